This design comes from an exercise in tuning for small area on the open sky130 flow, not from production work.
Function was checked by simulation only, so behaviour that the tests miss may differ from the original.
The runs stand in the order in which they began. Some may have run side by side, so a run need not build on the results above it, and the first need not be the original design.
Not every run is shown, and edits may drop behaviour that the tests do not exercise.

`flow/design.v`:
```
`timescale 1ns / 1ps
module pll(
    input wire sys_clk , 
    input wire sys_rst_n , 
    output wire vga_en 
);
reg clk_25;
always @(posedge sys_clk or negedge sys_rst_n) begin
    if (!sys_rst_n) begin
        clk_25 <= 0;
    end else begin
        clk_25 <= ~clk_25;
    end
end
assign vga_en = ~clk_25;
endmodule
`timescale 1ns / 1ps
module vga_ctrl(
    input  wire        vga_clk,     
    input  wire        vga_en,
    input  wire        sys_rst_n,   
    input  wire [15:0] pix_data,    
    output wire [9:0]  pix_x,       
    output wire [9:0]  pix_y,       
    output wire        hsync,       
    output wire        vsync,       
    output wire [15:0] rgb          
);
localparam H_SYNC_PULSE  = 10'd96;   
localparam H_BACK_PORCH  = 10'd40;  
localparam H_LEFT_BORDER = 10'd8;   
localparam H_ACTIVE      = 10'd640;  
localparam H_RIGHT_BORDER= 10'd8;    
localparam H_FRONT_PORCH = 10'd8;   
localparam H_TOTAL_CYCLES= 10'd800;  
localparam V_SYNC_PULSE  = 10'd2;   
localparam V_BACK_PORCH  = 10'd25;   
localparam V_TOP_BORDER  = 10'd8;    
localparam V_ACTIVE      = 10'd480;  
localparam V_BOTTOM_BORDER=10'd8;   
localparam V_FRONT_PORCH = 10'd2;   
localparam V_TOTAL_LINES = 10'd525;  
localparam H_SYNC_END   = H_SYNC_PULSE;
localparam H_BP_END     = H_SYNC_END + H_BACK_PORCH;
localparam H_BORDER_END = H_BP_END + H_LEFT_BORDER;
localparam H_ACTIVE_END = H_BORDER_END + H_ACTIVE;
localparam H_FP_START   = H_ACTIVE_END + H_RIGHT_BORDER;
localparam V_SYNC_END   = V_SYNC_PULSE;
localparam V_BP_END     = V_SYNC_END + V_BACK_PORCH;
localparam V_BORDER_END = V_BP_END + V_TOP_BORDER;
localparam V_ACTIVE_END = V_BORDER_END + V_ACTIVE;
localparam V_FP_START   = V_ACTIVE_END + V_BOTTOM_BORDER;
reg [9:0] h_counter;    
reg [9:0] v_counter;   
wire in_h_active_region;  
wire in_v_active_region;  
wire in_active_display;  
wire data_request_region; 
always @(posedge vga_clk or negedge sys_rst_n) begin
    if (!sys_rst_n) begin
        h_counter <= 10'd0;
    end else if (vga_en) begin
        if (h_counter == H_TOTAL_CYCLES - 1'd1) begin
            h_counter <= 10'd0;  
        end else begin
            h_counter <= h_counter + 1'd1;  
        end
    end
end
always @(posedge vga_clk or negedge sys_rst_n) begin
    if (!sys_rst_n) begin
        v_counter <= 10'd0;
    end else if (vga_en) begin
        if (h_counter == H_TOTAL_CYCLES - 1'd1) begin
            if (v_counter == V_TOTAL_LINES - 1'd1) begin
                v_counter <= 10'd0;  
            end else begin
                v_counter <= v_counter + 1'd1;  
            end
        end
    end
end
assign hsync = (h_counter < H_SYNC_PULSE) ? 1'b1 : 1'b0;
assign vsync = (v_counter < V_SYNC_PULSE) ? 1'b1 : 1'b0;
assign in_h_active_region = (h_counter >= H_BORDER_END) && 
                           (h_counter < H_ACTIVE_END);
assign in_v_active_region = (v_counter >= V_BORDER_END) && 
                           (v_counter < V_ACTIVE_END);
assign in_active_display = in_h_active_region && in_v_active_region;
assign data_request_region = ((h_counter >= H_BORDER_END - 1'd1) && 
                             (h_counter < H_ACTIVE_END - 1'd1)) &&
                             in_v_active_region;
assign pix_x = data_request_region ? 
              (h_counter - (H_BORDER_END - 1'd1)) : 10'h3FF;
assign pix_y = data_request_region ? 
              (v_counter - V_BORDER_END) : 10'h3FF;
assign rgb = in_active_display ? pix_data : 16'h0000;
endmodule
`timescale 1ns/1ps
module vga_bar_pic(
    input  wire        vga_clk,
    input  wire        vga_en,
    input  wire        sys_rst_n,
    input  wire [9:0]  pix_x,
    input  wire [9:0]  pix_y,
    output reg  [15:0] pix_data
);
    localparam COLOR_0  = 16'hF800;  
    localparam COLOR_1  = 16'hFC00;  
    localparam COLOR_2  = 16'hFFE0;  
    localparam COLOR_3  = 16'h87E0;  
    localparam COLOR_4  = 16'h07FF;  
    localparam COLOR_5  = 16'h001F;  
    localparam COLOR_6  = 16'h481F;  
    localparam COLOR_7  = 16'hF81F;  
    localparam COLOR_8  = 16'hFFFF;  
    localparam COLOR_9  = 16'h8410;  
    localparam SCREEN_WIDTH  = 10'd640;
    localparam SCREEN_HEIGHT = 10'd480;
    localparam NUM_BARS = 10;                     
    localparam BAR_WIDTH = SCREEN_WIDTH / NUM_BARS;  
    wire [3:0] bar_index;
    assign bar_index = pix_x / BAR_WIDTH;
    always @(posedge vga_clk or negedge sys_rst_n) begin
        if (!sys_rst_n)
            pix_data <= 16'h0000;  
        else if (vga_en) begin
            case (bar_index)
                4'd0: pix_data <= COLOR_0;
                4'd1: pix_data <= COLOR_1;
                4'd2: pix_data <= COLOR_2;
                4'd3: pix_data <= COLOR_3;
                4'd4: pix_data <= COLOR_4;
                4'd5: pix_data <= COLOR_5;
                4'd6: pix_data <= COLOR_6;
                4'd7: pix_data <= COLOR_7;
                4'd8: pix_data <= COLOR_8;
                4'd9: pix_data <= COLOR_9;
                default: pix_data <= 16'h0000;  
            endcase
        end
    end
endmodule
`timescale 1ns / 1ps
module vga_must_pic(
    input  wire        vga_clk,
    input  wire        vga_en,
    input  wire        sys_rst_n,
    input  wire [9:0]  pix_x,
    input  wire [9:0]  pix_y,
    output reg  [15:0] pix_data
);
    localparam BLACK  = 16'h0000;
    localparam WHITE  = 16'hFFFF;
    localparam X_START  = 10'd120;  
    localparam Y_START  = 10'd190;
    localparam LETTER_H = 10'd90;   
    localparam LETTER_W = 10'd90;   
    localparam GAP      = 10'd25;   
    localparam STROKE   = 10'd15;      
    localparam MID_STROKE = 10'd22;
    wire in_m_box = (pix_x >= X_START) &&
                    (pix_x <  X_START + LETTER_W) &&
                    (pix_y >= Y_START) &&
                    (pix_y <  Y_START + LETTER_H);
    wire [9:0] m_x_off = pix_x - X_START;
    wire [9:0] m_y_off = pix_y - Y_START;
    wire m_left_bar   = (m_x_off < STROKE + 2); 
    wire m_right_bar  = (m_x_off >= LETTER_W - STROKE - 2); 
    wire m_slope1     = (m_x_off >= STROKE - 2) && (m_x_off < LETTER_W/2) && 
                        (m_y_off >= (LETTER_H * (m_x_off - (STROKE - 2))) / (LETTER_W/2 - (STROKE - 2)) - STROKE/2) &&
                        (m_y_off <= (LETTER_H * (m_x_off - (STROKE - 2))) / (LETTER_W/2 - (STROKE - 2)) + STROKE/2) &&
                        (m_y_off >= 0);
    wire m_slope2     = (m_x_off >= LETTER_W/2) && (m_x_off < LETTER_W - STROKE + 2) && 
                        (m_y_off >= LETTER_H - (LETTER_H * (m_x_off - LETTER_W/2)) / (LETTER_W/2 - (STROKE - 2)) - STROKE/2) &&
                        (m_y_off <= LETTER_H - (LETTER_H * (m_x_off - LETTER_W/2)) / (LETTER_W/2 - (STROKE - 2)) + STROKE/2) &&
                        (m_y_off >= 0);
    wire draw_m = in_m_box && (m_left_bar || m_right_bar || m_slope1 || m_slope2);
    localparam U_X_START = X_START + LETTER_W + GAP;
    wire in_u_box = (pix_x >= U_X_START) &&
                    (pix_x < U_X_START + LETTER_W) &&
                    (pix_y >= Y_START) &&
                    (pix_y < Y_START + LETTER_H);
    wire [9:0] u_x_off = pix_x - U_X_START;
    wire [9:0] u_y_off = pix_y - Y_START;
    wire u_left_bar   = (u_x_off < STROKE);                            
    wire u_right_bar  = (u_x_off >= LETTER_W - STROKE);               
    wire u_bottom_bar = (u_y_off >= LETTER_H - STROKE) &&              
                        (u_x_off >= 0) && (u_x_off < LETTER_W);
    wire draw_u = in_u_box && (u_left_bar || u_right_bar || u_bottom_bar);
    localparam S_X_START = U_X_START + LETTER_W + GAP;
    wire in_s_box = (pix_x >= S_X_START) &&
                    (pix_x < S_X_START + LETTER_W) &&
                    (pix_y >= Y_START) &&
                    (pix_y < Y_START + LETTER_H);
    wire [9:0] s_x_off = pix_x - S_X_START;
    wire [9:0] s_y_off = pix_y - Y_START;
    wire s_top_bar = (s_y_off < STROKE) && 
                     (s_x_off >= STROKE);
    wire s_mid_bar = (s_y_off >= LETTER_H/2 - STROKE/2) &&
                     (s_y_off <= LETTER_H/2 + STROKE/2) &&
                     (s_x_off >= (s_y_off < LETTER_H/2 ? 0 : STROKE)) &&
                     (s_x_off <= (s_y_off < LETTER_H/2 ? LETTER_W - STROKE : LETTER_W));
    wire s_bottom_bar = (s_y_off > LETTER_H - STROKE) &&
                        (s_x_off <= LETTER_W - STROKE);
    wire s_left_top = (s_x_off < STROKE) &&
                      (s_y_off >= STROKE) &&
                      (s_y_off < LETTER_H/2);
    wire s_right_bottom = (s_x_off > LETTER_W - STROKE) &&
                          (s_y_off > LETTER_H/2) &&
                          (s_y_off <= LETTER_H - STROKE);
    wire draw_s = in_s_box && (s_top_bar || s_mid_bar || s_bottom_bar || s_left_top || s_right_bottom);
    localparam T_X_START = S_X_START + LETTER_W + GAP;
    wire in_t_box = (pix_x >= T_X_START) &&
                    (pix_x < T_X_START + LETTER_W) &&
                    (pix_y >= Y_START) &&
                    (pix_y < Y_START + LETTER_H);
    wire [9:0] t_x_off = pix_x - T_X_START;
    wire [9:0] t_y_off = pix_y - Y_START;
    wire t_horizontal = (t_y_off < STROKE) &&                        
                        (t_x_off >= 0) && (t_x_off < LETTER_W);
    wire t_vertical   = (t_x_off >= LETTER_W/2 - STROKE/2) &&       
                        (t_x_off <= LETTER_W/2 + STROKE/2) &&
                        (t_y_off >= STROKE);
    wire draw_t = in_t_box && (t_horizontal || t_vertical);
    always @(posedge vga_clk or negedge sys_rst_n) begin
        if (!sys_rst_n)
            pix_data <= BLACK;
        else if (vga_en)
            pix_data <= (draw_m || draw_u || draw_s || draw_t) ? WHITE : BLACK;
    end
endmodule
`timescale 1ns/1ps
module vga_end_pic(
    input  wire        vga_clk,
    input  wire        vga_en,
    input  wire        sys_rst_n,
    input  wire [9:0]  pix_x,
    input  wire [9:0]  pix_y,
    output reg  [15:0] pix_data
);
    localparam BLACK  = 16'h0000;
    localparam WHITE  = 16'hFFFF;
    localparam LETTER_H = 10'd80;     
    localparam LETTER_W = 10'd48;     
    localparam GAP      = 10'd12;     
    localparam STROKE   = 10'd10;     
    localparam TOTAL_WIDTH  = 3*LETTER_W + 2*GAP;   
    localparam X_START      = 10'd320 - (TOTAL_WIDTH/2);   
    localparam Y_START      = 10'd240 - (LETTER_H/2);      
    wire in_e_box = (pix_x >= X_START) && (pix_x < X_START + LETTER_W) &&
                    (pix_y >= Y_START) && (pix_y < Y_START + LETTER_H);
    wire in_n_box = (pix_x >= X_START + LETTER_W + GAP) && 
                    (pix_x < X_START + 2*LETTER_W + GAP) &&
                    (pix_y >= Y_START) && (pix_y < Y_START + LETTER_H);
    wire in_d_box = (pix_x >= X_START + 2*(LETTER_W + GAP)) && 
                    (pix_x < X_START + 3*LETTER_W + 2*GAP) &&
                    (pix_y >= Y_START) && (pix_y < Y_START + LETTER_H);
    wire draw_e = in_e_box && (
        (pix_x < X_START + STROKE) ||
        (pix_y < Y_START + STROKE) ||
        (pix_y > Y_START + LETTER_H - STROKE) ||
        (pix_y > Y_START + LETTER_H/2 - STROKE/2 && pix_y < Y_START + LETTER_H/2 + STROKE/2)
    );
    wire [9:0] n_x_base = X_START + LETTER_W + GAP;
    wire [9:0] n_x_off = pix_x - n_x_base;
    wire [9:0] n_y_off = pix_y - Y_START;
    wire n_diag = (n_y_off >= (LETTER_H * n_x_off) / LETTER_W - (STROKE/2)) &&
                  (n_y_off <= (LETTER_H * n_x_off) / LETTER_W + (STROKE/2));
    wire draw_n = in_n_box && (
        (pix_x < n_x_base + STROKE) ||
        (pix_x > n_x_base + LETTER_W - STROKE) ||
        n_diag
    );
    wire [9:0] d_x_base = X_START + 2*(LETTER_W + GAP);
    wire d_left  = (pix_x >= d_x_base) && (pix_x < d_x_base + STROKE);
    wire d_top   = (pix_y >= Y_START) && (pix_y < Y_START + STROKE) && 
                   (pix_x >= d_x_base) && (pix_x < d_x_base + STROKE);
    wire d_bottom= (pix_y >= Y_START + LETTER_H - STROKE) && (pix_y < Y_START + LETTER_H) && 
                   (pix_x >= d_x_base) && (pix_x < d_x_base + STROKE);
    wire [9:0] d_arc_cx = d_x_base + STROKE;
    wire [9:0] d_arc_cy = Y_START + LETTER_H/2;
    wire [9:0] d_arc_r = LETTER_H/2;   
    wire [19:0] dx_sq = (pix_x - d_arc_cx) * (pix_x - d_arc_cx);
    wire [19:0] dy_sq = (pix_y - d_arc_cy) * (pix_y - d_arc_cy);
    wire d_right_arc = (dx_sq + dy_sq <= d_arc_r * d_arc_r) && 
                       (dx_sq + dy_sq >= (d_arc_r - STROKE) * (d_arc_r - STROKE));
    wire draw_d = in_d_box && (d_left || d_top || d_bottom || d_right_arc);
    always @(posedge vga_clk or negedge sys_rst_n) begin
        if (!sys_rst_n)
            pix_data <= BLACK;
        else if (vga_en)
            pix_data <= (draw_e || draw_n || draw_d) ? WHITE : BLACK;
    end
endmodule
`timescale 1ns/1ps
module vga_ttop(
    input  wire        sys_clk, 
    input  wire        sys_rst_n, 
    input  wire        btn_next, 
    output wire        hsync, 
    output wire        vsync, 
    output wire [15:0] rgb       
);
    wire        vga_en;        
    wire [9:0]  pix_x;       
    wire [9:0]  pix_y;     
    wire [15:0] pix_data;      
    wire [15:0] bar_data;
    wire [15:0] must_data;
    wire [15:0] end_data;
    parameter S_BAR = 2'b00;
    parameter S_MUST      = 2'b01;
    parameter S_END       = 2'b10;
    reg [1:0] current_state;
    reg [1:0] next_state;
    reg [19:0] debounce_cnt;
    reg        key_reg0, key_reg1, key_reg2;
    wire       key_posedge;
    always @(posedge sys_clk or negedge sys_rst_n) begin
        if (!sys_rst_n) begin
            key_reg0 <= 1'b1;
            key_reg1 <= 1'b1;
            key_reg2 <= 1'b1;
        end else begin
            key_reg0 <= btn_next;
            key_reg1 <= key_reg0;
            key_reg2 <= key_reg1;
        end
    end
assign key_posedge = (key_reg1 == 1'b0) && (key_reg2 == 1'b1); 
    always @(posedge sys_clk or negedge sys_rst_n) begin
        if (!sys_rst_n)
            current_state <= S_BAR;
        else
            current_state <= next_state;
    end
    always @(*) begin
        case (current_state)
            S_BAR: next_state = key_posedge ? S_MUST : S_BAR;
            S_MUST:      next_state = key_posedge ? S_END  : S_MUST;
            S_END:       next_state = key_posedge ? S_BAR : S_END;
            default:     next_state = S_BAR;
        endcase
    end
    pll pll_inst (
        .sys_clk  (sys_clk),
        .sys_rst_n(sys_rst_n),
        .vga_en   (vga_en)
    );
    vga_bar_pic vga_bar_pic_inst (
        .vga_clk  (sys_clk),
        .vga_en   (vga_en),
        .sys_rst_n(sys_rst_n),
        .pix_x    (pix_x),
	     .pix_y    (pix_y),
        .pix_data (bar_data)
    );
    vga_must_pic vga_must_pic_inst (
        .vga_clk  (sys_clk),
        .vga_en   (vga_en),
        .sys_rst_n(sys_rst_n),
        .pix_x    (pix_x),
        .pix_y    (pix_y),
        .pix_data (must_data)
    );
    vga_end_pic vga_end_pic_inst (
        .vga_clk  (sys_clk),
        .vga_en   (vga_en),
        .sys_rst_n(sys_rst_n),
        .pix_x    (pix_x),
        .pix_y    (pix_y),
        .pix_data (end_data)
    );
    vga_ctrl vga_ctrl_inst (
        .vga_clk  (sys_clk),
        .vga_en   (vga_en),
        .sys_rst_n(sys_rst_n),
        .pix_data (pix_data),
        .pix_x    (pix_x),
        .pix_y    (pix_y),
        .hsync    (hsync),
        .vsync    (vsync),
        .rgb      (rgb)
    );
    assign pix_data = (current_state == S_BAR) ? bar_data :
                      (current_state == S_MUST)      ? must_data  :
                      (current_state == S_END)       ? end_data   :
                                                       16'h0000;
endmodule
```
`flow/run.sh`:
```
#!/bin/bash
# synth_recipe.tcl (not shown) runs the flow's synth.tcl, then flattens the netlist and writes it again
# the make line also repeats each setting of config.mk as NAME=value (left out here)
make -C /OpenROAD-flow-scripts/flow DESIGN_CONFIG=/design/flow/config.mk WORK_HOME=/design/flow/orfs CLKGATE_MAP_FILE= SYNTH_SCRIPT=/design/flow/synth_recipe.tcl finish
```
`flow/config.mk`:
```
export PLATFORM = sky130hd
export DESIGN_NAME = vga_ttop
export DESIGN_NICKNAME = vga_ttop
export VERILOG_FILES = /design/flow/design.v
export SDC_FILE = /design/flow/constraint.sdc
export NUM_CORES = 4
export LEC_CHECK = 0
export CAP_MARGIN = 20
export CORE_MARGIN = 2
export CORE_UTILIZATION = 40
export SLEW_MARGIN = 20
```
`flow/constraint.sdc`:
```
create_clock -name core_clock -period 20.0 [get_ports {sys_clk}]
set_input_delay 4.0000 -clock core_clock [delete_from_list [all_inputs] [get_ports {sys_clk}]]
set_output_delay 4.0000 -clock core_clock [all_outputs]
set_load 0.01 [all_outputs]
```
==> impl_metrics.toml, run 1 <==
[run_status]
status = "finished clean"

[route]
detailroute.via_count = 17500
routed_wire_length_per_instance_um = 17.8
ant_nets = 0
drc_errors = 0
overall_routed_net_length_mm = 56.8
detail_route.first_pass.iterations = 5
routed_via_density = 5.49
drt_iter0_drcs = 1048

[critical_path]
worst_path_largest_cell_delay_ns = 0.62
r2r.worst_path.cells = 48
reg2reg_to = "vga_end_pic_inst.pix_data[14]$_DFFE_PN0N_"
worst-r2r-setup-slack_ns = 6.95
critPathSlowestCell = "sky130_fd_sc_hd__or4b_4"
cp_class = "flip-flop to flip-flop"
crit_path_max_fanout = 32
critPathBufInv = 5
timing.critical_path.max_delay_family = "compound AO/OA/AOI/OAI gates"
worstSetupStartpointType = "flip-flop"
worst_r2r_startpoint = "vga_ctrl_inst.v_counter[0]$_DFFE_PN0P_"
critical_path.endpoint_type = "flip-flop"
crit_path_frequent_cell = "sky130_fd_sc_hd__ha_1"
worst-endpoint-arrival_ns = 13.22
wp_data_required_ns = 20.17

[clocking]
clock_insertion_delay_worst_skew_ns = 0.29
cts.path.max_buffers = 2
cts_hold_buf = 0
cts.htree.levels = 2
clkSlewWorstSetupHoldPaths_ns = 0.06
tritoncts = "built"
cts_repair_resize_count = 0
clock-sinks = 35
cts_root_buf = "sky130_fd_sc_hd__clkbuf_16"
tritoncts.num_buffers = 5
post-cts-setup-buffers = 0

[cells_and_area]
seqCellArea_um2 = 880
layout-drive-gt1-share_pct = 3.06
final_net_count = 3099
antenna_cells_inserted = 0
syn_to_final_growth_pct = 5.19
multi_input_combinational_cell_area_um2 = 18100
fillerInstances = 5220
layout.core_utilization_pct = 42.7

[place]
portBuffers = 20
place_hpwl_mm = 48.4
gp_routability_congestion = 0.946

[timing]
final_hold_viol_count = 0
timing.final.crit_share_pct = 65.3
clock.fmax_mhz = 76.6
worst_slew_margin_rel_pct = 27.3
timing.final.setup_violations = 0
finalClockSkew_ns = 0.00241
grt_setup_unrepaired = "false"
fin_tns_setup_ns = 0
min_period_ns = 13.05
timing_max_transition_violations_final = 0
worst_slew_pin_slew_ns = 1.09

[worst_hold_path]
hold_start = "key_reg0$_DFF_PN1_"
worst_hold_path_type = "flip-flop to flip-flop"
holdPathEnd = "key_reg1$_DFF_PN1_"
min_delay_path_depth = 0

[synthesis]
synthAdderAreaFrac_pct = 45.3
syn-instance-count = 2534
synth_area_leader_cell = "sky130_fd_sc_hd__fa_1"
post-synth-top-count-cell = "sky130_fd_sc_hd__inv_1"
ys_top_cells_by_count = "427 x sky130_fd_sc_hd__inv_1, 294 x sky130_fd_sc_hd__ha_1, 289 x sky130_fd_sc_hd__fa_1"
yosys-mux-area-fraction_pct = 0.239
synth-compound-area-share_pct = 15.7
postSynthNetCount = 3120
synth_top_area_share_pct = 27.6
ys_warn_count = 6
share_of_synthesized_registers_carrying_an_async_set_or_reset_pct = 100
syn_area_um2 = 20900
postSynth.topFlopCell = "sky130_fd_sc_hd__dfrtp_1"
synth.top_cells.by_area = "sky130_fd_sc_hd__fa_1 28%, sky130_fd_sc_hd__ha_1 18%, sky130_fd_sc_hd__inv_1 7.7%, sky130_fd_sc_hd__xnor2_1 6.7%, sky130_fd_sc_hd__nand2_1 4.0%"
synth.ff_latch_count = 35
synth-simple-area-share_pct = 15.9
synth_xor_area_share_pct = 9.36
synth_top_family_by_area = "adder cells"
post_synth.cell_area_avg_um2 = 8.26
synth.distinct_cells = 100
synth-edff-count = 0
synth.yosys.seq_area_share_pct = 4.20

[global_routing]
grtUsageTotal_pct = 21.5
global_route_wire_length_before_repair_mm = 93.4
via_count_of_the_first_global_routing_pass = 18100
antenna_violations_before_repair = 0
overflow_left_after_global_routing = 0
pin_count_of_the_biggest_net_entering_global_routing = 36

[run]
max_cap_viol_count = 0

[floorplanning]
chipWidth_um = 233
floorplan.die.height_um = 233
floorplan.io_pins = 21
rows = 83
floorplan.initialDensity_pct = 40.6
floorplan.core_area_um2 = 51500
die-area_um2 = 54200
-- stage by stage --
stage                     cell area (um2)  hold slack, ns  cells  setup slack (ns)
after global routing                22000           0.361   3194              5.88
after floorplan                     20900           0.345   2534              9.05
final                               22000           0.356   3194              6.95
after CTS                           22000           0.358   3194              7.04
after detailed placement            21800           0.349   3186              7.08
after global placement              21800           0.346   3186              7.32
-- logic make-up (layout without fill, tap and decap cells) --
| logic type | count (synthesis) | after routing |
|---|---|---|
| xor gates and xnor gates | 221 | 221 |
| and+or+nand+nor | 697 | 697 |
| buffers and inverters | 507 | 487 |
| AOI/OAI and AO/OA | 485 | 485 |
| DFF | 35 | 35 |
| muxes | 5 | 5 |
| adders and majority gates | 584 | 584 |
-- layer usage --
metal  share of wire (%)  track usage, %
met1                  45            29.1
met2                  49            37.1
met3                 4.0            1.45
met4                 2.4            5.21
met5                   0               0
-- flip-flops by register name, indices dropped and copies added (netlist names) --
register                    flops
key_reg1                        1
key_reg0                        1
vga_bar_pic_inst.pix_data       7
vga_ctrl_inst.h_counter        10
pll_inst.clk_25                 1
vga_must_pic_inst.pix_data      1
vga_ctrl_inst.v_counter        10
key_reg2                        1
vga_end_pic_inst.pix_data       1
current_state                   2
-- final cells by class --
cell class | count | area share (%)
repair buffers | 43 | 1.67
multi-input cells | 1992 | 82.3
well taps | 680 | 3.86
clock inverters | 1 | 0.0341
inverters | 436 | 7.43
clock buffers | 7 | 0.693
flip-flops and latches | 35 | 4.00
-- worst reg2reg max path, delay by kind of cell, from the launching register on --
family / cells / cell delay (ns)
AO/OA/AOI/OAI: 24 / 7.05
buffers and inverters: 5 / 0.97
flip-flops: 1 / 0.48
adder cells (fa/ha/maj): 7 / 2.27
AND/OR/NAND/NOR: 12 / 2.18
-- how the worst max path moves through the flow --
| stage | startpoint | end | slack (ns) | cells after the start |
|---|---|---|---|---|
| floorplan | vga_ctrl_inst.v_counter[1]$_DFFE_PN0P_ | vga_end_pic_inst.pix_data[14]$_DFFE_PN0N_ | 9.05 | 42 |
| CTS | vga_ctrl_inst.v_counter[0]$_DFFE_PN0P_ | vga_end_pic_inst.pix_data[14]$_DFFE_PN0N_ | 7.04 | 46 |
| global placement | vga_ctrl_inst.v_counter[0]$_DFFE_PN0P_ | vga_end_pic_inst.pix_data[14]$_DFFE_PN0N_ | 7.32 | 42 |
| global route | vga_ctrl_inst.v_counter[0]$_DFFE_PN0P_ | vga_end_pic_inst.pix_data[14]$_DFFE_PN0N_ | 5.88 | 48 |
| finish | vga_ctrl_inst.v_counter[0]$_DFFE_PN0P_ | vga_end_pic_inst.pix_data[14]$_DFFE_PN0N_ | 6.95 | 48 |
| detailed placement | vga_ctrl_inst.v_counter[0]$_DFFE_PN0P_ | vga_end_pic_inst.pix_data[14]$_DFFE_PN0N_ | 7.08 | 48 |
-- layout by cell type (no fill, tap or decap), drive strengths merged, types with 50 or more instances in the layout --
cell   count
a21oi    125
fa       289
ha       294
inv      428
nand2    225
nand3     50
nor2     174
nor3      53
o21ai    105
xnor2    164
xor2      57
Power of run 1 is not shown: the default activity estimate is doubtful for this run.
==> inputs of run 2 (changes only) <==
==> flow/design.v (replaced) <==
module must_pix(pix_x, pix_y, draw);
  input [9:0] pix_x;
  wire [9:0] pix_x;
  input [9:0] pix_y;
  wire [9:0] pix_y;
  output draw;
  wire draw;
  wire _000_;
  wire _001_;
  wire _002_;
  wire _003_;
  wire _004_;
  wire _005_;
  wire _006_;
  wire _007_;
  wire _008_;
  wire _009_;
  wire _010_;
  wire _011_;
  wire _012_;
  wire _013_;
  wire _014_;
  wire _015_;
  wire _016_;
  wire _017_;
  wire _018_;
  wire _019_;
  wire _020_;
  wire _021_;
  wire _022_;
  wire _023_;
  wire _024_;
  wire _025_;
  wire _026_;
  wire _027_;
  wire _028_;
  wire _029_;
  wire _030_;
  wire _031_;
  wire _032_;
  wire _033_;
  wire _034_;
  wire _035_;
  wire _036_;
  wire _037_;
  wire _038_;
  wire _039_;
  wire _040_;
  wire _041_;
  wire _042_;
  wire _043_;
  wire _044_;
  wire _045_;
  wire _046_;
  wire _047_;
  wire _048_;
  wire _049_;
  wire _050_;
  wire _051_;
  wire _052_;
  wire _053_;
  wire _054_;
  wire _055_;
  wire _056_;
  wire _057_;
  wire _058_;
  wire _059_;
  wire _060_;
  wire _061_;
  wire _062_;
  wire _063_;
  wire _064_;
  wire _065_;
  wire _066_;
  wire _067_;
  wire _068_;
  wire _069_;
  wire _070_;
  wire _071_;
  wire _072_;
  wire _073_;
  wire _074_;
  wire _075_;
  wire _076_;
  wire _077_;
  wire _078_;
  wire _079_;
  wire _080_;
  wire _081_;
  wire _082_;
  wire _083_;
  wire _084_;
  wire _085_;
  wire _086_;
  wire _087_;
  wire _088_;
  wire _089_;
  wire _090_;
  wire _091_;
  wire _092_;
  wire _093_;
  wire _094_;
  wire _095_;
  wire _096_;
  wire _097_;
  wire _098_;
  wire _099_;
  wire _100_;
  wire _101_;
  wire _102_;
  wire _103_;
  wire _104_;
  wire _105_;
  wire _106_;
  wire _107_;
  wire _108_;
  wire _109_;
  wire _110_;
  wire _111_;
  wire _112_;
  wire _113_;
  wire _114_;
  wire _115_;
  wire _116_;
  wire _117_;
  wire _118_;
  wire _119_;
  wire _120_;
  wire _121_;
  wire _122_;
  wire _123_;
  wire _124_;
  wire _125_;
  wire _126_;
  wire _127_;
  wire _128_;
  wire _129_;
  wire _130_;
  wire _131_;
  wire _132_;
  wire _133_;
  wire _134_;
  wire _135_;
  wire _136_;
  wire _137_;
  wire _138_;
  wire _139_;
  wire _140_;
  wire _141_;
  wire _142_;
  wire _143_;
  wire _144_;
  wire _145_;
  wire _146_;
  wire _147_;
  wire _148_;
  wire _149_;
  wire _150_;
  wire _151_;
  wire _152_;
  wire _153_;
  wire _154_;
  wire _155_;
  wire _156_;
  wire _157_;
  wire _158_;
  wire _159_;
  wire _160_;
  wire _161_;
  wire _162_;
  wire _163_;
  wire _164_;
  wire _165_;
  wire _166_;
  wire _167_;
  wire _168_;
  wire _169_;
  wire _170_;
  wire _171_;
  wire _172_;
  wire _173_;
  wire _174_;
  wire _175_;
  wire _176_;
  wire _177_;
  wire _178_;
  wire _179_;
  wire _180_;
  wire _181_;
  wire _182_;
  wire _183_;
  wire _184_;
  wire _185_;
  wire _186_;
  wire _187_;
  wire _188_;
  wire _189_;
  wire _190_;
  wire _191_;
  wire _192_;
  wire _193_;
  wire _194_;
  wire _195_;
  wire _196_;
  wire _197_;
  wire _198_;
  wire _199_;
  wire _200_;
  wire _201_;
  wire _202_;
  wire _203_;
  wire _204_;
  wire _205_;
  wire _206_;
  wire _207_;
  wire _208_;
  wire _209_;
  wire _210_;
  wire _211_;
  wire _212_;
  wire _213_;
  wire _214_;
  wire _215_;
  wire _216_;
  wire _217_;
  wire _218_;
  wire _219_;
  wire _220_;
  wire _221_;
  wire _222_;
  wire _223_;
  wire _224_;
  wire _225_;
  wire _226_;
  wire _227_;
  wire _228_;
  wire _229_;
  wire _230_;
  wire _231_;
  wire _232_;
  wire _233_;
  wire _234_;
  wire _235_;
  wire _236_;
  wire _237_;
  wire _238_;
  wire _239_;
  wire _240_;
  wire _241_;
  wire _242_;
  wire _243_;
  wire _244_;
  wire _245_;
  wire _246_;
  wire _247_;
  wire _248_;
  wire _249_;
  wire _250_;
  wire _251_;
  wire _252_;
  wire _253_;
  wire _254_;
  wire _255_;
  wire _256_;
  wire _257_;
  wire _258_;
  wire _259_;
  wire _260_;
  wire _261_;
  wire _262_;
  wire _263_;
  wire _264_;
  wire _265_;
  wire _266_;
  wire _267_;
  wire _268_;
  wire _269_;
  wire _270_;
  wire _271_;
  wire _272_;
  wire _273_;
  wire _274_;
  wire _275_;
  wire _276_;
  wire _277_;
  wire _278_;
  wire _279_;
  wire _280_;
  wire _281_;
  wire _282_;
  wire _283_;
  wire _284_;
  wire _285_;
  wire _286_;
  wire _287_;
  wire _288_;
  wire _289_;
  wire _290_;
  wire [8:0] hi;
  wire [8:0] lo;
  wire [9:0] x;
  wire [8:0] y;
  assign _110_ = 4'h8 >> pix_x[5:4];
  assign _121_ = 4'h2 >> { _110_, pix_x[2] };
  assign _132_ = 4'h2 >> { _121_, pix_x[3] };
  assign _143_ = 4'h2 >> { _132_, pix_x[4] };
  assign _154_ = 4'h8 >> { pix_x[0], pix_x[1] };
  assign _165_ = 4'h8 >> { _154_, pix_x[3] };
  assign _176_ = 4'h1 >> { pix_x[5], pix_x[3] };
  assign _187_ = 4'h4 >> { _176_, pix_x[1] };
  assign _198_ = 4'h1 >> { _187_, _165_ };
  assign _209_ = 4'h8 >> { _154_, _121_ };
  assign _220_ = 4'h2 >> { _209_, _198_ };
  assign _223_ = 4'h8 >> pix_x[2:1];
  assign _224_ = 4'h8 >> { pix_x[0], pix_x[4] };
  assign _225_ = 4'h8 >> { _224_, _223_ };
  assign _226_ = 4'h8 >> { _225_, _220_ };
  assign _227_ = 4'h2 >> { pix_x[1], pix_x[3] };
  assign _228_ = 4'h1 >> { pix_x[2], pix_x[5] };
  assign _229_ = 4'h8 >> { _228_, pix_x[4] };
  assign _230_ = 4'h4 >> { _229_, _227_ };
  assign _231_ = 4'h8 >> { pix_x[2], pix_x[3] };
  assign _232_ = 4'h4 >> { _231_, _110_ };
  assign _233_ = 4'h8 >> { _232_, pix_x[5] };
  assign _234_ = 4'h1 >> { _233_, _230_ };
  assign _235_ = 4'h4 >> { _234_, _226_ };
  assign _236_ = 4'h1 >> { _235_, _143_ };
  assign _237_ = 4'h8 >> { pix_x[5], pix_x[3] };
  assign _238_ = 4'h2 >> { _237_, pix_x[4] };
  assign _239_ = 4'h8 >> { _238_, _235_ };
  assign _240_ = 4'h1 >> { _239_, _236_ };
  assign _241_ = 4'h8 >> { _240_, _110_ };
  assign _242_ = 4'h8 >> { pix_y[2], pix_y[3] };
  assign _243_ = 4'h1 >> { _242_, pix_y[4] };
  assign _244_ = 4'h1 >> { pix_y[0], pix_y[1] };
  assign _245_ = 4'h4 >> { _244_, pix_y[4] };
  assign _246_ = 4'h1 >> { _245_, pix_y[5] };
  assign _247_ = 4'h4 >> { _246_, _243_ };
  assign _248_ = 4'h1 >> pix_y[6:5];
  assign _249_ = 4'h8 >> pix_y[6:5];
  assign _250_ = 4'h1 >> { _249_, _248_ };
  assign _251_ = 4'h4 >> { _250_, _247_ };
  assign _252_ = 4'h1 >> { pix_x[0], pix_x[1] };
  assign _253_ = 4'h2 >> { _252_, pix_x[4] };
  assign _254_ = 4'h1 >> { _253_, pix_x[5] };
  assign _255_ = 4'h8 >> { _254_, _240_ };
  assign _256_ = 4'h2 >> { _255_, _251_ };
  assign _257_ = 4'h1 >> { _256_, _241_ };
  assign _258_ = 4'h1 >> { _223_, pix_x[3] };
  assign _259_ = 4'h2 >> { _258_, _110_ };
  assign _260_ = 4'h2 >> { _244_, pix_y[3] };
  assign _261_ = 4'h2 >> { _260_, _243_ };
  assign _262_ = 4'h2 >> { _261_, pix_y[8] };
  assign _263_ = 4'h1 >> { _262_, _259_ };
  assign _264_ = 4'h1 >> { _263_, pix_x[6] };
  assign _265_ = 4'h1 >> { pix_x[1], pix_x[4] };
  assign _266_ = 4'h1 >> { _265_, _253_ };
  assign _267_ = 4'h2 >> { _266_, pix_x[3] };
  assign _268_ = 4'h2 >> { _267_, pix_x[2] };
  assign _269_ = 4'h8 >> { _265_, pix_x[0] };
  assign _270_ = 4'h1 >> { _269_, pix_x[3] };
  assign _271_ = 4'h2 >> { _270_, _268_ };
  assign _272_ = 4'h1 >> pix_x[2:1];
  assign _273_ = 4'h4 >> pix_x[4:3];
  assign _274_ = 4'h8 >> { _273_, _272_ };
  assign _275_ = 4'h1 >> { _274_, _271_ };
  assign _276_ = 4'h1 >> pix_x[5:4];
  assign _277_ = 4'h8 >> { _276_, _258_ };
  assign _278_ = 4'h8 >> { _277_, pix_x[6] };
  assign _279_ = 4'h8 >> { _278_, _275_ };
  assign _280_ = 4'h1 >> { _279_, _264_ };
  assign _281_ = 4'h8 >> { _280_, pix_x[7] };
  assign _282_ = 4'h4 >> { _281_, _257_ };
  assign _283_ = 4'h1 >> { _280_, pix_x[7] };
  assign _284_ = 4'h2 >> { _272_, _237_ };
  assign _285_ = 4'h1 >> { _284_, _110_ };
  assign _286_ = 4'h1 >> { _285_, pix_x[6] };
  assign _287_ = 4'h1 >> { pix_y[2], pix_y[3] };
  assign _288_ = 4'h2 >> { _287_, pix_y[5] };
  assign _289_ = 4'h1 >> { _288_, pix_y[8] };
  assign _290_ = 4'h1 >> { _289_, _286_ };
  assign _000_ = 4'h2 >> { _252_, pix_x[3] };
  assign _001_ = 4'h8 >> { pix_x[2], pix_x[5] };
  assign _002_ = 4'h1 >> { _001_, _228_ };
  assign _003_ = 4'h2 >> { _002_, _000_ };
  assign _004_ = 4'h2 >> { _110_, pix_x[6] };
  assign _005_ = 4'h4 >> { _004_, _003_ };
  assign _006_ = 4'h1 >> { _005_, _290_ };
  assign _007_ = 4'h8 >> { pix_y[0], pix_y[1] };
  assign _008_ = 4'h8 >> { _007_, pix_y[3] };
  assign _009_ = 4'h8 >> { _243_, pix_y[5] };
  assign _010_ = 4'h4 >> { _009_, _008_ };
  assign _011_ = 4'h1 >> pix_y[2:1];
  assign _012_ = 4'h8 >> { pix_y[8], pix_y[3] };
  assign _013_ = 4'h4 >> { _012_, _011_ };
  assign _014_ = 4'h8 >> { _237_, pix_x[4] };
  assign _015_ = 4'h4 >> { _014_, pix_x[6] };
  assign _016_ = 4'h1 >> { _015_, _013_ };
  assign _017_ = 4'h4 >> { _016_, _247_ };
  assign _018_ = 4'h4 >> { _017_, _010_ };
  assign _019_ = 4'h1 >> { _018_, _006_ };
  assign _020_ = 4'h2 >> { _007_, _287_ };
  assign _021_ = 4'h2 >> { _020_, pix_y[4] };
  assign _022_ = 4'h4 >> { _021_, pix_y[6] };
  assign _023_ = 4'h2 >> { _021_, pix_y[6] };
  assign _024_ = 4'h1 >> { _023_, _286_ };
  assign _025_ = 4'h4 >> { _024_, _022_ };
  assign _026_ = 4'h4 >> { _018_, _005_ };
  assign _027_ = 4'h4 >> { _026_, _025_ };
  assign _028_ = 4'h1 >> { _027_, _019_ };
  assign _029_ = 4'h1 >> pix_x[7:6];
  assign _030_ = 4'h8 >> pix_x[4:3];
  assign _031_ = 4'h8 >> { _030_, _223_ };
  assign _032_ = 4'h1 >> { _031_, pix_x[5] };
  assign _033_ = 4'h1 >> { _032_, pix_x[7] };
  assign _034_ = 4'h2 >> { _033_, pix_x[6] };
  assign _035_ = 4'h1 >> { _034_, _029_ };
  assign _036_ = 4'h4 >> { _035_, _028_ };
  assign _037_ = 4'h2 >> { _036_, pix_x[8] };
  assign _038_ = 4'h4 >> { _037_, _283_ };
  assign _039_ = 4'h4 >> { _038_, _282_ };
  assign _040_ = 4'h1 >> { _231_, pix_x[4] };
  assign _041_ = 4'h8 >> { _040_, _198_ };
  assign _042_ = 4'h2 >> { _041_, pix_x[5] };
  assign _043_ = 4'h4 >> { _030_, _272_ };
  assign _044_ = 4'h4 >> { _043_, _262_ };
  assign _045_ = 4'h2 >> { _044_, _042_ };
  assign _046_ = 4'h1 >> { pix_x[2], pix_x[3] };
  assign _047_ = 4'h8 >> { _252_, pix_x[6] };
  assign _048_ = 4'h8 >> { _047_, _046_ };
  assign _049_ = 4'h2 >> { _048_, _276_ };
  assign _050_ = 4'h2 >> pix_x[8:7];
  assign _051_ = 4'h4 >> { _050_, _274_ };
  assign _052_ = 4'h4 >> { _051_, _049_ };
  assign _053_ = 4'h4 >> { _052_, _045_ };
  assign _054_ = 4'h4 >> { _040_, _000_ };
  assign _055_ = 4'h1 >> { _054_, pix_x[6] };
  assign _056_ = 4'h1 >> { _014_, pix_x[7] };
  assign _057_ = 4'h1 >> { _056_, _055_ };
  assign _058_ = 4'h1 >> { pix_x[8], pix_x[9] };
  assign _059_ = 4'h4 >> { _058_, _057_ };
  assign _060_ = 4'h1 >> { _059_, _053_ };
  assign _061_ = 4'h4 >> { _060_, _039_ };
  assign _062_ = 4'h1 >> { pix_x[0], pix_x[4] };
  assign _063_ = 4'h2 >> { _062_, _002_ };
  assign _064_ = 4'h1 >> { _252_, pix_x[3] };
  assign _065_ = 4'h1 >> { _064_, _265_ };
  assign _066_ = 4'h8 >> { _065_, _063_ };
  assign _067_ = 4'h2 >> { _066_, _235_ };
  assign _068_ = 4'h1 >> { _067_, pix_y[4] };
  assign _069_ = 4'h8 >> { _067_, pix_y[4] };
  assign _070_ = 4'h1 >> { _069_, _068_ };
  assign _071_ = 4'h8 >> { _067_, pix_x[0] };
  assign _072_ = 4'h1 >> { _071_, _132_ };
  assign _073_ = 4'h8 >> { _071_, _132_ };
  assign _074_ = 4'h1 >> { _073_, pix_x[1] };
  assign _075_ = 4'h4 >> { _074_, _072_ };
  assign _076_ = 4'h1 >> { _276_, _220_ };
  assign _077_ = 4'h2 >> { pix_x[0], pix_x[1] };
  assign _078_ = 4'h8 >> { _046_, pix_x[5] };
  assign _079_ = 4'h1 >> { _276_, _232_ };
  assign _080_ = 4'h4 >> { _079_, _078_ };
  assign _081_ = 4'h2 >> { _080_, _077_ };
  assign _082_ = 4'h1 >> { _081_, _076_ };
  assign _083_ = 4'h4 >> { _082_, _075_ };
  assign _084_ = 4'h4 >> { _083_, pix_y[1] };
  assign _085_ = 4'h1 >> { _062_, _224_ };
  assign _086_ = 4'h1 >> { _258_, _231_ };
  assign _087_ = 4'h4 >> { _086_, _165_ };
  assign _088_ = 4'h2 >> { _087_, _085_ };
  assign _089_ = 4'h4 >> { _087_, _085_ };
  assign _090_ = 4'h1 >> { _089_, _088_ };
  assign _091_ = 4'h8 >> { _090_, pix_y[0] };
  assign _092_ = 4'h4 >> { _077_, _040_ };
  assign _093_ = 4'h1 >> { _002_, _269_ };
  assign _094_ = 4'h4 >> { _093_, _092_ };
  assign _095_ = 4'h1 >> { _252_, _154_ };
  assign _096_ = 4'h1 >> { _095_, pix_x[3] };
  assign _097_ = 4'h4 >> { _063_, _209_ };
  assign _098_ = 4'h4 >> { _097_, _096_ };
  assign _099_ = 4'h1 >> { _098_, _094_ };
  assign _100_ = 4'h1 >> { _143_, pix_x[1] };
  assign _101_ = 4'h8 >> { _231_, _224_ };
  assign _102_ = 4'h4 >> { _101_, _100_ };
  assign _103_ = 4'h1 >> { _176_, _110_ };
  assign _104_ = 4'h8 >> { _272_, pix_x[0] };
  assign _105_ = 4'h4 >> { _104_, _103_ };
  assign _106_ = 4'h4 >> { pix_x[2], pix_x[0] };
  assign _107_ = 4'h8 >> { _106_, _014_ };
  assign _108_ = 4'h1 >> { pix_x[2], pix_x[4] };
  assign _109_ = 4'h8 >> { _154_, pix_x[5] };
  assign _111_ = 4'h8 >> { _109_, _108_ };
  assign _112_ = 4'h1 >> { _111_, _107_ };
  assign _113_ = 4'h4 >> { _112_, _105_ };
  assign _114_ = 4'h4 >> { _113_, _102_ };
  assign _115_ = 4'h4 >> { _114_, _099_ };
  assign _116_ = 4'h2 >> { _115_, pix_y[2] };
  assign _117_ = 4'h1 >> { _116_, _091_ };
  assign _118_ = 4'h8 >> { _117_, _084_ };
  assign _119_ = 4'h1 >> { _115_, _083_ };
  assign _120_ = 4'h4 >> { _115_, pix_y[2] };
  assign _122_ = 4'h1 >> { _120_, _119_ };
  assign _123_ = 4'h4 >> { _122_, _118_ };
  assign _124_ = 4'h2 >> { _083_, pix_y[1] };
  assign _125_ = 4'h1 >> { _115_, pix_y[2] };
  assign _126_ = 4'h2 >> { _125_, _091_ };
  assign _127_ = 4'h8 >> { _126_, _124_ };
  assign _128_ = 4'h1 >> { _127_, _123_ };
  assign _129_ = 4'h4 >> { _128_, pix_y[3] };
  assign _130_ = 4'h1 >> { _253_, pix_x[3] };
  assign _131_ = 4'h8 >> { _130_, _121_ };
  assign _133_ = 4'h8 >> { _046_, _253_ };
  assign _134_ = 4'h8 >> { _133_, _198_ };
  assign _135_ = 4'h8 >> { _106_, _276_ };
  assign _136_ = 4'h1 >> { _135_, _111_ };
  assign _137_ = 4'h4 >> { _136_, _134_ };
  assign _138_ = 4'h4 >> { _137_, _131_ };
  assign _139_ = 4'h4 >> { _138_, _226_ };
  assign _140_ = 4'h1 >> { _107_, _143_ };
  assign _141_ = 4'h2 >> { _140_, _000_ };
  assign _142_ = 4'h1 >> { _108_, _105_ };
  assign _144_ = 4'h8 >> { _142_, _100_ };
  assign _145_ = 4'h1 >> { _144_, _141_ };
  assign _146_ = 4'h8 >> { _145_, _139_ };
  assign _147_ = 4'h4 >> { _146_, _129_ };
  assign _148_ = 4'h2 >> { _128_, pix_y[3] };
  assign _149_ = 4'h1 >> { _148_, _147_ };
  assign _150_ = 4'h8 >> { _149_, _070_ };
  assign _151_ = 4'h1 >> { _149_, _070_ };
  assign _152_ = 4'h8 >> { _108_, pix_x[0] };
  assign _153_ = 4'h2 >> { _152_, _227_ };
  assign _155_ = 4'h4 >> { _153_, _268_ };
  assign _156_ = 4'h1 >> { _228_, pix_x[1] };
  assign _157_ = 4'h2 >> { _106_, _064_ };
  assign _158_ = 4'h4 >> { _157_, _156_ };
  assign _159_ = 4'h8 >> { _062_, _001_ };
  assign _160_ = 4'h1 >> { _159_, _031_ };
  assign _161_ = 4'h4 >> { _160_, _158_ };
  assign _162_ = 4'h4 >> { _161_, _155_ };
  assign _163_ = 4'h8 >> { _162_, pix_y[3] };
  assign _164_ = 4'h1 >> { _090_, pix_y[0] };
  assign _166_ = 4'h1 >> { _164_, _084_ };
  assign _167_ = 4'h1 >> { _124_, _116_ };
  assign _168_ = 4'h4 >> { _167_, _166_ };
  assign _169_ = 4'h1 >> { _168_, _120_ };
  assign _170_ = 4'h1 >> { _169_, _163_ };
  assign _171_ = 4'h1 >> { _275_, pix_y[4] };
  assign _172_ = 4'h1 >> { _162_, pix_y[3] };
  assign _173_ = 4'h8 >> { pix_y[3], pix_y[4] };
  assign _174_ = 4'h4 >> { _173_, pix_y[6] };
  assign _175_ = 4'h1 >> { _174_, _172_ };
  assign _177_ = 4'h4 >> { _175_, _171_ };
  assign _178_ = 4'h4 >> { _177_, _170_ };
  assign _179_ = 4'h8 >> { _069_, _275_ };
  assign _180_ = 4'h1 >> { _240_, pix_y[5] };
  assign _181_ = 4'h8 >> { _240_, pix_y[5] };
  assign _182_ = 4'h1 >> { _181_, _180_ };
  assign _183_ = 4'h4 >> { _182_, _179_ };
  assign _184_ = 4'h4 >> { _183_, _178_ };
  assign _185_ = 4'h1 >> { _180_, pix_y[8] };
  assign _186_ = 4'h2 >> { _108_, pix_y[5] };
  assign _188_ = 4'h4 >> { _186_, _225_ };
  assign _189_ = 4'h1 >> { _030_, pix_x[5] };
  assign _190_ = 4'h1 >> { _189_, _259_ };
  assign _191_ = 4'h4 >> { _190_, _188_ };
  assign _192_ = 4'h1 >> { _191_, _185_ };
  assign _193_ = 4'h1 >> { _182_, _068_ };
  assign _194_ = 4'h4 >> { _191_, pix_y[8] };
  assign _195_ = 4'h2 >> { _276_, pix_x[6] };
  assign _196_ = 4'h2 >> { _195_, _050_ };
  assign _197_ = 4'h4 >> { _196_, _194_ };
  assign _199_ = 4'h4 >> { _197_, _193_ };
  assign _200_ = 4'h4 >> { _199_, _192_ };
  assign _201_ = 4'h4 >> { _200_, _184_ };
  assign _202_ = 4'h4 >> { _201_, _151_ };
  assign _203_ = 4'h4 >> { _202_, _150_ };
  assign _204_ = 4'h1 >> { _203_, _061_ };
  assign _205_ = 4'h8 >> pix_y[2:1];
  assign _206_ = 4'h8 >> { _205_, _173_ };
  assign _207_ = 4'h1 >> { _206_, pix_y[6] };
  assign _208_ = 4'h4 >> { pix_y[7], pix_y[8] };
  assign _210_ = 4'h4 >> { _208_, _248_ };
  assign _211_ = 4'h4 >> { _210_, _207_ };
  assign _212_ = 4'h2 >> { pix_y[7], pix_y[8] };
  assign _213_ = 4'h8 >> { _212_, _248_ };
  assign _214_ = 4'h4 >> { _213_, _173_ };
  assign _215_ = 4'h1 >> { _214_, _211_ };
  assign _216_ = 4'h1 >> { _277_, _251_ };
  assign _217_ = 4'h4 >> { _029_, pix_x[8] };
  assign _218_ = 4'h4 >> { _217_, _042_ };
  assign _219_ = 4'h4 >> { _218_, _216_ };
  assign _221_ = 4'h2 >> { _219_, pix_x[9] };
  assign _222_ = 4'h1 >> { _221_, _215_ };
  assign draw = 4'h4 >> { _222_, _204_ };
  assign hi[7] = hi[6];
  assign lo[0] = hi[0];
  assign y = pix_y[8:0];
  assign x = pix_x;
endmodule
module end_pix(pix_x, pix_y, draw);
  input [9:0] pix_x;
  wire [9:0] pix_x;
  input [9:0] pix_y;
  wire [9:0] pix_y;
  output draw;
  wire draw;
  wire _000_;
  wire _001_;
  wire _002_;
  wire _003_;
  wire _004_;
  wire _005_;
  wire _006_;
  wire _007_;
  wire _008_;
  wire _009_;
  wire _010_;
  wire _011_;
  wire _012_;
  wire _013_;
  wire _014_;
  wire _015_;
  wire _016_;
  wire _017_;
  wire _018_;
  wire _019_;
  wire _020_;
  wire _021_;
  wire _022_;
  wire _023_;
  wire _024_;
  wire _025_;
  wire _026_;
  wire _027_;
  wire _028_;
  wire _029_;
  wire _030_;
  wire _031_;
  wire _032_;
  wire _033_;
  wire _034_;
  wire _035_;
  wire _036_;
  wire _037_;
  wire _038_;
  wire _039_;
  wire _040_;
  wire _041_;
  wire _042_;
  wire _043_;
  wire _044_;
  wire _045_;
  wire _046_;
  wire _047_;
  wire _048_;
  wire _049_;
  wire _050_;
  wire _051_;
  wire _052_;
  wire _053_;
  wire _054_;
  wire _055_;
  wire _056_;
  wire _057_;
  wire _058_;
  wire _059_;
  wire _060_;
  wire _061_;
  wire _062_;
  wire _063_;
  wire _064_;
  wire _065_;
  wire _066_;
  wire _067_;
  wire _068_;
  wire _069_;
  wire _070_;
  wire _071_;
  wire _072_;
  wire _073_;
  wire _074_;
  wire _075_;
  wire _076_;
  wire _077_;
  wire _078_;
  wire _079_;
  wire _080_;
  wire _081_;
  wire _082_;
  wire _083_;
  wire _084_;
  wire _085_;
  wire _086_;
  wire _087_;
  wire _088_;
  wire _089_;
  wire _090_;
  wire _091_;
  wire _092_;
  wire _093_;
  wire _094_;
  wire _095_;
  wire _096_;
  wire _097_;
  wire _098_;
  wire _099_;
  wire _100_;
  wire _101_;
  wire _102_;
  wire _103_;
  wire _104_;
  wire _105_;
  wire _106_;
  wire _107_;
  wire _108_;
  wire _109_;
  wire _110_;
  wire _111_;
  wire _112_;
  wire _113_;
  wire _114_;
  wire _115_;
  wire _116_;
  wire _117_;
  wire _118_;
  wire _119_;
  wire _120_;
  wire _121_;
  wire _122_;
  wire _123_;
  wire _124_;
  wire _125_;
  wire _126_;
  wire _127_;
  wire _128_;
  wire _129_;
  wire _130_;
  wire _131_;
  wire _132_;
  wire _133_;
  wire _134_;
  wire _135_;
  wire _136_;
  wire _137_;
  wire _138_;
  wire _139_;
  wire _140_;
  wire _141_;
  wire _142_;
  wire _143_;
  wire _144_;
  wire _145_;
  wire _146_;
  wire _147_;
  wire _148_;
  wire _149_;
  wire _150_;
  wire _151_;
  wire _152_;
  wire _153_;
  wire _154_;
  wire _155_;
  wire _156_;
  wire _157_;
  wire _158_;
  wire _159_;
  wire _160_;
  wire _161_;
  wire _162_;
  wire _163_;
  wire _164_;
  wire _165_;
  wire _166_;
  wire _167_;
  wire _168_;
  wire _169_;
  wire _170_;
  wire _171_;
  wire _172_;
  wire _173_;
  wire _174_;
  wire _175_;
  wire _176_;
  wire _177_;
  wire _178_;
  wire _179_;
  wire _180_;
  wire _181_;
  wire _182_;
  wire _183_;
  wire _184_;
  wire _185_;
  wire _186_;
  wire _187_;
  wire _188_;
  wire _189_;
  wire _190_;
  wire _191_;
  wire _192_;
  wire _193_;
  wire _194_;
  wire _195_;
  wire _196_;
  wire _197_;
  wire _198_;
  wire _199_;
  wire _200_;
  wire _201_;
  wire _202_;
  wire _203_;
  wire _204_;
  wire _205_;
  wire _206_;
  wire _207_;
  wire _208_;
  wire _209_;
  wire _210_;
  wire _211_;
  wire _212_;
  wire _213_;
  wire _214_;
  wire _215_;
  wire _216_;
  wire _217_;
  wire _218_;
  wire _219_;
  wire _220_;
  wire _221_;
  wire _222_;
  wire _223_;
  wire _224_;
  wire _225_;
  wire _226_;
  wire _227_;
  wire _228_;
  wire _229_;
  wire _230_;
  wire _231_;
  wire _232_;
  wire _233_;
  wire _234_;
  wire _235_;
  wire _236_;
  wire _237_;
  wire _238_;
  wire _239_;
  wire _240_;
  wire _241_;
  wire _242_;
  wire _243_;
  wire _244_;
  wire _245_;
  wire _246_;
  wire _247_;
  wire _248_;
  wire _249_;
  wire _250_;
  wire _251_;
  wire _252_;
  wire _253_;
  wire _254_;
  wire _255_;
  wire _256_;
  wire _257_;
  wire _258_;
  wire _259_;
  wire _260_;
  wire _261_;
  wire _262_;
  wire _263_;
  wire _264_;
  wire _265_;
  wire _266_;
  wire _267_;
  wire _268_;
  wire _269_;
  wire _270_;
  wire _271_;
  wire _272_;
  wire _273_;
  wire _274_;
  wire _275_;
  wire _276_;
  wire _277_;
  wire _278_;
  wire _279_;
  wire _280_;
  wire _281_;
  wire _282_;
  wire _283_;
  wire _284_;
  wire _285_;
  wire _286_;
  wire _287_;
  wire _288_;
  wire _289_;
  wire _290_;
  wire _291_;
  wire _292_;
  wire _293_;
  wire _294_;
  wire _295_;
  wire _296_;
  wire _297_;
  wire _298_;
  wire _299_;
  wire _300_;
  wire _301_;
  wire _302_;
  wire _303_;
  wire _304_;
  wire _305_;
  wire _306_;
  wire _307_;
  wire _308_;
  wire _309_;
  wire _310_;
  wire _311_;
  wire _312_;
  wire _313_;
  wire _314_;
  wire _315_;
  wire _316_;
  wire _317_;
  wire _318_;
  wire _319_;
  wire _320_;
  wire _321_;
  wire _322_;
  wire _323_;
  wire _324_;
  wire _325_;
  wire _326_;
  wire _327_;
  wire _328_;
  wire _329_;
  wire _330_;
  wire _331_;
  wire _332_;
  wire _333_;
  wire _334_;
  wire _335_;
  wire _336_;
  wire _337_;
  wire _338_;
  wire _339_;
  wire _340_;
  wire _341_;
  wire _342_;
  wire _343_;
  wire _344_;
  wire _345_;
  wire _346_;
  wire _347_;
  wire _348_;
  wire _349_;
  wire _350_;
  wire _351_;
  wire _352_;
  wire _353_;
  wire _354_;
  wire _355_;
  wire _356_;
  wire _357_;
  wire _358_;
  wire [5:0] dx;
  wire [6:0] dyo;
  wire [8:0] nhi;
  wire [8:0] nlo;
  wire [5:0] nx;
  wire [9:0] x;
  wire [8:0] y;
  assign _110_ = 4'h8 >> pix_x[3:2];
  assign _121_ = 4'h8 >> { _110_, pix_x[4] };
  assign _132_ = 4'h4 >> { pix_x[2], pix_x[4] };
  assign _143_ = 4'h4 >> { _132_, pix_x[0] };
  assign _154_ = 4'h2 >> { pix_x[2], pix_x[4] };
  assign _165_ = 4'h1 >> { _154_, _143_ };
  assign _176_ = 4'h2 >> { pix_x[1], pix_x[3] };
  assign _187_ = 4'h4 >> { pix_x[1], pix_x[3] };
  assign _198_ = 4'h1 >> { _187_, _176_ };
  assign _209_ = 4'h2 >> { _198_, _165_ };
  assign _220_ = 4'h2 >> { _165_, pix_x[3] };
  assign _231_ = 4'h2 >> { _220_, pix_x[1] };
  assign _242_ = 4'h2 >> { _132_, pix_x[0] };
  assign _253_ = 4'h1 >> { _242_, _143_ };
  assign _264_ = 4'h1 >> { _165_, pix_x[1] };
  assign _275_ = 4'h1 >> { _264_, _253_ };
  assign _286_ = 4'h4 >> { _275_, _231_ };
  assign _297_ = 4'h1 >> { _286_, _209_ };
  assign _298_ = 4'h1 >> { _297_, _121_ };
  assign _299_ = 4'h1 >> { _110_, pix_x[4] };
  assign _300_ = 4'h1 >> { _299_, pix_x[1] };
  assign _301_ = 4'h4 >> { _300_, _298_ };
  assign _302_ = 4'h4 >> { pix_x[1], pix_x[4] };
  assign _303_ = 4'h1 >> { _302_, pix_x[0] };
  assign _304_ = 4'h8 >> { pix_x[1], pix_x[2] };
  assign _305_ = 4'h1 >> { pix_x[1], pix_x[2] };
  assign _306_ = 4'h1 >> { _305_, _304_ };
  assign _307_ = 4'h2 >> { _154_, pix_x[0] };
  assign _308_ = 4'h8 >> { _307_, _306_ };
  assign _309_ = 4'h1 >> { _308_, _303_ };
  assign _310_ = 4'h4 >> { _309_, pix_x[3] };
  assign _311_ = 4'h2 >> { _309_, _121_ };
  assign _312_ = 4'h8 >> { pix_x[0], pix_x[1] };
  assign _313_ = 4'h1 >> { _187_, pix_x[4] };
  assign _314_ = 4'h8 >> { _313_, _312_ };
  assign _315_ = 4'h1 >> { _314_, _311_ };
  assign _316_ = 4'h4 >> { _315_, _310_ };
  assign _317_ = 4'h4 >> { _316_, _301_ };
  assign _318_ = 4'h8 >> { _317_, pix_y[2] };
  assign _319_ = 4'h1 >> { _220_, _176_ };
  assign _320_ = 4'h8 >> { _319_, _253_ };
  assign _321_ = 4'h1 >> { _319_, _253_ };
  assign _322_ = 4'h1 >> { _321_, _320_ };
  assign _323_ = 4'h4 >> { _322_, _318_ };
  assign _324_ = 4'h2 >> { _317_, pix_y[2] };
  assign _325_ = 4'h2 >> { _297_, pix_y[0] };
  assign _326_ = 4'h1 >> { _322_, pix_y[1] };
  assign _327_ = 4'h4 >> { _326_, _325_ };
  assign _328_ = 4'h4 >> { _327_, _324_ };
  assign _329_ = 4'h1 >> { _328_, _323_ };
  assign _330_ = 4'h1 >> { _317_, pix_y[2] };
  assign _331_ = 4'h8 >> { _322_, pix_y[1] };
  assign _332_ = 4'h4 >> { _297_, pix_y[0] };
  assign _333_ = 4'h1 >> { _332_, _326_ };
  assign _334_ = 4'h1 >> { _333_, _331_ };
  assign _335_ = 4'h4 >> { _334_, _318_ };
  assign _336_ = 4'h1 >> { _335_, _330_ };
  assign _337_ = 4'h8 >> { pix_y[0], pix_y[1] };
  assign _338_ = 4'h4 >> { _337_, _297_ };
  assign _339_ = 4'h8 >> { _338_, _336_ };
  assign _340_ = 4'h1 >> { _339_, _329_ };
  assign _341_ = 4'h1 >> { _322_, pix_y[2] };
  assign _342_ = 4'h8 >> { _341_, _317_ };
  assign _343_ = 4'h8 >> { pix_y[4], pix_x[3] };
  assign _344_ = 4'h1 >> { pix_y[4], pix_x[3] };
  assign _345_ = 4'h1 >> { _344_, _343_ };
  assign _346_ = 4'h4 >> { pix_y[3], pix_x[2] };
  assign _347_ = 4'h2 >> { _346_, _345_ };
  assign _348_ = 4'h4 >> { _176_, pix_x[0] };
  assign _349_ = 4'h1 >> { _348_, _313_ };
  assign _350_ = 4'h2 >> { pix_y[3], pix_x[2] };
  assign _351_ = 4'h1 >> { _350_, _349_ };
  assign _352_ = 4'h2 >> { _351_, _347_ };
  assign _353_ = 4'h4 >> { _346_, _345_ };
  assign _354_ = 4'h1 >> { _349_, _347_ };
  assign _355_ = 4'h1 >> { _354_, _353_ };
  assign _356_ = 4'h4 >> { _355_, _352_ };
  assign _357_ = 4'h4 >> { _356_, _342_ };
  assign _358_ = 4'h4 >> { _357_, _340_ };
  assign _000_ = 4'h2 >> { pix_x[3], pix_x[4] };
  assign _001_ = 4'h8 >> { _000_, pix_y[4] };
  assign _002_ = 4'h4 >> { _001_, _297_ };
  assign _003_ = 4'h1 >> { _304_, pix_x[4] };
  assign _004_ = 4'h1 >> { _003_, _305_ };
  assign _005_ = 4'h8 >> { pix_x[0], pix_x[2] };
  assign _006_ = 4'h2 >> { _005_, _343_ };
  assign _007_ = 4'h4 >> { _006_, _004_ };
  assign _008_ = 4'h8 >> { _312_, _110_ };
  assign _009_ = 4'h1 >> { _312_, pix_x[3] };
  assign _010_ = 4'h4 >> { _009_, pix_x[4] };
  assign _011_ = 4'h1 >> { _010_, _008_ };
  assign _012_ = 4'h1 >> { _011_, pix_y[4] };
  assign _013_ = 4'h1 >> { _012_, _007_ };
  assign _014_ = 4'h4 >> { _013_, _002_ };
  assign _015_ = 4'h1 >> { _004_, pix_y[4] };
  assign _016_ = 4'h1 >> { pix_x[2], pix_x[4] };
  assign _017_ = 4'h1 >> { _016_, pix_y[3] };
  assign _018_ = 4'h8 >> { _017_, _345_ };
  assign _019_ = 4'h4 >> { _018_, _015_ };
  assign _020_ = 4'h2 >> { _019_, _014_ };
  assign _021_ = 4'h1 >> { _020_, _336_ };
  assign _022_ = 4'h1 >> { _350_, _345_ };
  assign _023_ = 4'h1 >> { _022_, _354_ };
  assign _024_ = 4'h2 >> { _023_, _014_ };
  assign _025_ = 4'h1 >> { _014_, pix_y[3] };
  assign _026_ = 4'h4 >> pix_y[5:4];
  assign _027_ = 4'h2 >> pix_y[5:4];
  assign _028_ = 4'h1 >> { _027_, _026_ };
  assign _029_ = 4'h8 >> { _110_, pix_y[4] };
  assign _030_ = 4'h2 >> { _029_, _028_ };
  assign _031_ = 4'h1 >> { _030_, pix_x[6] };
  assign _032_ = 4'h2 >> { _031_, pix_x[4] };
  assign _033_ = 4'h1 >> pix_x[3:2];
  assign _034_ = 4'h2 >> { _033_, _026_ };
  assign _035_ = 4'h1 >> { pix_y[5], pix_y[8] };
  assign _036_ = 4'h2 >> { _035_, pix_x[6] };
  assign _037_ = 4'h4 >> { _036_, _034_ };
  assign _038_ = 4'h1 >> { _037_, pix_x[4] };
  assign _039_ = 4'h1 >> { _009_, pix_y[4] };
  assign _040_ = 4'h2 >> { _039_, pix_y[8] };
  assign _041_ = 4'h8 >> { _027_, _110_ };
  assign _042_ = 4'h1 >> { _041_, _040_ };
  assign _043_ = 4'h4 >> { _042_, _038_ };
  assign _044_ = 4'h4 >> { _043_, _032_ };
  assign _045_ = 4'h4 >> { _044_, _025_ };
  assign _046_ = 4'h4 >> { _045_, _024_ };
  assign _047_ = 4'h4 >> { _046_, _021_ };
  assign _048_ = 4'h4 >> { _047_, _358_ };
  assign _049_ = 4'h2 >> { _305_, pix_x[5] };
  assign _050_ = 4'h2 >> { _049_, _000_ };
  assign _051_ = 4'h4 >> { pix_x[3], pix_x[6] };
  assign _052_ = 4'h8 >> { pix_x[5], pix_x[6] };
  assign _053_ = 4'h1 >> { _052_, _051_ };
  assign _054_ = 4'h4 >> { _053_, _008_ };
  assign _055_ = 4'h1 >> { _054_, pix_x[4] };
  assign _056_ = 4'h1 >> { _055_, _050_ };
  assign _057_ = 4'h4 >> { _056_, _048_ };
  assign _058_ = 4'h8 >> { _110_, pix_x[1] };
  assign _059_ = 4'h1 >> { _058_, _033_ };
  assign _060_ = 4'h2 >> { _059_, _052_ };
  assign _061_ = 4'h4 >> pix_x[8:7];
  assign _062_ = 4'h1 >> { pix_x[5], pix_x[6] };
  assign _063_ = 4'h2 >> { _062_, _061_ };
  assign _064_ = 4'h4 >> { _063_, _060_ };
  assign _065_ = 4'h4 >> { _064_, _057_ };
  assign _066_ = 4'h8 >> { pix_y[6], pix_y[4] };
  assign _067_ = 4'h4 >> pix_y[6:5];
  assign _068_ = 4'h1 >> { _067_, pix_y[4] };
  assign _069_ = 4'h1 >> { _068_, _066_ };
  assign _070_ = 4'h8 >> pix_y[4:3];
  assign _071_ = 4'h1 >> { _337_, pix_y[6] };
  assign _072_ = 4'h8 >> pix_y[3:2];
  assign _073_ = 4'h4 >> { _072_, _071_ };
  assign _074_ = 4'h1 >> { pix_y[0], pix_y[1] };
  assign _075_ = 4'h2 >> { _074_, pix_y[2] };
  assign _076_ = 4'h1 >> pix_y[2:1];
  assign _077_ = 4'h1 >> { _076_, pix_y[5] };
  assign _078_ = 4'h2 >> { _077_, pix_y[4] };
  assign _079_ = 4'h4 >> { _078_, _075_ };
  assign _080_ = 4'h1 >> { _079_, _073_ };
  assign _081_ = 4'h1 >> { _080_, _070_ };
  assign _082_ = 4'h1 >> { _081_, _069_ };
  assign _083_ = 4'h1 >> { _304_, pix_x[3] };
  assign _084_ = 4'h2 >> { _083_, pix_x[4] };
  assign _085_ = 4'h1 >> { _084_, pix_x[8] };
  assign _086_ = 4'h2 >> { _085_, _082_ };
  assign _087_ = 4'h2 >> pix_x[8:7];
  assign _088_ = 4'h8 >> { _087_, _052_ };
  assign _089_ = 4'h4 >> { _088_, _299_ };
  assign _090_ = 4'h8 >> { _062_, _061_ };
  assign _091_ = 4'h4 >> { _090_, _121_ };
  assign _092_ = 4'h1 >> { _091_, _089_ };
  assign _093_ = 4'h1 >> { _092_, _086_ };
  assign _094_ = 4'h1 >> { _083_, _058_ };
  assign _095_ = 4'h1 >> { _337_, pix_y[2] };
  assign _096_ = 4'h8 >> { _337_, pix_y[2] };
  assign _097_ = 4'h4 >> { pix_y[6], pix_y[3] };
  assign _098_ = 4'h4 >> { _097_, _096_ };
  assign _099_ = 4'h4 >> { _098_, _095_ };
  assign _100_ = 4'h1 >> pix_y[4:3];
  assign _101_ = 4'h2 >> { pix_y[4], pix_y[1] };
  assign _102_ = 4'h4 >> { _101_, pix_y[6] };
  assign _103_ = 4'h1 >> { _102_, _100_ };
  assign _104_ = 4'h1 >> { _103_, pix_y[2] };
  assign _105_ = 4'h1 >> { pix_y[6], pix_y[1] };
  assign _106_ = 4'h8 >> { _105_, _072_ };
  assign _107_ = 4'h8 >> pix_y[2:1];
  assign _108_ = 4'h8 >> { _107_, _070_ };
  assign _109_ = 4'h1 >> { _108_, pix_y[5] };
  assign _111_ = 4'h4 >> { _109_, _106_ };
  assign _112_ = 4'h4 >> { _111_, _104_ };
  assign _113_ = 4'h4 >> { _112_, _099_ };
  assign _114_ = 4'h8 >> { _113_, _094_ };
  assign _115_ = 4'h1 >> { _096_, _076_ };
  assign _116_ = 4'h2 >> { _115_, _082_ };
  assign _117_ = 4'h2 >> pix_y[4:3];
  assign _118_ = 4'h4 >> { _117_, pix_y[5] };
  assign _119_ = 4'h4 >> { _027_, pix_y[3] };
  assign _120_ = 4'h1 >> { _119_, _118_ };
  assign _122_ = 4'h1 >> { _120_, _116_ };
  assign _123_ = 4'h2 >> { _122_, _299_ };
  assign _124_ = 4'h4 >> { _122_, _299_ };
  assign _125_ = 4'h1 >> { _124_, _123_ };
  assign _126_ = 4'h1 >> { _113_, _094_ };
  assign _127_ = 4'h4 >> { _074_, pix_y[2] };
  assign _128_ = 4'h4 >> { _127_, pix_y[5] };
  assign _129_ = 4'h1 >> { _118_, _108_ };
  assign _130_ = 4'h4 >> { _129_, _128_ };
  assign _131_ = 4'h1 >> { _337_, pix_y[4] };
  assign _133_ = 4'h2 >> { _131_, pix_y[5] };
  assign _134_ = 4'h2 >> { _133_, _104_ };
  assign _135_ = 4'h1 >> { _134_, _130_ };
  assign _136_ = 4'h1 >> { _074_, _337_ };
  assign _137_ = 4'h8 >> { _136_, pix_y[6] };
  assign _138_ = 4'h2 >> { _137_, pix_y[4] };
  assign _139_ = 4'h2 >> { _138_, pix_y[2] };
  assign _140_ = 4'h1 >> { _133_, pix_y[3] };
  assign _141_ = 4'h4 >> { _140_, _139_ };
  assign _142_ = 4'h1 >> { _141_, _135_ };
  assign _144_ = 4'h4 >> { _142_, _306_ };
  assign _145_ = 4'h1 >> { _144_, _126_ };
  assign _146_ = 4'h1 >> { _145_, _121_ };
  assign _147_ = 4'h4 >> { _146_, _125_ };
  assign _148_ = 4'h1 >> { _123_, pix_x[4] };
  assign _149_ = 4'h4 >> pix_y[3:2];
  assign _150_ = 4'h1 >> { _149_, _117_ };
  assign _151_ = 4'h1 >> { _150_, pix_y[0] };
  assign _152_ = 4'h8 >> { _108_, pix_y[0] };
  assign _153_ = 4'h1 >> { _072_, pix_y[1] };
  assign _155_ = 4'h2 >> { _153_, _067_ };
  assign _156_ = 4'h4 >> { _155_, _152_ };
  assign _157_ = 4'h4 >> { _156_, _151_ };
  assign _158_ = 4'h2 >> { pix_y[5], pix_y[2] };
  assign _159_ = 4'h1 >> { _149_, pix_y[1] };
  assign _160_ = 4'h4 >> { _159_, _158_ };
  assign _161_ = 4'h1 >> { _160_, pix_y[0] };
  assign _162_ = 4'h1 >> { _107_, _028_ };
  assign _163_ = 4'h8 >> { _076_, pix_y[0] };
  assign _164_ = 4'h2 >> { _163_, _028_ };
  assign _166_ = 4'h1 >> { _164_, _162_ };
  assign _167_ = 4'h1 >> { _166_, _161_ };
  assign _168_ = 4'h4 >> { _167_, _157_ };
  assign _169_ = 4'h2 >> { _167_, pix_x[0] };
  assign _170_ = 4'h1 >> { _169_, _168_ };
  assign _171_ = 4'h8 >> { _170_, pix_x[1] };
  assign _172_ = 4'h2 >> { _337_, pix_y[4] };
  assign _173_ = 4'h8 >> { _172_, _158_ };
  assign _174_ = 4'h1 >> { _173_, pix_y[6] };
  assign _175_ = 4'h1 >> { _174_, _130_ };
  assign _177_ = 4'h2 >> { _173_, _130_ };
  assign _178_ = 4'h1 >> { _177_, _175_ };
  assign _179_ = 4'h2 >> pix_y[3:2];
  assign _180_ = 4'h1 >> { _179_, _149_ };
  assign _181_ = 4'h2 >> { _180_, _105_ };
  assign _182_ = 4'h4 >> { _181_, _178_ };
  assign _183_ = 4'h2 >> { _181_, _178_ };
  assign _184_ = 4'h8 >> { _127_, pix_y[3] };
  assign _185_ = 4'h4 >> { _100_, _095_ };
  assign _186_ = 4'h2 >> { _107_, _070_ };
  assign _188_ = 4'h2 >> { _186_, pix_y[5] };
  assign _189_ = 4'h4 >> { _188_, _185_ };
  assign _190_ = 4'h4 >> { _189_, _184_ };
  assign _191_ = 4'h1 >> { _190_, _183_ };
  assign _192_ = 4'h4 >> { _191_, _182_ };
  assign _193_ = 4'h4 >> { _192_, _171_ };
  assign _194_ = 4'h2 >> { _075_, pix_y[3] };
  assign _195_ = 4'h4 >> { _194_, _127_ };
  assign _196_ = 4'h8 >> { _100_, _076_ };
  assign _197_ = 4'h1 >> { _196_, pix_y[6] };
  assign _199_ = 4'h8 >> { _136_, pix_y[4] };
  assign _200_ = 4'h2 >> { _199_, _197_ };
  assign _201_ = 4'h4 >> { _200_, _195_ };
  assign _202_ = 4'h2 >> { _101_, _067_ };
  assign _203_ = 4'h4 >> { _202_, _179_ };
  assign _204_ = 4'h4 >> { _203_, _096_ };
  assign _205_ = 4'h1 >> { _204_, _201_ };
  assign _206_ = 4'h4 >> { _205_, _306_ };
  assign _207_ = 4'h8 >> { _206_, _082_ };
  assign _208_ = 4'h1 >> { _207_, _142_ };
  assign _210_ = 4'h1 >> { _170_, pix_x[1] };
  assign _211_ = 4'h2 >> { _210_, _145_ };
  assign _212_ = 4'h4 >> { _211_, _208_ };
  assign _213_ = 4'h4 >> { _212_, _193_ };
  assign _214_ = 4'h4 >> { _213_, _148_ };
  assign _215_ = 4'h1 >> { _214_, _147_ };
  assign _216_ = 4'h1 >> { _215_, _114_ };
  assign _217_ = 4'h2 >> { _127_, _069_ };
  assign _218_ = 4'h8 >> { _217_, _094_ };
  assign _219_ = 4'h2 >> { _218_, pix_x[7] };
  assign _221_ = 4'h8 >> { _121_, pix_x[1] };
  assign _222_ = 4'h1 >> { _221_, _124_ };
  assign _223_ = 4'h2 >> { _222_, _052_ };
  assign _224_ = 4'h1 >> { _223_, _219_ };
  assign _225_ = 4'h8 >> { _118_, pix_y[2] };
  assign _226_ = 4'h1 >> { _074_, pix_y[6] };
  assign _227_ = 4'h2 >> { _226_, _119_ };
  assign _228_ = 4'h1 >> { _100_, pix_y[2] };
  assign _229_ = 4'h8 >> { _228_, _226_ };
  assign _230_ = 4'h1 >> { _229_, _227_ };
  assign _232_ = 4'h4 >> { _230_, _225_ };
  assign _233_ = 4'h1 >> { _058_, pix_x[4] };
  assign _234_ = 4'h4 >> { _233_, _232_ };
  assign _235_ = 4'h4 >> { _232_, _122_ };
  assign _236_ = 4'h1 >> { _235_, _234_ };
  assign _237_ = 4'h2 >> { _236_, _062_ };
  assign _238_ = 4'h2 >> { _237_, pix_x[7] };
  assign _239_ = 4'h4 >> { _067_, pix_y[2] };
  assign _240_ = 4'h4 >> { _239_, _070_ };
  assign _241_ = 4'h1 >> { _240_, _196_ };
  assign _243_ = 4'h4 >> { _241_, _178_ };
  assign _244_ = 4'h1 >> { _243_, pix_y[0] };
  assign _245_ = 4'h8 >> { _066_, pix_y[0] };
  assign _246_ = 4'h1 >> { _245_, _105_ };
  assign _247_ = 4'h8 >> { _246_, _115_ };
  assign _248_ = 4'h1 >> { _097_, pix_y[5] };
  assign _249_ = 4'h4 >> { _248_, _247_ };
  assign _250_ = 4'h4 >> { _249_, _178_ };
  assign _251_ = 4'h1 >> { _250_, _244_ };
  assign _252_ = 4'h1 >> { _107_, pix_y[3] };
  assign _254_ = 4'h8 >> { _136_, pix_y[3] };
  assign _255_ = 4'h1 >> { _254_, _252_ };
  assign _256_ = 4'h2 >> { pix_y[0], pix_y[4] };
  assign _257_ = 4'h2 >> { _256_, _197_ };
  assign _258_ = 4'h4 >> { _257_, _255_ };
  assign _259_ = 4'h1 >> { _258_, _157_ };
  assign _260_ = 4'h2 >> { _259_, pix_x[1] };
  assign _261_ = 4'h2 >> { _260_, pix_x[0] };
  assign _262_ = 4'h4 >> { _261_, _251_ };
  assign _263_ = 4'h2 >> { _205_, _306_ };
  assign _265_ = 4'h4 >> { _259_, pix_x[1] };
  assign _266_ = 4'h1 >> { _265_, _263_ };
  assign _267_ = 4'h4 >> { _266_, _262_ };
  assign _268_ = 4'h2 >> { _217_, _083_ };
  assign _269_ = 4'h2 >> { _268_, _234_ };
  assign _270_ = 4'h4 >> { _217_, _094_ };
  assign _271_ = 4'h2 >> { _233_, _232_ };
  assign _272_ = 4'h4 >> { _271_, _270_ };
  assign _273_ = 4'h1 >> { _272_, _269_ };
  assign _274_ = 4'h1 >> { _273_, _206_ };
  assign _276_ = 4'h4 >> { _274_, _267_ };
  assign _277_ = 4'h8 >> { _232_, _084_ };
  assign _278_ = 4'h4 >> { _277_, _218_ };
  assign _279_ = 4'h2 >> { _278_, pix_x[8] };
  assign _280_ = 4'h4 >> { _279_, _276_ };
  assign _281_ = 4'h4 >> { _280_, _238_ };
  assign _282_ = 4'h4 >> { _281_, _224_ };
  assign _283_ = 4'h4 >> { _282_, _216_ };
  assign _284_ = 4'h1 >> { _283_, _093_ };
  assign _285_ = 4'h4 >> { _284_, _065_ };
  assign _287_ = 4'h1 >> { pix_y[5], pix_y[7] };
  assign _288_ = 4'h4 >> { _287_, pix_y[6] };
  assign _289_ = 4'h4 >> { _288_, _070_ };
  assign _290_ = 4'h2 >> { _289_, pix_y[8] };
  assign _291_ = 4'h8 >> { _100_, _035_ };
  assign _292_ = 4'h8 >> { pix_y[6], pix_y[7] };
  assign _293_ = 4'h1 >> { _292_, pix_y[8] };
  assign _294_ = 4'h1 >> { _293_, pix_x[9] };
  assign _295_ = 4'h4 >> { _294_, _291_ };
  assign _296_ = 4'h4 >> { _295_, _290_ };
  assign draw = 4'h4 >> { _296_, _285_ };
  assign dx[0] = pix_x[0];
  assign dyo[2:0] = pix_y[2:0];
  assign nhi[7] = nhi[6];
  assign { nlo[7], nlo[0] } = { nlo[6], nhi[0] };
  assign nx[2:0] = pix_x[2:0];
  assign y = pix_y[8:0];
  assign x = pix_x;
endmodule
`timescale 1ns/1ps
module vga_ttop(
    input  wire        sys_clk,
    input  wire        sys_rst_n,
    input  wire        btn_next,
    output wire        hsync,
    output wire        vsync,
    output wire [15:0] rgb
);
    reg key_reg0, key_reg1, key_reg2;
    always @(posedge sys_clk or negedge sys_rst_n) begin
        if (!sys_rst_n) begin
            key_reg0 <= 1'b1;
            key_reg1 <= 1'b1;
            key_reg2 <= 1'b1;
        end else begin
            key_reg0 <= btn_next;
            key_reg1 <= key_reg0;
            key_reg2 <= key_reg1;
        end
    end
    wire key_edge = ~key_reg1 & key_reg2;
    reg sel_must, sel_end;
    always @(posedge sys_clk or negedge sys_rst_n) begin
        if (!sys_rst_n) begin
            sel_must <= 1'b0;
            sel_end  <= 1'b0;
        end else if (key_edge) begin
            sel_must <= ~sel_must & ~sel_end;
            sel_end  <= sel_must;
        end
    end
    wire sel_bar = ~sel_must & ~sel_end;
    reg [10:0] hc;
    wire [10:0] hc_inc = hc + 11'd1;
    wire hwrap = hc[10] & ~hc[9] & hc[8] & (&hc[4:0]);    
    always @(posedge sys_clk or negedge sys_rst_n) begin
        if (!sys_rst_n)
            hc <= 11'd1761;
        else
            hc <= {hc_inc[10], hc_inc[9] | hwrap, hc_inc[8] & ~hwrap,
                   hc_inc[7] | hwrap, hc_inc[6] | hwrap, hc_inc[5:0]};
    end
    reg [9:0] vc;
    wire [9:0] vc_inc = vc + 10'd1;
    wire vwrap = vc[9] & vc[3] & vc[2];                   
    always @(posedge sys_clk or negedge sys_rst_n) begin
        if (!sys_rst_n)
            vc <= 10'd490;
        else if (hwrap)
            vc <= vwrap ? 10'd0 : vc_inc;
    end
    wire [9:0] x = hc[10:1];
    wire [9:0] y = vc;
    assign hsync = x[9] & x[8] & ~(x[7] & x[6] & (x[5] | x[4]));    
    assign vsync = (y[9:1] == 9'd245);                               
    wire active = (~x[9] | (~x[8] & ~x[7])) & ~y[9] & ~(y[8] & y[7] & y[6] & y[5]);
    reg [15:0] bar;
    always @(*) begin
        case (x[9:6])
            4'd0: bar = 16'hF800;
            4'd1: bar = 16'hFC00;
            4'd2: bar = 16'hFFE0;
            4'd3: bar = 16'h87E0;
            4'd4: bar = 16'h07FF;
            4'd5: bar = 16'h001F;
            4'd6: bar = 16'h481F;
            4'd7: bar = 16'hF81F;
            4'd8: bar = 16'hFFFF;
            default: bar = 16'h8410;
        endcase
    end
    wire mpix, epix;
    must_pix u_must (.pix_x(x), .pix_y(y), .draw(mpix));
    end_pix  u_end  (.pix_x(x), .pix_y(y), .draw(epix));
    wire white = (sel_must & mpix) | (sel_end & epix);
    assign rgb = active ? ((sel_bar ? bar : 16'h0000) | {16{white}}) : 16'h0000;
endmodule
==> impl_metrics.toml, run 2 <==
[timing]
grt_setup_unrepaired = "false"
worst_slew_margin_rel_pct = 34.5
worst_slew_pin_slew_ns = 0.983
final_hold_viol_count = 0
hold_slack_ns = 0.363
finalClockSkew_ns = 0.00501
clock.fmax_mhz = 106
timing.final.crit_share_pct = 47.2
timing_max_transition_violations_final = 0
min_period_ns = 9.45
fin_tns_setup_ns = 0
timing.final.setup_violations = 0

[clocking]
cts.htree.levels = 1
clkSlewWorstSetupHoldPaths_ns = 0.10
tritoncts.num_buffers = 3
post-cts-setup-buffers = 0
tritoncts = "built"
clock_insertion_delay_worst_skew_ns = 0.29
cts_root_buf = "sky130_fd_sc_hd__clkbuf_8"
cts_hold_buf = 0
cts_repair_resize_count = 0
clock-sinks = 26
cts.path.max_buffers = 2

[route]
wl_met3_mm = 1.23
detailroute.via_count = 4746
overall_routed_net_length_mm = 15.0
routed_wire_length_per_instance_um = 20.5
met1Wirelength_mm = 6.59
ant_nets = 0
drt_iter0_drcs = 551
routed_via_density = 6.50
routed-wl-met2_mm = 6.82
detail_route.first_pass.iterations = 6
dr.max_layer_used = "met4"
drc_errors = 0

[cells_and_area]
layout.cells.most_common_list = "71 x sky130_fd_sc_hd__nand2_1, 62 x sky130_fd_sc_hd__o21ai_0, 45 x sky130_fd_sc_hd__nor2_1, 39 x sky130_fd_sc_hd__a21oi_1, 34 x sky130_fd_sc_hd__ha_1"
antenna_cells_inserted = 0
mostFrequentLayoutCell = "sky130_fd_sc_hd__nand2_1"
final_net_count = 628
syn_to_final_growth_pct = 3.60
layout-drive-gt1-share_pct = 7.63
largest_register_ffs = 11
post-route-cell-area_um2 = 4570
largest_register = "hc"
stdcell_count = 730
largest_registers_in_the_final_layout = "hc: 11 flops, vc: 10 flops"

[synthesis]
postSynth.topFlopCell = "sky130_fd_sc_hd__dfstp_2"
synth_top_area_share_pct = 9.64
ys_warn_count = 1
synth_area_leader_cell = "sky130_fd_sc_hd__ha_1"
syn_area_um2 = 4410
postSynthNetCount = 657
synth.distinct_cells = 83
post-synth-top-count-cell = "sky130_fd_sc_hd__nand2_1"
synth-edff-count = 0
synth.ff_latch_count = 26
synth.top_cells.by_area = "sky130_fd_sc_hd__ha_1 9.6%, sky130_fd_sc_hd__dfstp_2 8.9%, sky130_fd_sc_hd__o21ai_0 7.0%, sky130_fd_sc_hd__dfrtp_1 6.2%, sky130_fd_sc_hd__nand2_1 6.0%"
syn-instance-count = 620
synth.yosys.seq_area_share_pct = 15.2
share_of_synthesized_registers_carrying_an_async_set_or_reset_pct = 100
post_synth.cell_area_avg_um2 = 7.12
ys_top_cells_by_count = "71 x sky130_fd_sc_hd__nand2_1, 62 x sky130_fd_sc_hd__o21ai_0, 45 x sky130_fd_sc_hd__nor2_1"

[global_routing]
pin_count_of_the_biggest_net_entering_global_routing = 40
overflow_left_after_global_routing = 0
global_route_wire_length_before_repair_mm = 23.8
grtUsageTotal_pct = 25.5
via_count_of_the_first_global_routing_pass = 4312
antenna_violations_before_repair = 0

[critical_path]
reg2reg_to = "vc[4]$_DFFE_PN0P_"
cp_class = "flip-flop to output port"
worstSetupStartpointType = "flip-flop"
worst-r2r-setup-slack_ns = 17.00
wp_data_required_ns = 16.00
r2r.worst_path.cells = 7
crit_path_max_fanout = 18
critical_path.endpoint_type = "output port"
worst-endpoint-arrival_ns = 5.45
worst_r2r_startpoint = "hc[2]$_DFF_PN0_"

[place]
placed_area_um2 = 4500
placedCellCount = 726
portBuffers = 20
place_hpwl_mm = 10.7
gp_routability_congestion = 0.949

[floorplanning]
floorplan.die.height_um = 109
die-area_um2 = 11900
floorplan.initialDensity_pct = 40.9
chipWidth_um = 109
rows = 38
floorplan.core_area_um2 = 10800
floorplan.io_pins = 21

[run_status]
status = "finished clean"

[worst_hold_path]
min_delay_path_depth = 0
holdPathEnd = "key_reg1$_DFF_PN1_"
hold_start = "key_reg0$_DFF_PN1_"
worst_hold_path_type = "flip-flop to flip-flop"

[run]
max_cap_viol_count = 0
[run 2: cell types whose count changed after synthesis, moves of 24 or more]
cell                       delta
sky130_fd_sc_hd__a21oi_1     -85
sky130_fd_sc_hd__clkbuf_1    -30
sky130_fd_sc_hd__fa_1       -289
sky130_fd_sc_hd__ha_1       -260
sky130_fd_sc_hd__inv_1      -406
sky130_fd_sc_hd__nand2_1    -152
sky130_fd_sc_hd__nand3_1     -29
sky130_fd_sc_hd__nor2_1     -129
sky130_fd_sc_hd__nor3_1      -44
sky130_fd_sc_hd__o21ai_0     -36
sky130_fd_sc_hd__o21bai_1    -24
sky130_fd_sc_hd__xnor2_1    -155
sky130_fd_sc_hd__xor2_1      -53
[run 2: critical path: stages (launching register included)]
cell                              delay, ns
sky130_fd_sc_hd__dfrtp_1               0.74
sky130_fd_sc_hd__clkinv_1              0.42
sky130_fd_sc_hd__ha_1                  0.38
sky130_fd_sc_hd__nand2b_1              0.18
sky130_fd_sc_hd__a21boi_0              0.17
sky130_fd_sc_hd__o41ai_1               0.59
sky130_fd_sc_hd__a21oi_1               0.26
sky130_fd_sc_hd__ha_1                  0.35
sky130_fd_sc_hd__a2111oi_0             0.42
sky130_fd_sc_hd__a32oi_1               0.09
sky130_fd_sc_hd__and4_1                0.22
sky130_fd_sc_hd__o211ai_1              0.18
sky130_fd_sc_hd__a31oi_2               0.17
sky130_fd_sc_hd__a41oi_4               0.29
sky130_fd_sc_hd__nand2_1               0.17
sky130_fd_sc_hd__clkdlybuf4s50_1       0.52
[run 2: worst max-delay path by stage]
stage	slack, ns	to	cells past startpoint	from
after floorplan	12.45	rgb[6]	14	hc[1]$_DFF_PN0_
after global placement	10.85	rgb[5]	15	vc[0]$_DFFE_PN0P_
after detailed placement	10.89	rgb[8]	15	vc[0]$_DFFE_PN0P_
after CTS	10.53	rgb[8]	15	vc[0]$_DFFE_PN0P_
after global routing	10.07	rgb[7]	15	vc[0]$_DFFE_PN0P_
final	10.55	rgb[8]	15	vc[0]$_DFFE_PN0P_
[run 2: routing by layer]
layer  up-vias  global-route usage [%]
li1       2246                       -
met1      2254                    36.2
met2       228                    40.1
met3        18                    2.81
met4         0                    8.15
met5         -                       0
[run 2: cell families (layout without fill, tap and decap cells)]
logic type      after synthesis  in the layout  synth area share (%)
buf+inv                      84             54                  9.41
simple gates                228            228                  26.2
flops                        26             26                  15.2
compound gates              227            227                  35.0
mux                           8              8                  1.87
xor+xnor                     10             10                  1.98
fa+ha+maj                    37             37                  10.3
[run 2: per-stage QoR]
step	setup slack (ns)	utilization, %
floorplan	12.45	-
global placement	10.85	41.7
detailed placement	10.89	41.7
CTS	10.53	42.4
global route	10.07	42.4
finish	10.55	42.4
[run 2: cell type report]
type / count / area [um2]
clock buffer: 3 / 41.3
clock inverter: 1 / 30.0
fill: 1084 / 6220
inverter: 26 / 97.6
multi-input combinational: 510 / 3330
sequential: 26 / 669
tap: 140 / 175
timing repair buffer: 24 / 230
Power of run 2 is not shown: the default activity estimate is doubtful for this run.
==> inputs of run 3 (changes only) <==
==> flow/flow/run.sh (new file) <==
#!/bin/bash
# Own layout flow: the standard synthesis, its combinational logic re-mapped for
# area (flip-flops untouched), then the standard ORFS layout with port buffers
# of the smallest buffer and a clock tree without dummy loads.
set -euo pipefail
W=$PWD
R=$W/orfs/results/$FLOW_PLATFORM/vga_ttop/base
LIB=$FLOW_HOME/platforms/$FLOW_PLATFORM/lib/sky130_fd_sc_hd__tt_025C_1v80.lib

bash standard.sh "$R/1_2_yosys.v" > synth.log 2>&1
cp "$R/1_2_yosys.v" std_netlist.v
ln -sf "$LIB" lib.lib
python3 flow/mkmodels.py "$LIB" models.v > models.log 2>&1
yosys -s flow/reopt.ys > reopt.log 2>&1
cp reopt_netlist.v "$R/1_2_yosys.v"

export BUFFER_PORTS_ARGS="-buffer_cell sky130_fd_sc_hd__buf_1"
export CTS_ARGS="-sink_clustering_enable -repair_clock_nets -dont_use_dummy_load"
bash standard.sh finish > layout.log 2>&1
==> flow/flow/area.abc (new file) <==
strash
&get -n
&deepsyn -T 60
&put
dch -f
map -a
topo
==> flow/flow/mkmodels.py (new file) <==
#!/usr/bin/env python3
"""Write Verilog models of the liberty's combinational cells (for re-mapping) and blackbox
stubs of its sequential cells. usage: mkmodels.py LIB OUT.v"""
import re, sys
lib = open(sys.argv[1]).read()
out = []
def conv(f):
    f = f.strip().strip('"')
    f = f.replace('!', '~').replace('+', '|').replace('*', '&')
    # implicit AND (space between operands)
    f = re.sub(r'(?<=[\w\)])\s+(?=[\w\(~])', ' & ', f)
    return f
for m in re.finditer(r'\n\s*cell\s*\(\s*"?(\w+)"?\s*\)\s*\{', lib):
    name = m.group(1)
    start = m.end(); depth = 1; i = start
    while depth:
        c = lib[i]
        if c == '{': depth += 1
        elif c == '}': depth -= 1
        i += 1
    body = lib[start:i]
    seq = re.search(r'\b(ff|latch|statetable)\s*\(', body) is not None
    pins = []
    for pm in re.finditer(r'\bpin\s*\(\s*"?(\w+)"?\s*\)\s*\{', body):
        ps = pm.end(); d = 1; j = ps
        while d:
            c = body[j]
            if c == '{': d += 1
            elif c == '}': d -= 1
            j += 1
        pb = body[ps:j]
        dm = re.search(r'direction\s*:\s*"?(\w+)"?', pb)
        fm = re.search(r'\bfunction\s*:\s*("[^"]*")', pb)
        pins.append((pm.group(1), dm.group(1) if dm else 'input', fm.group(1) if fm else None))
    seen=set(); pins=[p for p in pins if not (p[0] in seen or seen.add(p[0]))]
    if not pins: continue
    decl = ", ".join(p[0] for p in pins)
    lines = [f"module {name}({decl});"]
    for p, d, f in pins:
        lines.append(f"  {'output' if d == 'output' else 'input'} {p};")
    outs = [p for p in pins if p[1] == 'output']
    if seq or any(f is None for _, _, f in outs) or not outs:
        lines.insert(0, "(* blackbox *)")
    else:
        for p, d, f in outs:
            lines.append(f"  assign {p} = {conv(f)};")
    lines.append("endmodule")
    out.append("\n".join(lines))
open(sys.argv[2], 'w').write("\n\n".join(out) + "\n")
==> flow/flow/reopt.ys (new file) <==
# Re-map the combinational logic of the standard synthesis for area. Every
# flip-flop is a blackbox here, so its instance, name and cell stay as they are.
read_verilog -lib models.v
read_verilog std_netlist.v
hierarchy -top vga_ttop
read_verilog -overwrite models.v
hierarchy -top vga_ttop
tee -o reopt_before.txt stat -liberty lib.lib
flatten
opt -purge
techmap
opt -fast -purge
abc -script flow/area.abc -liberty lib.lib -dont_use sky130_fd_sc_hd__probe_p_8 -dont_use sky130_fd_sc_hd__probec_p_8 -dont_use sky130_fd_sc_hd__lpflow_*
opt_clean -purge
hilomap -singleton -hicell sky130_fd_sc_hd__conb_1 HI -locell sky130_fd_sc_hd__conb_1 LO
splitnets
opt_clean -purge
tee -o reopt_after.txt stat -liberty lib.lib
write_verilog -noattr -nohex -nodec reopt_netlist.v
==> flow/standard.sh (new file) <==
#!/bin/bash
# synth_recipe.tcl (not shown) runs the flow's synth.tcl, then flattens the netlist and writes it again
# the make line also repeats each setting of config.mk as NAME=value (left out here)
make -C /OpenROAD-flow-scripts/flow DESIGN_CONFIG=/design/flow/config.mk WORK_HOME=/design/flow/orfs CLKGATE_MAP_FILE= SYNTH_SCRIPT=/design/flow/synth_recipe.tcl "${@:-finish}"
removed: flow/run.sh
==> impl_metrics.toml, run 3 <==
[cells_and_area]
largest_registers_in_the_final_layout = "hc: 11 flops, vc: 10 flops"
final_net_count = 581
layout.cells.most_common_list = "139 x sky130_fd_sc_hd__nor2_1, 83 x sky130_fd_sc_hd__nand2_1, 77 x sky130_fd_sc_hd__clkinv_1, 46 x sky130_fd_sc_hd__a21oi_1, 45 x sky130_fd_sc_hd__o21ai_0"
stdcell_count = 678
largest_register_ffs = 11
layout-drive-gt1-share_pct = 4.17
syn_to_final_growth_pct = 8.17
mostFrequentLayoutCell = "sky130_fd_sc_hd__nor2_1"
antenna_cells_inserted = 0
largest_register = "hc"

[critical_path]
worst-r2r-setup-slack_ns = 15.84
wp_data_required_ns = 16.00
reg2reg_to = "vc[7]$_DFFE_PN1P_"
worstSetupStartpointType = "flip-flop"
cp_class = "flip-flop to output port"
worst_r2r_startpoint = "hc[3]$_DFF_PN0_"
crit_path_max_fanout = 14
r2r.worst_path.cells = 14
worst-endpoint-arrival_ns = 5.38
critical_path.endpoint_type = "output port"

[clocking]
clkSlewWorstSetupHoldPaths_ns = 0.08
post-cts-setup-buffers = 0
clock-sinks = 26
cts_hold_buf = 0
cts_root_buf = "sky130_fd_sc_hd__clkbuf_8"
cts.htree.levels = 1
cts_repair_resize_count = 0
tritoncts = "built"
clock_insertion_delay_worst_skew_ns = 0.27
tritoncts.num_buffers = 3
cts.path.max_buffers = 2

[worst_hold_path]
hold_start = "key_reg0$_DFF_PN1_"
min_delay_path_depth = 0
worst_hold_path_type = "flip-flop to flip-flop"
holdPathEnd = "key_reg1$_DFF_PN1_"

[synthesis]
postSynthNetCount = 554
syn-instance-count = 551
ys_warn_count = 1
post_synth.cell_area_avg_um2 = 5.75
syn_area_um2 = 3170

[place]
placedCellCount = 675
gp_routability_congestion = 1.01
place_hpwl_mm = 10.6
portBuffers = 20

[global_routing]
pin_count_of_the_biggest_net_entering_global_routing = 27
grtUsageTotal_pct = 31.1
global_route_wire_length_before_repair_mm = 21.1
overflow_left_after_global_routing = 0
via_count_of_the_first_global_routing_pass = 3943
antenna_violations_before_repair = 0

[route]
drc_errors = 0
drt_iter0_drcs = 522
detailroute.via_count = 4371
ant_nets = 0
routed_via_density = 6.45
routed_wire_length_per_instance_um = 19.9
overall_routed_net_length_mm = 13.5
detail_route.first_pass.iterations = 6

[run_status]
status = "finished clean"

[timing]
timing_max_transition_violations_final = 0
final_hold_viol_count = 0
timing.final.setup_violations = 0
min_period_ns = 9.38
timing.final.crit_share_pct = 46.9
finalClockSkew_ns = 0.00888
worst_slew_pin_slew_ns = 1.05
fin_tns_setup_ns = 0
clock.fmax_mhz = 107
worst_slew_margin_rel_pct = 28.9
grt_setup_unrepaired = "false"

[floorplanning]
floorplan.initialDensity_pct = 41.2
floorplan.io_pins = 21
floorplan.core_area_um2 = 7690
die-area_um2 = 8650
rows = 32
chipWidth_um = 93.0
floorplan.die.height_um = 93.0

[run]
max_cap_viol_count = 0
run 3: area by class of cell:
class | instances | area [um2]
flip-flops and latches | 26 | 669
repair buffers | 22 | 90.1
multi-input cells | 448 | 2210
clock buffers | 3 | 41.3
inverters | 77 | 289
fillers | 861 | 4260
well taps | 102 | 128
run 3: critical path: stages, from the launching register on:
cell,delay [ns]
sky130_fd_sc_hd__dfstp_2,0.71
sky130_fd_sc_hd__clkinv_1,0.44
sky130_fd_sc_hd__nor2_1,0.58
sky130_fd_sc_hd__clkinv_1,0.48
sky130_fd_sc_hd__o211ai_1,0.30
sky130_fd_sc_hd__o21ai_0,0.26
sky130_fd_sc_hd__nor3_1,0.24
sky130_fd_sc_hd__a221oi_1,0.07
sky130_fd_sc_hd__a21oi_1,0.36
sky130_fd_sc_hd__a2111oi_0,0.17
sky130_fd_sc_hd__o221ai_1,0.09
sky130_fd_sc_hd__o21ai_0,0.12
sky130_fd_sc_hd__nand2_1,0.08
sky130_fd_sc_hd__nor2_1,0.04
sky130_fd_sc_hd__o21ai_0,0.43
sky130_fd_sc_hd__o21ai_0,0.35
sky130_fd_sc_hd__o21bai_1,0.25
sky130_fd_sc_hd__buf_1,0.13
run 3: how the worst max path moves through the flow:
stage	from	endpoint	cells past startpoint	slack (ns)
4_1_cts	hc[5]$_DFF_PN1_	rgb[10]	17	10.80
6_report	hc[5]$_DFF_PN1_	rgb[10]	17	10.62
5_1_grt	hc[4]$_DFF_PN0_	rgb[10]	17	10.29
2_1_floorplan	hc[5]$_DFF_PN1_	rgb[10]	15	11.94
3_3_place_gp	hc[5]$_DFF_PN1_	rgb[10]	18	11.26
3_5_place_dp	hc[5]$_DFF_PN1_	rgb[10]	17	11.13
run 3: per-layer routing:
| metal | GRT usage (%) | up-vias | wire [um] |
|---|---|---|---|
| li1 | - | 2007 | - |
| met1 | 45.2 | 2010 | 5760 |
| met2 | 47.3 | 319 | 5910 |
| met3 | 3.63 | 35 | 1470 |
| met4 | 11.4 | 0 | 382 |
| met5 | 0 | - | 0 |
run 3: per-stage QoR:
step	hold WS, ns	setup WS (ns)	util (%)	area, um2
final	0.363	10.62	44.6	3430
after global placement	0.353	11.26	44.1	3390
after CTS	0.366	10.80	44.6	3430
after global routing	0.367	10.29	44.6	3430
after detailed placement	0.351	11.13	44.1	3390
after floorplan	0.345	11.94	-	3170
Power of run 3 is not shown: the default activity estimate is doubtful for this run.
==> inputs of run 4 (changes only) <==
==> flow/design.v (replaced) <==
module must_pix(pix_x, pix_y, draw);
  input [9:0] pix_x;
  wire [9:0] pix_x;
  input [9:0] pix_y;
  wire [9:0] pix_y;
  output draw;
  wire draw;
  wire _000_;
  wire _001_;
  wire _002_;
  wire _003_;
  wire _004_;
  wire _005_;
  wire _006_;
  wire _007_;
  wire _008_;
  wire _009_;
  wire _010_;
  wire _011_;
  wire _012_;
  wire _013_;
  wire _014_;
  wire _015_;
  wire _016_;
  wire _017_;
  wire _018_;
  wire _019_;
  wire _020_;
  wire _021_;
  wire _022_;
  wire _023_;
  wire _024_;
  wire _025_;
  wire _026_;
  wire _027_;
  wire _028_;
  wire _029_;
  wire _030_;
  wire _031_;
  wire _032_;
  wire _033_;
  wire _034_;
  wire _035_;
  wire _036_;
  wire _037_;
  wire _038_;
  wire _039_;
  wire _040_;
  wire _041_;
  wire _042_;
  wire _043_;
  wire _044_;
  wire _045_;
  wire _046_;
  wire _047_;
  wire _048_;
  wire _049_;
  wire _050_;
  wire _051_;
  wire _052_;
  wire _053_;
  wire _054_;
  wire _055_;
  wire _056_;
  wire _057_;
  wire _058_;
  wire _059_;
  wire _060_;
  wire _061_;
  wire _062_;
  wire _063_;
  wire _064_;
  wire _065_;
  wire _066_;
  wire _067_;
  wire _068_;
  wire _069_;
  wire _070_;
  wire _071_;
  wire _072_;
  wire _073_;
  wire _074_;
  wire _075_;
  wire _076_;
  wire _077_;
  wire _078_;
  wire _079_;
  wire _080_;
  wire _081_;
  wire _082_;
  wire _083_;
  wire _084_;
  wire _085_;
  wire _086_;
  wire _087_;
  wire _088_;
  wire _089_;
  wire _090_;
  wire _091_;
  wire _092_;
  wire _093_;
  wire _094_;
  wire _095_;
  wire _096_;
  wire _097_;
  wire _098_;
  wire _099_;
  wire _100_;
  wire _101_;
  wire _102_;
  wire _103_;
  wire _104_;
  wire _105_;
  wire _106_;
  wire _107_;
  wire _108_;
  wire _109_;
  wire _110_;
  wire _111_;
  wire _112_;
  wire _113_;
  wire _114_;
  wire _115_;
  wire _116_;
  wire _117_;
  wire _118_;
  wire _119_;
  wire _120_;
  wire _121_;
  wire _122_;
  wire _123_;
  wire _124_;
  wire _125_;
  wire _126_;
  wire _127_;
  wire _128_;
  wire _129_;
  wire _130_;
  wire _131_;
  wire _132_;
  wire _133_;
  wire _134_;
  wire _135_;
  wire _136_;
  wire _137_;
  wire _138_;
  wire _139_;
  wire _140_;
  wire _141_;
  wire _142_;
  wire _143_;
  wire _144_;
  wire _145_;
  wire _146_;
  wire _147_;
  wire _148_;
  wire _149_;
  wire _150_;
  wire _151_;
  wire _152_;
  wire _153_;
  wire _154_;
  wire _155_;
  wire _156_;
  wire _157_;
  wire _158_;
  wire _159_;
  wire _160_;
  wire _161_;
  wire _162_;
  wire _163_;
  wire _164_;
  wire _165_;
  wire _166_;
  wire _167_;
  wire _168_;
  wire _169_;
  wire _170_;
  wire _171_;
  wire _172_;
  wire _173_;
  wire _174_;
  wire _175_;
  wire _176_;
  wire _177_;
  wire _178_;
  wire _179_;
  wire _180_;
  wire _181_;
  wire _182_;
  wire _183_;
  wire _184_;
  wire _185_;
  wire _186_;
  wire _187_;
  wire _188_;
  wire _189_;
  wire _190_;
  wire _191_;
  wire _192_;
  wire _193_;
  wire _194_;
  wire _195_;
  wire _196_;
  wire _197_;
  wire _198_;
  wire _199_;
  wire _200_;
  wire _201_;
  wire _202_;
  wire _203_;
  wire _204_;
  wire _205_;
  wire _206_;
  wire _207_;
  wire _208_;
  wire _209_;
  wire _210_;
  wire _211_;
  wire _212_;
  wire _213_;
  wire _214_;
  wire _215_;
  wire _216_;
  wire _217_;
  wire _218_;
  wire _219_;
  wire _220_;
  wire _221_;
  wire _222_;
  wire _223_;
  wire _224_;
  wire _225_;
  wire _226_;
  wire _227_;
  wire _228_;
  wire _229_;
  wire _230_;
  wire _231_;
  wire _232_;
  wire _233_;
  wire _234_;
  wire _235_;
  wire _236_;
  wire _237_;
  wire _238_;
  wire _239_;
  wire _240_;
  wire _241_;
  wire _242_;
  wire _243_;
  wire _244_;
  wire _245_;
  wire _246_;
  wire _247_;
  wire _248_;
  wire _249_;
  wire _250_;
  wire _251_;
  wire _252_;
  wire _253_;
  wire _254_;
  wire _255_;
  wire _256_;
  wire _257_;
  wire _258_;
  wire _259_;
  wire _260_;
  wire _261_;
  wire _262_;
  wire _263_;
  wire [9:0] x;
  wire [8:0] y;
  assign _110_ = 4'h1 >> pix_y[6:5];
  assign _121_ = 4'h8 >> pix_y[4:3];
  assign _132_ = 4'h4 >> pix_y[8:7];
  assign _143_ = 4'h4 >> { _132_, _121_ };
  assign _154_ = 4'h8 >> { _143_, _110_ };
  assign _165_ = 4'h8 >> { pix_y[2], pix_y[3] };
  assign _176_ = 4'h8 >> { pix_y[4], pix_y[5] };
  assign _187_ = 4'h8 >> { _176_, pix_y[1] };
  assign _193_ = 4'h8 >> { _187_, _165_ };
  assign _194_ = 4'h1 >> { _193_, pix_y[6] };
  assign _195_ = 4'h2 >> pix_y[8:7];
  assign _196_ = 4'h4 >> { _195_, _194_ };
  assign _197_ = 4'h1 >> { _196_, _154_ };
  assign _198_ = 4'h8 >> { pix_x[0], pix_x[1] };
  assign _199_ = 4'h8 >> { _198_, pix_x[2] };
  assign _200_ = 4'h4 >> { pix_x[5], pix_x[3] };
  assign _201_ = 4'h2 >> { pix_x[5], pix_x[3] };
  assign _202_ = 4'h1 >> { _201_, _200_ };
  assign _203_ = 4'h2 >> { _202_, pix_x[4] };
  assign _204_ = 4'h4 >> { _203_, _199_ };
  assign _205_ = 4'h1 >> pix_x[5:4];
  assign _206_ = 4'h2 >> { _205_, pix_x[2] };
  assign _207_ = 4'h8 >> { pix_x[3], pix_x[4] };
  assign _208_ = 4'h1 >> { _207_, _200_ };
  assign _209_ = 4'h8 >> { _208_, _206_ };
  assign _210_ = 4'h1 >> { _209_, _204_ };
  assign _211_ = 4'h8 >> { _210_, pix_x[4] };
  assign _212_ = 4'h1 >> { pix_y[0], pix_y[1] };
  assign _213_ = 4'h2 >> { _212_, _165_ };
  assign _214_ = 4'h1 >> { pix_y[4], pix_y[5] };
  assign _215_ = 4'h4 >> { _214_, _213_ };
  assign _216_ = 4'h2 >> { _215_, pix_y[6] };
  assign _217_ = 4'h1 >> { _216_, _110_ };
  assign _218_ = 4'h4 >> { _217_, _205_ };
  assign _219_ = 4'h2 >> { _218_, pix_x[6] };
  assign _220_ = 4'h4 >> { _219_, _211_ };
  assign _221_ = 4'h1 >> pix_x[2:1];
  assign _222_ = 4'h2 >> { _221_, pix_x[3] };
  assign _223_ = 4'h1 >> { _222_, pix_x[4] };
  assign _224_ = 4'h2 >> { _223_, pix_x[5] };
  assign _225_ = 4'h1 >> { pix_x[0], pix_x[1] };
  assign _226_ = 4'h1 >> { pix_x[2], pix_x[5] };
  assign _227_ = 4'h4 >> { _226_, pix_x[3] };
  assign _228_ = 4'h8 >> { _227_, _225_ };
  assign _229_ = 4'h2 >> { _228_, _217_ };
  assign _230_ = 4'h1 >> { _229_, _224_ };
  assign _231_ = 4'h1 >> { _165_, pix_y[4] };
  assign _232_ = 4'h8 >> { pix_y[1], pix_y[3] };
  assign _233_ = 4'h2 >> { _232_, pix_y[8] };
  assign _234_ = 4'h8 >> { _233_, _231_ };
  assign _235_ = 4'h4 >> { _234_, _207_ };
  assign _236_ = 4'h1 >> { _235_, pix_x[6] };
  assign _237_ = 4'h2 >> { _236_, pix_x[7] };
  assign _238_ = 4'h4 >> { _237_, _230_ };
  assign _239_ = 4'h4 >> { _238_, _220_ };
  assign _240_ = 4'h2 >> { _224_, pix_x[7] };
  assign _241_ = 4'h1 >> { _240_, pix_x[6] };
  assign _242_ = 4'h8 >> { _232_, pix_y[0] };
  assign _243_ = 4'h2 >> { _242_, _231_ };
  assign _244_ = 4'h2 >> { _243_, pix_y[5] };
  assign _245_ = 4'h1 >> { _244_, _215_ };
  assign _246_ = 4'h8 >> { pix_x[5], pix_x[6] };
  assign _247_ = 4'h8 >> { pix_x[1], pix_x[3] };
  assign _248_ = 4'h8 >> { _247_, pix_x[2] };
  assign _249_ = 4'h1 >> { _248_, pix_x[4] };
  assign _250_ = 4'h8 >> { pix_x[2], pix_x[0] };
  assign _251_ = 4'h8 >> { _250_, pix_x[3] };
  assign _252_ = 4'h2 >> { _251_, _249_ };
  assign _253_ = 4'h2 >> { _252_, _246_ };
  assign _254_ = 4'h1 >> { _253_, pix_x[7] };
  assign _255_ = 4'h1 >> { pix_y[2], pix_y[3] };
  assign _256_ = 4'h2 >> { _255_, _231_ };
  assign _257_ = 4'h1 >> { _256_, _254_ };
  assign _258_ = 4'h2 >> { _257_, _245_ };
  assign _259_ = 4'h1 >> { _258_, pix_y[8] };
  assign _260_ = 4'h1 >> { _259_, _241_ };
  assign _261_ = 4'h8 >> { pix_y[0], pix_y[1] };
  assign _262_ = 4'h2 >> { _261_, _255_ };
  assign _263_ = 4'h8 >> { pix_y[6], pix_y[4] };
  assign _000_ = 4'h4 >> { _263_, _262_ };
  assign _001_ = 4'h1 >> { _000_, _241_ };
  assign _002_ = 4'h1 >> { _207_, pix_y[8] };
  assign _003_ = 4'h8 >> { _002_, _241_ };
  assign _004_ = 4'h1 >> { _003_, _001_ };
  assign _005_ = 4'h1 >> { _254_, _245_ };
  assign _006_ = 4'h4 >> { _005_, _004_ };
  assign _007_ = 4'h1 >> { _006_, _260_ };
  assign _008_ = 4'h8 >> { _248_, pix_x[4] };
  assign _009_ = 4'h1 >> { _008_, pix_x[5] };
  assign _010_ = 4'h1 >> { _009_, pix_x[7] };
  assign _011_ = 4'h2 >> { _010_, pix_x[6] };
  assign _012_ = 4'h1 >> { _011_, _234_ };
  assign _013_ = 4'h4 >> { _012_, _007_ };
  assign _014_ = 4'h1 >> { _013_, _239_ };
  assign _015_ = 4'h2 >> { _014_, pix_x[8] };
  assign _016_ = 4'h1 >> { pix_x[1], pix_x[3] };
  assign _017_ = 4'h1 >> { _016_, _227_ };
  assign _018_ = 4'h2 >> { _017_, _205_ };
  assign _019_ = 4'h4 >> { _018_, _250_ };
  assign _020_ = 4'h2 >> { _019_, pix_x[6] };
  assign _021_ = 4'h1 >> { pix_x[2], pix_x[3] };
  assign _022_ = 4'h2 >> { _021_, pix_x[4] };
  assign _023_ = 4'h8 >> { _022_, pix_x[5] };
  assign _024_ = 4'h4 >> { _023_, _016_ };
  assign _025_ = 4'h4 >> { _024_, pix_x[6] };
  assign _026_ = 4'h2 >> { _212_, pix_y[3] };
  assign _027_ = 4'h2 >> { _026_, _231_ };
  assign _028_ = 4'h2 >> { _027_, pix_y[8] };
  assign _029_ = 4'h2 >> { _024_, pix_x[6] };
  assign _030_ = 4'h1 >> { _029_, _028_ };
  assign _031_ = 4'h4 >> { _030_, _025_ };
  assign _032_ = 4'h1 >> { _031_, _020_ };
  assign _033_ = 4'h2 >> { _032_, pix_x[8] };
  assign _034_ = 4'h1 >> { _033_, pix_x[7] };
  assign _035_ = 4'h1 >> { _034_, _015_ };
  assign _036_ = 4'h1 >> { pix_x[8], pix_x[9] };
  assign _037_ = 4'h8 >> { _246_, _207_ };
  assign _038_ = 4'h2 >> { _037_, _036_ };
  assign _039_ = 4'h4 >> { pix_x[2], pix_x[4] };
  assign _040_ = 4'h1 >> { _039_, pix_x[0] };
  assign _041_ = 4'h4 >> { _040_, pix_x[4] };
  assign _042_ = 4'h2 >> { _041_, _224_ };
  assign _043_ = 4'h2 >> { _042_, _217_ };
  assign _044_ = 4'h1 >> { _043_, _018_ };
  assign _045_ = 4'h1 >> { pix_x[8], pix_x[6] };
  assign _046_ = 4'h4 >> { _045_, _044_ };
  assign _047_ = 4'h2 >> { _046_, pix_x[9] };
  assign _048_ = 4'h1 >> { _047_, _038_ };
  assign _049_ = 4'h4 >> { _048_, _035_ };
  assign _050_ = 4'h4 >> { _042_, _031_ };
  assign _051_ = 4'h1 >> { _221_, _200_ };
  assign _052_ = 4'h2 >> { _201_, pix_x[4] };
  assign _053_ = 4'h4 >> { _052_, _051_ };
  assign _054_ = 4'h1 >> { _053_, _205_ };
  assign _055_ = 4'h4 >> { _054_, _050_ };
  assign _056_ = 4'h2 >> { _039_, _225_ };
  assign _057_ = 4'h2 >> { _056_, pix_x[3] };
  assign _058_ = 4'h1 >> { _057_, pix_x[4] };
  assign _059_ = 4'h1 >> { _058_, pix_x[6] };
  assign _060_ = 4'h2 >> { _247_, pix_x[2] };
  assign _061_ = 4'h1 >> { _060_, _016_ };
  assign _062_ = 4'h8 >> { _041_, pix_x[6] };
  assign _063_ = 4'h4 >> { _062_, _061_ };
  assign _064_ = 4'h1 >> { _063_, _059_ };
  assign _065_ = 4'h4 >> { _064_, _055_ };
  assign _066_ = 4'h1 >> { _210_, pix_y[5] };
  assign _067_ = 4'h8 >> { _210_, pix_y[5] };
  assign _068_ = 4'h1 >> { _067_, _066_ };
  assign _069_ = 4'h2 >> { _225_, pix_x[2] };
  assign _070_ = 4'h2 >> { _069_, _207_ };
  assign _071_ = 4'h4 >> { pix_x[0], pix_x[1] };
  assign _072_ = 4'h1 >> { _071_, pix_x[3] };
  assign _073_ = 4'h1 >> { _072_, pix_x[4] };
  assign _074_ = 4'h4 >> { pix_x[1], pix_x[3] };
  assign _075_ = 4'h8 >> { pix_x[0], pix_x[4] };
  assign _076_ = 4'h8 >> { _075_, _074_ };
  assign _077_ = 4'h1 >> { _076_, _073_ };
  assign _078_ = 4'h2 >> { _077_, pix_x[2] };
  assign _079_ = 4'h1 >> { _078_, _070_ };
  assign _080_ = 4'h2 >> { _079_, pix_x[5] };
  assign _081_ = 4'h1 >> { _051_, _016_ };
  assign _082_ = 4'h1 >> { _081_, pix_x[2] };
  assign _083_ = 4'h1 >> { _198_, pix_x[5] };
  assign _084_ = 4'h8 >> { _083_, _222_ };
  assign _085_ = 4'h2 >> { _084_, pix_x[4] };
  assign _086_ = 4'h4 >> { _085_, _082_ };
  assign _087_ = 4'h1 >> { _086_, _249_ };
  assign _088_ = 4'h1 >> { _087_, _080_ };
  assign _089_ = 4'h8 >> { _088_, pix_y[4] };
  assign _090_ = 4'h2 >> { _089_, _068_ };
  assign _091_ = 4'h2 >> { _052_, _247_ };
  assign _092_ = 4'h4 >> { _016_, _226_ };
  assign _093_ = 4'h4 >> { pix_x[3], pix_x[4] };
  assign _094_ = 4'h4 >> { _093_, pix_x[2] };
  assign _095_ = 4'h1 >> { _094_, _092_ };
  assign _096_ = 4'h4 >> { _095_, _091_ };
  assign _097_ = 4'h2 >> { _096_, pix_x[0] };
  assign _098_ = 4'h4 >> { _247_, _206_ };
  assign _099_ = 4'h2 >> { _061_, _040_ };
  assign _100_ = 4'h1 >> { _099_, _098_ };
  assign _101_ = 4'h4 >> { _100_, _097_ };
  assign _102_ = 4'h2 >> { _101_, pix_y[3] };
  assign _103_ = 4'h4 >> { _101_, pix_y[3] };
  assign _104_ = 4'h1 >> { _103_, _102_ };
  assign _105_ = 4'h2 >> { _074_, pix_x[2] };
  assign _106_ = 4'h1 >> { _105_, _021_ };
  assign _107_ = 4'h2 >> { _106_, pix_x[0] };
  assign _108_ = 4'h2 >> { _247_, pix_x[0] };
  assign _109_ = 4'h2 >> { _108_, _106_ };
  assign _111_ = 4'h1 >> { _109_, _107_ };
  assign _112_ = 4'h2 >> { _111_, pix_x[4] };
  assign _113_ = 4'h4 >> { _111_, pix_x[4] };
  assign _114_ = 4'h1 >> { _113_, _112_ };
  assign _115_ = 4'h4 >> { _114_, pix_x[5] };
  assign _116_ = 4'h2 >> { _040_, pix_x[1] };
  assign _117_ = 4'h4 >> { _075_, pix_x[2] };
  assign _118_ = 4'h2 >> { _117_, _057_ };
  assign _119_ = 4'h4 >> { _118_, _116_ };
  assign _120_ = 4'h1 >> { _108_, _016_ };
  assign _122_ = 4'h4 >> { _120_, pix_x[2] };
  assign _123_ = 4'h4 >> { _250_, pix_x[4] };
  assign _124_ = 4'h2 >> { _123_, _072_ };
  assign _125_ = 4'h4 >> { _124_, _122_ };
  assign _126_ = 4'h1 >> { _125_, _119_ };
  assign _127_ = 4'h4 >> { _126_, _115_ };
  assign _128_ = 4'h1 >> { _127_, pix_x[5] };
  assign _129_ = 4'h2 >> { _120_, pix_x[2] };
  assign _130_ = 4'h1 >> { _129_, _122_ };
  assign _131_ = 4'h2 >> { _130_, pix_x[4] };
  assign _133_ = 4'h4 >> { _060_, pix_x[0] };
  assign _134_ = 4'h4 >> { _071_, pix_x[2] };
  assign _135_ = 4'h1 >> { _134_, _199_ };
  assign _136_ = 4'h4 >> { _135_, _133_ };
  assign _137_ = 4'h1 >> { _136_, pix_x[4] };
  assign _138_ = 4'h1 >> { _137_, _131_ };
  assign _139_ = 4'h2 >> { _138_, _128_ };
  assign _140_ = 4'h4 >> { _138_, _128_ };
  assign _141_ = 4'h1 >> { _140_, _139_ };
  assign _142_ = 4'h4 >> { _141_, pix_y[2] };
  assign _144_ = 4'h2 >> { _142_, _104_ };
  assign _145_ = 4'h2 >> { _141_, pix_y[2] };
  assign _146_ = 4'h2 >> { _126_, pix_y[1] };
  assign _147_ = 4'h4 >> { _126_, pix_y[1] };
  assign _148_ = 4'h1 >> { _147_, _146_ };
  assign _149_ = 4'h2 >> { _148_, pix_x[5] };
  assign _150_ = 4'h4 >> { _148_, pix_x[5] };
  assign _151_ = 4'h1 >> { _150_, _149_ };
  assign _152_ = 4'h2 >> { _151_, _114_ };
  assign _153_ = 4'h4 >> { _152_, pix_y[0] };
  assign _155_ = 4'h1 >> { _127_, pix_y[1] };
  assign _156_ = 4'h4 >> { _155_, _152_ };
  assign _157_ = 4'h1 >> { _156_, _153_ };
  assign _158_ = 4'h1 >> { _157_, _145_ };
  assign _159_ = 4'h2 >> { _158_, _144_ };
  assign _160_ = 4'h1 >> { _159_, _102_ };
  assign _161_ = 4'h1 >> { _088_, pix_y[4] };
  assign _162_ = 4'h1 >> { _161_, _160_ };
  assign _163_ = 4'h2 >> { _162_, _090_ };
  assign _164_ = 4'h1 >> { _145_, _104_ };
  assign _166_ = 4'h2 >> { _164_, _157_ };
  assign _167_ = 4'h1 >> { _166_, _144_ };
  assign _168_ = 4'h2 >> { _114_, pix_y[0] };
  assign _169_ = 4'h8 >> { _168_, _148_ };
  assign _170_ = 4'h1 >> { _169_, _153_ };
  assign _171_ = 4'h1 >> { _170_, _159_ };
  assign _172_ = 4'h4 >> { _171_, _167_ };
  assign _173_ = 4'h1 >> { _160_, _090_ };
  assign _174_ = 4'h1 >> { _161_, _068_ };
  assign _175_ = 4'h2 >> { _018_, pix_x[6] };
  assign _177_ = 4'h1 >> { _022_, pix_x[5] };
  assign _178_ = 4'h1 >> { _023_, pix_y[5] };
  assign _179_ = 4'h4 >> { _178_, _177_ };
  assign _180_ = 4'h2 >> { _179_, pix_y[6] };
  assign _181_ = 4'h4 >> { _179_, pix_y[6] };
  assign _182_ = 4'h1 >> { _181_, _180_ };
  assign _183_ = 4'h1 >> { _182_, _175_ };
  assign _184_ = 4'h4 >> { _183_, _174_ };
  assign _185_ = 4'h4 >> { _184_, _173_ };
  assign _186_ = 4'h4 >> { _185_, _172_ };
  assign _188_ = 4'h4 >> { _186_, _163_ };
  assign _189_ = 4'h1 >> { _188_, _065_ };
  assign _190_ = 4'h8 >> { _036_, pix_x[7] };
  assign _191_ = 4'h4 >> { _190_, _189_ };
  assign _192_ = 4'h1 >> { _191_, _049_ };
  assign draw = 4'h1 >> { _192_, _197_ };
  assign y = pix_y[8:0];
  assign x = pix_x;
endmodule
module end_pix(pix_x, pix_y, draw);
  input [9:0] pix_x;
  wire [9:0] pix_x;
  input [9:0] pix_y;
  wire [9:0] pix_y;
  output draw;
  wire draw;
  wire _000_;
  wire _001_;
  wire _002_;
  wire _003_;
  wire _004_;
  wire _005_;
  wire _006_;
  wire _007_;
  wire _008_;
  wire _009_;
  wire _010_;
  wire _011_;
  wire _012_;
  wire _013_;
  wire _014_;
  wire _015_;
  wire _016_;
  wire _017_;
  wire _018_;
  wire _019_;
  wire _020_;
  wire _021_;
  wire _022_;
  wire _023_;
  wire _024_;
  wire _025_;
  wire _026_;
  wire _027_;
  wire _028_;
  wire _029_;
  wire _030_;
  wire _031_;
  wire _032_;
  wire _033_;
  wire _034_;
  wire _035_;
  wire _036_;
  wire _037_;
  wire _038_;
  wire _039_;
  wire _040_;
  wire _041_;
  wire _042_;
  wire _043_;
  wire _044_;
  wire _045_;
  wire _046_;
  wire _047_;
  wire _048_;
  wire _049_;
  wire _050_;
  wire _051_;
  wire _052_;
  wire _053_;
  wire _054_;
  wire _055_;
  wire _056_;
  wire _057_;
  wire _058_;
  wire _059_;
  wire _060_;
  wire _061_;
  wire _062_;
  wire _063_;
  wire _064_;
  wire _065_;
  wire _066_;
  wire _067_;
  wire _068_;
  wire _069_;
  wire _070_;
  wire _071_;
  wire _072_;
  wire _073_;
  wire _074_;
  wire _075_;
  wire _076_;
  wire _077_;
  wire _078_;
  wire _079_;
  wire _080_;
  wire _081_;
  wire _082_;
  wire _083_;
  wire _084_;
  wire _085_;
  wire _086_;
  wire _087_;
  wire _088_;
  wire _089_;
  wire _090_;
  wire _091_;
  wire _092_;
  wire _093_;
  wire _094_;
  wire _095_;
  wire _096_;
  wire _097_;
  wire _098_;
  wire _099_;
  wire _100_;
  wire _101_;
  wire _102_;
  wire _103_;
  wire _104_;
  wire _105_;
  wire _106_;
  wire _107_;
  wire _108_;
  wire _109_;
  wire _110_;
  wire _111_;
  wire _112_;
  wire _113_;
  wire _114_;
  wire _115_;
  wire _116_;
  wire _117_;
  wire _118_;
  wire _119_;
  wire _120_;
  wire _121_;
  wire _122_;
  wire _123_;
  wire _124_;
  wire _125_;
  wire _126_;
  wire _127_;
  wire _128_;
  wire _129_;
  wire _130_;
  wire _131_;
  wire _132_;
  wire _133_;
  wire _134_;
  wire _135_;
  wire _136_;
  wire _137_;
  wire _138_;
  wire _139_;
  wire _140_;
  wire _141_;
  wire _142_;
  wire _143_;
  wire _144_;
  wire _145_;
  wire _146_;
  wire _147_;
  wire _148_;
  wire _149_;
  wire _150_;
  wire _151_;
  wire _152_;
  wire _153_;
  wire _154_;
  wire _155_;
  wire _156_;
  wire _157_;
  wire _158_;
  wire _159_;
  wire _160_;
  wire _161_;
  wire _162_;
  wire _163_;
  wire _164_;
  wire _165_;
  wire _166_;
  wire _167_;
  wire _168_;
  wire _169_;
  wire _170_;
  wire _171_;
  wire _172_;
  wire _173_;
  wire _174_;
  wire _175_;
  wire _176_;
  wire _177_;
  wire _178_;
  wire _179_;
  wire _180_;
  wire _181_;
  wire _182_;
  wire _183_;
  wire _184_;
  wire _185_;
  wire _186_;
  wire _187_;
  wire _188_;
  wire _189_;
  wire _190_;
  wire _191_;
  wire _192_;
  wire _193_;
  wire _194_;
  wire _195_;
  wire _196_;
  wire _197_;
  wire _198_;
  wire _199_;
  wire _200_;
  wire _201_;
  wire _202_;
  wire _203_;
  wire _204_;
  wire _205_;
  wire _206_;
  wire _207_;
  wire _208_;
  wire _209_;
  wire _210_;
  wire _211_;
  wire _212_;
  wire _213_;
  wire _214_;
  wire _215_;
  wire _216_;
  wire _217_;
  wire _218_;
  wire _219_;
  wire _220_;
  wire _221_;
  wire _222_;
  wire _223_;
  wire _224_;
  wire _225_;
  wire _226_;
  wire _227_;
  wire _228_;
  wire _229_;
  wire _230_;
  wire _231_;
  wire _232_;
  wire _233_;
  wire _234_;
  wire _235_;
  wire _236_;
  wire _237_;
  wire _238_;
  wire _239_;
  wire _240_;
  wire _241_;
  wire _242_;
  wire _243_;
  wire _244_;
  wire _245_;
  wire _246_;
  wire _247_;
  wire _248_;
  wire _249_;
  wire _250_;
  wire _251_;
  wire _252_;
  wire _253_;
  wire _254_;
  wire _255_;
  wire _256_;
  wire _257_;
  wire _258_;
  wire _259_;
  wire _260_;
  wire _261_;
  wire _262_;
  wire _263_;
  wire _264_;
  wire _265_;
  wire _266_;
  wire _267_;
  wire _268_;
  wire _269_;
  wire _270_;
  wire _271_;
  wire _272_;
  wire _273_;
  wire _274_;
  wire _275_;
  wire _276_;
  wire _277_;
  wire _278_;
  wire _279_;
  wire _280_;
  wire _281_;
  wire _282_;
  wire _283_;
  wire _284_;
  wire _285_;
  wire _286_;
  wire _287_;
  wire _288_;
  wire _289_;
  wire _290_;
  wire _291_;
  wire _292_;
  wire _293_;
  wire _294_;
  wire _295_;
  wire _296_;
  wire _297_;
  wire _298_;
  wire _299_;
  wire _300_;
  wire _301_;
  wire _302_;
  wire _303_;
  wire _304_;
  wire _305_;
  wire _306_;
  wire _307_;
  wire _308_;
  wire _309_;
  wire _310_;
  wire _311_;
  wire _312_;
  wire _313_;
  wire _314_;
  wire _315_;
  wire _316_;
  wire _317_;
  wire _318_;
  wire _319_;
  wire _320_;
  wire _321_;
  wire [5:0] a_lo;
  wire [5:0] ady;
  wire [5:0] dx;
  wire [6:0] dy;
  wire [9:0] x;
  wire [8:0] y;
  assign _110_ = 4'h8 >> { pix_y[6], pix_y[4] };
  assign _121_ = 4'h1 >> { pix_y[6], pix_y[4] };
  assign _132_ = 4'h1 >> { _121_, _110_ };
  assign _143_ = 4'h4 >> pix_y[4:3];
  assign _154_ = 4'h2 >> pix_y[4:3];
  assign _165_ = 4'h1 >> { _154_, _143_ };
  assign _176_ = 4'h2 >> { pix_y[0], pix_y[1] };
  assign _187_ = 4'h1 >> { pix_y[1], pix_y[2] };
  assign _198_ = 4'h8 >> { pix_y[1], pix_y[2] };
  assign _209_ = 4'h1 >> { _198_, _187_ };
  assign _220_ = 4'h4 >> { _209_, _176_ };
  assign _231_ = 4'h2 >> { _220_, _165_ };
  assign _242_ = 4'h1 >> { pix_y[2], pix_y[3] };
  assign _253_ = 4'h8 >> { pix_y[2], pix_y[3] };
  assign _257_ = 4'h1 >> { _253_, _242_ };
  assign _258_ = 4'h2 >> { _257_, _231_ };
  assign _259_ = 4'h8 >> { pix_y[0], pix_y[1] };
  assign _260_ = 4'h4 >> { _259_, pix_y[3] };
  assign _261_ = 4'h2 >> { pix_y[4], pix_y[1] };
  assign _262_ = 4'h4 >> { _261_, pix_y[2] };
  assign _263_ = 4'h2 >> { _261_, pix_y[2] };
  assign _264_ = 4'h1 >> { _263_, _262_ };
  assign _265_ = 4'h1 >> { _264_, _260_ };
  assign _266_ = 4'h1 >> { _265_, _242_ };
  assign _267_ = 4'h4 >> { _266_, pix_y[0] };
  assign _268_ = 4'h8 >> { pix_y[0], pix_y[4] };
  assign _269_ = 4'h4 >> { _268_, _198_ };
  assign _270_ = 4'h1 >> { _268_, _187_ };
  assign _271_ = 4'h1 >> { _270_, _269_ };
  assign _272_ = 4'h1 >> { _271_, _257_ };
  assign _273_ = 4'h2 >> { _253_, pix_y[0] };
  assign _274_ = 4'h4 >> { _273_, _272_ };
  assign _275_ = 4'h4 >> { pix_y[2], pix_y[3] };
  assign _276_ = 4'h2 >> { _198_, pix_y[4] };
  assign _277_ = 4'h4 >> { _276_, pix_y[0] };
  assign _278_ = 4'h1 >> { _277_, _275_ };
  assign _279_ = 4'h8 >> { _275_, pix_y[4] };
  assign _280_ = 4'h1 >> { _279_, _278_ };
  assign _281_ = 4'h1 >> { _280_, _274_ };
  assign _282_ = 4'h4 >> { _281_, _267_ };
  assign _283_ = 4'h4 >> { _282_, pix_y[2] };
  assign _284_ = 4'h2 >> { _282_, pix_y[2] };
  assign _285_ = 4'h1 >> { _284_, pix_y[1] };
  assign _286_ = 4'h4 >> { _285_, _283_ };
  assign _287_ = 4'h1 >> { _286_, _260_ };
  assign _288_ = 4'h1 >> { _287_, pix_y[5] };
  assign _289_ = 4'h1 >> { _288_, _258_ };
  assign _290_ = 4'h8 >> { _289_, _132_ };
  assign _291_ = 4'h1 >> { pix_y[0], pix_y[1] };
  assign _292_ = 4'h2 >> { _291_, pix_y[2] };
  assign _293_ = 4'h1 >> { _292_, pix_y[6] };
  assign _294_ = 4'h4 >> { _291_, pix_y[2] };
  assign _295_ = 4'h2 >> { _294_, _293_ };
  assign _296_ = 4'h8 >> { _295_, pix_y[3] };
  assign _297_ = 4'h8 >> { pix_y[6], pix_y[2] };
  assign _298_ = 4'h4 >> { _297_, pix_y[3] };
  assign _299_ = 4'h1 >> { _298_, pix_y[5] };
  assign _300_ = 4'h4 >> { _299_, _296_ };
  assign _301_ = 4'h4 >> { _300_, _290_ };
  assign _302_ = 4'h1 >> { _301_, pix_x[2] };
  assign _303_ = 4'h8 >> { pix_x[1], pix_x[2] };
  assign _304_ = 4'h8 >> pix_y[4:3];
  assign _305_ = 4'h4 >> { _304_, pix_y[2] };
  assign _306_ = 4'h1 >> { _305_, _132_ };
  assign _307_ = 4'h1 >> { _306_, pix_y[0] };
  assign _308_ = 4'h1 >> { _253_, pix_y[1] };
  assign _309_ = 4'h2 >> { _308_, pix_y[6] };
  assign _310_ = 4'h1 >> { _291_, _259_ };
  assign _311_ = 4'h2 >> { _310_, pix_y[3] };
  assign _312_ = 4'h1 >> { _198_, pix_y[6] };
  assign _313_ = 4'h1 >> { _312_, _253_ };
  assign _314_ = 4'h1 >> { _313_, _311_ };
  assign _315_ = 4'h1 >> { _314_, _309_ };
  assign _316_ = 4'h1 >> { _315_, _307_ };
  assign _317_ = 4'h1 >> { _316_, _303_ };
  assign _318_ = 4'h4 >> { _317_, _302_ };
  assign _319_ = 4'h1 >> { pix_x[1], pix_x[3] };
  assign _320_ = 4'h1 >> pix_x[3:2];
  assign _321_ = 4'h1 >> { _320_, _319_ };
  assign _000_ = 4'h8 >> { _303_, pix_x[3] };
  assign _001_ = 4'h2 >> { _000_, _321_ };
  assign _002_ = 4'h2 >> { _295_, _143_ };
  assign _003_ = 4'h2 >> { _297_, _154_ };
  assign _004_ = 4'h4 >> { _003_, _294_ };
  assign _005_ = 4'h1 >> { _004_, _002_ };
  assign _006_ = 4'h8 >> { _005_, _001_ };
  assign _007_ = 4'h8 >> { _176_, _165_ };
  assign _008_ = 4'h1 >> { _007_, _316_ };
  assign _009_ = 4'h1 >> { _008_, pix_x[2] };
  assign _010_ = 4'h8 >> { _282_, pix_x[0] };
  assign _011_ = 4'h4 >> { _010_, _009_ };
  assign _012_ = 4'h1 >> { _011_, _301_ };
  assign _013_ = 4'h1 >> { pix_x[1], pix_x[2] };
  assign _014_ = 4'h1 >> { _013_, _303_ };
  assign _015_ = 4'h4 >> { _271_, pix_x[0] };
  assign _016_ = 4'h2 >> { _015_, _014_ };
  assign _017_ = 4'h1 >> { _271_, pix_x[1] };
  assign _018_ = 4'h1 >> { _017_, _008_ };
  assign _019_ = 4'h2 >> { _282_, pix_x[0] };
  assign _020_ = 4'h4 >> { _019_, _018_ };
  assign _021_ = 4'h1 >> { _020_, _016_ };
  assign _022_ = 4'h1 >> { _021_, _012_ };
  assign _023_ = 4'h1 >> { _022_, _006_ };
  assign _024_ = 4'h4 >> { _023_, _318_ };
  assign _025_ = 4'h1 >> { _005_, _001_ };
  assign _026_ = 4'h8 >> { _187_, _143_ };
  assign _027_ = 4'h1 >> { _026_, _132_ };
  assign _028_ = 4'h1 >> { _027_, pix_y[5] };
  assign _029_ = 4'h1 >> { _259_, pix_y[6] };
  assign _030_ = 4'h8 >> { _154_, pix_y[2] };
  assign _031_ = 4'h4 >> { _030_, _029_ };
  assign _032_ = 4'h1 >> { _031_, _028_ };
  assign _033_ = 4'h8 >> { _032_, _005_ };
  assign _034_ = 4'h1 >> { _033_, pix_y[5] };
  assign _035_ = 4'h1 >> { _000_, pix_x[4] };
  assign _036_ = 4'h8 >> { pix_x[2], pix_x[4] };
  assign _037_ = 4'h8 >> { pix_x[1], pix_x[3] };
  assign _038_ = 4'h8 >> { _037_, _036_ };
  assign _039_ = 4'h1 >> { _038_, _035_ };
  assign _040_ = 4'h2 >> { _039_, _034_ };
  assign _041_ = 4'h2 >> { _297_, _132_ };
  assign _042_ = 4'h1 >> { _041_, _187_ };
  assign _043_ = 4'h1 >> { _042_, _276_ };
  assign _044_ = 4'h1 >> { _043_, _165_ };
  assign _045_ = 4'h1 >> { _044_, _035_ };
  assign _046_ = 4'h1 >> { _045_, _040_ };
  assign _047_ = 4'h1 >> { _046_, _025_ };
  assign _048_ = 4'h4 >> { _047_, _024_ };
  assign _049_ = 4'h2 >> { _014_, _289_ };
  assign _050_ = 4'h2 >> { _049_, _001_ };
  assign _051_ = 4'h1 >> { _280_, _266_ };
  assign _052_ = 4'h1 >> { _051_, pix_y[5] };
  assign _053_ = 4'h1 >> { _052_, _050_ };
  assign _054_ = 4'h4 >> { _014_, _289_ };
  assign _055_ = 4'h2 >> { _051_, _001_ };
  assign _056_ = 4'h1 >> { _271_, _231_ };
  assign _057_ = 4'h2 >> { _056_, pix_x[0] };
  assign _058_ = 4'h1 >> { _057_, _272_ };
  assign _059_ = 4'h1 >> { _058_, _291_ };
  assign _060_ = 4'h1 >> { _059_, _055_ };
  assign _061_ = 4'h8 >> { _154_, pix_y[0] };
  assign _062_ = 4'h2 >> { _143_, pix_x[0] };
  assign _063_ = 4'h8 >> { _062_, _257_ };
  assign _064_ = 4'h4 >> { _063_, _061_ };
  assign _065_ = 4'h8 >> { _220_, _165_ };
  assign _066_ = 4'h2 >> { _065_, pix_y[5] };
  assign _067_ = 4'h4 >> { _066_, _064_ };
  assign _068_ = 4'h1 >> { _067_, _060_ };
  assign _069_ = 4'h1 >> { pix_x[0], pix_y[0] };
  assign _070_ = 4'h4 >> { _069_, _264_ };
  assign _071_ = 4'h1 >> { _070_, pix_x[1] };
  assign _072_ = 4'h1 >> { _071_, _068_ };
  assign _073_ = 4'h4 >> { _072_, _054_ };
  assign _074_ = 4'h8 >> { _039_, _271_ };
  assign _075_ = 4'h1 >> { pix_x[2], pix_x[4] };
  assign _076_ = 4'h8 >> { _075_, _319_ };
  assign _077_ = 4'h4 >> { _076_, _271_ };
  assign _078_ = 4'h1 >> { _077_, _074_ };
  assign _079_ = 4'h4 >> { _078_, _073_ };
  assign _080_ = 4'h4 >> { _079_, _053_ };
  assign _081_ = 4'h4 >> { _040_, _271_ };
  assign _082_ = 4'h8 >> pix_x[3:2];
  assign _083_ = 4'h1 >> { _082_, pix_x[4] };
  assign _084_ = 4'h8 >> { pix_x[3], pix_x[4] };
  assign _085_ = 4'h1 >> { _084_, pix_x[5] };
  assign _086_ = 4'h4 >> { _085_, _083_ };
  assign _087_ = 4'h1 >> { _086_, _028_ };
  assign _088_ = 4'h4 >> { _087_, _081_ };
  assign _089_ = 4'h4 >> { _088_, _080_ };
  assign _090_ = 4'h2 >> { _035_, _034_ };
  assign _091_ = 4'h1 >> { pix_x[5], pix_x[6] };
  assign _092_ = 4'h8 >> { _091_, pix_x[7] };
  assign _093_ = 4'h4 >> { _092_, _036_ };
  assign _094_ = 4'h4 >> { _093_, _090_ };
  assign _095_ = 4'h2 >> pix_x[7:6];
  assign _096_ = 4'h8 >> { _095_, pix_x[5] };
  assign _097_ = 4'h8 >> { _096_, _090_ };
  assign _098_ = 4'h1 >> { _097_, _094_ };
  assign _099_ = 4'h4 >> { _041_, _293_ };
  assign _100_ = 4'h8 >> { _099_, _040_ };
  assign _101_ = 4'h1 >> { _100_, _098_ };
  assign _102_ = 4'h4 >> { _101_, _089_ };
  assign _103_ = 4'h4 >> { _102_, _048_ };
  assign _104_ = 4'h8 >> { pix_x[0], pix_x[3] };
  assign _105_ = 4'h4 >> { pix_x[1], pix_x[4] };
  assign _106_ = 4'h8 >> { pix_x[0], pix_x[1] };
  assign _107_ = 4'h1 >> { _106_, _082_ };
  assign _108_ = 4'h1 >> { _107_, _105_ };
  assign _109_ = 4'h2 >> { _014_, pix_x[0] };
  assign _111_ = 4'h1 >> { _109_, _108_ };
  assign _112_ = 4'h1 >> { _111_, _104_ };
  assign _113_ = 4'h4 >> { _112_, _303_ };
  assign _114_ = 4'h1 >> { _113_, pix_x[4] };
  assign _115_ = 4'h2 >> { _303_, pix_x[4] };
  assign _116_ = 4'h4 >> { _037_, pix_x[0] };
  assign _117_ = 4'h1 >> { _116_, _115_ };
  assign _118_ = 4'h4 >> { _117_, _114_ };
  assign _119_ = 4'h4 >> { pix_x[0], pix_x[3] };
  assign _120_ = 4'h2 >> { _119_, _075_ };
  assign _122_ = 4'h8 >> { _119_, _036_ };
  assign _123_ = 4'h1 >> { _122_, _013_ };
  assign _124_ = 4'h4 >> { _123_, _120_ };
  assign _125_ = 4'h4 >> { _124_, _118_ };
  assign _126_ = 4'h8 >> { _125_, pix_y[3] };
  assign _127_ = 4'h1 >> { _125_, pix_y[3] };
  assign _128_ = 4'h1 >> { _127_, _126_ };
  assign _129_ = 4'h2 >> { pix_x[1], pix_x[4] };
  assign _130_ = 4'h1 >> { _129_, _105_ };
  assign _131_ = 4'h1 >> { _119_, _116_ };
  assign _133_ = 4'h4 >> { _131_, _130_ };
  assign _134_ = 4'h1 >> { _133_, _112_ };
  assign _135_ = 4'h1 >> { _134_, pix_y[2] };
  assign _136_ = 4'h2 >> { _135_, _128_ };
  assign _137_ = 4'h4 >> { pix_x[2], pix_x[4] };
  assign _138_ = 4'h1 >> { _137_, pix_x[3] };
  assign _139_ = 4'h1 >> { _082_, _037_ };
  assign _140_ = 4'h1 >> { _139_, _115_ };
  assign _141_ = 4'h1 >> { _140_, _138_ };
  assign _142_ = 4'h8 >> { _141_, pix_x[0] };
  assign _144_ = 4'h1 >> { _141_, pix_x[0] };
  assign _145_ = 4'h1 >> { _144_, _142_ };
  assign _146_ = 4'h1 >> { _145_, pix_y[1] };
  assign _147_ = 4'h4 >> { _137_, pix_x[0] };
  assign _148_ = 4'h2 >> { _147_, _037_ };
  assign _149_ = 4'h4 >> { _148_, _142_ };
  assign _150_ = 4'h2 >> { _141_, pix_x[0] };
  assign _151_ = 4'h2 >> { _150_, _319_ };
  assign _152_ = 4'h2 >> { pix_x[2], pix_x[4] };
  assign _153_ = 4'h1 >> { _152_, _147_ };
  assign _155_ = 4'h1 >> { _153_, _037_ };
  assign _156_ = 4'h1 >> { _155_, _151_ };
  assign _157_ = 4'h4 >> { _156_, _149_ };
  assign _158_ = 4'h1 >> { _157_, pix_y[0] };
  assign _159_ = 4'h1 >> { _158_, _146_ };
  assign _160_ = 4'h8 >> { _134_, pix_y[2] };
  assign _161_ = 4'h8 >> { _145_, pix_y[1] };
  assign _162_ = 4'h1 >> { _161_, _160_ };
  assign _163_ = 4'h4 >> { _162_, _159_ };
  assign _164_ = 4'h2 >> { _163_, _136_ };
  assign _166_ = 4'h1 >> { _162_, _135_ };
  assign _167_ = 4'h1 >> { _166_, _128_ };
  assign _168_ = 4'h8 >> { _157_, pix_y[0] };
  assign _169_ = 4'h4 >> { _168_, _167_ };
  assign _170_ = 4'h1 >> { _160_, _128_ };
  assign _171_ = 4'h1 >> { _170_, _146_ };
  assign _172_ = 4'h1 >> { pix_x[0], pix_x[1] };
  assign _173_ = 4'h2 >> { _172_, pix_x[2] };
  assign _174_ = 4'h1 >> { _173_, pix_x[5] };
  assign _175_ = 4'h1 >> { _174_, _139_ };
  assign _177_ = 4'h4 >> { _320_, pix_x[5] };
  assign _178_ = 4'h4 >> { _177_, _106_ };
  assign _179_ = 4'h1 >> { _178_, _175_ };
  assign _180_ = 4'h8 >> pix_y[5:4];
  assign _181_ = 4'h4 >> { _180_, _179_ };
  assign _182_ = 4'h4 >> { pix_y[6], pix_x[5] };
  assign _183_ = 4'h2 >> { pix_y[5], pix_x[5] };
  assign _184_ = 4'h1 >> { _183_, pix_y[4] };
  assign _185_ = 4'h4 >> { _184_, _182_ };
  assign _186_ = 4'h8 >> { _185_, _179_ };
  assign _188_ = 4'h1 >> { _186_, _181_ };
  assign _189_ = 4'h4 >> { _188_, _126_ };
  assign _190_ = 4'h1 >> { _189_, _171_ };
  assign _191_ = 4'h4 >> { _190_, _169_ };
  assign _192_ = 4'h1 >> { _191_, _164_ };
  assign _193_ = 4'h1 >> { _136_, _126_ };
  assign _194_ = 4'h4 >> { pix_y[5], pix_x[5] };
  assign _195_ = 4'h1 >> { _194_, _183_ };
  assign _196_ = 4'h2 >> { _195_, _110_ };
  assign _197_ = 4'h8 >> { _196_, _179_ };
  assign _199_ = 4'h2 >> { _185_, pix_x[2] };
  assign _200_ = 4'h4 >> pix_y[5:4];
  assign _201_ = 4'h1 >> { _200_, pix_x[2] };
  assign _202_ = 4'h1 >> { _201_, _199_ };
  assign _203_ = 4'h4 >> { _202_, _179_ };
  assign _204_ = 4'h1 >> { _203_, _197_ };
  assign _205_ = 4'h4 >> { _204_, _193_ };
  assign _206_ = 4'h8 >> { pix_x[5], pix_x[6] };
  assign _207_ = 4'h1 >> { _206_, pix_x[7] };
  assign _208_ = 4'h4 >> { pix_x[4], pix_x[5] };
  assign _210_ = 4'h1 >> { pix_x[4], pix_x[6] };
  assign _211_ = 4'h1 >> { _210_, _208_ };
  assign _212_ = 4'h8 >> { _211_, _207_ };
  assign _213_ = 4'h4 >> { _212_, _205_ };
  assign _214_ = 4'h4 >> { _213_, _192_ };
  assign _215_ = 4'h8 >> { _321_, pix_x[4] };
  assign _216_ = 4'h2 >> { _215_, pix_x[5] };
  assign _217_ = 4'h8 >> { _143_, pix_y[5] };
  assign _218_ = 4'h4 >> { _217_, _292_ };
  assign _219_ = 4'h1 >> { _218_, _216_ };
  assign _221_ = 4'h8 >> { _219_, _032_ };
  assign _222_ = 4'h1 >> { _221_, _095_ };
  assign _223_ = 4'h1 >> { _082_, pix_x[5] };
  assign _224_ = 4'h1 >> { _129_, pix_x[3] };
  assign _225_ = 4'h2 >> { _320_, pix_x[4] };
  assign _226_ = 4'h1 >> { _225_, _224_ };
  assign _227_ = 4'h1 >> { _226_, _223_ };
  assign _228_ = 4'h1 >> { _227_, pix_x[7] };
  assign _229_ = 4'h2 >> { _228_, pix_x[8] };
  assign _230_ = 4'h2 >> { _229_, _222_ };
  assign _232_ = 4'h2 >> { _106_, pix_x[3] };
  assign _233_ = 4'h2 >> { _232_, _086_ };
  assign _234_ = 4'h2 >> { _320_, pix_x[5] };
  assign _235_ = 4'h8 >> { _234_, _035_ };
  assign _236_ = 4'h1 >> { _235_, _233_ };
  assign _237_ = 4'h2 >> { _236_, _095_ };
  assign _238_ = 4'h1 >> { _237_, _230_ };
  assign _239_ = 4'h4 >> { _238_, _214_ };
  assign _240_ = 4'h4 >> { _239_, _103_ };
  assign _241_ = 4'h4 >> { _206_, _083_ };
  assign _243_ = 4'h8 >> { _241_, _222_ };
  assign _244_ = 4'h1 >> { _243_, pix_x[8] };
  assign _245_ = 4'h1 >> { _304_, pix_y[5] };
  assign _246_ = 4'h8 >> { _245_, _165_ };
  assign _247_ = 4'h4 >> { pix_y[7], pix_y[8] };
  assign _248_ = 4'h8 >> { _247_, pix_y[6] };
  assign _249_ = 4'h4 >> { _248_, _246_ };
  assign _250_ = 4'h2 >> { pix_y[7], pix_y[8] };
  assign _251_ = 4'h4 >> { _250_, pix_y[6] };
  assign _252_ = 4'h8 >> { _251_, _245_ };
  assign _254_ = 4'h1 >> { _252_, _249_ };
  assign _255_ = 4'h1 >> { _254_, pix_x[9] };
  assign _256_ = 4'h4 >> { _255_, _244_ };
  assign draw = 4'h4 >> { _256_, _240_ };
  assign a_lo[5] = 1'h0;
  assign ady[0] = pix_y[0];
  assign dy[3:0] = pix_y[3:0];
  assign dx[0] = pix_x[0];
  assign y = pix_y[8:0];
  assign x = pix_x;
endmodule
`timescale 1ns/1ps
module vga_ttop(
    input  wire        sys_clk,
    input  wire        sys_rst_n,
    input  wire        btn_next,
    output wire        hsync,
    output wire        vsync,
    output wire [15:0] rgb
);
    reg key_reg0, key_reg1, key_reg2;
    always @(posedge sys_clk or negedge sys_rst_n) begin
        if (!sys_rst_n) begin
            key_reg0 <= 1'b1;
            key_reg1 <= 1'b1;
            key_reg2 <= 1'b1;
        end else begin
            key_reg0 <= btn_next;
            key_reg1 <= key_reg0;
            key_reg2 <= key_reg1;
        end
    end
    wire key_edge = ~key_reg1 & key_reg2;
    reg sel_must, sel_end;
    always @(posedge sys_clk or negedge sys_rst_n) begin
        if (!sys_rst_n) begin
            sel_must <= 1'b0;
            sel_end  <= 1'b0;
        end else if (key_edge) begin
            sel_must <= ~sel_must & ~sel_end;
            sel_end  <= sel_must;
        end
    end
    wire sel_bar = ~sel_must & ~sel_end;
    reg [10:0] hc;
    wire [10:0] hc_inc = hc + 11'd1;
    wire hwrap = hc[10] & ~hc[9] & hc[8] & (&hc[4:0]);    
    always @(posedge sys_clk or negedge sys_rst_n) begin
        if (!sys_rst_n)
            hc <= 11'd1761;
        else
            hc <= {hc_inc[10], hc_inc[9] | hwrap, hc_inc[8] & ~hwrap,
                   hc_inc[7] | hwrap, hc_inc[6] | hwrap, hc_inc[5:0]};
    end
    reg [9:0] vc;
    wire [9:0] vc_inc = vc + {9'd0, hwrap};
    wire vclr = hwrap & vc[9] & vc[3] & vc[2];            
    always @(posedge sys_clk or negedge sys_rst_n) begin
        if (!sys_rst_n)
            vc <= 10'd490;
        else
            vc <= vc_inc & ~({10{vclr}} & 10'b10_0000_1101);
    end
    wire [9:0] x = hc[10:1];
    wire [9:0] y = vc;
    assign hsync = x[9] & x[8] & ~(x[7] & x[6] & (x[5] | x[4]));    
    assign vsync = (y[9:1] == 9'd245);                               
    wire active = (~x[9] | (~x[8] & ~x[7])) & ~y[9] & ~(y[8] & y[7] & y[6] & y[5]);
    wire [3:0] b = x[9:6];
    wire g0  = b[2] | (b[3] & ~b[0]);                                         
    wire g4  = b[2] | b[3];                                                   
    wire g5  = (~b[2] & b[1]) | (~b[1] & ~b[0] & (b[2] | b[3]));              
    wire g10 = b[3] | (~b[2] & (b[1] | b[0])) | (b[2] & ~b[1] & ~b[0]);       
    wire lo3 = ~b[3] & ~b[2] & ~(b[1] & b[0]);                                
    wire g11 = lo3 | (b[2] & b[1]) | (b[3] & ~b[0]);                          
    wire g12 = lo3 | (b[2] & b[1] & b[0]) | (b[3] & ~b[0]);                   
    wire g15 = ~b[2] | (b[1] & b[0]);                                         
    wire [15:0] bar = {g15, g11, g12, g12, g11, g10, g5, g5, g5, g5, g5, g4, g0, g0, g0, g0};
    wire mpix, epix;
    must_pix u_must (.pix_x(x), .pix_y(y), .draw(mpix));
    end_pix  u_end  (.pix_x(x), .pix_y(y), .draw(epix));
    wire white = (sel_must & mpix) | (sel_end & epix);
    assign rgb = active ? ((sel_bar ? bar : 16'h0000) | {16{white}}) : 16'h0000;
endmodule
==> flow/flow/area.abc (replaced) <==
strash
&get -n
&deepsyn -T 60
&put
dch -f
amap
topo
==> impl_metrics.toml, run 4 <==
[worst_hold_path]
worst_hold_path_type = "flip-flop to flip-flop"

[timing]
clock.fmax_mhz = 102
worst_slew_pin_slew_ns = 0.747
grt_setup_unrepaired = "false"
final_hold_viol_count = 0
timing.final.crit_share_pct = 49.0
finalClockSkew_ns = 0.0193
hold_slack_ns = 0.368
fin_tns_setup_ns = 0
timing.final.setup_violations = 0
timing_max_transition_violations_final = 0
min_period_ns = 9.80
worst_slew_margin_rel_pct = 50.0

[place]
placedCellCount = 610
portBuffers = 20
gp_routability_congestion = 1.03
placed_area_um2 = 3140
place_hpwl_mm = 8.91

[run_status]
status = "finished clean"

[critical_path]
worst-endpoint-arrival_ns = 5.80
crit_path_max_fanout = 11
crit_path_frequent_cell = "sky130_fd_sc_hd__o21ai_0"
cp_class = "flip-flop to output port"
worst_path_largest_cell_delay_ns = 0.64
worst-r2r-setup-slack_ns = 15.67
cell_chain_of_the_critical_path = "clkinv_1 > nor2_1 > nor2_1 > clkinv_1 > nor3_1 > a2111oi_0 > o21ai_0 > a31oi_1 > a21boi_0 > a21o_1 > o211ai_1 > o21ai_0 > o31ai_1 > a31oi_1 > or4_1 > nor2b_1 > o21ai_0 > nor2b_1 > buf_1"
timing.critical_path.max_delay_family = "compound AO/OA/AOI/OAI gates"
worstSetupStartpointType = "flip-flop"
wp_data_required_ns = 16.00
critPathSlowestCell = "sky130_fd_sc_hd__dfrtp_1"
critical_path.endpoint_type = "output port"
critPathBufInv = 3

[route]
drt_iter0_drcs = 545
detail_route.first_pass.iterations = 7
routed_via_density = 6.30
routed_wire_length_per_instance_um = 18.7
detailroute.via_count = 3859
overall_routed_net_length_mm = 11.4
ant_nets = 0
drc_errors = 0

[global_routing]
antenna_violations_before_repair = 0
global_route_wire_length_before_repair_mm = 18.3
overflow_left_after_global_routing = 0
grtUsageTotal_pct = 27.8
via_count_of_the_first_global_routing_pass = 3399
pin_count_of_the_biggest_net_entering_global_routing = 27

[synthesis]
syn_area_um2 = 2940
postSynthNetCount = 493
post_synth.cell_area_avg_um2 = 6.00
ys_warn_count = 1
syn-instance-count = 490

[cells_and_area]
largest_registers_in_the_final_layout = "hc: 11 flops, vc: 10 flops"
largest_register_ffs = 11
seqCellArea_um2 = 669
mostFrequentLayoutCell = "sky130_fd_sc_hd__nor2_1"
largest_register = "hc"
layout.cells.most_common_list = "153 x sky130_fd_sc_hd__nor2_1, 69 x sky130_fd_sc_hd__clkinv_1, 40 x sky130_fd_sc_hd__o21ai_0, 36 x sky130_fd_sc_hd__nor3_1, 33 x sky130_fd_sc_hd__nand2_1"
fillerInstances = 777
post-route-cell-area_um2 = 3190
stdcell_count = 613
multi_input_combinational_cell_area_um2 = 2010
layout-drive-gt1-share_pct = 3.70
syn_to_final_growth_pct = 8.43
final_net_count = 519
antenna_cells_inserted = 0

[floorplanning]
floorplan.die.height_um = 89.7
floorplan.core_area_um2 = 7180
chipWidth_um = 89.7
floorplan.io_pins = 21
rows = 31
floorplan.initialDensity_pct = 40.9
die-area_um2 = 8050

[clocking]
cts_repair_resize_count = 0
clkSlewWorstSetupHoldPaths_ns = 0.10
tritoncts = "built"
post-cts-setup-buffers = 0
tritoncts.num_buffers = 3
clock_insertion_delay_worst_skew_ns = 0.29
cts.htree.levels = 1
cts.path.max_buffers = 2
cts_root_buf = "sky130_fd_sc_hd__clkbuf_8"
cts_hold_buf = 0
clock-sinks = 26

[run]
max_cap_viol_count = 0
## run 4: changes by cell type in the layout (fill, tap and decap cells not counted), moves of 7 or more
cell | previous run | this run
sky130_fd_sc_hd__nand3_1 | 18 | 2
sky130_fd_sc_hd__nor3_1 | 24 | 36
sky130_fd_sc_hd__a21oi_1 | 46 | 28
sky130_fd_sc_hd__clkinv_1 | 77 | 69
sky130_fd_sc_hd__nand4_1 | 8 | 0
sky130_fd_sc_hd__o211ai_1 | 10 | 3
sky130_fd_sc_hd__nand2_1 | 83 | 33
sky130_fd_sc_hd__nor2_1 | 139 | 153
## run 4: worst paths after layout
check / startpoint / end / cells past startpoint
min in group asynchronous: sys_rst_n / vc[9]$_DFF_PN0_ / 2
worst max register to register: hc[3]$_DFF_PN0_ / vc[8]$_DFF_PN1_ / 14
worst max-delay path: hc[3]$_DFF_PN0_ / rgb[3] / 19
max in group asynchronous: sys_rst_n / hc[0]$_DFF_PN1_ / 2
worst min-delay path: key_reg0$_DFF_PN1_ / key_reg1$_DFF_PN1_ / 0
worst min register to register: key_reg0$_DFF_PN1_ / key_reg1$_DFF_PN1_ / 0
## run 4: routing by layer
metal / GRT usage, % / wire length (um) / vias to the layer above
met5: 0 / 0 / -
met1: 40.6 / 4980 / 1753
met4: 8.33 / 350 / 0
met3: 3.60 / 1150 / 43
met2: 43.0 / 4960 / 262
li1: - / - / 1801
## run 4: worst reg2reg max path, cell delays in order (launching register included)
cell and delay [ns]:
sky130_fd_sc_hd__dfrtp_1 0.64, sky130_fd_sc_hd__clkinv_1 0.35, sky130_fd_sc_hd__nor2_1 0.63, sky130_fd_sc_hd__nand2_1 0.16
sky130_fd_sc_hd__nor2_1 0.19, sky130_fd_sc_hd__clkinv_1 0.16, sky130_fd_sc_hd__nor3_1 0.41, sky130_fd_sc_hd__clkinv_1 0.36
sky130_fd_sc_hd__nor2_1 0.28, sky130_fd_sc_hd__clkinv_1 0.13, sky130_fd_sc_hd__nor3_1 0.43, sky130_fd_sc_hd__nand2_1 0.14
sky130_fd_sc_hd__nor2_1 0.20, sky130_fd_sc_hd__nor2_1 0.06, sky130_fd_sc_hd__a21oi_1 0.14
## run 4: area by class of cell
type / instances / share of cell area, %
flip-flops and latches: 26 / 21.0
multi-input cells: 395 / 63.1
clock buffers: 3 / 1.30
well taps: 99 / 3.89
repair buffers: 21 / 2.59
inverters: 69 / 8.13
## run 4: through the flow
step | util (%) | worst slack (ns)
2_1_floorplan | - | 11.61
5_1_grt | 44.4 | 9.66
6_report | 44.4 | 10.20
3_3_place_gp | 43.8 | 10.67
3_5_place_dp | 43.8 | 10.72
4_1_cts | 44.4 | 10.39
Power of run 4 is not shown: the default activity estimate is doubtful for this run.
==> inputs of run 5 (changes only) <==
--- a/flow/flow/run.sh
+++ b/flow/flow/run.sh
@@ -16,4 +16,4 @@
 
 export BUFFER_PORTS_ARGS="-buffer_cell sky130_fd_sc_hd__buf_1"
-export CTS_ARGS="-sink_clustering_enable -repair_clock_nets -dont_use_dummy_load"
+export CTS_ARGS="-sink_clustering_enable -repair_clock_nets -dont_use_dummy_load -sink_clustering_size 30 -sink_clustering_max_diameter 200 -buf_list sky130_fd_sc_hd__clkbuf_8 -root_buf sky130_fd_sc_hd__clkbuf_8"
 bash standard.sh finish > layout.log 2>&1
==> impl_metrics.toml, run 5 <==
[run_status]
status = "finished clean"

[floorplanning]
floorplan.core_area_um2 = 7180
floorplan.die.height_um = 89.7
chipWidth_um = 89.7
rows = 31
floorplan.io_pins = 21
floorplan.initialDensity_pct = 40.9
die-area_um2 = 8050

[timing]
min_period_ns = 9.80
hold_slack_ns = 0.368
timing_max_transition_violations_final = 0
fin_tns_setup_ns = 0
grt_setup_unrepaired = "false"
worst_slew_margin_rel_pct = 50.0
timing.final.crit_share_pct = 49.0
worst_slew_pin_slew_ns = 0.747
timing.final.setup_violations = 0
clock.fmax_mhz = 102
final_hold_viol_count = 0
finalClockSkew_ns = 0.0193

[global_routing]
antenna_violations_before_repair = 0
overflow_left_after_global_routing = 0
grtUsageTotal_pct = 27.8
global_route_wire_length_before_repair_mm = 18.3
pin_count_of_the_biggest_net_entering_global_routing = 27
via_count_of_the_first_global_routing_pass = 3399

[cells_and_area]
stdcell_count = 613
seqCellArea_um2 = 669
largest_register_ffs = 11
antenna_cells_inserted = 0
syn_to_final_growth_pct = 8.43
mostFrequentLayoutCell = "sky130_fd_sc_hd__nor2_1"
layout-drive-gt1-share_pct = 3.70
largest_register = "hc"
final_net_count = 519
multi_input_combinational_cell_area_um2 = 2010
fillerInstances = 777
largest_registers_in_the_final_layout = "hc: 11 flops, vc: 10 flops"
layout.cells.most_common_list = "153 x sky130_fd_sc_hd__nor2_1, 69 x sky130_fd_sc_hd__clkinv_1, 40 x sky130_fd_sc_hd__o21ai_0, 36 x sky130_fd_sc_hd__nor3_1, 33 x sky130_fd_sc_hd__nand2_1"
layout.core_utilization_pct = 44.4

[worst_hold_path]
hold_start = "key_reg0$_DFF_PN1_"
worst_hold_path_type = "flip-flop to flip-flop"

[critical_path]
cp_class = "flip-flop to output port"
worstSetupStartpointType = "flip-flop"
worst-endpoint-arrival_ns = 5.80
crit_path_max_fanout = 11
critical_path.endpoint_type = "output port"
wp_data_required_ns = 16.00
worst_r2r_startpoint = "hc[3]$_DFF_PN0_"
critPathLaunch = "hc[3]$_DFF_PN0_"

[route]
routed_wire_length_per_instance_um = 18.7
ant_nets = 0
drt_iter0_drcs = 545
overall_routed_net_length_mm = 11.4
drc_errors = 0
routed_via_density = 6.30
detailroute.via_count = 3859
detail_route.first_pass.iterations = 7

[place]
placedCellCount = 610
portBuffers = 20
gp_routability_congestion = 1.03
place_hpwl_mm = 8.91

[clocking]
tritoncts = "built"
cts_root_buf = "sky130_fd_sc_hd__clkbuf_8"
clock_insertion_delay_worst_skew_ns = 0.29
cts.htree.levels = 1
cts_hold_buf = 0
cts_repair_resize_count = 0
tritoncts.num_buffers = 3
cts.path.max_buffers = 2
post-cts-setup-buffers = 0
clock-sinks = 26
clkSlewWorstSetupHoldPaths_ns = 0.10

[synthesis]
syn-instance-count = 490
ys_warn_count = 1
syn_area_um2 = 2940
post_synth.cell_area_avg_um2 = 6.00
postSynthNetCount = 493

[run]
max_cap_viol_count = 0
## run 5: cell counts in the layout (fill, tap and decap cells not counted)
Identical to the previous run, type by type.
## run 5: final timing paths
check                                      to  slack [ns]  cells past startpoint
max                                    rgb[3]       10.20                     19
min                        key_reg1$_DFF_PN1_        0.37                      0
max reg2reg                   vc[8]$_DFF_PN1_       15.67                     14
min reg2reg                key_reg1$_DFF_PN1_        0.37                      0
max in group asynchronous     hc[0]$_DFF_PN1_       15.99                      2
min in group asynchronous     vc[9]$_DFF_PN0_        3.68                      2
## run 5: worst max-delay path, cell delays in order (launching register included)
cell	delay, ns
sky130_fd_sc_hd__dfrtp_1	0.64
sky130_fd_sc_hd__clkinv_1	0.35
sky130_fd_sc_hd__nor2_1	0.63
sky130_fd_sc_hd__nor2_1	0.27
sky130_fd_sc_hd__clkinv_1	0.18
sky130_fd_sc_hd__nor3_1	0.06
sky130_fd_sc_hd__a2111oi_0	0.50
sky130_fd_sc_hd__o21ai_0	0.32
sky130_fd_sc_hd__a31oi_1	0.26
sky130_fd_sc_hd__a21boi_0	0.14
sky130_fd_sc_hd__a21o_1	0.20
sky130_fd_sc_hd__o211ai_1	0.21
sky130_fd_sc_hd__o21ai_0	0.14
sky130_fd_sc_hd__o31ai_1	0.28
sky130_fd_sc_hd__a31oi_1	0.17
sky130_fd_sc_hd__or4_1	0.42
sky130_fd_sc_hd__nor2b_1	0.17
sky130_fd_sc_hd__o21ai_0	0.13
sky130_fd_sc_hd__nor2b_1	0.26
sky130_fd_sc_hd__buf_1	0.18
## run 5: area by class of cell
cell class / count / share of cell area (%)
Multi-Input combinational cell: 395 / 63.1
Sequential cell: 26 / 21.0
Clock buffer: 3 / 1.30
Timing Repair Buffer: 21 / 2.59
Inverter: 69 / 8.13
Tap cell: 99 / 3.89
## run 5: per-layer routing
metal	part of all wire, %	wire [um]	vias up	global-route usage (%)
met3	10	1150	43	3.60
met2	43	4960	262	43.0
met1	44	4980	1753	40.6
met4	3.1	350	0	8.33
met5	0	0	-	0
li1	-	-	1801	-
## run 5: per-stage QoR
step                instance area [um2]  setup slack [ns]
floorplan                          2940             11.61
global placement                   3140             10.67
detailed placement                 3140             10.72
CTS                                3190             10.39
global route                       3190              9.66
finish                             3190             10.20
Power of run 5 is not shown: the default activity estimate is doubtful for this run.
==> inputs of run 6 (changes only) <==
==> flow/design.v (replaced) <==
module pic_pix(sel_end, pix_x, pix_y, draw);
  input sel_end;
  wire sel_end;
  input [9:0] pix_x;
  wire [9:0] pix_x;
  input [9:0] pix_y;
  wire [9:0] pix_y;
  output draw;
  wire draw;
  wire _0000_;
  wire _0001_;
  wire _0002_;
  wire _0003_;
  wire _0004_;
  wire _0005_;
  wire _0006_;
  wire _0007_;
  wire _0008_;
  wire _0009_;
  wire _0010_;
  wire _0011_;
  wire _0012_;
  wire _0013_;
  wire _0014_;
  wire _0015_;
  wire _0016_;
  wire _0017_;
  wire _0018_;
  wire _0019_;
  wire _0020_;
  wire _0021_;
  wire _0022_;
  wire _0023_;
  wire _0024_;
  wire _0025_;
  wire _0026_;
  wire _0027_;
  wire _0028_;
  wire _0029_;
  wire _0030_;
  wire _0031_;
  wire _0032_;
  wire _0033_;
  wire _0034_;
  wire _0035_;
  wire _0036_;
  wire _0037_;
  wire _0038_;
  wire _0039_;
  wire _0040_;
  wire _0041_;
  wire _0042_;
  wire _0043_;
  wire _0044_;
  wire _0045_;
  wire _0046_;
  wire _0047_;
  wire _0048_;
  wire _0049_;
  wire _0050_;
  wire _0051_;
  wire _0052_;
  wire _0053_;
  wire _0054_;
  wire _0055_;
  wire _0056_;
  wire _0057_;
  wire _0058_;
  wire _0059_;
  wire _0060_;
  wire _0061_;
  wire _0062_;
  wire _0063_;
  wire _0064_;
  wire _0065_;
  wire _0066_;
  wire _0067_;
  wire _0068_;
  wire _0069_;
  wire _0070_;
  wire _0071_;
  wire _0072_;
  wire _0073_;
  wire _0074_;
  wire _0075_;
  wire _0076_;
  wire _0077_;
  wire _0078_;
  wire _0079_;
  wire _0080_;
  wire _0081_;
  wire _0082_;
  wire _0083_;
  wire _0084_;
  wire _0085_;
  wire _0086_;
  wire _0087_;
  wire _0088_;
  wire _0089_;
  wire _0090_;
  wire _0091_;
  wire _0092_;
  wire _0093_;
  wire _0094_;
  wire _0095_;
  wire _0096_;
  wire _0097_;
  wire _0098_;
  wire _0099_;
  wire _0100_;
  wire _0101_;
  wire _0102_;
  wire _0103_;
  wire _0104_;
  wire _0105_;
  wire _0106_;
  wire _0107_;
  wire _0108_;
  wire _0109_;
  wire _0110_;
  wire _0111_;
  wire _0112_;
  wire _0113_;
  wire _0114_;
  wire _0115_;
  wire _0116_;
  wire _0117_;
  wire _0118_;
  wire _0119_;
  wire _0120_;
  wire _0121_;
  wire _0122_;
  wire _0123_;
  wire _0124_;
  wire _0125_;
  wire _0126_;
  wire _0127_;
  wire _0128_;
  wire _0129_;
  wire _0130_;
  wire _0131_;
  wire _0132_;
  wire _0133_;
  wire _0134_;
  wire _0135_;
  wire _0136_;
  wire _0137_;
  wire _0138_;
  wire _0139_;
  wire _0140_;
  wire _0141_;
  wire _0142_;
  wire _0143_;
  wire _0144_;
  wire _0145_;
  wire _0146_;
  wire _0147_;
  wire _0148_;
  wire _0149_;
  wire _0150_;
  wire _0151_;
  wire _0152_;
  wire _0153_;
  wire _0154_;
  wire _0155_;
  wire _0156_;
  wire _0157_;
  wire _0158_;
  wire _0159_;
  wire _0160_;
  wire _0161_;
  wire _0162_;
  wire _0163_;
  wire _0164_;
  wire _0165_;
  wire _0166_;
  wire _0167_;
  wire _0168_;
  wire _0169_;
  wire _0170_;
  wire _0171_;
  wire _0172_;
  wire _0173_;
  wire _0174_;
  wire _0175_;
  wire _0176_;
  wire _0177_;
  wire _0178_;
  wire _0179_;
  wire _0180_;
  wire _0181_;
  wire _0182_;
  wire _0183_;
  wire _0184_;
  wire _0185_;
  wire _0186_;
  wire _0187_;
  wire _0188_;
  wire _0189_;
  wire _0190_;
  wire _0191_;
  wire _0192_;
  wire _0193_;
  wire _0194_;
  wire _0195_;
  wire _0196_;
  wire _0197_;
  wire _0198_;
  wire _0199_;
  wire _0200_;
  wire _0201_;
  wire _0202_;
  wire _0203_;
  wire _0204_;
  wire _0205_;
  wire _0206_;
  wire _0207_;
  wire _0208_;
  wire _0209_;
  wire _0210_;
  wire _0211_;
  wire _0212_;
  wire _0213_;
  wire _0214_;
  wire _0215_;
  wire _0216_;
  wire _0217_;
  wire _0218_;
  wire _0219_;
  wire _0220_;
  wire _0221_;
  wire _0222_;
  wire _0223_;
  wire _0224_;
  wire _0225_;
  wire _0226_;
  wire _0227_;
  wire _0228_;
  wire _0229_;
  wire _0230_;
  wire _0231_;
  wire _0232_;
  wire _0233_;
  wire _0234_;
  wire _0235_;
  wire _0236_;
  wire _0237_;
  wire _0238_;
  wire _0239_;
  wire _0240_;
  wire _0241_;
  wire _0242_;
  wire _0243_;
  wire _0244_;
  wire _0245_;
  wire _0246_;
  wire _0247_;
  wire _0248_;
  wire _0249_;
  wire _0250_;
  wire _0251_;
  wire _0252_;
  wire _0253_;
  wire _0254_;
  wire _0255_;
  wire _0256_;
  wire _0257_;
  wire _0258_;
  wire _0259_;
  wire _0260_;
  wire _0261_;
  wire _0262_;
  wire _0263_;
  wire _0264_;
  wire _0265_;
  wire _0266_;
  wire _0267_;
  wire _0268_;
  wire _0269_;
  wire _0270_;
  wire _0271_;
  wire _0272_;
  wire _0273_;
  wire _0274_;
  wire _0275_;
  wire _0276_;
  wire _0277_;
  wire _0278_;
  wire _0279_;
  wire _0280_;
  wire _0281_;
  wire _0282_;
  wire _0283_;
  wire _0284_;
  wire _0285_;
  wire _0286_;
  wire _0287_;
  wire _0288_;
  wire _0289_;
  wire _0290_;
  wire _0291_;
  wire _0292_;
  wire _0293_;
  wire _0294_;
  wire _0295_;
  wire _0296_;
  wire _0297_;
  wire _0298_;
  wire _0299_;
  wire _0300_;
  wire _0301_;
  wire _0302_;
  wire _0303_;
  wire _0304_;
  wire _0305_;
  wire _0306_;
  wire _0307_;
  wire _0308_;
  wire _0309_;
  wire _0310_;
  wire _0311_;
  wire _0312_;
  wire _0313_;
  wire _0314_;
  wire _0315_;
  wire _0316_;
  wire _0317_;
  wire _0318_;
  wire _0319_;
  wire _0320_;
  wire _0321_;
  wire _0322_;
  wire _0323_;
  wire _0324_;
  wire _0325_;
  wire _0326_;
  wire _0327_;
  wire _0328_;
  wire _0329_;
  wire _0330_;
  wire _0331_;
  wire _0332_;
  wire _0333_;
  wire _0334_;
  wire _0335_;
  wire _0336_;
  wire _0337_;
  wire _0338_;
  wire _0339_;
  wire _0340_;
  wire _0341_;
  wire _0342_;
  wire _0343_;
  wire _0344_;
  wire _0345_;
  wire _0346_;
  wire _0347_;
  wire _0348_;
  wire _0349_;
  wire _0350_;
  wire _0351_;
  wire _0352_;
  wire _0353_;
  wire _0354_;
  wire _0355_;
  wire _0356_;
  wire _0357_;
  wire _0358_;
  wire _0359_;
  wire _0360_;
  wire _0361_;
  wire _0362_;
  wire _0363_;
  wire _0364_;
  wire _0365_;
  wire _0366_;
  wire _0367_;
  wire _0368_;
  wire _0369_;
  wire _0370_;
  wire _0371_;
  wire _0372_;
  wire _0373_;
  wire _0374_;
  wire _0375_;
  wire _0376_;
  wire _0377_;
  wire _0378_;
  wire _0379_;
  wire _0380_;
  wire _0381_;
  wire _0382_;
  wire _0383_;
  wire _0384_;
  wire _0385_;
  wire _0386_;
  wire _0387_;
  wire _0388_;
  wire _0389_;
  wire _0390_;
  wire _0391_;
  wire _0392_;
  wire _0393_;
  wire _0394_;
  wire _0395_;
  wire _0396_;
  wire _0397_;
  wire _0398_;
  wire _0399_;
  wire _0400_;
  wire _0401_;
  wire _0402_;
  wire _0403_;
  wire _0404_;
  wire _0405_;
  wire _0406_;
  wire _0407_;
  wire _0408_;
  wire _0409_;
  wire _0410_;
  wire _0411_;
  wire _0412_;
  wire _0413_;
  wire _0414_;
  wire _0415_;
  wire _0416_;
  wire _0417_;
  wire _0418_;
  wire _0419_;
  wire _0420_;
  wire _0421_;
  wire _0422_;
  wire _0423_;
  wire _0424_;
  wire _0425_;
  wire _0426_;
  wire _0427_;
  wire _0428_;
  wire _0429_;
  wire _0430_;
  wire _0431_;
  wire _0432_;
  wire _0433_;
  wire _0434_;
  wire _0435_;
  wire _0436_;
  wire _0437_;
  wire _0438_;
  wire _0439_;
  wire _0440_;
  wire _0441_;
  wire _0442_;
  wire _0443_;
  wire _0444_;
  wire _0445_;
  wire _0446_;
  wire _0447_;
  wire _0448_;
  wire _0449_;
  wire _0450_;
  wire _0451_;
  wire _0452_;
  wire _0453_;
  wire _0454_;
  wire _0455_;
  wire _0456_;
  wire _0457_;
  wire _0458_;
  wire _0459_;
  wire _0460_;
  wire _0461_;
  wire _0462_;
  wire _0463_;
  wire _0464_;
  wire _0465_;
  wire _0466_;
  wire _0467_;
  wire _0468_;
  wire _0469_;
  wire _0470_;
  wire _0471_;
  wire _0472_;
  wire _0473_;
  wire _0474_;
  wire _0475_;
  wire _0476_;
  wire _0477_;
  wire _0478_;
  wire _0479_;
  wire _0480_;
  wire _0481_;
  wire _0482_;
  wire _0483_;
  wire _0484_;
  wire _0485_;
  wire _0486_;
  wire _0487_;
  wire _0488_;
  wire _0489_;
  wire _0490_;
  wire _0491_;
  wire _0492_;
  wire _0493_;
  wire _0494_;
  wire _0495_;
  wire _0496_;
  wire _0497_;
  wire _0498_;
  wire _0499_;
  wire _0500_;
  wire _0501_;
  wire _0502_;
  wire _0503_;
  wire _0504_;
  wire _0505_;
  wire _0506_;
  wire _0507_;
  wire _0508_;
  wire _0509_;
  wire _0510_;
  wire _0511_;
  wire _0512_;
  wire _0513_;
  wire _0514_;
  wire _0515_;
  wire _0516_;
  wire _0517_;
  wire _0518_;
  wire _0519_;
  wire _0520_;
  wire _0521_;
  wire _0522_;
  wire _0523_;
  wire _0524_;
  wire _0525_;
  wire _0526_;
  wire _0527_;
  wire _0528_;
  wire _0529_;
  wire _0530_;
  wire _0531_;
  wire _0532_;
  wire _0533_;
  wire _0534_;
  wire _0535_;
  wire _0536_;
  wire _0537_;
  wire _0538_;
  wire [5:0] a_lo;
  wire [5:0] ady;
  wire [5:0] dx;
  wire [6:0] dy;
  wire [9:0] x;
  wire [8:0] y;
  assign _0120_ = 4'h8 >> { pix_x[4], pix_x[5] };
  assign _0131_ = 4'h2 >> pix_x[9:8];
  assign _0142_ = 4'h1 >> { pix_x[6], pix_x[7] };
  assign _0153_ = 4'h8 >> { _0142_, _0131_ };
  assign _0164_ = 4'h8 >> { _0153_, _0120_ };
  assign _0175_ = 4'h1 >> { pix_x[7], pix_x[5] };
  assign _0186_ = 4'h8 >> { _0175_, pix_x[6] };
  assign _0197_ = 4'h8 >> pix_x[4:3];
  assign _0208_ = 4'h2 >> { _0197_, _0131_ };
  assign _0219_ = 4'h8 >> { _0208_, _0186_ };
  assign _0230_ = 4'h1 >> { _0219_, _0164_ };
  assign _0241_ = 4'h1 >> { pix_x[1], pix_x[2] };
  assign _0252_ = 4'h1 >> { pix_x[0], pix_x[1] };
  assign _0263_ = 4'h2 >> { _0252_, pix_x[2] };
  assign _0274_ = 4'h1 >> { _0263_, _0241_ };
  assign _0285_ = 4'h4 >> { _0274_, pix_x[3] };
  assign _0296_ = 4'h8 >> { pix_x[0], pix_x[1] };
  assign _0307_ = 4'h1 >> { _0296_, _0252_ };
  assign _0318_ = 4'h1 >> { _0307_, pix_x[3] };
  assign _0329_ = 4'h8 >> { _0318_, pix_x[2] };
  assign _0340_ = 4'h8 >> { pix_x[1], pix_x[2] };
  assign _0351_ = 4'h1 >> { _0340_, pix_x[3] };
  assign _0362_ = 4'h4 >> { _0351_, pix_x[0] };
  assign _0373_ = 4'h1 >> { _0362_, _0329_ };
  assign _0384_ = 4'h8 >> { _0373_, _0263_ };
  assign _0395_ = 4'h1 >> { _0384_, _0285_ };
  assign _0406_ = 4'h2 >> { _0395_, _0120_ };
  assign _0417_ = 4'h2 >> { _0241_, pix_x[3] };
  assign _0428_ = 4'h1 >> { pix_x[2], pix_x[3] };
  assign _0439_ = 4'h1 >> { _0428_, _0417_ };
  assign _0450_ = 4'h8 >> { _0340_, pix_x[0] };
  assign _0461_ = 4'h1 >> { _0450_, _0439_ };
  assign _0472_ = 4'h2 >> { _0461_, pix_x[4] };
  assign _0483_ = 4'h1 >> { _0340_, pix_x[4] };
  assign _0494_ = 4'h1 >> { _0483_, _0472_ };
  assign _0496_ = 4'h1 >> { _0494_, pix_x[5] };
  assign _0497_ = 4'h8 >> { pix_x[2], pix_x[3] };
  assign _0498_ = 4'h1 >> { _0497_, pix_x[4] };
  assign _0499_ = 4'h8 >> { _0498_, pix_x[5] };
  assign _0500_ = 4'h8 >> { pix_x[0], pix_x[2] };
  assign _0501_ = 4'h4 >> { _0500_, pix_x[1] };
  assign _0502_ = 4'h2 >> { _0501_, _0499_ };
  assign _0503_ = 4'h1 >> { _0502_, _0496_ };
  assign _0504_ = 4'h4 >> { _0503_, _0406_ };
  assign _0505_ = 4'h1 >> { _0504_, sel_end };
  assign _0506_ = 4'h2 >> { _0417_, pix_x[5] };
  assign _0507_ = 4'h2 >> { _0506_, sel_end };
  assign _0508_ = 4'h8 >> { _0500_, pix_x[3] };
  assign _0509_ = 4'h8 >> { _0340_, pix_x[3] };
  assign _0510_ = 4'h1 >> { _0509_, pix_x[4] };
  assign _0511_ = 4'h4 >> { _0510_, _0508_ };
  assign _0512_ = 4'h4 >> { _0428_, _0296_ };
  assign _0513_ = 4'h2 >> { _0512_, _0511_ };
  assign _0514_ = 4'h2 >> { _0513_, _0507_ };
  assign _0515_ = 4'h1 >> { _0514_, _0505_ };
  assign _0516_ = 4'h2 >> { _0515_, pix_y[4] };
  assign _0517_ = 4'h1 >> { _0511_, pix_x[5] };
  assign _0518_ = 4'h2 >> { _0517_, _0507_ };
  assign _0519_ = 4'h8 >> { _0417_, _0307_ };
  assign _0520_ = 4'h1 >> { _0519_, pix_x[5] };
  assign _0521_ = 4'h8 >> { _0340_, _0197_ };
  assign _0522_ = 4'h8 >> { _0521_, _0520_ };
  assign _0523_ = 4'h1 >> { _0499_, sel_end };
  assign _0524_ = 4'h4 >> { _0523_, _0522_ };
  assign _0525_ = 4'h2 >> { _0428_, pix_x[4] };
  assign _0526_ = 4'h1 >> { _0525_, pix_x[5] };
  assign _0527_ = 4'h2 >> { _0351_, _0120_ };
  assign _0528_ = 4'h8 >> { _0241_, pix_x[0] };
  assign _0529_ = 4'h2 >> { pix_x[0], pix_x[2] };
  assign _0530_ = 4'h2 >> { _0529_, pix_x[1] };
  assign _0531_ = 4'h1 >> { _0530_, pix_x[3] };
  assign _0532_ = 4'h4 >> { _0531_, _0528_ };
  assign _0533_ = 4'h2 >> { _0532_, _0527_ };
  assign _0534_ = 4'h1 >> { _0533_, _0526_ };
  assign _0535_ = 4'h8 >> { _0534_, _0524_ };
  assign _0536_ = 4'h1 >> { _0535_, _0518_ };
  assign _0537_ = 4'h1 >> { _0536_, pix_y[5] };
  assign _0538_ = 4'h8 >> { _0536_, pix_y[5] };
  assign _0000_ = 4'h1 >> { _0538_, _0537_ };
  assign _0001_ = 4'h4 >> { _0000_, _0516_ };
  assign _0002_ = 4'h1 >> { _0529_, _0528_ };
  assign _0003_ = 4'h1 >> { _0002_, pix_x[4] };
  assign _0004_ = 4'h8 >> { _0252_, pix_x[2] };
  assign _0005_ = 4'h8 >> { _0530_, pix_x[3] };
  assign _0006_ = 4'h1 >> { _0005_, _0004_ };
  assign _0007_ = 4'h4 >> { _0006_, _0532_ };
  assign _0008_ = 4'h4 >> { _0007_, _0003_ };
  assign _0009_ = 4'h1 >> { _0529_, pix_x[4] };
  assign _0010_ = 4'h1 >> { _0009_, _0517_ };
  assign _0011_ = 4'h1 >> { _0010_, _0008_ };
  assign _0012_ = 4'h2 >> { _0329_, pix_x[4] };
  assign _0013_ = 4'h8 >> { _0012_, _0285_ };
  assign _0014_ = 4'h4 >> pix_x[4:3];
  assign _0015_ = 4'h4 >> { _0014_, _0329_ };
  assign _0016_ = 4'h1 >> { _0015_, _0274_ };
  assign _0017_ = 4'h2 >> { _0016_, _0120_ };
  assign _0018_ = 4'h4 >> { _0017_, _0013_ };
  assign _0019_ = 4'h1 >> { _0018_, _0011_ };
  assign _0020_ = 4'h1 >> { _0019_, sel_end };
  assign _0021_ = 4'h2 >> { _0472_, pix_x[5] };
  assign _0022_ = 4'h4 >> { _0318_, _0241_ };
  assign _0023_ = 4'h1 >> { _0022_, _0263_ };
  assign _0024_ = 4'h4 >> { _0023_, _0021_ };
  assign _0025_ = 4'h1 >> { _0022_, _0472_ };
  assign _0026_ = 4'h8 >> { _0263_, pix_x[5] };
  assign _0027_ = 4'h4 >> { _0026_, _0025_ };
  assign _0028_ = 4'h2 >> { _0027_, sel_end };
  assign _0029_ = 4'h4 >> { _0028_, _0024_ };
  assign _0030_ = 4'h1 >> { _0029_, _0020_ };
  assign _0031_ = 4'h4 >> { _0030_, pix_y[3] };
  assign _0032_ = 4'h2 >> { _0030_, pix_y[3] };
  assign _0033_ = 4'h1 >> { _0032_, _0031_ };
  assign _0034_ = 4'h2 >> { _0530_, pix_x[3] };
  assign _0035_ = 4'h1 >> { _0034_, _0022_ };
  assign _0036_ = 4'h2 >> { _0035_, pix_x[5] };
  assign _0037_ = 4'h4 >> { _0307_, pix_x[2] };
  assign _0038_ = 4'h2 >> { _0037_, _0351_ };
  assign _0039_ = 4'h8 >> { _0241_, pix_x[3] };
  assign _0040_ = 4'h2 >> { _0039_, _0520_ };
  assign _0041_ = 4'h4 >> { _0040_, _0038_ };
  assign _0042_ = 4'h1 >> { _0041_, _0036_ };
  assign _0043_ = 4'h2 >> { _0042_, sel_end };
  assign _0044_ = 4'h4 >> { _0002_, _0340_ };
  assign _0045_ = 4'h1 >> { _0012_, _0519_ };
  assign _0046_ = 4'h1 >> { _0045_, _0044_ };
  assign _0047_ = 4'h4 >> { _0044_, pix_x[4] };
  assign _0048_ = 4'h4 >> { _0318_, pix_x[2] };
  assign _0049_ = 4'h1 >> { _0048_, _0047_ };
  assign _0050_ = 4'h4 >> { _0049_, _0046_ };
  assign _0051_ = 4'h2 >> { _0050_, pix_x[5] };
  assign _0052_ = 4'h2 >> { _0039_, _0037_ };
  assign _0053_ = 4'h1 >> { _0052_, _0508_ };
  assign _0054_ = 4'h8 >> { _0053_, _0012_ };
  assign _0055_ = 4'h1 >> { _0047_, pix_x[5] };
  assign _0056_ = 4'h4 >> { _0055_, _0054_ };
  assign _0057_ = 4'h1 >> { _0056_, sel_end };
  assign _0058_ = 4'h4 >> { _0057_, _0051_ };
  assign _0059_ = 4'h1 >> { _0058_, _0043_ };
  assign _0060_ = 4'h8 >> { _0059_, pix_y[2] };
  assign _0061_ = 4'h1 >> { pix_y[0], pix_y[1] };
  assign _0062_ = 4'h1 >> { _0007_, pix_x[5] };
  assign _0063_ = 4'h1 >> { _0340_, _0241_ };
  assign _0064_ = 4'h4 >> { _0063_, _0037_ };
  assign _0065_ = 4'h2 >> { _0064_, pix_x[3] };
  assign _0066_ = 4'h1 >> { _0065_, _0285_ };
  assign _0067_ = 4'h2 >> { _0066_, pix_x[5] };
  assign _0068_ = 4'h1 >> { _0067_, _0062_ };
  assign _0069_ = 4'h2 >> { _0068_, sel_end };
  assign _0070_ = 4'h2 >> { _0002_, pix_x[3] };
  assign _0071_ = 4'h2 >> { _0070_, _0373_ };
  assign _0072_ = 4'h2 >> { _0071_, pix_x[4] };
  assign _0073_ = 4'h4 >> { _0071_, pix_x[4] };
  assign _0074_ = 4'h1 >> { _0073_, _0072_ };
  assign _0075_ = 4'h1 >> { _0074_, sel_end };
  assign _0076_ = 4'h1 >> { _0075_, _0069_ };
  assign _0077_ = 4'h2 >> { _0076_, _0061_ };
  assign _0078_ = 4'h2 >> { pix_y[0], pix_y[1] };
  assign _0079_ = 4'h4 >> { _0078_, _0076_ };
  assign _0080_ = 4'h2 >> { _0079_, pix_y[1] };
  assign _0081_ = 4'h1 >> { _0074_, pix_x[5] };
  assign _0082_ = 4'h4 >> { _0252_, pix_x[2] };
  assign _0083_ = 4'h1 >> { _0340_, _0296_ };
  assign _0084_ = 4'h4 >> { _0083_, _0082_ };
  assign _0085_ = 4'h1 >> { _0084_, pix_x[3] };
  assign _0086_ = 4'h1 >> { _0085_, _0519_ };
  assign _0087_ = 4'h8 >> { _0086_, _0012_ };
  assign _0088_ = 4'h2 >> pix_x[4:3];
  assign _0089_ = 4'h4 >> { _0088_, _0084_ };
  assign _0090_ = 4'h4 >> { _0009_, pix_x[3] };
  assign _0091_ = 4'h4 >> { _0090_, _0048_ };
  assign _0092_ = 4'h1 >> { _0091_, _0089_ };
  assign _0093_ = 4'h4 >> { _0092_, _0087_ };
  assign _0094_ = 4'h1 >> { _0093_, _0081_ };
  assign _0095_ = 4'h8 >> { _0093_, _0081_ };
  assign _0096_ = 4'h1 >> { _0095_, sel_end };
  assign _0097_ = 4'h4 >> { _0096_, _0094_ };
  assign _0098_ = 4'h2 >> { _0439_, pix_x[0] };
  assign _0099_ = 4'h4 >> { _0439_, pix_x[0] };
  assign _0100_ = 4'h1 >> { _0099_, _0098_ };
  assign _0101_ = 4'h1 >> { _0100_, pix_x[5] };
  assign _0102_ = 4'h2 >> { _0340_, _0197_ };
  assign _0103_ = 4'h1 >> { _0102_, pix_x[0] };
  assign _0104_ = 4'h8 >> { _0102_, pix_x[0] };
  assign _0105_ = 4'h1 >> { _0104_, _0103_ };
  assign _0106_ = 4'h8 >> { _0105_, pix_x[5] };
  assign _0107_ = 4'h2 >> { _0106_, sel_end };
  assign _0108_ = 4'h4 >> { _0107_, _0101_ };
  assign _0109_ = 4'h1 >> { _0108_, _0097_ };
  assign _0110_ = 4'h1 >> { _0109_, _0080_ };
  assign _0111_ = 4'h1 >> { _0110_, _0077_ };
  assign _0112_ = 4'h1 >> { _0059_, pix_y[2] };
  assign _0113_ = 4'h1 >> { _0112_, _0060_ };
  assign _0114_ = 4'h8 >> { _0113_, _0111_ };
  assign _0115_ = 4'h1 >> { _0114_, _0060_ };
  assign _0116_ = 4'h8 >> { _0115_, _0033_ };
  assign _0117_ = 4'h1 >> { _0116_, _0031_ };
  assign _0118_ = 4'h4 >> { _0515_, pix_y[4] };
  assign _0119_ = 4'h2 >> { _0118_, _0117_ };
  assign _0121_ = 4'h2 >> { _0119_, _0001_ };
  assign _0122_ = 4'h1 >> { _0113_, _0111_ };
  assign _0123_ = 4'h1 >> { _0122_, _0114_ };
  assign _0124_ = 4'h8 >> { _0123_, sel_end };
  assign _0125_ = 4'h8 >> { pix_y[0], pix_y[1] };
  assign _0126_ = 4'h8 >> { _0125_, _0076_ };
  assign _0127_ = 4'h1 >> { _0126_, _0077_ };
  assign _0128_ = 4'h2 >> { _0127_, _0109_ };
  assign _0129_ = 4'h8 >> { _0076_, pix_y[0] };
  assign _0130_ = 4'h1 >> { _0129_, _0079_ };
  assign _0132_ = 4'h2 >> { _0130_, _0110_ };
  assign _0133_ = 4'h1 >> { _0132_, _0128_ };
  assign _0134_ = 4'h4 >> { _0133_, _0124_ };
  assign _0135_ = 4'h1 >> { _0115_, _0033_ };
  assign _0136_ = 4'h1 >> { _0135_, _0116_ };
  assign _0137_ = 4'h1 >> { _0123_, sel_end };
  assign _0138_ = 4'h1 >> { _0137_, _0136_ };
  assign _0139_ = 4'h4 >> { _0138_, _0134_ };
  assign _0140_ = 4'h4 >> { _0117_, _0001_ };
  assign _0141_ = 4'h8 >> { _0510_, pix_x[5] };
  assign _0143_ = 4'h4 >> { _0141_, _0508_ };
  assign _0144_ = 4'h1 >> { _0143_, _0517_ };
  assign _0145_ = 4'h1 >> { _0144_, _0524_ };
  assign _0146_ = 4'h1 >> { _0537_, pix_y[6] };
  assign _0147_ = 4'h8 >> { _0537_, pix_y[6] };
  assign _0148_ = 4'h1 >> { _0147_, _0146_ };
  assign _0149_ = 4'h4 >> { _0148_, _0145_ };
  assign _0150_ = 4'h2 >> { _0148_, _0145_ };
  assign _0151_ = 4'h1 >> { _0150_, _0149_ };
  assign _0152_ = 4'h1 >> { _0118_, _0000_ };
  assign _0154_ = 4'h1 >> { _0152_, _0151_ };
  assign _0155_ = 4'h4 >> { _0154_, _0140_ };
  assign _0156_ = 4'h4 >> { _0155_, _0139_ };
  assign _0157_ = 4'h4 >> { _0156_, _0121_ };
  assign _0158_ = 4'h4 >> { _0157_, _0230_ };
  assign _0159_ = 4'h1 >> { _0521_, _0510_ };
  assign _0160_ = 4'h8 >> { pix_y[4], pix_y[5] };
  assign _0161_ = 4'h2 >> { _0160_, pix_y[6] };
  assign _0162_ = 4'h4 >> { _0160_, pix_y[6] };
  assign _0163_ = 4'h1 >> { _0162_, _0161_ };
  assign _0165_ = 4'h1 >> { _0125_, _0061_ };
  assign _0166_ = 4'h8 >> { _0165_, _0163_ };
  assign _0167_ = 4'h2 >> { _0163_, pix_y[1] };
  assign _0168_ = 4'h1 >> { _0167_, _0166_ };
  assign _0169_ = 4'h2 >> { _0168_, pix_y[0] };
  assign _0170_ = 4'h1 >> { _0169_, _0061_ };
  assign _0171_ = 4'h4 >> { _0061_, pix_y[2] };
  assign _0172_ = 4'h2 >> { _0061_, pix_y[2] };
  assign _0173_ = 4'h1 >> { _0172_, _0171_ };
  assign _0174_ = 4'h4 >> { _0173_, _0163_ };
  assign _0176_ = 4'h8 >> { _0163_, pix_y[2] };
  assign _0177_ = 4'h1 >> { _0176_, _0174_ };
  assign _0178_ = 4'h4 >> { _0177_, _0170_ };
  assign _0179_ = 4'h2 >> { _0171_, pix_y[3] };
  assign _0180_ = 4'h4 >> { _0171_, pix_y[3] };
  assign _0181_ = 4'h1 >> { _0180_, _0163_ };
  assign _0182_ = 4'h4 >> { _0181_, _0179_ };
  assign _0183_ = 4'h8 >> { _0163_, pix_y[3] };
  assign _0184_ = 4'h1 >> { _0183_, _0182_ };
  assign _0185_ = 4'h2 >> { _0181_, pix_y[4] };
  assign _0187_ = 4'h4 >> { pix_y[6], pix_y[4] };
  assign _0188_ = 4'h4 >> { _0187_, _0180_ };
  assign _0189_ = 4'h1 >> { _0188_, _0185_ };
  assign _0190_ = 4'h4 >> { _0189_, _0184_ };
  assign _0191_ = 4'h4 >> { _0190_, _0178_ };
  assign _0192_ = 4'h8 >> { _0180_, pix_y[4] };
  assign _0193_ = 4'h1 >> { _0192_, _0187_ };
  assign _0194_ = 4'h1 >> { _0193_, pix_y[5] };
  assign _0195_ = 4'h1 >> { pix_y[4], pix_y[5] };
  assign _0196_ = 4'h1 >> { _0195_, pix_y[6] };
  assign _0198_ = 4'h4 >> { _0196_, _0192_ };
  assign _0199_ = 4'h1 >> { _0198_, _0194_ };
  assign _0200_ = 4'h4 >> { _0199_, _0191_ };
  assign _0201_ = 4'h8 >> { _0200_, _0159_ };
  assign _0202_ = 4'h1 >> { _0509_, _0351_ };
  assign _0203_ = 4'h4 >> { _0184_, _0177_ };
  assign _0204_ = 4'h2 >> { _0177_, _0170_ };
  assign _0205_ = 4'h1 >> { _0204_, _0178_ };
  assign _0206_ = 4'h1 >> { _0205_, _0184_ };
  assign _0207_ = 4'h1 >> { _0206_, _0203_ };
  assign _0209_ = 4'h2 >> { _0207_, _0189_ };
  assign _0210_ = 4'h1 >> { _0209_, _0202_ };
  assign _0211_ = 4'h8 >> { _0177_, _0170_ };
  assign _0212_ = 4'h4 >> { _0211_, _0184_ };
  assign _0213_ = 4'h1 >> { _0204_, _0189_ };
  assign _0214_ = 4'h1 >> { _0213_, _0203_ };
  assign _0215_ = 4'h4 >> { _0214_, _0212_ };
  assign _0216_ = 4'h8 >> { _0215_, _0063_ };
  assign _0217_ = 4'h1 >> { _0177_, _0061_ };
  assign _0218_ = 4'h8 >> { _0177_, _0168_ };
  assign _0220_ = 4'h1 >> { _0218_, _0217_ };
  assign _0221_ = 4'h8 >> { _0184_, _0078_ };
  assign _0222_ = 4'h1 >> { _0221_, _0220_ };
  assign _0223_ = 4'h8 >> { _0211_, _0184_ };
  assign _0224_ = 4'h2 >> { _0223_, _0189_ };
  assign _0225_ = 4'h4 >> { _0224_, _0222_ };
  assign _0226_ = 4'h1 >> { _0178_, _0078_ };
  assign _0227_ = 4'h1 >> { _0189_, _0184_ };
  assign _0228_ = 4'h4 >> { _0227_, _0226_ };
  assign _0229_ = 4'h1 >> { _0228_, _0225_ };
  assign _0231_ = 4'h1 >> { _0229_, pix_x[0] };
  assign _0232_ = 4'h8 >> { _0203_, _0169_ };
  assign _0233_ = 4'h1 >> { _0232_, _0061_ };
  assign _0234_ = 4'h4 >> { _0233_, _0212_ };
  assign _0235_ = 4'h2 >> { _0234_, _0189_ };
  assign _0236_ = 4'h2 >> { _0189_, _0184_ };
  assign _0237_ = 4'h4 >> { _0204_, _0189_ };
  assign _0238_ = 4'h1 >> { _0237_, _0236_ };
  assign _0239_ = 4'h4 >> { _0238_, _0235_ };
  assign _0240_ = 4'h4 >> { _0239_, _0231_ };
  assign _0242_ = 4'h2 >> { _0240_, pix_x[1] };
  assign _0243_ = 4'h1 >> { _0215_, _0063_ };
  assign _0244_ = 4'h2 >> { _0239_, _0231_ };
  assign _0245_ = 4'h1 >> { _0244_, _0243_ };
  assign _0246_ = 4'h4 >> { _0245_, _0242_ };
  assign _0247_ = 4'h1 >> { _0246_, _0216_ };
  assign _0248_ = 4'h1 >> { _0247_, _0210_ };
  assign _0249_ = 4'h8 >> { _0209_, _0202_ };
  assign _0250_ = 4'h2 >> { _0249_, _0199_ };
  assign _0251_ = 4'h4 >> { _0250_, _0248_ };
  assign _0253_ = 4'h1 >> { _0251_, _0201_ };
  assign _0254_ = 4'h1 >> { _0200_, _0159_ };
  assign _0255_ = 4'h1 >> { _0510_, pix_x[5] };
  assign _0256_ = 4'h1 >> { _0255_, _0141_ };
  assign _0257_ = 4'h4 >> { _0256_, _0254_ };
  assign _0258_ = 4'h4 >> { _0257_, _0253_ };
  assign _0259_ = 4'h4 >> { _0220_, _0199_ };
  assign _0260_ = 4'h2 >> { _0205_, _0184_ };
  assign _0261_ = 4'h2 >> { _0184_, _0168_ };
  assign _0262_ = 4'h1 >> { _0261_, _0260_ };
  assign _0264_ = 4'h2 >> { _0262_, _0259_ };
  assign _0265_ = 4'h4 >> { _0262_, _0259_ };
  assign _0266_ = 4'h1 >> { _0265_, _0264_ };
  assign _0267_ = 4'h2 >> { _0266_, pix_x[1] };
  assign _0268_ = 4'h1 >> { _0205_, _0199_ };
  assign _0269_ = 4'h2 >> { _0184_, pix_y[0] };
  assign _0270_ = 4'h1 >> { _0269_, _0221_ };
  assign _0271_ = 4'h8 >> { _0270_, _0224_ };
  assign _0272_ = 4'h1 >> { _0271_, _0268_ };
  assign _0273_ = 4'h2 >> { _0272_, pix_x[0] };
  assign _0275_ = 4'h4 >> { _0273_, _0267_ };
  assign _0276_ = 4'h4 >> { _0266_, pix_x[1] };
  assign _0277_ = 4'h2 >> { _0199_, _0168_ };
  assign _0278_ = 4'h1 >> { _0220_, _0211_ };
  assign _0279_ = 4'h1 >> { _0278_, _0184_ };
  assign _0280_ = 4'h8 >> { _0184_, _0178_ };
  assign _0281_ = 4'h2 >> { _0280_, _0189_ };
  assign _0282_ = 4'h4 >> { _0281_, _0279_ };
  assign _0283_ = 4'h1 >> { _0282_, _0277_ };
  assign _0284_ = 4'h2 >> { _0283_, _0063_ };
  assign _0286_ = 4'h1 >> { _0284_, _0276_ };
  assign _0287_ = 4'h4 >> { _0286_, _0275_ };
  assign _0288_ = 4'h4 >> { _0190_, _0171_ };
  assign _0289_ = 4'h2 >> { _0288_, _0199_ };
  assign _0290_ = 4'h8 >> { _0278_, _0236_ };
  assign _0291_ = 4'h1 >> { _0290_, _0199_ };
  assign _0292_ = 4'h1 >> { _0291_, _0289_ };
  assign _0293_ = 4'h4 >> { _0292_, _0202_ };
  assign _0294_ = 4'h4 >> { _0283_, _0063_ };
  assign _0295_ = 4'h1 >> { _0294_, _0293_ };
  assign _0297_ = 4'h4 >> { _0295_, _0287_ };
  assign _0298_ = 4'h2 >> { _0292_, _0202_ };
  assign _0299_ = 4'h8 >> { _0236_, _0217_ };
  assign _0300_ = 4'h2 >> { _0192_, _0171_ };
  assign _0301_ = 4'h1 >> { _0300_, _0299_ };
  assign _0302_ = 4'h1 >> { _0301_, _0159_ };
  assign _0303_ = 4'h1 >> { _0302_, _0298_ };
  assign _0304_ = 4'h4 >> { _0303_, _0297_ };
  assign _0305_ = 4'h4 >> { _0289_, _0159_ };
  assign _0306_ = 4'h2 >> { _0289_, _0159_ };
  assign _0308_ = 4'h8 >> { _0306_, _0301_ };
  assign _0309_ = 4'h1 >> { _0308_, _0305_ };
  assign _0310_ = 4'h4 >> { _0309_, _0304_ };
  assign _0311_ = 4'h1 >> { _0289_, _0256_ };
  assign _0312_ = 4'h4 >> { _0526_, pix_x[6] };
  assign _0313_ = 4'h2 >> { _0312_, pix_x[7] };
  assign _0314_ = 4'h8 >> pix_x[6:5];
  assign _0315_ = 4'h4 >> { _0314_, _0510_ };
  assign _0316_ = 4'h1 >> { _0315_, pix_x[7] };
  assign _0317_ = 4'h2 >> { _0316_, _0131_ };
  assign _0319_ = 4'h4 >> { _0317_, _0313_ };
  assign _0320_ = 4'h4 >> { _0319_, _0311_ };
  assign _0321_ = 4'h4 >> { _0320_, _0310_ };
  assign _0322_ = 4'h4 >> { _0321_, _0258_ };
  assign _0323_ = 4'h1 >> { _0527_, pix_x[8] };
  assign _0324_ = 4'h8 >> { pix_y[2], pix_y[3] };
  assign _0325_ = 4'h2 >> { _0324_, pix_y[5] };
  assign _0326_ = 4'h2 >> { _0325_, pix_y[6] };
  assign _0327_ = 4'h8 >> { _0324_, _0125_ };
  assign _0328_ = 4'h1 >> { _0327_, pix_y[4] };
  assign _0330_ = 4'h4 >> { _0328_, _0326_ };
  assign _0331_ = 4'h1 >> { pix_y[1], pix_y[2] };
  assign _0332_ = 4'h1 >> { _0331_, pix_y[5] };
  assign _0333_ = 4'h1 >> { _0172_, pix_y[3] };
  assign _0334_ = 4'h4 >> { _0333_, _0332_ };
  assign _0335_ = 4'h8 >> { pix_y[6], pix_y[4] };
  assign _0336_ = 4'h4 >> { _0335_, _0334_ };
  assign _0337_ = 4'h1 >> { _0336_, _0330_ };
  assign _0338_ = 4'h1 >> { _0337_, _0323_ };
  assign _0339_ = 4'h2 >> pix_x[8:7];
  assign _0341_ = 4'h4 >> { _0339_, pix_x[9] };
  assign _0342_ = 4'h4 >> { _0314_, _0498_ };
  assign _0343_ = 4'h8 >> { _0342_, _0341_ };
  assign _0344_ = 4'h8 >> { _0497_, pix_x[4] };
  assign _0345_ = 4'h4 >> { _0153_, pix_x[5] };
  assign _0346_ = 4'h4 >> { _0345_, _0344_ };
  assign _0347_ = 4'h1 >> { _0346_, _0343_ };
  assign _0348_ = 4'h1 >> { _0347_, _0338_ };
  assign _0349_ = 4'h2 >> { _0428_, _0131_ };
  assign _0350_ = 4'h8 >> { _0349_, _0314_ };
  assign _0352_ = 4'h8 >> { _0350_, _0316_ };
  assign _0353_ = 4'h8 >> { _0014_, _0241_ };
  assign _0354_ = 4'h1 >> { _0353_, _0088_ };
  assign _0355_ = 4'h8 >> { _0153_, pix_x[5] };
  assign _0356_ = 4'h4 >> { _0355_, _0354_ };
  assign _0357_ = 4'h2 >> { _0498_, _0219_ };
  assign _0358_ = 4'h4 >> { _0357_, _0034_ };
  assign _0359_ = 4'h1 >> { _0358_, _0356_ };
  assign _0360_ = 4'h4 >> { _0359_, _0352_ };
  assign _0361_ = 4'h4 >> { _0360_, _0348_ };
  assign _0363_ = 4'h4 >> { _0361_, _0322_ };
  assign _0364_ = 4'h4 >> { _0363_, _0158_ };
  assign _0365_ = 4'h4 >> { pix_y[7], pix_y[8] };
  assign _0366_ = 4'h8 >> { _0365_, pix_y[6] };
  assign _0367_ = 4'h8 >> { pix_y[3], pix_y[4] };
  assign _0368_ = 4'h2 >> { pix_y[7], pix_y[8] };
  assign _0369_ = 4'h1 >> pix_y[6:5];
  assign _0370_ = 4'h8 >> { _0369_, _0368_ };
  assign _0371_ = 4'h4 >> { _0370_, _0367_ };
  assign _0372_ = 4'h1 >> { _0371_, _0366_ };
  assign _0374_ = 4'h1 >> { pix_y[3], pix_y[5] };
  assign _0375_ = 4'h8 >> { _0374_, _0187_ };
  assign _0376_ = 4'h2 >> { _0375_, sel_end };
  assign _0377_ = 4'h4 >> { _0376_, _0372_ };
  assign _0378_ = 4'h4 >> { _0377_, _0364_ };
  assign _0379_ = 4'h1 >> { pix_x[4], pix_x[5] };
  assign _0380_ = 4'h8 >> { _0379_, _0351_ };
  assign _0381_ = 4'h2 >> { _0380_, pix_x[6] };
  assign _0382_ = 4'h4 >> { _0380_, pix_x[6] };
  assign _0383_ = 4'h2 >> { _0382_, _0341_ };
  assign _0385_ = 4'h4 >> { _0383_, _0381_ };
  assign _0386_ = 4'h8 >> { _0385_, _0157_ };
  assign _0387_ = 4'h8 >> { _0120_, pix_x[3] };
  assign _0388_ = 4'h1 >> { _0387_, pix_x[6] };
  assign _0389_ = 4'h2 >> { _0388_, pix_x[7] };
  assign _0390_ = 4'h1 >> { _0417_, pix_x[4] };
  assign _0391_ = 4'h2 >> { _0390_, pix_x[5] };
  assign _0392_ = 4'h1 >> { _0391_, pix_x[6] };
  assign _0393_ = 4'h2 >> { _0392_, pix_x[7] };
  assign _0394_ = 4'h1 >> { _0125_, pix_y[2] };
  assign _0396_ = 4'h4 >> { _0394_, pix_y[3] };
  assign _0397_ = 4'h2 >> { _0396_, _0160_ };
  assign _0398_ = 4'h8 >> { _0397_, _0393_ };
  assign _0399_ = 4'h4 >> { _0324_, _0061_ };
  assign _0400_ = 4'h2 >> { _0399_, _0195_ };
  assign _0401_ = 4'h2 >> { _0400_, pix_y[6] };
  assign _0402_ = 4'h2 >> { _0394_, pix_y[3] };
  assign _0403_ = 4'h1 >> { _0402_, pix_y[4] };
  assign _0404_ = 4'h2 >> { _0403_, pix_y[5] };
  assign _0405_ = 4'h4 >> { _0404_, _0397_ };
  assign _0407_ = 4'h2 >> { _0405_, _0401_ };
  assign _0408_ = 4'h4 >> { _0314_, _0511_ };
  assign _0409_ = 4'h1 >> { _0408_, pix_x[7] };
  assign _0410_ = 4'h1 >> { _0409_, _0407_ };
  assign _0411_ = 4'h1 >> { _0410_, _0398_ };
  assign _0412_ = 4'h1 >> { _0411_, _0389_ };
  assign _0413_ = 4'h8 >> { _0409_, _0401_ };
  assign _0414_ = 4'h1 >> { pix_y[3], pix_y[4] };
  assign _0415_ = 4'h4 >> { _0414_, pix_y[2] };
  assign _0416_ = 4'h2 >> { _0415_, pix_y[5] };
  assign _0418_ = 4'h1 >> { _0416_, _0413_ };
  assign _0419_ = 4'h2 >> { _0521_, _0175_ };
  assign _0420_ = 4'h1 >> { _0419_, _0142_ };
  assign _0421_ = 4'h4 >> { _0420_, _0393_ };
  assign _0422_ = 4'h4 >> { _0421_, _0404_ };
  assign _0423_ = 4'h4 >> { _0422_, _0418_ };
  assign _0424_ = 4'h1 >> { _0423_, _0412_ };
  assign _0425_ = 4'h2 >> { _0331_, pix_y[3] };
  assign _0426_ = 4'h1 >> { _0425_, pix_y[4] };
  assign _0427_ = 4'h8 >> { _0426_, _0393_ };
  assign _0429_ = 4'h2 >> { _0427_, pix_y[8] };
  assign _0430_ = 4'h2 >> { _0429_, pix_x[8] };
  assign _0431_ = 4'h4 >> { _0430_, _0424_ };
  assign _0432_ = 4'h8 >> { _0314_, _0197_ };
  assign _0433_ = 4'h4 >> { _0432_, _0241_ };
  assign _0434_ = 4'h1 >> { _0527_, pix_x[6] };
  assign _0435_ = 4'h1 >> { _0434_, _0433_ };
  assign _0436_ = 4'h1 >> { _0179_, pix_y[4] };
  assign _0437_ = 4'h2 >> { _0436_, pix_y[8] };
  assign _0438_ = 4'h1 >> { _0437_, _0435_ };
  assign _0440_ = 4'h2 >> { _0105_, _0009_ };
  assign _0441_ = 4'h2 >> { _0440_, _0391_ };
  assign _0442_ = 4'h8 >> { _0339_, pix_x[6] };
  assign _0443_ = 4'h8 >> { _0442_, _0441_ };
  assign _0444_ = 4'h4 >> { _0380_, _0500_ };
  assign _0445_ = 4'h2 >> { _0444_, pix_x[6] };
  assign _0446_ = 4'h4 >> pix_x[8:7];
  assign _0447_ = 4'h4 >> { _0446_, _0445_ };
  assign _0448_ = 4'h1 >> { _0447_, _0443_ };
  assign _0449_ = 4'h1 >> { _0448_, _0438_ };
  assign _0451_ = 4'h8 >> { pix_y[8], pix_x[8] };
  assign _0452_ = 4'h4 >> { _0451_, _0426_ };
  assign _0453_ = 4'h8 >> { _0452_, _0421_ };
  assign _0454_ = 4'h1 >> { _0453_, _0449_ };
  assign _0455_ = 4'h4 >> { _0454_, _0431_ };
  assign _0456_ = 4'h1 >> { _0455_, pix_x[9] };
  assign _0457_ = 4'h4 >> pix_x[9:8];
  assign _0458_ = 4'h8 >> { _0457_, _0142_ };
  assign _0459_ = 4'h4 >> { _0458_, _0441_ };
  assign _0460_ = 4'h2 >> { _0252_, pix_x[4] };
  assign _0462_ = 4'h2 >> { _0460_, _0526_ };
  assign _0463_ = 4'h8 >> { pix_x[6], pix_x[7] };
  assign _0464_ = 4'h8 >> { _0463_, _0131_ };
  assign _0465_ = 4'h4 >> { _0464_, _0462_ };
  assign _0466_ = 4'h1 >> { _0465_, _0459_ };
  assign _0467_ = 4'h1 >> { _0401_, pix_y[8] };
  assign _0468_ = 4'h1 >> { _0380_, _0533_ };
  assign _0469_ = 4'h4 >> { _0468_, _0467_ };
  assign _0470_ = 4'h1 >> { _0469_, _0466_ };
  assign _0471_ = 4'h2 >> { _0082_, pix_x[3] };
  assign _0473_ = 4'h8 >> { _0379_, pix_x[7] };
  assign _0474_ = 4'h4 >> { _0473_, _0471_ };
  assign _0475_ = 4'h1 >> { _0474_, _0432_ };
  assign _0476_ = 4'h1 >> { _0475_, _0463_ };
  assign _0477_ = 4'h8 >> { _0090_, _0252_ };
  assign _0478_ = 4'h8 >> { pix_x[1], pix_x[4] };
  assign _0479_ = 4'h2 >> { _0478_, _0463_ };
  assign _0480_ = 4'h8 >> { _0479_, _0526_ };
  assign _0481_ = 4'h4 >> { _0480_, _0477_ };
  assign _0482_ = 4'h1 >> { _0481_, _0476_ };
  assign _0484_ = 4'h1 >> pix_x[9:8];
  assign _0485_ = 4'h4 >> { _0484_, _0482_ };
  assign _0486_ = 4'h1 >> { _0485_, _0470_ };
  assign _0487_ = 4'h4 >> { _0486_, _0456_ };
  assign _0488_ = 4'h4 >> { _0487_, _0386_ };
  assign _0489_ = 4'h8 >> { _0160_, pix_y[1] };
  assign _0490_ = 4'h8 >> { _0365_, _0324_ };
  assign _0491_ = 4'h8 >> { _0490_, _0489_ };
  assign _0492_ = 4'h2 >> { _0491_, _0372_ };
  assign _0493_ = 4'h1 >> { _0492_, sel_end };
  assign _0495_ = 4'h4 >> { _0493_, _0488_ };
  assign draw = 4'he >> { _0495_, _0378_ };
  assign a_lo[5] = 1'h0;
  assign ady[0] = pix_y[0];
  assign dy[3:0] = pix_y[3:0];
  assign dx[0] = pix_x[0];
  assign y = pix_y[8:0];
  assign x = pix_x;
endmodule
`timescale 1ns/1ps
module vga_ttop(
    input  wire        sys_clk,
    input  wire        sys_rst_n,
    input  wire        btn_next,
    output wire        hsync,
    output wire        vsync,
    output wire [15:0] rgb
);
    reg key_reg0, key_reg1, key_reg2;
    always @(posedge sys_clk or negedge sys_rst_n) begin
        if (!sys_rst_n) begin
            key_reg0 <= 1'b1;
            key_reg1 <= 1'b1;
            key_reg2 <= 1'b1;
        end else begin
            key_reg0 <= btn_next;
            key_reg1 <= key_reg0;
            key_reg2 <= key_reg1;
        end
    end
    wire key_edge = ~key_reg1 & key_reg2;
    reg sel_must, sel_end;
    always @(posedge sys_clk or negedge sys_rst_n) begin
        if (!sys_rst_n) begin
            sel_must <= 1'b0;
            sel_end  <= 1'b0;
        end else if (key_edge) begin
            sel_must <= ~sel_must & ~sel_end;
            sel_end  <= sel_must;
        end
    end
    wire sel_bar = ~sel_must & ~sel_end;
    reg [10:0] hc;
    wire [10:0] hc_inc = hc + 11'd1;
    wire hwrap = hc[10] & ~hc[9] & hc[8] & (&hc[4:0]);    
    always @(posedge sys_clk or negedge sys_rst_n) begin
        if (!sys_rst_n)
            hc <= 11'd1761;
        else
            hc <= {hc_inc[10], hc_inc[9] | hwrap, hc_inc[8] & ~hwrap,
                   hc_inc[7] | hwrap, hc_inc[6] | hwrap, hc_inc[5:0]};
    end
    reg [9:0] vc;
    wire [9:0] vc_inc = vc + {9'd0, hwrap};
    wire vclr = hwrap & vc[9] & vc[3] & vc[2];            
    always @(posedge sys_clk or negedge sys_rst_n) begin
        if (!sys_rst_n)
            vc <= 10'd490;
        else
            vc <= vc_inc & ~({10{vclr}} & 10'b10_0000_1101);
    end
    wire [9:0] x = hc[10:1];
    wire [9:0] y = vc;
    assign hsync = x[9] & x[8] & ~(x[7] & x[6] & (x[5] | x[4]));    
    assign vsync = (y[9:1] == 9'd245);                               
    wire active = (~x[9] | (~x[8] & ~x[7])) & ~y[9] & ~(y[8] & y[7] & y[6] & y[5]);
    wire [3:0] b = x[9:6];
    wire g0  = b[2] | (b[3] & ~b[0]);                                         
    wire g4  = b[2] | b[3];                                                   
    wire g5  = (~b[2] & b[1]) | (~b[1] & ~b[0] & (b[2] | b[3]));              
    wire g10 = b[3] | (~b[2] & (b[1] | b[0])) | (b[2] & ~b[1] & ~b[0]);       
    wire lo3 = ~b[3] & ~b[2] & ~(b[1] & b[0]);                                
    wire g11 = lo3 | (b[2] & b[1]) | (b[3] & ~b[0]);                          
    wire g12 = lo3 | (b[2] & b[1] & b[0]) | (b[3] & ~b[0]);                   
    wire g15 = ~b[2] | (b[1] & b[0]);                                         
    wire [15:0] bar = {g15, g11, g12, g12, g11, g10, g5, g5, g5, g5, g5, g4, g0, g0, g0, g0};
    wire pix;
    pic_pix u_pix (.sel_end(sel_end), .pix_x(x), .pix_y(y), .draw(pix));
    wire white = ~sel_bar & pix;
    assign rgb = active ? ((sel_bar ? bar : 16'h0000) | {16{white}}) : 16'h0000;
endmodule
--- a/flow/flow/run.sh
+++ b/flow/flow/run.sh
@@ -16,4 +16,4 @@
 
 export BUFFER_PORTS_ARGS="-buffer_cell sky130_fd_sc_hd__buf_1"
-export CTS_ARGS="-sink_clustering_enable -repair_clock_nets -dont_use_dummy_load -sink_clustering_size 30 -sink_clustering_max_diameter 200 -buf_list sky130_fd_sc_hd__clkbuf_8 -root_buf sky130_fd_sc_hd__clkbuf_8"
+export CTS_ARGS="-sink_clustering_enable -repair_clock_nets -dont_use_dummy_load"
 bash standard.sh finish > layout.log 2>&1
==> impl_metrics.toml, run 6 <==
[clocking]
clock-sinks = 26
clock_insertion_delay_worst_skew_ns = 0.27
tritoncts.num_buffers = 3
cts_repair_resize_count = 0
tritoncts = "built"
cts.path.max_buffers = 2
clkSlewWorstSetupHoldPaths_ns = 0.09
cts_root_buf = "sky130_fd_sc_hd__clkbuf_8"
post-cts-setup-buffers = 0
cts.htree.levels = 1
cts_hold_buf = 0

[critical_path]
worst_r2r_startpoint = "hc[1]$_DFF_PN0_"
worst-endpoint-arrival_ns = 6.34
timing.critical_path.max_delay_family = "simple AND/OR/NAND/NOR gates"
reg2reg_to = "vc[6]$_DFF_PN1_"
worst_path_largest_cell_delay_ns = 0.59
critPathBufInv = 5
critical_path.endpoint_type = "output port"
r2r.worst_path.cells = 14
wp_data_required_ns = 16.00
worst-r2r-setup-slack_ns = 16.68
worstSetupStartpointType = "flip-flop"
crit_path_frequent_cell = "sky130_fd_sc_hd__nor2_1"
crit_path_max_fanout = 8
critPathSlowestCell = "sky130_fd_sc_hd__or4b_1"
cp_class = "flip-flop to output port"

[worst_hold_path]
min_delay_path_depth = 0
worst_hold_path_type = "flip-flop to flip-flop"
hold_start = "key_reg0$_DFF_PN1_"
holdPathEnd = "key_reg1$_DFF_PN1_"

[route]
detail_route.first_pass.iterations = 5
overall_routed_net_length_mm = 9.81
drc_errors = 0
routed_via_density = 6.02
drt_iter0_drcs = 321
routed_wire_length_per_instance_um = 16.3
detailroute.via_count = 3621
ant_nets = 0

[synthesis]
ys_warn_count = 1
syn-instance-count = 478
post_synth.cell_area_avg_um2 = 6.07
postSynthNetCount = 481
syn_area_um2 = 2900

[cells_and_area]
layout-drive-gt1-share_pct = 3.78
layout.cells.most_common_list = "138 x sky130_fd_sc_hd__nor2_1, 67 x sky130_fd_sc_hd__clkinv_1, 41 x sky130_fd_sc_hd__nand2_1, 41 x sky130_fd_sc_hd__a21oi_1, 35 x sky130_fd_sc_hd__o21ai_0"
largest_register = "hc"
largest_register_ffs = 11
mostFrequentLayoutCell = "sky130_fd_sc_hd__nor2_1"
fillerInstances = 807
final_net_count = 507
layout.core_utilization_pct = 44.1
syn_to_final_growth_pct = 8.54
antenna_cells_inserted = 0
largest_registers_in_the_final_layout = "hc: 11 flops, vc: 10 flops"

[timing]
worst_slew_margin_rel_pct = 45.3
min_period_ns = 10.34
finalClockSkew_ns = 0.00506
timing.final.crit_share_pct = 51.7
clock.fmax_mhz = 96.7
timing_max_transition_violations_final = 0
final_hold_viol_count = 0
worst_slew_pin_slew_ns = 0.817
timing.final.setup_violations = 0
fin_tns_setup_ns = 0
grt_setup_unrepaired = "false"

[place]
place_hpwl_mm = 7.71
gp_routability_congestion = 1.02
portBuffers = 20

[global_routing]
pin_count_of_the_biggest_net_entering_global_routing = 27
global_route_wire_length_before_repair_mm = 16.1
overflow_left_after_global_routing = 0
grtUsageTotal_pct = 25.4
antenna_violations_before_repair = 0
via_count_of_the_first_global_routing_pass = 3207

[run_status]
status = "finished clean"

[floorplanning]
chipWidth_um = 89.2
floorplan.initialDensity_pct = 40.7
floorplan.io_pins = 21
die-area_um2 = 7950
floorplan.die.height_um = 89.2
floorplan.core_area_um2 = 7140
rows = 31

[run]
max_cap_viol_count = 0
run 6: through the flow:
stage	cell area (um2)	setup WS (ns)	hold WS, ns	cells
2_1_floorplan	2900	10.67	0.345	478
3_3_place_gp	3110	10.10	0.349	598
3_5_place_dp	3110	10.06	0.350	598
4_1_cts	3150	9.74	0.364	601
5_1_grt	3150	9.08	0.365	601
6_report	3150	9.66	0.362	601
run 6: worst reg2reg max path, cell delays in order (launching register included):
cell                       delay, ns
sky130_fd_sc_hd__dfrtp_1        0.54
sky130_fd_sc_hd__clkinv_1       0.40
sky130_fd_sc_hd__nor2_1         0.25
sky130_fd_sc_hd__clkinv_1       0.12
sky130_fd_sc_hd__nor2_1         0.15
sky130_fd_sc_hd__clkinv_1       0.15
sky130_fd_sc_hd__nor2_1         0.22
sky130_fd_sc_hd__nand2_1        0.23
sky130_fd_sc_hd__nor2_1         0.23
sky130_fd_sc_hd__nand2_1        0.17
sky130_fd_sc_hd__nor3_1         0.31
sky130_fd_sc_hd__nand2_1        0.15
sky130_fd_sc_hd__nor2_1         0.16
sky130_fd_sc_hd__nor2_1         0.06
sky130_fd_sc_hd__a21oi_1        0.12
run 6: metal layers:
metal,up-vias,global-route usage (%),part of all wire (%)
li1,1765,-,-
met1,1676,35.8,47
met2,158,40.7,45
met3,22,2.22,6.1
met4,0,8.55,2.6
met5,-,0,0
run 6: cell type report:
type	count	area (um2)	area share [%]
timing repair buffer	21	82.6	2.62
clock buffer	3	41.3	1.31
tap	99	124	3.93
sequential	26	669	21.3
inverter	67	251	7.99
multi-input combinational	385	1980	62.9
run 6: how the worst max path moves through the flow:
stage	depth (start not counted)	slack, ns	end	from
finish	29	9.66	rgb[7]	hc[3]$_DFF_PN0_
global route	29	9.08	rgb[6]	hc[3]$_DFF_PN0_
CTS	29	9.74	rgb[7]	hc[3]$_DFF_PN0_
detailed placement	29	10.06	rgb[7]	hc[3]$_DFF_PN0_
global placement	29	10.10	rgb[9]	hc[3]$_DFF_PN0_
floorplan	27	10.67	rgb[5]	hc[2]$_DFF_PN0_
Power of run 6 is not shown: the default activity estimate is doubtful for this run.
==> inputs of run 7 (changes only) <==
--- a/flow/design.v
+++ b/flow/design.v
@@ -1109,17 +1109,17 @@
     output wire [15:0] rgb
 );
-    reg key_reg0, key_reg1, key_reg2;
+    reg key_n0, key_n1, key_n2;
     always @(posedge sys_clk or negedge sys_rst_n) begin
         if (!sys_rst_n) begin
-            key_reg0 <= 1'b1;
-            key_reg1 <= 1'b1;
-            key_reg2 <= 1'b1;
+            key_n0 <= 1'b0;
+            key_n1 <= 1'b0;
+            key_n2 <= 1'b0;
         end else begin
-            key_reg0 <= btn_next;
-            key_reg1 <= key_reg0;
-            key_reg2 <= key_reg1;
+            key_n0 <= ~btn_next;
+            key_n1 <= key_n0;
+            key_n2 <= key_n1;
         end
     end
-    wire key_edge = ~key_reg1 & key_reg2;
+    wire key_edge = key_n1 & ~key_n2;    
     reg sel_must, sel_end;
     always @(posedge sys_clk or negedge sys_rst_n) begin
@@ -1133,22 +1133,28 @@
     end
     wire sel_bar = ~sel_must & ~sel_end;
-    reg [10:0] hc;
+    localparam [10:0] HC_RST = 11'd1761;
+    reg  [10:0] hc_q;
+    wire [10:0] hc = hc_q ^ HC_RST;
     wire [10:0] hc_inc = hc + 11'd1;
     wire hwrap = hc[10] & ~hc[9] & hc[8] & (&hc[4:0]);    
+    wire [10:0] hc_next = {hc_inc[10], hc_inc[9] | hwrap, hc_inc[8] & ~hwrap,
+                           hc_inc[7] | hwrap, hc_inc[6] | hwrap, hc_inc[5:0]};
     always @(posedge sys_clk or negedge sys_rst_n) begin
         if (!sys_rst_n)
-            hc <= 11'd1761;
+            hc_q <= 11'd0;
         else
-            hc <= {hc_inc[10], hc_inc[9] | hwrap, hc_inc[8] & ~hwrap,
-                   hc_inc[7] | hwrap, hc_inc[6] | hwrap, hc_inc[5:0]};
+            hc_q <= hc_next ^ HC_RST;
     end
-    reg [9:0] vc;
+    localparam [9:0] VC_RST = 10'd490;
+    reg  [9:0] vc_q;
+    wire [9:0] vc = vc_q ^ VC_RST;
     wire [9:0] vc_inc = vc + {9'd0, hwrap};
     wire vclr = hwrap & vc[9] & vc[3] & vc[2];            
+    wire [9:0] vc_next = vc_inc & ~({10{vclr}} & 10'b10_0000_1101);
     always @(posedge sys_clk or negedge sys_rst_n) begin
         if (!sys_rst_n)
-            vc <= 10'd490;
+            vc_q <= 10'd0;
         else
-            vc <= vc_inc & ~({10{vclr}} & 10'b10_0000_1101);
+            vc_q <= vc_next ^ VC_RST;
     end
     wire [9:0] x = hc[10:1];
==> flow/flow/run.sh (replaced) <==
#!/bin/bash
# Own layout flow: the standard synthesis; its combinational logic re-mapped for
# area with a few ABC scripts in parallel (flip-flops untouched), keeping the
# smallest netlist; then the standard ORFS layout, with port buffers of the
# smallest buffer and a clock tree without dummy loads.
set -euo pipefail
W=$PWD
R=$W/orfs/results/$FLOW_PLATFORM/vga_ttop/base
LIB=$FLOW_HOME/platforms/$FLOW_PLATFORM/lib/sky130_fd_sc_hd__tt_025C_1v80.lib

bash standard.sh "$R/1_2_yosys.v" > synth.log 2>&1
cp "$R/1_2_yosys.v" std_netlist.v
ln -sf "$LIB" lib.lib
python3 flow/mkmodels.py "$LIB" models.v > models.log 2>&1

for i in 1 2 3 4; do
  mkdir -p reopt$i
  cp flow/area$i.abc reopt$i/area.abc
  (cd reopt$i && yosys -s ../flow/reopt.ys > reopt.log 2>&1) &
done
wait

best=""; best_area=""
for i in 1 2 3 4; do
  a=$(grep 'Chip area' reopt$i/reopt_after.txt 2>/dev/null | head -1 | awk '{print $NF}' || true)
  echo "reopt$i: ${a:-failed}" >> reopt_summary.log
  [ -n "$a" ] && [ -s reopt$i/reopt_netlist.v ] || continue
  if [ -z "$best" ] || awk -v a="$a" -v b="$best_area" 'BEGIN{exit !(a < b)}'; then
    best=$i; best_area=$a
  fi
done
echo "chosen: reopt$best ($best_area)" >> reopt_summary.log
cp reopt$best/reopt_netlist.v "$R/1_2_yosys.v"

export BUFFER_PORTS_ARGS="-buffer_cell sky130_fd_sc_hd__buf_1"
export CTS_ARGS="-sink_clustering_enable -repair_clock_nets -dont_use_dummy_load"
bash standard.sh finish > layout.log 2>&1
==> flow/flow/area1.abc (new file) <==
strash
&get -n
&deepsyn -T 20 -I 5
&put
dch -f
amap
topo
==> flow/flow/area2.abc (new file) <==
strash
&get -n
&deepsyn -T 30 -I 8
&put
dch -f
amap
topo
==> flow/flow/area3.abc (new file) <==
strash
&get -n
&deepsyn -T 60
&put
dch -f
amap
topo
==> flow/flow/area4.abc (new file) <==
strash
dch -f
amap
topo
==> flow/flow/reopt.ys (replaced) <==
# Re-map the combinational logic of the standard synthesis for area. Every
# flip-flop is a blackbox here, so its instance, name and cell stay as they are.
read_verilog -lib ../models.v
read_verilog ../std_netlist.v
hierarchy -top vga_ttop
read_verilog -overwrite ../models.v
hierarchy -top vga_ttop
tee -o reopt_before.txt stat -liberty ../lib.lib
flatten
opt -purge
techmap
opt -fast -purge
abc -script area.abc -liberty ../lib.lib -dont_use sky130_fd_sc_hd__probe_p_8 -dont_use sky130_fd_sc_hd__probec_p_8 -dont_use sky130_fd_sc_hd__lpflow_*
opt_clean -purge
hilomap -singleton -hicell sky130_fd_sc_hd__conb_1 HI -locell sky130_fd_sc_hd__conb_1 LO
splitnets
opt_clean -purge
tee -o reopt_after.txt stat -liberty ../lib.lib
write_verilog -noattr -nohex -nodec reopt_netlist.v
removed: flow/flow/area.abc
==> impl_metrics.toml, run 7 <==
[run_status]
status = "finished clean"

[route]
routed-wl-met2_mm = 4.49
detail_route.first_pass.iterations = 6
met1Wirelength_mm = 4.56
wl_met3_um = 780
routed_wire_length_per_instance_um = 17.1
drt_iter0_drcs = 443
overall_routed_net_length_mm = 9.95
detailroute.via_count = 3604
dr.max_layer_used = "met4"
routed_via_density = 6.18
drc_errors = 0
ant_nets = 0

[global_routing]
overflow_left_after_global_routing = 0
via_count_of_the_first_global_routing_pass = 3233
grtUsageTotal_pct = 26.2
antenna_violations_before_repair = 0
global_route_wire_length_before_repair_mm = 16.0
pin_count_of_the_biggest_net_entering_global_routing = 27

[cells_and_area]
layout.cells.most_common_list = "127 x sky130_fd_sc_hd__nor2_1, 72 x sky130_fd_sc_hd__clkinv_1, 34 x sky130_fd_sc_hd__a21oi_1, 31 x sky130_fd_sc_hd__nand2_1, 29 x sky130_fd_sc_hd__o21ai_0"
mostFrequentLayoutCell = "sky130_fd_sc_hd__nor2_1"
syn_to_final_growth_pct = 8.64
final_net_count = 492
layout-drive-gt1-share_pct = 0.821
largest_register = "hc_q"
fillerInstances = 753
antenna_cells_inserted = 0
largest_registers_in_the_final_layout = "hc_q: 11 flops, vc_q: 10 flops"
largest_register_ffs = 11

[place]
gp_routability_congestion = 0.966
portBuffers = 20
place_hpwl_mm = 7.59

[timing]
timing.final.setup_violations = 0
final_hold_viol_count = 0
worst_slew_pin_slew_ns = 0.591
hold_slack_ns = 0.364
timing.final.crit_share_pct = 51.6
timing_max_transition_violations_final = 0
finalClockSkew_ns = 0.0157
min_period_ns = 10.31
grt_setup_unrepaired = "false"
worst_slew_margin_rel_pct = 59.6
clock.fmax_mhz = 97.0
fin_tns_setup_ns = 0

[floorplanning]
die-area_um2 = 7750
floorplan.die.height_um = 88.0
floorplan.initialDensity_pct = 41.4
floorplan.io_pins = 21
chipWidth_um = 88.0
floorplan.core_area_um2 = 6830
rows = 30

[critical_path]
cp_class = "flip-flop to output port"
wp_data_required_ns = 16.00
crit_path_max_fanout = 13
worst_path_largest_cell_delay_ns = 0.59
worstSetupStartpointType = "flip-flop"
critPathSlowestCell = "sky130_fd_sc_hd__dfrtp_1"
worst-endpoint-arrival_ns = 6.31
cell_chain_of_the_critical_path = "clkinv_1 > nor2_1 > clkinv_1 > a21oi_1 > o22ai_1 > a221oi_1 > clkinv_1 > nor3_1 > nor3_1 > a31oi_1 > nor2_1 > o41ai_1 > and2_0 > nor2_1 > and2_0 > nor4_1 > nor3_1 > a222oi_1 > a21oi_1 > clkinv_1 > nor2_1 > a31o_1 > buf_1"
critical_path.endpoint_type = "output port"

[clocking]
clock_insertion_delay_worst_skew_ns = 0.28
tritoncts.num_buffers = 3
cts_repair_resize_count = 0
post-cts-setup-buffers = 0
cts.path.max_buffers = 2
cts.htree.levels = 1
cts_root_buf = "sky130_fd_sc_hd__clkbuf_8"
clock-sinks = 26
clkSlewWorstSetupHoldPaths_ns = 0.09
cts_hold_buf = 0
tritoncts = "built"

[synthesis]
syn-instance-count = 463
ys_warn_count = 1
post_synth.cell_area_avg_um2 = 6.10
postSynthNetCount = 466
syn_area_um2 = 2830

[worst_hold_path]
worst_hold_path_type = "flip-flop to flip-flop"

[run]
max_cap_viol_count = 0
-- run 7: cell types whose count changed in the layout (fill, tap and decap cells not counted), moves of 5 or more --
| cell | change |
|---|---|
| sky130_fd_sc_hd__dfstp_2 | -15 |
| sky130_fd_sc_hd__nand2_1 | -10 |
| sky130_fd_sc_hd__o21ai_0 | -6 |
| sky130_fd_sc_hd__nor2_1 | -11 |
| sky130_fd_sc_hd__dfrtp_1 | +15 |
| sky130_fd_sc_hd__nor3_1 | +10 |
| sky130_fd_sc_hd__o22ai_1 | +13 |
| sky130_fd_sc_hd__a221oi_1 | +5 |
| sky130_fd_sc_hd__clkinv_1 | +5 |
| sky130_fd_sc_hd__a21oi_1 | -7 |
-- run 7: worst paths after layout --
check                             startpoint              endpoint  slack, ns  cells after the start
min in group asynchronous          sys_rst_n  sel_must$_DFFE_PN0P_       3.70                      2
max                        hc_q[2]$_DFF_PN0_               rgb[10]       9.69                     23
max reg2reg                hc_q[2]$_DFF_PN0_     vc_q[9]$_DFF_PN0_      15.72                     16
min                         key_n0$_DFF_PN0_      key_n1$_DFF_PN0_       0.36                      0
max in group asynchronous          sys_rst_n     hc_q[5]$_DFF_PN0_      16.05                      2
min reg2reg                 key_n0$_DFF_PN0_      key_n1$_DFF_PN0_       0.36                      0
-- run 7: layer usage --
metal | GRT usage, % | vias to the layer above
li1 | - | 1742
met1 | 37.6 | 1650
met3 | 3.11 | 13
met2 | 41.9 | 199
met4 | 7.02 | 0
met5 | 0 | -
-- run 7: stage by stage --
| stage | instances | instance area [um2] | utilization, % | worst slack [ns] |
|---|---|---|---|---|
| final | 583 | 3070 | 44.9 | 9.69 |
| after global routing | 583 | 3070 | 44.9 | 9.20 |
| after CTS | 583 | 3070 | 44.9 | 9.84 |
| after detailed placement | 580 | 3030 | 44.3 | 10.16 |
| after global placement | 580 | 3030 | 44.3 | 10.08 |
| after floorplan | 463 | 2830 | - | 11.04 |
-- run 7: cell type report --
cell class | count | area [um2] | share of cell area [%]
multi-input combinational | 365 | 1900 | 62.0
sequential | 26 | 651 | 21.2
inverter | 72 | 270 | 8.81
tap | 96 | 120 | 3.91
timing repair buffer | 21 | 82.6 | 2.69
clock buffer | 3 | 41.3 | 1.35
-- run 7: critical path, delay by kind of cell (launching register included) --
family | cells | cell delay (ns)
buffers and inverters | 5 | 1.23
AO/OA/AOI/OAI | 8 | 2.19
AND/OR/NAND/NOR | 10 | 2.03
flip-flops | 1 | 0.59
Power of run 7 is not shown: the default activity estimate is doubtful for this run.
==> inputs of run 8 (changes only) <==
==> flow/design.v (replaced) <==
module pic_pix(sel_end, pix_x, pix_y, draw);
  input sel_end;
  wire sel_end;
  input [9:0] pix_x;
  wire [9:0] pix_x;
  input [9:0] pix_y;
  wire [9:0] pix_y;
  output draw;
  wire draw;
  wire _0000_;
  wire _0001_;
  wire _0002_;
  wire _0003_;
  wire _0004_;
  wire _0005_;
  wire _0006_;
  wire _0007_;
  wire _0008_;
  wire _0009_;
  wire _0010_;
  wire _0011_;
  wire _0012_;
  wire _0013_;
  wire _0014_;
  wire _0015_;
  wire _0016_;
  wire _0017_;
  wire _0018_;
  wire _0019_;
  wire _0020_;
  wire _0021_;
  wire _0022_;
  wire _0023_;
  wire _0024_;
  wire _0025_;
  wire _0026_;
  wire _0027_;
  wire _0028_;
  wire _0029_;
  wire _0030_;
  wire _0031_;
  wire _0032_;
  wire _0033_;
  wire _0034_;
  wire _0035_;
  wire _0036_;
  wire _0037_;
  wire _0038_;
  wire _0039_;
  wire _0040_;
  wire _0041_;
  wire _0042_;
  wire _0043_;
  wire _0044_;
  wire _0045_;
  wire _0046_;
  wire _0047_;
  wire _0048_;
  wire _0049_;
  wire _0050_;
  wire _0051_;
  wire _0052_;
  wire _0053_;
  wire _0054_;
  wire _0055_;
  wire _0056_;
  wire _0057_;
  wire _0058_;
  wire _0059_;
  wire _0060_;
  wire _0061_;
  wire _0062_;
  wire _0063_;
  wire _0064_;
  wire _0065_;
  wire _0066_;
  wire _0067_;
  wire _0068_;
  wire _0069_;
  wire _0070_;
  wire _0071_;
  wire _0072_;
  wire _0073_;
  wire _0074_;
  wire _0075_;
  wire _0076_;
  wire _0077_;
  wire _0078_;
  wire _0079_;
  wire _0080_;
  wire _0081_;
  wire _0082_;
  wire _0083_;
  wire _0084_;
  wire _0085_;
  wire _0086_;
  wire _0087_;
  wire _0088_;
  wire _0089_;
  wire _0090_;
  wire _0091_;
  wire _0092_;
  wire _0093_;
  wire _0094_;
  wire _0095_;
  wire _0096_;
  wire _0097_;
  wire _0098_;
  wire _0099_;
  wire _0100_;
  wire _0101_;
  wire _0102_;
  wire _0103_;
  wire _0104_;
  wire _0105_;
  wire _0106_;
  wire _0107_;
  wire _0108_;
  wire _0109_;
  wire _0110_;
  wire _0111_;
  wire _0112_;
  wire _0113_;
  wire _0114_;
  wire _0115_;
  wire _0116_;
  wire _0117_;
  wire _0118_;
  wire _0119_;
  wire _0120_;
  wire _0121_;
  wire _0122_;
  wire _0123_;
  wire _0124_;
  wire _0125_;
  wire _0126_;
  wire _0127_;
  wire _0128_;
  wire _0129_;
  wire _0130_;
  wire _0131_;
  wire _0132_;
  wire _0133_;
  wire _0134_;
  wire _0135_;
  wire _0136_;
  wire _0137_;
  wire _0138_;
  wire _0139_;
  wire _0140_;
  wire _0141_;
  wire _0142_;
  wire _0143_;
  wire _0144_;
  wire _0145_;
  wire _0146_;
  wire _0147_;
  wire _0148_;
  wire _0149_;
  wire _0150_;
  wire _0151_;
  wire _0152_;
  wire _0153_;
  wire _0154_;
  wire _0155_;
  wire _0156_;
  wire _0157_;
  wire _0158_;
  wire _0159_;
  wire _0160_;
  wire _0161_;
  wire _0162_;
  wire _0163_;
  wire _0164_;
  wire _0165_;
  wire _0166_;
  wire _0167_;
  wire _0168_;
  wire _0169_;
  wire _0170_;
  wire _0171_;
  wire _0172_;
  wire _0173_;
  wire _0174_;
  wire _0175_;
  wire _0176_;
  wire _0177_;
  wire _0178_;
  wire _0179_;
  wire _0180_;
  wire _0181_;
  wire _0182_;
  wire _0183_;
  wire _0184_;
  wire _0185_;
  wire _0186_;
  wire _0187_;
  wire _0188_;
  wire _0189_;
  wire _0190_;
  wire _0191_;
  wire _0192_;
  wire _0193_;
  wire _0194_;
  wire _0195_;
  wire _0196_;
  wire _0197_;
  wire _0198_;
  wire _0199_;
  wire _0200_;
  wire _0201_;
  wire _0202_;
  wire _0203_;
  wire _0204_;
  wire _0205_;
  wire _0206_;
  wire _0207_;
  wire _0208_;
  wire _0209_;
  wire _0210_;
  wire _0211_;
  wire _0212_;
  wire _0213_;
  wire _0214_;
  wire _0215_;
  wire _0216_;
  wire _0217_;
  wire _0218_;
  wire _0219_;
  wire _0220_;
  wire _0221_;
  wire _0222_;
  wire _0223_;
  wire _0224_;
  wire _0225_;
  wire _0226_;
  wire _0227_;
  wire _0228_;
  wire _0229_;
  wire _0230_;
  wire _0231_;
  wire _0232_;
  wire _0233_;
  wire _0234_;
  wire _0235_;
  wire _0236_;
  wire _0237_;
  wire _0238_;
  wire _0239_;
  wire _0240_;
  wire _0241_;
  wire _0242_;
  wire _0243_;
  wire _0244_;
  wire _0245_;
  wire _0246_;
  wire _0247_;
  wire _0248_;
  wire _0249_;
  wire _0250_;
  wire _0251_;
  wire _0252_;
  wire _0253_;
  wire _0254_;
  wire _0255_;
  wire _0256_;
  wire _0257_;
  wire _0258_;
  wire _0259_;
  wire _0260_;
  wire _0261_;
  wire _0262_;
  wire _0263_;
  wire _0264_;
  wire _0265_;
  wire _0266_;
  wire _0267_;
  wire _0268_;
  wire _0269_;
  wire _0270_;
  wire _0271_;
  wire _0272_;
  wire _0273_;
  wire _0274_;
  wire _0275_;
  wire _0276_;
  wire _0277_;
  wire _0278_;
  wire _0279_;
  wire _0280_;
  wire _0281_;
  wire _0282_;
  wire _0283_;
  wire _0284_;
  wire _0285_;
  wire _0286_;
  wire _0287_;
  wire _0288_;
  wire _0289_;
  wire _0290_;
  wire _0291_;
  wire _0292_;
  wire _0293_;
  wire _0294_;
  wire _0295_;
  wire _0296_;
  wire _0297_;
  wire _0298_;
  wire _0299_;
  wire _0300_;
  wire _0301_;
  wire _0302_;
  wire _0303_;
  wire _0304_;
  wire _0305_;
  wire _0306_;
  wire _0307_;
  wire _0308_;
  wire _0309_;
  wire _0310_;
  wire _0311_;
  wire _0312_;
  wire _0313_;
  wire _0314_;
  wire _0315_;
  wire _0316_;
  wire _0317_;
  wire _0318_;
  wire _0319_;
  wire _0320_;
  wire _0321_;
  wire _0322_;
  wire _0323_;
  wire _0324_;
  wire _0325_;
  wire _0326_;
  wire _0327_;
  wire _0328_;
  wire _0329_;
  wire _0330_;
  wire _0331_;
  wire _0332_;
  wire _0333_;
  wire _0334_;
  wire _0335_;
  wire _0336_;
  wire _0337_;
  wire _0338_;
  wire _0339_;
  wire _0340_;
  wire _0341_;
  wire _0342_;
  wire _0343_;
  wire _0344_;
  wire _0345_;
  wire _0346_;
  wire _0347_;
  wire _0348_;
  wire _0349_;
  wire _0350_;
  wire _0351_;
  wire _0352_;
  wire _0353_;
  wire _0354_;
  wire _0355_;
  wire _0356_;
  wire _0357_;
  wire _0358_;
  wire _0359_;
  wire _0360_;
  wire _0361_;
  wire _0362_;
  wire _0363_;
  wire _0364_;
  wire _0365_;
  wire _0366_;
  wire _0367_;
  wire _0368_;
  wire _0369_;
  wire _0370_;
  wire _0371_;
  wire _0372_;
  wire _0373_;
  wire _0374_;
  wire _0375_;
  wire _0376_;
  wire _0377_;
  wire _0378_;
  wire _0379_;
  wire _0380_;
  wire _0381_;
  wire _0382_;
  wire _0383_;
  wire _0384_;
  wire _0385_;
  wire _0386_;
  wire _0387_;
  wire _0388_;
  wire _0389_;
  wire _0390_;
  wire _0391_;
  wire _0392_;
  wire _0393_;
  wire _0394_;
  wire _0395_;
  wire _0396_;
  wire _0397_;
  wire _0398_;
  wire _0399_;
  wire _0400_;
  wire _0401_;
  wire _0402_;
  wire _0403_;
  wire _0404_;
  wire _0405_;
  wire _0406_;
  wire _0407_;
  wire _0408_;
  wire _0409_;
  wire _0410_;
  wire _0411_;
  wire _0412_;
  wire _0413_;
  wire _0414_;
  wire _0415_;
  wire _0416_;
  wire _0417_;
  wire _0418_;
  wire _0419_;
  wire _0420_;
  wire _0421_;
  wire _0422_;
  wire _0423_;
  wire _0424_;
  wire _0425_;
  wire _0426_;
  wire _0427_;
  wire _0428_;
  wire _0429_;
  wire _0430_;
  wire _0431_;
  wire _0432_;
  wire _0433_;
  wire _0434_;
  wire _0435_;
  wire _0436_;
  wire _0437_;
  wire _0438_;
  wire _0439_;
  wire _0440_;
  wire _0441_;
  wire _0442_;
  wire _0443_;
  wire _0444_;
  wire _0445_;
  wire _0446_;
  wire _0447_;
  wire _0448_;
  wire _0449_;
  wire _0450_;
  wire _0451_;
  wire _0452_;
  wire _0453_;
  wire _0454_;
  wire _0455_;
  wire _0456_;
  wire _0457_;
  wire _0458_;
  wire _0459_;
  wire _0460_;
  wire _0461_;
  wire _0462_;
  wire _0463_;
  wire _0464_;
  wire _0465_;
  wire _0466_;
  wire _0467_;
  wire _0468_;
  wire _0469_;
  wire _0470_;
  wire _0471_;
  wire _0472_;
  wire _0473_;
  wire _0474_;
  wire _0475_;
  wire _0476_;
  wire _0477_;
  wire _0478_;
  wire _0479_;
  wire _0480_;
  wire _0481_;
  wire _0482_;
  wire _0483_;
  wire _0484_;
  wire _0485_;
  wire _0486_;
  wire _0487_;
  wire _0488_;
  wire _0489_;
  wire _0490_;
  wire _0491_;
  wire _0492_;
  wire _0493_;
  wire _0494_;
  wire _0495_;
  wire _0496_;
  wire _0497_;
  wire _0498_;
  wire _0499_;
  wire _0500_;
  wire _0501_;
  wire _0502_;
  wire _0503_;
  wire _0504_;
  wire _0505_;
  wire _0506_;
  wire _0507_;
  wire _0508_;
  wire _0509_;
  wire _0510_;
  wire _0511_;
  wire _0512_;
  wire _0513_;
  wire _0514_;
  wire _0515_;
  wire _0516_;
  wire _0517_;
  wire _0518_;
  wire _0519_;
  wire _0520_;
  wire _0521_;
  wire _0522_;
  wire _0523_;
  wire _0524_;
  wire [5:0] a_lo;
  wire [5:0] ady;
  wire [5:0] dx;
  wire [6:0] dy;
  wire [9:0] x;
  wire [8:0] y;
  assign _0120_ = 4'h1 >> { pix_x[1], pix_x[2] };
  assign _0131_ = 4'h2 >> { _0120_, pix_x[3] };
  assign _0142_ = 4'h1 >> { pix_x[0], pix_x[1] };
  assign _0153_ = 4'h8 >> { pix_x[0], pix_x[1] };
  assign _0164_ = 4'h1 >> { _0153_, _0142_ };
  assign _0175_ = 4'h8 >> { _0164_, _0131_ };
  assign _0186_ = 4'h8 >> { pix_x[1], pix_x[2] };
  assign _0197_ = 4'h4 >> { _0186_, pix_x[4] };
  assign _0208_ = 4'h2 >> { pix_x[0], pix_x[2] };
  assign _0219_ = 4'h4 >> { pix_x[0], pix_x[2] };
  assign _0230_ = 4'h4 >> { _0219_, pix_x[1] };
  assign _0241_ = 4'h1 >> { _0230_, _0208_ };
  assign _0252_ = 4'h1 >> { _0241_, pix_x[4] };
  assign _0263_ = 4'h1 >> { _0252_, _0197_ };
  assign _0274_ = 4'h1 >> { _0263_, _0175_ };
  assign _0285_ = 4'h1 >> { pix_x[2], pix_x[3] };
  assign _0296_ = 4'h2 >> { _0285_, pix_x[4] };
  assign _0307_ = 4'h1 >> { _0186_, pix_x[3] };
  assign _0318_ = 4'h4 >> { _0307_, _0241_ };
  assign _0329_ = 4'h8 >> { pix_x[2], pix_x[3] };
  assign _0340_ = 4'h2 >> { _0219_, pix_x[1] };
  assign _0351_ = 4'h1 >> { _0340_, _0329_ };
  assign _0362_ = 4'h1 >> { _0351_, _0208_ };
  assign _0373_ = 4'h1 >> { _0362_, _0318_ };
  assign _0384_ = 4'h2 >> { _0373_, pix_x[4] };
  assign _0395_ = 4'h1 >> { _0384_, _0296_ };
  assign _0406_ = 4'h8 >> { _0186_, pix_x[3] };
  assign _0417_ = 4'h1 >> { pix_x[1], pix_x[3] };
  assign _0428_ = 4'h4 >> { _0417_, _0219_ };
  assign _0439_ = 4'h1 >> { _0428_, _0241_ };
  assign _0450_ = 4'h1 >> { _0439_, _0406_ };
  assign _0461_ = 4'h4 >> { _0450_, _0395_ };
  assign _0472_ = 4'h1 >> { _0461_, _0274_ };
  assign _0480_ = 4'h2 >> { _0472_, pix_x[5] };
  assign _0481_ = 4'h4 >> { _0263_, pix_x[5] };
  assign _0482_ = 4'h4 >> { _0481_, _0384_ };
  assign _0483_ = 4'h1 >> { _0482_, _0480_ };
  assign _0484_ = 4'h1 >> { _0483_, sel_end };
  assign _0485_ = 4'h1 >> { _0340_, _0230_ };
  assign _0486_ = 4'h1 >> { _0485_, pix_x[3] };
  assign _0487_ = 4'h2 >> { _0164_, _0131_ };
  assign _0488_ = 4'h1 >> { _0487_, pix_x[5] };
  assign _0489_ = 4'h4 >> { _0488_, _0486_ };
  assign _0490_ = 4'h8 >> { pix_x[1], pix_x[3] };
  assign _0491_ = 4'h4 >> { _0490_, _0208_ };
  assign _0492_ = 4'h4 >> { _0164_, pix_x[3] };
  assign _0493_ = 4'h1 >> { _0492_, _0491_ };
  assign _0494_ = 4'h2 >> { _0493_, pix_x[5] };
  assign _0495_ = 4'h2 >> { _0494_, sel_end };
  assign _0496_ = 4'h4 >> { _0495_, _0489_ };
  assign _0497_ = 4'h1 >> { _0496_, _0484_ };
  assign _0498_ = 4'h8 >> { _0497_, pix_y[2] };
  assign _0499_ = 4'h1 >> { _0497_, pix_y[2] };
  assign _0500_ = 4'h1 >> { _0499_, _0498_ };
  assign _0501_ = 4'h8 >> { _0241_, pix_x[3] };
  assign _0502_ = 4'h8 >> { _0186_, pix_x[0] };
  assign _0503_ = 4'h1 >> { pix_x[0], pix_x[2] };
  assign _0504_ = 4'h1 >> { _0503_, pix_x[3] };
  assign _0505_ = 4'h4 >> { _0504_, _0502_ };
  assign _0506_ = 4'h1 >> { _0505_, _0501_ };
  assign _0507_ = 4'h4 >> { _0208_, pix_x[1] };
  assign _0508_ = 4'h1 >> { _0507_, _0506_ };
  assign _0509_ = 4'h2 >> { _0508_, pix_x[4] };
  assign _0510_ = 4'h4 >> { _0508_, pix_x[4] };
  assign _0511_ = 4'h1 >> { _0510_, _0509_ };
  assign _0512_ = 4'h2 >> { _0511_, pix_x[5] };
  assign _0513_ = 4'h4 >> { pix_x[1], pix_x[3] };
  assign _0514_ = 4'h1 >> { _0513_, pix_x[4] };
  assign _0515_ = 4'h4 >> { _0514_, _0175_ };
  assign _0516_ = 4'h1 >> { _0502_, _0120_ };
  assign _0517_ = 4'h1 >> { _0516_, pix_x[3] };
  assign _0518_ = 4'h2 >> { _0517_, pix_x[4] };
  assign _0519_ = 4'h4 >> { _0501_, _0164_ };
  assign _0520_ = 4'h1 >> { _0417_, _0406_ };
  assign _0521_ = 4'h4 >> { _0520_, _0519_ };
  assign _0522_ = 4'h8 >> { _0521_, _0518_ };
  assign _0523_ = 4'h1 >> { _0522_, _0515_ };
  assign _0524_ = 4'h4 >> { _0523_, _0512_ };
  assign _0000_ = 4'h2 >> { _0523_, _0512_ };
  assign _0001_ = 4'h1 >> { _0000_, sel_end };
  assign _0002_ = 4'h4 >> { _0001_, _0524_ };
  assign _0003_ = 4'h8 >> { _0516_, pix_x[3] };
  assign _0004_ = 4'h1 >> { _0003_, _0285_ };
  assign _0005_ = 4'h4 >> { _0004_, pix_x[5] };
  assign _0006_ = 4'h8 >> pix_x[4:3];
  assign _0007_ = 4'h4 >> { _0006_, _0186_ };
  assign _0008_ = 4'h2 >> { _0007_, pix_x[0] };
  assign _0009_ = 4'h4 >> { _0007_, pix_x[0] };
  assign _0010_ = 4'h1 >> { _0009_, _0008_ };
  assign _0011_ = 4'h1 >> { _0010_, _0005_ };
  assign _0012_ = 4'h8 >> { _0010_, _0005_ };
  assign _0013_ = 4'h2 >> { _0012_, sel_end };
  assign _0014_ = 4'h4 >> { _0013_, _0011_ };
  assign _0015_ = 4'h1 >> { _0014_, _0002_ };
  assign _0016_ = 4'h1 >> { _0015_, pix_y[1] };
  assign _0017_ = 4'h8 >> { _0015_, pix_y[1] };
  assign _0018_ = 4'h1 >> { _0017_, _0016_ };
  assign _0019_ = 4'h4 >> { _0511_, sel_end };
  assign _0020_ = 4'h2 >> { _0142_, pix_x[2] };
  assign _0021_ = 4'h1 >> { _0020_, _0120_ };
  assign _0022_ = 4'h1 >> { _0021_, pix_x[3] };
  assign _0023_ = 4'h2 >> { _0340_, _0131_ };
  assign _0024_ = 4'h2 >> { _0023_, pix_x[5] };
  assign _0025_ = 4'h4 >> { _0024_, _0022_ };
  assign _0026_ = 4'h2 >> { _0490_, _0208_ };
  assign _0027_ = 4'h1 >> { _0026_, _0491_ };
  assign _0028_ = 4'h4 >> { _0027_, _0428_ };
  assign _0029_ = 4'h1 >> { _0028_, pix_x[5] };
  assign _0030_ = 4'h2 >> { _0029_, sel_end };
  assign _0031_ = 4'h4 >> { _0030_, _0025_ };
  assign _0032_ = 4'h1 >> { _0031_, _0019_ };
  assign _0033_ = 4'h4 >> { _0032_, pix_y[0] };
  assign _0034_ = 4'h8 >> { _0033_, _0018_ };
  assign _0035_ = 4'h1 >> { _0034_, _0016_ };
  assign _0036_ = 4'h2 >> { _0035_, _0500_ };
  assign _0037_ = 4'h2 >> { _0032_, pix_y[0] };
  assign _0038_ = 4'h4 >> { _0037_, _0018_ };
  assign _0039_ = 4'h1 >> { _0038_, _0034_ };
  assign _0040_ = 4'h2 >> { _0039_, sel_end };
  assign _0041_ = 4'h4 >> { _0035_, _0500_ };
  assign _0042_ = 4'h1 >> { _0041_, _0040_ };
  assign _0043_ = 4'h4 >> { _0042_, _0036_ };
  assign _0044_ = 4'h4 >> { _0039_, sel_end };
  assign _0045_ = 4'h1 >> { _0044_, _0043_ };
  assign _0046_ = 4'h8 >> { pix_x[0], pix_x[2] };
  assign _0047_ = 4'h1 >> { _0046_, _0027_ };
  assign _0048_ = 4'h1 >> { _0047_, _0417_ };
  assign _0049_ = 4'h2 >> { _0048_, pix_x[4] };
  assign _0050_ = 4'h8 >> { _0219_, pix_x[3] };
  assign _0051_ = 4'h1 >> { _0050_, _0491_ };
  assign _0052_ = 4'h4 >> { _0051_, _0022_ };
  assign _0053_ = 4'h2 >> { _0052_, _0514_ };
  assign _0054_ = 4'h2 >> { _0053_, pix_x[5] };
  assign _0055_ = 4'h4 >> { _0054_, _0049_ };
  assign _0056_ = 4'h8 >> { _0028_, _0252_ };
  assign _0057_ = 4'h1 >> { _0028_, _0252_ };
  assign _0058_ = 4'h1 >> { _0057_, pix_x[5] };
  assign _0059_ = 4'h4 >> { _0058_, _0056_ };
  assign _0060_ = 4'h1 >> { _0059_, _0055_ };
  assign _0061_ = 4'h1 >> { _0060_, sel_end };
  assign _0062_ = 4'h2 >> { _0004_, pix_x[4] };
  assign _0063_ = 4'h1 >> { _0062_, _0021_ };
  assign _0064_ = 4'h2 >> { _0063_, pix_x[5] };
  assign _0065_ = 4'h2 >> { _0020_, pix_x[3] };
  assign _0066_ = 4'h1 >> { _0153_, pix_x[2] };
  assign _0067_ = 4'h1 >> { _0066_, pix_x[5] };
  assign _0068_ = 4'h4 >> { _0067_, _0065_ };
  assign _0069_ = 4'h2 >> { _0068_, sel_end };
  assign _0070_ = 4'h4 >> { _0069_, _0064_ };
  assign _0071_ = 4'h1 >> { _0070_, _0061_ };
  assign _0072_ = 4'h8 >> { _0071_, pix_y[3] };
  assign _0073_ = 4'h1 >> { _0071_, pix_y[3] };
  assign _0074_ = 4'h1 >> { _0073_, _0072_ };
  assign _0075_ = 4'h1 >> { _0036_, _0499_ };
  assign _0076_ = 4'h1 >> { _0075_, _0074_ };
  assign _0077_ = 4'h8 >> { _0075_, _0074_ };
  assign _0078_ = 4'h1 >> { _0077_, _0076_ };
  assign _0079_ = 4'h8 >> { _0078_, _0045_ };
  assign _0080_ = 4'h4 >> { _0329_, _0142_ };
  assign _0081_ = 4'h1 >> { _0080_, pix_x[4] };
  assign _0082_ = 4'h2 >> { _0081_, _0131_ };
  assign _0083_ = 4'h4 >> { _0285_, pix_x[4] };
  assign _0084_ = 4'h4 >> { _0083_, _0153_ };
  assign _0085_ = 4'h2 >> { _0084_, sel_end };
  assign _0086_ = 4'h4 >> { _0085_, _0082_ };
  assign _0087_ = 4'h1 >> { _0197_, pix_x[5] };
  assign _0088_ = 4'h4 >> { _0087_, _0062_ };
  assign _0089_ = 4'h2 >> { _0065_, pix_x[5] };
  assign _0090_ = 4'h8 >> { _0089_, _0518_ };
  assign _0091_ = 4'h1 >> { _0329_, pix_x[4] };
  assign _0092_ = 4'h8 >> { _0091_, pix_x[5] };
  assign _0093_ = 4'h4 >> { _0046_, pix_x[1] };
  assign _0094_ = 4'h2 >> { _0093_, _0092_ };
  assign _0095_ = 4'h1 >> { _0094_, sel_end };
  assign _0096_ = 4'h4 >> { _0095_, _0090_ };
  assign _0097_ = 4'h4 >> { _0096_, _0088_ };
  assign _0098_ = 4'h1 >> { _0097_, _0086_ };
  assign _0099_ = 4'h1 >> { _0098_, pix_y[4] };
  assign _0100_ = 4'h1 >> { _0092_, sel_end };
  assign _0101_ = 4'h4 >> { _0285_, pix_x[1] };
  assign _0102_ = 4'h2 >> { _0101_, pix_x[4] };
  assign _0103_ = 4'h8 >> { _0102_, pix_x[5] };
  assign _0104_ = 4'h4 >> { _0103_, _0307_ };
  assign _0105_ = 4'h4 >> { _0104_, _0492_ };
  assign _0106_ = 4'h8 >> { _0329_, _0153_ };
  assign _0107_ = 4'h2 >> { _0106_, _0296_ };
  assign _0108_ = 4'h1 >> { _0107_, pix_x[5] };
  assign _0109_ = 4'h1 >> { _0108_, _0105_ };
  assign _0110_ = 4'h4 >> { _0109_, _0100_ };
  assign _0111_ = 4'h4 >> { _0081_, pix_x[5] };
  assign _0112_ = 4'h8 >> { _0131_, pix_x[5] };
  assign _0113_ = 4'h1 >> { _0112_, _0111_ };
  assign _0114_ = 4'h1 >> { _0113_, _0100_ };
  assign _0115_ = 4'h1 >> { _0114_, _0109_ };
  assign _0116_ = 4'h1 >> { _0115_, _0110_ };
  assign _0117_ = 4'h2 >> { _0116_, pix_y[5] };
  assign _0118_ = 4'h4 >> { _0116_, pix_y[5] };
  assign _0119_ = 4'h1 >> { _0118_, _0117_ };
  assign _0121_ = 4'h1 >> { _0119_, _0099_ };
  assign _0122_ = 4'h8 >> { _0006_, pix_x[2] };
  assign _0123_ = 4'h8 >> { _0122_, _0153_ };
  assign _0124_ = 4'h2 >> { _0123_, _0100_ };
  assign _0125_ = 4'h2 >> { _0081_, pix_x[5] };
  assign _0126_ = 4'h1 >> { _0125_, _0111_ };
  assign _0127_ = 4'h4 >> { _0126_, _0124_ };
  assign _0128_ = 4'h2 >> { _0127_, pix_y[6] };
  assign _0129_ = 4'h1 >> { pix_y[4], pix_y[5] };
  assign _0130_ = 4'h4 >> { _0129_, _0098_ };
  assign _0132_ = 4'h8 >> { _0130_, _0128_ };
  assign _0133_ = 4'h4 >> { _0127_, pix_y[6] };
  assign _0134_ = 4'h1 >> { _0133_, _0128_ };
  assign _0135_ = 4'h4 >> { _0134_, _0130_ };
  assign _0136_ = 4'h1 >> { _0135_, _0132_ };
  assign _0137_ = 4'h4 >> { _0136_, _0121_ };
  assign _0138_ = 4'h4 >> { _0137_, _0079_ };
  assign _0139_ = 4'h8 >> { _0098_, pix_y[4] };
  assign _0140_ = 4'h1 >> { _0139_, _0099_ };
  assign _0141_ = 4'h1 >> { _0077_, _0072_ };
  assign _0143_ = 4'h1 >> { _0141_, _0140_ };
  assign _0144_ = 4'h2 >> { _0139_, _0119_ };
  assign _0145_ = 4'h8 >> { _0144_, _0141_ };
  assign _0146_ = 4'h1 >> { _0145_, _0143_ };
  assign _0147_ = 4'h8 >> { _0146_, _0138_ };
  assign _0148_ = 4'h1 >> { pix_x[4], pix_x[5] };
  assign _0149_ = 4'h8 >> { _0148_, _0307_ };
  assign _0150_ = 4'h2 >> { _0149_, pix_x[6] };
  assign _0151_ = 4'h4 >> { _0149_, pix_x[6] };
  assign _0152_ = 4'h1 >> pix_x[9:8];
  assign _0154_ = 4'h8 >> { _0152_, pix_x[7] };
  assign _0155_ = 4'h4 >> { _0154_, _0151_ };
  assign _0156_ = 4'h4 >> { _0155_, _0150_ };
  assign _0157_ = 4'h8 >> { _0156_, _0147_ };
  assign _0158_ = 4'h2 >> pix_x[9:8];
  assign _0159_ = 4'h8 >> { _0122_, pix_x[1] };
  assign _0160_ = 4'h1 >> { _0159_, pix_x[5] };
  assign _0161_ = 4'h2 >> { _0160_, pix_x[6] };
  assign _0162_ = 4'h1 >> { _0161_, pix_x[7] };
  assign _0163_ = 4'h1 >> { pix_y[1], pix_y[2] };
  assign _0165_ = 4'h2 >> { _0163_, pix_y[3] };
  assign _0166_ = 4'h2 >> { _0165_, _0129_ };
  assign _0167_ = 4'h2 >> { _0166_, pix_y[8] };
  assign _0168_ = 4'h8 >> { pix_y[0], pix_y[1] };
  assign _0169_ = 4'h1 >> { _0168_, pix_y[2] };
  assign _0170_ = 4'h2 >> { _0169_, pix_y[3] };
  assign _0171_ = 4'h1 >> { pix_y[3], pix_y[4] };
  assign _0172_ = 4'h4 >> { _0171_, pix_y[2] };
  assign _0173_ = 4'h2 >> { _0172_, pix_y[5] };
  assign _0174_ = 4'h4 >> { _0173_, pix_y[4] };
  assign _0176_ = 4'h4 >> { _0174_, _0170_ };
  assign _0177_ = 4'h1 >> { _0176_, _0167_ };
  assign _0178_ = 4'h8 >> { pix_x[6], pix_x[7] };
  assign _0179_ = 4'h1 >> { _0131_, pix_x[4] };
  assign _0180_ = 4'h8 >> { pix_x[7], pix_x[5] };
  assign _0181_ = 4'h4 >> { _0180_, _0179_ };
  assign _0182_ = 4'h1 >> { _0181_, _0178_ };
  assign _0183_ = 4'h4 >> { _0182_, _0177_ };
  assign _0184_ = 4'h8 >> { pix_y[4], pix_y[5] };
  assign _0185_ = 4'h2 >> { _0184_, pix_y[6] };
  assign _0187_ = 4'h4 >> { _0184_, pix_y[6] };
  assign _0188_ = 4'h1 >> { _0187_, _0185_ };
  assign _0189_ = 4'h8 >> { _0188_, pix_y[1] };
  assign _0190_ = 4'h1 >> { pix_y[0], pix_y[1] };
  assign _0191_ = 4'h1 >> { _0190_, _0188_ };
  assign _0192_ = 4'h4 >> { _0191_, _0168_ };
  assign _0193_ = 4'h1 >> { _0192_, _0189_ };
  assign _0194_ = 4'h1 >> { _0191_, pix_y[2] };
  assign _0195_ = 4'h8 >> { _0191_, pix_y[2] };
  assign _0196_ = 4'h1 >> { _0195_, _0194_ };
  assign _0198_ = 4'h1 >> { _0196_, _0193_ };
  assign _0199_ = 4'h8 >> { _0188_, pix_y[3] };
  assign _0200_ = 4'h4 >> { _0190_, pix_y[2] };
  assign _0201_ = 4'h2 >> { _0200_, pix_y[3] };
  assign _0202_ = 4'h4 >> { _0200_, pix_y[3] };
  assign _0203_ = 4'h1 >> { _0202_, _0188_ };
  assign _0204_ = 4'h4 >> { _0203_, _0201_ };
  assign _0205_ = 4'h1 >> { _0204_, _0199_ };
  assign _0206_ = 4'h8 >> { _0205_, _0198_ };
  assign _0207_ = 4'h8 >> { pix_y[2], pix_y[3] };
  assign _0209_ = 4'h8 >> { _0207_, _0168_ };
  assign _0210_ = 4'h2 >> { _0209_, _0129_ };
  assign _0211_ = 4'h4 >> { _0210_, _0206_ };
  assign _0212_ = 4'h2 >> { _0211_, pix_y[6] };
  assign _0213_ = 4'h8 >> pix_x[6:5];
  assign _0214_ = 4'h4 >> { _0213_, _0081_ };
  assign _0215_ = 4'h1 >> { _0214_, pix_x[7] };
  assign _0216_ = 4'h4 >> { _0215_, _0173_ };
  assign _0217_ = 4'h8 >> { _0216_, _0212_ };
  assign _0218_ = 4'h1 >> { _0217_, _0183_ };
  assign _0220_ = 4'h1 >> { _0218_, _0162_ };
  assign _0221_ = 4'h8 >> { _0184_, _0181_ };
  assign _0222_ = 4'h8 >> { _0174_, _0170_ };
  assign _0223_ = 4'h4 >> { _0184_, pix_y[3] };
  assign _0224_ = 4'h8 >> { _0223_, _0169_ };
  assign _0225_ = 4'h1 >> { _0224_, _0222_ };
  assign _0226_ = 4'h8 >> { _0225_, _0212_ };
  assign _0227_ = 4'h1 >> { _0226_, _0215_ };
  assign _0228_ = 4'h1 >> { _0227_, _0221_ };
  assign _0229_ = 4'h8 >> { _0181_, _0166_ };
  assign _0231_ = 4'h2 >> { _0229_, pix_y[8] };
  assign _0232_ = 4'h8 >> { _0180_, _0006_ };
  assign _0233_ = 4'h1 >> { _0232_, _0178_ };
  assign _0234_ = 4'h4 >> { _0233_, _0231_ };
  assign _0235_ = 4'h4 >> { _0234_, _0228_ };
  assign _0236_ = 4'h1 >> { _0235_, _0220_ };
  assign _0237_ = 4'h2 >> { _0236_, _0158_ };
  assign _0238_ = 4'h2 >> { _0066_, pix_x[3] };
  assign _0239_ = 4'h1 >> { _0238_, pix_x[4] };
  assign _0240_ = 4'h2 >> { _0239_, pix_x[5] };
  assign _0242_ = 4'h1 >> pix_x[8:7];
  assign _0243_ = 4'h2 >> { pix_x[6], pix_x[9] };
  assign _0244_ = 4'h8 >> { _0243_, _0242_ };
  assign _0245_ = 4'h4 >> { _0244_, _0240_ };
  assign _0246_ = 4'h8 >> { _0029_, _0285_ };
  assign _0247_ = 4'h8 >> { _0158_, pix_x[7] };
  assign _0248_ = 4'h2 >> { _0148_, pix_x[6] };
  assign _0249_ = 4'h8 >> { _0248_, _0247_ };
  assign _0250_ = 4'h4 >> { _0249_, _0246_ };
  assign _0251_ = 4'h1 >> { _0250_, _0245_ };
  assign _0253_ = 4'h1 >> { _0212_, pix_y[8] };
  assign _0254_ = 4'h1 >> { _0149_, _0105_ };
  assign _0255_ = 4'h4 >> { _0254_, _0253_ };
  assign _0256_ = 4'h1 >> { _0255_, _0251_ };
  assign _0257_ = 4'h2 >> { _0201_, _0129_ };
  assign _0258_ = 4'h2 >> { _0257_, pix_y[8] };
  assign _0259_ = 4'h1 >> { _0104_, pix_x[6] };
  assign _0260_ = 4'h8 >> { _0213_, _0006_ };
  assign _0261_ = 4'h4 >> { _0260_, _0120_ };
  assign _0262_ = 4'h1 >> { _0261_, _0259_ };
  assign _0264_ = 4'h1 >> { _0262_, _0258_ };
  assign _0265_ = 4'h4 >> { _0149_, _0020_ };
  assign _0266_ = 4'h2 >> { _0265_, pix_x[6] };
  assign _0267_ = 4'h4 >> pix_x[8:7];
  assign _0268_ = 4'h4 >> { _0267_, _0266_ };
  assign _0269_ = 4'h4 >> { _0178_, pix_x[8] };
  assign _0270_ = 4'h8 >> { _0269_, _0240_ };
  assign _0271_ = 4'h1 >> { _0270_, _0268_ };
  assign _0272_ = 4'h1 >> { _0271_, pix_x[9] };
  assign _0273_ = 4'h4 >> { _0272_, _0264_ };
  assign _0275_ = 4'h4 >> { _0179_, pix_x[6] };
  assign _0276_ = 4'h8 >> { _0275_, _0051_ };
  assign _0277_ = 4'h4 >> { _0083_, _0028_ };
  assign _0278_ = 4'h2 >> { _0102_, pix_x[6] };
  assign _0279_ = 4'h4 >> { _0278_, _0277_ };
  assign _0280_ = 4'h1 >> { _0279_, _0276_ };
  assign _0281_ = 4'h2 >> { _0280_, pix_x[7] };
  assign _0282_ = 4'h1 >> { _0281_, _0260_ };
  assign _0283_ = 4'h2 >> { _0180_, _0152_ };
  assign _0284_ = 4'h4 >> { _0283_, _0282_ };
  assign _0286_ = 4'h1 >> { _0284_, _0273_ };
  assign _0287_ = 4'h4 >> { _0286_, _0256_ };
  assign _0288_ = 4'h4 >> { _0287_, _0237_ };
  assign _0289_ = 4'h4 >> { _0288_, _0157_ };
  assign _0290_ = 4'h4 >> { pix_y[7], pix_y[8] };
  assign _0291_ = 4'h8 >> { _0290_, pix_y[6] };
  assign _0292_ = 4'h8 >> { pix_y[3], pix_y[4] };
  assign _0293_ = 4'h1 >> { _0292_, pix_y[5] };
  assign _0294_ = 4'h2 >> { pix_y[7], pix_y[8] };
  assign _0295_ = 4'h4 >> { _0294_, pix_y[6] };
  assign _0297_ = 4'h8 >> { _0295_, _0293_ };
  assign _0298_ = 4'h1 >> { _0297_, _0291_ };
  assign _0299_ = 4'h8 >> { _0290_, pix_y[1] };
  assign _0300_ = 4'h8 >> { _0207_, _0184_ };
  assign _0301_ = 4'h8 >> { _0300_, _0299_ };
  assign _0302_ = 4'h2 >> { _0301_, _0298_ };
  assign _0303_ = 4'h1 >> { _0302_, sel_end };
  assign _0304_ = 4'h4 >> { _0303_, _0289_ };
  assign _0305_ = 4'h1 >> pix_x[4:3];
  assign _0306_ = 4'h1 >> { _0305_, pix_x[6] };
  assign _0308_ = 4'h1 >> { _0006_, pix_x[5] };
  assign _0309_ = 4'h1 >> { _0308_, _0306_ };
  assign _0310_ = 4'h1 >> pix_x[6:5];
  assign _0311_ = 4'h4 >> { _0158_, pix_x[7] };
  assign _0312_ = 4'h4 >> { _0311_, _0310_ };
  assign _0313_ = 4'h4 >> { _0312_, _0309_ };
  assign _0314_ = 4'h8 >> { _0313_, _0147_ };
  assign _0315_ = 4'h1 >> { _0406_, _0307_ };
  assign _0316_ = 4'h2 >> { _0203_, pix_y[4] };
  assign _0317_ = 4'h4 >> { _0203_, pix_y[4] };
  assign _0319_ = 4'h1 >> { _0317_, _0316_ };
  assign _0320_ = 4'h4 >> { _0196_, _0193_ };
  assign _0321_ = 4'h1 >> { _0320_, _0319_ };
  assign _0322_ = 4'h4 >> { _0321_, _0205_ };
  assign _0323_ = 4'h2 >> { _0196_, _0193_ };
  assign _0324_ = 4'h1 >> { _0323_, _0320_ };
  assign _0325_ = 4'h8 >> { _0205_, _0196_ };
  assign _0326_ = 4'h2 >> { _0205_, _0198_ };
  assign _0327_ = 4'h1 >> { _0326_, _0325_ };
  assign _0328_ = 4'h2 >> { _0327_, _0324_ };
  assign _0330_ = 4'h4 >> { _0319_, _0190_ };
  assign _0331_ = 4'h4 >> { _0330_, _0328_ };
  assign _0332_ = 4'h1 >> { _0331_, _0322_ };
  assign _0333_ = 4'h1 >> { _0332_, pix_x[1] };
  assign _0334_ = 4'h4 >> { _0319_, _0206_ };
  assign _0335_ = 4'h2 >> { pix_y[0], pix_y[1] };
  assign _0336_ = 4'h8 >> { _0335_, _0205_ };
  assign _0337_ = 4'h4 >> { _0196_, _0190_ };
  assign _0338_ = 4'h2 >> { _0193_, pix_y[0] };
  assign _0339_ = 4'h1 >> { _0338_, _0190_ };
  assign _0341_ = 4'h1 >> { _0339_, _0196_ };
  assign _0342_ = 4'h1 >> { _0341_, _0337_ };
  assign _0343_ = 4'h1 >> { _0342_, _0336_ };
  assign _0344_ = 4'h2 >> { _0343_, _0334_ };
  assign _0345_ = 4'h1 >> { _0335_, _0323_ };
  assign _0346_ = 4'h1 >> { _0319_, _0205_ };
  assign _0347_ = 4'h4 >> { _0346_, _0345_ };
  assign _0348_ = 4'h1 >> { _0347_, _0344_ };
  assign _0349_ = 4'h1 >> { _0348_, pix_x[0] };
  assign _0350_ = 4'h4 >> { _0349_, _0333_ };
  assign _0352_ = 4'h1 >> { _0186_, _0120_ };
  assign _0353_ = 4'h4 >> { _0327_, _0321_ };
  assign _0354_ = 4'h1 >> { _0353_, _0352_ };
  assign _0355_ = 4'h8 >> { _0332_, pix_x[1] };
  assign _0356_ = 4'h1 >> { _0355_, _0354_ };
  assign _0357_ = 4'h4 >> { _0356_, _0350_ };
  assign _0358_ = 4'h1 >> { _0319_, pix_y[5] };
  assign _0359_ = 4'h8 >> { _0353_, _0352_ };
  assign _0360_ = 4'h1 >> { _0359_, _0358_ };
  assign _0361_ = 4'h4 >> { _0360_, _0357_ };
  assign _0363_ = 4'h2 >> { _0361_, _0315_ };
  assign _0364_ = 4'h1 >> { _0325_, _0320_ };
  assign _0365_ = 4'h2 >> { _0364_, _0319_ };
  assign _0366_ = 4'h4 >> { _0319_, _0205_ };
  assign _0367_ = 4'h8 >> { _0366_, _0323_ };
  assign _0368_ = 4'h1 >> { _0367_, _0358_ };
  assign _0369_ = 4'h4 >> { _0368_, _0365_ };
  assign _0370_ = 4'h4 >> { _0369_, _0363_ };
  assign _0371_ = 4'h4 >> { _0366_, _0323_ };
  assign _0372_ = 4'h1 >> { _0371_, _0358_ };
  assign _0374_ = 4'h1 >> { _0406_, pix_x[4] };
  assign _0375_ = 4'h1 >> { _0374_, _0159_ };
  assign _0376_ = 4'h8 >> { _0375_, _0372_ };
  assign _0377_ = 4'h4 >> { _0361_, _0315_ };
  assign _0378_ = 4'h1 >> { _0377_, _0376_ };
  assign _0379_ = 4'h4 >> { _0378_, _0370_ };
  assign _0380_ = 4'h8 >> { _0374_, pix_x[5] };
  assign _0381_ = 4'h1 >> { _0374_, pix_x[5] };
  assign _0382_ = 4'h1 >> { _0381_, _0380_ };
  assign _0383_ = 4'h1 >> { _0375_, _0372_ };
  assign _0385_ = 4'h2 >> { _0383_, _0382_ };
  assign _0386_ = 4'h4 >> { _0385_, _0379_ };
  assign _0387_ = 4'h2 >> { _0205_, pix_y[0] };
  assign _0388_ = 4'h4 >> { _0387_, pix_y[5] };
  assign _0389_ = 4'h2 >> { _0388_, _0372_ };
  assign _0390_ = 4'h1 >> { _0337_, _0200_ };
  assign _0391_ = 4'h2 >> { _0390_, _0205_ };
  assign _0392_ = 4'h2 >> { _0391_, _0358_ };
  assign _0393_ = 4'h1 >> { _0392_, _0389_ };
  assign _0394_ = 4'h2 >> { _0393_, _0315_ };
  assign _0396_ = 4'h4 >> { _0358_, _0324_ };
  assign _0397_ = 4'h1 >> { _0387_, _0336_ };
  assign _0398_ = 4'h8 >> { _0397_, _0334_ };
  assign _0399_ = 4'h1 >> { _0398_, _0396_ };
  assign _0400_ = 4'h2 >> { _0399_, pix_x[0] };
  assign _0401_ = 4'h8 >> { _0358_, _0342_ };
  assign _0402_ = 4'h2 >> { _0324_, _0205_ };
  assign _0403_ = 4'h1 >> { _0339_, _0205_ };
  assign _0404_ = 4'h1 >> { _0403_, _0402_ };
  assign _0405_ = 4'h2 >> { _0404_, _0401_ };
  assign _0407_ = 4'h4 >> { _0404_, _0401_ };
  assign _0408_ = 4'h1 >> { _0407_, _0405_ };
  assign _0409_ = 4'h1 >> { _0408_, _0400_ };
  assign _0410_ = 4'h1 >> { _0409_, pix_x[1] };
  assign _0411_ = 4'h4 >> { _0358_, _0339_ };
  assign _0412_ = 4'h4 >> { _0390_, _0205_ };
  assign _0413_ = 4'h8 >> { _0323_, _0205_ };
  assign _0414_ = 4'h2 >> { _0413_, _0319_ };
  assign _0415_ = 4'h4 >> { _0414_, _0412_ };
  assign _0416_ = 4'h1 >> { _0415_, _0411_ };
  assign _0418_ = 4'h2 >> { _0416_, _0352_ };
  assign _0419_ = 4'h8 >> { _0408_, _0400_ };
  assign _0420_ = 4'h1 >> { _0419_, _0418_ };
  assign _0421_ = 4'h4 >> { _0420_, _0410_ };
  assign _0422_ = 4'h4 >> { _0393_, _0315_ };
  assign _0423_ = 4'h4 >> { _0416_, _0352_ };
  assign _0424_ = 4'h1 >> { _0423_, _0422_ };
  assign _0425_ = 4'h4 >> { _0424_, _0421_ };
  assign _0426_ = 4'h1 >> { _0425_, _0394_ };
  assign _0427_ = 4'h1 >> { _0426_, _0375_ };
  assign _0429_ = 4'h2 >> { _0337_, _0205_ };
  assign _0430_ = 4'h2 >> { _0429_, _0358_ };
  assign _0431_ = 4'h1 >> { _0430_, _0389_ };
  assign _0432_ = 4'h4 >> { _0431_, _0427_ };
  assign _0433_ = 4'h4 >> { _0389_, _0375_ };
  assign _0434_ = 4'h8 >> { _0426_, _0375_ };
  assign _0435_ = 4'h1 >> { _0434_, _0433_ };
  assign _0436_ = 4'h4 >> { _0435_, _0432_ };
  assign _0437_ = 4'h8 >> { _0310_, _0247_ };
  assign _0438_ = 4'h4 >> { _0437_, _0296_ };
  assign _0440_ = 4'h4 >> { _0213_, _0083_ };
  assign _0441_ = 4'h8 >> { _0440_, _0311_ };
  assign _0442_ = 4'h1 >> { _0441_, _0438_ };
  assign _0443_ = 4'h1 >> { _0389_, _0382_ };
  assign _0444_ = 4'h1 >> { _0443_, _0442_ };
  assign _0445_ = 4'h4 >> { _0444_, _0436_ };
  assign _0446_ = 4'h4 >> { _0445_, _0386_ };
  assign _0447_ = 4'h8 >> { _0210_, pix_y[8] };
  assign _0448_ = 4'h4 >> { _0429_, _0185_ };
  assign _0449_ = 4'h2 >> { _0163_, pix_y[4] };
  assign _0451_ = 4'h2 >> { _0449_, _0293_ };
  assign _0452_ = 4'h4 >> { _0207_, pix_y[4] };
  assign _0453_ = 4'h2 >> { _0452_, _0291_ };
  assign _0454_ = 4'h4 >> { _0453_, _0451_ };
  assign _0455_ = 4'h4 >> { _0454_, _0448_ };
  assign _0456_ = 4'h1 >> { _0455_, _0447_ };
  assign _0457_ = 4'h4 >> { _0152_, _0104_ };
  assign _0458_ = 4'h1 >> { _0457_, _0456_ };
  assign _0459_ = 4'h4 >> { _0213_, _0091_ };
  assign _0460_ = 4'h8 >> { _0459_, _0154_ };
  assign _0462_ = 4'h4 >> { _0310_, _0122_ };
  assign _0463_ = 4'h8 >> { _0462_, _0311_ };
  assign _0464_ = 4'h1 >> { _0463_, _0460_ };
  assign _0465_ = 4'h1 >> { _0464_, _0458_ };
  assign _0466_ = 4'h2 >> { _0442_, _0380_ };
  assign _0467_ = 4'h4 >> { _0148_, _0106_ };
  assign _0468_ = 4'h1 >> { _0467_, _0103_ };
  assign _0469_ = 4'h8 >> { _0468_, _0313_ };
  assign _0470_ = 4'h1 >> { _0469_, _0466_ };
  assign _0471_ = 4'h4 >> { _0470_, _0465_ };
  assign _0473_ = 4'h4 >> { _0471_, _0446_ };
  assign _0474_ = 4'h4 >> { _0473_, _0314_ };
  assign _0475_ = 4'h4 >> { _0129_, pix_y[3] };
  assign _0476_ = 4'h4 >> { _0475_, _0295_ };
  assign _0477_ = 4'h2 >> { _0476_, sel_end };
  assign _0478_ = 4'h4 >> { _0477_, _0298_ };
  assign _0479_ = 4'h4 >> { _0478_, _0474_ };
  assign draw = 4'he >> { _0479_, _0304_ };
  assign a_lo[5] = 1'h0;
  assign ady[0] = pix_y[0];
  assign dy[3:0] = pix_y[3:0];
  assign dx[0] = pix_x[0];
  assign y = pix_y[8:0];
  assign x = pix_x;
endmodule
`timescale 1ns/1ps
module vga_ttop(
    input  wire        sys_clk,
    input  wire        sys_rst_n,
    input  wire        btn_next,
    output wire        hsync,
    output wire        vsync,
    output wire [15:0] rgb
);
    reg key_n0, key_n1, key_n2;
    always @(posedge sys_clk or negedge sys_rst_n) begin
        if (!sys_rst_n) begin
            key_n0 <= 1'b0;
            key_n1 <= 1'b0;
            key_n2 <= 1'b0;
        end else begin
            key_n0 <= ~btn_next;
            key_n1 <= key_n0;
            key_n2 <= key_n1;
        end
    end
    wire key_edge = key_n1 & ~key_n2;    
    reg sel_must, sel_end;
    always @(posedge sys_clk or negedge sys_rst_n) begin
        if (!sys_rst_n) begin
            sel_must <= 1'b0;
            sel_end  <= 1'b0;
        end else if (key_edge) begin
            sel_must <= ~sel_must & ~sel_end;
            sel_end  <= sel_must;
        end
    end
    wire sel_bar = ~sel_must & ~sel_end;
    localparam [10:0] HC_RST = 11'd1761;
    reg  [10:0] hc_q;
    wire [10:0] hc = hc_q ^ HC_RST;
    wire [10:0] hc_inc = hc + 11'd1;
    wire hwrap = hc[10] & ~hc[9] & hc[8] & (&hc[4:0]);    
    wire [10:0] hc_next = {hc_inc[10], hc_inc[9] | hwrap, hc_inc[8] & ~hwrap,
                           hc_inc[7] | hwrap, hc_inc[6] | hwrap, hc_inc[5:0]};
    always @(posedge sys_clk or negedge sys_rst_n) begin
        if (!sys_rst_n)
            hc_q <= 11'd0;
        else
            hc_q <= hc_next ^ HC_RST;
    end
    localparam [9:0] VC_RST = 10'd490;
    reg  [9:0] vc_q;
    wire [9:0] vc = vc_q ^ VC_RST;
    wire [9:0] vc_inc = vc + {9'd0, hwrap};
    wire vclr = hwrap & vc[9] & vc[3] & vc[2];            
    wire [9:0] vc_next = vc_inc & ~({10{vclr}} & 10'b10_0000_1101);
    always @(posedge sys_clk or negedge sys_rst_n) begin
        if (!sys_rst_n)
            vc_q <= 10'd0;
        else
            vc_q <= vc_next ^ VC_RST;
    end
    wire [9:0] x = hc[10:1];
    wire [9:0] y = vc;
    assign hsync = x[9] & x[8] & ~(x[7] & x[6] & (x[5] | x[4]));    
    assign vsync = (y[9:1] == 9'd245);                               
    wire active = (~x[9] | (~x[8] & ~x[7])) & ~y[9] & ~(y[8] & y[7] & y[6] & y[5]);
    wire [3:0] b = x[9:6];
    wire g0  = b[2] | (b[3] & ~b[0]);                                         
    wire g4  = b[2] | b[3];                                                   
    wire g5  = (~b[2] & b[1]) | (~b[1] & ~b[0] & (b[2] | b[3]));              
    wire g10 = b[3] | (~b[2] & (b[1] | b[0])) | (b[2] & ~b[1] & ~b[0]);       
    wire lo3 = ~b[3] & ~b[2] & ~(b[1] & b[0]);                                
    wire g11 = lo3 | (b[2] & b[1]) | (b[3] & ~b[0]);                          
    wire g12 = lo3 | (b[2] & b[1] & b[0]) | (b[3] & ~b[0]);                   
    wire g15 = ~b[2] | (b[1] & b[0]);                                         
    wire [15:0] bar = {g15, g11, g12, g12, g11, g10, g5, g5, g5, g5, g5, g4, g0, g0, g0, g0};
    wire pix;
    pic_pix u_pix (.sel_end(sel_end), .pix_x(x), .pix_y(y), .draw(pix));
    wire white = ~sel_bar & pix;
    assign rgb = active ? ((sel_bar ? bar : 16'h0000) | {16{white}}) : 16'h0000;
endmodule
--- a/flow/config.mk
+++ b/flow/config.mk
@@ -6,4 +6,5 @@
 export NUM_CORES = 4
 export LEC_CHECK = 0
+export ABC_AREA = 1
 export CAP_MARGIN = 20
 export CORE_MARGIN = 2
==> impl_metrics.toml, run 8 <==
[run_status]
status = "finished clean"

[cells_and_area]
seqCellArea_um2 = 651
layout.cells.most_common_list = "130 x sky130_fd_sc_hd__nor2_1, 61 x sky130_fd_sc_hd__clkinv_1, 50 x sky130_fd_sc_hd__a21oi_1, 42 x sky130_fd_sc_hd__nand2_1, 38 x sky130_fd_sc_hd__o21ai_0"
post-route-cell-area_um2 = 3000
largest_register = "hc_q"
largest_registers_in_the_final_layout = "hc_q: 11 flops, vc_q: 10 flops"
mostFrequentLayoutCell = "sky130_fd_sc_hd__nor2_1"
antenna_cells_inserted = 0
final_net_count = 494
syn_to_final_growth_pct = 8.07
multi_input_combinational_cell_area_um2 = 1900
layout-drive-gt1-share_pct = 0.818
fillerInstances = 742
largest_register_ffs = 11

[critical_path]
worstSetupStartpointType = "flip-flop"
wp_data_required_ns = 16.00
worst-endpoint-arrival_ns = 6.46
r2r.worst_path.cells = 11
worst_r2r_startpoint = "hc_q[2]$_DFF_PN0_"
crit_path_max_fanout = 11
worst-r2r-setup-slack_ns = 17.02
critical_path.endpoint_type = "output port"
cp_class = "flip-flop to output port"
reg2reg_to = "vc_q[8]$_DFF_PN0_"

[route]
routed_via_density = 6.17
detailroute.via_count = 3512
ant_nets = 0
drt_iter0_drcs = 329
drc_errors = 0
routed_wire_length_per_instance_um = 15.8
overall_routed_net_length_mm = 8.99
detail_route.first_pass.iterations = 5

[worst_hold_path]
worst_hold_path_type = "flip-flop to flip-flop"
min_delay_path_depth = 0
hold_start = "key_n0$_DFF_PN0_"
holdPathEnd = "key_n1$_DFF_PN0_"

[place]
place_hpwl_mm = 7.00
placed_area_um2 = 2960
portBuffers = 20
gp_routability_congestion = 1.08

[global_routing]
pin_count_of_the_biggest_net_entering_global_routing = 27
via_count_of_the_first_global_routing_pass = 3176
antenna_violations_before_repair = 0
global_route_wire_length_before_repair_mm = 14.7
overflow_left_after_global_routing = 0
grtUsageTotal_pct = 24.0

[timing]
timing.final.crit_share_pct = 52.3
timing_max_transition_violations_final = 0
hold_slack_ns = 0.366
worst_slew_pin_slew_ns = 0.693
clock.fmax_mhz = 95.6
fin_tns_setup_ns = 0
worst_slew_margin_rel_pct = 53.8
timing.final.setup_violations = 0
min_period_ns = 10.46
grt_setup_unrepaired = "false"
final_hold_viol_count = 0
finalClockSkew_ns = 0.0163

[synthesis]
ys_warn_count = 1
syn-instance-count = 465
syn_area_um2 = 2780
postSynthNetCount = 468
post_synth.cell_area_avg_um2 = 5.97

[floorplanning]
floorplan.die.height_um = 87.3
floorplan.initialDensity_pct = 41.1
floorplan.io_pins = 21
floorplan.core_area_um2 = 6760
chipWidth_um = 87.3
rows = 30
die-area_um2 = 7620

[clocking]
cts.path.max_buffers = 2
post-cts-setup-buffers = 0
tritoncts.num_buffers = 3
clock_insertion_delay_worst_skew_ns = 0.28
cts_hold_buf = 0
clkSlewWorstSetupHoldPaths_ns = 0.10
clock-sinks = 26
cts.htree.levels = 1
tritoncts = "built"
cts_repair_resize_count = 0
cts_root_buf = "sky130_fd_sc_hd__clkbuf_8"

[run]
max_cap_viol_count = 0
==> run 8: metal layers <==
layer	up-vias	routed length, um	track usage (%)
met5	-	0	0
met2	193	4000	37.9
li1	1707	-	-
met1	1573	3890	32.0
met3	39	751	3.41
met4	0	343	11.5
==> run 8: through the flow <==
step	setup slack (ns)	utilization [%]	instances
global placement	10.06	43.8	566
CTS	9.63	44.4	569
floorplan	10.83	-	465
global route	8.93	44.4	569
detailed placement	9.99	43.8	566
finish	9.54	44.4	569
==> run 8: area by class of cell <==
type	instances	share of cell area (%)
flip-flops and latches	26	21.7
inverters	61	7.63
well taps	80	3.34
multi-input cells	378	63.2
repair buffers	21	2.75
clock buffers	3	1.38
==> run 8: worst max-delay path, cell delays in order, from the launching register on <==
cell and delay [ns]:
sky130_fd_sc_hd__dfrtp_1 0.42, sky130_fd_sc_hd__clkinv_1 0.31, sky130_fd_sc_hd__nor2_1 0.38, sky130_fd_sc_hd__clkinv_1 0.21, sky130_fd_sc_hd__o22ai_1 0.34, sky130_fd_sc_hd__a21oi_1 0.12, sky130_fd_sc_hd__o22ai_1 0.56, sky130_fd_sc_hd__clkinv_1 0.34
sky130_fd_sc_hd__nor3_1 0.34, sky130_fd_sc_hd__or2_0 0.19, sky130_fd_sc_hd__nor2_1 0.06, sky130_fd_sc_hd__o21ai_0 0.26, sky130_fd_sc_hd__a21oi_1 0.13, sky130_fd_sc_hd__o32ai_1 0.27, sky130_fd_sc_hd__o21ai_0 0.13, sky130_fd_sc_hd__nand3_1 0.11
sky130_fd_sc_hd__o21ai_0 0.09, sky130_fd_sc_hd__nand2_1 0.08, sky130_fd_sc_hd__a21o_1 0.08, sky130_fd_sc_hd__nor2b_1 0.13, sky130_fd_sc_hd__or2_0 0.11, sky130_fd_sc_hd__a21oi_1 0.04, sky130_fd_sc_hd__o21a_1 0.12, sky130_fd_sc_hd__or4b_1 0.46
sky130_fd_sc_hd__nand2b_1 0.09, sky130_fd_sc_hd__nand4_1 0.25, sky130_fd_sc_hd__a31oi_1 0.37, sky130_fd_sc_hd__buf_1 0.19
==> run 8: worst max path at each step <==
stage	start	to	slack, ns	depth (start not counted)
final	vc_q[4]$_DFF_PN0_	rgb[8]	9.54	27
after global routing	vc_q[4]$_DFF_PN0_	rgb[8]	8.93	27
after CTS	vc_q[4]$_DFF_PN0_	rgb[8]	9.63	27
after detailed placement	vc_q[4]$_DFF_PN0_	rgb[8]	9.99	27
after global placement	vc_q[4]$_DFF_PN0_	rgb[9]	10.06	27
after floorplan	vc_q[4]$_DFF_PN0_	rgb[5]	10.83	26
Power of run 8 is not shown: the default activity estimate is doubtful for this run.
==> inputs of run 9 (changes only) <==
==> flow/design.v: back to that of run 7 <==
==> impl_metrics.toml, run 9 <==
[run_status]
status = "finished clean"

[global_routing]
pin_count_of_the_biggest_net_entering_global_routing = 27
overflow_left_after_global_routing = 0
global_route_wire_length_before_repair_mm = 15.6
grtUsageTotal_pct = 26.1
antenna_violations_before_repair = 0
via_count_of_the_first_global_routing_pass = 3131

[cells_and_area]
largest_register_ffs = 11
largest_register = "hc_q"
seqCellArea_um2 = 651
mostFrequentLayoutCell = "sky130_fd_sc_hd__nor2_1"
final_net_count = 480
layout.cells.most_common_list = "122 x sky130_fd_sc_hd__nor2_1, 67 x sky130_fd_sc_hd__clkinv_1, 43 x sky130_fd_sc_hd__o21ai_0, 32 x sky130_fd_sc_hd__nand2_1, 31 x sky130_fd_sc_hd__a21oi_1"
layout-drive-gt1-share_pct = 0.842
antenna_cells_inserted = 0
fillerInstances = 708
stdcell_count = 555
layout.core_utilization_pct = 44.2
syn_to_final_growth_pct = 8.15
largest_registers_in_the_final_layout = "hc_q: 11 flops, vc_q: 10 flops"
multi_input_combinational_cell_area_um2 = 1840

[clocking]
tritoncts.num_buffers = 3
cts_hold_buf = 0
cts.htree.levels = 1
tritoncts = "built"
clock_insertion_delay_worst_skew_ns = 0.27
cts.path.max_buffers = 2
cts_repair_resize_count = 0
clkSlewWorstSetupHoldPaths_ns = 0.09
post-cts-setup-buffers = 0
clock-sinks = 26
cts_root_buf = "sky130_fd_sc_hd__clkbuf_8"

[timing]
final_hold_viol_count = 0
finalClockSkew_ns = 0.00222
timing.final.crit_share_pct = 48.8
clock.fmax_mhz = 102
fin_tns_setup_ns = 0
worst_slew_pin_slew_ns = 0.560
min_period_ns = 9.77
grt_setup_unrepaired = "false"
timing_max_transition_violations_final = 0
timing.final.setup_violations = 0
worst_slew_margin_rel_pct = 62.7

[synthesis]
syn_area_um2 = 2750
syn-instance-count = 451
post_synth.cell_area_avg_um2 = 6.09
postSynthNetCount = 454
ys_warn_count = 1

[floorplanning]
rows = 30
die-area_um2 = 7540
floorplan.core_area_um2 = 6720
floorplan.initialDensity_pct = 40.9
floorplan.die.height_um = 86.9
chipWidth_um = 86.9
floorplan.io_pins = 21

[critical_path]
worst-endpoint-arrival_ns = 5.77
crit_path_max_fanout = 10
worstSetupStartpointType = "flip-flop"
cp_class = "flip-flop to output port"
wp_data_required_ns = 16.00
critical_path.endpoint_type = "output port"

[run]
max_cap_viol_count = 0

[place]
gp_routability_congestion = 1.06
place_hpwl_mm = 7.45
placedCellCount = 552
portBuffers = 20

[route]
routed_wire_length_per_instance_um = 17.1
drt_iter0_drcs = 353
overall_routed_net_length_mm = 9.51
routed_via_density = 6.26
ant_nets = 0
detailroute.via_count = 3472
drc_errors = 0
detail_route.first_pass.iterations = 5

[worst_hold_path]
worst_hold_path_type = "flip-flop to flip-flop"
## run 9: changes by cell type in the layout (fill, tap and decap cells not counted), moves of 4 or more
cell / before / now
sky130_fd_sc_hd__clkinv_1: 61 / 67
sky130_fd_sc_hd__nand2_1: 42 / 32
sky130_fd_sc_hd__a21oi_1: 50 / 31
sky130_fd_sc_hd__o21ai_0: 38 / 43
sky130_fd_sc_hd__a31oi_1: 10 / 14
sky130_fd_sc_hd__nor2_1: 130 / 122
sky130_fd_sc_hd__nand3_1: 9 / 5
sky130_fd_sc_hd__nor3_1: 19 / 27
## run 9: worst max-delay path, stage by stage (launching register included)
cell	delay, ns
sky130_fd_sc_hd__dfrtp_1	0.51
sky130_fd_sc_hd__clkinv_1	0.37
sky130_fd_sc_hd__nor2_1	0.27
sky130_fd_sc_hd__nor2_1	0.11
sky130_fd_sc_hd__nor2_1	0.20
sky130_fd_sc_hd__clkinv_1	0.14
sky130_fd_sc_hd__o21ai_0	0.33
sky130_fd_sc_hd__clkinv_1	0.16
sky130_fd_sc_hd__o21ai_0	0.17
sky130_fd_sc_hd__o21ai_0	0.20
sky130_fd_sc_hd__o21ai_0	0.20
sky130_fd_sc_hd__o311a_1	0.18
sky130_fd_sc_hd__a31oi_1	0.07
sky130_fd_sc_hd__nor2_1	0.13
sky130_fd_sc_hd__a21oi_1	0.06
sky130_fd_sc_hd__nand2_1	0.10
sky130_fd_sc_hd__o21ai_0	0.11
sky130_fd_sc_hd__and2_0	0.19
sky130_fd_sc_hd__o221a_1	0.23
sky130_fd_sc_hd__nor3b_1	0.15
sky130_fd_sc_hd__or3b_1	0.39
sky130_fd_sc_hd__o21ai_0	0.20
sky130_fd_sc_hd__o2111ai_1	0.13
sky130_fd_sc_hd__nand2_1	0.09
sky130_fd_sc_hd__nand2b_1	0.10
sky130_fd_sc_hd__nand3_1	0.18
sky130_fd_sc_hd__a31oi_1	0.34
sky130_fd_sc_hd__buf_1	0.19
## run 9: routing by layer
metal  global-route usage, %  routed length (um)  up-vias
li1                        -                   -     1677
met1                    36.3                4230     1570
met2                    40.5                4160      194
met3                    3.13                 710       31
met4                    11.6                 402        0
met5                       0                   0        -
## run 9: path summary, 6_finish.rpt
path / slack, ns / end / cells past startpoint / start
max in group asynchronous: 16.03 / vc_q[3]$_DFF_PN0_ / 2 / sys_rst_n
worst min register to register: 0.37 / key_n1$_DFF_PN0_ / 0 / key_n0$_DFF_PN0_
min in group asynchronous: 3.71 / hc_q[7]$_DFF_PN0_ / 2 / sys_rst_n
worst max register to register: 16.82 / vc_q[5]$_DFF_PN0_ / 14 / hc_q[1]$_DFF_PN0_
worst min-delay path: 0.37 / key_n1$_DFF_PN0_ / 0 / key_n0$_DFF_PN0_
worst max-delay path: 10.23 / rgb[9] / 27 / hc_q[2]$_DFF_PN0_
## run 9: metrics by stage
step	area, um2	setup WS (ns)	hold slack, ns
after CTS	2970	10.34	0.369
after floorplan	2750	11.31	0.331
after global placement	2930	10.63	0.351
after global routing	2970	9.73	0.382
final	2970	10.23	0.366
after detailed placement	2930	10.70	0.338
## run 9: layout make-up
| class | count | share of cell area, % |
|---|---|---|
| multi-input combinational | 358 | 62.1 |
| timing repair buffer | 21 | 2.78 |
| tap | 80 | 3.37 |
| sequential | 26 | 21.9 |
| clock buffer | 3 | 1.39 |
| inverter | 67 | 8.47 |
Power of run 9 is not shown: the default activity estimate is doubtful for this run.
==> inputs of run 10 (changes only) <==
--- a/flow/flow/run.sh
+++ b/flow/flow/run.sh
@@ -1,5 +1,5 @@
 #!/bin/bash
 # Own layout flow: the standard synthesis; its combinational logic re-mapped for
-# area with a few ABC scripts in parallel (flip-flops untouched), keeping the
+# area with eight ABC scripts, four at a time (flip-flops untouched), keeping the
 # smallest netlist; then the standard ORFS layout, with port buffers of the
 # smallest buffer and a clock tree without dummy loads.
@@ -14,13 +14,15 @@
 python3 flow/mkmodels.py "$LIB" models.v > models.log 2>&1
 
-for i in 1 2 3 4; do
-  mkdir -p reopt$i
-  cp flow/area$i.abc reopt$i/area.abc
-  (cd reopt$i && yosys -s ../flow/reopt.ys > reopt.log 2>&1) &
+for wave in "1 2 3 4" "5 6 7 8"; do
+  for i in $wave; do
+    mkdir -p reopt$i
+    cp flow/area$i.abc reopt$i/area.abc
+    (cd reopt$i && yosys -s ../flow/reopt.ys > reopt.log 2>&1) &
+  done
+  wait
 done
-wait
 
 best=""; best_area=""
-for i in 1 2 3 4; do
+for i in 1 2 3 4 5 6 7 8; do
   a=$(grep 'Chip area' reopt$i/reopt_after.txt 2>/dev/null | head -1 | awk '{print $NF}' || true)
   echo "reopt$i: ${a:-failed}" >> reopt_summary.log
==> flow/flow/area1.abc (replaced) <==
strash
&get -n
&deepsyn -T 20 -I 5
&put
dch -f
amap -A 10 -F 3
topo
==> flow/flow/area2.abc (replaced) <==
strash
&get -n
&deepsyn -T 20 -I 5
&put
dch -f
amap
topo
==> flow/flow/area3.abc (replaced) <==
strash
&get -n
&deepsyn -T 30 -I 8
&put
dch -f
amap -A 10 -F 3
topo
==> flow/flow/area4.abc (replaced) <==
strash
&get -n
&deepsyn -T 60
&put
dch -f
amap -A 10 -F 3
topo
==> flow/flow/area5.abc (new file) <==
strash
&get -n
&deepsyn -T 10 -I 10
&put
dch -f
amap -A 10 -F 3
topo
==> flow/flow/area6.abc (new file) <==
strash
&get -n
&deepsyn -T 30 -I 8
&put
dch -f
amap
topo
==> flow/flow/area7.abc (new file) <==
strash
dch -f
amap -A 10 -F 3
topo
==> flow/flow/area8.abc (new file) <==
strash
&get -n
&deepsyn -T 60
&put
dch -f
amap
topo
==> impl_metrics.toml, run 10 <==
[critical_path]
worst_path_largest_cell_delay_ns = 0.51
crit_path_frequent_cell = "sky130_fd_sc_hd__nor2_1"
worstSetupStartpointType = "flip-flop"
worst-r2r-setup-slack_ns = 16.57
worst-endpoint-arrival_ns = 6.42
crit_path_max_fanout = 9
critical_path.endpoint_type = "output port"
wp_data_required_ns = 16.00
critPathSlowestCell = "sky130_fd_sc_hd__or4_1"
cp_class = "flip-flop to output port"

[clocking]
clock-sinks = 26
cts_root_buf = "sky130_fd_sc_hd__clkbuf_8"
tritoncts.num_buffers = 3
cts_repair_resize_count = 0
cts.path.max_buffers = 2
cts_hold_buf = 0
clkSlewWorstSetupHoldPaths_ns = 0.10
clock_insertion_delay_worst_skew_ns = 0.28
cts.htree.levels = 1
tritoncts = "built"
post-cts-setup-buffers = 0

[timing]
timing.final.crit_share_pct = 52.1
timing.final.setup_violations = 0
grt_setup_unrepaired = "false"
clock.fmax_mhz = 96.0
final_hold_viol_count = 0
fin_tns_setup_ns = 0
worst_slew_margin_rel_pct = 54.3
worst_slew_pin_slew_ns = 0.686
finalClockSkew_ns = 0.0146
timing_max_transition_violations_final = 0
min_period_ns = 10.42
setup_slack_ns = 9.58

[place]
placedCellCount = 550
pre_cts_slack_ns = 10.03
place_hpwl_mm = 7.11
portBuffers = 20
gp_routability_congestion = 0.963

[cells_and_area]
mostFrequentLayoutCell = "sky130_fd_sc_hd__nor2_1"
syn_to_final_growth_pct = 8.24
largest_register_ffs = 11
final_net_count = 478
fillerInstances = 681
layout-drive-gt1-share_pct = 0.846
largest_register = "hc_q"
largest_registers_in_the_final_layout = "hc_q: 11 flops, vc_q: 10 flops"
layout.cells.most_common_list = "116 x sky130_fd_sc_hd__nor2_1, 70 x sky130_fd_sc_hd__clkinv_1, 60 x sky130_fd_sc_hd__o21ai_0, 37 x sky130_fd_sc_hd__nand2_1, 30 x sky130_fd_sc_hd__a21oi_1"
stdcell_count = 553
antenna_cells_inserted = 0

[synthesis]
syn_area_um2 = 2720
syn-instance-count = 449
postSynthNetCount = 452
ys_warn_count = 1
post_synth.cell_area_avg_um2 = 6.06

[route]
drc_errors = 0
drt_iter0_drcs = 373
detail_route.first_pass.iterations = 6
ant_nets = 0
routed_via_density = 6.21
routed_wire_length_per_instance_um = 16.4
detailroute.via_count = 3434
overall_routed_net_length_mm = 9.06

[global_routing]
via_count_of_the_first_global_routing_pass = 3100
grtUsageTotal_pct = 24.8
antenna_violations_before_repair = 0
overflow_left_after_global_routing = 0
pin_count_of_the_biggest_net_entering_global_routing = 27
global_route_wire_length_before_repair_mm = 15.0

[floorplanning]
chipWidth_um = 86.4
floorplan.io_pins = 21
die-area_um2 = 7470
rows = 30
floorplan.die.height_um = 86.4
floorplan.core_area_um2 = 6680
floorplan.initialDensity_pct = 40.7

[run_status]
status = "finished clean"

[worst_hold_path]
worst_hold_path_type = "flip-flop to flip-flop"

[run]
max_cap_viol_count = 0
-- run 10: layout make-up --
type / count / area (um2) / share of cell area (%)
clock buffer: 3 / 41.3 / 1.40
sequential: 26 / 651 / 22.1
timing repair buffer: 21 / 82.6 / 2.81
multi-input combinational: 353 / 1810 / 61.4
inverter: 70 / 263 / 8.93
tap: 80 / 100 / 3.40
-- run 10: through the flow --
| stage | cell area (um2) | hold slack (ns) | util (%) |
|---|---|---|---|
| after floorplan | 2720 | 0.331 | - |
| after global placement | 2900 | 0.341 | 43.4 |
| after detailed placement | 2900 | 0.337 | 43.4 |
| after CTS | 2940 | 0.368 | 44.0 |
| after global routing | 2940 | 0.372 | 44.0 |
| final | 2940 | 0.364 | 44.0 |
-- run 10: layer usage --
metal	track usage, %	routed length [um]
met5	0	0
met4	7.81	249
met3	2.57	641
met2	41.0	4260
met1	34.0	3910
-- run 10: path summary, 6_finish.rpt --
path                                             end         startpoint  cells past startpoint
max in group asynchronous          vc_q[9]$_DFF_PN0_          sys_rst_n                      2
worst min-delay path                key_n1$_DFF_PN0_   key_n0$_DFF_PN0_                      0
worst min register to register      key_n1$_DFF_PN0_   key_n0$_DFF_PN0_                      0
worst max register to register     vc_q[8]$_DFF_PN0_  hc_q[1]$_DFF_PN0_                     17
worst max-delay path                         rgb[13]  vc_q[4]$_DFF_PN0_                     28
min in group asynchronous       sel_must$_DFFE_PN0P_          sys_rst_n                      2
-- run 10: worst max-delay path: cells and delay by family, from the launching register on --
kind	cells	cell delay, ns
and+or+nand+nor	12	2.05
AOI/OAI and AO/OA	10	2.51
DFF	1	0.47
buffers and inverters	6	1.13
Power of run 10 is not shown: the default activity estimate is doubtful for this run.
==> inputs of run 11 (changes only) <==
--- a/flow/flow/run.sh
+++ b/flow/flow/run.sh
@@ -1,5 +1,5 @@
 #!/bin/bash
 # Own layout flow: the standard synthesis; its combinational logic re-mapped for
-# area with eight ABC scripts, four at a time (flip-flops untouched), keeping the
+# area with twelve ABC scripts, four at a time (flip-flops untouched), keeping the
 # smallest netlist; then the standard ORFS layout, with port buffers of the
 # smallest buffer and a clock tree without dummy loads.
@@ -14,5 +14,5 @@
 python3 flow/mkmodels.py "$LIB" models.v > models.log 2>&1
 
-for wave in "1 2 3 4" "5 6 7 8"; do
+for wave in "1 2 3 4" "5 6 7 8" "9 10 11 12"; do
   for i in $wave; do
     mkdir -p reopt$i
@@ -24,5 +24,5 @@
 
 best=""; best_area=""
-for i in 1 2 3 4 5 6 7 8; do
+for i in 1 2 3 4 5 6 7 8 9 10 11 12; do
   a=$(grep 'Chip area' reopt$i/reopt_after.txt 2>/dev/null | head -1 | awk '{print $NF}' || true)
   echo "reopt$i: ${a:-failed}" >> reopt_summary.log
==> flow/flow/area10.abc (new file) <==
strash
&get -n
&deepsyn -T 15 -I 7
&put
dch -f
amap -A 10 -F 3
topo
==> flow/flow/area11.abc (new file) <==
strash
&get -n
&deepsyn -T 25 -I 4
&put
dch -f
amap -A 10 -F 3
topo
==> flow/flow/area12.abc (new file) <==
strash
&get -n
&deepsyn -T 20 -I 10
&put
dch -f
amap -A 10 -F 3
topo
==> flow/flow/area9.abc (new file) <==
strash
&get -n
&deepsyn -T 20 -I 5
&put
dch -f
amap -A 20 -F 5
topo
==> impl_metrics.toml, run 11 <==
[timing]
fin_tns_setup_ns = 0
clock.fmax_mhz = 96.0
grt_setup_unrepaired = "false"
timing.final.setup_violations = 0
min_period_ns = 10.42
timing_max_transition_violations_final = 0
timing.final.crit_share_pct = 52.1
worst_slew_margin_rel_pct = 54.3
worst_slew_pin_slew_ns = 0.686
finalClockSkew_ns = 0.0146
final_hold_viol_count = 0

[worst_hold_path]
worst_hold_path_type = "flip-flop to flip-flop"
hold_start = "key_n0$_DFF_PN0_"
holdPathEnd = "key_n1$_DFF_PN0_"
min_delay_path_depth = 0

[critical_path]
crit_path_frequent_cell = "sky130_fd_sc_hd__nor2_1"
reg2reg_to = "vc_q[8]$_DFF_PN0_"
worst_r2r_startpoint = "hc_q[1]$_DFF_PN0_"
worst_path_largest_cell_delay_ns = 0.51
worstSetupStartpointType = "flip-flop"
critical_path.endpoint_type = "output port"
r2r.worst_path.cells = 17
worst-r2r-setup-slack_ns = 16.57
critPathSlowestCell = "sky130_fd_sc_hd__or4_1"
critPathLaunch = "vc_q[4]$_DFF_PN0_"
cp_class = "flip-flop to output port"
worst-endpoint-arrival_ns = 6.42
wp_data_required_ns = 16.00
crit_path_max_fanout = 9

[cells_and_area]
layout-drive-gt1-share_pct = 0.846
antenna_cells_inserted = 0
syn_to_final_growth_pct = 8.24
multi_input_combinational_cell_area_um2 = 1810
fillerInstances = 681
seqCellArea_um2 = 651
largest_register_ffs = 11
largest_registers_in_the_final_layout = "hc_q: 11 flops, vc_q: 10 flops"
largest_register = "hc_q"
layout.cells.most_common_list = "116 x sky130_fd_sc_hd__nor2_1, 70 x sky130_fd_sc_hd__clkinv_1, 60 x sky130_fd_sc_hd__o21ai_0, 37 x sky130_fd_sc_hd__nand2_1, 30 x sky130_fd_sc_hd__a21oi_1"
final_net_count = 478
mostFrequentLayoutCell = "sky130_fd_sc_hd__nor2_1"

[clocking]
tritoncts.num_buffers = 3
cts_hold_buf = 0
cts_repair_resize_count = 0
clock_insertion_delay_worst_skew_ns = 0.28
tritoncts = "built"
cts_root_buf = "sky130_fd_sc_hd__clkbuf_8"
post-cts-setup-buffers = 0
cts.path.max_buffers = 2
clkSlewWorstSetupHoldPaths_ns = 0.10
cts.htree.levels = 1
clock-sinks = 26

[route]
overall_routed_net_length_mm = 9.06
detail_route.first_pass.iterations = 6
ant_nets = 0
detailroute.via_count = 3434
drt_iter0_drcs = 373
routed_via_density = 6.21
drc_errors = 0
routed_wire_length_per_instance_um = 16.4

[synthesis]
syn-instance-count = 449
syn_area_um2 = 2720
postSynthNetCount = 452
post_synth.cell_area_avg_um2 = 6.06
ys_warn_count = 1

[floorplanning]
floorplan.io_pins = 21
floorplan.initialDensity_pct = 40.7
floorplan.die.height_um = 86.4
die-area_um2 = 7470
rows = 30
chipWidth_um = 86.4
floorplan.core_area_um2 = 6680

[run_status]
status = "finished clean"

[place]
gp_routability_congestion = 0.963
portBuffers = 20
place_hpwl_mm = 7.11

[global_routing]
grtUsageTotal_pct = 24.8
overflow_left_after_global_routing = 0
global_route_wire_length_before_repair_mm = 15.0
via_count_of_the_first_global_routing_pass = 3100
antenna_violations_before_repair = 0
pin_count_of_the_biggest_net_entering_global_routing = 27

[run]
max_cap_viol_count = 0
-- run 11: through the flow --
stage / hold slack, ns / setup slack [ns] / area, um2 / util [%] / instances
2_1_floorplan: 0.331 / 10.80 / 2720 / - / 449
3_3_place_gp: 0.341 / 9.96 / 2900 / 43.4 / 550
3_5_place_dp: 0.337 / 10.03 / 2900 / 43.4 / 550
5_1_grt: 0.372 / 8.92 / 2940 / 44.0 / 553
6_report: 0.364 / 9.58 / 2940 / 44.0 / 553
4_1_cts: 0.368 / 9.70 / 2940 / 44.0 / 553
-- run 11: worst max path at each step --
stage | to | slack, ns | cells after the start
final | rgb[13] | 9.58 | 28
after global routing | rgb[8] | 8.92 | 29
after CTS | rgb[8] | 9.70 | 27
after detailed placement | rgb[8] | 10.03 | 27
after global placement | rgb[8] | 9.96 | 29
after floorplan | rgb[5] | 10.80 | 26
-- run 11: area by class of cell --
cell class              instances  share of cell area (%)
clock buffers                   3                    1.40
repair buffers                 21                    2.81
multi-input cells             353                    61.4
inverters                      70                    8.93
flip-flops and latches         26                    22.1
well taps                      80                    3.40
-- run 11: worst max-delay path, delay by kind of cell, from the launching register on --
kind	cells	cell delay, ns
AND/OR/NAND/NOR	12	2.05
buffers and inverters	6	1.13
flip-flops	1	0.47
AO/OA/AOI/OAI	10	2.51
-- run 11: layer usage --
metal  part of all wire, %  routed length, um  global-route usage, %
met5                     0                  0                      0
met4                   2.7                249                   7.81
met3                   7.1                641                   2.57
met2                    47               4260                   41.0
met1                    43               3910                   34.0
Power of run 11 is not shown: the default activity estimate is doubtful for this run.
==> inputs of run 12 (changes only) <==
==> flow/design.v: back to that of run 8 <==
==> impl_metrics.toml, run 12 <==
[route]
overall_routed_net_length_mm = 8.99
ant_nets = 0
detail_route.first_pass.iterations = 5
drt_iter0_drcs = 329
drc_errors = 0
routed_via_density = 6.17
detailroute.via_count = 3512
routed_wire_length_per_instance_um = 15.8

[critical_path]
reg2reg_to = "vc_q[8]$_DFF_PN0_"
worst_r2r_startpoint = "hc_q[2]$_DFF_PN0_"
worst-r2r-setup-slack_ns = 17.02
worstSetupStartpointType = "flip-flop"
critPathSlowestCell = "sky130_fd_sc_hd__o22ai_1"
r2r.worst_path.cells = 11
cp_class = "flip-flop to output port"
wp_data_required_ns = 16.00
worst-endpoint-arrival_ns = 6.46
critical_path.endpoint_type = "output port"
critPathLaunch = "vc_q[4]$_DFF_PN0_"
worst_path_largest_cell_delay_ns = 0.56
crit_path_max_fanout = 11

[cells_and_area]
largest_registers_in_the_final_layout = "hc_q: 11 flops, vc_q: 10 flops"
largest_register = "hc_q"
layout-drive-gt1-share_pct = 0.818
final_net_count = 494
layout.cells.most_common_list = "130 x sky130_fd_sc_hd__nor2_1, 61 x sky130_fd_sc_hd__clkinv_1, 50 x sky130_fd_sc_hd__a21oi_1, 42 x sky130_fd_sc_hd__nand2_1, 38 x sky130_fd_sc_hd__o21ai_0"
largest_register_ffs = 11
mostFrequentLayoutCell = "sky130_fd_sc_hd__nor2_1"
syn_to_final_growth_pct = 8.07
antenna_cells_inserted = 0

[global_routing]
via_count_of_the_first_global_routing_pass = 3176
global_route.usage.met1_pct = 32.0
global_route_wire_length_before_repair_mm = 14.7
global_route.peak_usage_layer = "met2"
grtUsageTotal_pct = 24.0
use_met3_pct = 3.41
overflow_left_after_global_routing = 0
pin_count_of_the_biggest_net_entering_global_routing = 27
globalRouteMet2Util_pct = 37.9
antenna_violations_before_repair = 0

[clocking]
cts.path.max_buffers = 2
cts.htree.levels = 1
tritoncts.num_buffers = 3
clock-sinks = 26
cts_repair_resize_count = 0
post-cts-setup-buffers = 0
cts_hold_buf = 0
clkSlewWorstSetupHoldPaths_ns = 0.10
clock_insertion_delay_worst_skew_ns = 0.28
cts_root_buf = "sky130_fd_sc_hd__clkbuf_8"
tritoncts = "built"

[floorplanning]
rows = 30
die-area_um2 = 7620
floorplan.die.height_um = 87.3
floorplan.io_pins = 21
floorplan.core_area_um2 = 6760
chipWidth_um = 87.3
floorplan.initialDensity_pct = 41.1

[run]
max_cap_viol_count = 0

[timing]
grt_setup_unrepaired = "false"
timing.final.crit_share_pct = 52.3
fin_tns_setup_ns = 0
worst_slew_pin_slew_ns = 0.693
min_period_ns = 10.46
final_hold_viol_count = 0
worst_slew_margin_rel_pct = 53.8
finalClockSkew_ns = 0.0163
timing_max_transition_violations_final = 0
clock.fmax_mhz = 95.6
timing.final.setup_violations = 0

[worst_hold_path]
holdPathEnd = "key_n1$_DFF_PN0_"
hold_start = "key_n0$_DFF_PN0_"
min_delay_path_depth = 0
worst_hold_path_type = "flip-flop to flip-flop"

[synthesis]
ys_warn_count = 1
syn-instance-count = 465
syn_area_um2 = 2780
post_synth.cell_area_avg_um2 = 5.97
postSynthNetCount = 468

[place]
gp_routability_congestion = 1.08
place_hpwl_mm = 7.00
portBuffers = 20

[run_status]
status = "finished clean"
[run 12: layout make-up]
type                            count  area [um2]
Fill cell                         742        3760
Multi-Input combinational cell    378        1900
Sequential cell                    26         651
Inverter                           61         229
Tap cell                           80         100
Timing Repair Buffer               21        82.6
Clock buffer                        3        41.3
[run 12: metal layers]
layer / wire length, um / part of all wire (%)
met5: 0 / 0
met4: 343 / 3.8
met3: 751 / 8.4
met2: 4000 / 45
met1: 3890 / 43
[run 12: worst max-delay path by stage]
| stage | to | slack (ns) | cells after the start |
|---|---|---|---|
| after floorplan | rgb[5] | 10.83 | 26 |
| after global placement | rgb[9] | 10.06 | 27 |
| after detailed placement | rgb[8] | 9.99 | 27 |
| after CTS | rgb[8] | 9.63 | 27 |
| after global routing | rgb[8] | 8.93 | 27 |
| final | rgb[8] | 9.54 | 27 |
[run 12: per-stage QoR]
step	setup WS [ns]	area (um2)	std cells	hold slack, ns	utilization (%)
5_1_grt	8.93	3000	569	0.374	44.4
4_1_cts	9.63	3000	569	0.369	44.4
3_5_place_dp	9.99	2960	566	0.346	43.8
6_report	9.54	3000	569	0.366	44.4
3_3_place_gp	10.06	2960	566	0.337	43.8
2_1_floorplan	10.83	2780	465	0.331	-
[run 12: worst max-delay path: cells and delay by family, from the launching register on]
family	cells	cell delay, ns
flops	1	0.42
compound gates	12	2.51
simple gates	11	2.20
buf+inv	4	1.05
Power of run 12 is not shown: the default activity estimate is doubtful for this run.

-- re-timing with driven ports --
How much do the figures lean on ideal ports? The routed layouts below were timed once more, with nothing changed but the port constraints.
Step 1, drivers: a clkbuf_16 drives sys_clk and a buf_2 each remaining input, both assumed.
Step 2 moves the port delays by t, midway between the first and last clock arrival at a register: inputs arrive t later, outputs are due t later. That takes back most of the time a late clock gives input paths.
a / b / c = no drivers / after step 1 / after step 2; a / b = the first two.
run | t (ns) | slack for setup (ns) | worst setup path after step 2 | pins driven straight from the clock port
run 1 | 0.324 | 6.947 / 6.947 / 6.947 | register to register | 1
run 2 | 0.321 | 10.553 / 10.521 / 10.841 | register to output | 1
run 3 | 0.293 | 10.616 / 10.589 / 10.882 | register to output | 1
run 4 | 0.309 | 10.203 / 10.173 / 10.482 | register to output | 1
run 5 | 0.309 | 10.203 / 10.173 / 10.482 | register to output | 1
run 6 | 0.297 | 9.660 / 9.630 / 9.928 | register to output | 1
run 7 | 0.296 | 9.687 / 9.661 / 9.957 | register to output | 1
run 8 | 0.295 | 9.541 / 9.515 / 9.810 | register to output | 1
run 9 | 0.301 | 10.232 / 10.202 / 10.504 | register to output | 1
run 10 | 0.302 | 9.578 / 9.548 / 9.850 | register to output | 1
run 11 | 0.302 | 9.578 / 9.548 / 9.850 | register to output | 1
run 12 | 0.295 | 9.541 / 9.515 / 9.810 | register to output | 1
After both steps every run listed still meets setup and hold.
